Background: an optimization exercise with open tools, aiming at small area and a short achievable clock period. Do not read the settings as production practice.
At most, simulation tests tie the RTL to the original design; equivalence was not proved.
Runs are listed by start time; runs that overlapped did not see each other's results, and the first one shown may already differ from the original design.
Some runs may be left out. An edit can pass the tests and still lose a function that they never use.
For runs 2 to 11 and 13 to 16, only the layout was checked, not whether the RTL still works.
No activity file was given, so power comes from the tool's default toggle rates.

<file path="design/flow/design.v">
`timescale 1ns / 1ps
module fir_filter (clk, reset, x, y);
    input clk, reset;
    input signed [31:0] x;
    output signed [31:0] y;
    reg signed [31:0] x_reg [9:0];
    reg signed [31:0] y_reg;
    reg signed [31:0] acc;
    integer i;
    localparam signed [31:0] C0 = -3;
    localparam signed [31:0] C1 = 4;
    localparam signed [31:0] C2 = 6;
    localparam signed [31:0] C3 = -2;
    localparam signed [31:0] C4 = -5;
    localparam signed [31:0] C5 = 3;
    localparam signed [31:0] C6 = 7;
    localparam signed [31:0] C7 = 2;
    localparam signed [31:0] C8 = -1;
    localparam signed [31:0] C9 = 4;
    always @(*) begin
        acc = x_reg[0] * C0 + x_reg[1] * C1 + x_reg[2] * C2 + x_reg[3] * C3
            + x_reg[4] * C4 + x_reg[5] * C5 + x_reg[6] * C6 + x_reg[7] * C7
            + x_reg[8] * C8 + x_reg[9] * C9;
    end
    always @(posedge clk or posedge reset) begin
        if (reset) begin
            y_reg <= 0;
            for (i = 0; i < 10; i = i + 1) begin
                x_reg[i] <= 0;
            end
        end else begin
            for (i = 9; i > 0; i = i - 1) begin
                x_reg[i] <= x_reg[i - 1];
            end
            x_reg[0] <= x;
            y_reg <= acc;
        end
    end
    assign y = y_reg;
endmodule
</file>
<file path="design/flow/run.sh">
#!/bin/bash
# synth_recipe.tcl (not shown) runs the flow's synth.tcl, then flattens the netlist and writes it again
# the make line also repeats each setting of config.mk as NAME=value (left out here)
make -C /OpenROAD-flow-scripts/flow DESIGN_CONFIG=/design/flow/config.mk WORK_HOME=/design/flow/orfs CLKGATE_MAP_FILE= SYNTH_SCRIPT=/design/flow/synth_recipe.tcl finish
</file>
<file path="design/flow/config.mk">
export PLATFORM = sky130hd
export DESIGN_NAME = fir_filter
export DESIGN_NICKNAME = fir_filter
export VERILOG_FILES = /design/flow/design.v
export SDC_FILE = /design/flow/constraint.sdc
export NUM_CORES = 4
export LEC_CHECK = 0
export CAP_MARGIN = 20
export CORE_MARGIN = 2
export CORE_UTILIZATION = 40
export SLEW_MARGIN = 20
</file>
<file path="design/flow/constraint.sdc">
create_clock -name core_clock -period 8.0 [get_ports {clk}]
set_input_delay 1.6000 -clock core_clock [delete_from_list [all_inputs] [get_ports {clk}]]
set_output_delay 1.6000 -clock core_clock [all_outputs]
set_load 0.01 [all_outputs]
</file>
==> out/qor.yml, run 1 <==
outcome: "timing/DRC/antenna clean"
synth.largest_area_cell: "dfrtp_1"
root_buffer: "clkbuf_16"
syn_avg_cell_area_um2: 12.9
hold_viol_final: 0
initial_core_util_pct: 40.3
post-dp-hpwl_um: 40300
synth_edf_count: 0
die_w_um: 250
antenna_found_initial: 0
path_class: "reg -> reg"
drc_errors: 0
clk_latency_ps: 590
clk_path_buf_depth: 3
hp-class: "reg -> reg"
ys_ff_latch: 350
tightest_slew_ps: 1060
layout_setup_ws_ps: 412
final_max_slew_viol_count: 0
slowest_stage: "fa_1"
max_freq_mhz: 132
via_per_inst: 4.65
largest_reg_flops: 318
yosys_warnings: 2
syn-cell-area_um2: 24300
rsz0062_at_grt: "true"
core_area_um2: 60200
antenna_left: 0
dpl_worst_slack_ps: 91.2
critPathArrivalTime_ps: 8080
nets: 2661
fin_skew_ps: 18.4
cts_tree: "built"
firstDrtPassIters: 5
wl_per_cell_um: 17.6
finalCritPeriodShare_pct: 94.9
syn_inst: 1880
setup_tns_ps: 0
vias: 13100
setup_viol: 0
yosysMostFrequentCell: "inv_1"
die-area_um2: 62700
first_global_vias: 15600
rows: 90
critPathRequiredTime_ps: 8500
relSlewSlack_pct: 29.6
synth_ff_type: "dfrtp_1"
totalWireLength_um: 49500
cp_common_cell: "fa_1"
max_stage_delay_ps: 550
num-fill-cells: 5338
drive_gt1_share_pct: 5.13
ys_types: 52
die_h_um: 250
fin_util_pct: 45.8
syn_nets: 2545
async_flop_share_pct: 100
cts_buffers: 43
area_delta_synth_final_pct: 13.5
place_congestion: 0.893
hold_buffers: 0
drt-initial-drc-count: 593
grt_pass1_wl_um: 83900
diodes: 0
holdWs_ps: 347
synth_top_area_share_pct: 36.1
synth-seq-area-share_pct: 36.1
min_period_ps: 7590
endpoint_kind: "register"
synthTopCellsByCount: "inv_1 (497), fa_1 (410), dfrtp_1 (350)"
cts.clk_slew.worst_paths_ps: 60
synth_area_leaders: "dfrtp_1 (36%), fa_1 (34%), ha_1 (11%)"
crit_path_max_fanout: 5
drv_cap: 0
start_kind: "register"
htree_levels: 2
grt_max_degree: 179
io_buffers: 65
numClockSinks: 350
grt_usage_pct: 17.3
overflow: 0
top_level_ports: 66
==> routing by layer <==
layer	vias up	wire [um]	share of wire (%)	track usage, %
met3	87	1640	3.3	2.59
met5	-	0	0	0
met2	173	25600	52	30.3
met1	6866	21000	43	22.4
li1	5930	-	-	-
met4	0	1230	2.5	4.94
==> final timing paths <==
path | from | endpoint | slack (ps) | cells past startpoint
hold / removal | x_reg[1][31]$_DFF_PP0_ | x_reg[2][31]$_DFF_PP0_ | 350 | 0
hold reg to reg | x_reg[1][31]$_DFF_PP0_ | x_reg[2][31]$_DFF_PP0_ | 350 | 0
setup / recovery | x_reg[2][1]$_DFF_PP0_ | y_reg[25]$_DFF_PP0_ | 410 | 30
min in group asynchronous | reset | x_reg[0][17]$_DFF_PP0_ | 1510 | 2
setup reg to reg | x_reg[2][1]$_DFF_PP0_ | y_reg[25]$_DFF_PP0_ | 410 | 30
max in group asynchronous | reset | x_reg[0][13]$_DFF_PP0_ | 5030 | 3
==> timing repair <==
action                                  in CTS  in global routing
setup buffers                                0                  2
gates resized for setup                      0                 13
endpoints found under the setup margin       0                  6
==> per-stage QoR <==
stage               area, um^2  instances
finish                   27600       2810
global route             27600       2810
global placement         26000       2731
floorplan                24300       1880
CTS                      27500       2808
detailed placement       26000       2731
==> final cells by class <==
type / instances / area, um^2 / share of cell area [%]
flip-flops and latches: 350 / 8760 / 31.8
well taps: 782 / 978 / 3.55
clock buffers: 62 / 1260 / 4.56
inverters: 497 / 1870 / 6.78
multi-input cells: 1031 / 13700 / 49.8
clock inverters: 15 / 245 / 0.889
repair buffers: 73 / 736 / 2.67
==> kinds of logic after synthesis <==
| kind of cell | synth area share, % |
|---|---|
| XOR/XNOR | 4.29 |
| flip-flops | 36.1 |
| multiplexers | 0.0876 |
| AND/OR/NAND/NOR | 3.16 |
| buffers and inverters | 7.71 |
| adder cells (fa/ha/maj) | 45.2 |
| AO/OA/AOI/OAI | 3.53 |
==> critical path: cells and delay by family (launching register included) <==
kind                     cells  cell delay, ps
AND/OR/NAND/NOR              6             730
AO/OA/AOI/OAI               11            2290
buffers and inverters        2             100
XOR/XNOR                     2             250
adder cells (fa/ha/maj)      9            3710
flip-flops                   1             400
==> cell usage in the layout, fill, tap and decap left out, types with 13 or more instances in the layout <==
master           instances
o21ai_0                 24
ha_1                   218
nor3_1                  15
clkdlybuf4s50_1         65
a21o_1                  21
nand2_1                 19
nor2_1                  42
fa_1                   409
o21a_1                  13
clkbuf_16               43
dfrtp_1                350
a21oi_1                 45
xnor2_1                101
inv_1                  496
xor2_1                  18
Power of run 1 is not shown: default switching activity piles up to over one toggle a cycle in this logic, so the estimate is an artifact.
==> run 2, diff against run 1 <==
==> design/flow/design.v (replaced) <==
module fir_filter (clk, reset, x, y);
  input clk, reset;
  input signed [31:0] x;
  output signed [31:0] y;
  reg [31:0] h0, h1, h2, h3, h4, h5, h6, h7, h8;
  reg [31:0] q0, q1;
  reg [31:0] y_reg;
  wire qs1, qc2;
  fir_fa u_qs1 (.a(h3[0]), .b(h5[0]), .c(h7[0]), .s(qs1), .co(qc2));
  wire qs3, qc4;
  fir_fa u_qs3 (.a(h1[0]), .b(h4[0]), .c(h4[1]), .s(qs3), .co(qc4));
  wire qs5, qc6;
  fir_fa u_qs5 (.a(h2[0]), .b(h3[1]), .c(h5[1]), .s(qs5), .co(qc6));
  wire qs7, qc8;
  fir_fa u_qs7 (.a(~h6[0]), .b(h7[1]), .c(qc2), .s(qs7), .co(qc8));
  wire qs9, qc10;
  fir_fa u_qs9 (.a(~qs3), .b(qs5), .c(qs7), .s(qs9), .co(qc10));
  wire qs11, qc12;
  fir_fa u_qs11 (.a(h0[0]), .b(h1[0]), .c(h1[1]), .s(qs11), .co(qc12));
  wire qs13, qc14;
  fir_fa u_qs13 (.a(h4[1]), .b(h4[2]), .c(h6[1]), .s(qs13), .co(qc14));
  wire qs15, qc16;
  fir_fa u_qs15 (.a(h2[1]), .b(h3[0]), .c(h3[2]), .s(qs15), .co(qc16));
  wire qs17, qc18;
  fir_fa u_qs17 (.a(h5[2]), .b(h7[2]), .c(~h8[0]), .s(qs17), .co(qc18));
  wire qs19, qc20;
  fir_fa u_qs19 (.a(qc4), .b(qs11), .c(qs13), .s(qs19), .co(qc20));
  wire qs21, qc22;
  fir_fa u_qs21 (.a(qc6), .b(qs15), .c(qs17), .s(qs21), .co(qc22));
  wire qs23, qc24;
  fir_fa u_qs23 (.a(qc8), .b(~qs19), .c(qs21), .s(qs23), .co(qc24));
  wire qs25, qc26;
  fir_fa u_qs25 (.a(h0[1]), .b(h1[1]), .c(h1[2]), .s(qs25), .co(qc26));
  wire qs27, qc28;
  fir_fa u_qs27 (.a(h4[2]), .b(h4[3]), .c(h5[0]), .s(qs27), .co(qc28));
  wire qs29, qc30;
  fir_fa u_qs29 (.a(h2[2]), .b(h3[1]), .c(h3[3]), .s(qs29), .co(qc30));
  wire qs31, qc32;
  fir_fa u_qs31 (.a(h5[3]), .b(~h6[2]), .c(h7[3]), .s(qs31), .co(qc32));
  wire qs33, qc34;
  fir_fa u_qs33 (.a(h8[1]), .b(qc12), .c(qc14), .s(qs33), .co(qc34));
  wire qs35, qc36;
  fir_fa u_qs35 (.a(qc16), .b(qc18), .c(qs29), .s(qs35), .co(qc36));
  wire qs37, qc38;
  fir_fa u_qs37 (.a(qs25), .b(qs27), .c(~qs31), .s(qs37), .co(qc38));
  wire qs39, qc40;
  fir_fa u_qs39 (.a(qc20), .b(~qc22), .c(qs33), .s(qs39), .co(qc40));
  wire qs41, qc42;
  fir_fa u_qs41 (.a(qs35), .b(~qs37), .c(qc24), .s(qs41), .co(qc42));
  wire qs43, qc44;
  fir_fa u_qs43 (.a(h0[2]), .b(h1[2]), .c(h1[3]), .s(qs43), .co(qc44));
  wire qs45, qc46;
  fir_fa u_qs45 (.a(h4[3]), .b(h4[4]), .c(h5[1]), .s(qs45), .co(qc46));
  wire qs47, qc48;
  fir_fa u_qs47 (.a(h2[3]), .b(h3[2]), .c(h3[4]), .s(qs47), .co(qc48));
  wire qs49, qc50;
  fir_fa u_qs49 (.a(h5[4]), .b(~h6[3]), .c(h7[4]), .s(qs49), .co(qc50));
  wire qs51, qc52;
  fir_fa u_qs51 (.a(h8[2]), .b(qc26), .c(qc28), .s(qs51), .co(qc52));
  wire qs53, qc54;
  fir_fa u_qs53 (.a(qc30), .b(qc32), .c(qs47), .s(qs53), .co(qc54));
  wire qs55, qc56;
  fir_fa u_qs55 (.a(qs43), .b(qs45), .c(~qs49), .s(qs55), .co(qc56));
  wire qs57, qc58;
  fir_fa u_qs57 (.a(qc34), .b(qc38), .c(qs51), .s(qs57), .co(qc58));
  wire qs59, qc60;
  fir_fa u_qs59 (.a(qc36), .b(qs53), .c(~qs55), .s(qs59), .co(qc60));
  wire qs61, qc62;
  fir_fa u_qs61 (.a(qc40), .b(qs57), .c(~qs59), .s(qs61), .co(qc62));
  wire qs63, qc64;
  fir_fa u_qs63 (.a(h0[3]), .b(h1[3]), .c(h1[4]), .s(qs63), .co(qc64));
  wire qs65, qc66;
  fir_fa u_qs65 (.a(h4[4]), .b(h4[5]), .c(h5[2]), .s(qs65), .co(qc66));
  wire qs67, qc68;
  fir_fa u_qs67 (.a(h2[4]), .b(h3[3]), .c(h3[5]), .s(qs67), .co(qc68));
  wire qs69, qc70;
  fir_fa u_qs69 (.a(h5[5]), .b(~h6[4]), .c(h7[5]), .s(qs69), .co(qc70));
  wire qs71, qc72;
  fir_fa u_qs71 (.a(h8[3]), .b(qc44), .c(qc46), .s(qs71), .co(qc72));
  wire qs73, qc74;
  fir_fa u_qs73 (.a(qc48), .b(qc50), .c(qs67), .s(qs73), .co(qc74));
  wire qs75, qc76;
  fir_fa u_qs75 (.a(qs63), .b(qs65), .c(~qs69), .s(qs75), .co(qc76));
  wire qs77, qc78;
  fir_fa u_qs77 (.a(qc52), .b(qc56), .c(qs71), .s(qs77), .co(qc78));
  wire qs79, qc80;
  fir_fa u_qs79 (.a(qc54), .b(qs73), .c(~qs75), .s(qs79), .co(qc80));
  wire qs81, qc82;
  fir_fa u_qs81 (.a(qc58), .b(~qc60), .c(qs77), .s(qs81), .co(qc82));
  wire qs83, qc84;
  fir_fa u_qs83 (.a(~qs79), .b(qc62), .c(qs81), .s(qs83), .co(qc84));
  wire qs85, qc86;
  fir_fa u_qs85 (.a(h0[4]), .b(h1[4]), .c(h1[5]), .s(qs85), .co(qc86));
  wire qs87, qc88;
  fir_fa u_qs87 (.a(h4[5]), .b(h4[6]), .c(h5[3]), .s(qs87), .co(qc88));
  wire qs89, qc90;
  fir_fa u_qs89 (.a(h2[5]), .b(h3[4]), .c(h3[6]), .s(qs89), .co(qc90));
  wire qs91, qc92;
  fir_fa u_qs91 (.a(h5[6]), .b(~h6[5]), .c(h7[6]), .s(qs91), .co(qc92));
  wire qs93, qc94;
  fir_fa u_qs93 (.a(h8[4]), .b(qc64), .c(qc66), .s(qs93), .co(qc94));
  wire qs95, qc96;
  fir_fa u_qs95 (.a(qc68), .b(qc70), .c(qs89), .s(qs95), .co(qc96));
  wire qs97, qc98;
  fir_fa u_qs97 (.a(qs85), .b(qs87), .c(~qs91), .s(qs97), .co(qc98));
  wire qs99, qc100;
  fir_fa u_qs99 (.a(qc72), .b(qc76), .c(qs93), .s(qs99), .co(qc100));
  wire qs101, qc102;
  fir_fa u_qs101 (.a(qc74), .b(qs95), .c(~qs97), .s(qs101), .co(qc102));
  wire qs103, qc104;
  fir_fa u_qs103 (.a(qc78), .b(~qc80), .c(qs99), .s(qs103), .co(qc104));
  wire qs105, qc106;
  fir_fa u_qs105 (.a(~qs101), .b(qc82), .c(qs103), .s(qs105), .co(qc106));
  wire qs107, qc108;
  fir_fa u_qs107 (.a(h0[5]), .b(h1[5]), .c(h1[6]), .s(qs107), .co(qc108));
  wire qs109, qc110;
  fir_fa u_qs109 (.a(h4[6]), .b(h4[7]), .c(h5[4]), .s(qs109), .co(qc110));
  wire qs111, qc112;
  fir_fa u_qs111 (.a(h2[6]), .b(h3[5]), .c(h3[7]), .s(qs111), .co(qc112));
  wire qs113, qc114;
  fir_fa u_qs113 (.a(h5[7]), .b(~h6[6]), .c(h7[7]), .s(qs113), .co(qc114));
  wire qs115, qc116;
  fir_fa u_qs115 (.a(h8[5]), .b(qc86), .c(qc88), .s(qs115), .co(qc116));
  wire qs117, qc118;
  fir_fa u_qs117 (.a(qc90), .b(qc92), .c(qs111), .s(qs117), .co(qc118));
  wire qs119, qc120;
  fir_fa u_qs119 (.a(qs107), .b(qs109), .c(~qs113), .s(qs119), .co(qc120));
  wire qs121, qc122;
  fir_fa u_qs121 (.a(qc94), .b(qc98), .c(qs115), .s(qs121), .co(qc122));
  wire qs123, qc124;
  fir_fa u_qs123 (.a(qc96), .b(qs117), .c(~qs119), .s(qs123), .co(qc124));
  wire qs125, qc126;
  fir_fa u_qs125 (.a(qc100), .b(~qc102), .c(qs121), .s(qs125), .co(qc126));
  wire qs127, qc128;
  fir_fa u_qs127 (.a(~qs123), .b(qc104), .c(qs125), .s(qs127), .co(qc128));
  wire qs129, qc130;
  fir_fa u_qs129 (.a(h0[6]), .b(h1[6]), .c(h1[7]), .s(qs129), .co(qc130));
  wire qs131, qc132;
  fir_fa u_qs131 (.a(h4[7]), .b(h4[8]), .c(h5[5]), .s(qs131), .co(qc132));
  wire qs133, qc134;
  fir_fa u_qs133 (.a(h2[7]), .b(h3[6]), .c(h3[8]), .s(qs133), .co(qc134));
  wire qs135, qc136;
  fir_fa u_qs135 (.a(h5[8]), .b(~h6[7]), .c(h7[8]), .s(qs135), .co(qc136));
  wire qs137, qc138;
  fir_fa u_qs137 (.a(h8[6]), .b(qc108), .c(qc110), .s(qs137), .co(qc138));
  wire qs139, qc140;
  fir_fa u_qs139 (.a(qc112), .b(qc114), .c(qs133), .s(qs139), .co(qc140));
  wire qs141, qc142;
  fir_fa u_qs141 (.a(qs129), .b(qs131), .c(~qs135), .s(qs141), .co(qc142));
  wire qs143, qc144;
  fir_fa u_qs143 (.a(qc116), .b(qc120), .c(qs137), .s(qs143), .co(qc144));
  wire qs145, qc146;
  fir_fa u_qs145 (.a(qc118), .b(qs139), .c(~qs141), .s(qs145), .co(qc146));
  wire qs147, qc148;
  fir_fa u_qs147 (.a(qc122), .b(~qc124), .c(qs143), .s(qs147), .co(qc148));
  wire qs149, qc150;
  fir_fa u_qs149 (.a(~qs145), .b(qc126), .c(qs147), .s(qs149), .co(qc150));
  wire qs151, qc152;
  fir_fa u_qs151 (.a(h0[7]), .b(h1[7]), .c(h1[8]), .s(qs151), .co(qc152));
  wire qs153, qc154;
  fir_fa u_qs153 (.a(h4[8]), .b(h4[9]), .c(h5[6]), .s(qs153), .co(qc154));
  wire qs155, qc156;
  fir_fa u_qs155 (.a(h2[8]), .b(h3[7]), .c(h3[9]), .s(qs155), .co(qc156));
  wire qs157, qc158;
  fir_fa u_qs157 (.a(h5[9]), .b(~h6[8]), .c(h7[9]), .s(qs157), .co(qc158));
  wire qs159, qc160;
  fir_fa u_qs159 (.a(h8[7]), .b(qc130), .c(qc132), .s(qs159), .co(qc160));
  wire qs161, qc162;
  fir_fa u_qs161 (.a(qc134), .b(qc136), .c(qs155), .s(qs161), .co(qc162));
  wire qs163, qc164;
  fir_fa u_qs163 (.a(qs151), .b(qs153), .c(~qs157), .s(qs163), .co(qc164));
  wire qs165, qc166;
  fir_fa u_qs165 (.a(qc138), .b(qc142), .c(qs159), .s(qs165), .co(qc166));
  wire qs167, qc168;
  fir_fa u_qs167 (.a(qc140), .b(qs161), .c(~qs163), .s(qs167), .co(qc168));
  wire qs169, qc170;
  fir_fa u_qs169 (.a(qc144), .b(~qc146), .c(qs165), .s(qs169), .co(qc170));
  wire qs171, qc172;
  fir_fa u_qs171 (.a(~qs167), .b(qc148), .c(qs169), .s(qs171), .co(qc172));
  wire qs173, qc174;
  fir_fa u_qs173 (.a(h0[8]), .b(h1[8]), .c(h1[9]), .s(qs173), .co(qc174));
  wire qs175, qc176;
  fir_fa u_qs175 (.a(h4[9]), .b(h4[10]), .c(h5[7]), .s(qs175), .co(qc176));
  wire qs177, qc178;
  fir_fa u_qs177 (.a(h2[9]), .b(h3[8]), .c(h3[10]), .s(qs177), .co(qc178));
  wire qs179, qc180;
  fir_fa u_qs179 (.a(h5[10]), .b(~h6[9]), .c(h7[10]), .s(qs179), .co(qc180));
  wire qs181, qc182;
  fir_fa u_qs181 (.a(h8[8]), .b(qc152), .c(qc154), .s(qs181), .co(qc182));
  wire qs183, qc184;
  fir_fa u_qs183 (.a(qc156), .b(qc158), .c(qs177), .s(qs183), .co(qc184));
  wire qs185, qc186;
  fir_fa u_qs185 (.a(qs173), .b(qs175), .c(~qs179), .s(qs185), .co(qc186));
  wire qs187, qc188;
  fir_fa u_qs187 (.a(qc160), .b(qc164), .c(qs181), .s(qs187), .co(qc188));
  wire qs189, qc190;
  fir_fa u_qs189 (.a(qc162), .b(qs183), .c(~qs185), .s(qs189), .co(qc190));
  wire qs191, qc192;
  fir_fa u_qs191 (.a(qc166), .b(~qc168), .c(qs187), .s(qs191), .co(qc192));
  wire qs193, qc194;
  fir_fa u_qs193 (.a(~qs189), .b(qc170), .c(qs191), .s(qs193), .co(qc194));
  wire qs195, qc196;
  fir_fa u_qs195 (.a(h0[9]), .b(h1[9]), .c(h1[10]), .s(qs195), .co(qc196));
  wire qs197, qc198;
  fir_fa u_qs197 (.a(h4[10]), .b(h4[11]), .c(h5[8]), .s(qs197), .co(qc198));
  wire qs199, qc200;
  fir_fa u_qs199 (.a(h2[10]), .b(h3[9]), .c(h3[11]), .s(qs199), .co(qc200));
  wire qs201, qc202;
  fir_fa u_qs201 (.a(h5[11]), .b(~h6[10]), .c(h7[11]), .s(qs201), .co(qc202));
  wire qs203, qc204;
  fir_fa u_qs203 (.a(h8[9]), .b(qc174), .c(qc176), .s(qs203), .co(qc204));
  wire qs205, qc206;
  fir_fa u_qs205 (.a(qc178), .b(qc180), .c(qs199), .s(qs205), .co(qc206));
  wire qs207, qc208;
  fir_fa u_qs207 (.a(qs195), .b(qs197), .c(~qs201), .s(qs207), .co(qc208));
  wire qs209, qc210;
  fir_fa u_qs209 (.a(qc182), .b(qc186), .c(qs203), .s(qs209), .co(qc210));
  wire qs211, qc212;
  fir_fa u_qs211 (.a(qc184), .b(qs205), .c(~qs207), .s(qs211), .co(qc212));
  wire qs213, qc214;
  fir_fa u_qs213 (.a(qc188), .b(~qc190), .c(qs209), .s(qs213), .co(qc214));
  wire qs215, qc216;
  fir_fa u_qs215 (.a(~qs211), .b(qc192), .c(qs213), .s(qs215), .co(qc216));
  wire qs217, qc218;
  fir_fa u_qs217 (.a(h0[10]), .b(h1[10]), .c(h1[11]), .s(qs217), .co(qc218));
  wire qs219, qc220;
  fir_fa u_qs219 (.a(h4[11]), .b(h4[12]), .c(h5[9]), .s(qs219), .co(qc220));
  wire qs221, qc222;
  fir_fa u_qs221 (.a(h2[11]), .b(h3[10]), .c(h3[12]), .s(qs221), .co(qc222));
  wire qs223, qc224;
  fir_fa u_qs223 (.a(h5[12]), .b(~h6[11]), .c(h7[12]), .s(qs223), .co(qc224));
  wire qs225, qc226;
  fir_fa u_qs225 (.a(h8[10]), .b(qc196), .c(qc198), .s(qs225), .co(qc226));
  wire qs227, qc228;
  fir_fa u_qs227 (.a(qc200), .b(qc202), .c(qs221), .s(qs227), .co(qc228));
  wire qs229, qc230;
  fir_fa u_qs229 (.a(qs217), .b(qs219), .c(~qs223), .s(qs229), .co(qc230));
  wire qs231, qc232;
  fir_fa u_qs231 (.a(qc204), .b(qc208), .c(qs225), .s(qs231), .co(qc232));
  wire qs233, qc234;
  fir_fa u_qs233 (.a(qc206), .b(qs227), .c(~qs229), .s(qs233), .co(qc234));
  wire qs235, qc236;
  fir_fa u_qs235 (.a(qc210), .b(~qc212), .c(qs231), .s(qs235), .co(qc236));
  wire qs237, qc238;
  fir_fa u_qs237 (.a(~qs233), .b(qc214), .c(qs235), .s(qs237), .co(qc238));
  wire qs239, qc240;
  fir_fa u_qs239 (.a(h0[11]), .b(h1[11]), .c(h1[12]), .s(qs239), .co(qc240));
  wire qs241, qc242;
  fir_fa u_qs241 (.a(h4[12]), .b(h4[13]), .c(h5[10]), .s(qs241), .co(qc242));
  wire qs243, qc244;
  fir_fa u_qs243 (.a(h2[12]), .b(h3[11]), .c(h3[13]), .s(qs243), .co(qc244));
  wire qs245, qc246;
  fir_fa u_qs245 (.a(h5[13]), .b(~h6[12]), .c(h7[13]), .s(qs245), .co(qc246));
  wire qs247, qc248;
  fir_fa u_qs247 (.a(h8[11]), .b(qc218), .c(qc220), .s(qs247), .co(qc248));
  wire qs249, qc250;
  fir_fa u_qs249 (.a(qc222), .b(qc224), .c(qs243), .s(qs249), .co(qc250));
  wire qs251, qc252;
  fir_fa u_qs251 (.a(qs239), .b(qs241), .c(~qs245), .s(qs251), .co(qc252));
  wire qs253, qc254;
  fir_fa u_qs253 (.a(qc226), .b(qc230), .c(qs247), .s(qs253), .co(qc254));
  wire qs255, qc256;
  fir_fa u_qs255 (.a(qc228), .b(qs249), .c(~qs251), .s(qs255), .co(qc256));
  wire qs257, qc258;
  fir_fa u_qs257 (.a(qc232), .b(~qc234), .c(qs253), .s(qs257), .co(qc258));
  wire qs259, qc260;
  fir_fa u_qs259 (.a(~qs255), .b(qc236), .c(qs257), .s(qs259), .co(qc260));
  wire qs261, qc262;
  fir_fa u_qs261 (.a(h0[12]), .b(h1[12]), .c(h1[13]), .s(qs261), .co(qc262));
  wire qs263, qc264;
  fir_fa u_qs263 (.a(h4[13]), .b(h4[14]), .c(h5[11]), .s(qs263), .co(qc264));
  wire qs265, qc266;
  fir_fa u_qs265 (.a(h2[13]), .b(h3[12]), .c(h3[14]), .s(qs265), .co(qc266));
  wire qs267, qc268;
  fir_fa u_qs267 (.a(h5[14]), .b(~h6[13]), .c(h7[14]), .s(qs267), .co(qc268));
  wire qs269, qc270;
  fir_fa u_qs269 (.a(h8[12]), .b(qc240), .c(qc242), .s(qs269), .co(qc270));
  wire qs271, qc272;
  fir_fa u_qs271 (.a(qc244), .b(qc246), .c(qs265), .s(qs271), .co(qc272));
  wire qs273, qc274;
  fir_fa u_qs273 (.a(qs261), .b(qs263), .c(~qs267), .s(qs273), .co(qc274));
  wire qs275, qc276;
  fir_fa u_qs275 (.a(qc248), .b(qc252), .c(qs269), .s(qs275), .co(qc276));
  wire qs277, qc278;
  fir_fa u_qs277 (.a(qc250), .b(qs271), .c(~qs273), .s(qs277), .co(qc278));
  wire qs279, qc280;
  fir_fa u_qs279 (.a(qc254), .b(~qc256), .c(qs275), .s(qs279), .co(qc280));
  wire qs281, qc282;
  fir_fa u_qs281 (.a(~qs277), .b(qc258), .c(qs279), .s(qs281), .co(qc282));
  wire qs283, qc284;
  fir_fa u_qs283 (.a(h0[13]), .b(h1[13]), .c(h1[14]), .s(qs283), .co(qc284));
  wire qs285, qc286;
  fir_fa u_qs285 (.a(h4[14]), .b(h4[15]), .c(h5[12]), .s(qs285), .co(qc286));
  wire qs287, qc288;
  fir_fa u_qs287 (.a(h2[14]), .b(h3[13]), .c(h3[15]), .s(qs287), .co(qc288));
  wire qs289, qc290;
  fir_fa u_qs289 (.a(h5[15]), .b(~h6[14]), .c(h7[15]), .s(qs289), .co(qc290));
  wire qs291, qc292;
  fir_fa u_qs291 (.a(h8[13]), .b(qc262), .c(qc264), .s(qs291), .co(qc292));
  wire qs293, qc294;
  fir_fa u_qs293 (.a(qc266), .b(qc268), .c(qs287), .s(qs293), .co(qc294));
  wire qs295, qc296;
  fir_fa u_qs295 (.a(qs283), .b(qs285), .c(~qs289), .s(qs295), .co(qc296));
  wire qs297, qc298;
  fir_fa u_qs297 (.a(qc270), .b(qc274), .c(qs291), .s(qs297), .co(qc298));
  wire qs299, qc300;
  fir_fa u_qs299 (.a(qc272), .b(qs293), .c(~qs295), .s(qs299), .co(qc300));
  wire qs301, qc302;
  fir_fa u_qs301 (.a(qc276), .b(~qc278), .c(qs297), .s(qs301), .co(qc302));
  wire qs303, qc304;
  fir_fa u_qs303 (.a(~qs299), .b(qc280), .c(qs301), .s(qs303), .co(qc304));
  wire qs305, qc306;
  fir_fa u_qs305 (.a(h0[14]), .b(h1[14]), .c(h1[15]), .s(qs305), .co(qc306));
  wire qs307, qc308;
  fir_fa u_qs307 (.a(h4[15]), .b(h4[16]), .c(h5[13]), .s(qs307), .co(qc308));
  wire qs309, qc310;
  fir_fa u_qs309 (.a(h2[15]), .b(h3[14]), .c(h3[16]), .s(qs309), .co(qc310));
  wire qs311, qc312;
  fir_fa u_qs311 (.a(h5[16]), .b(~h6[15]), .c(h7[16]), .s(qs311), .co(qc312));
  wire qs313, qc314;
  fir_fa u_qs313 (.a(h8[14]), .b(qc284), .c(qc286), .s(qs313), .co(qc314));
  wire qs315, qc316;
  fir_fa u_qs315 (.a(qc288), .b(qc290), .c(qs309), .s(qs315), .co(qc316));
  wire qs317, qc318;
  fir_fa u_qs317 (.a(qs305), .b(qs307), .c(~qs311), .s(qs317), .co(qc318));
  wire qs319, qc320;
  fir_fa u_qs319 (.a(qc292), .b(qc296), .c(qs313), .s(qs319), .co(qc320));
  wire qs321, qc322;
  fir_fa u_qs321 (.a(qc294), .b(qs315), .c(~qs317), .s(qs321), .co(qc322));
  wire qs323, qc324;
  fir_fa u_qs323 (.a(qc298), .b(~qc300), .c(qs319), .s(qs323), .co(qc324));
  wire qs325, qc326;
  fir_fa u_qs325 (.a(~qs321), .b(qc302), .c(qs323), .s(qs325), .co(qc326));
  wire qs327, qc328;
  fir_fa u_qs327 (.a(h0[15]), .b(h1[15]), .c(h1[16]), .s(qs327), .co(qc328));
  wire qs329, qc330;
  fir_fa u_qs329 (.a(h4[16]), .b(h4[17]), .c(h5[14]), .s(qs329), .co(qc330));
  wire qs331, qc332;
  fir_fa u_qs331 (.a(h2[16]), .b(h3[15]), .c(h3[17]), .s(qs331), .co(qc332));
  wire qs333, qc334;
  fir_fa u_qs333 (.a(h5[17]), .b(~h6[16]), .c(h7[17]), .s(qs333), .co(qc334));
  wire qs335, qc336;
  fir_fa u_qs335 (.a(h8[15]), .b(qc306), .c(qc308), .s(qs335), .co(qc336));
  wire qs337, qc338;
  fir_fa u_qs337 (.a(qc310), .b(qc312), .c(qs331), .s(qs337), .co(qc338));
  wire qs339, qc340;
  fir_fa u_qs339 (.a(qs327), .b(qs329), .c(~qs333), .s(qs339), .co(qc340));
  wire qs341, qc342;
  fir_fa u_qs341 (.a(qc314), .b(qc318), .c(qs335), .s(qs341), .co(qc342));
  wire qs343, qc344;
  fir_fa u_qs343 (.a(qc316), .b(qs337), .c(~qs339), .s(qs343), .co(qc344));
  wire qs345, qc346;
  fir_fa u_qs345 (.a(qc320), .b(~qc322), .c(qs341), .s(qs345), .co(qc346));
  wire qs347, qc348;
  fir_fa u_qs347 (.a(~qs343), .b(qc324), .c(qs345), .s(qs347), .co(qc348));
  wire qs349, qc350;
  fir_fa u_qs349 (.a(h0[16]), .b(h1[16]), .c(h1[17]), .s(qs349), .co(qc350));
  wire qs351, qc352;
  fir_fa u_qs351 (.a(h4[17]), .b(h4[18]), .c(h5[15]), .s(qs351), .co(qc352));
  wire qs353, qc354;
  fir_fa u_qs353 (.a(h2[17]), .b(h3[16]), .c(h3[18]), .s(qs353), .co(qc354));
  wire qs355, qc356;
  fir_fa u_qs355 (.a(h5[18]), .b(~h6[17]), .c(h7[18]), .s(qs355), .co(qc356));
  wire qs357, qc358;
  fir_fa u_qs357 (.a(h8[16]), .b(qc328), .c(qc330), .s(qs357), .co(qc358));
  wire qs359, qc360;
  fir_fa u_qs359 (.a(qc332), .b(qc334), .c(qs353), .s(qs359), .co(qc360));
  wire qs361, qc362;
  fir_fa u_qs361 (.a(qs349), .b(qs351), .c(~qs355), .s(qs361), .co(qc362));
  wire qs363, qc364;
  fir_fa u_qs363 (.a(qc336), .b(qc340), .c(qs357), .s(qs363), .co(qc364));
  wire qs365, qc366;
  fir_fa u_qs365 (.a(qc338), .b(qs359), .c(~qs361), .s(qs365), .co(qc366));
  wire qs367, qc368;
  fir_fa u_qs367 (.a(qc342), .b(~qc344), .c(qs363), .s(qs367), .co(qc368));
  wire qs369, qc370;
  fir_fa u_qs369 (.a(~qs365), .b(qc346), .c(qs367), .s(qs369), .co(qc370));
  wire qs371, qc372;
  fir_fa u_qs371 (.a(h0[17]), .b(h1[17]), .c(h1[18]), .s(qs371), .co(qc372));
  wire qs373, qc374;
  fir_fa u_qs373 (.a(h4[18]), .b(h4[19]), .c(h5[16]), .s(qs373), .co(qc374));
  wire qs375, qc376;
  fir_fa u_qs375 (.a(h2[18]), .b(h3[17]), .c(h3[19]), .s(qs375), .co(qc376));
  wire qs377, qc378;
  fir_fa u_qs377 (.a(h5[19]), .b(~h6[18]), .c(h7[19]), .s(qs377), .co(qc378));
  wire qs379, qc380;
  fir_fa u_qs379 (.a(h8[17]), .b(qc350), .c(qc352), .s(qs379), .co(qc380));
  wire qs381, qc382;
  fir_fa u_qs381 (.a(qc354), .b(qc356), .c(qs375), .s(qs381), .co(qc382));
  wire qs383, qc384;
  fir_fa u_qs383 (.a(qs371), .b(qs373), .c(~qs377), .s(qs383), .co(qc384));
  wire qs385, qc386;
  fir_fa u_qs385 (.a(qc358), .b(qc362), .c(qs379), .s(qs385), .co(qc386));
  wire qs387, qc388;
  fir_fa u_qs387 (.a(qc360), .b(qs381), .c(~qs383), .s(qs387), .co(qc388));
  wire qs389, qc390;
  fir_fa u_qs389 (.a(qc364), .b(~qc366), .c(qs385), .s(qs389), .co(qc390));
  wire qs391, qc392;
  fir_fa u_qs391 (.a(~qs387), .b(qc368), .c(qs389), .s(qs391), .co(qc392));
  wire qs393, qc394;
  fir_fa u_qs393 (.a(h0[18]), .b(h1[18]), .c(h1[19]), .s(qs393), .co(qc394));
  wire qs395, qc396;
  fir_fa u_qs395 (.a(h4[19]), .b(h4[20]), .c(h5[17]), .s(qs395), .co(qc396));
  wire qs397, qc398;
  fir_fa u_qs397 (.a(h2[19]), .b(h3[18]), .c(h3[20]), .s(qs397), .co(qc398));
  wire qs399, qc400;
  fir_fa u_qs399 (.a(h5[20]), .b(~h6[19]), .c(h7[20]), .s(qs399), .co(qc400));
  wire qs401, qc402;
  fir_fa u_qs401 (.a(h8[18]), .b(qc372), .c(qc374), .s(qs401), .co(qc402));
  wire qs403, qc404;
  fir_fa u_qs403 (.a(qc376), .b(qc378), .c(qs397), .s(qs403), .co(qc404));
  wire qs405, qc406;
  fir_fa u_qs405 (.a(qs393), .b(qs395), .c(~qs399), .s(qs405), .co(qc406));
  wire qs407, qc408;
  fir_fa u_qs407 (.a(qc380), .b(qc384), .c(qs401), .s(qs407), .co(qc408));
  wire qs409, qc410;
  fir_fa u_qs409 (.a(qc382), .b(qs403), .c(~qs405), .s(qs409), .co(qc410));
  wire qs411, qc412;
  fir_fa u_qs411 (.a(qc386), .b(~qc388), .c(qs407), .s(qs411), .co(qc412));
  wire qs413, qc414;
  fir_fa u_qs413 (.a(~qs409), .b(qc390), .c(qs411), .s(qs413), .co(qc414));
  wire qs415, qc416;
  fir_fa u_qs415 (.a(h0[19]), .b(h1[19]), .c(h1[20]), .s(qs415), .co(qc416));
  wire qs417, qc418;
  fir_fa u_qs417 (.a(h4[20]), .b(h4[21]), .c(h5[18]), .s(qs417), .co(qc418));
  wire qs419, qc420;
  fir_fa u_qs419 (.a(h2[20]), .b(h3[19]), .c(h3[21]), .s(qs419), .co(qc420));
  wire qs421, qc422;
  fir_fa u_qs421 (.a(h5[21]), .b(~h6[20]), .c(h7[21]), .s(qs421), .co(qc422));
  wire qs423, qc424;
  fir_fa u_qs423 (.a(h8[19]), .b(qc394), .c(qc396), .s(qs423), .co(qc424));
  wire qs425, qc426;
  fir_fa u_qs425 (.a(qc398), .b(qc400), .c(qs419), .s(qs425), .co(qc426));
  wire qs427, qc428;
  fir_fa u_qs427 (.a(qs415), .b(qs417), .c(~qs421), .s(qs427), .co(qc428));
  wire qs429, qc430;
  fir_fa u_qs429 (.a(qc402), .b(qc406), .c(qs423), .s(qs429), .co(qc430));
  wire qs431, qc432;
  fir_fa u_qs431 (.a(qc404), .b(qs425), .c(~qs427), .s(qs431), .co(qc432));
  wire qs433, qc434;
  fir_fa u_qs433 (.a(qc408), .b(~qc410), .c(qs429), .s(qs433), .co(qc434));
  wire qs435, qc436;
  fir_fa u_qs435 (.a(~qs431), .b(qc412), .c(qs433), .s(qs435), .co(qc436));
  wire qs437, qc438;
  fir_fa u_qs437 (.a(h0[20]), .b(h1[20]), .c(h1[21]), .s(qs437), .co(qc438));
  wire qs439, qc440;
  fir_fa u_qs439 (.a(h4[21]), .b(h4[22]), .c(h5[19]), .s(qs439), .co(qc440));
  wire qs441, qc442;
  fir_fa u_qs441 (.a(h2[21]), .b(h3[20]), .c(h3[22]), .s(qs441), .co(qc442));
  wire qs443, qc444;
  fir_fa u_qs443 (.a(h5[22]), .b(~h6[21]), .c(h7[22]), .s(qs443), .co(qc444));
  wire qs445, qc446;
  fir_fa u_qs445 (.a(h8[20]), .b(qc416), .c(qc418), .s(qs445), .co(qc446));
  wire qs447, qc448;
  fir_fa u_qs447 (.a(qc420), .b(qc422), .c(qs441), .s(qs447), .co(qc448));
  wire qs449, qc450;
  fir_fa u_qs449 (.a(qs437), .b(qs439), .c(~qs443), .s(qs449), .co(qc450));
  wire qs451, qc452;
  fir_fa u_qs451 (.a(qc424), .b(qc428), .c(qs445), .s(qs451), .co(qc452));
  wire qs453, qc454;
  fir_fa u_qs453 (.a(qc426), .b(qs447), .c(~qs449), .s(qs453), .co(qc454));
  wire qs455, qc456;
  fir_fa u_qs455 (.a(qc430), .b(~qc432), .c(qs451), .s(qs455), .co(qc456));
  wire qs457, qc458;
  fir_fa u_qs457 (.a(~qs453), .b(qc434), .c(qs455), .s(qs457), .co(qc458));
  wire qs459, qc460;
  fir_fa u_qs459 (.a(h0[21]), .b(h1[21]), .c(h1[22]), .s(qs459), .co(qc460));
  wire qs461, qc462;
  fir_fa u_qs461 (.a(h4[22]), .b(h4[23]), .c(h5[20]), .s(qs461), .co(qc462));
  wire qs463, qc464;
  fir_fa u_qs463 (.a(h2[22]), .b(h3[21]), .c(h3[23]), .s(qs463), .co(qc464));
  wire qs465, qc466;
  fir_fa u_qs465 (.a(h5[23]), .b(~h6[22]), .c(h7[23]), .s(qs465), .co(qc466));
  wire qs467, qc468;
  fir_fa u_qs467 (.a(h8[21]), .b(qc438), .c(qc440), .s(qs467), .co(qc468));
  wire qs469, qc470;
  fir_fa u_qs469 (.a(qc442), .b(qc444), .c(qs463), .s(qs469), .co(qc470));
  wire qs471, qc472;
  fir_fa u_qs471 (.a(qs459), .b(qs461), .c(~qs465), .s(qs471), .co(qc472));
  wire qs473, qc474;
  fir_fa u_qs473 (.a(qc446), .b(qc450), .c(qs467), .s(qs473), .co(qc474));
  wire qs475, qc476;
  fir_fa u_qs475 (.a(qc448), .b(qs469), .c(~qs471), .s(qs475), .co(qc476));
  wire qs477, qc478;
  fir_fa u_qs477 (.a(qc452), .b(~qc454), .c(qs473), .s(qs477), .co(qc478));
  wire qs479, qc480;
  fir_fa u_qs479 (.a(~qs475), .b(qc456), .c(qs477), .s(qs479), .co(qc480));
  wire qs481, qc482;
  fir_fa u_qs481 (.a(h0[22]), .b(h1[22]), .c(h1[23]), .s(qs481), .co(qc482));
  wire qs483, qc484;
  fir_fa u_qs483 (.a(h4[23]), .b(h4[24]), .c(h5[21]), .s(qs483), .co(qc484));
  wire qs485, qc486;
  fir_fa u_qs485 (.a(h2[23]), .b(h3[22]), .c(h3[24]), .s(qs485), .co(qc486));
  wire qs487, qc488;
  fir_fa u_qs487 (.a(h5[24]), .b(~h6[23]), .c(h7[24]), .s(qs487), .co(qc488));
  wire qs489, qc490;
  fir_fa u_qs489 (.a(h8[22]), .b(qc460), .c(qc462), .s(qs489), .co(qc490));
  wire qs491, qc492;
  fir_fa u_qs491 (.a(qc464), .b(qc466), .c(qs485), .s(qs491), .co(qc492));
  wire qs493, qc494;
  fir_fa u_qs493 (.a(qs481), .b(qs483), .c(~qs487), .s(qs493), .co(qc494));
  wire qs495, qc496;
  fir_fa u_qs495 (.a(qc468), .b(qc472), .c(qs489), .s(qs495), .co(qc496));
  wire qs497, qc498;
  fir_fa u_qs497 (.a(qc470), .b(qs491), .c(~qs493), .s(qs497), .co(qc498));
  wire qs499, qc500;
  fir_fa u_qs499 (.a(qc474), .b(~qc476), .c(qs495), .s(qs499), .co(qc500));
  wire qs501, qc502;
  fir_fa u_qs501 (.a(~qs497), .b(qc478), .c(qs499), .s(qs501), .co(qc502));
  wire qs503, qc504;
  fir_fa u_qs503 (.a(h0[23]), .b(h1[23]), .c(h1[24]), .s(qs503), .co(qc504));
  wire qs505, qc506;
  fir_fa u_qs505 (.a(h4[24]), .b(h4[25]), .c(h5[22]), .s(qs505), .co(qc506));
  wire qs507, qc508;
  fir_fa u_qs507 (.a(h2[24]), .b(h3[23]), .c(h3[25]), .s(qs507), .co(qc508));
  wire qs509, qc510;
  fir_fa u_qs509 (.a(h5[25]), .b(~h6[24]), .c(h7[25]), .s(qs509), .co(qc510));
  wire qs511, qc512;
  fir_fa u_qs511 (.a(h8[23]), .b(qc482), .c(qc484), .s(qs511), .co(qc512));
  wire qs513, qc514;
  fir_fa u_qs513 (.a(qc486), .b(qc488), .c(qs507), .s(qs513), .co(qc514));
  wire qs515, qc516;
  fir_fa u_qs515 (.a(qs503), .b(qs505), .c(~qs509), .s(qs515), .co(qc516));
  wire qs517, qc518;
  fir_fa u_qs517 (.a(qc490), .b(qc494), .c(qs511), .s(qs517), .co(qc518));
  wire qs519, qc520;
  fir_fa u_qs519 (.a(qc492), .b(qs513), .c(~qs515), .s(qs519), .co(qc520));
  wire qs521, qc522;
  fir_fa u_qs521 (.a(qc496), .b(~qc498), .c(qs517), .s(qs521), .co(qc522));
  wire qs523, qc524;
  fir_fa u_qs523 (.a(~qs519), .b(qc500), .c(qs521), .s(qs523), .co(qc524));
  wire qs525, qc526;
  fir_fa u_qs525 (.a(h0[24]), .b(h1[24]), .c(h1[25]), .s(qs525), .co(qc526));
  wire qs527, qc528;
  fir_fa u_qs527 (.a(h4[25]), .b(h4[26]), .c(h5[23]), .s(qs527), .co(qc528));
  wire qs529, qc530;
  fir_fa u_qs529 (.a(h2[25]), .b(h3[24]), .c(h3[26]), .s(qs529), .co(qc530));
  wire qs531, qc532;
  fir_fa u_qs531 (.a(h5[26]), .b(~h6[25]), .c(h7[26]), .s(qs531), .co(qc532));
  wire qs533, qc534;
  fir_fa u_qs533 (.a(h8[24]), .b(qc504), .c(qc506), .s(qs533), .co(qc534));
  wire qs535, qc536;
  fir_fa u_qs535 (.a(qc508), .b(qc510), .c(qs529), .s(qs535), .co(qc536));
  wire qs537, qc538;
  fir_fa u_qs537 (.a(qs525), .b(qs527), .c(~qs531), .s(qs537), .co(qc538));
  wire qs539, qc540;
  fir_fa u_qs539 (.a(qc512), .b(qc516), .c(qs533), .s(qs539), .co(qc540));
  wire qs541, qc542;
  fir_fa u_qs541 (.a(qc514), .b(qs535), .c(~qs537), .s(qs541), .co(qc542));
  wire qs543, qc544;
  fir_fa u_qs543 (.a(qc518), .b(~qc520), .c(qs539), .s(qs543), .co(qc544));
  wire qs545, qc546;
  fir_fa u_qs545 (.a(~qs541), .b(qc522), .c(qs543), .s(qs545), .co(qc546));
  wire qs547, qc548;
  fir_fa u_qs547 (.a(h0[25]), .b(h1[25]), .c(h1[26]), .s(qs547), .co(qc548));
  wire qs549, qc550;
  fir_fa u_qs549 (.a(h4[26]), .b(h4[27]), .c(h5[24]), .s(qs549), .co(qc550));
  wire qs551, qc552;
  fir_fa u_qs551 (.a(h2[26]), .b(h3[25]), .c(h3[27]), .s(qs551), .co(qc552));
  wire qs553, qc554;
  fir_fa u_qs553 (.a(h5[27]), .b(~h6[26]), .c(h7[27]), .s(qs553), .co(qc554));
  wire qs555, qc556;
  fir_fa u_qs555 (.a(h8[25]), .b(qc526), .c(qc528), .s(qs555), .co(qc556));
  wire qs557, qc558;
  fir_fa u_qs557 (.a(qc530), .b(qc532), .c(qs551), .s(qs557), .co(qc558));
  wire qs559, qc560;
  fir_fa u_qs559 (.a(qs547), .b(qs549), .c(~qs553), .s(qs559), .co(qc560));
  wire qs561, qc562;
  fir_fa u_qs561 (.a(qc534), .b(qc538), .c(qs555), .s(qs561), .co(qc562));
  wire qs563, qc564;
  fir_fa u_qs563 (.a(qc536), .b(qs557), .c(~qs559), .s(qs563), .co(qc564));
  wire qs565, qc566;
  fir_fa u_qs565 (.a(qc540), .b(~qc542), .c(qs561), .s(qs565), .co(qc566));
  wire qs567, qc568;
  fir_fa u_qs567 (.a(~qs563), .b(qc544), .c(qs565), .s(qs567), .co(qc568));
  wire qs569, qc570;
  fir_fa u_qs569 (.a(h0[26]), .b(h1[26]), .c(h1[27]), .s(qs569), .co(qc570));
  wire qs571, qc572;
  fir_fa u_qs571 (.a(h4[27]), .b(h4[28]), .c(h5[25]), .s(qs571), .co(qc572));
  wire qs573, qc574;
  fir_fa u_qs573 (.a(h2[27]), .b(h3[26]), .c(h3[28]), .s(qs573), .co(qc574));
  wire qs575, qc576;
  fir_fa u_qs575 (.a(h5[28]), .b(~h6[27]), .c(h7[28]), .s(qs575), .co(qc576));
  wire qs577, qc578;
  fir_fa u_qs577 (.a(h8[26]), .b(qc548), .c(qc550), .s(qs577), .co(qc578));
  wire qs579, qc580;
  fir_fa u_qs579 (.a(qc552), .b(qc554), .c(qs573), .s(qs579), .co(qc580));
  wire qs581, qc582;
  fir_fa u_qs581 (.a(qs569), .b(qs571), .c(~qs575), .s(qs581), .co(qc582));
  wire qs583, qc584;
  fir_fa u_qs583 (.a(qc556), .b(qc560), .c(qs577), .s(qs583), .co(qc584));
  wire qs585, qc586;
  fir_fa u_qs585 (.a(qc558), .b(qs579), .c(~qs581), .s(qs585), .co(qc586));
  wire qs587, qc588;
  fir_fa u_qs587 (.a(qc562), .b(~qc564), .c(qs583), .s(qs587), .co(qc588));
  wire qs589, qc590;
  fir_fa u_qs589 (.a(~qs585), .b(qc566), .c(qs587), .s(qs589), .co(qc590));
  wire qs591, qc592;
  fir_fa u_qs591 (.a(h0[27]), .b(h1[27]), .c(h1[28]), .s(qs591), .co(qc592));
  wire qs593, qc594;
  fir_fa u_qs593 (.a(h4[28]), .b(h4[29]), .c(h5[26]), .s(qs593), .co(qc594));
  wire qs595, qc596;
  fir_fa u_qs595 (.a(h2[28]), .b(h3[27]), .c(h3[29]), .s(qs595), .co(qc596));
  wire qs597, qc598;
  fir_fa u_qs597 (.a(h5[29]), .b(~h6[28]), .c(h7[29]), .s(qs597), .co(qc598));
  wire qs599, qc600;
  fir_fa u_qs599 (.a(h8[27]), .b(qc570), .c(qc572), .s(qs599), .co(qc600));
  wire qs601, qc602;
  fir_fa u_qs601 (.a(qc574), .b(qc576), .c(qs595), .s(qs601), .co(qc602));
  wire qs603, qc604;
  fir_fa u_qs603 (.a(qs591), .b(qs593), .c(~qs597), .s(qs603), .co(qc604));
  wire qs605, qc606;
  fir_fa u_qs605 (.a(qc578), .b(qc582), .c(qs599), .s(qs605), .co(qc606));
  wire qs607, qc608;
  fir_fa u_qs607 (.a(qc580), .b(qs601), .c(~qs603), .s(qs607), .co(qc608));
  wire qs609, qc610;
  fir_fa u_qs609 (.a(qc584), .b(~qc586), .c(qs605), .s(qs609), .co(qc610));
  wire qs611, qc612;
  fir_fa u_qs611 (.a(~qs607), .b(qc588), .c(qs609), .s(qs611), .co(qc612));
  wire qs613, qc614;
  fir_fa u_qs613 (.a(h0[28]), .b(h1[28]), .c(h1[29]), .s(qs613), .co(qc614));
  wire qs615, qc616;
  fir_fa u_qs615 (.a(h4[29]), .b(h4[30]), .c(h5[27]), .s(qs615), .co(qc616));
  wire qs617, qc618;
  fir_fa u_qs617 (.a(h2[29]), .b(h3[28]), .c(h3[30]), .s(qs617), .co(qc618));
  wire qs619, qc620;
  fir_fa u_qs619 (.a(h5[30]), .b(~h6[29]), .c(h7[30]), .s(qs619), .co(qc620));
  wire qs621, qc622;
  fir_fa u_qs621 (.a(h8[28]), .b(qc592), .c(qc594), .s(qs621), .co(qc622));
  wire qs623, qc624;
  fir_fa u_qs623 (.a(qc596), .b(qc598), .c(qs617), .s(qs623), .co(qc624));
  wire qs625, qc626;
  fir_fa u_qs625 (.a(qs613), .b(qs615), .c(~qs619), .s(qs625), .co(qc626));
  wire qs627, qc628;
  fir_fa u_qs627 (.a(qc600), .b(qc604), .c(qs621), .s(qs627), .co(qc628));
  wire qs629, qc630;
  fir_fa u_qs629 (.a(qc602), .b(qs623), .c(~qs625), .s(qs629), .co(qc630));
  wire qs631, qc632;
  fir_fa u_qs631 (.a(qc606), .b(~qc608), .c(qs627), .s(qs631), .co(qc632));
  wire qs633, qc634;
  fir_fa u_qs633 (.a(~qs629), .b(qc610), .c(qs631), .s(qs633), .co(qc634));
  wire qs635, qc636;
  fir_fa u_qs635 (.a(h0[29]), .b(h1[29]), .c(h1[30]), .s(qs635), .co(qc636));
  wire qs637, qc638;
  fir_fa u_qs637 (.a(h4[30]), .b(h4[31]), .c(h5[28]), .s(qs637), .co(qc638));
  wire qs639, qc640;
  fir_fa u_qs639 (.a(h2[30]), .b(h3[29]), .c(h3[31]), .s(qs639), .co(qc640));
  wire qs641, qc642;
  fir_fa u_qs641 (.a(h5[31]), .b(~h6[30]), .c(h7[31]), .s(qs641), .co(qc642));
  wire qs643, qc644;
  fir_fa u_qs643 (.a(h8[29]), .b(qc614), .c(qc616), .s(qs643), .co(qc644));
  wire qs645, qc646;
  fir_fa u_qs645 (.a(qc618), .b(qc620), .c(qs639), .s(qs645), .co(qc646));
  wire qs647, qc648;
  fir_fa u_qs647 (.a(qs635), .b(qs637), .c(~qs641), .s(qs647), .co(qc648));
  wire qs649, qc650;
  fir_fa u_qs649 (.a(qc622), .b(qc626), .c(qs643), .s(qs649), .co(qc650));
  wire qs651, qc652;
  fir_fa u_qs651 (.a(qc624), .b(qs645), .c(~qs647), .s(qs651), .co(qc652));
  wire qs653, qc654;
  fir_fa u_qs653 (.a(qc628), .b(~qc630), .c(qs649), .s(qs653), .co(qc654));
  wire qs655, qc656;
  fir_fa u_qs655 (.a(~qs651), .b(qc632), .c(qs653), .s(qs655), .co(qc656));
  wire [31:0] q0_d = {qc634, qc612, qc590, qc568, qc546, qc524, qc502, qc480, qc458, qc436, qc414, qc392, qc370, qc348, qc326, qc304, qc282, qc260, qc238, qc216, qc194, qc172, qc150, qc128, qc106, qc84, qs83, qc42, qs39, qc10, qs9, h4[0]};
  wire [31:0] q1_d = {qs655, qs633, qs611, qs589, qs567, qs545, qs523, qs501, qs479, qs457, qs435, qs413, qs391, qs369, qs347, qs325, qs303, qs281, qs259, qs237, qs215, qs193, qs171, qs149, qs127, qs105, 1'b0, qs61, qs41, qs23, 1'b0, qs1};
  wire ys657, yc658;
  fir_fa u_ys657 (.a(~q0[0]), .b(q1[0]), .c(h0[0]), .s(ys657), .co(yc658));
  wire ys659, yc660;
  fir_fa u_ys659 (.a(q0[1]), .b(h0[0]), .c(h0[1]), .s(ys659), .co(yc660));
  wire ys661, yc662;
  fir_fa u_ys661 (.a(q0[2]), .b(q1[2]), .c(h0[1]), .s(ys661), .co(yc662));
  wire ys663 = h0[2] ^ yc660;
  wire yc664 = h0[2] & yc660;
  wire ys665, yc666;
  fir_fa u_ys665 (.a(q1[3]), .b(h0[2]), .c(h0[3]), .s(ys665), .co(yc666));
  wire ys667 = ~(q0[3] ^ ~yc662);
  wire yc668 = q0[3] | ~yc662;
  wire ys669, yc670;
  fir_fa u_ys669 (.a(ys665), .b(yc664), .c(~ys667), .s(ys669), .co(yc670));
  wire ys671, yc672;
  fir_fa u_ys671 (.a(q0[4]), .b(h0[3]), .c(h0[4]), .s(ys671), .co(yc672));
  wire ys673, yc674;
  fir_fa u_ys673 (.a(~q1[4]), .b(yc666), .c(ys671), .s(ys673), .co(yc674));
  wire ys675, yc676;
  fir_fa u_ys675 (.a(~yc668), .b(ys673), .c(yc670), .s(ys675), .co(yc676));
  wire ys677, yc678;
  fir_fa u_ys677 (.a(~q0[5]), .b(h0[4]), .c(h0[5]), .s(ys677), .co(yc678));
  wire ys679, yc680;
  fir_fa u_ys679 (.a(yc672), .b(ys677), .c(yc674), .s(ys679), .co(yc680));
  wire ys681, yc682;
  fir_fa u_ys681 (.a(q0[6]), .b(q1[6]), .c(~h0[5]), .s(ys681), .co(yc682));
  wire ys683, yc684;
  fir_fa u_ys683 (.a(h0[6]), .b(yc678), .c(~ys681), .s(ys683), .co(yc684));
  wire ys685, yc686;
  fir_fa u_ys685 (.a(q0[7]), .b(q1[7]), .c(~h0[6]), .s(ys685), .co(yc686));
  wire ys687, yc688;
  fir_fa u_ys687 (.a(~h0[7]), .b(yc682), .c(ys685), .s(ys687), .co(yc688));
  wire ys689, yc690;
  fir_fa u_ys689 (.a(q0[8]), .b(q1[8]), .c(~h0[7]), .s(ys689), .co(yc690));
  wire ys691, yc692;
  fir_fa u_ys691 (.a(~h0[8]), .b(yc686), .c(ys689), .s(ys691), .co(yc692));
  wire ys693, yc694;
  fir_fa u_ys693 (.a(q0[9]), .b(q1[9]), .c(~h0[8]), .s(ys693), .co(yc694));
  wire ys695, yc696;
  fir_fa u_ys695 (.a(~h0[9]), .b(yc690), .c(ys693), .s(ys695), .co(yc696));
  wire ys697, yc698;
  fir_fa u_ys697 (.a(q0[10]), .b(q1[10]), .c(~h0[9]), .s(ys697), .co(yc698));
  wire ys699, yc700;
  fir_fa u_ys699 (.a(~h0[10]), .b(yc694), .c(ys697), .s(ys699), .co(yc700));
  wire ys701, yc702;
  fir_fa u_ys701 (.a(q0[11]), .b(q1[11]), .c(~h0[10]), .s(ys701), .co(yc702));
  wire ys703, yc704;
  fir_fa u_ys703 (.a(~h0[11]), .b(yc698), .c(ys701), .s(ys703), .co(yc704));
  wire ys705, yc706;
  fir_fa u_ys705 (.a(q0[12]), .b(q1[12]), .c(~h0[11]), .s(ys705), .co(yc706));
  wire ys707, yc708;
  fir_fa u_ys707 (.a(~h0[12]), .b(yc702), .c(ys705), .s(ys707), .co(yc708));
  wire ys709, yc710;
  fir_fa u_ys709 (.a(q0[13]), .b(q1[13]), .c(~h0[12]), .s(ys709), .co(yc710));
  wire ys711, yc712;
  fir_fa u_ys711 (.a(~h0[13]), .b(yc706), .c(ys709), .s(ys711), .co(yc712));
  wire ys713, yc714;
  fir_fa u_ys713 (.a(q0[14]), .b(q1[14]), .c(~h0[13]), .s(ys713), .co(yc714));
  wire ys715, yc716;
  fir_fa u_ys715 (.a(~h0[14]), .b(yc710), .c(ys713), .s(ys715), .co(yc716));
  wire ys717, yc718;
  fir_fa u_ys717 (.a(q0[15]), .b(q1[15]), .c(~h0[14]), .s(ys717), .co(yc718));
  wire ys719, yc720;
  fir_fa u_ys719 (.a(~h0[15]), .b(yc714), .c(ys717), .s(ys719), .co(yc720));
  wire ys721, yc722;
  fir_fa u_ys721 (.a(q0[16]), .b(q1[16]), .c(~h0[15]), .s(ys721), .co(yc722));
  wire ys723, yc724;
  fir_fa u_ys723 (.a(~h0[16]), .b(yc718), .c(ys721), .s(ys723), .co(yc724));
  wire ys725, yc726;
  fir_fa u_ys725 (.a(q0[17]), .b(q1[17]), .c(~h0[16]), .s(ys725), .co(yc726));
  wire ys727, yc728;
  fir_fa u_ys727 (.a(~h0[17]), .b(yc722), .c(ys725), .s(ys727), .co(yc728));
  wire ys729, yc730;
  fir_fa u_ys729 (.a(q0[18]), .b(q1[18]), .c(~h0[17]), .s(ys729), .co(yc730));
  wire ys731, yc732;
  fir_fa u_ys731 (.a(~h0[18]), .b(yc726), .c(ys729), .s(ys731), .co(yc732));
  wire ys733, yc734;
  fir_fa u_ys733 (.a(q0[19]), .b(q1[19]), .c(~h0[18]), .s(ys733), .co(yc734));
  wire ys735, yc736;
  fir_fa u_ys735 (.a(~h0[19]), .b(yc730), .c(ys733), .s(ys735), .co(yc736));
  wire ys737, yc738;
  fir_fa u_ys737 (.a(q0[20]), .b(q1[20]), .c(~h0[19]), .s(ys737), .co(yc738));
  wire ys739, yc740;
  fir_fa u_ys739 (.a(~h0[20]), .b(yc734), .c(ys737), .s(ys739), .co(yc740));
  wire ys741, yc742;
  fir_fa u_ys741 (.a(q0[21]), .b(q1[21]), .c(~h0[20]), .s(ys741), .co(yc742));
  wire ys743, yc744;
  fir_fa u_ys743 (.a(~h0[21]), .b(yc738), .c(ys741), .s(ys743), .co(yc744));
  wire ys745, yc746;
  fir_fa u_ys745 (.a(q0[22]), .b(q1[22]), .c(~h0[21]), .s(ys745), .co(yc746));
  wire ys747, yc748;
  fir_fa u_ys747 (.a(~h0[22]), .b(yc742), .c(ys745), .s(ys747), .co(yc748));
  wire ys749, yc750;
  fir_fa u_ys749 (.a(q0[23]), .b(q1[23]), .c(~h0[22]), .s(ys749), .co(yc750));
  wire ys751, yc752;
  fir_fa u_ys751 (.a(~h0[23]), .b(yc746), .c(ys749), .s(ys751), .co(yc752));
  wire ys753, yc754;
  fir_fa u_ys753 (.a(q0[24]), .b(q1[24]), .c(~h0[23]), .s(ys753), .co(yc754));
  wire ys755, yc756;
  fir_fa u_ys755 (.a(~h0[24]), .b(yc750), .c(ys753), .s(ys755), .co(yc756));
  wire ys757, yc758;
  fir_fa u_ys757 (.a(q0[25]), .b(q1[25]), .c(~h0[24]), .s(ys757), .co(yc758));
  wire ys759, yc760;
  fir_fa u_ys759 (.a(~h0[25]), .b(yc754), .c(ys757), .s(ys759), .co(yc760));
  wire ys761, yc762;
  fir_fa u_ys761 (.a(q0[26]), .b(q1[26]), .c(~h0[25]), .s(ys761), .co(yc762));
  wire ys763, yc764;
  fir_fa u_ys763 (.a(~h0[26]), .b(yc758), .c(ys761), .s(ys763), .co(yc764));
  wire ys765, yc766;
  fir_fa u_ys765 (.a(q0[27]), .b(q1[27]), .c(~h0[26]), .s(ys765), .co(yc766));
  wire ys767, yc768;
  fir_fa u_ys767 (.a(~h0[27]), .b(yc762), .c(ys765), .s(ys767), .co(yc768));
  wire ys769, yc770;
  fir_fa u_ys769 (.a(q0[28]), .b(q1[28]), .c(~h0[27]), .s(ys769), .co(yc770));
  wire ys771, yc772;
  fir_fa u_ys771 (.a(~h0[28]), .b(yc766), .c(ys769), .s(ys771), .co(yc772));
  wire ys773, yc774;
  fir_fa u_ys773 (.a(q0[29]), .b(q1[29]), .c(~h0[28]), .s(ys773), .co(yc774));
  wire ys775, yc776;
  fir_fa u_ys775 (.a(~h0[29]), .b(yc770), .c(ys773), .s(ys775), .co(yc776));
  wire ys777, yc778;
  fir_fa u_ys777 (.a(q0[30]), .b(q1[30]), .c(~h0[29]), .s(ys777), .co(yc778));
  wire ys779, yc780;
  fir_fa u_ys779 (.a(~h0[30]), .b(yc774), .c(ys777), .s(ys779), .co(yc780));
  wire ys781, yc782;
  fir_fa u_ys781 (.a(q0[31]), .b(q1[31]), .c(~h0[30]), .s(ys781), .co(yc782));
  wire ys783, yc784;
  fir_fa u_ys783 (.a(~h0[31]), .b(yc778), .c(ys781), .s(ys783), .co(yc784));
  wire [31:0] ya = {yc780, yc776, yc772, yc768, yc764, yc760, yc756, yc752, yc748, yc744, yc740, yc736, yc732, yc728, yc724, yc720, yc716, yc712, yc708, yc704, yc700, yc696, yc692, yc688, ~yc684, ~yc680, ~yc676, ~ys675, ~ys669, ~ys661, ~yc658, ~ys657};
  wire [31:0] yb = {ys783, ys779, ys775, ys771, ys767, ys763, ys759, ys755, ys751, ys747, ys743, ys739, ys735, ys731, ys727, ys723, ys719, ys715, ys711, ys707, ys703, ys699, ys695, ys691, ys687, ~ys683, ~ys679, 1'b0, 1'b0, ~ys663, ~ys659, 1'b0};
  wire [31:0] y_d = ya + yb;
  always @(posedge clk or posedge reset) begin
    if (reset) begin
      h0 <= 32'd0; h1 <= 32'd0; h2 <= 32'd0; h3 <= 32'd0; h4 <= 32'd0;
      h5 <= 32'd0; h6 <= 32'd0; h7 <= 32'd0; h8 <= 32'd0;
      q0 <= 32'h0000003c;
      q1 <= 32'hffffffc0;
      y_reg <= 32'd0;
    end else begin
      h0 <= x; h1 <= h0; h2 <= h1; h3 <= h2; h4 <= h3;
      h5 <= h4; h6 <= h5; h7 <= h6; h8 <= h7;
      q0 <= q0_d;
      q1 <= q1_d;
      y_reg <= y_d;
    end
  end
  assign y = y_reg;
endmodule
module fir_fa (a, b, c, s, co);
  input a, b, c;
  output s, co;
  assign s = a ^ b ^ c;
  assign co = (a & b) | (a & c) | (b & c);
endmodule
--- a/design/flow/config.mk
+++ b/design/flow/config.mk
@@ -6,6 +6,9 @@
 export NUM_CORES = 4
 export LEC_CHECK = 0
+export ABC_CLOCK_PERIOD_IN_PS = 2500
 export CAP_MARGIN = 20
 export CORE_MARGIN = 2
 export CORE_UTILIZATION = 40
 export SLEW_MARGIN = 20
+export SYNTH_HIERARCHICAL = 1
+export SYNTH_MINIMUM_KEEP_SIZE = 0
==> run 2 against run 1 <==
  * Core utilization up 0.73 points
  * Cell count shrank 28%
  * Clock skew increased by 0.72 ps
  * Setup slack improved by 3800 ps
  * Maximum frequency up 100%
  * Non-clock buffer count is 4 lower
  * Synthesized cell count down 34%
  * Hold slack lost 1.2 ps
  * Via count decreased by 28%
  * Synthesized area down 18%
  * Global-route usage decreased by 1.5 points
  * Critical endpoint is now y_reg[24]$_DFF_PP0_
==> out/qor.yml, run 2 <==
outcome: "timing/DRC/antenna clean"  # unchanged
cpLargestDelayFamily: "adder cells"  # unchanged
drt-initial-drc-count: 705  # was 593
r2r_slack_ps: 4250  # was 410 ps
core_area_um2: 49200  # was 60200 um^2
die_h_um: 227  # was 250 um
area_delta_synth_final_pct: 14.5  # was 13.5%
min_period_ps: 3750  # was 7590 ps
ctsResizeCount: 0  # unchanged
setup_viol: 0  # unchanged
syn-cell-area_um2: 20000  # was 24300 um^2
yosys_warnings: 7  # was 2
synth-seq-area-share_pct: 47.7  # was 36.1%
hold_viol_final: 0  # unchanged
slowest_stage: "fa_1"  # unchanged
numClockSinks: 379  # was 350
synth.largest_area_cell: "dfrtp_1"  # unchanged
synth_ff_type: "dfrtp_1"  # unchanged
setup_tns_ps: 0  # unchanged
max_stage_delay_ps: 490  # was 550 ps
tightest_slew_ps: 968  # was 1060 ps
drive_gt1_share_pct: 8.92  # was 5.13%
firstDrtPassIters: 5  # unchanged
holdWs_ps: 345  # was 347 ps
grt_usage_pct: 15.8  # was 17.3%
post-dp-hpwl_um: 28400  # was 40300 um
async_flop_share_pct: 100  # unchanged
hp-class: "reg -> reg"  # unchanged
crit_chain: "fa_1, fa_1, fa_1, inv_1, ha_1, nand2_1, o41ai_2, nand3_1, a211oi_2, nor4b_1, a311oi_1"
cts_buffers: 42  # was 43
post_cts_buffers: 0  # unchanged
grt_pass1_wl_um: 62400  # was 83900 um
syn_nets: 1689  # was 2545
critPathRequiredTime_ps: 8450  # was 8500 ps
initial_core_util_pct: 40.6  # was 40.3%
dpl_worst_slack_ps: 4080  # was 91.2 ps
rows: 81  # was 90
start_kind: "register"  # unchanged
antenna_left: 0  # unchanged
worst-path-buf-inv: 1  # was 2
final_cell_mix: "fa_1 (391), dfrtp_1 (349), inv_1 (191), clkdlybuf4s50_1 (65), clkbuf_16 (42)"  # was inv_1 (496), fa_1 (409), dfrtp_1 (350), ha_1 (218), xnor2_1 (101)
crit_path_max_fanout: 5  # unchanged
diodes: 0  # unchanged
vias: 9452  # was 13100
synth_edf_count: 0  # unchanged
overflow: 0  # unchanged
regToRegStartpoint: "h0[4]$_DFF_PP0_"  # was x_reg[2][1]$_DFF_PP0_
first_global_vias: 11400  # was 15600
layout_setup_ws_ps: 4250  # was 412 ps
die_w_um: 227  # was 250 um
clk_latency_ps: 570  # was 590 ps
cts.clk_slew.worst_paths_ps: 60  # about the same
rsz0062_at_grt: "false"  # was true
synth_area_leaders: "dfrtp_1 (44%), fa_1 (39%), dfstp_2 (3.9%)"  # was dfrtp_1 (36%), fa_1 (34%), ha_1 (11%)
critPathArrivalTime_ps: 4210  # was 8080 ps
relSlewSlack_pct: 35.5  # was 29.6%
max_freq_mhz: 267  # was 132 MHz
final_max_slew_viol_count: 0  # unchanged
root_buffer: "clkbuf_16"  # unchanged
num-fill-cells: 4256  # was 5338
syn_avg_cell_area_um2: 16.2  # was 12.9 um^2
synthTopCellsByCount: "fa_1 (391), dfrtp_1 (349), inv_1 (192)"  # was inv_1 (497), fa_1 (410), dfrtp_1 (350)
fin_skew_ps: 19.1  # was 18.4 ps
via_per_inst: 4.65  # about the same
drv_cap: 0  # unchanged
multi_input_comb_area_um2: 9670  # was 13700 um^2
startpoint: "h0[4]$_DFF_PP0_"  # was x_reg[2][1]$_DFF_PP0_
finalCritPeriodShare_pct: 46.9  # was 94.9%
htree_levels: 2  # unchanged
cts_tree: "built"  # unchanged
die-area_um2: 51700  # was 62700 um^2
clk_path_buf_depth: 3  # unchanged
syn_inst: 1234  # was 1880
cp_common_cell: "fa_1"  # unchanged
endpoint_kind: "register"  # unchanged
yosysMostFrequentCell: "fa_1"  # was inv_1
dp_cells: 1955  # was 2731
totalWireLength_um: 36100  # was 49500 um
hold_buffers: 0  # unchanged
io_buffers: 65  # unchanged
worstHoldStart: "h2[31]$_DFF_PP0_"  # was x_reg[1][31]$_DFF_PP0_
grt_max_degree: 166  # was 179
place_congestion: 0.811  # was 0.893
path_class: "reg -> reg"  # unchanged
synth_top_area_share_pct: 43.7  # was 36.1%
register_area_um2: 9520  # was 8760 um^2
wl_per_cell_um: 17.7  # was 17.6 um
nets: 1790  # was 2661
ys_ff_latch: 379  # was 350
stdcell_count: 2031  # was 2810
drc_errors: 0  # unchanged
antenna_found_initial: 0  # unchanged
final_common_cell: "fa_1"  # was inv_1
top_level_ports: 66  # unchanged
ys_types: 56  # was 52
-- run 2: cell count changes in the layout (fill, tap and decap cells not counted), moves of 11 or more --
cell     before  now
a21o_1       21    7
a21oi_1      45   28
dfstp_2       0   30
fa_1        409  391
ha_1        218   30
inv_1       496  191
nand2_1      19   31
nor2_1       42   23
xnor2_1     101   17
xor2_1       18    7
-- run 2: area by class of cell --
type                    count  share of cell area (%)
clock buffers              56                    5.13
clock inverters            20                    1.09
flip-flops and latches    379                    41.6
repair buffers             69                    3.03
multi-input cells         651                    42.3
inverters                 192                    3.17
well taps                 664                    3.63
-- run 2: final timing paths --
kind | depth (start not counted) | endpoint
worst max register to register | 11 | y_reg[24]$_DFF_PP0_
worst min register to register | 0 | h3[31]$_DFF_PP0_
min in group asynchronous | 2 | h6[30]$_DFF_PP0_
worst max-delay path | 11 | y_reg[24]$_DFF_PP0_
max in group asynchronous | 4 | h5[9]$_DFF_PP0_
worst min-delay path | 0 | h3[31]$_DFF_PP0_
-- run 2: cells by family (layout without fill, tap and decap cells) --
family / Yosys count / count (layout) / synth area share [%]
adders and majority gates: 421 / 421 / 41.1
DFF: 379 / 379 / 47.7
buffers and inverters: 204 / 337 / 3.89
AOI/OAI and AO/OA: 103 / 103 / 3.67
and+or+nand+nor: 102 / 102 / 2.58
xor gates and xnor gates: 24 / 24 / 1.05
muxes: 1 / 1 / 0.0564
-- run 2: per-stage QoR --
| step | util, % | area [um^2] |
|---|---|---|
| after global placement | 43.6 | 21400 |
| after detailed placement | 43.6 | 21400 |
| after floorplan | - | 20000 |
| after global routing | 46.5 | 22900 |
| final | 46.5 | 22900 |
| after CTS | 46.5 | 22900 |
-- run 2: layer usage --
| metal | share of wire, % | GRT usage, % | vias up |
|---|---|---|---|
| li1 | - | - | 4011 |
| met1 | 44 | 22.4 | 5229 |
| met2 | 50 | 25.3 | 160 |
| met3 | 3.8 | 2.93 | 52 |
| met4 | 2.0 | 4.26 | 0 |
| met5 | 0 | 0 | - |
-- run 2: Yosys stat by module (local to each module, per instance) --
module / times used / cells / flops+latches
fir_filter: 1 / 844 / 379
fir_fa: 390 / 1 / 0
Power of run 2 is not shown: the default activity estimate is doubtful for this run.
==> run 3, diff against run 2 <==
--- a/design/flow/config.mk
+++ b/design/flow/config.mk
@@ -10,4 +10,5 @@
 export CORE_MARGIN = 2
 export CORE_UTILIZATION = 40
+export SETUP_SLACK_MARGIN = 5.0
 export SLEW_MARGIN = 20
 export SYNTH_HIERARCHICAL = 1
==> run 3 against run 2 <==
  * Die area stayed put
  * Maximum frequency is 11% higher
  * Count of clock-buffer cells in the layout increased by 3
  * Highest routed layer unchanged
==> out/qor.yml, run 3 <==
outcome: "timing/DRC/antenna clean"  # unchanged
synthAdderAreaFrac_pct: 41.1  # unchanged
cp_common_cell: "fa_2"  # was fa_1
io_buffers: 65  # unchanged
slowest_stage: "fa_2"  # was fa_1
synth.largest_area_cell: "dfrtp_1"  # unchanged
setup_viol: 0  # unchanged
post-dp-hpwl_um: 29000  # was 28400 um
max_stage_delay_ps: 560  # was 490 ps
drive_gt1_share_pct: 29.9  # was 8.92%
grt_pass1_wl_um: 64100  # was 62400 um
ys_ff_latch: 379  # unchanged
synth_edf_count: 0  # unchanged
synth_compound_area_share_pct: 3.67  # unchanged
yosysMostFrequentCell: "fa_1"  # unchanged
syn_avg_cell_area_um2: 16.2  # unchanged
drc_errors: 0  # unchanged
final_max_slew_viol_count: 0  # unchanged
vias: 9603  # was 9452
die_h_um: 227  # unchanged
synth_ff_type: "dfrtp_1"  # unchanged
synthTopCellsByCount: "fa_1 (391), dfrtp_1 (349), inv_1 (192)"  # unchanged
numClockSinks: 379  # unchanged
yosys_warnings: 7  # unchanged
crit_chain: "fa_1, fa_2, fa_2, nand4bb_4, a21oi_4, a2111oi_4, buf_4, o21ai_4, a21oi_2, xnor2_2"  # was fa_1, fa_1, fa_1, inv_1, ha_1, nand2_1, o41ai_2, nand3_1, a211oi_2, nor4b_1, a311oi_1
yosys-mux-area-fraction_pct: 0.0564  # unchanged
multi_input_comb_area_um2: 10200  # was 9670 um^2
critPathArrivalTime_ps: 3830  # was 4210 ps
synth_top_area_share_pct: 43.7  # unchanged
synth-seq-area-share_pct: 47.7  # unchanged
synth-simple-area-share_pct: 2.58  # unchanged
rsz0062_at_grt: "true"  # was false
die-area_um2: 51700  # unchanged
syn_nets: 1689  # unchanged
hp-class: "reg -> reg"  # unchanged
synth_top_family_by_area: "adder cells"  # unchanged
clk_latency_ps: 560  # was 570 ps
syn-cell-area_um2: 20000  # unchanged
tightest_slew_ps: 749  # was 968 ps
setup_tns_ps: 0  # unchanged
drt-initial-drc-count: 582  # was 705
ys_types: 56  # unchanged
wl_per_cell_um: 18.2  # was 17.7 um
antenna_left: 0  # unchanged
nets: 1854  # was 1790
cts.clk_slew.worst_paths_ps: 60  # about the same
holdWs_ps: 347  # was 345 ps
place_congestion: 0.846  # was 0.811
drv_cap: 0  # unchanged
relSlewSlack_pct: 50.1  # was 35.5%
finalCritPeriodShare_pct: 42.2  # was 46.9%
final_common_cell: "fa_1"  # unchanged
register_area_um2: 9600  # was 9520 um^2
postPlaceCellArea_um2: 21500  # was 21400 um^2
firstDrtPassIters: 4  # was 5
synthXorXnorAreaFrac_pct: 1.05  # unchanged
core_area_um2: 49200  # unchanged
synth_area_leaders: "dfrtp_1 (44%), fa_1 (39%), dfstp_2 (3.9%)"  # unchanged
endpoint_kind: "register"  # unchanged
max_freq_mhz: 296  # was 267 MHz
root_buffer: "clkbuf_16"  # unchanged
via_per_inst: 4.58  # was 4.65
async_flop_share_pct: 100  # unchanged
top_level_ports: 66  # unchanged
hold_viol_final: 0  # unchanged
fin_skew_ps: 15.8  # was 19.1 ps
rows: 81  # unchanged
grt_usage_pct: 16.4  # was 15.8%
htree_levels: 2  # unchanged
min_period_ps: 3380  # was 3750 ps
final_cell_mix: "fa_1 (301), dfrtp_1 (290), inv_1 (153), fa_2 (90), dfrtp_2 (59)"  # was fa_1 (391), dfrtp_1 (349), inv_1 (191), clkdlybuf4s50_1 (65), clkbuf_16 (42)
area_delta_synth_final_pct: 21.0  # was 14.5%
antenna_found_initial: 4  # was 0
totalWireLength_um: 38100  # was 36100 um
syn_inst: 1234  # unchanged
cts_buffers: 42  # unchanged
first_global_vias: 11600  # was 11400
cts_tree: "built"  # unchanged
overflow: 0  # unchanged
die_w_um: 227  # unchanged
crit_path_max_fanout: 4  # was 5
clk_path_buf_depth: 3  # unchanged
initial_core_util_pct: 40.6  # unchanged
critPathRequiredTime_ps: 8460  # was 8450 ps
num-fill-cells: 4117  # was 4256
cpLargestDelayFamily: "adder cells"  # unchanged
start_kind: "register"  # unchanged
post-route-cell-area_um2: 24200  # was 22900 um^2
worst-path-buf-inv: 1  # unchanged
path_class: "reg -> reg"  # unchanged
grt_max_degree: 156  # was 166
-- run 3: layout make-up --
cell class | instances | area share, %
Antenna cell | 1 | 0.0104
Clock buffer | 59 | 5.21
Clock inverter | 19 | 0.958
Inverter | 192 | 3.00
Multi-Input combinational cell | 651 | 42.3
Sequential cell | 379 | 39.7
Tap cell | 664 | 3.44
Timing Repair Buffer | 133 | 5.43
-- run 3: kinds of logic after synthesis --
logic type,Yosys count
buf+inv,204
mux,1
simple gates,102
flops,379
xor+xnor,24
fa+ha+maj,421
compound gates,103
-- run 3: path summary, 6_finish.rpt --
check / start / end / slack (ps) / cells after the start
worst max-delay path: q0[4]$_DFF_PP1_ / y_reg[25]$_DFF_PP0_ / 4620 / 10
worst min-delay path: h1[31]$_DFF_PP0_ / h2[31]$_DFF_PP0_ / 350 / 0
worst max register to register: q0[4]$_DFF_PP1_ / y_reg[25]$_DFF_PP0_ / 4620 / 10
min in group asynchronous: reset / h3[31]$_DFF_PP0_ / 1540 / 3
worst min register to register: h1[31]$_DFF_PP0_ / h2[31]$_DFF_PP0_ / 350 / 0
max in group asynchronous: reset / h4[10]$_DFF_PP0_ / 5270 / 4
-- run 3: what timing repair did --
| item | CTS | global route |
|---|---|---|
| pin swaps | 63 | 88 |
| endpoints found under the setup margin | 238 | 232 |
| setup buffers | 35 | 29 |
| gates resized for setup | 136 | 151 |
| cloned | 1 | 0 |
| hold buffers | 0 | 0 |
-- run 3: modules after synthesis (local to each module, per instance) --
module | flops+latches | times used
fir_fa | 0 | 390
fir_filter | 379 | 1
-- run 3: metrics by stage --
stage,setup slack (ps),util (%),cells
floorplan,1330,-,1234
global placement,4350,43.8,1954
detailed placement,4340,43.8,1954
CTS,4590,48.0,2068
global route,4530,49.2,2097
finish,4620,49.2,2098
-- run 3: metal layers --
layer	wire length, um	track usage, %	vias up
met3	1340	2.72	55
met1	17100	23.5	5254
li1	-	-	4137
met4	844	4.76	0
met2	18800	26.1	157
met5	0	0	-
Power of run 3 is not shown: the default activity estimate is doubtful for this run.
==> run 4, diff against run 3 <==
--- a/design/flow/config.mk
+++ b/design/flow/config.mk
@@ -9,5 +9,7 @@
 export CAP_MARGIN = 20
 export CORE_MARGIN = 2
-export CORE_UTILIZATION = 40
+export CORE_UTILIZATION = 60
+export CTS_BUF_LIST = sky130_fd_sc_hd__clkbuf_8
+export CTS_CLUSTER_SIZE = 20
 export SETUP_SLACK_MARGIN = 5.0
 export SLEW_MARGIN = 20
==> run 4 against run 3 <==
  * Maximum frequency decreased by 1.9%
  * Die area decreased by 33%
  * Via count increased by 0.53%
  * Setup slack got worse by 64 ps
  * Non-clock buffer count decreased by 7
  * Design area decreased by 2.3%
  * Routed wire length decreased by 3.7%
  * Largest cell class unchanged
  * Highest routed layer is now met5
==> out/qor.yml, run 4 <==
drv_cap: 0  # unchanged
crit_path_max_fanout: 4  # unchanged
synth_area_leaders: "dfrtp_1 (44%), fa_1 (39%), dfstp_2 (3.9%)"  # unchanged
wl_per_cell_um: 19.3  # was 18.2 um
min_to: "h2[31]$_DFF_PP0_"  # unchanged
setup_tns_ps: 0  # unchanged
final_max_slew_viol_count: 0  # unchanged
die_w_um: 186  # was 227 um
synth.largest_area_cell: "dfrtp_1"  # unchanged
slowest_stage: "dfstp_2"  # was fa_2
diodes: 0  # was 1
min_period_ps: 3440  # was 3380 ps
totalWireLength_um: 36700  # was 38100 um
rsz0062_at_grt: "true"  # unchanged
grt_max_degree: 154  # was 156
async_flop_share_pct: 100  # unchanged
antenna_found_initial: 1  # was 4
critPathRequiredTime_ps: 8490  # was 8460 ps
reg2regPathDepth: 11  # was 10
drt-initial-drc-count: 331  # was 582
worstHoldStart: "h1[31]$_DFF_PP0_"  # unchanged
cts_buffers: 66  # was 42
area_delta_synth_final_pct: 18.3  # was 21.0%
hp-class: "reg -> reg"  # unchanged
post-dp-hpwl_um: 27200  # was 29000 um
io_buffers: 65  # unchanged
synth-seq-area-share_pct: 47.7  # unchanged
fin_skew_ps: 26.8  # was 15.8 ps
grtUsageMet1_pct: 34.5  # was 23.5%
overflow: 0  # unchanged
cp_common_cell: "fa_1"  # was fa_2
use_met3_pct: 4.80  # was 2.72%
tightest_slew_ps: 879  # was 749 ps
syn_nets: 1689  # unchanged
cts_tree: "built"  # unchanged
endpoint_kind: "register"  # unchanged
grt_usage_pct: 23.6  # was 16.4%
layout_setup_ws_ps: 4560  # was 4620 ps
clk_path_buf_depth: 3  # unchanged
r2r_end: "y_reg[24]$_DFF_PP0_"  # was y_reg[25]$_DFF_PP0_
register_area_um2: 9580  # was 9600 um^2
hold_buffers: 0  # unchanged
crit_chain: "fa_1, fa_2, fa_1, inv_2, ha_4, nand2_4, o41ai_4, nand3_2, a211oi_4, nor4b_1, a311oi_1"  # was fa_1, fa_2, fa_2, nand4bb_4, a21oi_4, a2111oi_4, buf_4, o21ai_4, a21oi_2, xnor2_2
met2_usage_pct: 37.1  # was 26.1%
yosysMostFrequentCell: "fa_1"  # unchanged
max_stage_delay_ps: 530  # was 560 ps
die_h_um: 186  # was 227 um
drc_errors: 0  # unchanged
r2r_slack_ps: 4560  # was 4620 ps
via_per_inst: 5.07  # was 4.58
grt-busiest-layer: "met2"  # unchanged
nets: 1871  # was 1854
num-fill-cells: 2110  # was 4117
max_freq_mhz: 291  # was 296 MHz
outcome: "timing/DRC/antenna clean"  # unchanged
ys_ff_latch: 379  # unchanged
yosys_warnings: 7  # unchanged
numClockSinks: 379  # unchanged
syn-cell-area_um2: 20000  # unchanged
stdcell_count: 1906  # was 2098
rows: 66  # was 81
synthTopCellsByCount: "fa_1 (391), dfrtp_1 (349), inv_1 (192)"  # unchanged
holdWs_ps: 350  # was 347 ps
core_area_um2: 32600  # was 49200 um^2
first_global_vias: 11700  # was 11600
clk_latency_ps: 590  # was 560 ps
critPathArrivalTime_ps: 3930  # was 3830 ps
relSlewSlack_pct: 41.4  # was 50.1%
start_kind: "register"  # unchanged
antenna_left: 0  # unchanged
hold_path_depth: 0  # unchanged
regToRegStartpoint: "q0[4]$_DFF_PP1_"  # unchanged
syn_inst: 1234  # unchanged
cts.clk_slew.worst_paths_ps: 70  # was 60 ps
die-area_um2: 34800  # was 51700 um^2
path_class: "reg -> reg"  # unchanged
place_congestion: 0.819  # was 0.846
dpl_worst_slack_ps: 4310  # was 4340 ps
grt_pass1_wl_um: 62700  # was 64100 um
synth_top_area_share_pct: 43.7  # unchanged
hold_viol_final: 0  # unchanged
root_buffer: "clkbuf_8"  # was clkbuf_16
firstDrtPassIters: 5  # was 4
final_common_cell: "fa_1"  # unchanged
ys_types: 56  # unchanged
dp_cells: 1731  # was 1954
top_level_ports: 66  # unchanged
final_cell_mix: "fa_1 (308), dfrtp_1 (303), inv_1 (167), fa_2 (83), clkbuf_8 (81)"  # was fa_1 (301), dfrtp_1 (290), inv_1 (153), fa_2 (90), dfrtp_2 (59)
synth_ff_type: "dfrtp_1"  # unchanged
syn_avg_cell_area_um2: 16.2  # unchanged
initial_core_util_pct: 61.2  # was 40.6%
multi_input_comb_area_um2: 10200  # about the same
finalCritPeriodShare_pct: 43.0  # was 42.2%
vias: 9654  # was 9603
synth_edf_count: 0  # unchanged
htree_levels: 3  # was 2
setup_viol: 0  # unchanged
drive_gt1_share_pct: 29.4  # was 29.9%
==> run 4: critical path, delay by kind of cell (launching register included) <==
family                     cells  cell delay (ps)
adders and majority gates      4             1570
and+or+nand+nor                3              330
buffers and inverters          1               50
DFF                            1              530
AOI/OAI and AO/OA              3              850
==> run 4: worst max path at each step <==
stage | start | endpoint | slack, ps
floorplan | reset | h0[0]$_DFF_PP0_ | 1330
CTS | q0[4]$_DFF_PP1_ | y_reg[24]$_DFF_PP0_ | 4580
global placement | reset | h7[18]$_DFF_PP0_ | 4320
finish | q0[4]$_DFF_PP1_ | y_reg[24]$_DFF_PP0_ | 4560
global route | q0[4]$_DFF_PP1_ | y_reg[24]$_DFF_PP0_ | 4450
detailed placement | reset | h4[17]$_DFF_PP0_ | 4310
==> run 4: logic make-up (layout without fill, tap and decap cells) <==
logic type / after synthesis / after routing / share of synthesized area [%]
adder cells (fa/ha/maj): 421 / 421 / 41.1
flip-flops: 379 / 379 / 47.7
buffers and inverters: 204 / 434 / 3.89
AO/OA/AOI/OAI: 103 / 103 / 3.67
AND/OR/NAND/NOR: 102 / 102 / 2.58
XOR/XNOR: 24 / 24 / 1.05
multiplexers: 1 / 1 / 0.0564
==> run 4: layer usage <==
metal	share of wire, %	vias up	wire length (um)
li1	-	4164	-
met1	44	5271	16100
met2	51	155	18500
met3	3.4	62	1260
met4	2.0	2	737
met5	0.035	-	13
==> run 4: timing repair <==
action	in CTS	in global routing
setup endpoints to repair	166	76
resized for setup	172	107
pin swaps	74	85
cloned	1	0
setup buffers	34	23
==> run 4: per-stage QoR <==
step / util [%] / instance area (um^2)
after CTS: 71.1 / 23200
after global routing: 72.4 / 23600
after detailed placement: 65.2 / 21300
final: 72.4 / 23600
after global placement: 65.2 / 21300
after floorplan: - / 20100
==> run 4: layout make-up <==
type / instances / share of cell area [%]
Multi-Input combinational cell: 651 / 43.3
Inverter: 192 / 3.07
Timing Repair Buffer: 126 / 5.28
Clock inverter: 35 / 0.726
Clock buffer: 81 / 4.72
Tap cell: 442 / 2.34
Sequential cell: 379 / 40.6
==> run 4: per-module statistics from Yosys, one instance, submodules excluded <==
module / times used / cells inside / flops+latches / cell area, um^2
fir_filter: 1 / 844 / 379 / 12200
fir_fa: 390 / 1 / 0 / 20.0
Power of run 4 is not shown: the default activity estimate is doubtful for this run.
==> run 5, diff against run 4 <==
--- a/design/flow/config.mk
+++ b/design/flow/config.mk
@@ -9,7 +9,8 @@
 export CAP_MARGIN = 20
 export CORE_MARGIN = 2
-export CORE_UTILIZATION = 60
-export CTS_BUF_LIST = sky130_fd_sc_hd__clkbuf_8
-export CTS_CLUSTER_SIZE = 20
+export CORE_UTILIZATION = 40
+export CTS_BUF_LIST = sky130_fd_sc_hd__clkbuf_8 sky130_fd_sc_hd__clkbuf_16
+export CTS_CLUSTER_DIAMETER = 60
+export CTS_CLUSTER_SIZE = 24
 export SETUP_SLACK_MARGIN = 5.0
 export SLEW_MARGIN = 20
==> run 5 against run 4 <==
  * Cell count is 9.2% higher
  * Setup slack better by 5.8 ps
  * Design area is 1.4% higher
  * Non-clock buffer count is 5 higher
  * Maximum frequency is 0.17% higher
  * Core utilization is 24 points lower
  * Register-to-register slack hardly changed
  * Synthesized area stayed put
  * Critical path depth stayed put
  * Critical path type unchanged
  * Largest cell class unchanged
==> out/qor.yml, run 5 <==
die_h_um: 227  # was 186 um
cts_tree: "built"  # unchanged
place_congestion: 0.846  # was 0.819
syn_avg_cell_area_um2: 16.2  # unchanged
drv_cap: 0  # unchanged
endpoint: "y_reg[24]$_DFF_PP0_"  # unchanged
first_global_vias: 11600  # was 11700
firstDrtPassIters: 4  # was 5
cts_buffers: 35  # was 66
r2r_slack_ps: 4560  # about the same
startpoint: "q0[4]$_DFF_PP1_"  # unchanged
tightest_slew_ps: 652  # was 879 ps
slowest_stage: "dfstp_2"  # unchanged
reg2regPathDepth: 11  # unchanged
hold_viol_final: 0  # unchanged
yosys_warnings: 7  # unchanged
synth_top_family_by_area: "adder cells"  # unchanged
synth_compound_area_share_pct: 3.67  # unchanged
top_level_ports: 66  # unchanged
core_area_um2: 49200  # was 32600 um^2
cpLargestDelayFamily: "adder cells"  # unchanged
final_max_slew_viol_count: 0  # unchanged
die-area_um2: 51700  # was 34800 um^2
regToRegStartpoint: "q0[4]$_DFF_PP1_"  # unchanged
drt-met1-wl_um: 17200  # was 16100 um
wl_met2_um: 18900  # was 18500 um
grt_max_degree: 156  # was 154
wl_per_cell_um: 18.5  # was 19.3 um
max_freq_mhz: 291  # about the same
die_w_um: 227  # was 186 um
nets: 1845  # was 1871
async_flop_share_pct: 100  # unchanged
synth.largest_area_cell: "dfrtp_1"  # unchanged
crit_chain: "fa_1, fa_2, fa_1, inv_2, ha_4, nand2_4, o41ai_4, nand3_2, a211oi_4, nor4b_1, a311oi_1"  # unchanged
setup_tns_ps: 0  # unchanged
via_per_inst: 4.61  # was 5.07
synth_edf_count: 0  # unchanged
timing.critical_path.depth: 11  # unchanged
initial_core_util_pct: 40.6  # was 61.2%
yosysMostFrequentCell: "fa_1"  # unchanged
clk_latency_ps: 560  # was 590 ps
outcome: "timing/DRC/antenna clean"  # unchanged
numClockSinks: 379  # unchanged
synth_top_area_share_pct: 43.7  # unchanged
num-fill-cells: 4152  # was 2110
post-route-cell-area_um2: 24000  # was 23600 um^2
fin_skew_ps: 22.3  # was 26.8 ps
drt-initial-drc-count: 566  # was 331
min_period_ps: 3440  # about the same
synth_ff_type: "dfrtp_1"  # unchanged
synthAdderAreaFrac_pct: 41.1  # unchanged
synth_area_leaders: "dfrtp_1 (44%), fa_1 (39%), dfstp_2 (3.9%)"  # unchanged
drc_errors: 0  # unchanged
clk_path_buf_depth: 3  # unchanged
syn_nets: 1689  # unchanged
synthTopCellsByCount: "fa_1 (391), dfrtp_1 (349), inv_1 (192)"  # unchanged
syn-cell-area_um2: 20000  # unchanged
cts.clk_slew.worst_paths_ps: 70  # about the same
postPlaceCellArea_um2: 21500  # was 21300 um^2
start_kind: "register"  # unchanged
path_class: "reg -> reg"  # unchanged
final_common_cell: "fa_1"  # unchanged
io_buffers: 65  # unchanged
routed.top_layer: "met4"  # was met5
grt_pass1_wl_um: 64100  # was 62700 um
antenna_left: 0  # unchanged
antenna_found_initial: 3  # was 1
syn_inst: 1234  # unchanged
relSlewSlack_pct: 56.6  # was 41.4%
drive_gt1_share_pct: 29.9  # was 29.4%
htree_levels: 2  # was 3
wl_met3_um: 1440  # was 1260 um
critPathRequiredTime_ps: 8420  # was 8490 ps
area_delta_synth_final_pct: 20.0  # was 18.3%
totalWireLength_um: 38500  # was 36700 um
setup_viol: 0  # unchanged
rows: 81  # was 66
overflow: 0  # unchanged
synthXorXnorAreaFrac_pct: 1.05  # unchanged
multi_input_comb_area_um2: 10300  # was 10200 um^2
yosys-mux-area-fraction_pct: 0.0564  # unchanged
ys_types: 56  # unchanged
register_area_um2: 9590  # was 9580 um^2
r2r_end: "y_reg[24]$_DFF_PP0_"  # unchanged
crit_path_max_fanout: 4  # unchanged
finalCritPeriodShare_pct: 43.0  # about the same
critPathArrivalTime_ps: 3860  # was 3930 ps
synth-seq-area-share_pct: 47.7  # unchanged
root_buffer: "clkbuf_16"  # was clkbuf_8
final_cell_mix: "fa_1 (294), dfrtp_1 (292), inv_1 (153), fa_2 (97), dfrtp_2 (57)"  # was fa_1 (308), dfrtp_1 (303), inv_1 (167), fa_2 (83), clkbuf_8 (81)
hold_buffers: 0  # unchanged
hp-class: "reg -> reg"  # unchanged
grt_usage_pct: 16.4  # was 23.6%
rsz0062_at_grt: "true"  # unchanged
synth-simple-area-share_pct: 2.58  # unchanged
vias: 9594  # was 9654
cp_common_cell: "fa_1"  # unchanged
endpoint_kind: "register"  # unchanged
worst-path-buf-inv: 1  # unchanged
ys_ff_latch: 379  # unchanged
max_stage_delay_ps: 540  # was 530 ps
post-dp-hpwl_um: 29000  # was 27200 um
[run 5: worst reg2reg max path: cells and delay by family (launching register included)]
kind	cells	cell delay [ps]
compound gates	3	880
fa+ha+maj	4	1560
buf+inv	1	50
flops	1	540
simple gates	3	290
[run 5: worst min path at each step]
stage / startpoint / end / slack (ps) / depth (start not counted)
2_1_floorplan: h1[31]$_DFF_PP0_ / h2[31]$_DFF_PP0_ / 330 / 0
3_3_place_gp: h1[31]$_DFF_PP0_ / h2[31]$_DFF_PP0_ / 330 / 0
3_5_place_dp: h2[31]$_DFF_PP0_ / h3[31]$_DFF_PP0_ / 340 / 0
4_1_cts: h1[31]$_DFF_PP0_ / h2[31]$_DFF_PP0_ / 350 / 0
5_1_grt: h1[31]$_DFF_PP0_ / h2[31]$_DFF_PP0_ / 370 / 0
6_report: h1[31]$_DFF_PP0_ / h2[31]$_DFF_PP0_ / 350 / 0
[run 5: logic make-up (layout without fill, tap and decap cells)]
family,Yosys count,after routing
DFF,379,379
xor gates and xnor gates,24,24
other,0,1
and+or+nand+nor,102,102
muxes,1,1
AOI/OAI and AO/OA,103,103
buffers and inverters,204,386
adders and majority gates,421,421
[run 5: area by class of cell]
| cell class | count | area share, % |
|---|---|---|
| tap | 664 | 3.47 |
| clock buffer | 37 | 3.77 |
| sequential | 379 | 40.0 |
| multi-input combinational | 651 | 43.0 |
| clock inverter | 26 | 1.35 |
| timing repair buffer | 131 | 5.39 |
| inverter | 192 | 3.02 |
| antenna | 1 | 0.0104 |
[run 5: per-stage QoR]
step / hold slack (ps) / util (%) / std cells / setup WS [ps]
after detailed placement: 344 / 43.8 / 1954 / 4340
final: 350 / 48.7 / 2081 / 4560
after CTS: 352 / 47.5 / 2055 / 4590
after floorplan: 331 / - / 1234 / 1330
after global placement: 333 / 43.8 / 1954 / 4350
after global routing: 369 / 48.7 / 2080 / 4490
[run 5: per-module statistics from Yosys, one instance, submodules excluded]
module      cell area, um^2  flip-flops and latches  cells inside  copies in the design
fir_fa                 20.0                       0             1                   390
fir_filter            12200                     379           844                     1
[run 5: timing repair]
| action | 4_1_cts | 5_1_grt |
|---|---|---|
| endpoints found under the setup margin | 241 | 230 |
| endpoints found under the hold margin | 0 | 0 |
| gates resized for setup | 131 | 171 |
| cloned | 1 | 1 |
| buffers inserted | 37 | 24 |
| pin swaps | 59 | 83 |
[run 5: per-layer routing]
metal | track usage (%) | up-vias
met5 | 0 | -
met4 | 5.08 | 0
met3 | 2.71 | 56
met2 | 26.1 | 161
met1 | 23.4 | 5261
li1 | - | 4116
Power of run 5 is not shown: the default activity estimate is doubtful for this run.
==> run 6, diff against run 5 <==
--- a/design/flow/config.mk
+++ b/design/flow/config.mk
@@ -10,7 +10,7 @@
 export CORE_MARGIN = 2
 export CORE_UTILIZATION = 40
-export CTS_BUF_LIST = sky130_fd_sc_hd__clkbuf_8 sky130_fd_sc_hd__clkbuf_16
-export CTS_CLUSTER_DIAMETER = 60
-export CTS_CLUSTER_SIZE = 24
+export CTS_BUF_LIST = sky130_fd_sc_hd__clkbuf_4 sky130_fd_sc_hd__clkbuf_8
+export CTS_CLUSTER_DIAMETER = 50
+export CTS_CLUSTER_SIZE = 16
 export SETUP_SLACK_MARGIN = 5.0
 export SLEW_MARGIN = 20
==> run 6 against run 5 <==
  * Critical endpoint is now y_reg[25]$_DFF_PP0_
  * Critical path depth down 1
  * Flip-flop and latch count unchanged
  * Via count down 0.76%
  * Core utilization down 0.51 points
  * Cell count up 0.62%
  * Non-clock buffer count down 1
  * Setup slack better by 30 ps
  * Routed wire length down 1.5%
  * Synthesized area unchanged
==> out/qor.yml, run 6 <==
synth_edf_count: 0  # unchanged
cpLargestDelayFamily: "adder cells"  # unchanged
firstDrtPassIters: 4  # unchanged
clk_path_buf_depth: 3  # unchanged
relSlewSlack_pct: 45.9  # was 56.6%
post-dp-hpwl_um: 29000  # unchanged
top_level_ports: 66  # unchanged
nets: 1851  # was 1845
critPathArrivalTime_ps: 3940  # was 3860 ps
cts_tree: "built"  # unchanged
die_h_um: 227  # unchanged
antenna_left: 0  # unchanged
grt_usage_pct: 16.3  # was 16.4%
die-area_um2: 51700  # unchanged
crit_path_max_fanout: 4  # unchanged
final_common_cell: "fa_1"  # unchanged
via_per_inst: 4.55  # was 4.61
tightest_slew_ps: 812  # was 652 ps
hp-class: "reg -> reg"  # unchanged
start_kind: "register"  # unchanged
regToRegStartpoint: "h0[3]$_DFF_PP0_"  # was q0[4]$_DFF_PP1_
min_to: "h2[31]$_DFF_PP0_"  # unchanged
synth_top_area_share_pct: 43.7  # unchanged
final_max_slew_viol_count: 0  # unchanged
drt-initial-drc-count: 488  # was 566
synth-seq-area-share_pct: 47.7  # unchanged
syn-cell-area_um2: 20000  # unchanged
fin_skew_ps: 38.4  # was 22.3 ps
syn_inst: 1234  # unchanged
overflow: 0  # unchanged
yosys_warnings: 7  # unchanged
wl_per_cell_um: 18.1  # was 18.5 um
outcome: "timing/DRC/antenna clean"  # unchanged
reg2regPathDepth: 10  # was 11
finalCritPeriodShare_pct: 42.6  # was 43.0%
yosysMostFrequentCell: "fa_1"  # unchanged
max_stage_delay_ps: 620  # was 540 ps
hold_viol_final: 0  # unchanged
cts_buffers: 42  # was 35
multi_input_comb_area_um2: 10300  # about the same
syn_nets: 1689  # unchanged
hold_path_depth: 0  # unchanged
drv_cap: 0  # unchanged
grt_max_degree: 170  # was 156
ys_types: 56  # unchanged
synthTopCellsByCount: "fa_1 (391), dfrtp_1 (349), inv_1 (192)"  # unchanged
cp_common_cell: "fa_2"  # was fa_1
setup_viol: 0  # unchanged
path_class: "reg -> reg"  # unchanged
drc_errors: 0  # unchanged
htree_levels: 2  # unchanged
synth_ff_type: "dfrtp_1"  # unchanged
antenna_found_initial: 1  # was 3
synth_area_leaders: "dfrtp_1 (44%), fa_1 (39%), dfstp_2 (3.9%)"  # unchanged
setup_tns_ps: 0  # unchanged
slowest_stage: "fa_2"  # was dfstp_2
place_congestion: 0.846  # unchanged
ys_ff_latch: 379  # unchanged
syn_avg_cell_area_um2: 16.2  # unchanged
first_global_vias: 11600  # about the same
max_freq_mhz: 294  # was 291 MHz
cts.clk_slew.worst_paths_ps: 90  # was 70 ps
drive_gt1_share_pct: 30.4  # was 29.9%
r2r_slack_ps: 4590  # was 4560 ps
worstHoldStart: "h1[31]$_DFF_PP0_"  # unchanged
final_cell_mix: "fa_1 (300), dfrtp_1 (294), inv_1 (146), fa_2 (91), dfrtp_2 (55)"  # was fa_1 (294), dfrtp_1 (292), inv_1 (153), fa_2 (97), dfrtp_2 (57)
area_delta_synth_final_pct: 18.7  # was 20.0%
r2r_end: "y_reg[25]$_DFF_PP0_"  # was y_reg[24]$_DFF_PP0_
min_period_ps: 3410  # was 3440 ps
numClockSinks: 379  # unchanged
core_area_um2: 49200  # unchanged
rsz0062_at_grt: "true"  # unchanged
critPathRequiredTime_ps: 8540  # was 8420 ps
grt_pass1_wl_um: 63600  # was 64100 um
rows: 81  # unchanged
root_buffer: "clkbuf_8"  # was clkbuf_16
endpoint_kind: "register"  # unchanged
vias: 9521  # was 9594
die_w_um: 227  # unchanged
async_flop_share_pct: 100  # unchanged
hold_buffers: 0  # unchanged
worst-path-buf-inv: 1  # unchanged
synth.largest_area_cell: "dfrtp_1"  # unchanged
register_area_um2: 9590  # about the same
io_buffers: 65  # unchanged
crit_chain: "fa_1, fa_2, fa_2, nand4bb_4, a21oi_4, a2111oi_4, buf_4, o21ai_4, a21oi_2, xnor2_2"  # was fa_1, fa_2, fa_1, inv_2, ha_4, nand2_4, o41ai_4, nand3_2, a211oi_4, nor4b_1, a311oi_1
initial_core_util_pct: 40.6  # unchanged
totalWireLength_um: 37900  # was 38500 um
clk_latency_ps: 630  # was 560 ps
num-fill-cells: 4188  # was 4152
[run 6: cells by family after synthesis]
logic type / after synthesis / share of synthesized area [%]
AOI/OAI and AO/OA: 103 / 3.67
xor gates and xnor gates: 24 / 1.05
adders and majority gates: 421 / 41.1
buffers and inverters: 204 / 3.89
DFF: 379 / 47.7
muxes: 1 / 0.0564
and+or+nand+nor: 102 / 2.58
[run 6: final cells by class]
cell class / instances / share of cell area, %
diodes: 1 / 0.0106
clock buffers: 45 / 2.59
flip-flops and latches: 379 / 40.4
well taps: 664 / 3.50
clock inverters: 32 / 1.85
inverters: 192 / 3.06
multi-input cells: 651 / 43.2
repair buffers: 130 / 5.32
[run 6: layer usage]
| layer | up-vias | share of wire, % | track usage [%] |
|---|---|---|---|
| li1 | 4133 | - | - |
| met3 | 52 | 4.5 | 3.70 |
| met5 | - | 0 | 0 |
| met1 | 5190 | 44 | 23.3 |
| met2 | 146 | 49 | 25.8 |
| met4 | 0 | 1.7 | 3.35 |
[run 6: worst max path at each step]
stage | end | startpoint | cells past startpoint | slack [ps]
finish | y_reg[25]$_DFF_PP0_ | h0[3]$_DFF_PP0_ | 10 | 4590
global route | y_reg[28]$_DFF_PP0_ | h0[7]$_DFF_PP0_ | 11 | 4500
floorplan | h0[0]$_DFF_PP0_ | reset | 1 | 1330
CTS | y_reg[28]$_DFF_PP0_ | h0[10]$_DFF_PP0_ | 11 | 4570
global placement | h5[19]$_DFF_PP0_ | reset | 4 | 4350
detailed placement | h3[22]$_DFF_PP0_ | reset | 4 | 4340
[run 6: per-module statistics from Yosys (local to each module, per instance)]
module,cells,flops+latches,copies in the design,area (um^2)
fir_filter,844,379,1,12200
fir_fa,1,0,390,20.0
[run 6: what timing repair did]
| item | in CTS | in global routing |
|---|---|---|
| buffers inserted | 42 | 19 |
| pin swaps | 84 | 77 |
| cloned | 0 | 1 |
| gates resized for setup | 183 | 129 |
| endpoints found under the setup margin | 93 | 368 |
[run 6: per-stage QoR]
step / cells / util, % / area [um^2] / setup WS (ps) / hold WS, ps
2_1_floorplan: 1234 / - / 20100 / 1330 / 331
3_3_place_gp: 1954 / 43.8 / 21500 / 4350 / 333
3_5_place_dp: 1954 / 43.8 / 21500 / 4340 / 344
4_1_cts: 2073 / 47.3 / 23300 / 4570 / 325
5_1_grt: 2093 / 48.2 / 23700 / 4500 / 351
6_report: 2094 / 48.2 / 23700 / 4590 / 330
Power of run 6 is not shown: the default activity estimate is doubtful for this run.
==> run 7, diff against run 6 <==
==> design/flow/design.v (replaced) <==
module fir_filter (clk, reset, x, y);
  input clk, reset;
  input signed [31:0] x;
  output signed [31:0] y;
  reg [31:0] h0, h1, h2, h3, h4, h5, h6, h7;
  reg [31:0] r0;
  reg [31:0] r1;
  reg [31:0] q0;
  reg [31:0] q1;
  reg [31:0] y_reg;
  wire rs1, rc2;
  fir_fa u_rs1 (.a(h2[0]), .b(h4[0]), .c(h6[0]), .s(rs1), .co(rc2));
  wire rs3, rc4;
  fir_fa u_rs3 (.a(h3[0]), .b(h3[1]), .c(h5[0]), .s(rs3), .co(rc4));
  wire rs5, rc6;
  fir_fa u_rs5 (.a(h2[1]), .b(h4[1]), .c(h6[1]), .s(rs5), .co(rc6));
  wire rs7, rc8;
  fir_fa u_rs7 (.a(rc2), .b(~rs3), .c(rs5), .s(rs7), .co(rc8));
  wire rs9, rc10;
  fir_fa u_rs9 (.a(h3[1]), .b(h3[2]), .c(h5[1]), .s(rs9), .co(rc10));
  wire rs11, rc12;
  fir_fa u_rs11 (.a(h2[0]), .b(h2[2]), .c(h4[2]), .s(rs11), .co(rc12));
  wire rs13, rc14;
  fir_fa u_rs13 (.a(~h6[2]), .b(h7[0]), .c(rc4), .s(rs13), .co(rc14));
  wire rs15, rc16;
  fir_fa u_rs15 (.a(rc6), .b(~rs9), .c(rs11), .s(rs15), .co(rc16));
  wire rs17, rc18;
  fir_fa u_rs17 (.a(~rs13), .b(rc8), .c(rs15), .s(rs17), .co(rc18));
  wire rs19, rc20;
  fir_fa u_rs19 (.a(h3[2]), .b(h3[3]), .c(h4[0]), .s(rs19), .co(rc20));
  wire rs21, rc22;
  fir_fa u_rs21 (.a(h2[1]), .b(h2[3]), .c(h4[3]), .s(rs21), .co(rc22));
  wire rs23, rc24;
  fir_fa u_rs23 (.a(h5[2]), .b(~h6[3]), .c(h7[1]), .s(rs23), .co(rc24));
  wire rs25, rc26;
  fir_fa u_rs25 (.a(rc10), .b(~rc12), .c(rs19), .s(rs25), .co(rc26));
  wire rs27, rc28;
  fir_fa u_rs27 (.a(~rs21), .b(rs23), .c(rc14), .s(rs27), .co(rc28));
  wire rs29, rc30;
  fir_fa u_rs29 (.a(~rc16), .b(rs25), .c(rs27), .s(rs29), .co(rc30));
  wire rs31, rc32;
  fir_fa u_rs31 (.a(h3[3]), .b(h3[4]), .c(h4[1]), .s(rs31), .co(rc32));
  wire rs33, rc34;
  fir_fa u_rs33 (.a(h2[2]), .b(h2[4]), .c(h4[4]), .s(rs33), .co(rc34));
  wire rs35, rc36;
  fir_fa u_rs35 (.a(h5[3]), .b(~h6[4]), .c(h7[2]), .s(rs35), .co(rc36));
  wire rs37, rc38;
  fir_fa u_rs37 (.a(rc20), .b(rc24), .c(rs31), .s(rs37), .co(rc38));
  wire rs39, rc40;
  fir_fa u_rs39 (.a(rc22), .b(rs33), .c(~rs35), .s(rs39), .co(rc40));
  wire rs41, rc42;
  fir_fa u_rs41 (.a(rc26), .b(rs37), .c(~rs39), .s(rs41), .co(rc42));
  wire rs43, rc44;
  fir_fa u_rs43 (.a(rc28), .b(rs41), .c(rc30), .s(rs43), .co(rc44));
  wire rs45, rc46;
  fir_fa u_rs45 (.a(h3[4]), .b(h3[5]), .c(h4[2]), .s(rs45), .co(rc46));
  wire rs47, rc48;
  fir_fa u_rs47 (.a(h2[3]), .b(h2[5]), .c(h4[5]), .s(rs47), .co(rc48));
  wire rs49, rc50;
  fir_fa u_rs49 (.a(h5[4]), .b(~h6[5]), .c(h7[3]), .s(rs49), .co(rc50));
  wire rs51, rc52;
  fir_fa u_rs51 (.a(rc32), .b(rc36), .c(rs45), .s(rs51), .co(rc52));
  wire rs53, rc54;
  fir_fa u_rs53 (.a(rc34), .b(rs47), .c(~rs49), .s(rs53), .co(rc54));
  wire rs55, rc56;
  fir_fa u_rs55 (.a(rc38), .b(rs51), .c(~rc40), .s(rs55), .co(rc56));
  wire rs57, rc58;
  fir_fa u_rs57 (.a(~rs53), .b(rc42), .c(rs55), .s(rs57), .co(rc58));
  wire rs59, rc60;
  fir_fa u_rs59 (.a(h3[5]), .b(h3[6]), .c(h4[3]), .s(rs59), .co(rc60));
  wire rs61, rc62;
  fir_fa u_rs61 (.a(h2[4]), .b(h2[6]), .c(h4[6]), .s(rs61), .co(rc62));
  wire rs63, rc64;
  fir_fa u_rs63 (.a(h5[5]), .b(~h6[6]), .c(h7[4]), .s(rs63), .co(rc64));
  wire rs65, rc66;
  fir_fa u_rs65 (.a(rc46), .b(rc50), .c(rs59), .s(rs65), .co(rc66));
  wire rs67, rc68;
  fir_fa u_rs67 (.a(rc48), .b(rs61), .c(~rs63), .s(rs67), .co(rc68));
  wire rs69, rc70;
  fir_fa u_rs69 (.a(rc52), .b(rs65), .c(~rc54), .s(rs69), .co(rc70));
  wire rs71, rc72;
  fir_fa u_rs71 (.a(~rs67), .b(rc56), .c(rs69), .s(rs71), .co(rc72));
  wire rs73, rc74;
  fir_fa u_rs73 (.a(h3[6]), .b(h3[7]), .c(h4[4]), .s(rs73), .co(rc74));
  wire rs75, rc76;
  fir_fa u_rs75 (.a(h2[5]), .b(h2[7]), .c(h4[7]), .s(rs75), .co(rc76));
  wire rs77, rc78;
  fir_fa u_rs77 (.a(h5[6]), .b(~h6[7]), .c(h7[5]), .s(rs77), .co(rc78));
  wire rs79, rc80;
  fir_fa u_rs79 (.a(rc60), .b(rc64), .c(rs73), .s(rs79), .co(rc80));
  wire rs81, rc82;
  fir_fa u_rs81 (.a(rc62), .b(rs75), .c(~rs77), .s(rs81), .co(rc82));
  wire rs83, rc84;
  fir_fa u_rs83 (.a(rc66), .b(rs79), .c(~rc68), .s(rs83), .co(rc84));
  wire rs85, rc86;
  fir_fa u_rs85 (.a(~rs81), .b(rc70), .c(rs83), .s(rs85), .co(rc86));
  wire rs87, rc88;
  fir_fa u_rs87 (.a(h3[7]), .b(h3[8]), .c(h4[5]), .s(rs87), .co(rc88));
  wire rs89, rc90;
  fir_fa u_rs89 (.a(h2[6]), .b(h2[8]), .c(h4[8]), .s(rs89), .co(rc90));
  wire rs91, rc92;
  fir_fa u_rs91 (.a(h5[7]), .b(~h6[8]), .c(h7[6]), .s(rs91), .co(rc92));
  wire rs93, rc94;
  fir_fa u_rs93 (.a(rc74), .b(rc78), .c(rs87), .s(rs93), .co(rc94));
  wire rs95, rc96;
  fir_fa u_rs95 (.a(rc76), .b(rs89), .c(~rs91), .s(rs95), .co(rc96));
  wire rs97, rc98;
  fir_fa u_rs97 (.a(rc80), .b(rs93), .c(~rc82), .s(rs97), .co(rc98));
  wire rs99, rc100;
  fir_fa u_rs99 (.a(~rs95), .b(rc84), .c(rs97), .s(rs99), .co(rc100));
  wire rs101, rc102;
  fir_fa u_rs101 (.a(h3[8]), .b(h3[9]), .c(h4[6]), .s(rs101), .co(rc102));
  wire rs103, rc104;
  fir_fa u_rs103 (.a(h2[7]), .b(h2[9]), .c(h4[9]), .s(rs103), .co(rc104));
  wire rs105, rc106;
  fir_fa u_rs105 (.a(h5[8]), .b(~h6[9]), .c(h7[7]), .s(rs105), .co(rc106));
  wire rs107, rc108;
  fir_fa u_rs107 (.a(rc88), .b(rc92), .c(rs101), .s(rs107), .co(rc108));
  wire rs109, rc110;
  fir_fa u_rs109 (.a(rc90), .b(rs103), .c(~rs105), .s(rs109), .co(rc110));
  wire rs111, rc112;
  fir_fa u_rs111 (.a(rc94), .b(rs107), .c(~rc96), .s(rs111), .co(rc112));
  wire rs113, rc114;
  fir_fa u_rs113 (.a(~rs109), .b(rc98), .c(rs111), .s(rs113), .co(rc114));
  wire rs115, rc116;
  fir_fa u_rs115 (.a(h3[9]), .b(h3[10]), .c(h4[7]), .s(rs115), .co(rc116));
  wire rs117, rc118;
  fir_fa u_rs117 (.a(h2[8]), .b(h2[10]), .c(h4[10]), .s(rs117), .co(rc118));
  wire rs119, rc120;
  fir_fa u_rs119 (.a(h5[9]), .b(~h6[10]), .c(h7[8]), .s(rs119), .co(rc120));
  wire rs121, rc122;
  fir_fa u_rs121 (.a(rc102), .b(rc106), .c(rs115), .s(rs121), .co(rc122));
  wire rs123, rc124;
  fir_fa u_rs123 (.a(rc104), .b(rs117), .c(~rs119), .s(rs123), .co(rc124));
  wire rs125, rc126;
  fir_fa u_rs125 (.a(rc108), .b(rs121), .c(~rc110), .s(rs125), .co(rc126));
  wire rs127, rc128;
  fir_fa u_rs127 (.a(~rs123), .b(rc112), .c(rs125), .s(rs127), .co(rc128));
  wire rs129, rc130;
  fir_fa u_rs129 (.a(h3[10]), .b(h3[11]), .c(h4[8]), .s(rs129), .co(rc130));
  wire rs131, rc132;
  fir_fa u_rs131 (.a(h2[9]), .b(h2[11]), .c(h4[11]), .s(rs131), .co(rc132));
  wire rs133, rc134;
  fir_fa u_rs133 (.a(h5[10]), .b(~h6[11]), .c(h7[9]), .s(rs133), .co(rc134));
  wire rs135, rc136;
  fir_fa u_rs135 (.a(rc116), .b(rc120), .c(rs129), .s(rs135), .co(rc136));
  wire rs137, rc138;
  fir_fa u_rs137 (.a(rc118), .b(rs131), .c(~rs133), .s(rs137), .co(rc138));
  wire rs139, rc140;
  fir_fa u_rs139 (.a(rc122), .b(rs135), .c(~rc124), .s(rs139), .co(rc140));
  wire rs141, rc142;
  fir_fa u_rs141 (.a(~rs137), .b(rc126), .c(rs139), .s(rs141), .co(rc142));
  wire rs143, rc144;
  fir_fa u_rs143 (.a(h3[11]), .b(h3[12]), .c(h4[9]), .s(rs143), .co(rc144));
  wire rs145, rc146;
  fir_fa u_rs145 (.a(h2[10]), .b(h2[12]), .c(h4[12]), .s(rs145), .co(rc146));
  wire rs147, rc148;
  fir_fa u_rs147 (.a(h5[11]), .b(~h6[12]), .c(h7[10]), .s(rs147), .co(rc148));
  wire rs149, rc150;
  fir_fa u_rs149 (.a(rc130), .b(rc134), .c(rs143), .s(rs149), .co(rc150));
  wire rs151, rc152;
  fir_fa u_rs151 (.a(rc132), .b(rs145), .c(~rs147), .s(rs151), .co(rc152));
  wire rs153, rc154;
  fir_fa u_rs153 (.a(rc136), .b(rs149), .c(~rc138), .s(rs153), .co(rc154));
  wire rs155, rc156;
  fir_fa u_rs155 (.a(~rs151), .b(rc140), .c(rs153), .s(rs155), .co(rc156));
  wire rs157, rc158;
  fir_fa u_rs157 (.a(h3[12]), .b(h3[13]), .c(h4[10]), .s(rs157), .co(rc158));
  wire rs159, rc160;
  fir_fa u_rs159 (.a(h2[11]), .b(h2[13]), .c(h4[13]), .s(rs159), .co(rc160));
  wire rs161, rc162;
  fir_fa u_rs161 (.a(h5[12]), .b(~h6[13]), .c(h7[11]), .s(rs161), .co(rc162));
  wire rs163, rc164;
  fir_fa u_rs163 (.a(rc144), .b(rc148), .c(rs157), .s(rs163), .co(rc164));
  wire rs165, rc166;
  fir_fa u_rs165 (.a(rc146), .b(rs159), .c(~rs161), .s(rs165), .co(rc166));
  wire rs167, rc168;
  fir_fa u_rs167 (.a(rc150), .b(rs163), .c(~rc152), .s(rs167), .co(rc168));
  wire rs169, rc170;
  fir_fa u_rs169 (.a(~rs165), .b(rc154), .c(rs167), .s(rs169), .co(rc170));
  wire rs171, rc172;
  fir_fa u_rs171 (.a(h3[13]), .b(h3[14]), .c(h4[11]), .s(rs171), .co(rc172));
  wire rs173, rc174;
  fir_fa u_rs173 (.a(h2[12]), .b(h2[14]), .c(h4[14]), .s(rs173), .co(rc174));
  wire rs175, rc176;
  fir_fa u_rs175 (.a(h5[13]), .b(~h6[14]), .c(h7[12]), .s(rs175), .co(rc176));
  wire rs177, rc178;
  fir_fa u_rs177 (.a(rc158), .b(rc162), .c(rs171), .s(rs177), .co(rc178));
  wire rs179, rc180;
  fir_fa u_rs179 (.a(rc160), .b(rs173), .c(~rs175), .s(rs179), .co(rc180));
  wire rs181, rc182;
  fir_fa u_rs181 (.a(rc164), .b(rs177), .c(~rc166), .s(rs181), .co(rc182));
  wire rs183, rc184;
  fir_fa u_rs183 (.a(~rs179), .b(rc168), .c(rs181), .s(rs183), .co(rc184));
  wire rs185, rc186;
  fir_fa u_rs185 (.a(h3[14]), .b(h3[15]), .c(h4[12]), .s(rs185), .co(rc186));
  wire rs187, rc188;
  fir_fa u_rs187 (.a(h2[13]), .b(h2[15]), .c(h4[15]), .s(rs187), .co(rc188));
  wire rs189, rc190;
  fir_fa u_rs189 (.a(h5[14]), .b(~h6[15]), .c(h7[13]), .s(rs189), .co(rc190));
  wire rs191, rc192;
  fir_fa u_rs191 (.a(rc172), .b(rc176), .c(rs185), .s(rs191), .co(rc192));
  wire rs193, rc194;
  fir_fa u_rs193 (.a(rc174), .b(rs187), .c(~rs189), .s(rs193), .co(rc194));
  wire rs195, rc196;
  fir_fa u_rs195 (.a(rc178), .b(rs191), .c(~rc180), .s(rs195), .co(rc196));
  wire rs197, rc198;
  fir_fa u_rs197 (.a(~rs193), .b(rc182), .c(rs195), .s(rs197), .co(rc198));
  wire rs199, rc200;
  fir_fa u_rs199 (.a(h3[15]), .b(h3[16]), .c(h4[13]), .s(rs199), .co(rc200));
  wire rs201, rc202;
  fir_fa u_rs201 (.a(h2[14]), .b(h2[16]), .c(h4[16]), .s(rs201), .co(rc202));
  wire rs203, rc204;
  fir_fa u_rs203 (.a(h5[15]), .b(~h6[16]), .c(h7[14]), .s(rs203), .co(rc204));
  wire rs205, rc206;
  fir_fa u_rs205 (.a(rc186), .b(rc190), .c(rs199), .s(rs205), .co(rc206));
  wire rs207, rc208;
  fir_fa u_rs207 (.a(rc188), .b(rs201), .c(~rs203), .s(rs207), .co(rc208));
  wire rs209, rc210;
  fir_fa u_rs209 (.a(rc192), .b(rs205), .c(~rc194), .s(rs209), .co(rc210));
  wire rs211, rc212;
  fir_fa u_rs211 (.a(~rs207), .b(rc196), .c(rs209), .s(rs211), .co(rc212));
  wire rs213, rc214;
  fir_fa u_rs213 (.a(h3[16]), .b(h3[17]), .c(h4[14]), .s(rs213), .co(rc214));
  wire rs215, rc216;
  fir_fa u_rs215 (.a(h2[15]), .b(h2[17]), .c(h4[17]), .s(rs215), .co(rc216));
  wire rs217, rc218;
  fir_fa u_rs217 (.a(h5[16]), .b(~h6[17]), .c(h7[15]), .s(rs217), .co(rc218));
  wire rs219, rc220;
  fir_fa u_rs219 (.a(rc200), .b(rc204), .c(rs213), .s(rs219), .co(rc220));
  wire rs221, rc222;
  fir_fa u_rs221 (.a(rc202), .b(rs215), .c(~rs217), .s(rs221), .co(rc222));
  wire rs223, rc224;
  fir_fa u_rs223 (.a(rc206), .b(rs219), .c(~rc208), .s(rs223), .co(rc224));
  wire rs225, rc226;
  fir_fa u_rs225 (.a(~rs221), .b(rc210), .c(rs223), .s(rs225), .co(rc226));
  wire rs227, rc228;
  fir_fa u_rs227 (.a(h3[17]), .b(h3[18]), .c(h4[15]), .s(rs227), .co(rc228));
  wire rs229, rc230;
  fir_fa u_rs229 (.a(h2[16]), .b(h2[18]), .c(h4[18]), .s(rs229), .co(rc230));
  wire rs231, rc232;
  fir_fa u_rs231 (.a(h5[17]), .b(~h6[18]), .c(h7[16]), .s(rs231), .co(rc232));
  wire rs233, rc234;
  fir_fa u_rs233 (.a(rc214), .b(rc218), .c(rs227), .s(rs233), .co(rc234));
  wire rs235, rc236;
  fir_fa u_rs235 (.a(rc216), .b(rs229), .c(~rs231), .s(rs235), .co(rc236));
  wire rs237, rc238;
  fir_fa u_rs237 (.a(rc220), .b(rs233), .c(~rc222), .s(rs237), .co(rc238));
  wire rs239, rc240;
  fir_fa u_rs239 (.a(~rs235), .b(rc224), .c(rs237), .s(rs239), .co(rc240));
  wire rs241, rc242;
  fir_fa u_rs241 (.a(h3[18]), .b(h3[19]), .c(h4[16]), .s(rs241), .co(rc242));
  wire rs243, rc244;
  fir_fa u_rs243 (.a(h2[17]), .b(h2[19]), .c(h4[19]), .s(rs243), .co(rc244));
  wire rs245, rc246;
  fir_fa u_rs245 (.a(h5[18]), .b(~h6[19]), .c(h7[17]), .s(rs245), .co(rc246));
  wire rs247, rc248;
  fir_fa u_rs247 (.a(rc228), .b(rc232), .c(rs241), .s(rs247), .co(rc248));
  wire rs249, rc250;
  fir_fa u_rs249 (.a(rc230), .b(rs243), .c(~rs245), .s(rs249), .co(rc250));
  wire rs251, rc252;
  fir_fa u_rs251 (.a(rc234), .b(rs247), .c(~rc236), .s(rs251), .co(rc252));
  wire rs253, rc254;
  fir_fa u_rs253 (.a(~rs249), .b(rc238), .c(rs251), .s(rs253), .co(rc254));
  wire rs255, rc256;
  fir_fa u_rs255 (.a(h3[19]), .b(h3[20]), .c(h4[17]), .s(rs255), .co(rc256));
  wire rs257, rc258;
  fir_fa u_rs257 (.a(h2[18]), .b(h2[20]), .c(h4[20]), .s(rs257), .co(rc258));
  wire rs259, rc260;
  fir_fa u_rs259 (.a(h5[19]), .b(~h6[20]), .c(h7[18]), .s(rs259), .co(rc260));
  wire rs261, rc262;
  fir_fa u_rs261 (.a(rc242), .b(rc246), .c(rs255), .s(rs261), .co(rc262));
  wire rs263, rc264;
  fir_fa u_rs263 (.a(rc244), .b(rs257), .c(~rs259), .s(rs263), .co(rc264));
  wire rs265, rc266;
  fir_fa u_rs265 (.a(rc248), .b(rs261), .c(~rc250), .s(rs265), .co(rc266));
  wire rs267, rc268;
  fir_fa u_rs267 (.a(~rs263), .b(rc252), .c(rs265), .s(rs267), .co(rc268));
  wire rs269, rc270;
  fir_fa u_rs269 (.a(h3[20]), .b(h3[21]), .c(h4[18]), .s(rs269), .co(rc270));
  wire rs271, rc272;
  fir_fa u_rs271 (.a(h2[19]), .b(h2[21]), .c(h4[21]), .s(rs271), .co(rc272));
  wire rs273, rc274;
  fir_fa u_rs273 (.a(h5[20]), .b(~h6[21]), .c(h7[19]), .s(rs273), .co(rc274));
  wire rs275, rc276;
  fir_fa u_rs275 (.a(rc256), .b(rc260), .c(rs269), .s(rs275), .co(rc276));
  wire rs277, rc278;
  fir_fa u_rs277 (.a(rc258), .b(rs271), .c(~rs273), .s(rs277), .co(rc278));
  wire rs279, rc280;
  fir_fa u_rs279 (.a(rc262), .b(rs275), .c(~rc264), .s(rs279), .co(rc280));
  wire rs281, rc282;
  fir_fa u_rs281 (.a(~rs277), .b(rc266), .c(rs279), .s(rs281), .co(rc282));
  wire rs283, rc284;
  fir_fa u_rs283 (.a(h3[21]), .b(h3[22]), .c(h4[19]), .s(rs283), .co(rc284));
  wire rs285, rc286;
  fir_fa u_rs285 (.a(h2[20]), .b(h2[22]), .c(h4[22]), .s(rs285), .co(rc286));
  wire rs287, rc288;
  fir_fa u_rs287 (.a(h5[21]), .b(~h6[22]), .c(h7[20]), .s(rs287), .co(rc288));
  wire rs289, rc290;
  fir_fa u_rs289 (.a(rc270), .b(rc274), .c(rs283), .s(rs289), .co(rc290));
  wire rs291, rc292;
  fir_fa u_rs291 (.a(rc272), .b(rs285), .c(~rs287), .s(rs291), .co(rc292));
  wire rs293, rc294;
  fir_fa u_rs293 (.a(rc276), .b(rs289), .c(~rc278), .s(rs293), .co(rc294));
  wire rs295, rc296;
  fir_fa u_rs295 (.a(~rs291), .b(rc280), .c(rs293), .s(rs295), .co(rc296));
  wire rs297, rc298;
  fir_fa u_rs297 (.a(h3[22]), .b(h3[23]), .c(h4[20]), .s(rs297), .co(rc298));
  wire rs299, rc300;
  fir_fa u_rs299 (.a(h2[21]), .b(h2[23]), .c(h4[23]), .s(rs299), .co(rc300));
  wire rs301, rc302;
  fir_fa u_rs301 (.a(h5[22]), .b(~h6[23]), .c(h7[21]), .s(rs301), .co(rc302));
  wire rs303, rc304;
  fir_fa u_rs303 (.a(rc284), .b(rc288), .c(rs297), .s(rs303), .co(rc304));
  wire rs305, rc306;
  fir_fa u_rs305 (.a(rc286), .b(rs299), .c(~rs301), .s(rs305), .co(rc306));
  wire rs307, rc308;
  fir_fa u_rs307 (.a(rc290), .b(rs303), .c(~rc292), .s(rs307), .co(rc308));
  wire rs309, rc310;
  fir_fa u_rs309 (.a(~rs305), .b(rc294), .c(rs307), .s(rs309), .co(rc310));
  wire rs311, rc312;
  fir_fa u_rs311 (.a(h3[23]), .b(h3[24]), .c(h4[21]), .s(rs311), .co(rc312));
  wire rs313, rc314;
  fir_fa u_rs313 (.a(h2[22]), .b(h2[24]), .c(h4[24]), .s(rs313), .co(rc314));
  wire rs315, rc316;
  fir_fa u_rs315 (.a(h5[23]), .b(~h6[24]), .c(h7[22]), .s(rs315), .co(rc316));
  wire rs317, rc318;
  fir_fa u_rs317 (.a(rc298), .b(rc302), .c(rs311), .s(rs317), .co(rc318));
  wire rs319, rc320;
  fir_fa u_rs319 (.a(rc300), .b(rs313), .c(~rs315), .s(rs319), .co(rc320));
  wire rs321, rc322;
  fir_fa u_rs321 (.a(rc304), .b(rs317), .c(~rc306), .s(rs321), .co(rc322));
  wire rs323, rc324;
  fir_fa u_rs323 (.a(~rs319), .b(rc308), .c(rs321), .s(rs323), .co(rc324));
  wire rs325, rc326;
  fir_fa u_rs325 (.a(h3[24]), .b(h3[25]), .c(h4[22]), .s(rs325), .co(rc326));
  wire rs327, rc328;
  fir_fa u_rs327 (.a(h2[23]), .b(h2[25]), .c(h4[25]), .s(rs327), .co(rc328));
  wire rs329, rc330;
  fir_fa u_rs329 (.a(h5[24]), .b(~h6[25]), .c(h7[23]), .s(rs329), .co(rc330));
  wire rs331, rc332;
  fir_fa u_rs331 (.a(rc312), .b(rc316), .c(rs325), .s(rs331), .co(rc332));
  wire rs333, rc334;
  fir_fa u_rs333 (.a(rc314), .b(rs327), .c(~rs329), .s(rs333), .co(rc334));
  wire rs335, rc336;
  fir_fa u_rs335 (.a(rc318), .b(rs331), .c(~rc320), .s(rs335), .co(rc336));
  wire rs337, rc338;
  fir_fa u_rs337 (.a(~rs333), .b(rc322), .c(rs335), .s(rs337), .co(rc338));
  wire rs339, rc340;
  fir_fa u_rs339 (.a(h3[25]), .b(h3[26]), .c(h4[23]), .s(rs339), .co(rc340));
  wire rs341, rc342;
  fir_fa u_rs341 (.a(h2[24]), .b(h2[26]), .c(h4[26]), .s(rs341), .co(rc342));
  wire rs343, rc344;
  fir_fa u_rs343 (.a(h5[25]), .b(~h6[26]), .c(h7[24]), .s(rs343), .co(rc344));
  wire rs345, rc346;
  fir_fa u_rs345 (.a(rc326), .b(rc330), .c(rs339), .s(rs345), .co(rc346));
  wire rs347, rc348;
  fir_fa u_rs347 (.a(rc328), .b(rs341), .c(~rs343), .s(rs347), .co(rc348));
  wire rs349, rc350;
  fir_fa u_rs349 (.a(rc332), .b(rs345), .c(~rc334), .s(rs349), .co(rc350));
  wire rs351, rc352;
  fir_fa u_rs351 (.a(~rs347), .b(rc336), .c(rs349), .s(rs351), .co(rc352));
  wire rs353, rc354;
  fir_fa u_rs353 (.a(h3[26]), .b(h3[27]), .c(h4[24]), .s(rs353), .co(rc354));
  wire rs355, rc356;
  fir_fa u_rs355 (.a(h2[25]), .b(h2[27]), .c(h4[27]), .s(rs355), .co(rc356));
  wire rs357, rc358;
  fir_fa u_rs357 (.a(h5[26]), .b(~h6[27]), .c(h7[25]), .s(rs357), .co(rc358));
  wire rs359, rc360;
  fir_fa u_rs359 (.a(rc340), .b(rc344), .c(rs353), .s(rs359), .co(rc360));
  wire rs361, rc362;
  fir_fa u_rs361 (.a(rc342), .b(rs355), .c(~rs357), .s(rs361), .co(rc362));
  wire rs363, rc364;
  fir_fa u_rs363 (.a(rc346), .b(rs359), .c(~rc348), .s(rs363), .co(rc364));
  wire rs365, rc366;
  fir_fa u_rs365 (.a(~rs361), .b(rc350), .c(rs363), .s(rs365), .co(rc366));
  wire rs367, rc368;
  fir_fa u_rs367 (.a(h3[27]), .b(h3[28]), .c(h4[25]), .s(rs367), .co(rc368));
  wire rs369, rc370;
  fir_fa u_rs369 (.a(h2[26]), .b(h2[28]), .c(h4[28]), .s(rs369), .co(rc370));
  wire rs371, rc372;
  fir_fa u_rs371 (.a(h5[27]), .b(~h6[28]), .c(h7[26]), .s(rs371), .co(rc372));
  wire rs373, rc374;
  fir_fa u_rs373 (.a(rc354), .b(rc358), .c(rs367), .s(rs373), .co(rc374));
  wire rs375, rc376;
  fir_fa u_rs375 (.a(rc356), .b(rs369), .c(~rs371), .s(rs375), .co(rc376));
  wire rs377, rc378;
  fir_fa u_rs377 (.a(rc360), .b(rs373), .c(~rc362), .s(rs377), .co(rc378));
  wire rs379, rc380;
  fir_fa u_rs379 (.a(~rs375), .b(rc364), .c(rs377), .s(rs379), .co(rc380));
  wire rs381, rc382;
  fir_fa u_rs381 (.a(h3[28]), .b(h3[29]), .c(h4[26]), .s(rs381), .co(rc382));
  wire rs383, rc384;
  fir_fa u_rs383 (.a(h2[27]), .b(h2[29]), .c(h4[29]), .s(rs383), .co(rc384));
  wire rs385, rc386;
  fir_fa u_rs385 (.a(h5[28]), .b(~h6[29]), .c(h7[27]), .s(rs385), .co(rc386));
  wire rs387, rc388;
  fir_fa u_rs387 (.a(rc368), .b(rc372), .c(rs381), .s(rs387), .co(rc388));
  wire rs389, rc390;
  fir_fa u_rs389 (.a(rc370), .b(rs383), .c(~rs385), .s(rs389), .co(rc390));
  wire rs391, rc392;
  fir_fa u_rs391 (.a(rc374), .b(rs387), .c(~rc376), .s(rs391), .co(rc392));
  wire rs393, rc394;
  fir_fa u_rs393 (.a(~rs389), .b(rc378), .c(rs391), .s(rs393), .co(rc394));
  wire rs395, rc396;
  fir_fa u_rs395 (.a(h3[29]), .b(h3[30]), .c(h4[27]), .s(rs395), .co(rc396));
  wire rs397, rc398;
  fir_fa u_rs397 (.a(h2[28]), .b(h2[30]), .c(h4[30]), .s(rs397), .co(rc398));
  wire rs399, rc400;
  fir_fa u_rs399 (.a(h5[29]), .b(~h6[30]), .c(h7[28]), .s(rs399), .co(rc400));
  wire rs401, rc402;
  fir_fa u_rs401 (.a(rc382), .b(rc386), .c(rs395), .s(rs401), .co(rc402));
  wire rs403, rc404;
  fir_fa u_rs403 (.a(rc384), .b(rs397), .c(~rs399), .s(rs403), .co(rc404));
  wire rs405, rc406;
  fir_fa u_rs405 (.a(rc388), .b(rs401), .c(~rc390), .s(rs405), .co(rc406));
  wire rs407, rc408;
  fir_fa u_rs407 (.a(~rs403), .b(rc392), .c(rs405), .s(rs407), .co(rc408));
  wire rs409, rc410;
  fir_fa u_rs409 (.a(h3[30]), .b(h3[31]), .c(h4[28]), .s(rs409), .co(rc410));
  wire rs411, rc412;
  fir_fa u_rs411 (.a(h2[29]), .b(h2[31]), .c(h4[31]), .s(rs411), .co(rc412));
  wire rs413, rc414;
  fir_fa u_rs413 (.a(h5[30]), .b(~h6[31]), .c(h7[29]), .s(rs413), .co(rc414));
  wire rs415, rc416;
  fir_fa u_rs415 (.a(rc396), .b(rc400), .c(rs409), .s(rs415), .co(rc416));
  wire rs417, rc418;
  fir_fa u_rs417 (.a(rc398), .b(rs411), .c(~rs413), .s(rs417), .co(rc418));
  wire rs419, rc420;
  fir_fa u_rs419 (.a(rc402), .b(rs415), .c(~rc404), .s(rs419), .co(rc420));
  wire rs421, rc422;
  fir_fa u_rs421 (.a(~rs417), .b(rc406), .c(rs419), .s(rs421), .co(rc422));
  wire qs423, qc424;
  fir_fa u_qs423 (.a(~r0[0]), .b(r1[0]), .c(x[0]), .s(qs423), .co(qc424));
  wire qs425, qc426;
  fir_fa u_qs425 (.a(~h1[0]), .b(h2[0]), .c(r0[1]), .s(qs425), .co(qc426));
  wire qs427, qc428;
  fir_fa u_qs427 (.a(qs425), .b(x[1]), .c(qc424), .s(qs427), .co(qc428));
  wire qs429, qc430;
  fir_fa u_qs429 (.a(h0[0]), .b(h1[0]), .c(h1[1]), .s(qs429), .co(qc430));
  wire qs431, qc432;
  fir_fa u_qs431 (.a(h2[1]), .b(r0[2]), .c(qc426), .s(qs431), .co(qc432));
  wire qs433, qc434;
  fir_fa u_qs433 (.a(~qs429), .b(x[2]), .c(qs431), .s(qs433), .co(qc434));
  wire qs435, qc436;
  fir_fa u_qs435 (.a(h0[1]), .b(h1[1]), .c(h1[2]), .s(qs435), .co(qc436));
  wire qs437, qc438;
  fir_fa u_qs437 (.a(h2[2]), .b(r0[3]), .c(~r1[3]), .s(qs437), .co(qc438));
  wire qs439, qc440;
  fir_fa u_qs439 (.a(qc430), .b(qs435), .c(~qs437), .s(qs439), .co(qc440));
  wire qs441, qc442;
  fir_fa u_qs441 (.a(x[3]), .b(qc432), .c(~qs439), .s(qs441), .co(qc442));
  wire qs443, qc444;
  fir_fa u_qs443 (.a(h0[2]), .b(h1[2]), .c(h1[3]), .s(qs443), .co(qc444));
  wire qs445, qc446;
  fir_fa u_qs445 (.a(~h2[3]), .b(r0[4]), .c(qc436), .s(qs445), .co(qc446));
  wire qs447, qc448;
  fir_fa u_qs447 (.a(qc438), .b(~qs443), .c(x[4]), .s(qs447), .co(qc448));
  wire qs449, qc450;
  fir_fa u_qs449 (.a(qs445), .b(qc440), .c(~qs447), .s(qs449), .co(qc450));
  wire qs451, qc452;
  fir_fa u_qs451 (.a(h0[3]), .b(h1[3]), .c(h1[4]), .s(qs451), .co(qc452));
  wire qs453, qc454;
  fir_fa u_qs453 (.a(~h2[4]), .b(r0[5]), .c(r1[5]), .s(qs453), .co(qc454));
  wire qs455, qc456;
  fir_fa u_qs455 (.a(qc444), .b(qs451), .c(qs453), .s(qs455), .co(qc456));
  wire qs457, qc458;
  fir_fa u_qs457 (.a(qc446), .b(~x[5]), .c(qs455), .s(qs457), .co(qc458));
  wire qs459, qc460;
  fir_fa u_qs459 (.a(~qc448), .b(qs457), .c(qc450), .s(qs459), .co(qc460));
  wire qs461, qc462;
  fir_fa u_qs461 (.a(h0[4]), .b(h1[4]), .c(h1[5]), .s(qs461), .co(qc462));
  wire qs463, qc464;
  fir_fa u_qs463 (.a(~h2[5]), .b(r0[6]), .c(r1[6]), .s(qs463), .co(qc464));
  wire qs465, qc466;
  fir_fa u_qs465 (.a(qc452), .b(qc454), .c(qs461), .s(qs465), .co(qc466));
  wire qs467, qc468;
  fir_fa u_qs467 (.a(qs463), .b(qc456), .c(qs465), .s(qs467), .co(qc468));
  wire qs469, qc470;
  fir_fa u_qs469 (.a(~x[6]), .b(qc458), .c(qs467), .s(qs469), .co(qc470));
  wire qs471, qc472;
  fir_fa u_qs471 (.a(h0[5]), .b(h1[5]), .c(h1[6]), .s(qs471), .co(qc472));
  wire qs473, qc474;
  fir_fa u_qs473 (.a(~h2[6]), .b(r0[7]), .c(r1[7]), .s(qs473), .co(qc474));
  wire qs475, qc476;
  fir_fa u_qs475 (.a(qc462), .b(qc464), .c(qs471), .s(qs475), .co(qc476));
  wire qs477, qc478;
  fir_fa u_qs477 (.a(qs473), .b(~x[7]), .c(qc466), .s(qs477), .co(qc478));
  wire qs479, qc480;
  fir_fa u_qs479 (.a(qs475), .b(qc468), .c(qs477), .s(qs479), .co(qc480));
  wire qs481, qc482;
  fir_fa u_qs481 (.a(h0[6]), .b(h1[6]), .c(h1[7]), .s(qs481), .co(qc482));
  wire qs483, qc484;
  fir_fa u_qs483 (.a(~h2[7]), .b(r0[8]), .c(r1[8]), .s(qs483), .co(qc484));
  wire qs485, qc486;
  fir_fa u_qs485 (.a(qc472), .b(qc474), .c(qs481), .s(qs485), .co(qc486));
  wire qs487, qc488;
  fir_fa u_qs487 (.a(qs483), .b(~x[8]), .c(qc476), .s(qs487), .co(qc488));
  wire qs489, qc490;
  fir_fa u_qs489 (.a(qs485), .b(qc478), .c(qs487), .s(qs489), .co(qc490));
  wire qs491, qc492;
  fir_fa u_qs491 (.a(h0[7]), .b(h1[7]), .c(h1[8]), .s(qs491), .co(qc492));
  wire qs493, qc494;
  fir_fa u_qs493 (.a(~h2[8]), .b(r0[9]), .c(r1[9]), .s(qs493), .co(qc494));
  wire qs495, qc496;
  fir_fa u_qs495 (.a(qc482), .b(qc484), .c(qs491), .s(qs495), .co(qc496));
  wire qs497, qc498;
  fir_fa u_qs497 (.a(qs493), .b(~x[9]), .c(qc486), .s(qs497), .co(qc498));
  wire qs499, qc500;
  fir_fa u_qs499 (.a(qs495), .b(qc488), .c(qs497), .s(qs499), .co(qc500));
  wire qs501, qc502;
  fir_fa u_qs501 (.a(h0[8]), .b(h1[8]), .c(h1[9]), .s(qs501), .co(qc502));
  wire qs503, qc504;
  fir_fa u_qs503 (.a(~h2[9]), .b(r0[10]), .c(r1[10]), .s(qs503), .co(qc504));
  wire qs505, qc506;
  fir_fa u_qs505 (.a(qc492), .b(qc494), .c(qs501), .s(qs505), .co(qc506));
  wire qs507, qc508;
  fir_fa u_qs507 (.a(qs503), .b(~x[10]), .c(qc496), .s(qs507), .co(qc508));
  wire qs509, qc510;
  fir_fa u_qs509 (.a(qs505), .b(qc498), .c(qs507), .s(qs509), .co(qc510));
  wire qs511, qc512;
  fir_fa u_qs511 (.a(h0[9]), .b(h1[9]), .c(h1[10]), .s(qs511), .co(qc512));
  wire qs513, qc514;
  fir_fa u_qs513 (.a(~h2[10]), .b(r0[11]), .c(r1[11]), .s(qs513), .co(qc514));
  wire qs515, qc516;
  fir_fa u_qs515 (.a(qc502), .b(qc504), .c(qs511), .s(qs515), .co(qc516));
  wire qs517, qc518;
  fir_fa u_qs517 (.a(qs513), .b(~x[11]), .c(qc506), .s(qs517), .co(qc518));
  wire qs519, qc520;
  fir_fa u_qs519 (.a(qs515), .b(qc508), .c(qs517), .s(qs519), .co(qc520));
  wire qs521, qc522;
  fir_fa u_qs521 (.a(h0[10]), .b(h1[10]), .c(h1[11]), .s(qs521), .co(qc522));
  wire qs523, qc524;
  fir_fa u_qs523 (.a(~h2[11]), .b(r0[12]), .c(r1[12]), .s(qs523), .co(qc524));
  wire qs525, qc526;
  fir_fa u_qs525 (.a(qc512), .b(qc514), .c(qs521), .s(qs525), .co(qc526));
  wire qs527, qc528;
  fir_fa u_qs527 (.a(qs523), .b(~x[12]), .c(qc516), .s(qs527), .co(qc528));
  wire qs529, qc530;
  fir_fa u_qs529 (.a(qs525), .b(qc518), .c(qs527), .s(qs529), .co(qc530));
  wire qs531, qc532;
  fir_fa u_qs531 (.a(h0[11]), .b(h1[11]), .c(h1[12]), .s(qs531), .co(qc532));
  wire qs533, qc534;
  fir_fa u_qs533 (.a(~h2[12]), .b(r0[13]), .c(r1[13]), .s(qs533), .co(qc534));
  wire qs535, qc536;
  fir_fa u_qs535 (.a(qc522), .b(qc524), .c(qs531), .s(qs535), .co(qc536));
  wire qs537, qc538;
  fir_fa u_qs537 (.a(qs533), .b(~x[13]), .c(qc526), .s(qs537), .co(qc538));
  wire qs539, qc540;
  fir_fa u_qs539 (.a(qs535), .b(qc528), .c(qs537), .s(qs539), .co(qc540));
  wire qs541, qc542;
  fir_fa u_qs541 (.a(h0[12]), .b(h1[12]), .c(h1[13]), .s(qs541), .co(qc542));
  wire qs543, qc544;
  fir_fa u_qs543 (.a(~h2[13]), .b(r0[14]), .c(r1[14]), .s(qs543), .co(qc544));
  wire qs545, qc546;
  fir_fa u_qs545 (.a(qc532), .b(qc534), .c(qs541), .s(qs545), .co(qc546));
  wire qs547, qc548;
  fir_fa u_qs547 (.a(qs543), .b(~x[14]), .c(qc536), .s(qs547), .co(qc548));
  wire qs549, qc550;
  fir_fa u_qs549 (.a(qs545), .b(qc538), .c(qs547), .s(qs549), .co(qc550));
  wire qs551, qc552;
  fir_fa u_qs551 (.a(h0[13]), .b(h1[13]), .c(h1[14]), .s(qs551), .co(qc552));
  wire qs553, qc554;
  fir_fa u_qs553 (.a(~h2[14]), .b(r0[15]), .c(r1[15]), .s(qs553), .co(qc554));
  wire qs555, qc556;
  fir_fa u_qs555 (.a(qc542), .b(qc544), .c(qs551), .s(qs555), .co(qc556));
  wire qs557, qc558;
  fir_fa u_qs557 (.a(qs553), .b(~x[15]), .c(qc546), .s(qs557), .co(qc558));
  wire qs559, qc560;
  fir_fa u_qs559 (.a(qs555), .b(qc548), .c(qs557), .s(qs559), .co(qc560));
  wire qs561, qc562;
  fir_fa u_qs561 (.a(h0[14]), .b(h1[14]), .c(h1[15]), .s(qs561), .co(qc562));
  wire qs563, qc564;
  fir_fa u_qs563 (.a(~h2[15]), .b(r0[16]), .c(r1[16]), .s(qs563), .co(qc564));
  wire qs565, qc566;
  fir_fa u_qs565 (.a(qc552), .b(qc554), .c(qs561), .s(qs565), .co(qc566));
  wire qs567, qc568;
  fir_fa u_qs567 (.a(qs563), .b(~x[16]), .c(qc556), .s(qs567), .co(qc568));
  wire qs569, qc570;
  fir_fa u_qs569 (.a(qs565), .b(qc558), .c(qs567), .s(qs569), .co(qc570));
  wire qs571, qc572;
  fir_fa u_qs571 (.a(h0[15]), .b(h1[15]), .c(h1[16]), .s(qs571), .co(qc572));
  wire qs573, qc574;
  fir_fa u_qs573 (.a(~h2[16]), .b(r0[17]), .c(r1[17]), .s(qs573), .co(qc574));
  wire qs575, qc576;
  fir_fa u_qs575 (.a(qc562), .b(qc564), .c(qs571), .s(qs575), .co(qc576));
  wire qs577, qc578;
  fir_fa u_qs577 (.a(qs573), .b(~x[17]), .c(qc566), .s(qs577), .co(qc578));
  wire qs579, qc580;
  fir_fa u_qs579 (.a(qs575), .b(qc568), .c(qs577), .s(qs579), .co(qc580));
  wire qs581, qc582;
  fir_fa u_qs581 (.a(h0[16]), .b(h1[16]), .c(h1[17]), .s(qs581), .co(qc582));
  wire qs583, qc584;
  fir_fa u_qs583 (.a(~h2[17]), .b(r0[18]), .c(r1[18]), .s(qs583), .co(qc584));
  wire qs585, qc586;
  fir_fa u_qs585 (.a(qc572), .b(qc574), .c(qs581), .s(qs585), .co(qc586));
  wire qs587, qc588;
  fir_fa u_qs587 (.a(qs583), .b(~x[18]), .c(qc576), .s(qs587), .co(qc588));
  wire qs589, qc590;
  fir_fa u_qs589 (.a(qs585), .b(qc578), .c(qs587), .s(qs589), .co(qc590));
  wire qs591, qc592;
  fir_fa u_qs591 (.a(h0[17]), .b(h1[17]), .c(h1[18]), .s(qs591), .co(qc592));
  wire qs593, qc594;
  fir_fa u_qs593 (.a(~h2[18]), .b(r0[19]), .c(r1[19]), .s(qs593), .co(qc594));
  wire qs595, qc596;
  fir_fa u_qs595 (.a(qc582), .b(qc584), .c(qs591), .s(qs595), .co(qc596));
  wire qs597, qc598;
  fir_fa u_qs597 (.a(qs593), .b(~x[19]), .c(qc586), .s(qs597), .co(qc598));
  wire qs599, qc600;
  fir_fa u_qs599 (.a(qs595), .b(qc588), .c(qs597), .s(qs599), .co(qc600));
  wire qs601, qc602;
  fir_fa u_qs601 (.a(h0[18]), .b(h1[18]), .c(h1[19]), .s(qs601), .co(qc602));
  wire qs603, qc604;
  fir_fa u_qs603 (.a(~h2[19]), .b(r0[20]), .c(r1[20]), .s(qs603), .co(qc604));
  wire qs605, qc606;
  fir_fa u_qs605 (.a(qc592), .b(qc594), .c(qs601), .s(qs605), .co(qc606));
  wire qs607, qc608;
  fir_fa u_qs607 (.a(qs603), .b(~x[20]), .c(qc596), .s(qs607), .co(qc608));
  wire qs609, qc610;
  fir_fa u_qs609 (.a(qs605), .b(qc598), .c(qs607), .s(qs609), .co(qc610));
  wire qs611, qc612;
  fir_fa u_qs611 (.a(h0[19]), .b(h1[19]), .c(h1[20]), .s(qs611), .co(qc612));
  wire qs613, qc614;
  fir_fa u_qs613 (.a(~h2[20]), .b(r0[21]), .c(r1[21]), .s(qs613), .co(qc614));
  wire qs615, qc616;
  fir_fa u_qs615 (.a(qc602), .b(qc604), .c(qs611), .s(qs615), .co(qc616));
  wire qs617, qc618;
  fir_fa u_qs617 (.a(qs613), .b(~x[21]), .c(qc606), .s(qs617), .co(qc618));
  wire qs619, qc620;
  fir_fa u_qs619 (.a(qs615), .b(qc608), .c(qs617), .s(qs619), .co(qc620));
  wire qs621, qc622;
  fir_fa u_qs621 (.a(h0[20]), .b(h1[20]), .c(h1[21]), .s(qs621), .co(qc622));
  wire qs623, qc624;
  fir_fa u_qs623 (.a(~h2[21]), .b(r0[22]), .c(r1[22]), .s(qs623), .co(qc624));
  wire qs625, qc626;
  fir_fa u_qs625 (.a(qc612), .b(qc614), .c(qs621), .s(qs625), .co(qc626));
  wire qs627, qc628;
  fir_fa u_qs627 (.a(qs623), .b(~x[22]), .c(qc616), .s(qs627), .co(qc628));
  wire qs629, qc630;
  fir_fa u_qs629 (.a(qs625), .b(qc618), .c(qs627), .s(qs629), .co(qc630));
  wire qs631, qc632;
  fir_fa u_qs631 (.a(h0[21]), .b(h1[21]), .c(h1[22]), .s(qs631), .co(qc632));
  wire qs633, qc634;
  fir_fa u_qs633 (.a(~h2[22]), .b(r0[23]), .c(r1[23]), .s(qs633), .co(qc634));
  wire qs635, qc636;
  fir_fa u_qs635 (.a(qc622), .b(qc624), .c(qs631), .s(qs635), .co(qc636));
  wire qs637, qc638;
  fir_fa u_qs637 (.a(qs633), .b(~x[23]), .c(qc626), .s(qs637), .co(qc638));
  wire qs639, qc640;
  fir_fa u_qs639 (.a(qs635), .b(qc628), .c(qs637), .s(qs639), .co(qc640));
  wire qs641, qc642;
  fir_fa u_qs641 (.a(h0[22]), .b(h1[22]), .c(h1[23]), .s(qs641), .co(qc642));
  wire qs643, qc644;
  fir_fa u_qs643 (.a(~h2[23]), .b(r0[24]), .c(r1[24]), .s(qs643), .co(qc644));
  wire qs645, qc646;
  fir_fa u_qs645 (.a(qc632), .b(qc634), .c(qs641), .s(qs645), .co(qc646));
  wire qs647, qc648;
  fir_fa u_qs647 (.a(qs643), .b(~x[24]), .c(qc636), .s(qs647), .co(qc648));
  wire qs649, qc650;
  fir_fa u_qs649 (.a(qs645), .b(qc638), .c(qs647), .s(qs649), .co(qc650));
  wire qs651, qc652;
  fir_fa u_qs651 (.a(h0[23]), .b(h1[23]), .c(h1[24]), .s(qs651), .co(qc652));
  wire qs653, qc654;
  fir_fa u_qs653 (.a(~h2[24]), .b(r0[25]), .c(r1[25]), .s(qs653), .co(qc654));
  wire qs655, qc656;
  fir_fa u_qs655 (.a(qc642), .b(qc644), .c(qs651), .s(qs655), .co(qc656));
  wire qs657, qc658;
  fir_fa u_qs657 (.a(qs653), .b(~x[25]), .c(qc646), .s(qs657), .co(qc658));
  wire qs659, qc660;
  fir_fa u_qs659 (.a(qs655), .b(qc648), .c(qs657), .s(qs659), .co(qc660));
  wire qs661, qc662;
  fir_fa u_qs661 (.a(h0[24]), .b(h1[24]), .c(h1[25]), .s(qs661), .co(qc662));
  wire qs663, qc664;
  fir_fa u_qs663 (.a(~h2[25]), .b(r0[26]), .c(r1[26]), .s(qs663), .co(qc664));
  wire qs665, qc666;
  fir_fa u_qs665 (.a(qc652), .b(qc654), .c(qs661), .s(qs665), .co(qc666));
  wire qs667, qc668;
  fir_fa u_qs667 (.a(qs663), .b(~x[26]), .c(qc656), .s(qs667), .co(qc668));
  wire qs669, qc670;
  fir_fa u_qs669 (.a(qs665), .b(qc658), .c(qs667), .s(qs669), .co(qc670));
  wire qs671, qc672;
  fir_fa u_qs671 (.a(h0[25]), .b(h1[25]), .c(h1[26]), .s(qs671), .co(qc672));
  wire qs673, qc674;
  fir_fa u_qs673 (.a(~h2[26]), .b(r0[27]), .c(r1[27]), .s(qs673), .co(qc674));
  wire qs675, qc676;
  fir_fa u_qs675 (.a(qc662), .b(qc664), .c(qs671), .s(qs675), .co(qc676));
  wire qs677, qc678;
  fir_fa u_qs677 (.a(qs673), .b(~x[27]), .c(qc666), .s(qs677), .co(qc678));
  wire qs679, qc680;
  fir_fa u_qs679 (.a(qs675), .b(qc668), .c(qs677), .s(qs679), .co(qc680));
  wire qs681, qc682;
  fir_fa u_qs681 (.a(h0[26]), .b(h1[26]), .c(h1[27]), .s(qs681), .co(qc682));
  wire qs683, qc684;
  fir_fa u_qs683 (.a(~h2[27]), .b(r0[28]), .c(r1[28]), .s(qs683), .co(qc684));
  wire qs685, qc686;
  fir_fa u_qs685 (.a(qc672), .b(qc674), .c(qs681), .s(qs685), .co(qc686));
  wire qs687, qc688;
  fir_fa u_qs687 (.a(qs683), .b(~x[28]), .c(qc676), .s(qs687), .co(qc688));
  wire qs689, qc690;
  fir_fa u_qs689 (.a(qs685), .b(qc678), .c(qs687), .s(qs689), .co(qc690));
  wire qs691, qc692;
  fir_fa u_qs691 (.a(h0[27]), .b(h1[27]), .c(h1[28]), .s(qs691), .co(qc692));
  wire qs693, qc694;
  fir_fa u_qs693 (.a(~h2[28]), .b(r0[29]), .c(r1[29]), .s(qs693), .co(qc694));
  wire qs695, qc696;
  fir_fa u_qs695 (.a(qc682), .b(qc684), .c(qs691), .s(qs695), .co(qc696));
  wire qs697, qc698;
  fir_fa u_qs697 (.a(qs693), .b(~x[29]), .c(qc686), .s(qs697), .co(qc698));
  wire qs699, qc700;
  fir_fa u_qs699 (.a(qs695), .b(qc688), .c(qs697), .s(qs699), .co(qc700));
  wire qs701, qc702;
  fir_fa u_qs701 (.a(h0[28]), .b(h1[28]), .c(h1[29]), .s(qs701), .co(qc702));
  wire qs703, qc704;
  fir_fa u_qs703 (.a(~h2[29]), .b(r0[30]), .c(r1[30]), .s(qs703), .co(qc704));
  wire qs705, qc706;
  fir_fa u_qs705 (.a(qc692), .b(qc694), .c(qs701), .s(qs705), .co(qc706));
  wire qs707, qc708;
  fir_fa u_qs707 (.a(qs703), .b(~x[30]), .c(qc696), .s(qs707), .co(qc708));
  wire qs709, qc710;
  fir_fa u_qs709 (.a(qs705), .b(qc698), .c(qs707), .s(qs709), .co(qc710));
  wire qs711, qc712;
  fir_fa u_qs711 (.a(h0[29]), .b(h1[29]), .c(h1[30]), .s(qs711), .co(qc712));
  wire qs713, qc714;
  fir_fa u_qs713 (.a(~h2[30]), .b(r0[31]), .c(r1[31]), .s(qs713), .co(qc714));
  wire qs715, qc716;
  fir_fa u_qs715 (.a(qc702), .b(qc704), .c(qs711), .s(qs715), .co(qc716));
  wire qs717, qc718;
  fir_fa u_qs717 (.a(qs713), .b(~x[31]), .c(qc706), .s(qs717), .co(qc718));
  wire qs719, qc720;
  fir_fa u_qs719 (.a(qs715), .b(qc708), .c(qs717), .s(qs719), .co(qc720));
  wire ys721, yc722;
  fir_fa u_ys721 (.a(h0[1]), .b(q0[2]), .c(q1[2]), .s(ys721), .co(yc722));
  wire ys723, yc724;
  fir_fa u_ys723 (.a(h0[2]), .b(q0[3]), .c(q1[3]), .s(ys723), .co(yc724));
  wire ys725 = ~(~yc722 ^ ~ys723);
  wire yc726 = ~yc722 | ~ys723;
  wire ys727, yc728;
  fir_fa u_ys727 (.a(h0[3]), .b(q0[4]), .c(~q1[4]), .s(ys727), .co(yc728));
  wire ys729, yc730;
  fir_fa u_ys729 (.a(yc724), .b(ys727), .c(~yc726), .s(ys729), .co(yc730));
  wire ys731, yc732;
  fir_fa u_ys731 (.a(h0[4]), .b(~q0[5]), .c(yc728), .s(ys731), .co(yc732));
  wire ys733, yc734;
  fir_fa u_ys733 (.a(~h0[5]), .b(q0[6]), .c(q1[6]), .s(ys733), .co(yc734));
  wire ys735, yc736;
  fir_fa u_ys735 (.a(~h0[6]), .b(q0[7]), .c(q1[7]), .s(ys735), .co(yc736));
  wire ys737, yc738;
  fir_fa u_ys737 (.a(~h0[7]), .b(q0[8]), .c(q1[8]), .s(ys737), .co(yc738));
  wire ys739, yc740;
  fir_fa u_ys739 (.a(~h0[8]), .b(q0[9]), .c(q1[9]), .s(ys739), .co(yc740));
  wire ys741, yc742;
  fir_fa u_ys741 (.a(~h0[9]), .b(q0[10]), .c(q1[10]), .s(ys741), .co(yc742));
  wire ys743, yc744;
  fir_fa u_ys743 (.a(~h0[10]), .b(q0[11]), .c(q1[11]), .s(ys743), .co(yc744));
  wire ys745, yc746;
  fir_fa u_ys745 (.a(~h0[11]), .b(q0[12]), .c(q1[12]), .s(ys745), .co(yc746));
  wire ys747, yc748;
  fir_fa u_ys747 (.a(~h0[12]), .b(q0[13]), .c(q1[13]), .s(ys747), .co(yc748));
  wire ys749, yc750;
  fir_fa u_ys749 (.a(~h0[13]), .b(q0[14]), .c(q1[14]), .s(ys749), .co(yc750));
  wire ys751, yc752;
  fir_fa u_ys751 (.a(~h0[14]), .b(q0[15]), .c(q1[15]), .s(ys751), .co(yc752));
  wire ys753, yc754;
  fir_fa u_ys753 (.a(~h0[15]), .b(q0[16]), .c(q1[16]), .s(ys753), .co(yc754));
  wire ys755, yc756;
  fir_fa u_ys755 (.a(~h0[16]), .b(q0[17]), .c(q1[17]), .s(ys755), .co(yc756));
  wire ys757, yc758;
  fir_fa u_ys757 (.a(~h0[17]), .b(q0[18]), .c(q1[18]), .s(ys757), .co(yc758));
  wire ys759, yc760;
  fir_fa u_ys759 (.a(~h0[18]), .b(q0[19]), .c(q1[19]), .s(ys759), .co(yc760));
  wire ys761, yc762;
  fir_fa u_ys761 (.a(~h0[19]), .b(q0[20]), .c(q1[20]), .s(ys761), .co(yc762));
  wire ys763, yc764;
  fir_fa u_ys763 (.a(~h0[20]), .b(q0[21]), .c(q1[21]), .s(ys763), .co(yc764));
  wire ys765, yc766;
  fir_fa u_ys765 (.a(~h0[21]), .b(q0[22]), .c(q1[22]), .s(ys765), .co(yc766));
  wire ys767, yc768;
  fir_fa u_ys767 (.a(~h0[22]), .b(q0[23]), .c(q1[23]), .s(ys767), .co(yc768));
  wire ys769, yc770;
  fir_fa u_ys769 (.a(~h0[23]), .b(q0[24]), .c(q1[24]), .s(ys769), .co(yc770));
  wire ys771, yc772;
  fir_fa u_ys771 (.a(~h0[24]), .b(q0[25]), .c(q1[25]), .s(ys771), .co(yc772));
  wire ys773, yc774;
  fir_fa u_ys773 (.a(~h0[25]), .b(q0[26]), .c(q1[26]), .s(ys773), .co(yc774));
  wire ys775, yc776;
  fir_fa u_ys775 (.a(~h0[26]), .b(q0[27]), .c(q1[27]), .s(ys775), .co(yc776));
  wire ys777, yc778;
  fir_fa u_ys777 (.a(~h0[27]), .b(q0[28]), .c(q1[28]), .s(ys777), .co(yc778));
  wire ys779, yc780;
  fir_fa u_ys779 (.a(~h0[28]), .b(q0[29]), .c(q1[29]), .s(ys779), .co(yc780));
  wire ys781, yc782;
  fir_fa u_ys781 (.a(~h0[29]), .b(q0[30]), .c(q1[30]), .s(ys781), .co(yc782));
  wire ys783, yc784;
  fir_fa u_ys783 (.a(~h0[30]), .b(q0[31]), .c(q1[31]), .s(ys783), .co(yc784));
  wire [31:0] r0_d = {rc408, rc394, rc380, rc366, rc352, rc338, rc324, rc310, rc296, rc282, rc268, rc254, rc240, rc226, rc212, rc198, rc184, rc170, rc156, rc142, rc128, rc114, rc100, rc86, rc72, rc58, rc44, rs43, rc18, rs17, rs7, h3[0]};
  wire [31:0] r1_d = {rs421, rs407, rs393, rs379, rs365, rs351, rs337, rs323, rs309, rs295, rs281, rs267, rs253, rs239, rs225, rs211, rs197, rs183, rs169, rs155, rs141, rs127, rs113, rs99, rs85, rs71, rs57, 1'b0, rs29, 1'b0, 1'b0, rs1};
  wire [31:0] q0_d = {qc710, qc700, qc690, qc680, qc670, qc660, qc650, qc640, qc630, qc620, qc610, qc600, qc590, qc580, qc570, qc560, qc550, qc540, qc530, qc520, qc510, qc500, qc490, qc480, qc470, qc460, qs459, qc442, qc434, qc428, qs427, qs423};
  wire [31:0] q1_d = {qs719, qs709, qs699, qs689, qs679, qs669, qs659, qs649, qs639, qs629, qs619, qs609, qs599, qs589, qs579, qs569, qs559, qs549, qs539, qs529, qs519, qs509, qs499, qs489, qs479, qs469, 1'b0, qs449, qs441, qs433, 1'b0, 1'b0};
  wire [31:0] ya = {yc782, yc780, yc778, yc776, yc774, yc772, yc770, yc768, yc766, yc764, yc762, yc760, yc758, yc756, yc754, yc752, yc750, yc748, yc746, yc744, yc742, yc740, yc738, yc736, yc734, ~yc732, ~yc730, ~ys729, ys725, 1'b1, ~h0[0], ~q0[0]};
  wire [31:0] yb = {ys783, ys781, ys779, ys777, ys775, ys773, ys771, ys769, ys767, ys765, ys763, ys761, ys759, ys757, ys755, ys753, ys751, ys749, ys747, ys745, ys743, ys741, ys739, ys737, ys735, ys733, ~ys731, 1'b0, 1'b0, ~ys721, ~q0[1], 1'b0};
  wire [31:0] y_d = ya + yb;
  always @(posedge clk or posedge reset) begin
    if (reset) begin
      h0 <= 32'd0; h1 <= 32'd0; h2 <= 32'd0; h3 <= 32'd0; h4 <= 32'd0; h5 <= 32'd0; h6 <= 32'd0; h7 <= 32'd0;
      r0 <= 32'hfffffff6;
      r1 <= 32'h00000000;
      q0 <= 32'hffffffb1;
      q1 <= 32'h00000044;
      y_reg <= 32'd0;
    end else begin
      h0 <= x; h1 <= h0; h2 <= h1; h3 <= h2; h4 <= h3; h5 <= h4; h6 <= h5; h7 <= h6;
      r0 <= r0_d;
      r1 <= r1_d;
      q0 <= q0_d;
      q1 <= q1_d;
      y_reg <= y_d;
    end
  end
  assign y = y_reg;
endmodule
module fir_fa (a, b, c, s, co);
  input a, b, c;
  output s, co;
  assign s = a ^ b ^ c;
  assign co = (a & b) | (a & c) | (b & c);
endmodule
==> run 7 against run 6 <==
  * Still clean on timing, DRC and antenna
  * Routed wire length is 3.3% lower
  * Die area is 2.6% higher
  * Non-clock buffer count is 44 lower
  * Highest routed layer unchanged
==> out/qor.yml, run 7 <==
rsz0062_at_grt: "true"  # unchanged
synth_top_area_share_pct: 42.4  # was 43.7%
synth_ff_type: "dfrtp_1"  # unchanged
critPathArrivalTime_ps: 3700  # was 3940 ps
root_buffer: "clkbuf_8"  # unchanged
syn_inst: 1238  # was 1234
start_kind: "register"  # unchanged
vias: 9320  # was 9521
die-area_um2: 53100  # was 51700 um^2
relSlewSlack_pct: 45.6  # was 45.9%
cts_buffers: 41  # was 42
drv_cap: 0  # unchanged
grt_usage_pct: 15.2  # was 16.3%
antenna_left: 0  # unchanged
top_level_ports: 66  # unchanged
firstDrtPassIters: 4  # unchanged
finalCritPeriodShare_pct: 39.8  # was 42.6%
overflow: 0  # unchanged
drt-initial-drc-count: 437  # was 488
area_delta_synth_final_pct: 14.1  # was 18.7%
setup_tns_ps: 0  # unchanged
ys_types: 47  # was 56
final_max_slew_viol_count: 0  # unchanged
cts.clk_slew.worst_paths_ps: 100  # was 90 ps
outcome: "timing/DRC/antenna clean"  # unchanged
via_per_inst: 4.52  # was 4.55
critPathRequiredTime_ps: 8520  # was 8540 ps
totalWireLength_um: 36700  # was 37900 um
initial_core_util_pct: 40.7  # was 40.6%
fin_skew_ps: 34.0  # was 38.4 ps
drive_gt1_share_pct: 14.0  # was 30.4%
max_freq_mhz: 314  # was 294 MHz
antenna_found_initial: 0  # was 1
yosys_warnings: 7  # unchanged
yosysMostFrequentCell: "fa_1"  # unchanged
numClockSinks: 407  # was 379
holdWs_ps: 360  # was 330 ps
io_buffers: 65  # unchanged
startpoint: "q1[3]$_DFF_PP0_"  # was h0[3]$_DFF_PP0_
crit_path_max_fanout: 3  # was 4
synthTopCellsByCount: "fa_1 (391), dfrtp_1 (347), inv_1 (223)"  # was fa_1 (391), dfrtp_1 (349), inv_1 (192)
endpoint: "y_reg[13]$_DFF_PP0_"  # was y_reg[25]$_DFF_PP0_
syn_avg_cell_area_um2: 16.6  # was 16.2 um^2
clk_path_buf_depth: 3  # unchanged
grt_pass1_wl_um: 61900  # was 63600 um
synth-seq-area-share_pct: 50.1  # was 47.7%
r2r_slack_ps: 4810  # was 4590 ps
endpoint_kind: "register"  # unchanged
hold_buffers: 0  # unchanged
die_w_um: 230  # was 227 um
r2r_end: "y_reg[13]$_DFF_PP0_"  # was y_reg[25]$_DFF_PP0_
grt_max_degree: 133  # was 170
drc_errors: 0  # unchanged
min_period_ps: 3190  # was 3410 ps
place_congestion: 0.819  # was 0.846
syn-cell-area_um2: 20500  # was 20000 um^2
async_flop_share_pct: 100  # unchanged
clk_latency_ps: 630  # about the same
final_cell_mix: "fa_1 (388), dfrtp_1 (346), inv_1 (221), dfstp_2 (60), clkbuf_8 (46)"  # was fa_1 (300), dfrtp_1 (294), inv_1 (146), fa_2 (91), dfrtp_2 (55)
synth.largest_area_cell: "dfrtp_1"  # unchanged
hp-class: "reg -> reg"  # unchanged
htree_levels: 2  # unchanged
path_class: "reg -> reg"  # unchanged
post-route-cell-area_um2: 23400  # was 23700 um^2
postPlaceCellArea_um2: 22000  # was 21500 um^2
post-dp-hpwl_um: 28200  # was 29000 um
wl_per_cell_um: 17.8  # was 18.1 um
syn_nets: 1692  # was 1689
diodes: 0  # was 1
cts_tree: "built"  # unchanged
rows: 82  # was 81
setup_viol: 0  # unchanged
core_area_um2: 50400  # was 49200 um^2
final_common_cell: "fa_1"  # unchanged
synth_area_leaders: "dfrtp_1 (42%), fa_1 (38%), dfstp_2 (7.7%)"  # was dfrtp_1 (44%), fa_1 (39%), dfstp_2 (3.9%)
tightest_slew_ps: 816  # was 812 ps
reg2regPathDepth: 12  # was 10
hold_viol_final: 0  # unchanged
regToRegStartpoint: "q1[3]$_DFF_PP0_"  # was h0[3]$_DFF_PP0_
nets: 1811  # was 1851
first_global_vias: 11400  # was 11600
synth_edf_count: 0  # unchanged
ys_ff_latch: 407  # was 379
die_h_um: 230  # was 227 um
layout_setup_ws_ps: 4810  # was 4590 ps
dpl_worst_slack_ps: 4210  # was 4340 ps
-- run 7: kinds of logic after synthesis --
logic type / share of synthesized area, %
flip-flops: 50.1
AND/OR/NAND/NOR: 1.43
adder cells (fa/ha/maj): 40.0
XOR/XNOR: 1.20
AO/OA/AOI/OAI: 3.09
buffers and inverters: 4.27
-- run 7: how the worst min path moves through the flow --
stage | startpoint | end | slack, ps | cells after the start
2_1_floorplan | h0[31]$_DFF_PP0_ | h1[31]$_DFF_PP0_ | 330 | 0
3_3_place_gp | h0[31]$_DFF_PP0_ | h1[31]$_DFF_PP0_ | 330 | 0
3_5_place_dp | h1[31]$_DFF_PP0_ | h2[31]$_DFF_PP0_ | 340 | 0
4_1_cts | h0[31]$_DFF_PP0_ | h1[31]$_DFF_PP0_ | 360 | 0
5_1_grt | h0[31]$_DFF_PP0_ | h1[31]$_DFF_PP0_ | 360 | 0
6_report | h0[31]$_DFF_PP0_ | h1[31]$_DFF_PP0_ | 360 | 0
-- run 7: layout make-up --
type                    count  area [um^2]
clock buffers              47          641
clock inverters            29          373
fillers                  4334        27000
inverters                 223          841
multi-input cells         598         9610
flip-flops and latches    407        10300
well taps                 672          841
repair buffers             86          825
-- run 7: critical path, stage by stage, from the launching register on --
cell,delay (ps)
dfrtp_1,400
fa_1,490
ha_2,210
fa_2,340
inv_2,80
ha_4,130
or3b_4,390
o221ai_4,220
buf_6,150
a31oi_4,110
o21bai_1,220
a21oi_2,110
xnor2_2,220
-- run 7: metal layers --
metal	part of all wire, %	track usage (%)
met4	2.1	4.44
met5	0	0
met1	44	21.4
met3	3.4	2.40
met2	50	24.7
-- run 7: Yosys stat by module (local to each module, per instance) --
| module | area [um^2] | cells | flip-flops and latches |
|---|---|---|---|
| fir_filter | 12700 | 847 | 407 |
| fir_fa | 20.0 | 1 | 0 |
-- run 7: metrics by stage --
step | cells | util [%]
4_1_cts | 2058 | 46.2
3_5_place_dp | 1970 | 43.7
6_report | 2062 | 46.4
5_1_grt | 2062 | 46.4
3_3_place_gp | 1970 | 43.7
2_1_floorplan | 1238 | -
-- run 7: timing repair --
| item | in CTS | in global routing |
|---|---|---|
| setup endpoints to repair | 179 | 97 |
| pin swaps | 18 | 15 |
| resized for setup | 72 | 20 |
| buffers inserted | 12 | 4 |
Power of run 7 is not shown: the default activity estimate is doubtful for this run.
==> run 8, diff against run 7 <==
==> design/flow/design.v (replaced) <==
module fir_filter (clk, reset, x, y);
  input clk, reset;
  input signed [31:0] x;
  output signed [31:0] y;
  reg [31:0] h0, h1, h2, h3, h4, h5, h6, h7;
  reg [31:0] r0;
  reg [31:0] r1;
  reg [31:0] q0;
  reg [31:0] q1;
  reg [31:0] y_reg;
  wire rs1, rc2;
  fir_fa u_rs1 (.a(h3[0]), .b(~h2[0]), .c(~h4[0]), .s(rs1), .co(rc2));
  wire rs3, rc4;
  fir_fa u_rs3 (.a(h3[0]), .b(h3[1]), .c(h5[0]), .s(rs3), .co(rc4));
  wire rs5, rc6;
  fir_fa u_rs5 (.a(~h2[1]), .b(~h4[1]), .c(~h6[1]), .s(rs5), .co(rc6));
  wire rs7, rc8;
  fir_fa u_rs7 (.a(rc2), .b(rs3), .c(rs5), .s(rs7), .co(rc8));
  wire rs9, rc10;
  fir_fa u_rs9 (.a(h3[1]), .b(h3[2]), .c(h5[1]), .s(rs9), .co(rc10));
  wire rs11, rc12;
  fir_fa u_rs11 (.a(h7[0]), .b(~h2[0]), .c(~h2[2]), .s(rs11), .co(rc12));
  wire rs13, rc14;
  fir_fa u_rs13 (.a(~h4[2]), .b(~h6[2]), .c(rc4), .s(rs13), .co(rc14));
  wire rs15, rc16;
  fir_fa u_rs15 (.a(rc6), .b(rs9), .c(rs11), .s(rs15), .co(rc16));
  wire rs17, rc18;
  fir_fa u_rs17 (.a(rs13), .b(rc8), .c(rs15), .s(rs17), .co(rc18));
  wire rs19, rc20;
  fir_fa u_rs19 (.a(h3[2]), .b(h3[3]), .c(h4[0]), .s(rs19), .co(rc20));
  wire rs21, rc22;
  fir_fa u_rs21 (.a(h5[2]), .b(h7[1]), .c(~h2[1]), .s(rs21), .co(rc22));
  wire rs23, rc24;
  fir_fa u_rs23 (.a(~h2[3]), .b(~h4[3]), .c(~h6[3]), .s(rs23), .co(rc24));
  wire rs25, rc26;
  fir_fa u_rs25 (.a(rc10), .b(rc12), .c(rs19), .s(rs25), .co(rc26));
  wire rs27, rc28;
  fir_fa u_rs27 (.a(rs21), .b(rs23), .c(rc14), .s(rs27), .co(rc28));
  wire rs29, rc30;
  fir_fa u_rs29 (.a(rc16), .b(rs25), .c(rs27), .s(rs29), .co(rc30));
  wire rs31, rc32;
  fir_fa u_rs31 (.a(h3[3]), .b(h3[4]), .c(h4[1]), .s(rs31), .co(rc32));
  wire rs33, rc34;
  fir_fa u_rs33 (.a(h5[3]), .b(h7[2]), .c(~h2[2]), .s(rs33), .co(rc34));
  wire rs35, rc36;
  fir_fa u_rs35 (.a(~h2[4]), .b(~h4[4]), .c(~h6[4]), .s(rs35), .co(rc36));
  wire rs37, rc38;
  fir_fa u_rs37 (.a(rc20), .b(rc22), .c(rc24), .s(rs37), .co(rc38));
  wire rs39, rc40;
  fir_fa u_rs39 (.a(rs31), .b(rs33), .c(rs35), .s(rs39), .co(rc40));
  wire rs41, rc42;
  fir_fa u_rs41 (.a(rc26), .b(rs37), .c(rs39), .s(rs41), .co(rc42));
  wire rs43, rc44;
  fir_fa u_rs43 (.a(rc28), .b(rs41), .c(rc30), .s(rs43), .co(rc44));
  wire rs45, rc46;
  fir_fa u_rs45 (.a(h3[4]), .b(h3[5]), .c(h4[2]), .s(rs45), .co(rc46));
  wire rs47, rc48;
  fir_fa u_rs47 (.a(h5[4]), .b(h7[3]), .c(~h2[3]), .s(rs47), .co(rc48));
  wire rs49, rc50;
  fir_fa u_rs49 (.a(~h2[5]), .b(~h4[5]), .c(~h6[5]), .s(rs49), .co(rc50));
  wire rs51, rc52;
  fir_fa u_rs51 (.a(rc32), .b(rc34), .c(rc36), .s(rs51), .co(rc52));
  wire rs53, rc54;
  fir_fa u_rs53 (.a(rs45), .b(rs47), .c(rs49), .s(rs53), .co(rc54));
  wire rs55, rc56;
  fir_fa u_rs55 (.a(rc38), .b(rc40), .c(rs51), .s(rs55), .co(rc56));
  wire rs57, rc58;
  fir_fa u_rs57 (.a(rs53), .b(rc42), .c(rs55), .s(rs57), .co(rc58));
  wire rs59, rc60;
  fir_fa u_rs59 (.a(h3[5]), .b(h3[6]), .c(h4[3]), .s(rs59), .co(rc60));
  wire rs61, rc62;
  fir_fa u_rs61 (.a(h5[5]), .b(h7[4]), .c(~h2[4]), .s(rs61), .co(rc62));
  wire rs63, rc64;
  fir_fa u_rs63 (.a(~h2[6]), .b(~h4[6]), .c(~h6[6]), .s(rs63), .co(rc64));
  wire rs65, rc66;
  fir_fa u_rs65 (.a(rc46), .b(rc48), .c(rc50), .s(rs65), .co(rc66));
  wire rs67, rc68;
  fir_fa u_rs67 (.a(rs59), .b(rs61), .c(rs63), .s(rs67), .co(rc68));
  wire rs69, rc70;
  fir_fa u_rs69 (.a(rc52), .b(rc54), .c(rs65), .s(rs69), .co(rc70));
  wire rs71, rc72;
  fir_fa u_rs71 (.a(rs67), .b(rc56), .c(rs69), .s(rs71), .co(rc72));
  wire rs73, rc74;
  fir_fa u_rs73 (.a(h3[6]), .b(h3[7]), .c(h4[4]), .s(rs73), .co(rc74));
  wire rs75, rc76;
  fir_fa u_rs75 (.a(h5[6]), .b(h7[5]), .c(~h2[5]), .s(rs75), .co(rc76));
  wire rs77, rc78;
  fir_fa u_rs77 (.a(~h2[7]), .b(~h4[7]), .c(~h6[7]), .s(rs77), .co(rc78));
  wire rs79, rc80;
  fir_fa u_rs79 (.a(rc60), .b(rc62), .c(rc64), .s(rs79), .co(rc80));
  wire rs81, rc82;
  fir_fa u_rs81 (.a(rs73), .b(rs75), .c(rs77), .s(rs81), .co(rc82));
  wire rs83, rc84;
  fir_fa u_rs83 (.a(rc66), .b(rc68), .c(rs79), .s(rs83), .co(rc84));
  wire rs85, rc86;
  fir_fa u_rs85 (.a(rs81), .b(rc70), .c(rs83), .s(rs85), .co(rc86));
  wire rs87, rc88;
  fir_fa u_rs87 (.a(h3[7]), .b(h3[8]), .c(h4[5]), .s(rs87), .co(rc88));
  wire rs89, rc90;
  fir_fa u_rs89 (.a(h5[7]), .b(h7[6]), .c(~h2[6]), .s(rs89), .co(rc90));
  wire rs91, rc92;
  fir_fa u_rs91 (.a(~h2[8]), .b(~h4[8]), .c(~h6[8]), .s(rs91), .co(rc92));
  wire rs93, rc94;
  fir_fa u_rs93 (.a(rc74), .b(rc76), .c(rc78), .s(rs93), .co(rc94));
  wire rs95, rc96;
  fir_fa u_rs95 (.a(rs87), .b(rs89), .c(rs91), .s(rs95), .co(rc96));
  wire rs97, rc98;
  fir_fa u_rs97 (.a(rc80), .b(rc82), .c(rs93), .s(rs97), .co(rc98));
  wire rs99, rc100;
  fir_fa u_rs99 (.a(rs95), .b(rc84), .c(rs97), .s(rs99), .co(rc100));
  wire rs101, rc102;
  fir_fa u_rs101 (.a(h3[8]), .b(h3[9]), .c(h4[6]), .s(rs101), .co(rc102));
  wire rs103, rc104;
  fir_fa u_rs103 (.a(h5[8]), .b(h7[7]), .c(~h2[7]), .s(rs103), .co(rc104));
  wire rs105, rc106;
  fir_fa u_rs105 (.a(~h2[9]), .b(~h4[9]), .c(~h6[9]), .s(rs105), .co(rc106));
  wire rs107, rc108;
  fir_fa u_rs107 (.a(rc88), .b(rc90), .c(rc92), .s(rs107), .co(rc108));
  wire rs109, rc110;
  fir_fa u_rs109 (.a(rs101), .b(rs103), .c(rs105), .s(rs109), .co(rc110));
  wire rs111, rc112;
  fir_fa u_rs111 (.a(rc94), .b(rc96), .c(rs107), .s(rs111), .co(rc112));
  wire rs113, rc114;
  fir_fa u_rs113 (.a(rs109), .b(rc98), .c(rs111), .s(rs113), .co(rc114));
  wire rs115, rc116;
  fir_fa u_rs115 (.a(h3[9]), .b(h3[10]), .c(h4[7]), .s(rs115), .co(rc116));
  wire rs117, rc118;
  fir_fa u_rs117 (.a(h5[9]), .b(h7[8]), .c(~h2[8]), .s(rs117), .co(rc118));
  wire rs119, rc120;
  fir_fa u_rs119 (.a(~h2[10]), .b(~h4[10]), .c(~h6[10]), .s(rs119), .co(rc120));
  wire rs121, rc122;
  fir_fa u_rs121 (.a(rc102), .b(rc104), .c(rc106), .s(rs121), .co(rc122));
  wire rs123, rc124;
  fir_fa u_rs123 (.a(rs115), .b(rs117), .c(rs119), .s(rs123), .co(rc124));
  wire rs125, rc126;
  fir_fa u_rs125 (.a(rc108), .b(rc110), .c(rs121), .s(rs125), .co(rc126));
  wire rs127, rc128;
  fir_fa u_rs127 (.a(rs123), .b(rc112), .c(rs125), .s(rs127), .co(rc128));
  wire rs129, rc130;
  fir_fa u_rs129 (.a(h3[10]), .b(h3[11]), .c(h4[8]), .s(rs129), .co(rc130));
  wire rs131, rc132;
  fir_fa u_rs131 (.a(h5[10]), .b(h7[9]), .c(~h2[9]), .s(rs131), .co(rc132));
  wire rs133, rc134;
  fir_fa u_rs133 (.a(~h2[11]), .b(~h4[11]), .c(~h6[11]), .s(rs133), .co(rc134));
  wire rs135, rc136;
  fir_fa u_rs135 (.a(rc116), .b(rc118), .c(rc120), .s(rs135), .co(rc136));
  wire rs137, rc138;
  fir_fa u_rs137 (.a(rs129), .b(rs131), .c(rs133), .s(rs137), .co(rc138));
  wire rs139, rc140;
  fir_fa u_rs139 (.a(rc122), .b(rc124), .c(rs135), .s(rs139), .co(rc140));
  wire rs141, rc142;
  fir_fa u_rs141 (.a(rs137), .b(rc126), .c(rs139), .s(rs141), .co(rc142));
  wire rs143, rc144;
  fir_fa u_rs143 (.a(h3[11]), .b(h3[12]), .c(h4[9]), .s(rs143), .co(rc144));
  wire rs145, rc146;
  fir_fa u_rs145 (.a(h5[11]), .b(h7[10]), .c(~h2[10]), .s(rs145), .co(rc146));
  wire rs147, rc148;
  fir_fa u_rs147 (.a(~h2[12]), .b(~h4[12]), .c(~h6[12]), .s(rs147), .co(rc148));
  wire rs149, rc150;
  fir_fa u_rs149 (.a(rc130), .b(rc132), .c(rc134), .s(rs149), .co(rc150));
  wire rs151, rc152;
  fir_fa u_rs151 (.a(rs143), .b(rs145), .c(rs147), .s(rs151), .co(rc152));
  wire rs153, rc154;
  fir_fa u_rs153 (.a(rc136), .b(rc138), .c(rs149), .s(rs153), .co(rc154));
  wire rs155, rc156;
  fir_fa u_rs155 (.a(rs151), .b(rc140), .c(rs153), .s(rs155), .co(rc156));
  wire rs157, rc158;
  fir_fa u_rs157 (.a(h3[12]), .b(h3[13]), .c(h4[10]), .s(rs157), .co(rc158));
  wire rs159, rc160;
  fir_fa u_rs159 (.a(h5[12]), .b(h7[11]), .c(~h2[11]), .s(rs159), .co(rc160));
  wire rs161, rc162;
  fir_fa u_rs161 (.a(~h2[13]), .b(~h4[13]), .c(~h6[13]), .s(rs161), .co(rc162));
  wire rs163, rc164;
  fir_fa u_rs163 (.a(rc144), .b(rc146), .c(rc148), .s(rs163), .co(rc164));
  wire rs165, rc166;
  fir_fa u_rs165 (.a(rs157), .b(rs159), .c(rs161), .s(rs165), .co(rc166));
  wire rs167, rc168;
  fir_fa u_rs167 (.a(rc150), .b(rc152), .c(rs163), .s(rs167), .co(rc168));
  wire rs169, rc170;
  fir_fa u_rs169 (.a(rs165), .b(rc154), .c(rs167), .s(rs169), .co(rc170));
  wire rs171, rc172;
  fir_fa u_rs171 (.a(h3[13]), .b(h3[14]), .c(h4[11]), .s(rs171), .co(rc172));
  wire rs173, rc174;
  fir_fa u_rs173 (.a(h5[13]), .b(h7[12]), .c(~h2[12]), .s(rs173), .co(rc174));
  wire rs175, rc176;
  fir_fa u_rs175 (.a(~h2[14]), .b(~h4[14]), .c(~h6[14]), .s(rs175), .co(rc176));
  wire rs177, rc178;
  fir_fa u_rs177 (.a(rc158), .b(rc160), .c(rc162), .s(rs177), .co(rc178));
  wire rs179, rc180;
  fir_fa u_rs179 (.a(rs171), .b(rs173), .c(rs175), .s(rs179), .co(rc180));
  wire rs181, rc182;
  fir_fa u_rs181 (.a(rc164), .b(rc166), .c(rs177), .s(rs181), .co(rc182));
  wire rs183, rc184;
  fir_fa u_rs183 (.a(rs179), .b(rc168), .c(rs181), .s(rs183), .co(rc184));
  wire rs185, rc186;
  fir_fa u_rs185 (.a(h3[14]), .b(h3[15]), .c(h4[12]), .s(rs185), .co(rc186));
  wire rs187, rc188;
  fir_fa u_rs187 (.a(h5[14]), .b(h7[13]), .c(~h2[13]), .s(rs187), .co(rc188));
  wire rs189, rc190;
  fir_fa u_rs189 (.a(~h2[15]), .b(~h4[15]), .c(~h6[15]), .s(rs189), .co(rc190));
  wire rs191, rc192;
  fir_fa u_rs191 (.a(rc172), .b(rc174), .c(rc176), .s(rs191), .co(rc192));
  wire rs193, rc194;
  fir_fa u_rs193 (.a(rs185), .b(rs187), .c(rs189), .s(rs193), .co(rc194));
  wire rs195, rc196;
  fir_fa u_rs195 (.a(rc178), .b(rc180), .c(rs191), .s(rs195), .co(rc196));
  wire rs197, rc198;
  fir_fa u_rs197 (.a(rs193), .b(rc182), .c(rs195), .s(rs197), .co(rc198));
  wire rs199, rc200;
  fir_fa u_rs199 (.a(h3[15]), .b(h3[16]), .c(h4[13]), .s(rs199), .co(rc200));
  wire rs201, rc202;
  fir_fa u_rs201 (.a(h5[15]), .b(h7[14]), .c(~h2[14]), .s(rs201), .co(rc202));
  wire rs203, rc204;
  fir_fa u_rs203 (.a(~h2[16]), .b(~h4[16]), .c(~h6[16]), .s(rs203), .co(rc204));
  wire rs205, rc206;
  fir_fa u_rs205 (.a(rc186), .b(rc188), .c(rc190), .s(rs205), .co(rc206));
  wire rs207, rc208;
  fir_fa u_rs207 (.a(rs199), .b(rs201), .c(rs203), .s(rs207), .co(rc208));
  wire rs209, rc210;
  fir_fa u_rs209 (.a(rc192), .b(rc194), .c(rs205), .s(rs209), .co(rc210));
  wire rs211, rc212;
  fir_fa u_rs211 (.a(rs207), .b(rc196), .c(rs209), .s(rs211), .co(rc212));
  wire rs213, rc214;
  fir_fa u_rs213 (.a(h3[16]), .b(h3[17]), .c(h4[14]), .s(rs213), .co(rc214));
  wire rs215, rc216;
  fir_fa u_rs215 (.a(h5[16]), .b(h7[15]), .c(~h2[15]), .s(rs215), .co(rc216));
  wire rs217, rc218;
  fir_fa u_rs217 (.a(~h2[17]), .b(~h4[17]), .c(~h6[17]), .s(rs217), .co(rc218));
  wire rs219, rc220;
  fir_fa u_rs219 (.a(rc200), .b(rc202), .c(rc204), .s(rs219), .co(rc220));
  wire rs221, rc222;
  fir_fa u_rs221 (.a(rs213), .b(rs215), .c(rs217), .s(rs221), .co(rc222));
  wire rs223, rc224;
  fir_fa u_rs223 (.a(rc206), .b(rc208), .c(rs219), .s(rs223), .co(rc224));
  wire rs225, rc226;
  fir_fa u_rs225 (.a(rs221), .b(rc210), .c(rs223), .s(rs225), .co(rc226));
  wire rs227, rc228;
  fir_fa u_rs227 (.a(h3[17]), .b(h3[18]), .c(h4[15]), .s(rs227), .co(rc228));
  wire rs229, rc230;
  fir_fa u_rs229 (.a(h5[17]), .b(h7[16]), .c(~h2[16]), .s(rs229), .co(rc230));
  wire rs231, rc232;
  fir_fa u_rs231 (.a(~h2[18]), .b(~h4[18]), .c(~h6[18]), .s(rs231), .co(rc232));
  wire rs233, rc234;
  fir_fa u_rs233 (.a(rc214), .b(rc216), .c(rc218), .s(rs233), .co(rc234));
  wire rs235, rc236;
  fir_fa u_rs235 (.a(rs227), .b(rs229), .c(rs231), .s(rs235), .co(rc236));
  wire rs237, rc238;
  fir_fa u_rs237 (.a(rc220), .b(rc222), .c(rs233), .s(rs237), .co(rc238));
  wire rs239, rc240;
  fir_fa u_rs239 (.a(rs235), .b(rc224), .c(rs237), .s(rs239), .co(rc240));
  wire rs241, rc242;
  fir_fa u_rs241 (.a(h3[18]), .b(h3[19]), .c(h4[16]), .s(rs241), .co(rc242));
  wire rs243, rc244;
  fir_fa u_rs243 (.a(h5[18]), .b(h7[17]), .c(~h2[17]), .s(rs243), .co(rc244));
  wire rs245, rc246;
  fir_fa u_rs245 (.a(~h2[19]), .b(~h4[19]), .c(~h6[19]), .s(rs245), .co(rc246));
  wire rs247, rc248;
  fir_fa u_rs247 (.a(rc228), .b(rc230), .c(rc232), .s(rs247), .co(rc248));
  wire rs249, rc250;
  fir_fa u_rs249 (.a(rs241), .b(rs243), .c(rs245), .s(rs249), .co(rc250));
  wire rs251, rc252;
  fir_fa u_rs251 (.a(rc234), .b(rc236), .c(rs247), .s(rs251), .co(rc252));
  wire rs253, rc254;
  fir_fa u_rs253 (.a(rs249), .b(rc238), .c(rs251), .s(rs253), .co(rc254));
  wire rs255, rc256;
  fir_fa u_rs255 (.a(h3[19]), .b(h3[20]), .c(h4[17]), .s(rs255), .co(rc256));
  wire rs257, rc258;
  fir_fa u_rs257 (.a(h5[19]), .b(h7[18]), .c(~h2[18]), .s(rs257), .co(rc258));
  wire rs259, rc260;
  fir_fa u_rs259 (.a(~h2[20]), .b(~h4[20]), .c(~h6[20]), .s(rs259), .co(rc260));
  wire rs261, rc262;
  fir_fa u_rs261 (.a(rc242), .b(rc244), .c(rc246), .s(rs261), .co(rc262));
  wire rs263, rc264;
  fir_fa u_rs263 (.a(rs255), .b(rs257), .c(rs259), .s(rs263), .co(rc264));
  wire rs265, rc266;
  fir_fa u_rs265 (.a(rc248), .b(rc250), .c(rs261), .s(rs265), .co(rc266));
  wire rs267, rc268;
  fir_fa u_rs267 (.a(rs263), .b(rc252), .c(rs265), .s(rs267), .co(rc268));
  wire rs269, rc270;
  fir_fa u_rs269 (.a(h3[20]), .b(h3[21]), .c(h4[18]), .s(rs269), .co(rc270));
  wire rs271, rc272;
  fir_fa u_rs271 (.a(h5[20]), .b(h7[19]), .c(~h2[19]), .s(rs271), .co(rc272));
  wire rs273, rc274;
  fir_fa u_rs273 (.a(~h2[21]), .b(~h4[21]), .c(~h6[21]), .s(rs273), .co(rc274));
  wire rs275, rc276;
  fir_fa u_rs275 (.a(rc256), .b(rc258), .c(rc260), .s(rs275), .co(rc276));
  wire rs277, rc278;
  fir_fa u_rs277 (.a(rs269), .b(rs271), .c(rs273), .s(rs277), .co(rc278));
  wire rs279, rc280;
  fir_fa u_rs279 (.a(rc262), .b(rc264), .c(rs275), .s(rs279), .co(rc280));
  wire rs281, rc282;
  fir_fa u_rs281 (.a(rs277), .b(rc266), .c(rs279), .s(rs281), .co(rc282));
  wire rs283, rc284;
  fir_fa u_rs283 (.a(h3[21]), .b(h3[22]), .c(h4[19]), .s(rs283), .co(rc284));
  wire rs285, rc286;
  fir_fa u_rs285 (.a(h5[21]), .b(h7[20]), .c(~h2[20]), .s(rs285), .co(rc286));
  wire rs287, rc288;
  fir_fa u_rs287 (.a(~h2[22]), .b(~h4[22]), .c(~h6[22]), .s(rs287), .co(rc288));
  wire rs289, rc290;
  fir_fa u_rs289 (.a(rc270), .b(rc272), .c(rc274), .s(rs289), .co(rc290));
  wire rs291, rc292;
  fir_fa u_rs291 (.a(rs283), .b(rs285), .c(rs287), .s(rs291), .co(rc292));
  wire rs293, rc294;
  fir_fa u_rs293 (.a(rc276), .b(rc278), .c(rs289), .s(rs293), .co(rc294));
  wire rs295, rc296;
  fir_fa u_rs295 (.a(rs291), .b(rc280), .c(rs293), .s(rs295), .co(rc296));
  wire rs297, rc298;
  fir_fa u_rs297 (.a(h3[22]), .b(h3[23]), .c(h4[20]), .s(rs297), .co(rc298));
  wire rs299, rc300;
  fir_fa u_rs299 (.a(h5[22]), .b(h7[21]), .c(~h2[21]), .s(rs299), .co(rc300));
  wire rs301, rc302;
  fir_fa u_rs301 (.a(~h2[23]), .b(~h4[23]), .c(~h6[23]), .s(rs301), .co(rc302));
  wire rs303, rc304;
  fir_fa u_rs303 (.a(rc284), .b(rc286), .c(rc288), .s(rs303), .co(rc304));
  wire rs305, rc306;
  fir_fa u_rs305 (.a(rs297), .b(rs299), .c(rs301), .s(rs305), .co(rc306));
  wire rs307, rc308;
  fir_fa u_rs307 (.a(rc290), .b(rc292), .c(rs303), .s(rs307), .co(rc308));
  wire rs309, rc310;
  fir_fa u_rs309 (.a(rs305), .b(rc294), .c(rs307), .s(rs309), .co(rc310));
  wire rs311, rc312;
  fir_fa u_rs311 (.a(h3[23]), .b(h3[24]), .c(h4[21]), .s(rs311), .co(rc312));
  wire rs313, rc314;
  fir_fa u_rs313 (.a(h5[23]), .b(h7[22]), .c(~h2[22]), .s(rs313), .co(rc314));
  wire rs315, rc316;
  fir_fa u_rs315 (.a(~h2[24]), .b(~h4[24]), .c(~h6[24]), .s(rs315), .co(rc316));
  wire rs317, rc318;
  fir_fa u_rs317 (.a(rc298), .b(rc300), .c(rc302), .s(rs317), .co(rc318));
  wire rs319, rc320;
  fir_fa u_rs319 (.a(rs311), .b(rs313), .c(rs315), .s(rs319), .co(rc320));
  wire rs321, rc322;
  fir_fa u_rs321 (.a(rc304), .b(rc306), .c(rs317), .s(rs321), .co(rc322));
  wire rs323, rc324;
  fir_fa u_rs323 (.a(rs319), .b(rc308), .c(rs321), .s(rs323), .co(rc324));
  wire rs325, rc326;
  fir_fa u_rs325 (.a(h3[24]), .b(h3[25]), .c(h4[22]), .s(rs325), .co(rc326));
  wire rs327, rc328;
  fir_fa u_rs327 (.a(h5[24]), .b(h7[23]), .c(~h2[23]), .s(rs327), .co(rc328));
  wire rs329, rc330;
  fir_fa u_rs329 (.a(~h2[25]), .b(~h4[25]), .c(~h6[25]), .s(rs329), .co(rc330));
  wire rs331, rc332;
  fir_fa u_rs331 (.a(rc312), .b(rc314), .c(rc316), .s(rs331), .co(rc332));
  wire rs333, rc334;
  fir_fa u_rs333 (.a(rs325), .b(rs327), .c(rs329), .s(rs333), .co(rc334));
  wire rs335, rc336;
  fir_fa u_rs335 (.a(rc318), .b(rc320), .c(rs331), .s(rs335), .co(rc336));
  wire rs337, rc338;
  fir_fa u_rs337 (.a(rs333), .b(rc322), .c(rs335), .s(rs337), .co(rc338));
  wire rs339, rc340;
  fir_fa u_rs339 (.a(h3[25]), .b(h3[26]), .c(h4[23]), .s(rs339), .co(rc340));
  wire rs341, rc342;
  fir_fa u_rs341 (.a(h5[25]), .b(h7[24]), .c(~h2[24]), .s(rs341), .co(rc342));
  wire rs343, rc344;
  fir_fa u_rs343 (.a(~h2[26]), .b(~h4[26]), .c(~h6[26]), .s(rs343), .co(rc344));
  wire rs345, rc346;
  fir_fa u_rs345 (.a(rc326), .b(rc328), .c(rc330), .s(rs345), .co(rc346));
  wire rs347, rc348;
  fir_fa u_rs347 (.a(rs339), .b(rs341), .c(rs343), .s(rs347), .co(rc348));
  wire rs349, rc350;
  fir_fa u_rs349 (.a(rc332), .b(rc334), .c(rs345), .s(rs349), .co(rc350));
  wire rs351, rc352;
  fir_fa u_rs351 (.a(rs347), .b(rc336), .c(rs349), .s(rs351), .co(rc352));
  wire rs353, rc354;
  fir_fa u_rs353 (.a(h3[26]), .b(h3[27]), .c(h4[24]), .s(rs353), .co(rc354));
  wire rs355, rc356;
  fir_fa u_rs355 (.a(h5[26]), .b(h7[25]), .c(~h2[25]), .s(rs355), .co(rc356));
  wire rs357, rc358;
  fir_fa u_rs357 (.a(~h2[27]), .b(~h4[27]), .c(~h6[27]), .s(rs357), .co(rc358));
  wire rs359, rc360;
  fir_fa u_rs359 (.a(rc340), .b(rc342), .c(rc344), .s(rs359), .co(rc360));
  wire rs361, rc362;
  fir_fa u_rs361 (.a(rs353), .b(rs355), .c(rs357), .s(rs361), .co(rc362));
  wire rs363, rc364;
  fir_fa u_rs363 (.a(rc346), .b(rc348), .c(rs359), .s(rs363), .co(rc364));
  wire rs365, rc366;
  fir_fa u_rs365 (.a(rs361), .b(rc350), .c(rs363), .s(rs365), .co(rc366));
  wire rs367, rc368;
  fir_fa u_rs367 (.a(h3[27]), .b(h3[28]), .c(h4[25]), .s(rs367), .co(rc368));
  wire rs369, rc370;
  fir_fa u_rs369 (.a(h5[27]), .b(h7[26]), .c(~h2[26]), .s(rs369), .co(rc370));
  wire rs371, rc372;
  fir_fa u_rs371 (.a(~h2[28]), .b(~h4[28]), .c(~h6[28]), .s(rs371), .co(rc372));
  wire rs373, rc374;
  fir_fa u_rs373 (.a(rc354), .b(rc356), .c(rc358), .s(rs373), .co(rc374));
  wire rs375, rc376;
  fir_fa u_rs375 (.a(rs367), .b(rs369), .c(rs371), .s(rs375), .co(rc376));
  wire rs377, rc378;
  fir_fa u_rs377 (.a(rc360), .b(rc362), .c(rs373), .s(rs377), .co(rc378));
  wire rs379, rc380;
  fir_fa u_rs379 (.a(rs375), .b(rc364), .c(rs377), .s(rs379), .co(rc380));
  wire rs381, rc382;
  fir_fa u_rs381 (.a(h3[28]), .b(h3[29]), .c(h4[26]), .s(rs381), .co(rc382));
  wire rs383, rc384;
  fir_fa u_rs383 (.a(h5[28]), .b(h7[27]), .c(~h2[27]), .s(rs383), .co(rc384));
  wire rs385, rc386;
  fir_fa u_rs385 (.a(~h2[29]), .b(~h4[29]), .c(~h6[29]), .s(rs385), .co(rc386));
  wire rs387, rc388;
  fir_fa u_rs387 (.a(rc368), .b(rc370), .c(rc372), .s(rs387), .co(rc388));
  wire rs389, rc390;
  fir_fa u_rs389 (.a(rs381), .b(rs383), .c(rs385), .s(rs389), .co(rc390));
  wire rs391, rc392;
  fir_fa u_rs391 (.a(rc374), .b(rc376), .c(rs387), .s(rs391), .co(rc392));
  wire rs393, rc394;
  fir_fa u_rs393 (.a(rs389), .b(rc378), .c(rs391), .s(rs393), .co(rc394));
  wire rs395, rc396;
  fir_fa u_rs395 (.a(h3[29]), .b(h3[30]), .c(h4[27]), .s(rs395), .co(rc396));
  wire rs397, rc398;
  fir_fa u_rs397 (.a(h5[29]), .b(h7[28]), .c(~h2[28]), .s(rs397), .co(rc398));
  wire rs399, rc400;
  fir_fa u_rs399 (.a(~h2[30]), .b(~h4[30]), .c(~h6[30]), .s(rs399), .co(rc400));
  wire rs401, rc402;
  fir_fa u_rs401 (.a(rc382), .b(rc384), .c(rc386), .s(rs401), .co(rc402));
  wire rs403, rc404;
  fir_fa u_rs403 (.a(rs395), .b(rs397), .c(rs399), .s(rs403), .co(rc404));
  wire rs405, rc406;
  fir_fa u_rs405 (.a(rc388), .b(rc390), .c(rs401), .s(rs405), .co(rc406));
  wire rs407, rc408;
  fir_fa u_rs407 (.a(rs403), .b(rc392), .c(rs405), .s(rs407), .co(rc408));
  wire rs409, rc410;
  fir_fa u_rs409 (.a(h3[30]), .b(h3[31]), .c(h4[28]), .s(rs409), .co(rc410));
  wire rs411, rc412;
  fir_fa u_rs411 (.a(h5[30]), .b(h7[29]), .c(~h2[29]), .s(rs411), .co(rc412));
  wire rs413, rc414;
  fir_fa u_rs413 (.a(~h2[31]), .b(~h4[31]), .c(~h6[31]), .s(rs413), .co(rc414));
  wire rs415, rc416;
  fir_fa u_rs415 (.a(rc396), .b(rc398), .c(rc400), .s(rs415), .co(rc416));
  wire rs417, rc418;
  fir_fa u_rs417 (.a(rs409), .b(rs411), .c(rs413), .s(rs417), .co(rc418));
  wire rs419, rc420;
  fir_fa u_rs419 (.a(rc402), .b(rc404), .c(rs415), .s(rs419), .co(rc420));
  wire rs421, rc422;
  fir_fa u_rs421 (.a(rs417), .b(rc406), .c(rs419), .s(rs421), .co(rc422));
  wire qs423, qc424;
  fir_fa u_qs423 (.a(r0[0]), .b(r1[0]), .c(~x[0]), .s(qs423), .co(qc424));
  wire qs425, qc426;
  fir_fa u_qs425 (.a(h1[0]), .b(r0[1]), .c(~h2[0]), .s(qs425), .co(qc426));
  wire qs427, qc428;
  fir_fa u_qs427 (.a(qs425), .b(~x[1]), .c(qc424), .s(qs427), .co(qc428));
  wire qs429, qc430;
  fir_fa u_qs429 (.a(h0[0]), .b(h1[0]), .c(h1[1]), .s(qs429), .co(qc430));
  wire qs431, qc432;
  fir_fa u_qs431 (.a(r0[2]), .b(~h2[1]), .c(qc426), .s(qs431), .co(qc432));
  wire qs433, qc434;
  fir_fa u_qs433 (.a(qs429), .b(~x[2]), .c(qs431), .s(qs433), .co(qc434));
  wire qs435, qc436;
  fir_fa u_qs435 (.a(h0[1]), .b(h1[1]), .c(h1[2]), .s(qs435), .co(qc436));
  wire qs437, qc438;
  fir_fa u_qs437 (.a(r0[3]), .b(r1[3]), .c(~h2[2]), .s(qs437), .co(qc438));
  wire qs439, qc440;
  fir_fa u_qs439 (.a(qc430), .b(qs435), .c(qs437), .s(qs439), .co(qc440));
  wire qs441, qc442;
  fir_fa u_qs441 (.a(qc432), .b(~x[3]), .c(qs439), .s(qs441), .co(qc442));
  wire qs443, qc444;
  fir_fa u_qs443 (.a(h0[2]), .b(h1[2]), .c(h1[3]), .s(qs443), .co(qc444));
  wire qs445, qc446;
  fir_fa u_qs445 (.a(r0[4]), .b(~h2[3]), .c(qc436), .s(qs445), .co(qc446));
  wire qs447, qc448;
  fir_fa u_qs447 (.a(qc438), .b(qs443), .c(qs445), .s(qs447), .co(qc448));
  wire qs449, qc450;
  fir_fa u_qs449 (.a(~x[4]), .b(qc440), .c(qs447), .s(qs449), .co(qc450));
  wire qs451, qc452;
  fir_fa u_qs451 (.a(h0[3]), .b(h1[3]), .c(h1[4]), .s(qs451), .co(qc452));
  wire qs453, qc454;
  fir_fa u_qs453 (.a(r0[5]), .b(r1[5]), .c(~h2[4]), .s(qs453), .co(qc454));
  wire qs455, qc456;
  fir_fa u_qs455 (.a(qc444), .b(qs451), .c(qs453), .s(qs455), .co(qc456));
  wire qs457, qc458;
  fir_fa u_qs457 (.a(qc446), .b(~x[5]), .c(qs455), .s(qs457), .co(qc458));
  wire qs459, qc460;
  fir_fa u_qs459 (.a(qc448), .b(qs457), .c(qc450), .s(qs459), .co(qc460));
  wire qs461, qc462;
  fir_fa u_qs461 (.a(h0[4]), .b(h1[4]), .c(h1[5]), .s(qs461), .co(qc462));
  wire qs463, qc464;
  fir_fa u_qs463 (.a(r0[6]), .b(r1[6]), .c(~h2[5]), .s(qs463), .co(qc464));
  wire qs465, qc466;
  fir_fa u_qs465 (.a(qc452), .b(qc454), .c(qs461), .s(qs465), .co(qc466));
  wire qs467, qc468;
  fir_fa u_qs467 (.a(qs463), .b(~x[6]), .c(qc456), .s(qs467), .co(qc468));
  wire qs469, qc470;
  fir_fa u_qs469 (.a(qs465), .b(qc458), .c(qs467), .s(qs469), .co(qc470));
  wire qs471, qc472;
  fir_fa u_qs471 (.a(h0[5]), .b(h1[5]), .c(h1[6]), .s(qs471), .co(qc472));
  wire qs473, qc474;
  fir_fa u_qs473 (.a(r0[7]), .b(r1[7]), .c(~h2[6]), .s(qs473), .co(qc474));
  wire qs475, qc476;
  fir_fa u_qs475 (.a(qc462), .b(qc464), .c(qs471), .s(qs475), .co(qc476));
  wire qs477, qc478;
  fir_fa u_qs477 (.a(qs473), .b(qc466), .c(~x[7]), .s(qs477), .co(qc478));
  wire qs479, qc480;
  fir_fa u_qs479 (.a(qs475), .b(qc468), .c(qs477), .s(qs479), .co(qc480));
  wire qs481, qc482;
  fir_fa u_qs481 (.a(h0[6]), .b(h1[6]), .c(h1[7]), .s(qs481), .co(qc482));
  wire qs483, qc484;
  fir_fa u_qs483 (.a(r0[8]), .b(r1[8]), .c(~h2[7]), .s(qs483), .co(qc484));
  wire qs485, qc486;
  fir_fa u_qs485 (.a(qc472), .b(qc474), .c(qs481), .s(qs485), .co(qc486));
  wire qs487, qc488;
  fir_fa u_qs487 (.a(qs483), .b(qc476), .c(~x[8]), .s(qs487), .co(qc488));
  wire qs489, qc490;
  fir_fa u_qs489 (.a(qs485), .b(qc478), .c(qs487), .s(qs489), .co(qc490));
  wire qs491, qc492;
  fir_fa u_qs491 (.a(h0[7]), .b(h1[7]), .c(h1[8]), .s(qs491), .co(qc492));
  wire qs493, qc494;
  fir_fa u_qs493 (.a(r0[9]), .b(r1[9]), .c(~h2[8]), .s(qs493), .co(qc494));
  wire qs495, qc496;
  fir_fa u_qs495 (.a(qc482), .b(qc484), .c(qs491), .s(qs495), .co(qc496));
  wire qs497, qc498;
  fir_fa u_qs497 (.a(qs493), .b(qc486), .c(~x[9]), .s(qs497), .co(qc498));
  wire qs499, qc500;
  fir_fa u_qs499 (.a(qs495), .b(qc488), .c(qs497), .s(qs499), .co(qc500));
  wire qs501, qc502;
  fir_fa u_qs501 (.a(h0[8]), .b(h1[8]), .c(h1[9]), .s(qs501), .co(qc502));
  wire qs503, qc504;
  fir_fa u_qs503 (.a(r0[10]), .b(r1[10]), .c(~h2[9]), .s(qs503), .co(qc504));
  wire qs505, qc506;
  fir_fa u_qs505 (.a(qc492), .b(qc494), .c(qs501), .s(qs505), .co(qc506));
  wire qs507, qc508;
  fir_fa u_qs507 (.a(qs503), .b(qc496), .c(~x[10]), .s(qs507), .co(qc508));
  wire qs509, qc510;
  fir_fa u_qs509 (.a(qs505), .b(qc498), .c(qs507), .s(qs509), .co(qc510));
  wire qs511, qc512;
  fir_fa u_qs511 (.a(h0[9]), .b(h1[9]), .c(h1[10]), .s(qs511), .co(qc512));
  wire qs513, qc514;
  fir_fa u_qs513 (.a(r0[11]), .b(r1[11]), .c(~h2[10]), .s(qs513), .co(qc514));
  wire qs515, qc516;
  fir_fa u_qs515 (.a(qc502), .b(qc504), .c(qs511), .s(qs515), .co(qc516));
  wire qs517, qc518;
  fir_fa u_qs517 (.a(qs513), .b(qc506), .c(~x[11]), .s(qs517), .co(qc518));
  wire qs519, qc520;
  fir_fa u_qs519 (.a(qs515), .b(qc508), .c(qs517), .s(qs519), .co(qc520));
  wire qs521, qc522;
  fir_fa u_qs521 (.a(h0[10]), .b(h1[10]), .c(h1[11]), .s(qs521), .co(qc522));
  wire qs523, qc524;
  fir_fa u_qs523 (.a(r0[12]), .b(r1[12]), .c(~h2[11]), .s(qs523), .co(qc524));
  wire qs525, qc526;
  fir_fa u_qs525 (.a(qc512), .b(qc514), .c(qs521), .s(qs525), .co(qc526));
  wire qs527, qc528;
  fir_fa u_qs527 (.a(qs523), .b(qc516), .c(~x[12]), .s(qs527), .co(qc528));
  wire qs529, qc530;
  fir_fa u_qs529 (.a(qs525), .b(qc518), .c(qs527), .s(qs529), .co(qc530));
  wire qs531, qc532;
  fir_fa u_qs531 (.a(h0[11]), .b(h1[11]), .c(h1[12]), .s(qs531), .co(qc532));
  wire qs533, qc534;
  fir_fa u_qs533 (.a(r0[13]), .b(r1[13]), .c(~h2[12]), .s(qs533), .co(qc534));
  wire qs535, qc536;
  fir_fa u_qs535 (.a(qc522), .b(qc524), .c(qs531), .s(qs535), .co(qc536));
  wire qs537, qc538;
  fir_fa u_qs537 (.a(qs533), .b(qc526), .c(~x[13]), .s(qs537), .co(qc538));
  wire qs539, qc540;
  fir_fa u_qs539 (.a(qs535), .b(qc528), .c(qs537), .s(qs539), .co(qc540));
  wire qs541, qc542;
  fir_fa u_qs541 (.a(h0[12]), .b(h1[12]), .c(h1[13]), .s(qs541), .co(qc542));
  wire qs543, qc544;
  fir_fa u_qs543 (.a(r0[14]), .b(r1[14]), .c(~h2[13]), .s(qs543), .co(qc544));
  wire qs545, qc546;
  fir_fa u_qs545 (.a(qc532), .b(qc534), .c(qs541), .s(qs545), .co(qc546));
  wire qs547, qc548;
  fir_fa u_qs547 (.a(qs543), .b(qc536), .c(~x[14]), .s(qs547), .co(qc548));
  wire qs549, qc550;
  fir_fa u_qs549 (.a(qs545), .b(qc538), .c(qs547), .s(qs549), .co(qc550));
  wire qs551, qc552;
  fir_fa u_qs551 (.a(h0[13]), .b(h1[13]), .c(h1[14]), .s(qs551), .co(qc552));
  wire qs553, qc554;
  fir_fa u_qs553 (.a(r0[15]), .b(r1[15]), .c(~h2[14]), .s(qs553), .co(qc554));
  wire qs555, qc556;
  fir_fa u_qs555 (.a(qc542), .b(qc544), .c(qs551), .s(qs555), .co(qc556));
  wire qs557, qc558;
  fir_fa u_qs557 (.a(qs553), .b(qc546), .c(~x[15]), .s(qs557), .co(qc558));
  wire qs559, qc560;
  fir_fa u_qs559 (.a(qs555), .b(qc548), .c(qs557), .s(qs559), .co(qc560));
  wire qs561, qc562;
  fir_fa u_qs561 (.a(h0[14]), .b(h1[14]), .c(h1[15]), .s(qs561), .co(qc562));
  wire qs563, qc564;
  fir_fa u_qs563 (.a(r0[16]), .b(r1[16]), .c(~h2[15]), .s(qs563), .co(qc564));
  wire qs565, qc566;
  fir_fa u_qs565 (.a(qc552), .b(qc554), .c(qs561), .s(qs565), .co(qc566));
  wire qs567, qc568;
  fir_fa u_qs567 (.a(qs563), .b(qc556), .c(~x[16]), .s(qs567), .co(qc568));
  wire qs569, qc570;
  fir_fa u_qs569 (.a(qs565), .b(qc558), .c(qs567), .s(qs569), .co(qc570));
  wire qs571, qc572;
  fir_fa u_qs571 (.a(h0[15]), .b(h1[15]), .c(h1[16]), .s(qs571), .co(qc572));
  wire qs573, qc574;
  fir_fa u_qs573 (.a(r0[17]), .b(r1[17]), .c(~h2[16]), .s(qs573), .co(qc574));
  wire qs575, qc576;
  fir_fa u_qs575 (.a(qc562), .b(qc564), .c(qs571), .s(qs575), .co(qc576));
  wire qs577, qc578;
  fir_fa u_qs577 (.a(qs573), .b(qc566), .c(~x[17]), .s(qs577), .co(qc578));
  wire qs579, qc580;
  fir_fa u_qs579 (.a(qs575), .b(qc568), .c(qs577), .s(qs579), .co(qc580));
  wire qs581, qc582;
  fir_fa u_qs581 (.a(h0[16]), .b(h1[16]), .c(h1[17]), .s(qs581), .co(qc582));
  wire qs583, qc584;
  fir_fa u_qs583 (.a(r0[18]), .b(r1[18]), .c(~h2[17]), .s(qs583), .co(qc584));
  wire qs585, qc586;
  fir_fa u_qs585 (.a(qc572), .b(qc574), .c(qs581), .s(qs585), .co(qc586));
  wire qs587, qc588;
  fir_fa u_qs587 (.a(qs583), .b(qc576), .c(~x[18]), .s(qs587), .co(qc588));
  wire qs589, qc590;
  fir_fa u_qs589 (.a(qs585), .b(qc578), .c(qs587), .s(qs589), .co(qc590));
  wire qs591, qc592;
  fir_fa u_qs591 (.a(h0[17]), .b(h1[17]), .c(h1[18]), .s(qs591), .co(qc592));
  wire qs593, qc594;
  fir_fa u_qs593 (.a(r0[19]), .b(r1[19]), .c(~h2[18]), .s(qs593), .co(qc594));
  wire qs595, qc596;
  fir_fa u_qs595 (.a(qc582), .b(qc584), .c(qs591), .s(qs595), .co(qc596));
  wire qs597, qc598;
  fir_fa u_qs597 (.a(qs593), .b(qc586), .c(~x[19]), .s(qs597), .co(qc598));
  wire qs599, qc600;
  fir_fa u_qs599 (.a(qs595), .b(qc588), .c(qs597), .s(qs599), .co(qc600));
  wire qs601, qc602;
  fir_fa u_qs601 (.a(h0[18]), .b(h1[18]), .c(h1[19]), .s(qs601), .co(qc602));
  wire qs603, qc604;
  fir_fa u_qs603 (.a(r0[20]), .b(r1[20]), .c(~h2[19]), .s(qs603), .co(qc604));
  wire qs605, qc606;
  fir_fa u_qs605 (.a(qc592), .b(qc594), .c(qs601), .s(qs605), .co(qc606));
  wire qs607, qc608;
  fir_fa u_qs607 (.a(qs603), .b(qc596), .c(~x[20]), .s(qs607), .co(qc608));
  wire qs609, qc610;
  fir_fa u_qs609 (.a(qs605), .b(qc598), .c(qs607), .s(qs609), .co(qc610));
  wire qs611, qc612;
  fir_fa u_qs611 (.a(h0[19]), .b(h1[19]), .c(h1[20]), .s(qs611), .co(qc612));
  wire qs613, qc614;
  fir_fa u_qs613 (.a(r0[21]), .b(r1[21]), .c(~h2[20]), .s(qs613), .co(qc614));
  wire qs615, qc616;
  fir_fa u_qs615 (.a(qc602), .b(qc604), .c(qs611), .s(qs615), .co(qc616));
  wire qs617, qc618;
  fir_fa u_qs617 (.a(qs613), .b(qc606), .c(~x[21]), .s(qs617), .co(qc618));
  wire qs619, qc620;
  fir_fa u_qs619 (.a(qs615), .b(qc608), .c(qs617), .s(qs619), .co(qc620));
  wire qs621, qc622;
  fir_fa u_qs621 (.a(h0[20]), .b(h1[20]), .c(h1[21]), .s(qs621), .co(qc622));
  wire qs623, qc624;
  fir_fa u_qs623 (.a(r0[22]), .b(r1[22]), .c(~h2[21]), .s(qs623), .co(qc624));
  wire qs625, qc626;
  fir_fa u_qs625 (.a(qc612), .b(qc614), .c(qs621), .s(qs625), .co(qc626));
  wire qs627, qc628;
  fir_fa u_qs627 (.a(qs623), .b(qc616), .c(~x[22]), .s(qs627), .co(qc628));
  wire qs629, qc630;
  fir_fa u_qs629 (.a(qs625), .b(qc618), .c(qs627), .s(qs629), .co(qc630));
  wire qs631, qc632;
  fir_fa u_qs631 (.a(h0[21]), .b(h1[21]), .c(h1[22]), .s(qs631), .co(qc632));
  wire qs633, qc634;
  fir_fa u_qs633 (.a(r0[23]), .b(r1[23]), .c(~h2[22]), .s(qs633), .co(qc634));
  wire qs635, qc636;
  fir_fa u_qs635 (.a(qc622), .b(qc624), .c(qs631), .s(qs635), .co(qc636));
  wire qs637, qc638;
  fir_fa u_qs637 (.a(qs633), .b(qc626), .c(~x[23]), .s(qs637), .co(qc638));
  wire qs639, qc640;
  fir_fa u_qs639 (.a(qs635), .b(qc628), .c(qs637), .s(qs639), .co(qc640));
  wire qs641, qc642;
  fir_fa u_qs641 (.a(h0[22]), .b(h1[22]), .c(h1[23]), .s(qs641), .co(qc642));
  wire qs643, qc644;
  fir_fa u_qs643 (.a(r0[24]), .b(r1[24]), .c(~h2[23]), .s(qs643), .co(qc644));
  wire qs645, qc646;
  fir_fa u_qs645 (.a(qc632), .b(qc634), .c(qs641), .s(qs645), .co(qc646));
  wire qs647, qc648;
  fir_fa u_qs647 (.a(qs643), .b(qc636), .c(~x[24]), .s(qs647), .co(qc648));
  wire qs649, qc650;
  fir_fa u_qs649 (.a(qs645), .b(qc638), .c(qs647), .s(qs649), .co(qc650));
  wire qs651, qc652;
  fir_fa u_qs651 (.a(h0[23]), .b(h1[23]), .c(h1[24]), .s(qs651), .co(qc652));
  wire qs653, qc654;
  fir_fa u_qs653 (.a(r0[25]), .b(r1[25]), .c(~h2[24]), .s(qs653), .co(qc654));
  wire qs655, qc656;
  fir_fa u_qs655 (.a(qc642), .b(qc644), .c(qs651), .s(qs655), .co(qc656));
  wire qs657, qc658;
  fir_fa u_qs657 (.a(qs653), .b(qc646), .c(~x[25]), .s(qs657), .co(qc658));
  wire qs659, qc660;
  fir_fa u_qs659 (.a(qs655), .b(qc648), .c(qs657), .s(qs659), .co(qc660));
  wire qs661, qc662;
  fir_fa u_qs661 (.a(h0[24]), .b(h1[24]), .c(h1[25]), .s(qs661), .co(qc662));
  wire qs663, qc664;
  fir_fa u_qs663 (.a(r0[26]), .b(r1[26]), .c(~h2[25]), .s(qs663), .co(qc664));
  wire qs665, qc666;
  fir_fa u_qs665 (.a(qc652), .b(qc654), .c(qs661), .s(qs665), .co(qc666));
  wire qs667, qc668;
  fir_fa u_qs667 (.a(qs663), .b(qc656), .c(~x[26]), .s(qs667), .co(qc668));
  wire qs669, qc670;
  fir_fa u_qs669 (.a(qs665), .b(qc658), .c(qs667), .s(qs669), .co(qc670));
  wire qs671, qc672;
  fir_fa u_qs671 (.a(h0[25]), .b(h1[25]), .c(h1[26]), .s(qs671), .co(qc672));
  wire qs673, qc674;
  fir_fa u_qs673 (.a(r0[27]), .b(r1[27]), .c(~h2[26]), .s(qs673), .co(qc674));
  wire qs675, qc676;
  fir_fa u_qs675 (.a(qc662), .b(qc664), .c(qs671), .s(qs675), .co(qc676));
  wire qs677, qc678;
  fir_fa u_qs677 (.a(qs673), .b(qc666), .c(~x[27]), .s(qs677), .co(qc678));
  wire qs679, qc680;
  fir_fa u_qs679 (.a(qs675), .b(qc668), .c(qs677), .s(qs679), .co(qc680));
  wire qs681, qc682;
  fir_fa u_qs681 (.a(h0[26]), .b(h1[26]), .c(h1[27]), .s(qs681), .co(qc682));
  wire qs683, qc684;
  fir_fa u_qs683 (.a(r0[28]), .b(r1[28]), .c(~h2[27]), .s(qs683), .co(qc684));
  wire qs685, qc686;
  fir_fa u_qs685 (.a(qc672), .b(qc674), .c(qs681), .s(qs685), .co(qc686));
  wire qs687, qc688;
  fir_fa u_qs687 (.a(qs683), .b(qc676), .c(~x[28]), .s(qs687), .co(qc688));
  wire qs689, qc690;
  fir_fa u_qs689 (.a(qs685), .b(qc678), .c(qs687), .s(qs689), .co(qc690));
  wire qs691, qc692;
  fir_fa u_qs691 (.a(h0[27]), .b(h1[27]), .c(h1[28]), .s(qs691), .co(qc692));
  wire qs693, qc694;
  fir_fa u_qs693 (.a(r0[29]), .b(r1[29]), .c(~h2[28]), .s(qs693), .co(qc694));
  wire qs695, qc696;
  fir_fa u_qs695 (.a(qc682), .b(qc684), .c(qs691), .s(qs695), .co(qc696));
  wire qs697, qc698;
  fir_fa u_qs697 (.a(qs693), .b(qc686), .c(~x[29]), .s(qs697), .co(qc698));
  wire qs699, qc700;
  fir_fa u_qs699 (.a(qs695), .b(qc688), .c(qs697), .s(qs699), .co(qc700));
  wire qs701, qc702;
  fir_fa u_qs701 (.a(h0[28]), .b(h1[28]), .c(h1[29]), .s(qs701), .co(qc702));
  wire qs703, qc704;
  fir_fa u_qs703 (.a(r0[30]), .b(r1[30]), .c(~h2[29]), .s(qs703), .co(qc704));
  wire qs705, qc706;
  fir_fa u_qs705 (.a(qc692), .b(qc694), .c(qs701), .s(qs705), .co(qc706));
  wire qs707, qc708;
  fir_fa u_qs707 (.a(qs703), .b(qc696), .c(~x[30]), .s(qs707), .co(qc708));
  wire qs709, qc710;
  fir_fa u_qs709 (.a(qs705), .b(qc698), .c(qs707), .s(qs709), .co(qc710));
  wire qs711, qc712;
  fir_fa u_qs711 (.a(h0[29]), .b(h1[29]), .c(h1[30]), .s(qs711), .co(qc712));
  wire qs713, qc714;
  fir_fa u_qs713 (.a(r0[31]), .b(r1[31]), .c(~h2[30]), .s(qs713), .co(qc714));
  wire qs715, qc716;
  fir_fa u_qs715 (.a(qc702), .b(qc704), .c(qs711), .s(qs715), .co(qc716));
  wire qs717, qc718;
  fir_fa u_qs717 (.a(qs713), .b(qc706), .c(~x[31]), .s(qs717), .co(qc718));
  wire qs719, qc720;
  fir_fa u_qs719 (.a(qs715), .b(qc708), .c(qs717), .s(qs719), .co(qc720));
  wire ys721 = ~(q0[2] ^ q1[2]);
  wire yc722 = q0[2] | q1[2];
  wire ys723 = ~(q0[3] ^ q1[3]);
  wire yc724 = q0[3] | q1[3];
  wire ys725, yc726;
  fir_fa u_ys725 (.a(~h0[2]), .b(yc722), .c(ys723), .s(ys725), .co(yc726));
  wire ys727, yc728;
  fir_fa u_ys727 (.a(q0[4]), .b(q1[4]), .c(~h0[3]), .s(ys727), .co(yc728));
  wire ys729, yc730;
  fir_fa u_ys729 (.a(yc724), .b(ys727), .c(yc726), .s(ys729), .co(yc730));
  wire ys731, yc732;
  fir_fa u_ys731 (.a(q0[5]), .b(~h0[4]), .c(yc728), .s(ys731), .co(yc732));
  wire ys733, yc734;
  fir_fa u_ys733 (.a(q0[6]), .b(q1[6]), .c(~h0[5]), .s(ys733), .co(yc734));
  wire ys735, yc736;
  fir_fa u_ys735 (.a(q0[7]), .b(q1[7]), .c(~h0[6]), .s(ys735), .co(yc736));
  wire ys737, yc738;
  fir_fa u_ys737 (.a(q0[8]), .b(q1[8]), .c(~h0[7]), .s(ys737), .co(yc738));
  wire ys739, yc740;
  fir_fa u_ys739 (.a(q0[9]), .b(q1[9]), .c(~h0[8]), .s(ys739), .co(yc740));
  wire ys741, yc742;
  fir_fa u_ys741 (.a(q0[10]), .b(q1[10]), .c(~h0[9]), .s(ys741), .co(yc742));
  wire ys743, yc744;
  fir_fa u_ys743 (.a(q0[11]), .b(q1[11]), .c(~h0[10]), .s(ys743), .co(yc744));
  wire ys745, yc746;
  fir_fa u_ys745 (.a(q0[12]), .b(q1[12]), .c(~h0[11]), .s(ys745), .co(yc746));
  wire ys747, yc748;
  fir_fa u_ys747 (.a(q0[13]), .b(q1[13]), .c(~h0[12]), .s(ys747), .co(yc748));
  wire ys749, yc750;
  fir_fa u_ys749 (.a(q0[14]), .b(q1[14]), .c(~h0[13]), .s(ys749), .co(yc750));
  wire ys751, yc752;
  fir_fa u_ys751 (.a(q0[15]), .b(q1[15]), .c(~h0[14]), .s(ys751), .co(yc752));
  wire ys753, yc754;
  fir_fa u_ys753 (.a(q0[16]), .b(q1[16]), .c(~h0[15]), .s(ys753), .co(yc754));
  wire ys755, yc756;
  fir_fa u_ys755 (.a(q0[17]), .b(q1[17]), .c(~h0[16]), .s(ys755), .co(yc756));
  wire ys757, yc758;
  fir_fa u_ys757 (.a(q0[18]), .b(q1[18]), .c(~h0[17]), .s(ys757), .co(yc758));
  wire ys759, yc760;
  fir_fa u_ys759 (.a(q0[19]), .b(q1[19]), .c(~h0[18]), .s(ys759), .co(yc760));
  wire ys761, yc762;
  fir_fa u_ys761 (.a(q0[20]), .b(q1[20]), .c(~h0[19]), .s(ys761), .co(yc762));
  wire ys763, yc764;
  fir_fa u_ys763 (.a(q0[21]), .b(q1[21]), .c(~h0[20]), .s(ys763), .co(yc764));
  wire ys765, yc766;
  fir_fa u_ys765 (.a(q0[22]), .b(q1[22]), .c(~h0[21]), .s(ys765), .co(yc766));
  wire ys767, yc768;
  fir_fa u_ys767 (.a(q0[23]), .b(q1[23]), .c(~h0[22]), .s(ys767), .co(yc768));
  wire ys769, yc770;
  fir_fa u_ys769 (.a(q0[24]), .b(q1[24]), .c(~h0[23]), .s(ys769), .co(yc770));
  wire ys771, yc772;
  fir_fa u_ys771 (.a(q0[25]), .b(q1[25]), .c(~h0[24]), .s(ys771), .co(yc772));
  wire ys773, yc774;
  fir_fa u_ys773 (.a(q0[26]), .b(q1[26]), .c(~h0[25]), .s(ys773), .co(yc774));
  wire ys775, yc776;
  fir_fa u_ys775 (.a(q0[27]), .b(q1[27]), .c(~h0[26]), .s(ys775), .co(yc776));
  wire ys777, yc778;
  fir_fa u_ys777 (.a(q0[28]), .b(q1[28]), .c(~h0[27]), .s(ys777), .co(yc778));
  wire ys779, yc780;
  fir_fa u_ys779 (.a(q0[29]), .b(q1[29]), .c(~h0[28]), .s(ys779), .co(yc780));
  wire ys781, yc782;
  fir_fa u_ys781 (.a(q0[30]), .b(q1[30]), .c(~h0[29]), .s(ys781), .co(yc782));
  wire ys783, yc784;
  fir_fa u_ys783 (.a(q0[31]), .b(q1[31]), .c(~h0[30]), .s(ys783), .co(yc784));
  wire [31:0] r0_d = {rc408, rc394, rc380, rc366, rc352, rc338, rc324, rc310, rc296, rc282, rc268, rc254, rc240, rc226, rc212, rc198, rc184, rc170, rc156, rc142, rc128, rc114, rc100, rc86, rc72, rc58, rc44, rs43, rc18, rs17, rs7, ~h6[0]};
  wire [31:0] r1_d = {rs421, rs407, rs393, rs379, rs365, rs351, rs337, rs323, rs309, rs295, rs281, rs267, rs253, rs239, rs225, rs211, rs197, rs183, rs169, rs155, rs141, rs127, rs113, rs99, rs85, rs71, rs57, 1'b0, rs29, 1'b0, 1'b0, rs1};
  wire [31:0] q0_d = {qc710, qc700, qc690, qc680, qc670, qc660, qc650, qc640, qc630, qc620, qc610, qc600, qc590, qc580, qc570, qc560, qc550, qc540, qc530, qc520, qc510, qc500, qc490, qc480, qc470, qc460, qs459, qc442, qc434, qc428, qs427, qs423};
  wire [31:0] q1_d = {qs719, qs709, qs699, qs689, qs679, qs669, qs659, qs649, qs639, qs629, qs619, qs609, qs599, qs589, qs579, qs569, qs559, qs549, qs539, qs529, qs519, qs509, qs499, qs489, qs479, qs469, 1'b0, qs449, qs441, qs433, 1'b0, 1'b0};
  wire [31:0] ya = {yc782, yc780, yc778, yc776, yc774, yc772, yc770, yc768, yc766, yc764, yc762, yc760, yc758, yc756, yc754, yc752, yc750, yc748, yc746, yc744, yc742, yc740, yc738, yc736, yc734, yc732, yc730, ys729, ys725, ~h0[1], ~h0[0], q0[0]};
  wire [31:0] yb = {ys783, ys781, ys779, ys777, ys775, ys773, ys771, ys769, ys767, ys765, ys763, ys761, ys759, ys757, ys755, ys753, ys751, ys749, ys747, ys745, ys743, ys741, ys739, ys737, ys735, ys733, ys731, 1'b0, 1'b0, ys721, q0[1], 1'b0};
  wire [31:0] y_d = ya + yb;
  always @(posedge clk or posedge reset) begin
    if (reset) begin
      h0 <= 32'd0; h1 <= 32'd0; h2 <= 32'd0; h3 <= 32'd0; h4 <= 32'd0; h5 <= 32'd0; h6 <= 32'd0; h7 <= 32'd0;
      r0 <= 32'h00000039;
      r1 <= 32'hffffffc0;
      q0 <= 32'hffffffae;
      q1 <= 32'h00000048;
      y_reg <= 32'd0;
    end else begin
      h0 <= x; h1 <= h0; h2 <= h1; h3 <= h2; h4 <= h3; h5 <= h4; h6 <= h5; h7 <= h6;
      r0 <= r0_d;
      r1 <= r1_d;
      q0 <= q0_d;
      q1 <= q1_d;
      y_reg <= y_d;
    end
  end
  assign y = y_reg;
endmodule
module fir_fa (a, b, c, s, co);
  input a, b, c;
  output s, co;
  assign s = a ^ b ^ c;
  assign co = (a & b) | (a & c) | (b & c);
endmodule
==> run 8 against run 7 <==
  * First-iteration DRC count rose by 22%
  * Cell count fell by 0.63%
  * Maximum frequency fell by 0.43%
  * Register-to-register slack barely moved
  * Hold slack got worse by 1.9 ps
  * Flip-flop and latch count rose by 1
  * Critical path depth rose by 1
  * Critical path type unchanged
==> out/qor.yml, run 8 <==
syn_nets: 1674  # was 1692
numClockSinks: 408  # was 407
regToRegStartpoint: "q1[3]$_DFF_PP1_"  # was q1[3]$_DFF_PP0_
core_area_um2: 51100  # was 50400 um^2
htree_levels: 2  # unchanged
cts.clk_slew.worst_paths_ps: 90  # was 100 ps
hold_path_depth: 0  # unchanged
grt_usage_pct: 14.9  # was 15.2%
drv_cap: 0  # unchanged
slowest_stage: "dfstp_2"  # was fa_1
syn-cell-area_um2: 20600  # was 20500 um^2
r2r_end: "y_reg[23]$_DFF_PP0_"  # was y_reg[13]$_DFF_PP0_
critPathRequiredTime_ps: 8510  # was 8520 ps
synth_edf_count: 0  # unchanged
top_level_ports: 66  # unchanged
postPlaceCellArea_um2: 22000  # about the same
cts_tree: "built"  # unchanged
syn_avg_cell_area_um2: 16.9  # was 16.6 um^2
synth-seq-area-share_pct: 50.0  # was 50.1%
min_to: "h1[31]$_DFF_PP0_"  # unchanged
yosys_warnings: 7  # unchanged
overflow: 0  # unchanged
die_h_um: 231  # was 230 um
endpoint_kind: "register"  # unchanged
grt_max_degree: 177  # was 133
crit_chain: "inv_2, ha_4, inv_2, fa_2, fa_2, ha_4, nand2_2, o211a_4, o211ai_4, nand3_2, buf_6, a21o_1, o311a_1"  # was fa_1, ha_2, fa_2, inv_2, ha_4, or3b_4, o221ai_4, buf_6, a31oi_4, o21bai_1, a21oi_2, xnor2_2
final_cell_mix: "fa_1 (389), dfrtp_1 (347), inv_1 (172), dfstp_2 (61), clkbuf_8 (50)"  # was fa_1 (388), dfrtp_1 (346), inv_1 (221), dfstp_2 (60), clkbuf_8 (46)
antenna_found_initial: 0  # unchanged
min_period_ps: 3200  # was 3190 ps
worst-path-buf-inv: 3  # was 2
io_buffers: 65  # unchanged
diodes: 0  # unchanged
critPathArrivalTime_ps: 3710  # was 3700 ps
reg2regPathDepth: 13  # was 12
setup_tns_ps: 0  # unchanged
vias: 9270  # was 9320
register_area_um2: 10300  # about the same
max_freq_mhz: 313  # was 314 MHz
antenna_left: 0  # unchanged
stdcell_count: 2049  # was 2062
place_congestion: 0.808  # was 0.819
path_class: "reg -> reg"  # unchanged
firstDrtPassIters: 4  # unchanged
dp_cells: 1955  # was 1970
async_flop_share_pct: 100  # unchanged
syn_inst: 1219  # was 1238
cpLargestDelayFamily: "adder cells"  # unchanged
synth.largest_area_cell: "dfrtp_1"  # unchanged
first_global_vias: 11400  # about the same
finalCritPeriodShare_pct: 40.0  # was 39.8%
nets: 1787  # was 1811
ys_ff_latch: 408  # was 407
final_max_slew_viol_count: 0  # unchanged
relSlewSlack_pct: 35.3  # was 45.6%
worstHoldStart: "h0[31]$_DFF_PP0_"  # unchanged
num-fill-cells: 4518  # was 4334
post-route-cell-area_um2: 23300  # was 23400 um^2
initial_core_util_pct: 40.3  # was 40.7%
drt-initial-drc-count: 532  # was 437
clk_latency_ps: 640  # was 630 ps
clk_path_buf_depth: 3  # unchanged
ys_types: 62  # was 47
hold_viol_final: 0  # unchanged
synth_ff_type: "dfrtp_1"  # unchanged
grt_pass1_wl_um: 61000  # was 61900 um
crit_path_max_fanout: 6  # was 3
die_w_um: 231  # was 230 um
synthTopCellsByCount: "fa_1 (391), dfrtp_1 (347), inv_1 (176)"  # was fa_1 (391), dfrtp_1 (347), inv_1 (223)
drc_errors: 0  # unchanged
root_buffer: "clkbuf_8"  # unchanged
final_common_cell: "fa_1"  # unchanged
outcome: "timing/DRC/antenna clean"  # unchanged
setup_viol: 0  # unchanged
max_stage_delay_ps: 530  # was 490 ps
totalWireLength_um: 35900  # was 36700 um
rows: 83  # was 82
start_kind: "register"  # unchanged
r2r_slack_ps: 4800  # was 4810 ps
yosysMostFrequentCell: "fa_1"  # unchanged
synth_area_leaders: "dfrtp_1 (42%), fa_1 (38%), dfstp_2 (7.8%)"  # was dfrtp_1 (42%), fa_1 (38%), dfstp_2 (7.7%)
via_per_inst: 4.52  # about the same
synth_top_area_share_pct: 42.2  # was 42.4%
multi_input_comb_area_um2: 9700  # was 9610 um^2
rsz0062_at_grt: "true"  # unchanged
drive_gt1_share_pct: 15.0  # was 14.0%
area_delta_synth_final_pct: 13.4  # was 14.1%
wl_per_cell_um: 17.5  # was 17.8 um
fin_skew_ps: 41.2  # was 34.0 ps
die-area_um2: 53300  # was 53100 um^2
post-dp-hpwl_um: 27700  # was 28200 um
hp-class: "reg -> reg"  # unchanged
tightest_slew_ps: 971  # was 816 ps
cts_buffers: 45  # was 41
-- run 8: cell count changes after synthesis, moves of 4 or more --
| cell | previous run | this run |
|---|---|---|
| a31oi_1 | 6 | 1 |
| clkbuf_1 | 9 | 0 |
| inv_1 | 223 | 176 |
| nand2_1 | 18 | 22 |
| nand3_1 | 3 | 9 |
| nor2_1 | 11 | 18 |
| clkbuf_2 | 0 | 4 |
-- run 8: final cells by class --
class | instances | share of cell area (%)
sequential | 408 | 44.1
multi-input combinational | 622 | 41.6
tap | 680 | 3.64
timing repair buffer | 79 | 3.30
clock buffer | 59 | 3.24
inverter | 176 | 2.85
clock inverter | 25 | 1.35
-- run 8: cells by family (layout without fill, tap and decap cells) --
logic type / count (synthesis) / in the layout / share of synthesized area [%]
XOR/XNOR: 24 / 24 / 1.02
AO/OA/AOI/OAI: 95 / 95 / 3.25
multiplexers: 1 / 1 / 0.0486
buffers and inverters: 189 / 339 / 3.77
flip-flops: 408 / 408 / 50.0
adder cells (fa/ha/maj): 421 / 421 / 39.8
AND/OR/NAND/NOR: 81 / 81 / 2.11
-- run 8: per-module statistics from Yosys, one instance, submodules excluded --
module | cells | cell area [um^2] | flops+latches | copies in the design
fir_fa | 1 | 20.0 | 0 | 390
fir_filter | 829 | 12800 | 408 | 1
-- run 8: timing repair --
item                                   in CTS  in global routing
endpoints found under the hold margin       0                  0
pin swaps                                  25                 13
buffers inserted                            5                  5
resized for setup                          75                 12
hold buffers                                0                  0
setup endpoints to repair                 132                 98
-- run 8: how the worst max path moves through the flow --
stage	cells after the start	end	start
after floorplan	1	h0[0]$_DFF_PP0_	reset
after global placement	4	h0[11]$_DFF_PP0_	reset
after detailed placement	4	h0[11]$_DFF_PP0_	reset
after CTS	11	y_reg[27]$_DFF_PP0_	q1[3]$_DFF_PP1_
after global routing	11	y_reg[27]$_DFF_PP0_	q1[3]$_DFF_PP1_
final	13	y_reg[23]$_DFF_PP0_	q1[3]$_DFF_PP1_
-- run 8: per-layer routing --
| metal | GRT usage, % | part of all wire (%) | up-vias |
|---|---|---|---|
| met5 | 0 | 0 | - |
| met4 | 4.31 | 2.0 | 0 |
| met3 | 2.37 | 3.3 | 47 |
| met2 | 24.0 | 50 | 126 |
| met1 | 21.2 | 45 | 5131 |
| li1 | - | - | 3966 |
-- run 8: per-stage QoR --
step                worst slack, ps  hold slack [ps]  util [%]
floorplan                       952              331         -
global placement               4050              332      43.1
detailed placement             4000              335      43.1
CTS                            4720              361      45.6
global route                   4720              367      45.7
finish                         4800              359      45.7
Power of run 8 is not shown: the default activity estimate is doubtful for this run.
==> run 9: too many edits to list; what changed since run 8 <==
design/flow/design.v: 826 -> 947 lines; modules unchanged: 1
  fir_filter: edited, 820 -> 941 lines, shown in part
==> module fir_filter, changes in run 9, first 36 of 1211 lines <==
@@ -10,45 +10,45 @@
   reg [31:0] y_reg;
   wire rs1, rc2;
-  fir_fa u_rs1 (.a(h3[0]), .b(~h2[0]), .c(~h4[0]), .s(rs1), .co(rc2));
+  fir_fa u_rs1 (.a(h2[0]), .b(h4[0]), .c(h6[0]), .s(rs1), .co(rc2));
   wire rs3, rc4;
   fir_fa u_rs3 (.a(h3[0]), .b(h3[1]), .c(h5[0]), .s(rs3), .co(rc4));
   wire rs5, rc6;
-  fir_fa u_rs5 (.a(~h2[1]), .b(~h4[1]), .c(~h6[1]), .s(rs5), .co(rc6));
+  fir_fa u_rs5 (.a(h2[1]), .b(h4[1]), .c(h6[1]), .s(rs5), .co(rc6));
   wire rs7, rc8;
-  fir_fa u_rs7 (.a(rc2), .b(rs3), .c(rs5), .s(rs7), .co(rc8));
+  fir_fa u_rs7 (.a(rc2), .b(~rs3), .c(rs5), .s(rs7), .co(rc8));
   wire rs9, rc10;
   fir_fa u_rs9 (.a(h3[1]), .b(h3[2]), .c(h5[1]), .s(rs9), .co(rc10));
   wire rs11, rc12;
-  fir_fa u_rs11 (.a(h7[0]), .b(~h2[0]), .c(~h2[2]), .s(rs11), .co(rc12));
+  fir_fa u_rs11 (.a(h2[0]), .b(h2[2]), .c(h4[2]), .s(rs11), .co(rc12));
   wire rs13, rc14;
-  fir_fa u_rs13 (.a(~h4[2]), .b(~h6[2]), .c(rc4), .s(rs13), .co(rc14));
+  fir_fa u_rs13 (.a(~h6[2]), .b(h7[0]), .c(rc4), .s(rs13), .co(rc14));
   wire rs15, rc16;
-  fir_fa u_rs15 (.a(rc6), .b(rs9), .c(rs11), .s(rs15), .co(rc16));
+  fir_fa u_rs15 (.a(rc6), .b(~rs9), .c(rs11), .s(rs15), .co(rc16));
   wire rs17, rc18;
-  fir_fa u_rs17 (.a(rs13), .b(rc8), .c(rs15), .s(rs17), .co(rc18));
+  fir_fa u_rs17 (.a(~rs13), .b(rc8), .c(rs15), .s(rs17), .co(rc18));
   wire rs19, rc20;
   fir_fa u_rs19 (.a(h3[2]), .b(h3[3]), .c(h4[0]), .s(rs19), .co(rc20));
   wire rs21, rc22;
-  fir_fa u_rs21 (.a(h5[2]), .b(h7[1]), .c(~h2[1]), .s(rs21), .co(rc22));
+  fir_fa u_rs21 (.a(h2[1]), .b(h2[3]), .c(h4[3]), .s(rs21), .co(rc22));
   wire rs23, rc24;
-  fir_fa u_rs23 (.a(~h2[3]), .b(~h4[3]), .c(~h6[3]), .s(rs23), .co(rc24));
+  fir_fa u_rs23 (.a(h5[2]), .b(~h6[3]), .c(h7[1]), .s(rs23), .co(rc24));
   wire rs25, rc26;
==> run 9 against run 8 <==
  * Hold slack worse by 1.1 ps
  * Routed wire length is 5.4% lower
  * Critical path depth is 4 lower
  * Clock skew is 15 ps lower
  * Non-clock buffer count is 13 higher
  * Die area is 2.4% lower
  * Design area is 1.3% lower
==> out/qor.yml, run 9 <==
p_comb_share_pct: 49.5
p_clk_share_pct: 17.4
path_class: "reg -> reg"  # unchanged
finalCritPeriodShare_pct: 42.0  # was 40.0%
rows: 82  # was 83
synth_ff_type: "dfrtp_1"  # unchanged
antenna_found_initial: 0  # unchanged
place_congestion: 0.756  # was 0.808
drc_errors: 0  # unchanged
tightest_slew_ps: 833  # was 971 ps
drive_gt1_share_pct: 15.6  # was 15.0%
crit_path_max_fanout: 5  # was 6
p_sw_share_pct: 37.9
final_common_cell: "fa_1"  # unchanged
async_flop_share_pct: 100  # unchanged
start_kind: "register"  # unchanged
root_buffer: "clkbuf_8"  # unchanged
min_period_ps: 3360  # was 3200 ps
die_w_um: 228  # was 231 um
syn_inst: 1165  # was 1219
cts_tree: "built"  # unchanged
io_buffers: 65  # unchanged
final_cell_mix: "fa_1 (389), dfrtp_1 (343), inv_1 (227), dfstp_2 (60), clkbuf_8 (46)"  # was fa_1 (389), dfrtp_1 (347), inv_1 (172), dfstp_2 (61), clkbuf_8 (50)
syn_avg_cell_area_um2: 17.2  # was 16.9 um^2
area_delta_synth_final_pct: 14.8  # was 13.4%
hp-class: "reg -> reg"  # unchanged
via_per_inst: 4.31  # was 4.52
totalWireLength_um: 34000  # was 35900 um
seqPwrFrac_pct: 33.1
relSlewSlack_pct: 44.4  # was 35.3%
ys_ff_latch: 407  # was 408
die_h_um: 228  # was 231 um
fin_util_pct: 46.2  # was 45.7%
cts_buffers: 44  # was 45
netSwitchingPower_mw: 3.47
power_density_nw_per_um2: 397
die-area_um2: 52000  # was 53300 um^2
top_level_ports: 66  # unchanged
clk_latency_ps: 640  # about the same
synth-seq-area-share_pct: 51.1  # was 50.0%
synthTopCellsByCount: "fa_1 (393), dfrtp_1 (347), inv_1 (229)"  # was fa_1 (391), dfrtp_1 (347), inv_1 (176)
rsz0062_at_grt: "true"  # unchanged
r2r_slack_ps: 4640  # was 4800 ps
hold_viol_final: 0  # unchanged
layout_setup_ws_ps: 4640  # was 4800 ps
ys_types: 32  # was 62
numClockSinks: 407  # was 408
grt_max_degree: 196  # was 177
ir_drop_v: 0.000192
first_global_vias: 10700  # was 11400
hold_buffers: 0  # unchanged
critPathRequiredTime_ps: 8520  # was 8510 ps
core_area_um2: 49900  # was 51100 um^2
nets: 1760  # was 1787
clk_path_buf_depth: 3  # unchanged
vias: 8667  # was 9270
post-dp-hpwl_um: 25900  # was 27700 um
yosys_warnings: 7  # unchanged
grt_pass1_wl_um: 57200  # was 61000 um
syn-cell-area_um2: 20100  # was 20600 um^2
grt_usage_pct: 14.2  # was 14.9%
synth_top_area_share_pct: 43.2  # was 42.2%
cts.clk_slew.worst_paths_ps: 100  # was 90 ps
antenna_left: 0  # unchanged
p_leak_nw: 10.3
synth_edf_count: 0  # unchanged
syn_nets: 1622  # was 1674
max_freq_mhz: 298  # was 313 MHz
initial_core_util_pct: 40.3  # about the same
firstDrtPassIters: 4  # unchanged
outcome: "timing/DRC/antenna clean"  # unchanged
endpoint_kind: "register"  # unchanged
htree_levels: 2  # unchanged
drt-initial-drc-count: 340  # was 532
setup_tns_ps: 0  # unchanged
synth.largest_area_cell: "dfrtp_1"  # unchanged
yosysMostFrequentCell: "fa_1"  # unchanged
critPathArrivalTime_ps: 3880  # was 3710 ps
setup_viol: 0  # unchanged
drv_cap: 0  # unchanged
p_int_mw: 5.69
overflow: 0  # unchanged
final_max_slew_viol_count: 0  # unchanged
wl_per_cell_um: 16.9  # was 17.5 um
synth_area_leaders: "dfrtp_1 (43%), fa_1 (39%), dfstp_2 (7.8%)"  # was dfrtp_1 (42%), fa_1 (38%), dfstp_2 (7.8%)
diodes: 0  # unchanged
dpl_worst_slack_ps: 4330  # was 4000 ps
fin_skew_ps: 25.9  # was 41.2 ps
## run 9: changes by cell type in the layout (fill, tap and decap cells not counted), sizes merged, moves of 5 or more
cell,delta
a21o,-9
a21oi,-13
buf,+12
clkbuf,-8
clkdlybuf4s15,-5
dlygate4sd2,+5
inv,+58
nand2,-13
nand3,-10
nand4,-5
nor2,-5
## run 9: Yosys stat by module, one instance, submodules excluded
module	times used	flip-flops and latches
fir_filter	1	407
fir_fa	391	0
## run 9: final cells by class
cell class,count,area [um^2]
inverters,229,863
well taps,672,841
fillers,4374,26800
multi-input cells,529,9120
clock inverters,32,393
clock buffers,50,663
flip-flops and latches,407,10300
repair buffers,92,903
## run 9: cell families (layout without fill, tap and decap cells)
group | count (synthesis) | after routing | share of synthesized area [%]
DFF | 407 | 407 | 51.1
and+or+nand+nor | 41 | 41 | 1.07
xor gates and xnor gates | 26 | 26 | 1.13
buffers and inverters | 229 | 403 | 4.28
adders and majority gates | 423 | 423 | 41.0
AOI/OAI and AO/OA | 39 | 39 | 1.41
## run 9: worst max-delay path: stages (launching register included)
cell and delay, ps:
dfrtp_1 390, fa_1 550, ha_2 180, fa_2 470, nor4b_4 400, a31oi_4 220, o21ai_4 290, a21oi_4 150
fa_2 540, inv_1 40
## run 9: path summary, 6_finish.rpt
path / from / end / cells after the start
min: h5[31]$_DFF_PP0_ / h6[31]$_DFF_PP0_ / 0
max reg2reg: q1[3]$_DFF_PP0_ / y_reg[16]$_DFF_PP0_ / 9
max in group asynchronous: reset / r0[17]$_DFF_PP1_ / 4
min in group asynchronous: reset / y_reg[25]$_DFF_PP0_ / 2
min reg2reg: h5[31]$_DFF_PP0_ / h6[31]$_DFF_PP0_ / 0
max: q1[3]$_DFF_PP0_ / y_reg[16]$_DFF_PP0_ / 9
## run 9: routing by layer
layer	GRT usage, %	vias up	routed length, um
met5	0	-	0
met1	20.0	4808	15300
met2	22.6	110	16700
met4	3.84	0	724
li1	-	3700	-
met3	2.80	49	1180
## run 9: what timing repair did
item                                    in CTS  in global routing
gates cloned                                 0                  1
pin swaps                                   27                 20
setup buffers                               13                  8
endpoints found under the setup margin      52                188
gates resized for setup                     57                 20
## run 9: power groups by stage
| stage | Sequential [mW] | Clock, mW | Combinational, mW |
|---|---|---|---|
| 5_1_grt | 3.10 | 1.76 | 5.23 |
| 2_1_floorplan | 3.05 | 0 | 2.97 |
| 3_3_place_gp | 3.07 | 0 | 4.08 |
| 4_1_cts | 3.04 | 1.66 | 4.42 |
| 6_report | 3.03 | 1.60 | 4.53 |
| 3_5_place_dp | 3.08 | 0 | 4.18 |
## run 9: per-stage QoR
stage / std cells / cell area [um^2] / hold slack, ps / power, mW
finish: 2011 / 23000 / 357 / 9.16
global route: 2011 / 23000 / 365 / 10.1
CTS: 2001 / 22900 / 360 / 9.13
detailed placement: 1906 / 21600 / 336 / 7.27
global placement: 1906 / 21600 / 334 / 7.15
floorplan: 1165 / 20100 / 331 / 6.01
==> run 10, diff against run 9 <==
--- a/design/flow/design.v
+++ b/design/flow/design.v
@@ -829,96 +829,50 @@
   wire y_dG15 = y_d_g[29] | (y_d_p[29] & y_d_g[28]);
   wire y_dP15 = y_d_p[29] & y_d_p[28];
-  wire y_dG16 = y_d_g[2] | (y_d_p[2] & y_dG1);
-  wire y_dG17 = y_dG2 | (y_dP2 & y_dG1);
-  wire y_dG18 = y_d_g[6] | (y_d_p[6] & y_dG3);
-  wire y_dP18 = y_d_p[6] & y_dP3;
-  wire y_dG19 = y_dG4 | (y_dP4 & y_dG3);
-  wire y_dP19 = y_dP4 & y_dP3;
-  wire y_dG20 = y_d_g[10] | (y_d_p[10] & y_dG5);
-  wire y_dP20 = y_d_p[10] & y_dP5;
-  wire y_dG21 = y_dG6 | (y_dP6 & y_dG5);
-  wire y_dP21 = y_dP6 & y_dP5;
-  wire y_dG22 = y_d_g[14] | (y_d_p[14] & y_dG7);
-  wire y_dP22 = y_d_p[14] & y_dP7;
-  wire y_dG23 = y_dG8 | (y_dP8 & y_dG7);
-  wire y_dP23 = y_dP8 & y_dP7;
-  wire y_dG24 = y_d_g[18] | (y_d_p[18] & y_dG9);
-  wire y_dP24 = y_d_p[18] & y_dP9;
-  wire y_dG25 = y_dG10 | (y_dP10 & y_dG9);
-  wire y_dP25 = y_dP10 & y_dP9;
-  wire y_dG26 = y_d_g[22] | (y_d_p[22] & y_dG11);
-  wire y_dP26 = y_d_p[22] & y_dP11;
-  wire y_dG27 = y_dG12 | (y_dP12 & y_dG11);
-  wire y_dP27 = y_dP12 & y_dP11;
-  wire y_dG28 = y_d_g[26] | (y_d_p[26] & y_dG13);
-  wire y_dP28 = y_d_p[26] & y_dP13;
-  wire y_dG29 = y_dG14 | (y_dP14 & y_dG13);
-  wire y_dP29 = y_dP14 & y_dP13;
-  wire y_dG30 = y_d_g[30] | (y_d_p[30] & y_dG15);
-  wire y_dP30 = y_d_p[30] & y_dP15;
-  wire y_dG31 = y_d_g[4] | (y_d_p[4] & y_dG17);
-  wire y_dG32 = y_dG3 | (y_dP3 & y_dG17);
-  wire y_dG33 = y_dG18 | (y_dP18 & y_dG17);
-  wire y_dG34 = y_dG19 | (y_dP19 & y_dG17);
-  wire y_dG35 = y_d_g[12] | (y_d_p[12] & y_dG21);
-  wire y_dP35 = y_d_p[12] & y_dP21;
-  wire y_dG36 = y_dG7 | (y_dP7 & y_dG21);
-  wire y_dP36 = y_dP7 & y_dP21;
-  wire y_dG37 = y_dG22 | (y_dP22 & y_dG21);
-  wire y_dP37 = y_dP22 & y_dP21;
-  wire y_dG38 = y_dG23 | (y_dP23 & y_dG21);
-  wire y_dP38 = y_dP23 & y_dP21;
-  wire y_dG39 = y_d_g[20] | (y_d_p[20] & y_dG25);
-  wire y_dP39 = y_d_p[20] & y_dP25;
-  wire y_dG40 = y_dG11 | (y_dP11 & y_dG25);
-  wire y_dP40 = y_dP11 & y_dP25;
-  wire y_dG41 = y_dG26 | (y_dP26 & y_dG25);
-  wire y_dP41 = y_dP26 & y_dP25;
-  wire y_dG42 = y_dG27 | (y_dP27 & y_dG25);
-  wire y_dP42 = y_dP27 & y_dP25;
-  wire y_dG43 = y_d_g[28] | (y_d_p[28] & y_dG29);
-  wire y_dP43 = y_d_p[28] & y_dP29;
-  wire y_dG44 = y_dG15 | (y_dP15 & y_dG29);
-  wire y_dP44 = y_dP15 & y_dP29;
-  wire y_dG45 = y_dG30 | (y_dP30 & y_dG29);
-  wire y_dP45 = y_dP30 & y_dP29;
-  wire y_dG46 = y_d_g[8] | (y_d_p[8] & y_dG34);
-  wire y_dG47 = y_dG5 | (y_dP5 & y_dG34);
-  wire y_dG48 = y_dG20 | (y_dP20 & y_dG34);
-  wire y_dG49 = y_dG21 | (y_dP21 & y_dG34);
-  wire y_dG50 = y_dG35 | (y_dP35 & y_dG34);
-  wire y_dG51 = y_dG36 | (y_dP36 & y_dG34);
-  wire y_dG52 = y_dG37 | (y_dP37 & y_dG34);
-  wire y_dG53 = y_dG38 | (y_dP38 & y_dG34);
-  wire y_dG54 = y_d_g[24] | (y_d_p[24] & y_dG42);
-  wire y_dP54 = y_d_p[24] & y_dP42;
-  wire y_dG55 = y_dG13 | (y_dP13 & y_dG42);
-  wire y_dP55 = y_dP13 & y_dP42;
-  wire y_dG56 = y_dG28 | (y_dP28 & y_dG42);
-  wire y_dP56 = y_dP28 & y_dP42;
-  wire y_dG57 = y_dG29 | (y_dP29 & y_dG42);
-  wire y_dP57 = y_dP29 & y_dP42;
-  wire y_dG58 = y_dG43 | (y_dP43 & y_dG42);
-  wire y_dP58 = y_dP43 & y_dP42;
-  wire y_dG59 = y_dG44 | (y_dP44 & y_dG42);
-  wire y_dP59 = y_dP44 & y_dP42;
-  wire y_dG60 = y_dG45 | (y_dP45 & y_dG42);
-  wire y_dP60 = y_dP45 & y_dP42;
-  wire y_dG61 = y_d_g[16] | (y_d_p[16] & y_dG53);
-  wire y_dG62 = y_dG9 | (y_dP9 & y_dG53);
-  wire y_dG63 = y_dG24 | (y_dP24 & y_dG53);
-  wire y_dG64 = y_dG25 | (y_dP25 & y_dG53);
-  wire y_dG65 = y_dG39 | (y_dP39 & y_dG53);
-  wire y_dG66 = y_dG40 | (y_dP40 & y_dG53);
-  wire y_dG67 = y_dG41 | (y_dP41 & y_dG53);
-  wire y_dG68 = y_dG42 | (y_dP42 & y_dG53);
-  wire y_dG69 = y_dG54 | (y_dP54 & y_dG53);
-  wire y_dG70 = y_dG55 | (y_dP55 & y_dG53);
-  wire y_dG71 = y_dG56 | (y_dP56 & y_dG53);
-  wire y_dG72 = y_dG57 | (y_dP57 & y_dG53);
-  wire y_dG73 = y_dG58 | (y_dP58 & y_dG53);
-  wire y_dG74 = y_dG59 | (y_dP59 & y_dG53);
-  wire y_dG75 = y_dG60 | (y_dP60 & y_dG53);
-  wire [31:0] y_d = {y_d_p[31] ^ y_dG75, y_d_p[30] ^ y_dG74, y_d_p[29] ^ y_dG73, y_d_p[28] ^ y_dG72, y_d_p[27] ^ y_dG71, y_d_p[26] ^ y_dG70, y_d_p[25] ^ y_dG69, y_d_p[24] ^ y_dG68, y_d_p[23] ^ y_dG67, y_d_p[22] ^ y_dG66, y_d_p[21] ^ y_dG65, y_d_p[20] ^ y_dG64, y_d_p[19] ^ y_dG63, y_d_p[18] ^ y_dG62, y_d_p[17] ^ y_dG61, y_d_p[16] ^ y_dG53, y_d_p[15] ^ y_dG52, y_d_p[14] ^ y_dG51, y_d_p[13] ^ y_dG50, y_d_p[12] ^ y_dG49, y_d_p[11] ^ y_dG48, y_d_p[10] ^ y_dG47, y_d_p[9] ^ y_dG46, y_d_p[8] ^ y_dG34, y_d_p[7] ^ y_dG33, y_d_p[6] ^ y_dG32, y_d_p[5] ^ y_dG31, y_d_p[4] ^ y_dG17, y_d_p[3] ^ y_dG16, y_d_p[2] ^ y_dG1, y_d_p[1] ^ y_d_g[0], y_d_p[0]};
+  wire y_dG16 = y_dG2 | (y_dP2 & y_dG1);
+  wire y_dG17 = y_dG4 | (y_dP4 & y_dG3);
+  wire y_dP17 = y_dP4 & y_dP3;
+  wire y_dG18 = y_dG6 | (y_dP6 & y_dG5);
+  wire y_dP18 = y_dP6 & y_dP5;
+  wire y_dG19 = y_dG8 | (y_dP8 & y_dG7);
+  wire y_dP19 = y_dP8 & y_dP7;
+  wire y_dG20 = y_dG10 | (y_dP10 & y_dG9);
+  wire y_dP20 = y_dP10 & y_dP9;
+  wire y_dG21 = y_dG12 | (y_dP12 & y_dG11);
+  wire y_dP21 = y_dP12 & y_dP11;
+  wire y_dG22 = y_dG14 | (y_dP14 & y_dG13);
+  wire y_dP22 = y_dP14 & y_dP13;
+  wire y_dG23 = y_dG17 | (y_dP17 & y_dG16);
+  wire y_dG24 = y_dG19 | (y_dP19 & y_dG18);
+  wire y_dP24 = y_dP19 & y_dP18;
+  wire y_dG25 = y_dG21 | (y_dP21 & y_dG20);
+  wire y_dP25 = y_dP21 & y_dP20;
+  wire y_dG26 = y_dG24 | (y_dP24 & y_dG23);
+  wire y_dG27 = y_dG25 | (y_dP25 & y_dG26);
+  wire y_dG28 = y_dG18 | (y_dP18 & y_dG23);
+  wire y_dG29 = y_dG20 | (y_dP20 & y_dG26);
+  wire y_dG30 = y_dG22 | (y_dP22 & y_dG27);
+  wire y_dG31 = y_dG3 | (y_dP3 & y_dG16);
+  wire y_dG32 = y_dG5 | (y_dP5 & y_dG23);
+  wire y_dG33 = y_dG7 | (y_dP7 & y_dG28);
+  wire y_dG34 = y_dG9 | (y_dP9 & y_dG26);
+  wire y_dG35 = y_dG11 | (y_dP11 & y_dG29);
+  wire y_dG36 = y_dG13 | (y_dP13 & y_dG27);
+  wire y_dG37 = y_dG15 | (y_dP15 & y_dG30);
+  wire y_dG38 = y_d_g[2] | (y_d_p[2] & y_dG1);
+  wire y_dG39 = y_d_g[4] | (y_d_p[4] & y_dG16);
+  wire y_dG40 = y_d_g[6] | (y_d_p[6] & y_dG31);
+  wire y_dG41 = y_d_g[8] | (y_d_p[8] & y_dG23);
+  wire y_dG42 = y_d_g[10] | (y_d_p[10] & y_dG32);
+  wire y_dG43 = y_d_g[12] | (y_d_p[12] & y_dG28);
+  wire y_dG44 = y_d_g[14] | (y_d_p[14] & y_dG33);
+  wire y_dG45 = y_d_g[16] | (y_d_p[16] & y_dG26);
+  wire y_dG46 = y_d_g[18] | (y_d_p[18] & y_dG34);
+  wire y_dG47 = y_d_g[20] | (y_d_p[20] & y_dG29);
+  wire y_dG48 = y_d_g[22] | (y_d_p[22] & y_dG35);
+  wire y_dG49 = y_d_g[24] | (y_d_p[24] & y_dG27);
+  wire y_dG50 = y_d_g[26] | (y_d_p[26] & y_dG36);
+  wire y_dG51 = y_d_g[28] | (y_d_p[28] & y_dG30);
+  wire y_dG52 = y_d_g[30] | (y_d_p[30] & y_dG37);
+  wire [31:0] y_d = {y_d_p[31] ^ y_dG52, y_d_p[30] ^ y_dG37, y_d_p[29] ^ y_dG51, y_d_p[28] ^ y_dG30, y_d_p[27] ^ y_dG50, y_d_p[26] ^ y_dG36, y_d_p[25] ^ y_dG49, y_d_p[24] ^ y_dG27, y_d_p[23] ^ y_dG48, y_d_p[22] ^ y_dG35, y_d_p[21] ^ y_dG47, y_d_p[20] ^ y_dG29, y_d_p[19] ^ y_dG46, y_d_p[18] ^ y_dG34, y_d_p[17] ^ y_dG45, y_d_p[16] ^ y_dG26, y_d_p[15] ^ y_dG44, y_d_p[14] ^ y_dG33, y_d_p[13] ^ y_dG43, y_d_p[12] ^ y_dG28, y_d_p[11] ^ y_dG42, y_d_p[10] ^ y_dG32, y_d_p[9] ^ y_dG41, y_d_p[8] ^ y_dG23, y_d_p[7] ^ y_dG40, y_d_p[6] ^ y_dG31, y_d_p[5] ^ y_dG39, y_d_p[4] ^ y_dG16, y_d_p[3] ^ y_dG38, y_d_p[2] ^ y_dG1, y_d_p[1] ^ y_d_g[0], y_d_p[0]};
   always @(posedge clk or posedge reset) begin
     if (reset) begin
==> run 10 against run 9 <==
  * Still clean on timing, DRC and antenna
  * Non-clock buffer count down 12
  * Sequential share of layout area is 0.53 points higher
  * Register-to-register slack worse by 40 ps
  * Die area hardly changed
  * Maximum frequency shrank 1.2%
  * Cell count shrank 1.7%
  * Critical path type unchanged
==> out/qor.yml, run 10 <==
antenna_left: 0  # unchanged
yosysMostFrequentCell: "fa_1"  # unchanged
synth-seq-area-share_pct: 51.1  # about the same
area_delta_synth_final_pct: 13.5  # was 14.8%
total_power_mw: 8.70  # was 9.16 mW
yosys_warnings: 7  # unchanged
r2r_end: "y_reg[24]$_DFF_PP0_"  # was y_reg[16]$_DFF_PP0_
io_buffers: 65  # unchanged
async_flop_share_pct: 100  # unchanged
postPlaceCellArea_um2: 21700  # was 21600 um^2
use_met3_pct: 3.18  # was 2.80%
met2_usage_pct: 23.2  # was 22.6%
antenna_found_initial: 0  # unchanged
hold_path_depth: 0  # unchanged
cts_buffers: 41  # was 44
endpoint: "y_reg[24]$_DFF_PP0_"  # was y_reg[16]$_DFF_PP0_
rows: 82  # unchanged
start_kind: "register"  # unchanged
drv_cap: 0  # unchanged
min_period_ps: 3400  # was 3360 ps
post-route-cell-area_um2: 22800  # was 23000 um^2
finalCritPeriodShare_pct: 42.5  # was 42.0%
drt-initial-drc-count: 281  # was 340
cts.clk_slew.worst_paths_ps: 90  # was 100 ps
p_leak_nw: 10.1  # was 10.3 nW
syn_inst: 1149  # was 1165
totalWireLength_um: 33200  # was 34000 um
synth_edf_count: 0  # unchanged
fin_util_pct: 45.7  # was 46.2%
crit_path_max_fanout: 4  # was 5
clk_latency_ps: 620  # was 640 ps
post-dp-hpwl_um: 25800  # was 25900 um
startpoint: "q0[3]$_DFF_PP0_"  # was q1[3]$_DFF_PP0_
dp_cells: 1889  # was 1906
drc_errors: 0  # unchanged
setup_tns_ps: 0  # unchanged
die_w_um: 228  # about the same
path_class: "reg -> reg"  # unchanged
place_congestion: 0.762  # was 0.756
syn-cell-area_um2: 20100  # about the same
relSlewSlack_pct: 36.7  # was 44.4%
numClockSinks: 407  # unchanged
final_common_cell: "fa_1"  # unchanged
stdcell_count: 1977  # was 2011
via_per_inst: 4.31  # about the same
grtUsageMet1_pct: 19.7  # was 20.0%
synth.largest_area_cell: "dfrtp_1"  # unchanged
wl_per_cell_um: 16.8  # was 16.9 um
first_global_vias: 10700  # about the same
cts_tree: "built"  # unchanged
synthTopCellsByCount: "fa_1 (404), dfrtp_1 (347), inv_1 (238)"  # was fa_1 (393), dfrtp_1 (347), inv_1 (229)
top_level_ports: 66  # unchanged
synth_ff_type: "dfrtp_1"  # unchanged
outcome: "timing/DRC/antenna clean"  # unchanged
final_cell_mix: "fa_1 (390), dfrtp_1 (343), inv_1 (232), dfstp_2 (60), clkbuf_8 (47)"  # was fa_1 (389), dfrtp_1 (343), inv_1 (227), dfstp_2 (60), clkbuf_8 (46)
regToRegStartpoint: "q0[3]$_DFF_PP0_"  # was q1[3]$_DFF_PP0_
synth_area_leaders: "dfrtp_1 (43%), fa_1 (40%), dfstp_2 (7.9%)"  # was dfrtp_1 (43%), fa_1 (39%), dfstp_2 (7.8%)
die_h_um: 228  # about the same
core_area_um2: 49900  # unchanged
ir_drop_v: 0.000176  # was 0.000192 V
synth_top_area_share_pct: 43.3  # was 43.2%
hp-class: "reg -> reg"  # unchanged
num-fill-cells: 4418  # was 4374
rsz0062_at_grt: "true"  # unchanged
htree_levels: 2  # unchanged
grt_max_degree: 176  # was 196
grt_usage_pct: 14.2  # about the same
critPathArrivalTime_ps: 3920  # was 3880 ps
r2r_slack_ps: 4600  # was 4640 ps
reg2regPathDepth: 10  # was 9
drive_gt1_share_pct: 15.2  # was 15.6%
grt-busiest-layer: "met2"  # unchanged
initial_core_util_pct: 40.3  # about the same
setup_viol: 0  # unchanged
hold_buffers: 0  # unchanged
nets: 1739  # was 1760
critPathRequiredTime_ps: 8520  # about the same
endpoint_kind: "register"  # unchanged
final_max_slew_viol_count: 0  # unchanged
ys_types: 28  # was 32
firstDrtPassIters: 4  # unchanged
syn_avg_cell_area_um2: 17.5  # was 17.2 um^2
ys_ff_latch: 407  # unchanged
fin_skew_ps: 28.8  # was 25.9 ps
max_freq_mhz: 294  # was 298 MHz
vias: 8524  # was 8667
overflow: 0  # unchanged
grt_pass1_wl_um: 57300  # was 57200 um
hold_viol_final: 0  # unchanged
die-area_um2: 52000  # about the same
diodes: 0  # unchanged
power_density_nw_per_um2: 382  # was 397 nW/um^2
syn_nets: 1616  # was 1622
root_buffer: "clkbuf_8"  # unchanged
clk_path_buf_depth: 3  # unchanged
tightest_slew_ps: 949  # was 833 ps
-- run 10: through the flow --
stage / setup slack [ps] / hold slack [ps]
2_1_floorplan: 965 / 331
3_3_place_gp: 4500 / 333
3_5_place_dp: 4430 / 335
4_1_cts: 4590 / 355
5_1_grt: 4500 / 384
6_report: 4600 / 353
-- run 10: critical path: stages, from the launching register on --
cell	delay [ps]
dfrtp_1	400
fa_1	560
ha_2	180
fa_2	460
nor4b_4	310
a31oi_4	150
o21ai_4	270
a31oi_4	170
or2_1	270
fa_2	530
inv_2	30
-- run 10: cells by family after synthesis --
| logic type | count (synthesis) | synth area share, % |
|---|---|---|
| simple gates | 26 | 0.711 |
| fa+ha+maj | 433 | 42.1 |
| xor+xnor | 16 | 0.698 |
| compound gates | 29 | 0.929 |
| buf+inv | 238 | 4.45 |
| flops | 407 | 51.1 |
-- run 10: Yosys stat by module, one instance, submodules excluded --
module / copies in the design / area, um^2
fir_filter: 1 / 12200
fir_fa: 391 / 20.0
-- run 10: per-layer routing --
layer  wire [um]  part of all wire [%]  vias to the layer above
met2       16900                    51                       99
met3        1250                   3.8                       47
met1       14500                    44                     4783
met5           0                     0                        -
met4         602                   1.8                        0
li1            -                     -                     3595
-- run 10: worst min-delay path by stage --
stage / start / endpoint / slack, ps
after floorplan: h0[31]$_DFF_PP0_ / h1[31]$_DFF_PP0_ / 330
after global placement: h5[31]$_DFF_PP0_ / h6[31]$_DFF_PP0_ / 330
after detailed placement: h5[31]$_DFF_PP0_ / h6[31]$_DFF_PP0_ / 330
after CTS: h5[31]$_DFF_PP0_ / h6[31]$_DFF_PP0_ / 360
after global routing: h5[31]$_DFF_PP0_ / h6[31]$_DFF_PP0_ / 380
final: h5[31]$_DFF_PP0_ / h6[31]$_DFF_PP0_ / 350
-- run 10: power breakdown --
group / total [mW] / switching, mW / internal, mW
logic: 4.26 / 2.24 / 2.02
registers: 3.03 / 0.278 / 2.75
clock network: 1.41 / 0.777 / 0.630
total: 8.70 / 3.30 / 5.40
-- run 10: cell type report --
type                    count  area [um^2]  area share, %
flip-flops and latches    407        10300           45.1
multi-input cells         504         9100           39.9
clock inverters            24          229           1.01
well taps                 672          841           3.69
repair buffers             80          766           3.36
inverters                 238          897           3.94
clock buffers              52          684           3.00
-- run 10: repair_timing --
action                     in CTS  in global routing
gates resized for setup        53                 23
setup endpoints to repair      52                101
setup buffers                   8                  4
pin swaps                      12                 11
## Run 11: large edit since run 10, in outline
design/flow/design.v: 901 -> 954 lines; modules unchanged: 1
  fir_filter: edited, 895 -> 942 lines, shown in part
  fir_pg: new, 6 lines
==> module fir_filter, changes in run 11, first 37 of 1359 lines <==
@@ -10,794 +10,795 @@
   reg [31:0] y_reg;
   wire rs1, rc2;
-  fir_fa u_rs1 (.a(h2[0]), .b(h4[0]), .c(h6[0]), .s(rs1), .co(rc2));
-  wire rs3, rc4;
-  fir_fa u_rs3 (.a(h3[0]), .b(h3[1]), .c(h5[0]), .s(rs3), .co(rc4));
+  fir_fa u_rs1 (.a(h3[0]), .b(~h2[0]), .c(~h4[0]), .s(rs1), .co(rc2));
+  wire rs3 = ~(~h6[0] ^ rs1);
+  wire rc4 = ~h6[0] | rs1;
   wire rs5, rc6;
-  fir_fa u_rs5 (.a(h2[1]), .b(h4[1]), .c(h6[1]), .s(rs5), .co(rc6));
+  fir_fa u_rs5 (.a(h3[0]), .b(h3[1]), .c(h5[0]), .s(rs5), .co(rc6));
   wire rs7, rc8;
-  fir_fa u_rs7 (.a(rc2), .b(~rs3), .c(rs5), .s(rs7), .co(rc8));
+  fir_fa u_rs7 (.a(~h2[1]), .b(~h4[1]), .c(~h6[1]), .s(rs7), .co(rc8));
   wire rs9, rc10;
-  fir_fa u_rs9 (.a(h3[1]), .b(h3[2]), .c(h5[1]), .s(rs9), .co(rc10));
+  fir_fa u_rs9 (.a(rc2), .b(rs5), .c(rs7), .s(rs9), .co(rc10));
   wire rs11, rc12;
-  fir_fa u_rs11 (.a(h2[0]), .b(h2[2]), .c(h4[2]), .s(rs11), .co(rc12));
+  fir_fa u_rs11 (.a(h3[1]), .b(h3[2]), .c(h5[1]), .s(rs11), .co(rc12));
   wire rs13, rc14;
-  fir_fa u_rs13 (.a(~h6[2]), .b(h7[0]), .c(rc4), .s(rs13), .co(rc14));
-  wire rs15, rc16;
-  fir_fa u_rs15 (.a(rc6), .b(~rs9), .c(rs11), .s(rs15), .co(rc16));
+  fir_fa u_rs13 (.a(h7[0]), .b(~h2[0]), .c(~h2[2]), .s(rs13), .co(rc14));
+  wire rs15 = ~(~h4[2] ^ ~h6[2]);
+  wire rc16 = ~h4[2] | ~h6[2];
   wire rs17, rc18;
-  fir_fa u_rs17 (.a(~rs13), .b(rc8), .c(rs15), .s(rs17), .co(rc18));
+  fir_fa u_rs17 (.a(rs15), .b(rc6), .c(rc8), .s(rs17), .co(rc18));
   wire rs19, rc20;
-  fir_fa u_rs19 (.a(h3[2]), .b(h3[3]), .c(h4[0]), .s(rs19), .co(rc20));
+  fir_fa u_rs19 (.a(rs11), .b(rs13), .c(rc10), .s(rs19), .co(rc20));
   wire rs21, rc22;
-  fir_fa u_rs21 (.a(h2[1]), .b(h2[3]), .c(h4[3]), .s(rs21), .co(rc22));
-  wire rs23, rc24;
==> module fir_pg as of run 11 <==
module fir_pg (a, b, p, g);
  input [31:0] a, b;
  output [31:0] p, g;
  assign p = a ^ b;
  assign g = a & b;
endmodule
==> run 11 against run 10 <==
  * Still clean on timing, DRC and antenna
  * Maximum frequency grew 12%
  * Sequential power is essentially flat
  * Hold slack lost 12 ps
  * Routed wire length grew 1.4%
  * Total power grew 4.1%
  * Core utilization grew 0.72 points
==> out/qor.yml, run 11 <==
outcome: "timing/DRC/antenna clean"  # unchanged
p_comb_share_pct: 48.3  # was 49.0%
fin_skew_ps: 49.5  # was 28.8 ps
p_int_mw: 5.67  # was 5.40 mW
synth_top_area_share_pct: 43.8  # was 43.3%
min_period_ps: 3020  # was 3400 ps
hp-class: "reg -> reg"  # unchanged
r2r_slack_ps: 4980  # was 4600 ps
p_leak_nw: 9.79  # was 10.1 nW
synth_area_leaders: "dfrtp_1 (44%), fa_1 (39%), dfstp_2 (8.1%)"  # was dfrtp_1 (43%), fa_1 (40%), dfstp_2 (7.9%)
die-area_um2: 51500  # was 52000 um^2
netSwitchingPower_mw: 3.38  # was 3.30 mW
synth_edf_count: 0  # unchanged
synth_ff_type: "dfrtp_1"  # unchanged
io_buffers: 65  # unchanged
root_buffer: "clkbuf_8"  # unchanged
ys_ff_latch: 409  # was 407
core_area_um2: 49100  # was 49900 um^2
die_w_um: 227  # was 228 um
drv_cap: 0  # unchanged
final_cell_mix: "fa_1 (387), dfrtp_1 (346), inv_1 (141), dfstp_2 (61), clkbuf_8 (46)"  # was fa_1 (390), dfrtp_1 (343), inv_1 (232), dfstp_2 (60), clkbuf_8 (47)
syn_avg_cell_area_um2: 18.4  # was 17.5 um^2
start_kind: "register"  # unchanged
via_per_inst: 4.36  # was 4.31
slowest_stage: "dfstp_2"  # was fa_1
place_congestion: 0.748  # was 0.762
synth-seq-area-share_pct: 51.9  # was 51.1%
nets: 1672  # was 1739
rows: 81  # was 82
post-dp-hpwl_um: 26000  # was 25800 um
firstDrtPassIters: 4  # unchanged
syn_inst: 1083  # was 1149
async_flop_share_pct: 100  # unchanged
fin_util_pct: 46.4  # was 45.7%
setup_viol: 0  # unchanged
tightest_slew_ps: 973  # was 949 ps
p_sw_share_pct: 37.4  # was 37.9%
p_clk_share_pct: 18.0  # was 16.2%
die_h_um: 227  # was 228 um
synth.largest_area_cell: "dfrtp_1"  # unchanged
yosysMostFrequentCell: "fa_1"  # unchanged
overflow: 0  # unchanged
critPathArrivalTime_ps: 3510  # was 3920 ps
synthTopCellsByCount: "fa_1 (387), dfrtp_1 (348), inv_1 (142)"  # was fa_1 (404), dfrtp_1 (347), inv_1 (238)
power_density_nw_per_um2: 398  # was 382 nW/um^2
max_stage_delay_ps: 530  # was 560 ps
ir_drop_v: 0.000172  # was 0.000176 V
drt-initial-drc-count: 316  # was 281
total_power_mw: 9.06  # was 8.70 mW
startpoint: "q1[9]$_DFF_PP1_"  # was q0[3]$_DFF_PP0_
htree_levels: 2  # unchanged
finalCritPeriodShare_pct: 37.8  # was 42.5%
area_delta_synth_final_pct: 14.5  # was 13.5%
rsz0062_at_grt: "true"  # unchanged
final_max_slew_viol_count: 0  # unchanged
critPathRequiredTime_ps: 8490  # was 8520 ps
setup_tns_ps: 0  # unchanged
endpoint_kind: "register"  # unchanged
antenna_found_initial: 0  # unchanged
antenna_left: 0  # unchanged
hold_buffers: 0  # unchanged
initial_core_util_pct: 40.5  # was 40.3%
hold_viol_final: 0  # unchanged
path_class: "reg -> reg"  # unchanged
clk_path_buf_depth: 3  # unchanged
ys_types: 38  # was 28
cts_tree: "built"  # unchanged
syn-cell-area_um2: 19900  # was 20100 um^2
numClockSinks: 409  # was 407
drc_errors: 0  # unchanged
cts.clk_slew.worst_paths_ps: 100  # was 90 ps
syn_nets: 1546  # was 1616
worst-path-buf-inv: 1  # unchanged
crit_path_max_fanout: 4  # unchanged
drive_gt1_share_pct: 15.9  # was 15.2%
grt_pass1_wl_um: 58000  # was 57300 um
relSlewSlack_pct: 35.1  # was 36.7%
max_freq_mhz: 331  # was 294 MHz
diodes: 0  # unchanged
clk_latency_ps: 630  # was 620 ps
grt_max_degree: 171  # was 176
cpLargestDelayFamily: "adder cells"  # unchanged
wl_per_cell_um: 17.7  # was 16.8 um
totalWireLength_um: 33700  # was 33200 um
cts_buffers: 43  # was 41
vias: 8316  # was 8524
first_global_vias: 10300  # was 10700
grt_usage_pct: 15.0  # was 14.2%
top_level_ports: 66  # unchanged
final_common_cell: "fa_1"  # unchanged
regToRegStartpoint: "q1[9]$_DFF_PP1_"  # was q0[3]$_DFF_PP0_
seqPwrFrac_pct: 33.8  # was 34.8%
worstHoldStart: "h6[4]$_DFF_PP0_"  # was h5[31]$_DFF_PP0_
yosys_warnings: 7  # unchanged
crit_chain: "fa_1, ha_4, nand4_1, buf_4, nor2_4, o2111ai_4, o211ai_4, nand3_4, o211ai_2, a31oi_1, xnor2_1"  # was fa_1, ha_2, fa_2, nor4b_4, a31oi_4, o21ai_4, a31oi_4, or2_1, fa_2, inv_2
## run 11: changes by cell type after synthesis, sizes merged, moves of 6 or more
| cell | before | now |
|---|---|---|
| inv | 238 | 142 |
| fa | 404 | 387 |
| ha | 29 | 42 |
| xnor2 | 6 | 19 |
| a21oi | 10 | 16 |
## run 11: logic make-up (layout without fill, tap and decap cells)
kind of cell	after synthesis	in the layout	share of synthesized area [%]
XOR/XNOR	26	26	1.15
flip-flops	409	409	51.9
buffers and inverters	142	301	2.68
other	1	1	0.0189
AND/OR/NAND/NOR	33	33	0.875
AO/OA/AOI/OAI	43	43	1.81
adder cells (fa/ha/maj)	429	429	41.6
## run 11: area by class of cell
class	instances	area (um^2)
timing repair buffer	81	777
multi-input combinational	532	9240
inverter	142	537
clock inverter	27	393
clock buffer	51	671
tap	664	831
fill	4242	26300
sequential	409	10300
## run 11: worst register-to-register path, delay by kind of cell, from the launching register on
| family | cells | cell delay [ps] |
|---|---|---|
| simple gates | 3 | 560 |
| buf+inv | 1 | 200 |
| fa+ha+maj | 2 | 770 |
| flops | 1 | 530 |
| compound gates | 4 | 700 |
| xor+xnor | 1 | 140 |
## run 11: worst paths after layout
| kind | end | depth (start not counted) |
|---|---|---|
| min in group asynchronous | h5[29]$_DFF_PP0_ | 2 |
| hold / removal | h7[4]$_DFF_PP0_ | 0 |
| hold reg to reg | h7[4]$_DFF_PP0_ | 0 |
| max in group asynchronous | r1[29]$_DFF_PP1_ | 4 |
| setup reg to reg | y_reg[31]$_DFF_PP0_ | 11 |
| setup / recovery | y_reg[31]$_DFF_PP0_ | 11 |
## run 11: power by group through the flow
stage	Sequential (mW)	Clock (mW)	Combinational (mW)
3_3_place_gp	3.11	0	4.12
2_1_floorplan	3.09	0	2.94
4_1_cts	3.08	1.70	4.40
3_5_place_dp	3.12	0	4.16
6_report	3.06	1.63	4.37
5_1_grt	3.14	1.79	5.01
## run 11: Yosys stat by module (local to each module, per instance)
module / flip-flops and latches / cell area (um^2) / cells / times used
fir_filter: 409 / 11700 / 664 / 1
fir_pg: 0 / 400 / 32 / 1
fir_fa: 0 / 20.0 / 1 / 387
## run 11: per-layer routing
metal  wire [um]  global-route usage, %
met5           0                      0
met2       15700                   22.3
met3        1070                   2.54
met4         687                   4.49
met1       16300                   23.1
## run 11: stage by stage
stage / cells / hold WS, ps / instance area (um^2) / worst slack (ps)
after floorplan: 1083 / 331 / 19900 / 938
after global placement: 1817 / 333 / 21400 / 4210
after detailed placement: 1817 / 336 / 21400 / 4210
after CTS: 1901 / 343 / 22700 / 4990
after global routing: 1906 / 355 / 22800 / 4910
final: 1906 / 341 / 22800 / 4980
## run 11: repair_timing
action / in CTS / in global routing
buffers inserted: 6 / 5
pin swaps: 11 / 18
gates resized for setup: 63 / 13
endpoints found under the setup margin: 125 / 41
==> run 12, diff against run 11 <==
--- a/design/flow/design.v
+++ b/design/flow/design.v
@@ -830,96 +830,50 @@
   wire y_dG15 = y_d_g[29] | (y_d_p[29] & y_d_g[28]);
   wire y_dP15 = y_d_p[29] & y_d_p[28];
-  wire y_dG16 = y_d_g[2] | (y_d_p[2] & y_dG1);
-  wire y_dG17 = y_dG2 | (y_dP2 & y_dG1);
-  wire y_dG18 = y_d_g[6] | (y_d_p[6] & y_dG3);
-  wire y_dP18 = y_d_p[6] & y_dP3;
-  wire y_dG19 = y_dG4 | (y_dP4 & y_dG3);
-  wire y_dP19 = y_dP4 & y_dP3;
-  wire y_dG20 = y_d_g[10] | (y_d_p[10] & y_dG5);
-  wire y_dP20 = y_d_p[10] & y_dP5;
-  wire y_dG21 = y_dG6 | (y_dP6 & y_dG5);
-  wire y_dP21 = y_dP6 & y_dP5;
-  wire y_dG22 = y_d_g[14] | (y_d_p[14] & y_dG7);
-  wire y_dP22 = y_d_p[14] & y_dP7;
-  wire y_dG23 = y_dG8 | (y_dP8 & y_dG7);
-  wire y_dP23 = y_dP8 & y_dP7;
-  wire y_dG24 = y_d_g[18] | (y_d_p[18] & y_dG9);
-  wire y_dP24 = y_d_p[18] & y_dP9;
-  wire y_dG25 = y_dG10 | (y_dP10 & y_dG9);
-  wire y_dP25 = y_dP10 & y_dP9;
-  wire y_dG26 = y_d_g[22] | (y_d_p[22] & y_dG11);
-  wire y_dP26 = y_d_p[22] & y_dP11;
-  wire y_dG27 = y_dG12 | (y_dP12 & y_dG11);
-  wire y_dP27 = y_dP12 & y_dP11;
-  wire y_dG28 = y_d_g[26] | (y_d_p[26] & y_dG13);
-  wire y_dP28 = y_d_p[26] & y_dP13;
-  wire y_dG29 = y_dG14 | (y_dP14 & y_dG13);
-  wire y_dP29 = y_dP14 & y_dP13;
-  wire y_dG30 = y_d_g[30] | (y_d_p[30] & y_dG15);
-  wire y_dP30 = y_d_p[30] & y_dP15;
-  wire y_dG31 = y_d_g[4] | (y_d_p[4] & y_dG17);
-  wire y_dG32 = y_dG3 | (y_dP3 & y_dG17);
-  wire y_dG33 = y_dG18 | (y_dP18 & y_dG17);
-  wire y_dG34 = y_dG19 | (y_dP19 & y_dG17);
-  wire y_dG35 = y_d_g[12] | (y_d_p[12] & y_dG21);
-  wire y_dP35 = y_d_p[12] & y_dP21;
-  wire y_dG36 = y_dG7 | (y_dP7 & y_dG21);
-  wire y_dP36 = y_dP7 & y_dP21;
-  wire y_dG37 = y_dG22 | (y_dP22 & y_dG21);
-  wire y_dP37 = y_dP22 & y_dP21;
-  wire y_dG38 = y_dG23 | (y_dP23 & y_dG21);
-  wire y_dP38 = y_dP23 & y_dP21;
-  wire y_dG39 = y_d_g[20] | (y_d_p[20] & y_dG25);
-  wire y_dP39 = y_d_p[20] & y_dP25;
-  wire y_dG40 = y_dG11 | (y_dP11 & y_dG25);
-  wire y_dP40 = y_dP11 & y_dP25;
-  wire y_dG41 = y_dG26 | (y_dP26 & y_dG25);
-  wire y_dP41 = y_dP26 & y_dP25;
-  wire y_dG42 = y_dG27 | (y_dP27 & y_dG25);
-  wire y_dP42 = y_dP27 & y_dP25;
-  wire y_dG43 = y_d_g[28] | (y_d_p[28] & y_dG29);
-  wire y_dP43 = y_d_p[28] & y_dP29;
-  wire y_dG44 = y_dG15 | (y_dP15 & y_dG29);
-  wire y_dP44 = y_dP15 & y_dP29;
-  wire y_dG45 = y_dG30 | (y_dP30 & y_dG29);
-  wire y_dP45 = y_dP30 & y_dP29;
-  wire y_dG46 = y_d_g[8] | (y_d_p[8] & y_dG34);
-  wire y_dG47 = y_dG5 | (y_dP5 & y_dG34);
-  wire y_dG48 = y_dG20 | (y_dP20 & y_dG34);
-  wire y_dG49 = y_dG21 | (y_dP21 & y_dG34);
-  wire y_dG50 = y_dG35 | (y_dP35 & y_dG34);
-  wire y_dG51 = y_dG36 | (y_dP36 & y_dG34);
-  wire y_dG52 = y_dG37 | (y_dP37 & y_dG34);
-  wire y_dG53 = y_dG38 | (y_dP38 & y_dG34);
-  wire y_dG54 = y_d_g[24] | (y_d_p[24] & y_dG42);
-  wire y_dP54 = y_d_p[24] & y_dP42;
-  wire y_dG55 = y_dG13 | (y_dP13 & y_dG42);
-  wire y_dP55 = y_dP13 & y_dP42;
-  wire y_dG56 = y_dG28 | (y_dP28 & y_dG42);
-  wire y_dP56 = y_dP28 & y_dP42;
-  wire y_dG57 = y_dG29 | (y_dP29 & y_dG42);
-  wire y_dP57 = y_dP29 & y_dP42;
-  wire y_dG58 = y_dG43 | (y_dP43 & y_dG42);
-  wire y_dP58 = y_dP43 & y_dP42;
-  wire y_dG59 = y_dG44 | (y_dP44 & y_dG42);
-  wire y_dP59 = y_dP44 & y_dP42;
-  wire y_dG60 = y_dG45 | (y_dP45 & y_dG42);
-  wire y_dP60 = y_dP45 & y_dP42;
-  wire y_dG61 = y_d_g[16] | (y_d_p[16] & y_dG53);
-  wire y_dG62 = y_dG9 | (y_dP9 & y_dG53);
-  wire y_dG63 = y_dG24 | (y_dP24 & y_dG53);
-  wire y_dG64 = y_dG25 | (y_dP25 & y_dG53);
-  wire y_dG65 = y_dG39 | (y_dP39 & y_dG53);
-  wire y_dG66 = y_dG40 | (y_dP40 & y_dG53);
-  wire y_dG67 = y_dG41 | (y_dP41 & y_dG53);
-  wire y_dG68 = y_dG42 | (y_dP42 & y_dG53);
-  wire y_dG69 = y_dG54 | (y_dP54 & y_dG53);
-  wire y_dG70 = y_dG55 | (y_dP55 & y_dG53);
-  wire y_dG71 = y_dG56 | (y_dP56 & y_dG53);
-  wire y_dG72 = y_dG57 | (y_dP57 & y_dG53);
-  wire y_dG73 = y_dG58 | (y_dP58 & y_dG53);
-  wire y_dG74 = y_dG59 | (y_dP59 & y_dG53);
-  wire y_dG75 = y_dG60 | (y_dP60 & y_dG53);
-  wire [31:0] y_d = {y_d_p[31] ^ y_dG75, y_d_p[30] ^ y_dG74, y_d_p[29] ^ y_dG73, y_d_p[28] ^ y_dG72, y_d_p[27] ^ y_dG71, y_d_p[26] ^ y_dG70, y_d_p[25] ^ y_dG69, y_d_p[24] ^ y_dG68, y_d_p[23] ^ y_dG67, y_d_p[22] ^ y_dG66, y_d_p[21] ^ y_dG65, y_d_p[20] ^ y_dG64, y_d_p[19] ^ y_dG63, y_d_p[18] ^ y_dG62, y_d_p[17] ^ y_dG61, y_d_p[16] ^ y_dG53, y_d_p[15] ^ y_dG52, y_d_p[14] ^ y_dG51, y_d_p[13] ^ y_dG50, y_d_p[12] ^ y_dG49, y_d_p[11] ^ y_dG48, y_d_p[10] ^ y_dG47, y_d_p[9] ^ y_dG46, y_d_p[8] ^ y_dG34, y_d_p[7] ^ y_dG33, y_d_p[6] ^ y_dG32, y_d_p[5] ^ y_dG31, y_d_p[4] ^ y_dG17, y_d_p[3] ^ y_dG16, y_d_p[2] ^ y_dG1, y_d_p[1] ^ y_d_g[0], y_d_p[0]};
+  wire y_dG16 = y_dG2 | (y_dP2 & y_dG1);
+  wire y_dG17 = y_dG4 | (y_dP4 & y_dG3);
+  wire y_dP17 = y_dP4 & y_dP3;
+  wire y_dG18 = y_dG6 | (y_dP6 & y_dG5);
+  wire y_dP18 = y_dP6 & y_dP5;
+  wire y_dG19 = y_dG8 | (y_dP8 & y_dG7);
+  wire y_dP19 = y_dP8 & y_dP7;
+  wire y_dG20 = y_dG10 | (y_dP10 & y_dG9);
+  wire y_dP20 = y_dP10 & y_dP9;
+  wire y_dG21 = y_dG12 | (y_dP12 & y_dG11);
+  wire y_dP21 = y_dP12 & y_dP11;
+  wire y_dG22 = y_dG14 | (y_dP14 & y_dG13);
+  wire y_dP22 = y_dP14 & y_dP13;
+  wire y_dG23 = y_dG17 | (y_dP17 & y_dG16);
+  wire y_dG24 = y_dG19 | (y_dP19 & y_dG18);
+  wire y_dP24 = y_dP19 & y_dP18;
+  wire y_dG25 = y_dG21 | (y_dP21 & y_dG20);
+  wire y_dP25 = y_dP21 & y_dP20;
+  wire y_dG26 = y_dG24 | (y_dP24 & y_dG23);
+  wire y_dG27 = y_dG25 | (y_dP25 & y_dG26);
+  wire y_dG28 = y_dG18 | (y_dP18 & y_dG23);
+  wire y_dG29 = y_dG20 | (y_dP20 & y_dG26);
+  wire y_dG30 = y_dG22 | (y_dP22 & y_dG27);
+  wire y_dG31 = y_dG3 | (y_dP3 & y_dG16);
+  wire y_dG32 = y_dG5 | (y_dP5 & y_dG23);
+  wire y_dG33 = y_dG7 | (y_dP7 & y_dG28);
+  wire y_dG34 = y_dG9 | (y_dP9 & y_dG26);
+  wire y_dG35 = y_dG11 | (y_dP11 & y_dG29);
+  wire y_dG36 = y_dG13 | (y_dP13 & y_dG27);
+  wire y_dG37 = y_dG15 | (y_dP15 & y_dG30);
+  wire y_dG38 = y_d_g[2] | (y_d_p[2] & y_dG1);
+  wire y_dG39 = y_d_g[4] | (y_d_p[4] & y_dG16);
+  wire y_dG40 = y_d_g[6] | (y_d_p[6] & y_dG31);
+  wire y_dG41 = y_d_g[8] | (y_d_p[8] & y_dG23);
+  wire y_dG42 = y_d_g[10] | (y_d_p[10] & y_dG32);
+  wire y_dG43 = y_d_g[12] | (y_d_p[12] & y_dG28);
+  wire y_dG44 = y_d_g[14] | (y_d_p[14] & y_dG33);
+  wire y_dG45 = y_d_g[16] | (y_d_p[16] & y_dG26);
+  wire y_dG46 = y_d_g[18] | (y_d_p[18] & y_dG34);
+  wire y_dG47 = y_d_g[20] | (y_d_p[20] & y_dG29);
+  wire y_dG48 = y_d_g[22] | (y_d_p[22] & y_dG35);
+  wire y_dG49 = y_d_g[24] | (y_d_p[24] & y_dG27);
+  wire y_dG50 = y_d_g[26] | (y_d_p[26] & y_dG36);
+  wire y_dG51 = y_d_g[28] | (y_d_p[28] & y_dG30);
+  wire y_dG52 = y_d_g[30] | (y_d_p[30] & y_dG37);
+  wire [31:0] y_d = {y_d_p[31] ^ y_dG52, y_d_p[30] ^ y_dG37, y_d_p[29] ^ y_dG51, y_d_p[28] ^ y_dG30, y_d_p[27] ^ y_dG50, y_d_p[26] ^ y_dG36, y_d_p[25] ^ y_dG49, y_d_p[24] ^ y_dG27, y_d_p[23] ^ y_dG48, y_d_p[22] ^ y_dG35, y_d_p[21] ^ y_dG47, y_d_p[20] ^ y_dG29, y_d_p[19] ^ y_dG46, y_d_p[18] ^ y_dG34, y_d_p[17] ^ y_dG45, y_d_p[16] ^ y_dG26, y_d_p[15] ^ y_dG44, y_d_p[14] ^ y_dG33, y_d_p[13] ^ y_dG43, y_d_p[12] ^ y_dG28, y_d_p[11] ^ y_dG42, y_d_p[10] ^ y_dG32, y_d_p[9] ^ y_dG41, y_d_p[8] ^ y_dG23, y_d_p[7] ^ y_dG40, y_d_p[6] ^ y_dG31, y_d_p[5] ^ y_dG39, y_d_p[4] ^ y_dG16, y_d_p[3] ^ y_dG38, y_d_p[2] ^ y_dG1, y_d_p[1] ^ y_d_g[0], y_d_p[0]};
   always @(posedge clk or posedge reset) begin
     if (reset) begin
==> run 12 against run 11 <==
  * Non-clock buffer count is 9 higher
  * Critical path depth increased by 2
  * Largest power group unchanged
  * Core utilization rose by 0.29 points
  * Sequential power hardly changed
  * Register-to-register slack improved by 40 ps
  * Still clean
  * Synthesized area shrank 0.12%
==> out/qor.yml, run 12 <==
place_congestion: 0.747  # was 0.748
netSwitchingPower_mw: 3.36  # was 3.38 mW
async_flop_share_pct: 100  # unchanged
synth_ff_type: "dfrtp_1"  # unchanged
drv_cap: 0  # unchanged
max_freq_mhz: 335  # was 331 MHz
p_int_mw: 5.71  # was 5.67 mW
critPathRequiredTime_ps: 8530  # was 8490 ps
crit_path_max_fanout: 4  # unchanged
top_level_ports: 66  # unchanged
stdcell_count: 1911  # was 1906
worstHoldStart: "r0[0]$_DFF_PP0_"  # was h6[4]$_DFF_PP0_
rsz0062_at_grt: "true"  # unchanged
rows: 81  # unchanged
regToRegStartpoint: "q1[15]$_DFF_PP1_"  # was q1[9]$_DFF_PP1_
hp-class: "reg -> reg"  # unchanged
finalCritPeriodShare_pct: 37.4  # was 37.8%
cts_buffers: 42  # was 43
firstDrtPassIters: 4  # unchanged
synth_top_family_by_area: "adder cells"  # unchanged
drive_gt1_share_pct: 17.0  # was 15.9%
synth_area_leaders: "dfrtp_1 (44%), fa_1 (39%), dfstp_2 (8.1%)"  # unchanged
synthXorXnorAreaFrac_pct: 0.662  # was 1.15%
yosys-mux-area-fraction_pct: 0  # unchanged
nets: 1688  # was 1672
die_h_um: 227  # about the same
seqPwrFrac_pct: 33.6  # was 33.8%
synthTopCellsByCount: "fa_1 (387), dfrtp_1 (348), inv_1 (135)"  # was fa_1 (387), dfrtp_1 (348), inv_1 (142)
clk_path_buf_depth: 3  # unchanged
power_density_nw_per_um2: 397  # was 398 nW/um^2
hold_viol_final: 0  # unchanged
drt-initial-drc-count: 421  # was 316
antenna_left: 0  # unchanged
numClockSinks: 409  # unchanged
fin_skew_ps: 37.2  # was 49.5 ps
min_period_ps: 2990  # was 3020 ps
antenna_found_initial: 0  # unchanged
first_global_vias: 10500  # was 10300
ys_ff_latch: 409  # unchanged
layout_setup_ws_ps: 5010  # was 4980 ps
crit_chain: "fa_1, ha_4, and4_4, nor4b_4, a211oi_2, o21ai_4, buf_12, a31oi_4, buf_12, inv_1, ha_1, nor2_2, xnor2_2"  # was fa_1, ha_4, nand4_1, buf_4, nor2_4, o2111ai_4, o211ai_4, nand3_4, o211ai_2, a31oi_1, xnor2_1
initial_core_util_pct: 40.6  # was 40.5%
area_delta_synth_final_pct: 15.1  # was 14.5%
root_buffer: "clkbuf_8"  # unchanged
syn-cell-area_um2: 19900  # about the same
critPathArrivalTime_ps: 3520  # was 3510 ps
p_leak_nw: 9.83  # was 9.79 nW
wl_met3_um: 1120  # was 1070 um
grt_usage_pct: 14.8  # was 15.0%
slowest_stage: "dfstp_2"  # unchanged
drc_errors: 0  # unchanged
io_buffers: 65  # unchanged
relSlewSlack_pct: 43.8  # was 35.1%
diodes: 0  # unchanged
min_to: "q1[0]$_DFF_PP0_"  # was h7[4]$_DFF_PP0_
via_per_inst: 4.39  # was 4.36
outcome: "timing/DRC/antenna clean"  # unchanged
syn_avg_cell_area_um2: 18.4  # about the same
dp_cells: 1814  # was 1817
synthAdderAreaFrac_pct: 42.4  # was 41.6%
reg2regPathDepth: 13  # was 11
cts.clk_slew.worst_paths_ps: 90  # was 100 ps
path_class: "reg -> reg"  # unchanged
ys_types: 34  # was 38
yosysMostFrequentCell: "fa_1"  # unchanged
r2r_end: "y_reg[25]$_DFF_PP0_"  # was y_reg[31]$_DFF_PP0_
routed.top_layer: "met4"  # unchanged
wl_per_cell_um: 17.6  # was 17.7 um
synth.largest_area_cell: "dfrtp_1"  # unchanged
p_sw_share_pct: 37.1  # was 37.4%
grt_pass1_wl_um: 57700  # was 58000 um
total_power_mw: 9.08  # was 9.06 mW
synth-simple-area-share_pct: 1.08  # was 0.875%
hold_path_depth: 0  # unchanged
synth-seq-area-share_pct: 51.9  # about the same
cp_common_cell: "buf_12"
syn_nets: 1554  # was 1546
core_area_um2: 49000  # was 49100 um^2
tightest_slew_ps: 843  # was 973 ps
grt_max_degree: 196  # was 171
synth_compound_area_share_pct: 1.41  # was 1.81%
final_cell_mix: "fa_1 (387), dfrtp_1 (347), inv_1 (133), dfstp_2 (61), clkbuf_8 (47)"  # was fa_1 (387), dfrtp_1 (346), inv_1 (141), dfstp_2 (61), clkbuf_8 (46)
synth_edf_count: 0  # unchanged
die_w_um: 227  # about the same
fin_util_pct: 46.7  # was 46.4%
wl_met2_um: 16400  # was 15700 um
yosys_warnings: 7  # unchanged
synth_top_area_share_pct: 43.9  # was 43.8%
endpoint_kind: "register"  # unchanged
setup_viol: 0  # unchanged
post-dp-hpwl_um: 25300  # was 26000 um
p_clk_share_pct: 16.8  # was 18.0%
cts_tree: "built"  # unchanged
syn_inst: 1080  # was 1083
drt-met1-wl_um: 15600  # was 16300 um
max_stage_delay_ps: 540  # was 530 ps
p_comb_share_pct: 49.6  # was 48.3%
ir_drop_v: 0.000175  # was 0.000172 V
vias: 8383  # was 8316
dpl_worst_slack_ps: 4470  # was 4210 ps
final_max_slew_viol_count: 0  # unchanged
setup_tns_ps: 0  # unchanged
die-area_um2: 51400  # was 51500 um^2
overflow: 0  # unchanged
start_kind: "register"  # unchanged
r2r_slack_ps: 5010  # was 4980 ps
worst-path-buf-inv: 3  # was 1
clk_latency_ps: 620  # was 630 ps
cpLargestDelayFamily: "adder cells"  # unchanged
htree_levels: 2  # unchanged
final_common_cell: "fa_1"  # unchanged
totalWireLength_um: 33700  # about the same
-- run 12: how the worst max path moves through the flow --
stage                          start                  end  slack [ps]  depth (start not counted)
global route        q1[15]$_DFF_PP1_  y_reg[27]$_DFF_PP0_        4900                         13
finish              q1[15]$_DFF_PP1_  y_reg[25]$_DFF_PP0_        5010                         13
CTS                 q1[17]$_DFF_PP1_  y_reg[25]$_DFF_PP0_        4980                         11
floorplan                      reset     h0[10]$_DFF_PP0_         940                          1
detailed placement             reset  y_reg[20]$_DFF_PP0_        4470                          4
global placement               reset  y_reg[20]$_DFF_PP0_        4480                          4
-- run 12: timing repair --
item | 4_1_cts | 5_1_grt
pin swaps | 17 | 23
hold buffers | 0 | 0
buffers inserted | 8 | 9
gates resized for setup | 68 | 16
cloned | 0 | 1
endpoints found under the setup margin | 49 | 103
-- run 12: logic make-up after synthesis --
logic type                 Yosys count
AOI/OAI and AO/OA                   38
xor gates and xnor gates            15
adders and majority gates          440
buffers and inverters              135
DFF                                409
other                                1
and+or+nand+nor                     42
-- run 12: stage by stage --
step / hold slack (ps) / area, um^2
final: 352 / 22900
after global routing: 362 / 22900
after CTS: 354 / 22600
after detailed placement: 335 / 21400
after global placement: 332 / 21400
after floorplan: 331 / 19900
-- run 12: power groups by stage --
stage | Combinational (mW) | Clock [mW] | Sequential [mW]
global route | 5.20 | 1.68 | 3.12
finish | 4.51 | 1.52 | 3.05
CTS | 4.44 | 1.59 | 3.07
detailed placement | 4.04 | 0 | 3.11
global placement | 3.98 | 0 | 3.10
floorplan | 2.77 | 0 | 3.09
-- run 12: worst reg2reg max path, stage by stage (launching register included) --
cell and delay (ps):
dfstp_2 540, fa_1 470, ha_4 280, and4_4 160, nor4b_4 130, a211oi_2 270, o21ai_4 100, buf_12 150
a31oi_4 150, buf_12 150, inv_1 50, ha_1 200, nor2_2 130, xnor2_2 140
-- run 12: modules after synthesis (local to each module, per instance) --
module      flops+latches  area (um^2)  copies in the design  cells
fir_filter            409        11700                     1    661
fir_pg                  0          400                     1     32
fir_fa                  0         20.0                   387      1
-- run 12: layout make-up --
cell class	instances	area [um^2]
fillers	4161	26100
flip-flops and latches	409	10300
multi-input cells	536	9320
repair buffers	90	897
well taps	664	831
clock buffers	51	677
inverters	135	510
clock inverters	26	304
-- run 12: per-layer routing --
| layer | track usage (%) | vias up |
|---|---|---|
| met5 | 0 | - |
| met4 | 4.01 | 0 |
| met3 | 2.86 | 53 |
| met2 | 22.7 | 94 |
| met1 | 21.7 | 4693 |
| li1 | - | 3543 |
==> run 13, diff against run 12 <==
--- a/design/flow/design.v
+++ b/design/flow/design.v
@@ -879,8 +879,8 @@
     if (reset) begin
       h0 <= 32'd0; h1 <= 32'd0; h2 <= 32'd0; h3 <= 32'd0; h4 <= 32'd0; h5 <= 32'd0; h6 <= 32'd0; h7 <= 32'd0;
-      r0 <= 32'h00000012;
-      r1 <= 32'hfffffff4;
-      q0 <= 32'h00000014;
-      q1 <= 32'hfffffff0;
+      r0 <= 32'h00000006;
+      r1 <= 32'h00000000;
+      q0 <= 32'h00000004;
+      q1 <= 32'h00000000;
       y_reg <= 32'd0;
     end else begin
==> run 13 against run 12 <==
  * Sequential power is 4% lower
  * Clock power up 7%
  * Non-clock buffer count is 4 higher
  * Synthesized area shrank 0.37%
  * Largest cell class unchanged
  * Largest power group unchanged
==> out/qor.yml, run 13 <==
die_w_um: 226  # was 227 um
root_buffer: "clkbuf_8"  # unchanged
async_flop_share_pct: 100  # unchanged
clk_path_buf_depth: 3  # unchanged
ys_ff_latch: 409  # unchanged
yosys_warnings: 7  # unchanged
relSlewSlack_pct: 40.2  # was 43.8%
p_clk_share_pct: 17.8  # was 16.8%
netSwitchingPower_mw: 3.42  # was 3.36 mW
path_class: "reg -> reg"  # unchanged
grt_max_degree: 142  # was 196
seqPwrFrac_pct: 32.1  # was 33.6%
fin_skew_ps: 25.7  # was 37.2 ps
final_cell_mix: "dfrtp_1 (405), fa_1 (386), inv_1 (129), clkbuf_8 (48), ha_1 (36)"  # was fa_1 (387), dfrtp_1 (347), inv_1 (133), dfstp_2 (61), clkbuf_8 (47)
min_period_ps: 2990  # about the same
synthTopCellsByCount: "dfrtp_1 (406), fa_1 (387), inv_1 (135)"  # was fa_1 (387), dfrtp_1 (348), inv_1 (135)
hp-class: "reg -> reg"  # unchanged
cts_tree: "built"  # unchanged
start_kind: "register"  # unchanged
antenna_found_initial: 0  # unchanged
p_comb_share_pct: 50.1  # was 49.6%
totalWireLength_um: 33500  # was 33700 um
ys_types: 34  # unchanged
synth_area_leaders: "dfrtp_1 (51%), fa_1 (39%), ha_1 (3.4%)"  # was dfrtp_1 (44%), fa_1 (39%), dfstp_2 (8.1%)
numClockSinks: 409  # unchanged
cts_buffers: 44  # was 42
via_per_inst: 4.41  # was 4.39
wl_per_cell_um: 17.5  # was 17.6 um
first_global_vias: 10700  # was 10500
diodes: 0  # unchanged
firstDrtPassIters: 4  # unchanged
io_buffers: 65  # unchanged
cts.clk_slew.worst_paths_ps: 110  # was 90 ps
max_freq_mhz: 334  # was 335 MHz
setup_viol: 0  # unchanged
die_h_um: 226  # was 227 um
grt_pass1_wl_um: 59100  # was 57700 um
area_delta_synth_final_pct: 15.7  # was 15.1%
syn-cell-area_um2: 19800  # was 19900 um^2
antenna_left: 0  # unchanged
die-area_um2: 51300  # was 51400 um^2
hold_viol_final: 0  # unchanged
final_common_cell: "dfrtp_1"  # was fa_1
vias: 8457  # was 8383
final_max_slew_viol_count: 0  # unchanged
initial_core_util_pct: 40.5  # was 40.6%
htree_levels: 2  # unchanged
drt-initial-drc-count: 413  # was 421
critPathRequiredTime_ps: 8540  # was 8530 ps
post-dp-hpwl_um: 25400  # was 25300 um
postPlaceCellArea_um2: 21300  # was 21400 um^2
synth.largest_area_cell: "dfrtp_1"  # unchanged
p_leak_nw: 9.94  # was 9.83 nW
critPathArrivalTime_ps: 3530  # was 3520 ps
grt_usage_pct: 15.1  # was 14.8%
synth_ff_type: "dfrtp_1"  # unchanged
syn_inst: 1080  # unchanged
crit_path_max_fanout: 4  # unchanged
ir_drop_v: 0.000179  # was 0.000175 V
nets: 1694  # was 1688
outcome: "timing/DRC/antenna clean"  # unchanged
post-route-cell-area_um2: 22900  # about the same
tightest_slew_ps: 897  # was 843 ps
top_level_ports: 66  # unchanged
finalCritPeriodShare_pct: 37.4  # about the same
drv_cap: 0  # unchanged
place_congestion: 0.743  # was 0.747
core_area_um2: 48800  # was 49000 um^2
overflow: 0  # unchanged
clk_latency_ps: 620  # about the same
holdWs_ps: 358  # was 352 ps
syn_nets: 1554  # unchanged
drc_errors: 0  # unchanged
synth_top_area_share_pct: 51.3  # was 43.9%
syn_avg_cell_area_um2: 18.3  # was 18.4 um^2
rsz0062_at_grt: "true"  # unchanged
yosysMostFrequentCell: "dfrtp_1"  # was fa_1
synth_edf_count: 0  # unchanged
layout_setup_ws_ps: 5010  # about the same
drive_gt1_share_pct: 13.6  # was 17.0%
synth-seq-area-share_pct: 51.7  # was 51.9%
p_int_mw: 5.70  # was 5.71 mW
rows: 81  # unchanged
power_density_nw_per_um2: 398  # was 397 nW/um^2
dpl_worst_slack_ps: 4550  # was 4470 ps
setup_tns_ps: 0  # unchanged
endpoint_kind: "register"  # unchanged
p_sw_share_pct: 37.5  # was 37.1%
-- run 13: cell types whose count changed after synthesis, sizes merged --
cell	change
dfrtp	+58
dfstp	-58
-- run 13: Yosys stat by module (local to each module, per instance) --
module / times used / area (um^2) / flip-flops and latches
fir_fa: 387 / 20.0 / 0
fir_filter: 1 / 11600 / 409
fir_pg: 1 / 400 / 0
-- run 13: critical path, cell delays in order, from the launching register on --
cell      delay [ps]
dfrtp_1          380
inv_2             50
fa_1             590
ha_4             240
a21oi_4          230
nor4b_4           70
a211oi_2         270
o21ai_4          100
buf_12           150
buf_6            110
buf_6            120
a21o_4           200
ha_4             150
nor2_4           110
xnor2_2          120
-- run 13: metal layers --
| layer | GRT usage [%] | part of all wire (%) | vias to the layer above |
|---|---|---|---|
| met5 | 0 | 0 | - |
| met4 | 4.52 | 2.3 | 0 |
| met3 | 2.31 | 3.0 | 55 |
| met2 | 23.8 | 49 | 109 |
| met1 | 22.2 | 46 | 4732 |
| li1 | - | - | 3561 |
-- run 13: path summary, 6_finish.rpt --
path / from / slack [ps] / end / cells past startpoint
worst max-delay path: h0[5]$_DFF_PP0_ / 5010 / y_reg[21]$_DFF_PP0_ / 14
max in group asynchronous: reset / 5300 / q1[31]$_DFF_PP0_ / 3
worst min-delay path: r0[0]$_DFF_PP0_ / 360 / q1[0]$_DFF_PP0_ / 0
min in group asynchronous: reset / 1390 / h6[29]$_DFF_PP0_ / 2
worst min register to register: r0[0]$_DFF_PP0_ / 360 / q1[0]$_DFF_PP0_ / 0
worst max register to register: h0[5]$_DFF_PP0_ / 5010 / y_reg[21]$_DFF_PP0_ / 14
-- run 13: logic make-up after synthesis --
| group | count (synthesis) | synth area share, % |
|---|---|---|
| compound gates | 38 | 1.42 |
| other cells | 1 | 0.0190 |
| xor+xnor | 15 | 0.664 |
| flops | 409 | 51.7 |
| fa+ha+maj | 440 | 42.5 |
| buf+inv | 135 | 2.56 |
| simple gates | 42 | 1.09 |
-- run 13: final cells by class --
| class | count | area [um^2] |
|---|---|---|
| tap | 664 | 831 |
| inverter | 135 | 510 |
| multi-input combinational | 536 | 9360 |
| fill | 4264 | 26000 |
| clock buffer | 50 | 676 |
| timing repair buffer | 94 | 878 |
| clock inverter | 31 | 395 |
| sequential | 409 | 10200 |
-- run 13: power by group through the flow --
| stage | Sequential (mW) | Combinational (mW) | Clock [mW] |
|---|---|---|---|
| final | 2.92 | 4.57 | 1.62 |
| after CTS | 2.95 | 4.40 | 1.70 |
| after global routing | 3.00 | 5.31 | 1.78 |
| after detailed placement | 2.98 | 4.00 | 0 |
| after floorplan | 2.97 | 2.72 | 0 |
| after global placement | 2.98 | 3.93 | 0 |
-- run 13: metrics by stage --
step / cells / util (%) / total power [mW]
after floorplan: 1080 / - / 5.68
after global placement: 1814 / 43.6 / 6.91
after detailed placement: 1814 / 43.6 / 6.98
after CTS: 1911 / 46.4 / 9.04
after global routing: 1919 / 46.9 / 10.1
final: 1919 / 46.9 / 9.12
-- run 13: timing repair --
action                                  in CTS  in global routing
endpoints found under the setup margin      48                 13
buffers inserted                            16                  8
resized for setup                           61                 37
hold buffers                                 0                  0
gates cloned                                 0                  0
pin swaps                                   13                 30
==> run 14, diff against run 13 <==
==> design/flow/flow/run.sh (new file) <==
#!/bin/bash
set -euo pipefail
MARGIN=5.4
sed "s/\"\\\${@:-finish}\"/SETUP_SLACK_MARGIN=$MARGIN \"\${@:-finish}\"/" standard.sh > standard_tight.sh
grep -q "SETUP_SLACK_MARGIN=$MARGIN" standard_tight.sh
bash standard_tight.sh > make_finish.log 2>&1
==> design/flow/standard.sh (new file) <==
#!/bin/bash
# synth_recipe.tcl (not shown) runs the flow's synth.tcl, then flattens the netlist and writes it again
# the make line also repeats each setting of config.mk as NAME=value (left out here)
make -C /OpenROAD-flow-scripts/flow DESIGN_CONFIG=/design/flow/config.mk WORK_HOME=/design/flow/orfs CLKGATE_MAP_FILE= SYNTH_SCRIPT=/design/flow/synth_recipe.tcl "${@:-finish}"
removed: design/flow/run.sh
==> run 14 against run 13 <==
  * Synthesized area unchanged
  * Non-clock buffer count grew 1
  * Core utilization rose by 0.37 points
  * Clock power barely moved
  * First-iteration DRC count up 13%
  * Global-route usage grew 0.14 points
  * Maximum frequency shrank 1.5%
  * Flip-flop and latch count unchanged
  * Hold slack got worse by 4.9 ps
  * Combinational power is 8.5% higher
  * Largest cell class unchanged
  * Register-to-register slack got worse by 50 ps
==> out/qor.yml, run 14 <==
synth_edf_count: 0  # unchanged
drt-initial-drc-count: 465  # was 413
fin_util_pct: 47.2  # was 46.9%
die_w_um: 226  # unchanged
root_buffer: "clkbuf_8"  # unchanged
drv_cap: 0  # unchanged
yosysMostFrequentCell: "dfrtp_1"  # unchanged
power_density_nw_per_um2: 412  # was 398 nW/um^2
critPathArrivalTime_ps: 3580  # was 3530 ps
r2r_end: "y_reg[29]$_DFF_PP0_"  # was y_reg[21]$_DFF_PP0_
grt_max_degree: 136  # was 142
reg2regPathDepth: 14  # unchanged
finalCritPeriodShare_pct: 38.0  # was 37.4%
totalWireLength_um: 34900  # was 33500 um
synth-seq-area-share_pct: 51.7  # unchanged
final_common_cell: "dfrtp_1"  # unchanged
relSlewSlack_pct: 62.8  # was 40.2%
async_flop_share_pct: 100  # unchanged
path_class: "reg -> reg"  # unchanged
outcome: "timing/DRC/antenna clean"  # unchanged
min_to: "q1[0]$_DFF_PP0_"  # unchanged
syn-cell-area_um2: 19800  # unchanged
cts_buffers: 43  # was 44
vias: 8411  # was 8457
ys_types: 34  # unchanged
initial_core_util_pct: 40.5  # unchanged
tightest_slew_ps: 558  # was 897 ps
yosys_warnings: 7  # unchanged
synth.largest_area_cell: "dfrtp_1"  # unchanged
clk_latency_ps: 630  # was 620 ps
synth_top_area_share_pct: 51.3  # unchanged
synth_ff_type: "dfrtp_1"  # unchanged
max_stage_delay_ps: 620  # was 590 ps
fin_skew_ps: 39.3  # was 25.7 ps
crit_path_max_fanout: 4  # unchanged
drive_gt1_share_pct: 21.4  # was 13.6%
die_h_um: 226  # unchanged
p_leak_nw: 9.92  # was 9.94 nW
top_level_ports: 66  # unchanged
rsz0062_at_grt: "true"  # unchanged
antenna_found_initial: 0  # unchanged
regToRegStartpoint: "q1[15]$_DFF_PP0_"  # was h0[5]$_DFF_PP0_
io_buffers: 65  # unchanged
grt_pass1_wl_um: 58900  # was 59100 um
cts_tree: "built"  # unchanged
r2r_slack_ps: 4960  # was 5010 ps
diodes: 0  # unchanged
crit_chain: "fa_2, ha_4, and4_4, nor4b_4, a211oi_2, o21ai_4, buf_12, a31oi_4, buf_12, buf_4, o21ai_2, ha_4, nor2_4, xnor2_2"  # was inv_2, fa_1, ha_4, a21oi_4, nor4b_4, a211oi_2, o21ai_4, buf_12, buf_6, buf_6, a21o_4, ha_4, nor2_4, xnor2_2
multi_input_comb_area_um2: 9520  # was 9360 um^2
ys_ff_latch: 409  # unchanged
synth_area_leaders: "dfrtp_1 (51%), fa_1 (39%), ha_1 (3.4%)"  # unchanged
cts.clk_slew.worst_paths_ps: 90  # was 110 ps
ir_drop_v: 0.000175  # was 0.000179 V
nets: 1694  # unchanged
synthTopCellsByCount: "dfrtp_1 (406), fa_1 (387), inv_1 (135)"  # unchanged
critPathRequiredTime_ps: 8540  # about the same
hold_path_depth: 0  # unchanged
die-area_um2: 51300  # unchanged
place_congestion: 0.778  # was 0.743
slowest_stage: "fa_2"  # was fa_1
syn_avg_cell_area_um2: 18.3  # unchanged
max_freq_mhz: 329  # was 334 MHz
register_area_um2: 10300  # was 10200 um^2
area_delta_synth_final_pct: 16.6  # was 15.7%
clk_path_buf_depth: 3  # unchanged
wl_per_cell_um: 18.2  # was 17.5 um
numClockSinks: 409  # unchanged
htree_levels: 2  # unchanged
drc_errors: 0  # unchanged
setup_tns_ps: 0  # unchanged
final_max_slew_viol_count: 0  # unchanged
syn_inst: 1080  # unchanged
start_kind: "register"  # unchanged
overflow: 0  # unchanged
final_cell_mix: "dfrtp_1 (395), fa_1 (372), inv_1 (104), clkbuf_8 (49), clkdlybuf4s50_1 (33)"  # was dfrtp_1 (405), fa_1 (386), inv_1 (129), clkbuf_8 (48), ha_1 (36)
core_area_um2: 48800  # unchanged
post-dp-hpwl_um: 26100  # was 25400 um
setup_viol: 0  # unchanged
hp-class: "reg -> reg"  # unchanged
num-fill-cells: 4164  # was 4264
first_global_vias: 10600  # was 10700
hold_viol_final: 0  # unchanged
min_period_ps: 3040  # was 2990 ps
grt_usage_pct: 15.3  # was 15.1%
syn_nets: 1554  # unchanged
firstDrtPassIters: 4  # unchanged
worstHoldStart: "r0[0]$_DFF_PP0_"  # unchanged
antenna_left: 0  # unchanged
via_per_inst: 4.39  # was 4.41
rows: 81  # unchanged
endpoint_kind: "register"  # unchanged
run 14: changes by cell type in the layout (fill, tap and decap cells not counted), moves of 5 or more:
cell / before / now
buf_2: 0 / 19
buf_6: 3 / 16
dfrtp_1: 405 / 395
dfrtp_2: 1 / 11
dlygate4sd2_1: 31 / 0
fa_1: 386 / 372
fa_2: 1 / 15
ha_1: 36 / 29
ha_4: 13 / 19
inv_1: 129 / 104
inv_2: 5 / 29
nor2_1: 11 / 6
run 14: layout make-up:
cell class	instances	area share [%]
multi-input combinational	536	41.3
timing repair buffer	95	3.95
clock buffer	54	3.09
inverter	135	2.22
sequential	409	44.4
clock inverter	24	1.43
tap	664	3.60
run 14: power by group:
part / leakage [nW] / switching (mW) / internal (mW)
sequential: 4.75 / 0.291 / 2.65
combinational: 4.64 / 2.48 / 2.48
clock: 0.527 / 0.812 / 0.785
total: 9.92 / 3.58 / 5.91
run 14: worst max-delay path by stage:
stage / startpoint / end / slack, ps
5_1_grt: q0[3]$_DFF_PP0_ / y_reg[29]$_DFF_PP0_ / 4870
2_1_floorplan: reset / h0[10]$_DFF_PP0_ / 890
3_5_place_dp: reset / y_reg[23]$_DFF_PP0_ / 4300
4_1_cts: q0[13]$_DFF_PP0_ / y_reg[31]$_DFF_PP0_ / 4960
3_3_place_gp: reset / y_reg[22]$_DFF_PP0_ / 4310
6_report: q1[15]$_DFF_PP0_ / y_reg[29]$_DFF_PP0_ / 4960
run 14: kinds of logic (layout without fill, tap and decap cells):
group / count (synthesis) / count (layout) / synth area share, %
AND/OR/NAND/NOR: 42 / 42 / 1.09
buffers and inverters: 135 / 308 / 2.56
adder cells (fa/ha/maj): 440 / 440 / 42.5
AO/OA/AOI/OAI: 38 / 38 / 1.42
flip-flops: 409 / 409 / 51.7
XOR/XNOR: 15 / 15 / 0.664
other: 1 / 1 / 0.0190
run 14: critical path: cells and delay by family, from the launching register on:
| family | cells | cell delay (ps) |
|---|---|---|
| AND/OR/NAND/NOR | 3 | 390 |
| flip-flops | 1 | 400 |
| AO/OA/AOI/OAI | 4 | 580 |
| buffers and inverters | 3 | 410 |
| adder cells (fa/ha/maj) | 3 | 1020 |
| XOR/XNOR | 1 | 120 |
run 14: metal layers:
metal,up-vias,track usage [%],share of wire [%]
met5,-,0,0
met4,0,4.07,2.1
met3,49,3.28,4.2
met2,110,23.0,47
met1,4704,22.8,47
li1,3548,-,-
run 14: through the flow:
step | worst slack, ps | hold slack [ps] | power, mW | cells | instance area, um^2
after floorplan | 891 | 331 | 5.76 | 1080 | 19800
after global placement | 4310 | 336 | 7.12 | 1813 | 21400
after detailed placement | 4300 | 338 | 7.20 | 1813 | 21400
after CTS | 4960 | 357 | 9.35 | 1910 | 22800
after global routing | 4870 | 360 | 10.4 | 1917 | 23100
final | 4960 | 353 | 9.50 | 1917 | 23100
run 14: per-module statistics from Yosys (local to each module, per instance):
module / area (um^2) / copies in the design / cells inside / flops+latches
fir_fa: 20.0 / 387 / 1 / 0
fir_filter: 11600 / 1 / 661 / 409
fir_pg: 400 / 1 / 32 / 0
run 14: repair_timing:
item	in CTS	in global routing
setup buffers	18	6
resized for setup	191	80
gates cloned	1	1
hold buffers	0	0
hold endpoints to repair	0	0
setup endpoints to repair	384	262
pin swaps	29	27
## Run 15: large edit since run 14, in outline
design/flow/design.v: 908 -> 916 lines; modules unchanged: 2
  fir_filter: edited, 896 -> 904 lines, shown in part
==> module fir_filter as of run 15, first 48 of 904 lines <==
module fir_filter (clk, reset, x, y);
  input clk, reset;
  input signed [31:0] x;
  output signed [31:0] y;
  reg [31:0] h0, h1, h2, h3, h4, h5, h6;
  reg [31:0] t0;
  reg [31:0] t1;
  reg [31:0] r0;
  reg [31:0] r1;
  reg [31:0] q0;
  reg [31:0] q1;
  reg [31:0] y_reg;
  wire ts1, tc2;
  fir_fa u_ts1 (.a(h2[0]), .b(~h1[0]), .c(~h3[0]), .s(ts1), .co(tc2));
  wire ts3 = ~(~h5[0] ^ ts1);
  wire tc4 = ~h5[0] | ts1;
  wire ts5, tc6;
  fir_fa u_ts5 (.a(h2[0]), .b(h2[1]), .c(h4[0]), .s(ts5), .co(tc6));
  wire ts7, tc8;
  fir_fa u_ts7 (.a(~h1[1]), .b(~h3[1]), .c(~h5[1]), .s(ts7), .co(tc8));
  wire ts9, tc10;
  fir_fa u_ts9 (.a(tc2), .b(ts5), .c(ts7), .s(ts9), .co(tc10));
  wire ts11, tc12;
  fir_fa u_ts11 (.a(h2[1]), .b(h2[2]), .c(h4[1]), .s(ts11), .co(tc12));
  wire ts13, tc14;
  fir_fa u_ts13 (.a(h6[0]), .b(~h1[0]), .c(~h1[2]), .s(ts13), .co(tc14));
  wire ts15 = ~(~h3[2] ^ ~h5[2]);
  wire tc16 = ~h3[2] | ~h5[2];
  wire ts17, tc18;
  fir_fa u_ts17 (.a(ts15), .b(tc6), .c(tc8), .s(ts17), .co(tc18));
  wire ts19, tc20;
  fir_fa u_ts19 (.a(ts11), .b(ts13), .c(tc10), .s(ts19), .co(tc20));
  wire ts21, tc22;
  fir_fa u_ts21 (.a(h2[2]), .b(h2[3]), .c(h3[0]), .s(ts21), .co(tc22));
  wire ts23 = ~(h4[2] ^ h6[1]);
  wire tc24 = h4[2] | h6[1];
  wire ts25, tc26;
  fir_fa u_ts25 (.a(~h1[1]), .b(~h1[3]), .c(~h3[3]), .s(ts25), .co(tc26));
  wire ts27, tc28;
  fir_fa u_ts27 (.a(~h5[3]), .b(ts23), .c(tc16), .s(ts27), .co(tc28));
  wire ts29, tc30;
  fir_fa u_ts29 (.a(tc12), .b(tc14), .c(ts21), .s(ts29), .co(tc30));
  wire ts31, tc32;
  fir_fa u_ts31 (.a(ts25), .b(ts27), .c(tc18), .s(ts31), .co(tc32));
  wire ts33, tc34;
  fir_fa u_ts33 (.a(ts29), .b(tc20), .c(ts31), .s(ts33), .co(tc34));
  wire ts35, tc36;
  fir_fa u_ts35 (.a(h2[3]), .b(h2[4]), .c(h3[1]), .s(ts35), .co(tc36));
==> design/flow/flow/run.sh (replaced) <==
#!/bin/bash
set -euo pipefail
export SETUP_SLACK_MARGIN=5.5
export BUFFER_PORTS_ARGS="-buffer_cell sky130_fd_sc_hd__buf_2"
bash standard.sh > make_finish.log 2>&1
--- a/design/flow/config.mk
+++ b/design/flow/config.mk
@@ -13,5 +13,4 @@
 export CTS_CLUSTER_DIAMETER = 50
 export CTS_CLUSTER_SIZE = 16
-export SETUP_SLACK_MARGIN = 5.0
 export SLEW_MARGIN = 20
 export SYNTH_HIERARCHICAL = 1
==> run 15 against run 14 <==
  * Still clean on timing, DRC and antenna
  * Synthesized cell count up 2.8%
  * Register-to-register slack better by 490 ps
  * Routed wire length about the same
  * Sequential power is 11% higher
  * Flip-flop and latch count is 30 higher
  * Core utilization decreased by 0.12 points
  * Cell count grew 4.0%
  * Setup slack improved by 200 ps
  * Design area is 4.1% higher
  * First-iteration DRC count fell by 1.7%
  * Critical path type is now reg -> out
  * Highest routed layer unchanged
==> out/qor.yml, run 15 <==
outcome: "timing/DRC/antenna clean"  # unchanged
register_area_um2: 11000  # was 10300 um^2
postPlaceCellArea_um2: 21800  # was 21400 um^2
cpLargestDelayFamily: "flip-flops"  # was adder cells
numClockSinks: 439  # was 409
grt_max_degree: 94  # was 136
synth_ff_type: "dfrtp_1"  # unchanged
drt-initial-drc-count: 457  # was 465
syn-cell-area_um2: 20500  # was 19800 um^2
cts.clk_slew.worst_paths_ps: 100  # was 90 ps
final_max_slew_viol_count: 0  # unchanged
drc_errors: 0  # unchanged
rows: 83  # was 81
first_global_vias: 10800  # was 10600
crit_path_max_fanout: 1  # was 4
vias: 8754  # was 8411
max_stage_delay_ps: 470  # was 620 ps
start_kind: "register"  # unchanged
async_flop_share_pct: 100  # unchanged
final_cell_mix: "dfrtp_1 (397), fa_1 (242), fa_2 (145), inv_1 (95)"  # was dfrtp_1 (395), fa_1 (372), inv_1 (104), clkbuf_8 (49), clkdlybuf4s50_1 (33)
syn_nets: 1584  # was 1554
num-fill-cells: 4273  # was 4164
post-dp-hpwl_um: 25800  # was 26100 um
finalCritPeriodShare_pct: 35.5  # was 38.0%
slowest_stage: "dfrtp_2"  # was fa_2
hp-class: "reg -> reg"  # unchanged
crit_chain: "buf_6"  # was fa_2, ha_4, and4_4, nor4b_4, a211oi_2, o21ai_4, buf_12, a31oi_4, buf_12, buf_4, o21ai_2, ha_4, nor2_4, xnor2_2
min_period_ps: 2840  # was 3040 ps
yosysMostFrequentCell: "dfrtp_1"  # unchanged
wl_per_cell_um: 17.5  # was 18.2 um
firstDrtPassIters: 4  # unchanged
die_w_um: 231  # was 226 um
area_delta_synth_final_pct: 17.0  # was 16.6%
clk_latency_ps: 630  # about the same
final_common_cell: "dfrtp_1"  # unchanged
synth_area_leaders: "dfrtp_1 (53%), fa_1 (38%), ha_1 (3.2%)"  # was dfrtp_1 (51%), fa_1 (39%), ha_1 (3.4%)
via_per_inst: 4.39  # about the same
drive_gt1_share_pct: 35.8  # was 21.4%
post-route-cell-area_um2: 24000  # was 23100 um^2
critPathRequiredTime_ps: 6400  # was 8540 ps
cts_tree: "built"  # unchanged
p_leak_nw: 10.2  # was 9.92 nW
synth_edf_count: 0  # unchanged
fin_skew_ps: 25.5  # was 39.3 ps
max_freq_mhz: 352  # was 329 MHz
multi_input_comb_area_um2: 9580  # was 9520 um^2
ys_ff_latch: 439  # was 409
ir_drop_v: 0.000200  # was 0.000175 V
total_power_mw: 8.83  # was 9.50 mW
drv_cap: 0  # unchanged
relSlewSlack_pct: 53.6  # was 62.8%
cts_buffers: 46  # was 43
tightest_slew_ps: 696  # was 558 ps
path_class: "reg -> out"  # was reg -> reg
top_level_ports: 66  # unchanged
htree_levels: 2  # unchanged
nets: 1752  # was 1694
setup_viol: 0  # unchanged
io_buffers: 65  # unchanged
root_buffer: "clkbuf_8"  # unchanged
setup_tns_ps: 0  # unchanged
hold_viol_final: 0  # unchanged
antenna_left: 0  # unchanged
core_area_um2: 51000  # was 48800 um^2
grt_usage_pct: 14.7  # was 15.3%
grt_pass1_wl_um: 60100  # was 58900 um
syn_avg_cell_area_um2: 18.5  # was 18.3 um^2
die_h_um: 231  # was 226 um
synth_top_area_share_pct: 53.1  # was 51.3%
endpoint_kind: "output port"  # was register
die-area_um2: 53200  # was 51300 um^2
synth-seq-area-share_pct: 53.5  # was 51.7%
syn_inst: 1110  # was 1080
synth.largest_area_cell: "dfrtp_1"  # unchanged
synthTopCellsByCount: "dfrtp_1 (436), fa_1 (387), inv_1 (135)"  # was dfrtp_1 (406), fa_1 (387), inv_1 (135)
critPathArrivalTime_ps: 1240  # was 3580 ps
yosys_warnings: 7  # unchanged
totalWireLength_um: 34900  # about the same
clk_path_buf_depth: 3  # unchanged
power_density_nw_per_um2: 368  # was 412 nW/um^2
overflow: 0  # unchanged
ys_types: 33  # was 34
antenna_found_initial: 0  # unchanged
diodes: 0  # unchanged
rsz0062_at_grt: "true"  # unchanged
initial_core_util_pct: 40.3  # was 40.5%
worst-path-buf-inv: 1  # was 3
place_congestion: 0.744  # was 0.778
run 15: changes by cell type in the layout (fill, tap and decap cells not counted), sizes merged:
cell           change
clkbuf             -1
clkdlybuf4s50     -33
dfrtp             +30
inv                +4
clkinv             +1
buf               +59
run 15: area by class of cell:
class	count	area share, %
clock buffer	54	3.02
clock inverter	29	1.64
inverter	135	2.15
multi-input combinational	536	39.9
sequential	439	46.0
tap	680	3.54
timing repair buffer	120	3.82
run 15: timing repair:
item                       CTS  global route
gates cloned                 1             0
hold buffers                 0             0
resized for setup          140           126
setup buffers               18            31
hold endpoints to repair     0             0
pin swaps                   31            55
setup endpoints to repair  427           336
run 15: metrics by stage:
step | hold WS [ps] | setup WS, ps | std cells | util, %
2_1_floorplan | 331 | 471 | 1110 | -
3_3_place_gp | 335 | 4530 | 1860 | 42.8
3_5_place_dp | 335 | 4500 | 1860 | 42.8
4_1_cts | 347 | 5060 | 1962 | 46.1
5_1_grt | 365 | 5090 | 1993 | 47.1
6_report | 344 | 5160 | 1993 | 47.1
run 15: cells by family (layout without fill, tap and decap cells):
group | Yosys count | count (layout) | synth area share (%)
adder cells (fa/ha/maj) | 440 | 440 | 41.0
flip-flops | 439 | 439 | 53.5
buffers and inverters | 135 | 338 | 2.47
AND/OR/NAND/NOR | 42 | 42 | 1.04
AO/OA/AOI/OAI | 38 | 38 | 1.35
XOR/XNOR | 15 | 15 | 0.640
other | 1 | 1 | 0.0183
run 15: worst paths after layout:
kind                                           from                   to  slack [ps]  cells after the start
worst max-delay path            y_reg[23]$_DFF_PP0_                y[23]        5160                      1
min in group asynchronous                     reset      q1[2]$_DFF_PP0_        1040                      2
worst max register to register      q1[1]$_DFF_PP0_  y_reg[31]$_DFF_PP0_        5450                     14
max in group asynchronous                     reset     h3[14]$_DFF_PP0_        5700                      4
worst min register to register      t0[0]$_DFF_PP0_      r0[0]$_DFF_PP0_         340                      0
worst min-delay path                t0[0]$_DFF_PP0_      r0[0]$_DFF_PP0_         340                      0
run 15: where the power goes:
group | internal, mW | leakage (nW) | switching, mW | total (mW)
Clock | 0.819 | 0.565 | 0.895 | 1.71
Combinational | 1.89 | 4.60 | 1.96 | 3.85
Sequential | 2.94 | 5.07 | 0.323 | 3.27
run 15: modules after synthesis (local to each module, per instance):
module      cells  flops+latches
fir_pg         32              0
fir_fa          1              0
fir_filter    691            439
run 15: worst reg2reg max path, stage by stage, from the launching register on:
cell and delay (ps):
dfrtp_1 410, ha_4 250, ha_4 150, o211ai_1 150
buf_4 150, a211oi_2 60, a21oi_2 240, o21ai_4 80
buf_12 150, a31oi_4 210, buf_12 150, o31ai_4 70
ha_2 200, nor2_2 110, xnor2_1 110
run 15: layer usage:
layer,global-route usage [%],part of all wire [%],vias to the layer above
li1,-,-,3711
met1,21.1,45,4892
met2,23.5,50,108
met3,2.29,3.0,43
met4,4.50,2.1,0
met5,0,0,-
--- run 16: outline of the changes from run 15 ---
design/flow/design.v: 916 -> 916 lines; modules unchanged: 2
  fir_filter: edited, 904 -> 904 lines, shown in part
==> module fir_filter, changes in run 16, first 40 of 998 lines <==
@@ -12,607 +12,607 @@
   reg [31:0] y_reg;
   wire ts1, tc2;
-  fir_fa u_ts1 (.a(h2[0]), .b(~h1[0]), .c(~h3[0]), .s(ts1), .co(tc2));
-  wire ts3 = ~(~h5[0] ^ ts1);
-  wire tc4 = ~h5[0] | ts1;
+  fir_fa u_ts1 (.a(h2[0]), .b(~h3[0]), .c(~h5[0]), .s(ts1), .co(tc2));
+  wire ts3, tc4;
+  fir_fa u_ts3 (.a(h2[0]), .b(h2[1]), .c(h4[0]), .s(ts3), .co(tc4));
   wire ts5, tc6;
-  fir_fa u_ts5 (.a(h2[0]), .b(h2[1]), .c(h4[0]), .s(ts5), .co(tc6));
+  fir_fa u_ts5 (.a(~h3[1]), .b(~h5[1]), .c(tc2), .s(ts5), .co(tc6));
   wire ts7, tc8;
-  fir_fa u_ts7 (.a(~h1[1]), .b(~h3[1]), .c(~h5[1]), .s(ts7), .co(tc8));
+  fir_fa u_ts7 (.a(h2[1]), .b(h2[2]), .c(h4[1]), .s(ts7), .co(tc8));
   wire ts9, tc10;
-  fir_fa u_ts9 (.a(tc2), .b(ts5), .c(ts7), .s(ts9), .co(tc10));
-  wire ts11, tc12;
-  fir_fa u_ts11 (.a(h2[1]), .b(h2[2]), .c(h4[1]), .s(ts11), .co(tc12));
+  fir_fa u_ts9 (.a(h6[0]), .b(~h3[2]), .c(~h5[2]), .s(ts9), .co(tc10));
+  wire ts11 = ~(tc4 ^ ts7);
+  wire tc12 = tc4 | ts7;
   wire ts13, tc14;
-  fir_fa u_ts13 (.a(h6[0]), .b(~h1[0]), .c(~h1[2]), .s(ts13), .co(tc14));
-  wire ts15 = ~(~h3[2] ^ ~h5[2]);
-  wire tc16 = ~h3[2] | ~h5[2];
-  wire ts17, tc18;
-  fir_fa u_ts17 (.a(ts15), .b(tc6), .c(tc8), .s(ts17), .co(tc18));
+  fir_fa u_ts13 (.a(ts9), .b(ts11), .c(tc6), .s(ts13), .co(tc14));
+  wire ts15, tc16;
+  fir_fa u_ts15 (.a(h2[2]), .b(h2[3]), .c(h3[0]), .s(ts15), .co(tc16));
+  wire ts17 = ~(h4[2] ^ h6[1]);
+  wire tc18 = h4[2] | h6[1];
   wire ts19, tc20;
-  fir_fa u_ts19 (.a(ts11), .b(ts13), .c(tc10), .s(ts19), .co(tc20));
+  fir_fa u_ts19 (.a(~h3[3]), .b(~h5[3]), .c(ts17), .s(ts19), .co(tc20));
   wire ts21, tc22;
-  fir_fa u_ts21 (.a(h2[2]), .b(h2[3]), .c(h3[0]), .s(ts21), .co(tc22));
-  wire ts23 = ~(h4[2] ^ h6[1]);
-  wire tc24 = h4[2] | h6[1];
==> run 16 against run 15 <==
  * Flip-flop and latch count stayed put
  * Count of clock-buffer cells in the layout is 2 lower
  * Core utilization is 1.1 points lower
  * Design area is 1.9% lower
  * Synthesized cell count is 3.2% higher
  * Sequential share of layout area is 1.2 points higher
  * Still clean on timing, DRC and antenna
  * Die area is 0.82% higher
  * Critical endpoint is now y[6]
  * Register-to-register slack better by 50 ps
  * Highest routed layer is now met5
  * Synthesized area is 0.83% higher
==> out/qor.yml, run 16 <==
finalCritPeriodShare_pct: 34.6  # was 35.5%
drive_gt1_share_pct: 25.8  # was 35.8%
core_area_um2: 51200  # was 51000 um^2
drt-initial-drc-count: 425  # was 457
timing.critical_path.depth: 1  # unchanged
hold_viol_final: 0  # unchanged
final_cell_mix: "dfrtp_1 (350), fa_1 (342), inv_1 (167), buf_2 (58), dfrtp_2 (57)"  # was dfrtp_1 (397), fa_1 (242), fa_2 (145), inv_1 (95)
crit_chain: "buf_2"  # was buf_6
reg2regPathDepth: 12  # was 14
layout_setup_ws_ps: 5230  # was 5160 ps
syn_nets: 1620  # was 1584
critPathRequiredTime_ps: 6400  # about the same
cts.clk_slew.worst_paths_ps: 90  # was 100 ps
overflow: 0  # unchanged
rsz0062_at_grt: "true"  # unchanged
outcome: "timing/DRC/antenna clean"  # unchanged
die_h_um: 232  # was 231 um
synthTopCellsByCount: "dfrtp_1 (407), fa_1 (387), inv_1 (171)"  # was dfrtp_1 (436), fa_1 (387), inv_1 (135)
fin_util_pct: 46.0  # was 47.1%
ys_types: 33  # unchanged
yosys_warnings: 7  # unchanged
max_freq_mhz: 361  # was 352 MHz
postPlaceCellArea_um2: 22000  # was 21800 um^2
endpoint_kind: "output port"  # unchanged
hp-class: "reg -> reg"  # unchanged
grt_max_degree: 141  # was 94
drv_cap: 0  # unchanged
p_leak_nw: 10.3  # was 10.2 nW
fin_skew_ps: 24.1  # was 25.5 ps
nets: 1752  # unchanged
slowest_stage: "dfrtp_1"  # was dfrtp_2
antenna_found_initial: 4  # was 0
die-area_um2: 53600  # was 53200 um^2
final_max_slew_viol_count: 0  # unchanged
crit_path_max_fanout: 1  # unchanged
tightest_slew_ps: 594  # was 696 ps
p_sw_share_pct: 35.7  # was 36.0%
grt_pass1_wl_um: 59500  # was 60100 um
syn-cell-area_um2: 20700  # was 20500 um^2
syn_inst: 1146  # was 1110
critPathArrivalTime_ps: 1170  # was 1240 ps
holdWs_ps: 355  # was 344 ps
p_int_mw: 5.66  # was 5.65 mW
top_level_ports: 66  # unchanged
yosysMostFrequentCell: "dfrtp_1"  # unchanged
synth_ff_type: "dfrtp_1"  # unchanged
totalWireLength_um: 35700  # was 34900 um
p_clk_share_pct: 18.6  # was 19.4%
hold_path_depth: 0  # unchanged
synth.largest_area_cell: "dfrtp_1"  # unchanged
min_period_ps: 2770  # was 2840 ps
relSlewSlack_pct: 60.4  # was 53.6%
via_per_inst: 4.40  # was 4.39
synth_area_leaders: "dfrtp_1 (49%), fa_1 (37%), dfstp_2 (4.1%)"  # was dfrtp_1 (53%), fa_1 (38%), ha_1 (3.2%)
clk_latency_ps: 620  # was 630 ps
area_delta_synth_final_pct: 13.8  # was 17.0%
dpl_worst_slack_ps: 4480  # was 4500 ps
cts_tree: "built"  # unchanged
syn_avg_cell_area_um2: 18.1  # was 18.5 um^2
dp_cells: 1895  # was 1860
io_buffers: 65  # unchanged
setup_viol: 0  # unchanged
synth_top_area_share_pct: 49.2  # was 53.1%
async_flop_share_pct: 100  # unchanged
firstDrtPassIters: 4  # unchanged
netSwitchingPower_mw: 3.14  # was 3.18 mW
first_global_vias: 10800  # about the same
rows: 83  # unchanged
initial_core_util_pct: 40.4  # was 40.3%
cts_buffers: 43  # was 46
post-dp-hpwl_um: 27000  # was 25800 um
max_stage_delay_ps: 410  # was 470 ps
htree_levels: 2  # unchanged
p_comb_share_pct: 43.9  # was 43.6%
clk_path_buf_depth: 3  # unchanged
wl_per_cell_um: 17.9  # was 17.5 um
place_congestion: 0.763  # was 0.744
seqPwrFrac_pct: 37.5  # was 37.0%
post-route-cell-area_um2: 23600  # was 24000 um^2
numClockSinks: 439  # unchanged
final_common_cell: "dfrtp_1"  # unchanged
path_class: "reg -> out"  # unchanged
total_power_mw: 8.80  # was 8.83 mW
root_buffer: "clkbuf_8"  # unchanged
cpLargestDelayFamily: "flip-flops"  # unchanged
power_density_nw_per_um2: 373  # was 368 nW/um^2
synth-seq-area-share_pct: 53.3  # was 53.5%
setup_tns_ps: 0  # unchanged
drc_errors: 0  # unchanged
stdcell_count: 1993  # unchanged
worst-path-buf-inv: 1  # unchanged
ir_drop_v: 0.000125  # was 0.000200 V
grt_usage_pct: 14.5  # was 14.7%
ys_ff_latch: 439  # unchanged
synth_edf_count: 0  # unchanged
antenna_left: 0  # unchanged
start_kind: "register"  # unchanged
die_w_um: 232  # was 231 um
vias: 8766  # was 8754
-- run 16: changes by cell type after synthesis --
cell / change
dfrtp_1: -29
inv_1: +36
dfstp_2: +29
-- run 16: layer usage --
metal / vias up / track usage [%] / share of wire (%)
met3: 61 / 2.76 / 3.7
met4: 4 / 3.97 / 2.2
met1: 4882 / 21.5 / 47
li1: 3712 / - / -
met2: 107 / 22.2 / 47
met5: - / 0 / 0.059
-- run 16: power by group through the flow --
stage	sequential, mW	combinational [mW]	clock, mW
floorplan	3.30	2.65	0
global route	3.37	4.57	1.80
global placement	3.33	3.62	0
detailed placement	3.35	3.76	0
CTS	3.31	3.88	1.71
finish	3.30	3.86	1.64
-- run 16: cell families (layout without fill, tap and decap cells) --
kind of cell,after synthesis,in the layout,share of synthesized area [%]
buffers and inverters,171,336,3.10
xor gates and xnor gates,15,15,0.635
AOI/OAI and AO/OA,38,38,1.34
and+or+nand+nor,42,42,1.03
adders and majority gates,440,440,40.6
DFF,439,439,53.3
other,1,3,0.0181
-- run 16: final timing paths --
| kind | from | to | slack [ps] |
|---|---|---|---|
| max | y_reg[6]$_DFF_PP0_ | y[6] | 5230 |
| min | h4[31]$_DFF_PP0_ | h5[31]$_DFF_PP0_ | 350 |
| max reg2reg | q0[1]$_DFF_PP0_ | y_reg[31]$_DFF_PP0_ | 5500 |
| min reg2reg | h4[31]$_DFF_PP0_ | h5[31]$_DFF_PP0_ | 350 |
| max in group asynchronous | reset | t0[27]$_DFF_PP1_ | 5650 |
| min in group asynchronous | reset | y_reg[26]$_DFF_PP0_ | 890 |
-- run 16: repair_timing --
action                                 4_1_cts  5_1_grt
buffers inserted                             5       11
hold buffers                                 0        0
setup endpoints to repair                  378      218
gates resized for setup                     48       75
endpoints found under the hold margin        0        0
cloned                                       1        1
pin swaps                                   20       20
-- run 16: per-module statistics from Yosys (local to each module, per instance) --
module      cell area (um^2)  cells inside  times used  flops+latches
fir_pg                   400            32           1              0
fir_filter             12600           727           1            439
fir_fa                  20.0             1         387              0
-- run 16: final cells by class --
class | count | area [um^2]
sequential | 439 | 11100
tap | 680 | 851
antenna | 2 | 5.00
timing repair buffer | 87 | 624
clock buffer | 52 | 691
fill | 4303 | 27600
clock inverter | 26 | 363
multi-input combinational | 536 | 9280
inverter | 171 | 646
==> run 17, diff against run 16 <==
--- a/design/flow/design.v
+++ b/design/flow/design.v
@@ -883,6 +883,6 @@
     if (reset) begin
       h0 <= 32'd0; h1 <= 32'd0; h2 <= 32'd0; h3 <= 32'd0; h4 <= 32'd0; h5 <= 32'd0; h6 <= 32'd0;
-      t0 <= 32'hffffffd8;
-      t1 <= 32'h00000032;
+      t0 <= 32'h0000000a;
+      t1 <= 32'h00000000;
       r0 <= 32'h00000004;
       r1 <= 32'h00000000;
--- a/design/flow/config.mk
+++ b/design/flow/config.mk
@@ -10,7 +10,7 @@
 export CORE_MARGIN = 2
 export CORE_UTILIZATION = 40
-export CTS_BUF_LIST = sky130_fd_sc_hd__clkbuf_4 sky130_fd_sc_hd__clkbuf_8
+export CTS_BUF_LIST = sky130_fd_sc_hd__clkbuf_8 sky130_fd_sc_hd__clkbuf_16
 export CTS_CLUSTER_DIAMETER = 50
-export CTS_CLUSTER_SIZE = 16
+export CTS_CLUSTER_SIZE = 20
 export SLEW_MARGIN = 20
 export SYNTH_HIERARCHICAL = 1
==> run 17 against run 16 <==
  * First-iteration DRC count increased by 2.6%
  * Core utilization increased by 0.34 points
  * Clock skew decreased by 4.9 ps
  * Clock power increased by about 20%
  * Synthesized area decreased by 0.18%
  * Routed wire length decreased by 1.9%
  * Total power increased by 1.9%
  * Non-clock buffer count decreased by 3
  * Register-to-register slack improved by 30 ps
  * Largest power group unchanged
==> out/qor.yml, run 17 <==
outcome: "timing/DRC/antenna clean"  # unchanged
grt_max_degree: 124  # was 141
antenna_found_initial: 3  # was 4
root_buffer: "clkbuf_16"  # was clkbuf_8
htree_levels: 2  # unchanged
numClockSinks: 439  # unchanged
synth.largest_area_cell: "dfrtp_1"  # unchanged
ys_types: 33  # unchanged
min_period_ps: 2700  # was 2770 ps
place_congestion: 0.751  # was 0.763
syn_nets: 1620  # unchanged
grt_usage_pct: 14.4  # was 14.5%
crit_chain: "buf_2"  # unchanged
via_per_inst: 4.38  # was 4.40
multi_input_comb_area_um2: 9230  # was 9280 um^2
layout_setup_ws_ps: 5300  # was 5230 ps
path_class: "reg -> out"  # unchanged
io_buffers: 65  # unchanged
final_cell_mix: "dfrtp_1 (383), fa_1 (343), inv_1 (168), buf_2 (59), dfrtp_2 (53)"  # was dfrtp_1 (350), fa_1 (342), inv_1 (167), buf_2 (58), dfrtp_2 (57)
die_h_um: 231  # was 232 um
final_max_slew_viol_count: 0  # unchanged
yosys-mux-area-fraction_pct: 0  # unchanged
clk_latency_ps: 570  # was 620 ps
stdcell_count: 1982  # was 1993
die_w_um: 231  # was 232 um
yosys_warnings: 7  # unchanged
drt-initial-drc-count: 436  # was 425
post-route-cell-area_um2: 23700  # was 23600 um^2
synth-simple-area-share_pct: 1.03  # about the same
synth_compound_area_share_pct: 1.34  # about the same
final_common_cell: "dfrtp_1"  # unchanged
synthAdderAreaFrac_pct: 40.7  # was 40.6%
cts_tree: "built"  # unchanged
drv_cap: 0  # unchanged
synth_top_area_share_pct: 52.8  # was 49.2%
critPathRequiredTime_ps: 6400  # about the same
antenna_left: 0  # unchanged
hp-class: "reg -> reg"  # unchanged
grt_pass1_wl_um: 59000  # was 59500 um
area_delta_synth_final_pct: 14.8  # was 13.8%
finalCritPeriodShare_pct: 33.8  # was 34.6%
synth_ff_type: "dfrtp_1"  # unchanged
start_kind: "register"  # unchanged
num-fill-cells: 4337  # was 4303
top_level_ports: 66  # unchanged
holdWs_ps: 352  # was 355 ps
clk_path_buf_depth: 3  # unchanged
synth_top_family_by_area: "adder cells"  # unchanged
power_density_nw_per_um2: 378  # was 373 nW/um^2
first_global_vias: 10600  # was 10800
post-dp-hpwl_um: 26600  # was 27000 um
tightest_slew_ps: 664  # was 594 ps
yosysMostFrequentCell: "dfrtp_1"  # unchanged
hold_viol_final: 0  # unchanged
max_stage_delay_ps: 390  # was 410 ps
core_area_um2: 51200  # unchanged
crit_path_max_fanout: 1  # unchanged
cts.clk_slew.worst_paths_ps: 70  # was 90 ps
firstDrtPassIters: 4  # unchanged
drive_gt1_share_pct: 22.2  # was 25.8%
drc_errors: 0  # unchanged
total_power_mw: 8.96  # was 8.80 mW
rows: 83  # unchanged
critPathArrivalTime_ps: 1100  # was 1170 ps
async_flop_share_pct: 100  # unchanged
overflow: 0  # unchanged
dp_cells: 1895  # unchanged
syn-cell-area_um2: 20700  # about the same
fin_skew_ps: 19.2  # was 24.1 ps
die-area_um2: 53500  # was 53600 um^2
p_leak_nw: 10.4  # was 10.3 nW
diodes: 0  # was 2
cts_buffers: 39  # was 43
synth-seq-area-share_pct: 53.2  # was 53.3%
dpl_worst_slack_ps: 4610  # was 4480 ps
register_area_um2: 11100  # about the same
initial_core_util_pct: 40.4  # about the same
ys_ff_latch: 439  # unchanged
max_freq_mhz: 370  # was 361 MHz
synth_area_leaders: "dfrtp_1 (53%), fa_1 (37%), ha_1 (3.2%)"  # was dfrtp_1 (49%), fa_1 (37%), dfstp_2 (4.1%)
ir_drop_v: 0.000165  # was 0.000125 V
rsz0062_at_grt: "true"  # unchanged
hold_buffers: 0  # unchanged
wl_per_cell_um: 17.7  # was 17.9 um
synthTopCellsByCount: "dfrtp_1 (436), fa_1 (387), inv_1 (171)"  # was dfrtp_1 (407), fa_1 (387), inv_1 (171)
relSlewSlack_pct: 55.7  # was 60.4%
totalWireLength_um: 35000  # was 35700 um
nets: 1745  # was 1752
setup_tns_ps: 0  # unchanged
worst-path-buf-inv: 1  # unchanged
endpoint_kind: "output port"  # unchanged
vias: 8680  # was 8766
syn_inst: 1146  # unchanged
synth_edf_count: 0  # unchanged
synthXorXnorAreaFrac_pct: 0.636  # was 0.635%
postPlaceCellArea_um2: 22000  # about the same
slowest_stage: "dfrtp_1"  # unchanged
cpLargestDelayFamily: "flip-flops"  # unchanged
setup_viol: 0  # unchanged
fin_util_pct: 46.4  # was 46.0%
syn_avg_cell_area_um2: 18.0  # was 18.1 um^2
## run 17: cell count changes after synthesis
cell	delta
dfstp_2	-29
dfrtp_1	+29
## run 17: worst register-to-register path: stages (launching register included)
cell and delay (ps):
dfrtp_2 430, ha_4 290, ha_4 140, o211ai_1 140, a211oi_2 250, a21oi_2 90
o21ai_4 240, a31oi_4 180, o31ai_2 250, ha_1 210, nor2_2 40, xnor2_1 110
## run 17: cells by family (layout without fill, tap and decap cells)
logic type                 Yosys count  after routing
buffers and inverters              171            327
and+or+nand+nor                     42             42
other                                1              1
DFF                                439            439
xor gates and xnor gates            15             15
adders and majority gates          440            440
AOI/OAI and AO/OA                   38             38
## run 17: layout make-up
type	count	share of cell area [%]
clock buffers	43	4.39
clock inverters	29	1.40
inverters	171	2.72
multi-input cells	536	38.9
flip-flops and latches	439	46.6
well taps	680	3.59
repair buffers	84	2.44
## run 17: Yosys stat by module, one instance, submodules excluded
module	area (um^2)	times used	flip-flops and latches	cells inside
fir_filter	12500	1	439	727
fir_fa	20.0	387	0	1
fir_pg	400	1	0	32
## run 17: path summary, 6_finish.rpt
kind | endpoint | depth (start not counted) | slack, ps | start
max | y[11] | 1 | 5300 | y_reg[11]$_DFF_PP0_
max in group asynchronous | h0[4]$_DFF_PP0_ | 4 | 5740 | reset
min reg2reg | h5[31]$_DFF_PP0_ | 0 | 350 | h4[31]$_DFF_PP0_
max reg2reg | y_reg[31]$_DFF_PP0_ | 11 | 5530 | q0[1]$_DFF_PP0_
min | h5[31]$_DFF_PP0_ | 0 | 350 | h4[31]$_DFF_PP0_
min in group asynchronous | y_reg[30]$_DFF_PP0_ | 2 | 1020 | reset
## run 17: what timing repair did
action / CTS / global route
resized for setup: 30 / 76
endpoints found under the setup margin: 253 / 86
gates cloned: 1 / 0
pin swaps: 10 / 19
buffers inserted: 3 / 10
## run 17: layer usage
layer	routed length, um	global-route usage [%]
met5	44	0
met4	658	3.89
met3	1530	3.38
met2	15900	21.2
met1	16900	21.6
## run 17: power breakdown
part | switching [mW] | leakage [nW] | internal (mW)
combinational | 1.92 | 4.71 | 1.82
clock | 0.934 | 0.670 | 1.03
sequential | 0.322 | 5.06 | 2.94
==> run 18, diff against run 17 <==
--- a/design/flow/config.mk
+++ b/design/flow/config.mk
@@ -10,7 +10,7 @@
 export CORE_MARGIN = 2
 export CORE_UTILIZATION = 40
-export CTS_BUF_LIST = sky130_fd_sc_hd__clkbuf_8 sky130_fd_sc_hd__clkbuf_16
-export CTS_CLUSTER_DIAMETER = 50
-export CTS_CLUSTER_SIZE = 20
+export CTS_BUF_LIST = sky130_fd_sc_hd__clkbuf_16
+export CTS_CLUSTER_DIAMETER = 60
+export CTS_CLUSTER_SIZE = 24
 export SLEW_MARGIN = 20
 export SYNTH_HIERARCHICAL = 1
==> run 18 against run 17 <==
  * Still clean on timing, DRC and antenna
  * Via count fell by 0.73%
  * Global-route usage rose by 0.15 points
  * Design area fell by 0.26%
  * Maximum frequency increased by 0.50%
  * Routed wire length increased by 0.81%
  * Critical path depth did not move
  * Sequential share of layout area up 0.14 points
  * Total power shrank 0.89%
  * First-iteration DRC count fell by 3.7%
  * Register-to-register slack about the same
==> out/qor.yml, run 18 <==
outcome: "timing/DRC/antenna clean"  # unchanged
min_period_ps: 2690  # was 2700 ps
first_global_vias: 10500  # was 10600
power_density_nw_per_um2: 375  # was 378 nW/um^2
p_sw_share_pct: 35.4  # about the same
max_freq_mhz: 372  # was 370 MHz
initial_core_util_pct: 40.4  # unchanged
drt-initial-drc-count: 420  # was 436
antenna_left: 0  # unchanged
grt_max_degree: 124  # unchanged
fin_util_pct: 46.2  # was 46.4%
hold_viol_final: 0  # unchanged
clk_latency_ps: 560  # was 570 ps
ir_drop_v: 0.000136  # was 0.000165 V
start_kind: "register"  # unchanged
grt-busiest-layer: "met1"  # unchanged
yosys-mux-area-fraction_pct: 0  # unchanged
worst-path-buf-inv: 1  # unchanged
setup_viol: 0  # unchanged
fin_skew_ps: 21.5  # was 19.2 ps
p_clk_share_pct: 20.7  # was 21.9%
synth_top_area_share_pct: 52.8  # unchanged
root_buffer: "clkbuf_16"  # unchanged
firstDrtPassIters: 6  # was 4
diodes: 0  # unchanged
dp_cells: 1895  # unchanged
synthXorXnorAreaFrac_pct: 0.636  # unchanged
seqPwrFrac_pct: 36.7  # was 36.4%
rsz0062_at_grt: "true"  # unchanged
netSwitchingPower_mw: 3.15  # was 3.17 mW
critPathArrivalTime_ps: 1090  # was 1100 ps
ys_ff_latch: 439  # unchanged
totalWireLength_um: 35300  # was 35000 um
numClockSinks: 439  # unchanged
antenna_found_initial: 3  # unchanged
final_common_cell: "dfrtp_1"  # unchanged
drive_gt1_share_pct: 23.0  # was 22.2%
async_flop_share_pct: 100  # unchanged
top_level_ports: 66  # unchanged
final_max_slew_viol_count: 0  # unchanged
clk_path_buf_depth: 3  # unchanged
p_int_mw: 5.74  # was 5.79 mW
wl_per_cell_um: 17.9  # was 17.7 um
die-area_um2: 53500  # unchanged
p_leak_nw: 10.4  # about the same
die_h_um: 231  # unchanged
synth_area_leaders: "dfrtp_1 (53%), fa_1 (37%), ha_1 (3.2%)"  # unchanged
area_delta_synth_final_pct: 14.5  # was 14.8%
startpoint: "y_reg[10]$_DFF_PP0_"  # was y_reg[11]$_DFF_PP0_
synth-seq-area-share_pct: 53.2  # unchanged
cts_tree: "built"  # unchanged
synthAdderAreaFrac_pct: 40.7  # unchanged
synth_ff_type: "dfrtp_1"  # unchanged
place_congestion: 0.751  # unchanged
overflow: 0  # unchanged
holdWs_ps: 354  # was 352 ps
core_area_um2: 51200  # unchanged
rows: 83  # unchanged
via_per_inst: 4.36  # was 4.38
syn_avg_cell_area_um2: 18.0  # unchanged
regToRegStartpoint: "q0[1]$_DFF_PP0_"  # unchanged
crit_path_max_fanout: 1  # unchanged
hold_buffers: 0  # unchanged
yosysMostFrequentCell: "dfrtp_1"  # unchanged
crit_chain: "buf_6"  # was buf_2
drv_cap: 0  # unchanged
syn_nets: 1620  # unchanged
path_class: "reg -> out"  # unchanged
grtUsageMet1_pct: 21.9  # was 21.6%
die_w_um: 231  # unchanged
cts.clk_slew.worst_paths_ps: 80  # was 70 ps
post-dp-hpwl_um: 26600  # unchanged
worstHoldStart: "h4[31]$_DFF_PP0_"  # unchanged
drc_errors: 0  # unchanged
grt_pass1_wl_um: 59300  # was 59000 um
cpLargestDelayFamily: "flip-flops"  # unchanged
htree_levels: 2  # unchanged
stdcell_count: 1978  # was 1982
synth-simple-area-share_pct: 1.03  # unchanged
met2_usage_pct: 21.3  # was 21.2%
max_stage_delay_ps: 400  # was 390 ps
cts_buffers: 35  # was 39
syn-cell-area_um2: 20700  # unchanged
tightest_slew_ps: 649  # was 664 ps
yosys_warnings: 7  # unchanged
use_met3_pct: 3.41  # was 3.38%
relSlewSlack_pct: 56.8  # was 55.7%
finalCritPeriodShare_pct: 33.6  # was 33.8%
synthTopCellsByCount: "dfrtp_1 (436), fa_1 (387), inv_1 (171)"  # unchanged
grt_usage_pct: 14.6  # was 14.4%
p_comb_share_pct: 42.6  # was 41.7%
final_cell_mix: "dfrtp_1 (380), fa_1 (338), inv_1 (164), buf_2 (59), dfrtp_2 (56)"  # was dfrtp_1 (383), fa_1 (343), inv_1 (168), buf_2 (59), dfrtp_2 (53)
setup_tns_ps: 0  # unchanged
io_buffers: 65  # unchanged
syn_inst: 1146  # unchanged
synth.largest_area_cell: "dfrtp_1"  # unchanged
synth_top_family_by_area: "adder cells"  # unchanged
r2r_slack_ps: 5540  # was 5530 ps
vias: 8617  # was 8680
hp-class: "reg -> reg"  # unchanged
synth_edf_count: 0  # unchanged
synth_compound_area_share_pct: 1.34  # unchanged
slowest_stage: "dfrtp_1"  # unchanged
nets: 1746  # was 1745
endpoint_kind: "output port"  # unchanged
ys_types: 33  # unchanged
critPathRequiredTime_ps: 6400  # about the same
run 18: cell counts after synthesis:
Identical to the previous run, type by type.
run 18: repair_timing:
item	in CTS	in global routing
pin swaps	11	21
buffers inserted	4	14
cloned	1	0
setup endpoints to repair	257	86
resized for setup	34	87
run 18: modules after synthesis (local to each module, per instance):
module,cell area (um^2),flip-flops and latches,times used
fir_filter,12500,439,1
fir_pg,400,0,1
fir_fa,20.0,0,387
run 18: metrics by stage:
step	power [mW]	cell area, um^2	worst slack (ps)
3_5_place_dp	7.01	22000	4610
4_1_cts	8.99	23400	5270
6_report	8.88	23700	5310
5_1_grt	9.83	23700	5250
3_3_place_gp	6.85	22000	4670
2_1_floorplan	5.90	20700	471
run 18: layout make-up:
type / instances / area (um^2)
timing repair buffer: 89 / 629
sequential: 439 / 11100
multi-input combinational: 536 / 9250
inverter: 171 / 646
clock buffer: 37 / 926
fill: 4357 / 27500
tap: 680 / 851
clock inverter: 26 / 304
run 18: final timing paths:
check | endpoint | depth (start not counted)
max | y[10] | 1
min | h5[31]$_DFF_PP0_ | 0
max reg2reg | y_reg[31]$_DFF_PP0_ | 11
min reg2reg | h5[31]$_DFF_PP0_ | 0
max in group asynchronous | h0[5]$_DFF_PP0_ | 4
min in group asynchronous | y_reg[29]$_DFF_PP0_ | 2
run 18: power by group through the flow:
stage | registers, mW | logic, mW | clock network, mW
global placement | 3.29 | 3.55 | 0
detailed placement | 3.31 | 3.71 | 0
floorplan | 3.26 | 2.64 | 0
CTS | 3.27 | 3.80 | 1.91
finish | 3.26 | 3.78 | 1.84
global route | 3.33 | 4.49 | 2.00
run 18: kinds of logic after synthesis:
| logic type | Yosys count |
|---|---|
| AOI/OAI and AO/OA | 38 |
| xor gates and xnor gates | 15 |
| adders and majority gates | 440 |
| buffers and inverters | 171 |
| DFF | 439 |
| other | 1 |
| and+or+nand+nor | 42 |
run 18: metal layers:
layer	vias to the layer above	wire (um)
li1	3696	-
met1	4769	17000
met2	101	16000
met3	45	1490
met4	6	816
met5	-	38
==> run 19, diff against run 18 <==
--- a/design/flow/config.mk
+++ b/design/flow/config.mk
@@ -11,6 +11,6 @@
 export CORE_UTILIZATION = 40
 export CTS_BUF_LIST = sky130_fd_sc_hd__clkbuf_16
-export CTS_CLUSTER_DIAMETER = 60
-export CTS_CLUSTER_SIZE = 24
+export CTS_CLUSTER_DIAMETER = 90
+export CTS_CLUSTER_SIZE = 32
 export SLEW_MARGIN = 20
 export SYNTH_HIERARCHICAL = 1
==> run 19 against run 18 <==
  * Still clean
  * Non-clock buffer count increased by 7
  * Total power decreased by 6.5%
  * Core utilization decreased by 0.97 points
  * Setup slack got worse by 13 ps
  * Design area decreased by 2.1%
  * Clock power decreased by about 30%
  * Largest cell class unchanged
==> out/qor.yml, run 19 <==
total_power_mw: 8.31  # was 8.88 mW
slowest_stage: "dfrtp_1"  # unchanged
ir_drop_v: 0.000184  # was 0.000136 V
drive_gt1_share_pct: 21.2  # was 23.0%
holdWs_ps: 349  # was 354 ps
totalWireLength_um: 34500  # was 35300 um
min_period_ps: 2700  # was 2690 ps
synth_edf_count: 0  # unchanged
syn_avg_cell_area_um2: 18.0  # unchanged
grt_pass1_wl_um: 57800  # was 59300 um
p_leak_nw: 10.2  # was 10.4 nW
synth_compound_area_share_pct: 1.34  # unchanged
yosys-mux-area-fraction_pct: 0  # unchanged
rsz0062_at_grt: "true"  # unchanged
worst-path-buf-inv: 1  # unchanged
firstDrtPassIters: 4  # was 6
synth-simple-area-share_pct: 1.03  # unchanged
via_per_inst: 4.35  # was 4.36
yosys_warnings: 7  # unchanged
synth_ff_type: "dfrtp_1"  # unchanged
place_congestion: 0.751  # unchanged
die_h_um: 231  # unchanged
relSlewSlack_pct: 55.9  # was 56.8%
start_kind: "register"  # unchanged
ys_types: 33  # unchanged
antenna_left: 0  # unchanged
wl_per_cell_um: 17.6  # was 17.9 um
final_cell_mix: "dfrtp_1 (381), fa_1 (337), inv_1 (167), buf_2 (59), dfrtp_2 (55)"  # was dfrtp_1 (380), fa_1 (338), inv_1 (164), buf_2 (59), dfrtp_2 (56)
numClockSinks: 439  # unchanged
syn-cell-area_um2: 20700  # unchanged
hold_viol_final: 0  # unchanged
synth_top_area_share_pct: 52.8  # unchanged
antenna_found_initial: 3  # unchanged
synth_area_leaders: "dfrtp_1 (53%), fa_1 (37%), ha_1 (3.2%)"  # unchanged
die-area_um2: 53500  # unchanged
critPathRequiredTime_ps: 6400  # about the same
r2r_slack_ps: 5520  # was 5540 ps
drt-initial-drc-count: 401  # was 420
htree_levels: 1  # was 2
power_density_nw_per_um2: 359  # was 375 nW/um^2
ys_ff_latch: 439  # unchanged
clk_path_buf_depth: 3  # unchanged
drc_errors: 0  # unchanged
outcome: "timing/DRC/antenna clean"  # unchanged
grt_usage_pct: 14.0  # was 14.6%
synthXorXnorAreaFrac_pct: 0.636  # unchanged
final_max_slew_viol_count: 0  # unchanged
top_level_ports: 66  # unchanged
rows: 83  # unchanged
synth_top_family_by_area: "adder cells"  # unchanged
endpoint_kind: "output port"  # unchanged
post-dp-hpwl_um: 26600  # unchanged
max_stage_delay_ps: 420  # was 400 ps
path_class: "reg -> out"  # unchanged
synth-seq-area-share_pct: 53.2  # unchanged
crit_chain: "buf_6"  # unchanged
cts.clk_slew.worst_paths_ps: 110  # was 80 ps
cpLargestDelayFamily: "flip-flops"  # unchanged
num-fill-cells: 4406  # was 4357
clk_latency_ps: 560  # about the same
yosysMostFrequentCell: "dfrtp_1"  # unchanged
finalCritPeriodShare_pct: 33.8  # was 33.6%
setup_viol: 0  # unchanged
async_flop_share_pct: 100  # unchanged
synth.largest_area_cell: "dfrtp_1"  # unchanged
crit_path_max_fanout: 1  # unchanged
initial_core_util_pct: 40.4  # unchanged
cts_buffers: 20  # was 35
fin_skew_ps: 21.3  # was 21.5 ps
hp-class: "reg -> reg"  # unchanged
tightest_slew_ps: 662  # was 649 ps
area_delta_synth_final_pct: 12.1  # was 14.5%
final_common_cell: "dfrtp_1"  # unchanged
diodes: 0  # unchanged
synthTopCellsByCount: "dfrtp_1 (436), fa_1 (387), inv_1 (171)"  # unchanged
synthAdderAreaFrac_pct: 40.7  # unchanged
setup_tns_ps: 0  # unchanged
nets: 1738  # was 1746
drv_cap: 0  # unchanged
root_buffer: "clkbuf_16"  # unchanged
cts_tree: "built"  # unchanged
syn_nets: 1620  # unchanged
max_freq_mhz: 370  # was 372 MHz
grt_max_degree: 124  # unchanged
overflow: 0  # unchanged
vias: 8497  # was 8617
syn_inst: 1146  # unchanged
first_global_vias: 10300  # was 10500
io_buffers: 65  # unchanged
critPathArrivalTime_ps: 1100  # was 1090 ps
die_w_um: 231  # unchanged
core_area_um2: 51200  # unchanged
[run 19: cell counts after synthesis]
Identical to the previous run, type by type.
[run 19: what timing repair did]
| action | in CTS | in global routing |
|---|---|---|
| gates cloned | 1 | 0 |
| buffers inserted | 5 | 20 |
| gates resized for setup | 35 | 80 |
| pin swaps | 12 | 24 |
| hold buffers | 0 | 0 |
| endpoints found under the setup margin | 255 | 93 |
[run 19: per-module statistics from Yosys (local to each module, per instance)]
module / copies in the design / flops+latches / area, um^2
fir_pg: 1 / 0 / 400
fir_fa: 387 / 0 / 20.0
fir_filter: 1 / 439 / 12500
[run 19: cell families (layout without fill, tap and decap cells)]
family | after synthesis | in the layout
adders and majority gates | 440 | 440
DFF | 439 | 439
buffers and inverters | 171 | 299
and+or+nand+nor | 42 | 42
AOI/OAI and AO/OA | 38 | 38
xor gates and xnor gates | 15 | 15
other | 1 | 1
[run 19: worst paths after layout]
path / start / to / depth (start not counted)
max: y_reg[10]$_DFF_PP0_ / y[10] / 1
min: h4[31]$_DFF_PP0_ / h5[31]$_DFF_PP0_ / 0
max reg2reg: q0[1]$_DFF_PP0_ / y_reg[31]$_DFF_PP0_ / 11
min reg2reg: h4[31]$_DFF_PP0_ / h5[31]$_DFF_PP0_ / 0
max in group asynchronous: reset / h2[2]$_DFF_PP0_ / 4
min in group asynchronous: reset / q0[31]$_DFF_PP0_ / 2
[run 19: area by class of cell]
cell class              instances  area [um^2]  area share [%]
repair buffers                 96          682            2.94
well taps                     680          851            3.67
flip-flops and latches        439        11100            47.7
inverters                     171          646            2.79
clock buffers                  21          526            2.27
multi-input cells             536         9250            39.9
clock inverters                11          156           0.675
[run 19: layer usage]
metal  part of all wire [%]  global-route usage [%]  up-vias
met2                     46                    21.0       86
met4                    1.6                    2.92        6
met1                     49                    21.6     4721
met5                   0.12                       0        -
li1                       -                       -     3649
met3                    3.8                    2.28       35
[run 19: power breakdown]
group	switching (mW)	internal [mW]	leakage [nW]
logic	1.93	1.84	4.76
clock network	0.738	0.544	0.335
registers	0.322	2.93	5.06
total	2.99	5.31	10.2
[run 19: per-stage QoR]
step	instance area, um^2	setup slack (ps)	util, %	instances
detailed placement	22000	4610	42.9	1895
floorplan	20700	471	-	1146
finish	23200	5300	45.3	1954
CTS	22800	5270	44.6	1933
global route	23200	5240	45.3	1954
global placement	22000	4670	42.9	1895
==> run 20, diff against run 19 <==
--- a/design/flow/config.mk
+++ b/design/flow/config.mk
@@ -9,8 +9,8 @@
 export CAP_MARGIN = 20
 export CORE_MARGIN = 2
-export CORE_UTILIZATION = 40
+export CORE_UTILIZATION = 65
 export CTS_BUF_LIST = sky130_fd_sc_hd__clkbuf_16
-export CTS_CLUSTER_DIAMETER = 90
-export CTS_CLUSTER_SIZE = 32
+export CTS_CLUSTER_DIAMETER = 60
+export CTS_CLUSTER_SIZE = 24
 export SLEW_MARGIN = 20
 export SYNTH_HIERARCHICAL = 1
==> run 20 against run 19 <==
  * Clock power rose by 43%
  * Design area increased by 1.0%
  * Cell count shrank 13%
  * First-iteration DRC count up 7.7%
  * Maximum frequency barely moved
  * Register-to-register slack got worse by 140 ps
  * Sequential share of layout area shrank 0.48 points
  * Via count is 3.1% higher
  * Flip-flop and latch count unchanged
  * Total power up 9.2%
  * Synthesized cell count stayed put
  * Non-clock buffer count shrank 10
  * Critical path type unchanged
  * Critical endpoint is now y[26]
  * Highest routed layer is now met4
==> out/qor.yml, run 20 <==
ys_types: 33  # unchanged
rsz0062_at_grt: "true"  # unchanged
post-dp-hpwl_um: 25600  # was 26600 um
diodes: 0  # unchanged
via_per_inst: 5.16  # was 4.35
p_int_mw: 5.80  # was 5.31 mW
syn-cell-area_um2: 20700  # unchanged
antenna_found_initial: 0  # was 3
ys_ff_latch: 439  # unchanged
synthTopCellsByCount: "dfrtp_1 (436), fa_1 (387), inv_1 (171)"  # unchanged
async_flop_share_pct: 100  # unchanged
syn_avg_cell_area_um2: 18.0  # unchanged
cpLargestDelayFamily: "flip-flops"  # unchanged
fin_util_pct: 74.6  # was 45.3%
clk_path_buf_depth: 3  # unchanged
clk_latency_ps: 530  # was 560 ps
crit_chain: "buf_2"  # was buf_6
firstDrtPassIters: 4  # unchanged
p_comb_share_pct: 43.9  # was 45.4%
drt-met1-wl_um: 15200  # was 16800 um
root_buffer: "clkbuf_16"  # unchanged
die_h_um: 182  # was 231 um
endpoint_kind: "output port"  # unchanged
fin_skew_ps: 22.7  # was 21.3 ps
setup_tns_ps: 0  # unchanged
wl_met3_um: 1040  # was 1310 um
totalWireLength_um: 34200  # was 34500 um
routed.top_layer: "met4"  # was met5
initial_core_util_pct: 65.8  # was 40.4%
cts_tree: "built"  # unchanged
drv_cap: 0  # unchanged
netSwitchingPower_mw: 3.28  # was 2.99 mW
critPathRequiredTime_ps: 6400  # about the same
top_level_ports: 66  # unchanged
relSlewSlack_pct: 63.1  # was 55.9%
seqPwrFrac_pct: 36.0  # was 39.2%
synth.largest_area_cell: "dfrtp_1"  # unchanged
synth_ff_type: "dfrtp_1"  # unchanged
p_clk_share_pct: 20.1  # was 15.4%
numClockSinks: 439  # unchanged
hp-class: "reg -> reg"  # unchanged
syn_inst: 1146  # unchanged
cts.clk_slew.worst_paths_ps: 80  # was 110 ps
postPlaceCellArea_um2: 21600  # was 22000 um^2
yosys_warnings: 7  # unchanged
grt_max_degree: 89  # was 124
antenna_left: 0  # unchanged
power_density_nw_per_um2: 387  # was 359 nW/um^2
post-route-cell-area_um2: 23400  # was 23200 um^2
drc_errors: 0  # unchanged
overflow: 0  # unchanged
synth_top_area_share_pct: 52.8  # unchanged
vias: 8762  # was 8497
synth-seq-area-share_pct: 53.2  # unchanged
die_w_um: 182  # was 231 um
hold_viol_final: 0  # unchanged
drt-initial-drc-count: 432  # was 401
grt_pass1_wl_um: 58600  # was 57800 um
htree_levels: 2  # was 1
max_stage_delay_ps: 420  # about the same
wl_met2_um: 17400  # was 15800 um
final_max_slew_viol_count: 0  # unchanged
core_area_um2: 31400  # was 51200 um^2
synth_area_leaders: "dfrtp_1 (53%), fa_1 (37%), ha_1 (3.2%)"  # unchanged
finalCritPeriodShare_pct: 33.8  # about the same
max_freq_mhz: 370  # about the same
die-area_um2: 33200  # was 53500 um^2
min_period_ps: 2700  # about the same
setup_viol: 0  # unchanged
rows: 65  # was 83
first_global_vias: 10800  # was 10300
synth_edf_count: 0  # unchanged
critPathArrivalTime_ps: 1100  # about the same
slowest_stage: "dfrtp_1"  # unchanged
crit_path_max_fanout: 1  # unchanged
final_common_cell: "dfrtp_1"  # unchanged
p_sw_share_pct: 36.1  # was 36.0%
outcome: "timing/DRC/antenna clean"  # unchanged
start_kind: "register"  # unchanged
cts_buffers: 36  # was 20
syn_nets: 1620  # unchanged
hold_buffers: 0  # unchanged
wl_per_cell_um: 20.1  # was 17.6 um
drive_gt1_share_pct: 23.4  # was 21.2%
tightest_slew_ps: 553  # was 662 ps
ir_drop_v: 0.000233  # was 0.000184 V
area_delta_synth_final_pct: 13.3  # was 12.1%
io_buffers: 65  # unchanged
final_cell_mix: "dfrtp_1 (380), fa_1 (337), inv_1 (165), dfrtp_2 (56), buf_2 (56)"  # was dfrtp_1 (381), fa_1 (337), inv_1 (167), buf_2 (59), dfrtp_2 (55)
grt_usage_pct: 23.6  # was 14.0%
path_class: "reg -> out"  # unchanged
yosysMostFrequentCell: "dfrtp_1"  # unchanged
worst-path-buf-inv: 1  # unchanged
nets: 1744  # was 1738
place_congestion: 0.812  # was 0.751
p_leak_nw: 10.4  # was 10.2 nW
-- run 20: cell types whose count changed in the layout (fill, tap and decap cells not counted), sizes merged --
cell	delta
clkinvlp	+3
clkbuf	+16
inv	+10
buf	-10
clkinv	+3
-- run 20: logic make-up (layout without fill, tap and decap cells) --
family | count (synthesis) | after routing | share of synthesized area [%]
adders and majority gates | 440 | 440 | 40.7
DFF | 439 | 439 | 53.2
buffers and inverters | 171 | 321 | 3.11
and+or+nand+nor | 42 | 42 | 1.03
AOI/OAI and AO/OA | 38 | 38 | 1.34
xor gates and xnor gates | 15 | 15 | 0.636
other | 1 | 1 | 0.0181
-- run 20: power groups by stage --
stage	combinational, mW	sequential [mW]	clock [mW]
2_1_floorplan	2.64	3.26	0
3_3_place_gp	3.55	3.29	0
3_5_place_dp	3.74	3.30	0
4_1_cts	4.00	3.27	1.88
5_1_grt	4.67	3.33	1.97
6_report	3.98	3.26	1.83
-- run 20: cell type report --
cell class / instances / area [um^2]
repair buffers: 86 / 627
multi-input cells: 536 / 9350
clock inverters: 27 / 299
well taps: 402 / 503
clock buffers: 37 / 926
fillers: 1899 / 7980
inverters: 171 / 646
flip-flops and latches: 439 / 11100
-- run 20: routing by layer --
| layer | up-vias | global-route usage, % |
|---|---|---|
| met3 | 41 | 3.25 |
| met5 | - | 0 |
| met1 | 4945 | 36.2 |
| met4 | 0 | 4.81 |
| met2 | 90 | 38.0 |
| li1 | 3686 | - |
-- run 20: timing repair --
item                                    CTS  global route
pin swaps                                22            10
endpoints found under the setup margin  393           335
setup buffers                             7             8
gates resized for setup                  60            87
gates cloned                              1             0
-- run 20: worst register-to-register path: stages, from the launching register on --
cell      delay [ps]
dfrtp_2          430
ha_4             280
ha_4             120
o211ai_1         130
a211oi_2         330
a21oi_4           90
o21ai_4          280
a31oi_4          140
buf_12           170
o31ai_4          230
ha_4             160
nor2_1            40
xnor2_1          110
-- run 20: final timing paths --
kind | slack (ps) | from | end | cells after the start
worst max-delay path | 5300 | y_reg[26]$_DFF_PP0_ | y[26] | 1
worst min-delay path | 350 | h4[31]$_DFF_PP0_ | h5[31]$_DFF_PP0_ | 0
worst max register to register | 5380 | q0[1]$_DFF_PP0_ | y_reg[31]$_DFF_PP0_ | 12
worst min register to register | 350 | h4[31]$_DFF_PP0_ | h5[31]$_DFF_PP0_ | 0
max in group asynchronous | 5740 | reset | t0[1]$_DFF_PP1_ | 4
min in group asynchronous | 1230 | reset | y_reg[28]$_DFF_PP0_ | 3
-- run 20: stage by stage --
stage          setup WS [ps]  hold slack, ps  total power, mW  instances
6_report                5300             349             9.07       1698
5_1_grt                 5260             362             9.98       1698
4_1_cts                 5270             352             9.15       1690
3_5_place_dp            4640             336             7.04       1618
3_3_place_gp            4680             332             6.84       1618
2_1_floorplan            471             331             5.90       1146
-- run 20: Yosys stat by module (local to each module, per instance) --
module,cell area (um^2),copies in the design,flops+latches
fir_fa,20.0,387,0
fir_pg,400,1,0
fir_filter,12500,1,439
==> run 21, diff against run 20 <==
--- a/design/flow/config.mk
+++ b/design/flow/config.mk
@@ -9,8 +9,8 @@
 export CAP_MARGIN = 20
 export CORE_MARGIN = 2
-export CORE_UTILIZATION = 65
+export CORE_UTILIZATION = 40
 export CTS_BUF_LIST = sky130_fd_sc_hd__clkbuf_16
-export CTS_CLUSTER_DIAMETER = 60
-export CTS_CLUSTER_SIZE = 24
+export CTS_CLUSTER_DIAMETER = 80
+export CTS_CLUSTER_SIZE = 32
 export SLEW_MARGIN = 20
 export SYNTH_HIERARCHICAL = 1
==> run 21 against run 20 <==
  * Non-clock buffer count up 6
  * Total power down 6.4%
  * Largest cell class unchanged
  * Synthesized cell count did not move
  * Flip-flop and latch count is the same
  * Critical path depth stayed put
  * Critical path type unchanged
  * Die area rose by 61%
==> out/qor.yml, run 21 <==
outcome: "timing/DRC/antenna clean"  # unchanged
ys_ff_latch: 439  # unchanged
cpLargestDelayFamily: "flip-flops"  # unchanged
synthXorXnorAreaFrac_pct: 0.636  # unchanged
htree_levels: 1  # was 2
drc_errors: 0  # unchanged
top_level_ports: 66  # unchanged
crit_chain: "buf_2"  # unchanged
cts_tree: "built"  # unchanged
cts.clk_slew.worst_paths_ps: 110  # was 80 ps
ys_types: 33  # unchanged
yosys-mux-area-fraction_pct: 0  # unchanged
r2r_end: "t1[17]$_DFF_PP0_"  # was y_reg[31]$_DFF_PP0_
p_leak_nw: 10.2  # was 10.4 nW
totalWireLength_um: 34700  # was 34200 um
hold_viol_final: 0  # unchanged
diodes: 0  # unchanged
die_h_um: 231  # was 182 um
wl_per_cell_um: 17.7  # was 20.1 um
p_clk_share_pct: 17.5  # was 20.1%
final_max_slew_viol_count: 0  # unchanged
synthAdderAreaFrac_pct: 40.7  # unchanged
synth_edf_count: 0  # unchanged
endpoint_kind: "output port"  # unchanged
p_sw_share_pct: 36.1  # about the same
drt-initial-drc-count: 413  # was 432
dpl_worst_slack_ps: 4610  # was 4640 ps
max_freq_mhz: 367  # was 370 MHz
core_area_um2: 51200  # was 31400 um^2
final_cell_mix: "dfrtp_1 (381), fa_1 (334), inv_1 (166), buf_2 (59), dfrtp_2 (55)"  # was dfrtp_1 (380), fa_1 (337), inv_1 (165), dfrtp_2 (56), buf_2 (56)
die-area_um2: 53500  # was 33200 um^2
setup_tns_ps: 0  # unchanged
numClockSinks: 439  # unchanged
grt_usage_pct: 14.1  # was 23.6%
synth-simple-area-share_pct: 1.03  # unchanged
synth_top_family_by_area: "adder cells"  # unchanged
rows: 83  # was 65
synth.largest_area_cell: "dfrtp_1"  # unchanged
hp-class: "reg -> reg"  # unchanged
io_buffers: 65  # unchanged
synth_top_area_share_pct: 52.8  # unchanged
worstHoldStart: "h4[31]$_DFF_PP0_"  # unchanged
power_density_nw_per_um2: 364  # was 387 nW/um^2
syn_inst: 1146  # unchanged
rsz0062_at_grt: "true"  # unchanged
endpoint: "y[11]"  # was y[26]
setup_viol: 0  # unchanged
clk_latency_ps: 570  # was 530 ps
reg2regPathDepth: 5  # was 12
syn_avg_cell_area_um2: 18.0  # unchanged
initial_core_util_pct: 40.4  # was 65.8%
synth_area_leaders: "dfrtp_1 (53%), fa_1 (37%), ha_1 (3.2%)"  # unchanged
p_comb_share_pct: 44.2  # was 43.9%
cts_buffers: 24  # was 36
firstDrtPassIters: 4  # unchanged
root_buffer: "clkbuf_16"  # unchanged
netSwitchingPower_mw: 3.07  # was 3.28 mW
worst-path-buf-inv: 1  # unchanged
slowest_stage: "dfrtp_1"  # unchanged
yosys_warnings: 7  # unchanged
p_int_mw: 5.43  # was 5.80 mW
critPathRequiredTime_ps: 6400  # about the same
die_w_um: 231  # was 182 um
startpoint: "y_reg[11]$_DFF_PP0_"  # was y_reg[26]$_DFF_PP0_
layout_setup_ws_ps: 5270  # was 5300 ps
grt_max_degree: 124  # was 89
async_flop_share_pct: 100  # unchanged
regToRegStartpoint: "h2[14]$_DFF_PP0_"  # was q0[1]$_DFF_PP0_
vias: 8586  # was 8762
synth-seq-area-share_pct: 53.2  # unchanged
register_area_um2: 11100  # about the same
max_stage_delay_ps: 410  # was 420 ps
synthTopCellsByCount: "dfrtp_1 (436), fa_1 (387), inv_1 (171)"  # unchanged
ir_drop_v: 0.000165  # was 0.000233 V
drive_gt1_share_pct: 22.0  # was 23.4%
fin_skew_ps: 22.6  # was 22.7 ps
r2r_slack_ps: 5490  # was 5380 ps
hold_buffers: 0  # unchanged
clk_path_buf_depth: 3  # unchanged
via_per_inst: 4.38  # was 5.16
yosysMostFrequentCell: "dfrtp_1"  # unchanged
first_global_vias: 10400  # was 10800
synth_compound_area_share_pct: 1.34  # unchanged
syn_nets: 1620  # unchanged
area_delta_synth_final_pct: 13.0  # was 13.3%
final_common_cell: "dfrtp_1"  # unchanged
multi_input_comb_area_um2: 9250  # was 9350 um^2
antenna_found_initial: 3  # was 0
synth_ff_type: "dfrtp_1"  # unchanged
tightest_slew_ps: 668  # was 553 ps
syn-cell-area_um2: 20700  # unchanged
seqPwrFrac_pct: 38.3  # was 36.0%
start_kind: "register"  # unchanged
relSlewSlack_pct: 55.4  # was 63.1%
crit_path_max_fanout: 1  # unchanged
drv_cap: 0  # unchanged
timing.critical_path.depth: 1  # unchanged
min_period_ps: 2730  # was 2700 ps
finalCritPeriodShare_pct: 34.1  # was 33.8%
grt_pass1_wl_um: 58400  # was 58600 um
antenna_left: 0  # unchanged
overflow: 0  # unchanged
num-fill-cells: 4394  # was 1899
path_class: "reg -> out"  # unchanged
place_congestion: 0.751  # was 0.812
post-dp-hpwl_um: 26600  # was 25600 um
nets: 1738  # was 1744
critPathArrivalTime_ps: 1130  # was 1100 ps
==> run 21: cell counts after synthesis <==
Identical to the previous run, type by type.
==> run 21: cells by family after synthesis <==
family,after synthesis
XOR/XNOR,15
AO/OA/AOI/OAI,38
adder cells (fa/ha/maj),440
buffers and inverters,171
other,1
flip-flops,439
AND/OR/NAND/NOR,42
==> run 21: Yosys stat by module (local to each module, per instance) <==
module / flops+latches / cells inside / times used / cell area, um^2
fir_filter: 439 / 727 / 1 / 12500
fir_fa: 0 / 1 / 387 / 20.0
fir_pg: 0 / 32 / 1 / 400
==> run 21: power groups by stage <==
stage,logic [mW],clock network [mW],registers (mW)
finish,3.75,1.49,3.26
global route,4.46,1.64,3.33
CTS,3.78,1.55,3.27
detailed placement,3.71,0,3.31
global placement,3.55,0,3.29
floorplan,2.64,0,3.26
==> run 21: layout make-up <==
type	instances	area share [%]
Sequential cell	439	47.4
Clock buffer	25	2.68
Inverter	171	2.76
Timing Repair Buffer	92	2.79
Clock inverter	19	1.16
Multi-Input combinational cell	536	39.6
Tap cell	680	3.64
==> run 21: metal layers <==
metal / vias to the layer above / share of wire [%] / global-route usage, %
li1: 3669 / - / -
met1: 4777 / 48 / 21.6
met2: 96 / 46 / 21.2
met3: 38 / 3.9 / 2.42
met4: 6 / 1.7 / 3.33
met5: - / 0.11 / 0
==> run 21: per-stage QoR <==
step / power, mW / instance area (um^2) / utilization (%) / instances / hold WS (ps)
floorplan: 5.90 / 20700 / - / 1146 / 331
global placement: 6.85 / 22000 / 42.9 / 1895 / 333
detailed placement: 7.01 / 22000 / 42.9 / 1895 / 338
CTS: 8.60 / 23000 / 45.0 / 1944 / 359
global route: 9.42 / 23400 / 45.6 / 1962 / 366
finish: 8.49 / 23400 / 45.6 / 1962 / 356
==> run 21: worst min path at each step <==
stage / endpoint / slack, ps / depth (start not counted)
2_1_floorplan: h1[31]$_DFF_PP0_ / 330 / 0
3_3_place_gp: h5[31]$_DFF_PP0_ / 330 / 0
3_5_place_dp: h5[31]$_DFF_PP0_ / 340 / 0
4_1_cts: h5[31]$_DFF_PP0_ / 360 / 0
5_1_grt: q1[0]$_DFF_PP0_ / 370 / 0
6_report: h5[31]$_DFF_PP0_ / 360 / 0
==> run 21: worst register-to-register path, delay by kind of cell, from the launching register on <==
| kind | cells | cell delay [ps] |
|---|---|---|
| adders and majority gates | 4 | 1820 |
| DFF | 1 | 440 |
| buffers and inverters | 1 | 140 |
==> run 21: repair_timing <==
action,4_1_cts,5_1_grt
setup endpoints to repair,259,87
buffers inserted,4,17
resized for setup,39,79
gates cloned,1,0
pin swaps,9,19
==> run 22, diff against run 21 <==
==> design/flow/flow/run.sh (replaced) <==
#!/bin/bash
set -euo pipefail
export SETUP_SLACK_MARGIN=5.3
export BUFFER_PORTS_ARGS="-buffer_cell sky130_fd_sc_hd__buf_2"
bash standard.sh > make_finish.log 2>&1
--- a/design/flow/config.mk
+++ b/design/flow/config.mk
@@ -11,5 +11,5 @@
 export CORE_UTILIZATION = 40
 export CTS_BUF_LIST = sky130_fd_sc_hd__clkbuf_16
-export CTS_CLUSTER_DIAMETER = 80
+export CTS_CLUSTER_DIAMETER = 90
 export CTS_CLUSTER_SIZE = 32
 export SLEW_MARGIN = 20
==> run 22 against run 21 <==
  * Still clean
  * Critical path depth did not move
  * Setup slack improved by 43 ps
  * Cell count fell by 1.6%
  * Synthesized cell count did not move
  * Total power fell by 6.9%
  * First-iteration DRC count rose by 3.1%
  * Synthesized area did not move
  * Count of clock-buffer cells in the layout fell by 6
  * Combinational power fell by 5.9%
==> out/qor.yml, run 22 <==
final_max_slew_viol_count: 0  # unchanged
async_flop_share_pct: 100  # unchanged
fin_skew_ps: 20.3  # was 22.6 ps
wl_per_cell_um: 17.1  # was 17.7 um
die_h_um: 231  # unchanged
rsz0062_at_grt: "true"  # unchanged
yosys_warnings: 7  # unchanged
critPathRequiredTime_ps: 6400  # about the same
setup_tns_ps: 0  # unchanged
diodes: 0  # unchanged
outcome: "timing/DRC/antenna clean"  # unchanged
regToRegStartpoint: "h2[12]$_DFF_PP0_"  # was h2[14]$_DFF_PP0_
drv_cap: 0  # unchanged
drt-initial-drc-count: 426  # was 413
antenna_found_initial: 4  # was 3
endpoint_kind: "output port"  # unchanged
synth-seq-area-share_pct: 53.2  # unchanged
final_cell_mix: "dfrtp_1 (434), fa_1 (387), inv_1 (175), buf_2 (61), ha_1 (51)"  # was dfrtp_1 (381), fa_1 (334), inv_1 (166), buf_2 (59), dfrtp_2 (55)
relSlewSlack_pct: 58.2  # was 55.4%
clk_latency_ps: 550  # was 570 ps
via_per_inst: 4.40  # was 4.38
synthTopCellsByCount: "dfrtp_1 (436), fa_1 (387), inv_1 (171)"  # unchanged
nets: 1716  # was 1738
startpoint: "y_reg[15]$_DFF_PP0_"  # was y_reg[11]$_DFF_PP0_
root_buffer: "clkbuf_16"  # unchanged
clk_path_buf_depth: 3  # unchanged
synth_ff_type: "dfrtp_1"  # unchanged
cpLargestDelayFamily: "flip-flops"  # unchanged
hp-class: "reg -> reg"  # unchanged
layout_setup_ws_ps: 5320  # was 5270 ps
worstHoldStart: "h4[31]$_DFF_PP0_"  # unchanged
yosysMostFrequentCell: "dfrtp_1"  # unchanged
htree_levels: 1  # unchanged
overflow: 0  # unchanged
syn_nets: 1620  # unchanged
start_kind: "register"  # unchanged
finalCritPeriodShare_pct: 33.5  # was 34.1%
syn-cell-area_um2: 20700  # unchanged
syn_avg_cell_area_um2: 18.0  # unchanged
synth.largest_area_cell: "dfrtp_1"  # unchanged
core_area_um2: 51200  # unchanged
max_freq_mhz: 373  # was 367 MHz
antenna_left: 0  # unchanged
max_stage_delay_ps: 410  # about the same
hold_viol_final: 0  # unchanged
cts_buffers: 18  # was 24
first_global_vias: 10200  # was 10400
cts.clk_slew.worst_paths_ps: 110  # about the same
grt_max_degree: 175  # was 124
grt_usage_pct: 13.4  # was 14.1%
rows: 83  # unchanged
area_delta_synth_final_pct: 9.21  # was 13.0%
numClockSinks: 439  # unchanged
min_period_ps: 2680  # was 2730 ps
post-dp-hpwl_um: 25800  # was 26600 um
drc_errors: 0  # unchanged
synth_top_area_share_pct: 52.8  # unchanged
ir_drop_v: 0.000158  # was 0.000165 V
place_congestion: 0.736  # was 0.751
ys_types: 33  # unchanged
path_class: "reg -> out"  # unchanged
worst-path-buf-inv: 1  # unchanged
crit_path_max_fanout: 1  # unchanged
drive_gt1_share_pct: 9.35  # was 22.0%
hold_buffers: 0  # unchanged
total_power_mw: 7.91  # was 8.49 mW
ys_ff_latch: 439  # unchanged
synth_area_leaders: "dfrtp_1 (53%), fa_1 (37%), ha_1 (3.2%)"  # unchanged
final_common_cell: "dfrtp_1"  # unchanged
synth_edf_count: 0  # unchanged
crit_chain: "buf_2"  # unchanged
syn_inst: 1146  # unchanged
vias: 8487  # was 8586
slowest_stage: "dfrtp_1"  # unchanged
die_w_um: 231  # unchanged
power_density_nw_per_um2: 350  # was 364 nW/um^2
p_leak_nw: 10.1  # was 10.2 nW
dpl_worst_slack_ps: 4330  # was 4610 ps
io_buffers: 65  # unchanged
totalWireLength_um: 33000  # was 34700 um
top_level_ports: 66  # unchanged
initial_core_util_pct: 40.4  # unchanged
tightest_slew_ps: 626  # was 668 ps
cts_tree: "built"  # unchanged
critPathArrivalTime_ps: 1080  # was 1130 ps
setup_viol: 0  # unchanged
grt_pass1_wl_um: 56300  # was 58400 um
firstDrtPassIters: 4  # unchanged
die-area_um2: 53500  # unchanged
run 22: cell counts after synthesis:
No cell type changed its count.
run 22: logic make-up (layout without fill, tap and decap cells):
logic type	after synthesis	after routing	synth area share [%]
XOR/XNOR	15	15	0.636
buffers and inverters	171	276	3.11
AO/OA/AOI/OAI	38	38	1.34
adder cells (fa/ha/maj)	440	440	40.7
flip-flops	439	439	53.2
AND/OR/NAND/NOR	42	42	1.03
other	1	1	0.0181
run 22: what timing repair did:
item | CTS | global route
resized for setup | 1 | 13
pin swaps | 0 | 7
gates cloned | 0 | 1
setup endpoints to repair | 345 | 401
hold endpoints to repair | 0 | 0
setup buffers | 0 | 5
run 22: metrics by stage:
stage	cells	utilization (%)	hold slack, ps	area [um^2]
floorplan	1146	-	331	20700
global placement	1896	42.8	331	21900
detailed placement	1896	42.8	336	21900
CTS	1925	43.8	362	22400
global route	1931	44.1	378	22600
finish	1931	44.1	359	22600
run 22: cell type report:
cell class | instances | area [um^2]
clock buffer | 19 | 475
clock inverter | 10 | 71.3
fill | 4441 | 28600
inverter | 171 | 646
multi-input combinational | 536 | 9050
sequential | 439 | 11000
tap | 680 | 851
timing repair buffer | 76 | 485
run 22: per-layer routing:
layer / track usage (%) / vias to the layer above / share of wire, %
li1: - / 3603 / -
met1: 21.3 / 4747 / 49
met2: 19.4 / 96 / 45
met3: 2.46 / 35 / 4.2
met4: 2.70 / 6 / 1.5
met5: 0 / - / 0.14
run 22: where the power goes:
group	internal, mW	switching, mW	total (mW)
sequential	2.93	0.311	3.24
clock	0.449	0.687	1.14
combinational	1.70	1.83	3.53
run 22: final timing paths:
path                               endpoint  slack (ps)  cells after the start
max reg2reg                r1[16]$_DFF_PP0_        5450                      5
min reg2reg                h5[31]$_DFF_PP0_         360                      0
min in group asynchronous  q1[31]$_DFF_PP0_         980                      2
max                                   y[15]        5320                      1
min                        h5[31]$_DFF_PP0_         360                      0
max in group asynchronous  t0[15]$_DFF_PP0_        5610                      4
run 22: per-module statistics from Yosys, one instance, submodules excluded:
module,flip-flops and latches,area (um^2),times used,cells inside
fir_fa,0,20.0,387,1
fir_filter,439,12500,1,727
fir_pg,0,400,1,32
run 22: worst register-to-register path: cells and delay by family (launching register included):
kind                       cells  cell delay (ps)
adders and majority gates      4             1780
DFF                            1              490
buffers and inverters          1              140
==> run 23, diff against run 22 <==
==> design/flow/flow/run.sh (replaced) <==
#!/bin/bash
set -euo pipefail
export SETUP_SLACK_MARGIN=5.2
export BUFFER_PORTS_ARGS="-buffer_cell sky130_fd_sc_hd__buf_2"
bash standard.sh > make_finish.log 2>&1
==> run 23 against run 22 <==
  * Flip-flop and latch count stayed put
  * Critical path type unchanged
  * Largest cell class unchanged
  * Routed wire length is 0.23% lower
  * Clock skew hardly changed
  * Synthesized area stayed put
  * Highest routed layer unchanged
  * Register-to-register slack hardly changed
  * Sequential power hardly changed
  * Synthesized cell count stayed put
==> out/qor.yml, run 23 <==
diodes: 0  # unchanged
fin_skew_ps: 20.2  # was 20.3 ps
stdcell_count: 1930  # was 1931
synth-seq-area-share_pct: 53.2  # unchanged
hp-class: "reg -> reg"  # unchanged
ys_ff_latch: 439  # unchanged
netSwitchingPower_mw: 2.82  # was 2.83 mW
critPathArrivalTime_ps: 1090  # was 1080 ps
relSlewSlack_pct: 49.3  # was 58.2%
yosysMostFrequentCell: "dfrtp_1"  # unchanged
ir_drop_v: 0.000158  # about the same
die-area_um2: 53500  # unchanged
dp_cells: 1896  # unchanged
p_comb_share_pct: 44.5  # was 44.7%
setup_tns_ps: 0  # unchanged
timing.critical_path.depth: 1  # unchanged
path_class: "reg -> out"  # unchanged
multi_input_comb_area_um2: 9040  # was 9050 um^2
drc_errors: 0  # unchanged
synthTopCellsByCount: "dfrtp_1 (436), fa_1 (387), inv_1 (171)"  # unchanged
power_density_nw_per_um2: 350  # about the same
core_area_um2: 51200  # unchanged
place_congestion: 0.736  # unchanged
num-fill-cells: 4442  # was 4441
crit_chain: "buf_2"  # unchanged
endpoint_kind: "output port"  # unchanged
crit_path_max_fanout: 1  # unchanged
cts.clk_slew.worst_paths_ps: 110  # about the same
seqPwrFrac_pct: 41.1  # was 41.0%
critPathRequiredTime_ps: 6400  # about the same
antenna_found_initial: 4  # unchanged
yosys_warnings: 7  # unchanged
synth.largest_area_cell: "dfrtp_1"  # unchanged
p_sw_share_pct: 35.8  # about the same
drv_cap: 0  # unchanged
tightest_slew_ps: 761  # was 626 ps
p_int_mw: 5.06  # was 5.08 mW
vias: 8448  # was 8487
reg2regPathDepth: 11  # was 5
initial_core_util_pct: 40.4  # unchanged
root_buffer: "clkbuf_16"  # unchanged
p_clk_share_pct: 14.4  # about the same
rows: 83  # unchanged
cts_tree: "built"  # unchanged
numClockSinks: 439  # unchanged
final_cell_mix: "dfrtp_1 (434), fa_1 (387), inv_1 (175), buf_2 (65), ha_1 (53)"  # was dfrtp_1 (434), fa_1 (387), inv_1 (175), buf_2 (61), ha_1 (51)
die_w_um: 231  # unchanged
min_to: "h5[31]$_DFF_PP0_"  # unchanged
die_h_um: 231  # unchanged
max_stage_delay_ps: 410  # about the same
totalWireLength_um: 33000  # about the same
via_per_inst: 4.38  # was 4.40
nets: 1715  # was 1716
slowest_stage: "dfrtp_1"  # unchanged
register_area_um2: 11000  # unchanged
rsz0062_at_grt: "false"  # was true
final_common_cell: "dfrtp_1"  # unchanged
r2r_end: "y_reg[13]$_DFF_PP0_"  # was r1[16]$_DFF_PP0_
setup_viol: 0  # unchanged
drive_gt1_share_pct: 9.12  # was 9.35%
finalCritPeriodShare_pct: 33.6  # was 33.5%
final_max_slew_viol_count: 0  # unchanged
overflow: 0  # unchanged
synth_edf_count: 0  # unchanged
first_global_vias: 10200  # about the same
post-dp-hpwl_um: 25800  # unchanged
synth_area_leaders: "dfrtp_1 (53%), fa_1 (37%), ha_1 (3.2%)"  # unchanged
syn_avg_cell_area_um2: 18.0  # unchanged
r2r_slack_ps: 5440  # was 5450 ps
wl_per_cell_um: 17.1  # about the same
cpLargestDelayFamily: "flip-flops"  # unchanged
async_flop_share_pct: 100  # unchanged
hold_viol_final: 0  # unchanged
fin_util_pct: 44.0  # was 44.1%
start_kind: "register"  # unchanged
synth_ff_type: "dfrtp_1"  # unchanged
grt_usage_pct: 13.4  # about the same
syn-cell-area_um2: 20700  # unchanged
firstDrtPassIters: 4  # unchanged
syn_inst: 1146  # unchanged
drt-initial-drc-count: 474  # was 426
outcome: "timing/DRC/antenna clean"  # unchanged
hold_path_depth: 0  # unchanged
worst-path-buf-inv: 1  # unchanged
antenna_left: 0  # unchanged
clk_path_buf_depth: 3  # unchanged
top_level_ports: 66  # unchanged
area_delta_synth_final_pct: 8.97  # was 9.21%
grt_pass1_wl_um: 56300  # about the same
io_buffers: 65  # unchanged
htree_levels: 1  # unchanged
regToRegStartpoint: "q0[1]$_DFF_PP0_"  # was h2[12]$_DFF_PP0_
p_leak_nw: 10.1  # about the same
min_period_ps: 2690  # was 2680 ps
clk_latency_ps: 550  # about the same
synth_top_area_share_pct: 52.8  # unchanged
ys_types: 33  # unchanged
syn_nets: 1620  # unchanged
cts_buffers: 18  # unchanged
hold_buffers: 0  # unchanged
worstHoldStart: "h4[31]$_DFF_PP0_"  # unchanged
max_freq_mhz: 372  # was 373 MHz
grt_max_degree: 175  # unchanged
[run 23: cell counts after synthesis]
No cell type changed its count.
[run 23: logic make-up (layout without fill, tap and decap cells)]
group | after synthesis | in the layout | synth area share [%]
adder cells (fa/ha/maj) | 440 | 440 | 40.7
flip-flops | 439 | 439 | 53.2
buffers and inverters | 171 | 275 | 3.11
AND/OR/NAND/NOR | 42 | 42 | 1.03
AO/OA/AOI/OAI | 38 | 38 | 1.34
XOR/XNOR | 15 | 15 | 0.636
other | 1 | 1 | 0.0181
[run 23: through the flow]
step	cell area, um^2	total power, mW	hold WS (ps)	setup slack [ps]
2_1_floorplan	20700	5.86	331	471
3_3_place_gp	21900	6.79	331	4420
3_5_place_dp	21900	6.93	336	4330
4_1_cts	22400	8.08	362	5130
5_1_grt	22500	8.81	378	5200
6_report	22500	7.88	359	5310
[run 23: modules after synthesis (local to each module, per instance)]
module      area [um^2]  copies in the design  flops+latches  cells inside
fir_filter        12500                     1            439           727
fir_pg              400                     1              0            32
fir_fa             20.0                   387              0             1
[run 23: cell type report]
class	count	share of cell area [%]
flip-flops and latches	439	48.8
multi-input cells	536	40.1
well taps	680	3.78
inverters	171	2.87
clock buffers	19	2.11
repair buffers	75	1.99
clock inverters	10	0.317
[run 23: timing repair]
action,4_1_cts,5_1_grt
resized for setup,1,5
setup buffers,0,4
gates cloned,0,1
pin swaps,0,2
setup endpoints to repair,330,342
[run 23: how the worst max path moves through the flow]
stage,startpoint,end,slack [ps]
floorplan,reset,h0[10]$_DFF_PP0_,470
global placement,reset,h6[9]$_DFF_PP0_,4420
detailed placement,reset,h4[9]$_DFF_PP0_,4330
CTS,reset,t0[15]$_DFF_PP0_,5130
global route,q0[1]$_DFF_PP0_,y_reg[13]$_DFF_PP0_,5200
finish,y_reg[15]$_DFF_PP0_,y[15],5310
[run 23: power groups by stage]
stage / combinational [mW] / sequential [mW] / clock [mW]
2_1_floorplan: 2.60 / 3.26 / 0
3_3_place_gp: 3.49 / 3.29 / 0
3_5_place_dp: 3.63 / 3.30 / 0
4_1_cts: 3.64 / 3.25 / 1.19
5_1_grt: 4.22 / 3.31 / 1.28
6_report: 3.51 / 3.24 / 1.14
[run 23: layer usage]
layer / global-route usage [%] / routed length, um
met1: 21.4 / 16300
met3: 2.46 / 1360
met2: 19.4 / 14700
met5: 0 / 46
met4: 2.70 / 489
==> run 24, diff against run 23 <==
==> design/flow/flow/run.sh (replaced) <==
#!/bin/bash
set -euo pipefail
export SETUP_SLACK_MARGIN=5.3
export BUFFER_PORTS_ARGS="-buffer_cell sky130_fd_sc_hd__buf_2"
bash standard.sh > make_finish.log 2>&1
--- a/design/flow/config.mk
+++ b/design/flow/config.mk
@@ -6,4 +6,5 @@
 export NUM_CORES = 4
 export LEC_CHECK = 0
+export ABC_AREA = 1
 export ABC_CLOCK_PERIOD_IN_PS = 2500
 export CAP_MARGIN = 20
==> run 24 against run 23 <==
  * Cell count rose by 1.5%
  * Still clean
  * Setup slack got worse by 46 ps
  * Flip-flop and latch count did not move
  * First-iteration DRC count rose by 1.7%
  * Via count fell by 0.88%
  * Hold slack improved by 0.66 ps
  * Combinational power fell by 3%
  * Critical endpoint is now y[11]
==> out/qor.yml, run 24 <==
outcome: "timing/DRC/antenna clean"  # unchanged
overflow: 0  # unchanged
critPathArrivalTime_ps: 1130  # was 1090 ps
cts.clk_slew.worst_paths_ps: 110  # about the same
relSlewSlack_pct: 44.5  # was 49.3%
hold_viol_final: 0  # unchanged
antenna_found_initial: 0  # was 4
initial_core_util_pct: 40.4  # about the same
area_delta_synth_final_pct: 10.2  # was 8.97%
core_area_um2: 51200  # unchanged
setup_tns_ps: 0  # unchanged
place_congestion: 0.744  # was 0.736
crit_path_max_fanout: 1  # unchanged
synth-seq-area-share_pct: 53.1  # was 53.2%
syn_nets: 1640  # was 1620
final_max_slew_viol_count: 0  # unchanged
reg2regPathDepth: 5  # was 11
max_stage_delay_ps: 420  # was 410 ps
synth_ff_type: "dfrtp_1"  # unchanged
drc_errors: 0  # unchanged
drv_cap: 0  # unchanged
wl_per_cell_um: 15.9  # was 17.1 um
first_global_vias: 10000  # was 10200
ir_drop_v: 0.000171  # was 0.000158 V
diodes: 0  # unchanged
clk_path_buf_depth: 3  # unchanged
synth_edf_count: 0  # unchanged
numClockSinks: 439  # unchanged
p_leak_nw: 10.3  # was 10.1 nW
setup_viol: 0  # unchanged
finalCritPeriodShare_pct: 34.2  # was 33.6%
post-dp-hpwl_um: 24000  # was 25800 um
worst-path-buf-inv: 1  # unchanged
power_density_nw_per_um2: 354  # was 350 nW/um^2
synth_top_area_share_pct: 52.8  # about the same
start_kind: "register"  # unchanged
synthTopCellsByCount: "dfrtp_1 (436), fa_1 (387), inv_1 (184)"  # was dfrtp_1 (436), fa_1 (387), inv_1 (171)
yosysMostFrequentCell: "dfrtp_1"  # unchanged
firstDrtPassIters: 4  # unchanged
io_buffers: 65  # unchanged
nets: 1735  # was 1715
die_h_um: 231  # about the same
drive_gt1_share_pct: 10.4  # was 9.12%
grt_pass1_wl_um: 54100  # was 56300 um
ys_types: 25  # was 33
syn-cell-area_um2: 20700  # about the same
total_power_mw: 8.06  # was 7.88 mW
htree_levels: 1  # unchanged
ys_ff_latch: 439  # unchanged
grt_usage_pct: 12.8  # was 13.4%
hold_buffers: 0  # unchanged
syn_inst: 1166  # was 1146
vias: 8374  # was 8448
clk_latency_ps: 570  # was 550 ps
async_flop_share_pct: 100  # unchanged
die-area_um2: 53500  # about the same
drt-initial-drc-count: 482  # was 474
grt_max_degree: 154  # was 175
final_common_cell: "dfrtp_1"  # unchanged
synth.largest_area_cell: "dfrtp_1"  # unchanged
endpoint_kind: "output port"  # unchanged
yosys_warnings: 7  # unchanged
die_w_um: 231  # about the same
path_class: "reg -> out"  # unchanged
via_per_inst: 4.28  # was 4.38
slowest_stage: "dfrtp_1"  # unchanged
tightest_slew_ps: 832  # was 761 ps
critPathRequiredTime_ps: 6400  # about the same
hold_path_depth: 0  # unchanged
syn_avg_cell_area_um2: 17.7  # was 18.0 um^2
cts_buffers: 23  # was 18
crit_chain: "buf_2"  # unchanged
cpLargestDelayFamily: "flip-flops"  # unchanged
totalWireLength_um: 31200  # was 33000 um
max_freq_mhz: 366  # was 372 MHz
fin_skew_ps: 22.9  # was 20.2 ps
final_cell_mix: "dfrtp_1 (435), fa_1 (387), inv_1 (185), buf_2 (63), ha_1 (53)"  # was dfrtp_1 (434), fa_1 (387), inv_1 (175), buf_2 (65), ha_1 (53)
hp-class: "reg -> reg"  # unchanged
synth_area_leaders: "dfrtp_1 (53%), fa_1 (37%), inv_1 (3.3%)"  # was dfrtp_1 (53%), fa_1 (37%), ha_1 (3.2%)
min_period_ps: 2730  # was 2690 ps
cts_tree: "built"  # unchanged
rsz0062_at_grt: "true"  # was false
top_level_ports: 66  # unchanged
timing.critical_path.depth: 1  # unchanged
root_buffer: "clkbuf_16"  # unchanged
antenna_left: 0  # unchanged
rows: 83  # unchanged
==> run 24: cell types whose count changed after synthesis, moves of 4 or more <==
cell,before,now
nand2_2,0,7
inv_1,171,184
nand2_4,0,4
o21ai_0,6,0
nand2_1,10,26
==> run 24: cells by family after synthesis <==
logic type / synth area share (%)
adders and majority gates: 40.7
DFF: 53.1
buffers and inverters: 3.36
and+or+nand+nor: 1.59
AOI/OAI and AO/OA: 0.587
xor gates and xnor gates: 0.635
other: 0.0181
==> run 24: per-module statistics from Yosys, one instance, submodules excluded <==
module      flip-flops and latches  cells  times used  area, um^2
fir_filter                     439    747           1       12500
fir_pg                           0     32           1         400
fir_fa                           0      1         387        20.0
==> run 24: area by class of cell <==
cell class	count	area, um^2
fillers	4438	28400
inverters	185	698
multi-input cells	542	8990
well taps	680	851
repair buffers	70	408
clock inverters	19	260
clock buffers	23	576
flip-flops and latches	439	11000
==> run 24: through the flow <==
step / instances / instance area, um^2 / util, % / hold WS [ps] / setup slack, ps
2_1_floorplan: 1166 / 20700 / - / 331 / 471
4_1_cts: 1957 / 22800 / 44.5 / 364 / 5220
5_1_grt: 1958 / 22800 / 44.5 / 381 / 5220
6_report: 1958 / 22800 / 44.5 / 360 / 5270
3_3_place_gp: 1915 / 21900 / 42.8 / 334 / 4510
3_5_place_dp: 1915 / 21900 / 42.8 / 337 / 4450
==> run 24: per-layer routing <==
metal  up-vias  GRT usage (%)  share of wire (%)
met5         -              0                  0
met4         0           2.98                1.7
met3        29           1.50                2.4
met2        70           18.8                 45
met1      4652           20.6                 51
li1       3623              -                  -
==> run 24: where the power goes <==
part / total, mW / switching, mW / internal (mW)
sequential: 3.23 / 0.303 / 2.93
combinational: 3.42 / 1.77 / 1.65
clock: 1.41 / 0.814 / 0.593
total: 8.06 / 2.89 / 5.17
==> run 24: path summary, 6_finish.rpt <==
check | to | slack (ps) | from
min in group asynchronous | h2[15]$_DFF_PP0_ | 990 | reset
max in group asynchronous | t0[3]$_DFF_PP1_ | 5560 | reset
max reg2reg | r1[15]$_DFF_PP0_ | 5480 | h2[11]$_DFF_PP0_
min reg2reg | h1[31]$_DFF_PP0_ | 360 | h0[31]$_DFF_PP0_
min | h1[31]$_DFF_PP0_ | 360 | h0[31]$_DFF_PP0_
max | y[11] | 5270 | y_reg[11]$_DFF_PP0_
==> run 24: what timing repair did <==
item,in CTS,in global routing
setup buffers,0,1
setup endpoints to repair,101,108
resized for setup,3,3
pin swaps,0,0
==> run 25, diff against run 24 <==
==> design/flow/flow/run.sh (replaced) <==
#!/bin/bash
set -euo pipefail
export SETUP_SLACK_MARGIN=5.3
export BUFFER_PORTS_ARGS="-buffer_cell sky130_fd_sc_hd__buf_1"
bash standard.sh > make_finish.log 2>&1
--- a/design/flow/config.mk
+++ b/design/flow/config.mk
@@ -6,5 +6,4 @@
 export NUM_CORES = 4
 export LEC_CHECK = 0
-export ABC_AREA = 1
 export ABC_CLOCK_PERIOD_IN_PS = 2500
 export CAP_MARGIN = 20
==> run 25 against run 24 <==
  * Count of clock-buffer cells in the layout fell by 4
  * Largest cell class unchanged
  * First-iteration DRC count fell by 29%
  * Via count rose by 1.3%
  * Setup slack improved by 34 ps
  * Cell count fell by 1.3%
  * Still clean on timing, DRC and antenna
  * Total power fell by 0.75%
  * Core utilization fell by 0.46 points
  * Flip-flop and latch count did not move
  * Die area barely moved
  * Combinational power rose by 5%
  * Synthesized area barely moved
  * Hold slack got worse by 1.3 ps
==> out/qor.yml, run 25 <==
synth.largest_area_cell: "dfrtp_1"  # unchanged
p_leak_nw: 9.98  # was 10.3 nW
max_freq_mhz: 371  # was 366 MHz
yosys_warnings: 7  # unchanged
totalWireLength_um: 33800  # was 31200 um
yosysMostFrequentCell: "dfrtp_1"  # unchanged
critPathRequiredTime_ps: 6400  # about the same
drive_gt1_share_pct: 5.99  # was 10.4%
vias: 8479  # was 8374
drc_errors: 0  # unchanged
place_congestion: 0.772  # was 0.744
hp-class: "reg -> reg"  # unchanged
grt_max_degree: 168  # was 154
die-area_um2: 53500  # about the same
synth_area_leaders: "dfrtp_1 (53%), fa_1 (37%), ha_1 (3.2%)"  # was dfrtp_1 (53%), fa_1 (37%), inv_1 (3.3%)
syn-cell-area_um2: 20700  # about the same
rsz0062_at_grt: "true"  # unchanged
setup_tns_ps: 0  # unchanged
start_kind: "register"  # unchanged
crit_path_max_fanout: 1  # unchanged
overflow: 0  # unchanged
root_buffer: "clkbuf_16"  # unchanged
wl_met2_um: 15700  # was 14100 um
synth_ff_type: "dfrtp_1"  # unchanged
cts_tree: "built"  # unchanged
total_power_mw: 8.00  # was 8.06 mW
synth_top_area_share_pct: 52.8  # about the same
cpLargestDelayFamily: "flip-flops"  # unchanged
outcome: "timing/DRC/antenna clean"  # unchanged
dp_cells: 1895  # was 1915
fin_skew_ps: 22.3  # was 22.9 ps
initial_core_util_pct: 40.4  # about the same
slowest_stage: "dfrtp_1"  # unchanged
via_per_inst: 4.39  # was 4.28
ir_drop_v: 0.000156  # was 0.000171 V
min_period_ps: 2700  # was 2730 ps
drt-met1-wl_um: 16300  # was 15800 um
ys_types: 33  # was 25
stdcell_count: 1932  # was 1958
antenna_found_initial: 3  # was 0
clk_latency_ps: 550  # was 570 ps
final_cell_mix: "dfrtp_1 (434), fa_1 (387), inv_1 (175), ha_1 (52), buf_1 (46)"  # was dfrtp_1 (435), fa_1 (387), inv_1 (185), buf_2 (63), ha_1 (53)
relSlewSlack_pct: 34.4  # was 44.5%
rows: 83  # unchanged
grt_pass1_wl_um: 57600  # was 54100 um
setup_viol: 0  # unchanged
syn_nets: 1620  # was 1640
core_area_um2: 51200  # unchanged
register_area_um2: 11000  # about the same
io_buffers: 65  # unchanged
post-dp-hpwl_um: 26800  # was 24000 um
area_delta_synth_final_pct: 9.06  # was 10.2%
routed.top_layer: "met5"  # was met4
hold_viol_final: 0  # unchanged
tightest_slew_ps: 985  # was 832 ps
ys_ff_latch: 439  # unchanged
firstDrtPassIters: 4  # unchanged
final_max_slew_viol_count: 0  # unchanged
synth-seq-area-share_pct: 53.2  # was 53.1%
hold_buffers: 0  # unchanged
top_level_ports: 66  # unchanged
wl_met3_um: 1170  # was 749 um
htree_levels: 1  # unchanged
endpoint_kind: "output port"  # unchanged
max_stage_delay_ps: 420  # about the same
num-fill-cells: 4445  # was 4438
die_w_um: 231  # about the same
cts.clk_slew.worst_paths_ps: 120  # was 110 ps
critPathArrivalTime_ps: 1100  # was 1130 ps
numClockSinks: 439  # unchanged
drv_cap: 0  # unchanged
multi_input_comb_area_um2: 9060  # was 8990 um^2
worst-path-buf-inv: 1  # unchanged
cts_buffers: 19  # was 23
syn_inst: 1146  # was 1166
clk_path_buf_depth: 3  # unchanged
async_flop_share_pct: 100  # unchanged
first_global_vias: 10300  # was 10000
finalCritPeriodShare_pct: 33.7  # was 34.2%
final_common_cell: "dfrtp_1"  # unchanged
path_class: "reg -> out"  # unchanged
crit_chain: "clkbuf_2"  # was buf_2
nets: 1716  # was 1735
die_h_um: 231  # about the same
grt_usage_pct: 13.9  # was 12.8%
wl_per_cell_um: 17.5  # was 15.9 um
power_density_nw_per_um2: 355  # was 354 nW/um^2
drt-initial-drc-count: 342  # was 482
syn_avg_cell_area_um2: 18.0  # was 17.7 um^2
antenna_left: 0  # unchanged
synth_edf_count: 0  # unchanged
synthTopCellsByCount: "dfrtp_1 (436), fa_1 (387), inv_1 (171)"  # was dfrtp_1 (436), fa_1 (387), inv_1 (184)
diodes: 0  # unchanged
[run 25: cell count changes in the layout (fill, tap and decap cells not counted), sizes merged, moves of 5 or more]
| cell | delta |
|---|---|
| nand2 | -27 |
| inv | -16 |
| clkbuf | +11 |
| buf | -10 |
| o21ai | +8 |
| clkinv | -5 |
[run 25: per-module statistics from Yosys (local to each module, per instance)]
| module | area, um^2 | flops+latches |
|---|---|---|
| fir_filter | 12500 | 439 |
| fir_pg | 400 | 0 |
| fir_fa | 20.0 | 0 |
[run 25: area by class of cell]
class                   instances  area share (%)
well taps                     680            3.77
flip-flops and latches        439            48.8
clock inverters                12           0.500
clock buffers                  19            2.11
multi-input cells             536            40.2
repair buffers                 75            1.77
inverters                     171            2.86
[run 25: logic make-up after synthesis]
group | Yosys count | share of synthesized area [%]
XOR/XNOR | 15 | 0.636
AO/OA/AOI/OAI | 38 | 1.34
adder cells (fa/ha/maj) | 440 | 40.7
buffers and inverters | 171 | 3.11
AND/OR/NAND/NOR | 42 | 1.03
flip-flops | 439 | 53.2
other | 1 | 0.0181
[run 25: report_power, final]
part	internal [mW]	switching, mW
combinational	1.71	1.88
sequential	2.93	0.317
clock	0.461	0.703
total	5.10	2.90
[run 25: metal layers]
metal | vias up | track usage (%)
li1 | 3610 | -
met1 | 4751 | 21.3
met2 | 78 | 21.3
met3 | 34 | 2.04
met4 | 6 | 2.94
met5 | - | 0
[run 25: per-stage QoR]
stage / setup slack [ps] / area (um^2) / hold WS, ps / utilization, %
2_1_floorplan: 471 / 20700 / 331 / -
3_3_place_gp: 4720 / 21800 / 333 / 42.6
3_5_place_dp: 4720 / 21800 / 337 / 42.6
4_1_cts: 5270 / 22400 / 362 / 43.8
5_1_grt: 5260 / 22500 / 372 / 44.0
6_report: 5300 / 22500 / 359 / 44.0
[run 25: what timing repair did]
action                                 in CTS  in global routing
buffers inserted                            1                  4
setup endpoints to repair                  13                 33
pin swaps                                   1                  6
endpoints found under the hold margin       0                  0
cloned                                      0                  0
gates resized for setup                    10                 23
[run 25: worst paths after layout]
kind	from	end	slack [ps]	cells past startpoint
worst max-delay path	y_reg[10]$_DFF_PP0_	y[10]	5300	1
worst min-delay path	h4[31]$_DFF_PP0_	h5[31]$_DFF_PP0_	360	0
worst max register to register	h2[6]$_DFF_PP0_	r1[10]$_DFF_PP0_	5450	5
worst min register to register	h4[31]$_DFF_PP0_	h5[31]$_DFF_PP0_	360	0
max in group asynchronous	reset	h0[13]$_DFF_PP0_	5700	3
min in group asynchronous	reset	r1[27]$_DFF_PP0_	1030	2
==> run 26, diff against run 25 <==
==> design/flow/flow/run.sh (replaced) <==
#!/bin/bash
set -euo pipefail
export SETUP_SLACK_MARGIN=5.3
export BUFFER_PORTS_ARGS="-buffer_cell sky130_fd_sc_hd__buf_2"
bash standard.sh > make_finish.log 2>&1
--- a/design/flow/config.mk
+++ b/design/flow/config.mk
@@ -13,4 +13,5 @@
 export CTS_CLUSTER_DIAMETER = 90
 export CTS_CLUSTER_SIZE = 32
+export PLACE_DENSITY = 0.75
 export SLEW_MARGIN = 20
 export SYNTH_HIERARCHICAL = 1
==> run 26 against run 25 <==
  * Register-to-register slack worse by 80 ps
  * Sequential share of layout area fell by 0.35 points
  * First-iteration DRC count grew 56%
  * Synthesized area unchanged
  * Sequential power about the same
  * Design area grew 0.73%
  * Largest power group unchanged
==> out/qor.yml, run 26 <==
die-area_um2: 53500  # unchanged
register_area_um2: 11000  # unchanged
min_period_ps: 2700  # about the same
synth_ff_type: "dfrtp_1"  # unchanged
r2r_end: "q1[5]$_DFF_PP0_"  # was r1[10]$_DFF_PP0_
synth_edf_count: 0  # unchanged
final_cell_mix: "dfrtp_1 (434), fa_1 (387), inv_1 (175), buf_2 (63), ha_1 (50)"  # was dfrtp_1 (434), fa_1 (387), inv_1 (175), ha_1 (52), buf_1 (46)
yosysMostFrequentCell: "dfrtp_1"  # unchanged
start_kind: "register"  # unchanged
totalWireLength_um: 31800  # was 33800 um
final_common_cell: "dfrtp_1"  # unchanged
numClockSinks: 439  # unchanged
seqPwrFrac_pct: 40.3  # was 40.6%
regToRegStartpoint: "q0[1]$_DFF_PP0_"  # was h2[6]$_DFF_PP0_
dp_cells: 1895  # unchanged
reg2regPathDepth: 6  # was 5
p_clk_share_pct: 15.4  # was 14.5%
syn_inst: 1146  # unchanged
ir_drop_v: 0.000220  # was 0.000156 V
die_h_um: 231  # unchanged
relSlewSlack_pct: 35.6  # was 34.4%
critPathArrivalTime_ps: 1100  # about the same
setup_tns_ps: 0  # unchanged
synthTopCellsByCount: "dfrtp_1 (436), fa_1 (387), inv_1 (171)"  # unchanged
critPathRequiredTime_ps: 6400  # about the same
power_density_nw_per_um2: 353  # was 355 nW/um^2
async_flop_share_pct: 100  # unchanged
hold_viol_final: 0  # unchanged
endpoint_kind: "output port"  # unchanged
firstDrtPassIters: 4  # unchanged
drt-initial-drc-count: 535  # was 342
ys_ff_latch: 439  # unchanged
drc_errors: 0  # unchanged
cts_buffers: 20  # was 19
fin_skew_ps: 39.9  # was 22.3 ps
min_to: "h6[12]$_DFF_PP0_"  # was h5[31]$_DFF_PP0_
max_freq_mhz: 371  # about the same
nets: 1718  # was 1716
r2r_slack_ps: 5370  # was 5450 ps
yosys_warnings: 7  # unchanged
hp-class: "reg -> reg"  # unchanged
finalCritPeriodShare_pct: 33.7  # about the same
wl_per_cell_um: 16.4  # was 17.5 um
area_delta_synth_final_pct: 9.86  # was 9.06%
synth_area_leaders: "dfrtp_1 (53%), fa_1 (37%), ha_1 (3.2%)"  # unchanged
p_int_mw: 5.16  # was 5.10 mW
root_buffer: "clkbuf_16"  # unchanged
multi_input_comb_area_um2: 9080  # was 9060 um^2
cts_tree: "built"  # unchanged
overflow: 0  # unchanged
grt_pass1_wl_um: 54200  # was 57600 um
setup_viol: 0  # unchanged
first_global_vias: 10300  # unchanged
synth.largest_area_cell: "dfrtp_1"  # unchanged
antenna_found_initial: 6  # was 3
drive_gt1_share_pct: 10.2  # was 5.99%
tightest_slew_ps: 960  # was 985 ps
hold_buffers: 0  # unchanged
synth_top_area_share_pct: 52.8  # unchanged
grt_usage_pct: 12.9  # was 13.9%
die_w_um: 231  # unchanged
via_per_inst: 4.44  # was 4.39
rsz0062_at_grt: "true"  # unchanged
holdWs_ps: 351  # was 359 ps
max_stage_delay_ps: 390  # was 420 ps
rows: 83  # unchanged
syn_nets: 1620  # unchanged
cts.clk_slew.worst_paths_ps: 120  # about the same
path_class: "reg -> out"  # unchanged
antenna_left: 0  # unchanged
p_sw_share_pct: 35.6  # was 36.3%
core_area_um2: 51200  # unchanged
place_congestion: 0.758  # was 0.772
ys_types: 33  # unchanged
clk_path_buf_depth: 3  # unchanged
syn_avg_cell_area_um2: 18.0  # unchanged
initial_core_util_pct: 40.4  # unchanged
worstHoldStart: "h5[12]$_DFF_PP0_"  # was h4[31]$_DFF_PP0_
outcome: "timing/DRC/antenna clean"  # unchanged
vias: 8610  # was 8479
final_max_slew_viol_count: 0  # unchanged
netSwitchingPower_mw: 2.85  # was 2.90 mW
hold_path_depth: 0  # unchanged
crit_path_max_fanout: 1  # unchanged
top_level_ports: 66  # unchanged
num-fill-cells: 4324  # was 4445
synth-seq-area-share_pct: 53.2  # unchanged
slowest_stage: "dfrtp_1"  # unchanged
cpLargestDelayFamily: "flip-flops"  # unchanged
p_comb_share_pct: 44.2  # was 44.9%
htree_levels: 1  # unchanged
p_leak_nw: 10.1  # was 9.98 nW
timing.critical_path.depth: 1  # unchanged
grt_max_degree: 183  # was 168
drv_cap: 0  # unchanged
crit_chain: "buf_2"  # was clkbuf_2
post-dp-hpwl_um: 25000  # was 26800 um
syn-cell-area_um2: 20700  # unchanged
stdcell_count: 1939  # was 1932
clk_latency_ps: 560  # was 550 ps
worst-path-buf-inv: 1  # unchanged
io_buffers: 65  # unchanged
[run 26: cell count changes in the layout (fill, tap and decap cells not counted), sizes merged]
cell and change:
buf +15, clkbuf -13, clkinv -3, clkinvlp +3, inv +3, diode +2
[run 26: cells by family (layout without fill, tap and decap cells)]
| kind of cell | Yosys count | after routing | share of synthesized area (%) |
|---|---|---|---|
| flops | 439 | 439 | 53.2 |
| xor+xnor | 15 | 15 | 0.636 |
| fa+ha+maj | 440 | 440 | 40.7 |
| buf+inv | 171 | 282 | 3.11 |
| compound gates | 38 | 38 | 1.34 |
| simple gates | 42 | 42 | 1.03 |
| other cells | 1 | 3 | 0.0181 |
[run 26: how the worst max path moves through the flow]
stage,slack (ps),end,startpoint
6_report,5300,y[3],y_reg[3]$_DFF_PP0_
5_1_grt,5240,y_reg[31]$_DFF_PP0_,q0[1]$_DFF_PP0_
4_1_cts,5260,y[3],y_reg[3]$_DFF_PP0_
3_5_place_dp,4500,h4[30]$_DFF_PP0_,reset
3_3_place_gp,4600,h4[27]$_DFF_PP0_,reset
2_1_floorplan,470,h0[10]$_DFF_PP0_,reset
[run 26: Yosys stat by module (local to each module, per instance)]
module      cell area [um^2]  flip-flops and latches
fir_fa                  20.0                       0
fir_filter             12500                     439
fir_pg                   400                       0
[run 26: metal layers]
layer	wire [um]	vias up	global-route usage [%]
li1	-	3623	-
met1	14100	4836	18.7
met2	15900	108	20.9
met3	1240	39	1.91
met4	586	4	2.56
met5	23	-	0
[run 26: per-stage QoR]
stage | total power, mW | cell area [um^2] | utilization, % | setup slack, ps
floorplan | 5.86 | 20700 | - | 471
global placement | 6.62 | 21900 | 42.8 | 4600
detailed placement | 6.85 | 21900 | 42.8 | 4500
CTS | 8.12 | 22600 | 44.1 | 5260
global route | 8.90 | 22700 | 44.3 | 5240
finish | 8.01 | 22700 | 44.3 | 5300
[run 26: layout make-up]
type | count | share of cell area, %
sequential | 439 | 48.4
multi-input combinational | 536 | 40.0
tap | 680 | 3.75
inverter | 171 | 2.84
clock buffer | 21 | 2.31
timing repair buffer | 75 | 1.99
clock inverter | 14 | 0.634
timing repair inverter | 1 | 0.0220
antenna | 2 | 0.0220
[run 26: power groups by stage]
stage | clock (mW) | sequential [mW] | combinational (mW)
6_report | 1.24 | 3.23 | 3.54
5_1_grt | 1.37 | 3.31 | 4.22
4_1_cts | 1.29 | 3.24 | 3.59
3_5_place_dp | 0 | 3.29 | 3.56
3_3_place_gp | 0 | 3.27 | 3.34
2_1_floorplan | 0 | 3.26 | 2.60
[run 26: what timing repair did]
item	4_1_cts	5_1_grt
gates resized for setup	8	9
buffers inserted	2	4
pin swaps	9	10
endpoints found under the setup margin	116	406
cloned	0	1
==> run 27, diff against run 26 <==
--- a/design/flow/config.mk
+++ b/design/flow/config.mk
@@ -13,5 +13,6 @@
 export CTS_CLUSTER_DIAMETER = 90
 export CTS_CLUSTER_SIZE = 32
-export PLACE_DENSITY = 0.75
+export GPL_ROUTABILITY_DRIVEN = 0
+export GPL_TIMING_DRIVEN = 0
 export SLEW_MARGIN = 20
 export SYNTH_HIERARCHICAL = 1
==> run 27 against run 26 <==
  * Still clean
  * Clock skew decreased by 19 ps
  * Highest routed layer unchanged
  * Setup slack got worse by 38 ps
  * Sequential share of layout area decreased by 0.51 points
  * Global-route usage increased by 0.58 points
  * Non-clock buffer count increased by 9
  * Largest power group unchanged
==> out/qor.yml, run 27 <==
clk_path_buf_depth: 3  # unchanged
drive_gt1_share_pct: 11.0  # was 10.2%
endpoint_kind: "output port"  # unchanged
p_clk_share_pct: 16.1  # was 15.4%
synth_ff_type: "dfrtp_1"  # unchanged
drv_cap: 0  # unchanged
post-dp-hpwl_um: 26000  # was 25000 um
synthAdderAreaFrac_pct: 40.7  # unchanged
yosysMostFrequentCell: "dfrtp_1"  # unchanged
cts_tree: "built"  # unchanged
met2_usage_pct: 20.1  # was 20.9%
hold_path_depth: 0  # unchanged
final_cell_mix: "dfrtp_1 (434), fa_1 (387), inv_1 (174), buf_2 (64), ha_1 (50)"  # was dfrtp_1 (434), fa_1 (387), inv_1 (175), buf_2 (63), ha_1 (50)
synth_area_leaders: "dfrtp_1 (53%), fa_1 (37%), ha_1 (3.2%)"  # unchanged
wl_per_cell_um: 16.7  # was 16.4 um
synth.largest_area_cell: "dfrtp_1"  # unchanged
yosys-mux-area-fraction_pct: 0  # unchanged
cts.clk_slew.worst_paths_ps: 110  # was 120 ps
power_density_nw_per_um2: 354  # was 353 nW/um^2
synthXorXnorAreaFrac_pct: 0.636  # unchanged
relSlewSlack_pct: 55.5  # was 35.6%
slowest_stage: "dfrtp_1"  # unchanged
drt-initial-drc-count: 438  # was 535
grt_usage_pct: 13.4  # was 12.9%
rsz0062_at_grt: "true"  # unchanged
cpLargestDelayFamily: "flip-flops"  # unchanged
antenna_left: 0  # unchanged
max_stage_delay_ps: 430  # was 390 ps
synth_top_family_by_area: "adder cells"  # unchanged
p_sw_share_pct: 35.6  # about the same
max_freq_mhz: 366  # was 371 MHz
seqPwrFrac_pct: 39.8  # was 40.3%
critPathRequiredTime_ps: 6400  # about the same
ys_ff_latch: 439  # unchanged
synth-simple-area-share_pct: 1.03  # unchanged
syn_inst: 1146  # unchanged
io_buffers: 65  # unchanged
syn_nets: 1620  # unchanged
overflow: 0  # unchanged
clk_latency_ps: 540  # was 560 ps
hold_viol_final: 0  # unchanged
root_buffer: "clkbuf_16"  # unchanged
setup_tns_ps: 0  # unchanged
use_met3_pct: 2.13  # was 1.91%
synth_edf_count: 0  # unchanged
vias: 8506  # was 8610
via_per_inst: 4.37  # was 4.44
htree_levels: 1  # unchanged
syn_avg_cell_area_um2: 18.0  # unchanged
r2r_end: "y_reg[29]$_DFF_PP0_"  # was q1[5]$_DFF_PP0_
worstHoldStart: "r0[0]$_DFF_PP0_"  # was h5[12]$_DFF_PP0_
die_w_um: 231  # unchanged
reg2regPathDepth: 11  # was 6
p_comb_share_pct: 44.1  # was 44.2%
fin_util_pct: 44.8  # was 44.3%
core_area_um2: 51200  # unchanged
firstDrtPassIters: 4  # unchanged
rows: 83  # unchanged
p_leak_nw: 10.3  # was 10.1 nW
hp-class: "reg -> reg"  # unchanged
finalCritPeriodShare_pct: 34.2  # was 33.7%
die_h_um: 231  # unchanged
worst-path-buf-inv: 1  # unchanged
outcome: "timing/DRC/antenna clean"  # unchanged
top_level_ports: 66  # unchanged
crit_path_max_fanout: 1  # unchanged
final_common_cell: "dfrtp_1"  # unchanged
critPathArrivalTime_ps: 1130  # was 1100 ps
synth_compound_area_share_pct: 1.34  # unchanged
dpl_worst_slack_ps: 4660  # was 4500 ps
antenna_found_initial: 4  # was 6
grt-busiest-layer: "met1"  # was met2
setup_viol: 0  # unchanged
final_max_slew_viol_count: 0  # unchanged
cts_buffers: 20  # unchanged
layout_setup_ws_ps: 5270  # was 5300 ps
yosys_warnings: 7  # unchanged
synth-seq-area-share_pct: 53.2  # unchanged
drc_errors: 0  # unchanged
start_kind: "register"  # unchanged
async_flop_share_pct: 100  # unchanged
netSwitchingPower_mw: 2.90  # was 2.85 mW
nets: 1727  # was 1718
die-area_um2: 53500  # unchanged
ys_types: 33  # unchanged
numClockSinks: 439  # unchanged
grtUsageMet1_pct: 21.1  # was 18.7%
totalWireLength_um: 32500  # was 31800 um
grt_pass1_wl_um: 56000  # was 54200 um
fin_skew_ps: 21.2  # was 39.9 ps
syn-cell-area_um2: 20700  # unchanged
path_class: "reg -> out"  # unchanged
ir_drop_v: 0.000180  # was 0.000220 V
initial_core_util_pct: 40.4  # unchanged
num-fill-cells: 4420  # was 4324
grt_max_degree: 37  # was 183
synthTopCellsByCount: "dfrtp_1 (436), fa_1 (387), inv_1 (171)"  # unchanged
synth_top_area_share_pct: 52.8  # unchanged
p_int_mw: 5.23  # was 5.16 mW
min_period_ps: 2730  # was 2700 ps
regToRegStartpoint: "q0[1]$_DFF_PP0_"  # unchanged
first_global_vias: 10300  # about the same
crit_chain: "buf_2"  # unchanged
tightest_slew_ps: 663  # was 960 ps
r2r_slack_ps: 5390  # was 5370 ps
area_delta_synth_final_pct: 11.0  # was 9.86%
hold_buffers: 0  # unchanged
min_to: "q1[0]$_DFF_PP0_"  # was h6[12]$_DFF_PP0_
==> run 27: cell counts after synthesis <==
No cell type changed its count.
==> run 27: logic make-up (layout without fill, tap and decap cells) <==
kind of cell / Yosys count / after routing
AND/OR/NAND/NOR: 42 / 42
buffers and inverters: 171 / 291
XOR/XNOR: 15 / 15
AO/OA/AOI/OAI: 38 / 38
adder cells (fa/ha/maj): 440 / 440
other: 1 / 2
flip-flops: 439 / 439
==> run 27: cell type report <==
cell class	count	area (um^2)	share of cell area (%)
Antenna cell	1	2.50	0.0109
Multi-Input combinational cell	536	9090	39.6
Clock buffer	21	526	2.29
Tap cell	680	851	3.71
Timing Repair inverter	1	5.00	0.0218
Inverter	171	646	2.81
Sequential cell	439	11000	47.9
Clock inverter	14	189	0.823
Timing Repair Buffer	84	644	2.81
==> run 27: repair_timing <==
action                                  4_1_cts  5_1_grt
gates resized for setup                       2       11
endpoints found under the setup margin       43       37
gates cloned                                  1        0
pin swaps                                     3       13
buffers inserted                              2        4
==> run 27: metal layers <==
layer / vias to the layer above / part of all wire [%]
li1: 3632 / -
met1: 4760 / 48
met2: 86 / 47
met3: 24 / 4.0
met4: 4 / 1.1
met5: - / 0.083
==> run 27: modules after synthesis (local to each module, per instance) <==
module      area, um^2  flip-flops and latches  cells
fir_pg             400                       0     32
fir_filter       12500                     439    727
fir_fa            20.0                       0      1
==> run 27: worst max path at each step <==
stage	cells past startpoint	startpoint	endpoint	slack, ps
floorplan	1	reset	h0[10]$_DFF_PP0_	470
global placement	2	reset	h6[6]$_DFF_PP0_	-1840
global route	1	y_reg[14]$_DFF_PP0_	y[14]	5200
detailed placement	7	reset	h5[7]$_DFF_PP0_	4660
finish	1	y_reg[14]$_DFF_PP0_	y[14]	5270
CTS	1	y_reg[14]$_DFF_PP0_	y[14]	5200
==> run 27: per-stage QoR <==
stage	power [mW]	area [um^2]	cells	hold WS, ps
3_5_place_dp	6.91	22100	1904	337
6_report	8.13	22900	1947	362
5_1_grt	9.07	22900	1946	369
2_1_floorplan	5.86	20700	1146	331
4_1_cts	8.27	22900	1942	365
3_3_place_gp	6.78	21800	1891	334
==> run 27: power by group through the flow <==
stage | Sequential (mW) | Combinational (mW) | Clock (mW)
after floorplan | 3.26 | 2.60 | 0
after global routing | 3.31 | 4.30 | 1.46
after detailed placement | 3.30 | 3.61 | 0
after global placement | 3.29 | 3.49 | 0
after CTS | 3.25 | 3.64 | 1.38
final | 3.23 | 3.59 | 1.31
==> run 28, diff against run 27 <==
==> design/flow/run.sh (new file) <==
#!/bin/bash
# synth_recipe.tcl (not shown) runs the flow's synth.tcl, then flattens the netlist and writes it again
# the make line also repeats each setting of config.mk as NAME=value (left out here)
make -C /OpenROAD-flow-scripts/flow DESIGN_CONFIG=/design/flow/config.mk WORK_HOME=/design/flow/orfs CLKGATE_MAP_FILE= SYNTH_SCRIPT=/design/flow/synth_recipe.tcl finish
--- a/design/flow/config.mk
+++ b/design/flow/config.mk
@@ -13,6 +13,5 @@
 export CTS_CLUSTER_DIAMETER = 90
 export CTS_CLUSTER_SIZE = 32
-export GPL_ROUTABILITY_DRIVEN = 0
-export GPL_TIMING_DRIVEN = 0
+export SETUP_SLACK_MARGIN = 5.0
 export SLEW_MARGIN = 20
 export SYNTH_HIERARCHICAL = 1
removed: design/flow/flow/run.sh
removed: design/flow/standard.sh
==> run 28 against run 27 <==
  * Count of clock-buffer cells in the layout decreased by 2
  * Design area down 0.63%
  * Sequential power about the same
  * Non-clock buffer count decreased by 12
  * Critical path depth stayed put
  * Sequential share of layout area increased by 0.29 points
  * Largest power group unchanged
  * Synthesized cell count unchanged
  * Routed wire length grew 4.1%
  * Flip-flop and latch count did not move
==> out/qor.yml, run 28 <==
fin_skew_ps: 14.4  # was 21.2 ps
grt_pass1_wl_um: 57100  # was 56000 um
place_congestion: 0.760
htree_levels: 1  # unchanged
root_buffer: "clkbuf_16"  # unchanged
drc_errors: 0  # unchanged
ir_drop_v: 0.000163  # was 0.000180 V
rsz0062_at_grt: "true"  # unchanged
synthTopCellsByCount: "dfrtp_1 (436), fa_1 (387), inv_1 (171)"  # unchanged
critPathRequiredTime_ps: 6400  # about the same
endpoint_kind: "output port"  # unchanged
antenna_left: 0  # unchanged
diodes: 0  # was 1
die_w_um: 231  # unchanged
hp-class: "reg -> reg"  # unchanged
fin_util_pct: 44.5  # was 44.8%
async_flop_share_pct: 100  # unchanged
min_to: "h5[31]$_DFF_PP0_"  # was q1[0]$_DFF_PP0_
antenna_found_initial: 3  # was 4
cpLargestDelayFamily: "flip-flops"  # unchanged
first_global_vias: 10200  # was 10300
layout_setup_ws_ps: 5160  # was 5270 ps
yosys_warnings: 7  # unchanged
crit_chain: "dlygate4sd2_1"  # was buf_2
synth_ff_type: "dfrtp_1"  # unchanged
final_cell_mix: "dfrtp_1 (436), fa_1 (387), inv_1 (173), ha_1 (53), clkdlybuf4s50_1 (33)"  # was dfrtp_1 (434), fa_1 (387), inv_1 (174), buf_2 (64), ha_1 (50)
syn_inst: 1146  # unchanged
finalCritPeriodShare_pct: 35.5  # was 34.2%
drt-initial-drc-count: 395  # was 438
syn_nets: 1620  # unchanged
yosysMostFrequentCell: "dfrtp_1"  # unchanged
crit_path_max_fanout: 1  # unchanged
totalWireLength_um: 33900  # was 32500 um
worst-path-buf-inv: 1  # unchanged
nets: 1712  # was 1727
critPathArrivalTime_ps: 1240  # was 1130 ps
grt_max_degree: 143  # was 37
die-area_um2: 53500  # unchanged
wl_per_cell_um: 17.6  # was 16.7 um
die_h_um: 231  # unchanged
clk_path_buf_depth: 3  # unchanged
synth_top_area_share_pct: 52.8  # unchanged
ys_ff_latch: 439  # unchanged
power_density_nw_per_um2: 349  # was 354 nW/um^2
synth-seq-area-share_pct: 53.2  # unchanged
clk_latency_ps: 540  # about the same
regToRegStartpoint: "q0[9]$_DFF_PP0_"  # was q0[1]$_DFF_PP0_
final_max_slew_viol_count: 0  # unchanged
cts_buffers: 18  # was 20
hold_viol_final: 0  # unchanged
grt_usage_pct: 13.8  # was 13.4%
post-dp-hpwl_um: 26900  # was 26000 um
synth.largest_area_cell: "dfrtp_1"  # unchanged
tightest_slew_ps: 809  # was 663 ps
final_common_cell: "dfrtp_1"  # unchanged
synth_area_leaders: "dfrtp_1 (53%), fa_1 (37%), ha_1 (3.2%)"  # unchanged
drive_gt1_share_pct: 3.69  # was 11.0%
drv_cap: 0  # unchanged
initial_core_util_pct: 40.4  # unchanged
min_period_ps: 2840  # was 2730 ps
r2r_slack_ps: 5240  # was 5390 ps
r2r_end: "y_reg[23]$_DFF_PP0_"  # was y_reg[29]$_DFF_PP0_
drt-met1-wl_um: 16600  # was 15700 um
routed.top_layer: "met5"  # unchanged
numClockSinks: 439  # unchanged
io_buffers: 65  # unchanged
area_delta_synth_final_pct: 10.3  # was 11.0%
max_stage_delay_ps: 390  # was 430 ps
worstHoldStart: "h4[31]$_DFF_PP0_"  # was r0[0]$_DFF_PP0_
relSlewSlack_pct: 46.0  # was 55.5%
top_level_ports: 66  # unchanged
outcome: "timing/DRC/antenna clean"  # unchanged
syn-cell-area_um2: 20700  # unchanged
synth_edf_count: 0  # unchanged
cts.clk_slew.worst_paths_ps: 110  # about the same
rows: 83  # unchanged
post_cts_buffers: 0  # was 2
overflow: 0  # unchanged
max_freq_mhz: 352  # was 366 MHz
p_leak_nw: 10.1  # was 10.3 nW
wl_met3_um: 1260  # was 1300 um
ys_types: 33  # unchanged
cts_tree: "built"  # unchanged
via_per_inst: 4.37  # about the same
wl_met2_um: 15400  # was 15100 um
setup_viol: 0  # unchanged
hold_path_depth: 0  # unchanged
setup_tns_ps: 0  # unchanged
syn_avg_cell_area_um2: 18.0  # unchanged
core_area_um2: 51200  # unchanged
holdWs_ps: 358  # was 362 ps
start_kind: "register"  # unchanged
firstDrtPassIters: 4  # unchanged
vias: 8424  # was 8506
slowest_stage: "dfrtp_1"  # unchanged
dpl_worst_slack_ps: 4320  # was 4660 ps
reg2regPathDepth: 10  # was 11
path_class: "reg -> out"  # unchanged
==> run 28: cell count changes in the layout (fill, tap and decap cells not counted), moves of 3 or more <==
cell | before | now
buf_4 | 6 | 3
clkdlybuf4s50_1 | 0 | 33
buf_12 | 12 | 0
inv_12 | 3 | 0
nor2_2 | 3 | 0
buf_2 | 64 | 0
ha_1 | 50 | 53
dlygate4sd2_1 | 0 | 32
nor2_1 | 15 | 18
==> run 28: how the worst max path moves through the flow <==
stage / startpoint / to / slack [ps] / depth (start not counted)
global placement: reset / h1[6]$_DFF_PP0_ / 4380 / 4
finish: y_reg[15]$_DFF_PP0_ / y[15] / 5160 / 1
CTS: reset / t0[11]$_DFF_PP0_ / 5100 / 4
global route: reset / r0[15]$_DFF_PP0_ / 4960 / 4
detailed placement: reset / h2[6]$_DFF_PP0_ / 4320 / 4
floorplan: reset / h0[10]$_DFF_PP0_ / 470 / 1
==> run 28: Yosys stat by module, one instance, submodules excluded <==
module,cells inside,copies in the design,flops+latches,area (um^2)
fir_fa,1,387,0,20.0
fir_filter,727,1,439,12500
fir_pg,32,1,0,400
==> run 28: report_power, final <==
| part | internal [mW] | switching [mW] |
|---|---|---|
| registers | 2.93 | 0.315 |
| clock network | 0.479 | 0.679 |
| logic | 1.70 | 1.85 |
==> run 28: kinds of logic after synthesis <==
| group | share of synthesized area, % |
|---|---|
| fa+ha+maj | 40.7 |
| flops | 53.2 |
| buf+inv | 3.11 |
| simple gates | 1.03 |
| compound gates | 1.34 |
| xor+xnor | 0.636 |
| other cells | 0.0181 |
==> run 28: metal layers <==
| layer | vias up | track usage (%) |
|---|---|---|
| met3 | 33 | 2.12 |
| met1 | 4691 | 21.5 |
| met5 | - | 0 |
| met4 | 6 | 2.96 |
| li1 | 3600 | - |
| met2 | 94 | 20.8 |
==> run 28: through the flow <==
| step | area (um^2) | instances | total power [mW] |
|---|---|---|---|
| 6_report | 22800 | 1927 | 7.95 |
| 5_1_grt | 22800 | 1927 | 8.86 |
| 4_1_cts | 22800 | 1926 | 8.15 |
| 3_5_place_dp | 22200 | 1897 | 7.03 |
| 3_3_place_gp | 22200 | 1897 | 6.91 |
| 2_1_floorplan | 20700 | 1146 | 5.86 |
==> run 28: cell type report <==
cell class                 instances  area (um^2)
fill                            4370        28400
sequential                       439        11000
multi-input combinational        536         9040
tap                              680          851
timing repair buffer              72          708
inverter                         171          646
clock buffer                      19          475
clock inverter                    10         90.1
==> run 28: what timing repair did <==
| item | in CTS | in global routing |
|---|---|---|
| gates resized for setup | 34 | 2 |
| gates cloned | 0 | 1 |
| pin swaps | 0 | 0 |
| hold buffers | 0 | 0 |
| setup endpoints to repair | 165 | 139 |
==> run 29, diff against run 28 <==
==> design/flow/flow/run.sh (new file) <==
#!/bin/bash
set -euo pipefail
export SETUP_SLACK_MARGIN=5.3
export BUFFER_PORTS_ARGS="-buffer_cell sky130_fd_sc_hd__buf_2"
bash standard.sh > make_finish.log 2>&1
==> design/flow/standard.sh (new file) <==
#!/bin/bash
# synth_recipe.tcl (not shown) runs the flow's synth.tcl, then flattens the netlist and writes it again
# the make line also repeats each setting of config.mk as NAME=value (left out here)
make -C /OpenROAD-flow-scripts/flow DESIGN_CONFIG=/design/flow/config.mk WORK_HOME=/design/flow/orfs CLKGATE_MAP_FILE= SYNTH_SCRIPT=/design/flow/synth_recipe.tcl "${@:-finish}"
--- a/design/flow/config.mk
+++ b/design/flow/config.mk
@@ -9,9 +9,8 @@
 export CAP_MARGIN = 20
 export CORE_MARGIN = 2
-export CORE_UTILIZATION = 40
+export CORE_UTILIZATION = 52
 export CTS_BUF_LIST = sky130_fd_sc_hd__clkbuf_16
 export CTS_CLUSTER_DIAMETER = 90
 export CTS_CLUSTER_SIZE = 32
-export SETUP_SLACK_MARGIN = 5.0
 export SLEW_MARGIN = 20
 export SYNTH_HIERARCHICAL = 1
removed: design/flow/run.sh
==> run 29 against run 28 <==
  * Maximum frequency grew 3.3%
  * Design area shrank 1.4%
  * Via count up 1.3%
  * Sequential power barely moved
  * Global-route usage rose by 4.0 points
  * Core utilization is 12 points higher
  * Die area down 23%
  * Sequential share of layout area up 0.70 points
  * Setup slack improved by 92 ps
  * Critical path depth unchanged
  * Clock skew grew 2.7 ps
  * Largest power group unchanged
==> out/qor.yml, run 29 <==
wl_per_cell_um: 18.9  # was 17.6 um
root_buffer: "clkbuf_16"  # unchanged
critPathRequiredTime_ps: 6400  # about the same
die_h_um: 203  # was 231 um
syn_inst: 1146  # unchanged
grt_max_degree: 140  # was 143
max_stage_delay_ps: 440  # was 390 ps
clk_latency_ps: 540  # about the same
path_class: "reg -> out"  # unchanged
crit_chain: "buf_2"  # was dlygate4sd2_1
post-dp-hpwl_um: 26500  # was 26900 um
synth_compound_area_share_pct: 1.34  # unchanged
crit_path_max_fanout: 1  # unchanged
synth.largest_area_cell: "dfrtp_1"  # unchanged
overflow: 0  # unchanged
antenna_found_initial: 0  # was 3
holdWs_ps: 353  # was 358 ps
htree_levels: 1  # unchanged
vias: 8537  # was 8424
synth_area_leaders: "dfrtp_1 (53%), fa_1 (37%), ha_1 (3.2%)"  # unchanged
first_global_vias: 10400  # was 10200
drc_errors: 0  # unchanged
relSlewSlack_pct: 59.2  # was 46.0%
worst-path-buf-inv: 1  # unchanged
endpoint_kind: "output port"  # unchanged
ys_ff_latch: 439  # unchanged
initial_core_util_pct: 52.4  # was 40.4%
die-area_um2: 41400  # was 53500 um^2
drive_gt1_share_pct: 9.80  # was 3.69%
antenna_left: 0  # unchanged
total_power_mw: 7.99  # was 7.95 mW
clk_path_buf_depth: 3  # unchanged
hold_buffers: 0  # unchanged
synth_top_area_share_pct: 52.8  # unchanged
totalWireLength_um: 33700  # was 33900 um
synthAdderAreaFrac_pct: 40.7  # unchanged
yosys_warnings: 7  # unchanged
nets: 1718  # was 1712
rsz0062_at_grt: "true"  # unchanged
cpLargestDelayFamily: "flip-flops"  # unchanged
place_congestion: 0.784  # was 0.760
synthTopCellsByCount: "dfrtp_1 (436), fa_1 (387), inv_1 (171)"  # unchanged
setup_viol: 0  # unchanged
final_common_cell: "dfrtp_1"  # unchanged
async_flop_share_pct: 100  # unchanged
post-route-cell-area_um2: 22500  # was 22800 um^2
drt-initial-drc-count: 352  # was 395
critPathArrivalTime_ps: 1150  # was 1240 ps
final_cell_mix: "dfrtp_1 (434), fa_1 (387), inv_1 (173), buf_2 (55), ha_1 (50)"  # was dfrtp_1 (436), fa_1 (387), inv_1 (173), ha_1 (53), clkdlybuf4s50_1 (33)
via_per_inst: 4.79  # was 4.37
io_buffers: 65  # unchanged
tightest_slew_ps: 612  # was 809 ps
p_leak_nw: 10.1  # about the same
syn_nets: 1620  # unchanged
syn_avg_cell_area_um2: 18.0  # unchanged
grt_usage_pct: 17.9  # was 13.8%
hold_viol_final: 0  # unchanged
cts_tree: "built"  # unchanged
yosysMostFrequentCell: "dfrtp_1"  # unchanged
top_level_ports: 66  # unchanged
numClockSinks: 439  # unchanged
slowest_stage: "dfrtp_1"  # unchanged
outcome: "timing/DRC/antenna clean"  # unchanged
synth_edf_count: 0  # unchanged
rows: 73  # was 83
hp-class: "reg -> reg"  # unchanged
finalCritPeriodShare_pct: 34.3  # was 35.5%
drv_cap: 0  # unchanged
final_max_slew_viol_count: 0  # unchanged
min_period_ps: 2750  # was 2840 ps
die_w_um: 203  # was 231 um
synth-seq-area-share_pct: 53.2  # unchanged
synthXorXnorAreaFrac_pct: 0.636  # unchanged
cts.clk_slew.worst_paths_ps: 120  # was 110 ps
grt_pass1_wl_um: 56200  # was 57100 um
syn-cell-area_um2: 20700  # unchanged
area_delta_synth_final_pct: 8.78  # was 10.3%
max_freq_mhz: 364  # was 352 MHz
yosys-mux-area-fraction_pct: 0  # unchanged
fin_util_pct: 57.0  # was 44.5%
synth_top_family_by_area: "adder cells"  # unchanged
ir_drop_v: 0.000144  # was 0.000163 V
start_kind: "register"  # unchanged
ys_types: 33  # unchanged
fin_skew_ps: 17.1  # was 14.4 ps
core_area_um2: 39500  # was 51200 um^2
power_density_nw_per_um2: 355  # was 349 nW/um^2
synth_ff_type: "dfrtp_1"  # unchanged
setup_tns_ps: 0  # unchanged
synth-simple-area-share_pct: 1.03  # unchanged
postPlaceCellArea_um2: 21700  # was 22200 um^2
firstDrtPassIters: 6  # was 4
cts_buffers: 18  # unchanged
[run 29: cell types whose count changed in the layout (fill, tap and decap cells not counted), sizes merged]
cell           delta
buf              +71
clkdlybuf4s50    -33
dlygate4sd2      -32
clkinv            +5
diode             +2
inv               -2
bufinv            -1
[run 29: cells by family (layout without fill, tap and decap cells)]
kind of cell               Yosys count  count (layout)
adders and majority gates          440             440
DFF                                439             439
buffers and inverters              171             280
and+or+nand+nor                     42              42
AOI/OAI and AO/OA                   38              38
xor gates and xnor gates            15              15
other                                1               3
[run 29: through the flow]
stage | setup slack (ps) | cells
after floorplan | 471 | 1146
after global placement | 4480 | 1742
after detailed placement | 4440 | 1742
after CTS | 5230 | 1775
after global routing | 5220 | 1780
final | 5250 | 1782
[run 29: path summary, 6_finish.rpt]
path / to / startpoint / depth (start not counted) / slack, ps
max: y[24] / y_reg[24]$_DFF_PP0_ / 1 / 5250
min: h2[31]$_DFF_PP0_ / h1[31]$_DFF_PP0_ / 0 / 350
max reg2reg: y_reg[19]$_DFF_PP0_ / q0[1]$_DFF_PP0_ / 14 / 5350
min reg2reg: h2[31]$_DFF_PP0_ / h1[31]$_DFF_PP0_ / 0 / 350
max in group asynchronous: q0[27]$_DFF_PP0_ / reset / 4 / 5550
min in group asynchronous: y_reg[3]$_DFF_PP0_ / reset / 2 / 1050
[run 29: report_power, final]
| part | total, mW | switching [mW] | leakage, nW | internal [mW] |
|---|---|---|---|---|
| Clock | 1.11 | 0.669 | 0.276 | 0.446 |
| Sequential | 3.26 | 0.328 | 5.11 | 2.93 |
| Combinational | 3.62 | 1.89 | 4.72 | 1.73 |
[run 29: cell type report]
cell class | count | area [um^2]
inverters | 171 | 646
repair buffers | 78 | 551
clock buffers | 19 | 475
multi-input cells | 536 | 9090
well taps | 525 | 657
diodes | 2 | 5.00
fillers | 3071 | 17000
clock inverters | 12 | 70.1
flip-flops and latches | 439 | 11000
[run 29: per-module statistics from Yosys, one instance, submodules excluded]
module	cells	flip-flops and latches
fir_filter	727	439
fir_pg	32	0
fir_fa	1	0
[run 29: timing repair]
action                     CTS  global route
pin swaps                    3             5
cloned                       0             1
setup endpoints to repair  362           304
setup buffers                2             4
resized for setup           20            16
[run 29: per-layer routing]
layer  global-route usage (%)  part of all wire (%)  vias up
met2                     30.0                    51       58
met3                     1.76                   1.9       23
met5                        0                     0        -
met4                     2.82                   1.3        0
met1                     26.5                    46     4841
li1                         -                     -     3615
[run 29: worst register-to-register path: stages, from the launching register on]
cell	delay [ps]
dfrtp_2	450
ha_4	280
ha_4	120
o211ai_1	80
buf_4	170
a211oi_4	230
a21oi_2	50
buf_6	130
o21ai_4	280
buf_4	180
nand3_1	70
nand2_1	70
ha_1	130
nor2_1	50
xnor2_1	250
==> run 30, diff against run 29 <==
--- a/design/flow/config.mk
+++ b/design/flow/config.mk
@@ -9,8 +9,8 @@
 export CAP_MARGIN = 20
 export CORE_MARGIN = 2
-export CORE_UTILIZATION = 52
+export CORE_UTILIZATION = 40
 export CTS_BUF_LIST = sky130_fd_sc_hd__clkbuf_16
 export CTS_CLUSTER_DIAMETER = 90
-export CTS_CLUSTER_SIZE = 32
+export CTS_CLUSTER_SIZE = 28
 export SLEW_MARGIN = 20
 export SYNTH_HIERARCHICAL = 1
==> run 30 against run 29 <==
  * Still clean
  * Maximum frequency is 1.9% higher
  * Synthesized cell count stayed put
  * Synthesized area stayed put
  * Core utilization is 13 points lower
  * Clock skew is 13 ps higher
  * Critical path depth stayed put
  * Sequential share of layout area is 0.33 points lower
  * Total power is 0.34% lower
  * Critical endpoint is now y[15]
  * Largest cell class unchanged
  * Largest power group unchanged
  * Highest routed layer is now met5
==> out/qor.yml, run 30 <==
outcome: "timing/DRC/antenna clean"  # unchanged
ys_ff_latch: 439  # unchanged
yosysMostFrequentCell: "dfrtp_1"  # unchanged
slowest_stage: "dfrtp_1"  # unchanged
finalCritPeriodShare_pct: 33.7  # was 34.3%
r2r_end: "y_reg[31]$_DFF_PP0_"  # was y_reg[19]$_DFF_PP0_
rows: 83  # was 73
final_cell_mix: "dfrtp_1 (434), fa_1 (387), inv_1 (177), buf_2 (60), ha_1 (53)"  # was dfrtp_1 (434), fa_1 (387), inv_1 (173), buf_2 (55), ha_1 (50)
min_to: "h5[31]$_DFF_PP0_"  # was h2[31]$_DFF_PP0_
synth.largest_area_cell: "dfrtp_1"  # unchanged
grt_pass1_wl_um: 56800  # was 56200 um
place_congestion: 0.736  # was 0.784
drc_errors: 0  # unchanged
synth_edf_count: 0  # unchanged
synth_ff_type: "dfrtp_1"  # unchanged
crit_chain: "buf_2"  # unchanged
wl_per_cell_um: 17.1  # was 18.9 um
regToRegStartpoint: "q0[1]$_DFF_PP0_"  # unchanged
antenna_found_initial: 4  # was 0
core_area_um2: 51200  # was 39500 um^2
initial_core_util_pct: 40.4  # was 52.4%
power_density_nw_per_um2: 352  # was 355 nW/um^2
ir_drop_v: 0.000166  # was 0.000144 V
vias: 8492  # was 8537
endpoint_kind: "output port"  # unchanged
async_flop_share_pct: 100  # unchanged
die_w_um: 231  # was 203 um
diodes: 0  # was 2
cts_buffers: 20  # was 18
die_h_um: 231  # was 203 um
via_per_inst: 4.39  # was 4.79
top_level_ports: 66  # unchanged
clk_path_buf_depth: 3  # unchanged
max_freq_mhz: 371  # was 364 MHz
p_int_mw: 5.13  # was 5.11 mW
relSlewSlack_pct: 58.2  # was 59.2%
synthTopCellsByCount: "dfrtp_1 (436), fa_1 (387), inv_1 (171)"  # unchanged
reg2regPathDepth: 12  # was 14
yosys_warnings: 7  # unchanged
grt_max_degree: 89  # was 140
hold_viol_final: 0  # unchanged
drive_gt1_share_pct: 9.41  # was 9.80%
syn_inst: 1146  # unchanged
synth_top_area_share_pct: 52.8  # unchanged
start_kind: "register"  # unchanged
hp-class: "reg -> reg"  # unchanged
numClockSinks: 439  # unchanged
post-route-cell-area_um2: 22600  # was 22500 um^2
setup_viol: 0  # unchanged
drv_cap: 0  # unchanged
first_global_vias: 10300  # was 10400
post-dp-hpwl_um: 25800  # was 26500 um
netSwitchingPower_mw: 2.84  # was 2.89 mW
cts.clk_slew.worst_paths_ps: 110  # was 120 ps
syn_nets: 1620  # unchanged
hold_buffers: 0  # unchanged
io_buffers: 65  # unchanged
cpLargestDelayFamily: "flip-flops"  # unchanged
overflow: 0  # unchanged
htree_levels: 1  # unchanged
tightest_slew_ps: 627  # was 612 ps
hold_path_depth: 0  # unchanged
rsz0062_at_grt: "true"  # unchanged
fin_skew_ps: 30.5  # was 17.1 ps
syn_avg_cell_area_um2: 18.0  # unchanged
path_class: "reg -> out"  # unchanged
r2r_slack_ps: 5400  # was 5350 ps
synth_area_leaders: "dfrtp_1 (53%), fa_1 (37%), ha_1 (3.2%)"  # unchanged
nets: 1719  # was 1718
worstHoldStart: "h4[31]$_DFF_PP0_"  # was h1[31]$_DFF_PP0_
max_stage_delay_ps: 410  # was 440 ps
clk_latency_ps: 550  # was 540 ps
postPlaceCellArea_um2: 21900  # was 21700 um^2
p_comb_share_pct: 44.5  # was 45.3%
totalWireLength_um: 33100  # was 33700 um
final_max_slew_viol_count: 0  # unchanged
drt-initial-drc-count: 497  # was 352
firstDrtPassIters: 5  # was 6
synth-seq-area-share_pct: 53.2  # unchanged
area_delta_synth_final_pct: 9.52  # was 8.78%
syn-cell-area_um2: 20700  # unchanged
root_buffer: "clkbuf_16"  # unchanged
critPathRequiredTime_ps: 6400  # about the same
p_sw_share_pct: 35.6  # was 36.1%
worst-path-buf-inv: 1  # unchanged
setup_tns_ps: 0  # unchanged
p_clk_share_pct: 14.8  # was 13.9%
cts_tree: "built"  # unchanged
grt_usage_pct: 13.6  # was 17.9%
ys_types: 33  # unchanged
seqPwrFrac_pct: 40.7  # was 40.8%
final_common_cell: "dfrtp_1"  # unchanged
min_period_ps: 2700  # was 2750 ps
die-area_um2: 53500  # was 41400 um^2
critPathArrivalTime_ps: 1100  # was 1150 ps
antenna_left: 0  # unchanged
p_leak_nw: 10.1  # about the same
crit_path_max_fanout: 1  # unchanged
run 30: cell counts after synthesis:
Identical to the previous run, type by type.
run 30: power by group through the flow:
stage	clock network, mW	logic, mW	registers, mW
after floorplan	0	2.60	3.26
after global placement	0	3.49	3.29
after detailed placement	0	3.63	3.30
after CTS	1.24	3.65	3.25
after global routing	1.32	4.26	3.31
final	1.18	3.55	3.24
run 30: worst reg2reg max path, delay by kind of cell (launching register included):
kind,cells,cell delay [ps]
adders and majority gates,3,670
and+or+nand+nor,1,50
AOI/OAI and AO/OA,6,1130
buffers and inverters,1,140
xor gates and xnor gates,1,110
DFF,1,410
run 30: worst max-delay path by stage:
stage	endpoint	slack (ps)	start	depth (start not counted)
floorplan	h0[10]$_DFF_PP0_	470	reset	1
global route	y[15]	5240	y_reg[15]$_DFF_PP0_	1
finish	y[15]	5300	y_reg[15]$_DFF_PP0_	1
detailed placement	h4[9]$_DFF_PP0_	4330	reset	4
CTS	h5[27]$_DFF_PP0_	5230	reset	4
global placement	h6[9]$_DFF_PP0_	4420	reset	4
run 30: modules after synthesis (local to each module, per instance):
module / cells inside / cell area (um^2) / copies in the design
fir_fa: 1 / 20.0 / 387
fir_filter: 727 / 12500 / 1
fir_pg: 32 / 400 / 1
run 30: through the flow:
stage	hold slack (ps)	total power [mW]	worst slack, ps	util [%]	cells
after floorplan	331	5.86	471	-	1146
final	358	7.96	5300	44.2	1934
after global placement	331	6.79	4420	42.8	1896
after global routing	377	8.89	5240	44.2	1934
after CTS	361	8.14	5230	44.1	1929
after detailed placement	336	6.93	4330	42.8	1896
run 30: kinds of logic after synthesis:
logic type | Yosys count | share of synthesized area [%]
AO/OA/AOI/OAI | 38 | 1.34
XOR/XNOR | 15 | 0.636
adder cells (fa/ha/maj) | 440 | 40.7
buffers and inverters | 171 | 3.11
flip-flops | 439 | 53.2
other | 1 | 0.0181
AND/OR/NAND/NOR | 42 | 1.03
run 30: per-layer routing:
metal	wire [um]	GRT usage [%]	up-vias	share of wire, %
met5	46	0	-	0.14
met4	495	2.72	6	1.5
met1	16400	21.4	4744	49
met3	1310	2.50	37	4.0
li1	-	-	3616	-
met2	14900	19.8	89	45
run 30: timing repair:
item,in CTS,in global routing
pin swaps,1,6
setup endpoints to repair,342,317
gates resized for setup,5,11
gates cloned,1,0
buffers inserted,1,5
run 30: area by class of cell:
cell class / instances / area, um^2
Tap cell: 680 / 851
Clock buffer: 21 / 526
Inverter: 171 / 646
Fill cell: 4419 / 28600
Timing Repair Buffer: 77 / 507
Clock inverter: 10 / 72.6
Sequential cell: 439 / 11000
Multi-Input combinational cell: 536 / 9040
==> run 31, diff against run 30 <==
--- a/design/flow/config.mk
+++ b/design/flow/config.mk
@@ -11,6 +11,6 @@
 export CORE_UTILIZATION = 40
 export CTS_BUF_LIST = sky130_fd_sc_hd__clkbuf_16
-export CTS_CLUSTER_DIAMETER = 90
-export CTS_CLUSTER_SIZE = 28
+export CTS_CLUSTER_DIAMETER = 80
+export CTS_CLUSTER_SIZE = 36
 export SLEW_MARGIN = 20
 export SYNTH_HIERARCHICAL = 1
==> run 31 against run 30 <==
  * Still clean on timing, DRC and antenna
  * Register-to-register slack better by 60 ps
  * Cell count is 0.31% higher
  * Hold slack better by 5.7 ps
  * First-iteration DRC count increased by 0.80%
  * Clock skew is 7.4 ps lower
  * Routed wire length shrank 0.66%
  * Largest power group unchanged
==> out/qor.yml, run 31 <==
grt_max_degree: 89  # unchanged
max_freq_mhz: 366  # was 371 MHz
startpoint: "y_reg[15]$_DFF_PP0_"  # unchanged
syn_avg_cell_area_um2: 18.0  # unchanged
die_h_um: 231  # unchanged
setup_viol: 0  # unchanged
yosysMostFrequentCell: "dfrtp_1"  # unchanged
synthXorXnorAreaFrac_pct: 0.636  # unchanged
clk_latency_ps: 570  # was 550 ps
finalCritPeriodShare_pct: 34.2  # was 33.7%
crit_path_max_fanout: 1  # unchanged
nets: 1719  # unchanged
die_w_um: 231  # unchanged
worst-path-buf-inv: 1  # unchanged
synth.largest_area_cell: "dfrtp_1"  # unchanged
wl_per_cell_um: 17.0  # was 17.1 um
reg2regPathDepth: 5  # was 12
antenna_found_initial: 4  # unchanged
synthTopCellsByCount: "dfrtp_1 (436), fa_1 (387), inv_1 (171)"  # unchanged
die-area_um2: 53500  # unchanged
ir_drop_v: 0.000194  # was 0.000166 V
first_global_vias: 10300  # about the same
initial_core_util_pct: 40.4  # unchanged
htree_levels: 1  # unchanged
cts_tree: "built"  # unchanged
tightest_slew_ps: 628  # was 627 ps
final_cell_mix: "dfrtp_1 (434), fa_1 (387), inv_1 (170), buf_2 (59), ha_1 (51)"  # was dfrtp_1 (434), fa_1 (387), inv_1 (177), buf_2 (60), ha_1 (53)
drive_gt1_share_pct: 10.5  # was 9.41%
core_area_um2: 51200  # unchanged
drv_cap: 0  # unchanged
io_buffers: 65  # unchanged
max_stage_delay_ps: 420  # was 410 ps
cts.clk_slew.worst_paths_ps: 120  # was 110 ps
ys_ff_latch: 439  # unchanged
hp-class: "reg -> reg"  # unchanged
top_level_ports: 66  # unchanged
yosys_warnings: 7  # unchanged
worstHoldStart: "h4[31]$_DFF_PP0_"  # unchanged
syn_inst: 1146  # unchanged
clk_path_buf_depth: 3  # unchanged
via_per_inst: 4.36  # was 4.39
synth-simple-area-share_pct: 1.03  # unchanged
vias: 8459  # was 8492
timing.critical_path.depth: 1  # unchanged
post-dp-hpwl_um: 25800  # unchanged
area_delta_synth_final_pct: 10.6  # was 9.52%
cpLargestDelayFamily: "flip-flops"  # unchanged
endpoint_kind: "output port"  # unchanged
numClockSinks: 439  # unchanged
power_density_nw_per_um2: 359  # was 352 nW/um^2
firstDrtPassIters: 4  # was 5
synth_top_family_by_area: "adder cells"  # unchanged
final_common_cell: "dfrtp_1"  # unchanged
synth_compound_area_share_pct: 1.34  # unchanged
overflow: 0  # unchanged
syn-cell-area_um2: 20700  # unchanged
totalWireLength_um: 32900  # was 33100 um
critPathArrivalTime_ps: 1130  # was 1100 ps
p_leak_nw: 10.2  # was 10.1 nW
synth-seq-area-share_pct: 53.2  # unchanged
crit_chain: "buf_2"  # unchanged
hold_buffers: 0  # unchanged
path_class: "reg -> out"  # unchanged
grt_pass1_wl_um: 56500  # was 56800 um
grt_usage_pct: 13.5  # was 13.6%
synth_top_area_share_pct: 52.8  # unchanged
start_kind: "register"  # unchanged
async_flop_share_pct: 100  # unchanged
setup_tns_ps: 0  # unchanged
synth_edf_count: 0  # unchanged
syn_nets: 1620  # unchanged
synth_ff_type: "dfrtp_1"  # unchanged
root_buffer: "clkbuf_16"  # unchanged
slowest_stage: "dfrtp_1"  # unchanged
place_congestion: 0.736  # unchanged
hold_path_depth: 0  # unchanged
hold_viol_final: 0  # unchanged
cts_buffers: 21  # was 20
outcome: "timing/DRC/antenna clean"  # unchanged
critPathRequiredTime_ps: 6400  # about the same
fin_skew_ps: 23.2  # was 30.5 ps
rsz0062_at_grt: "true"  # unchanged
min_period_ps: 2730  # was 2700 ps
synth_area_leaders: "dfrtp_1 (53%), fa_1 (37%), ha_1 (3.2%)"  # unchanged
ys_types: 33  # unchanged
drc_errors: 0  # unchanged
diodes: 0  # unchanged
fin_util_pct: 44.7  # was 44.2%
rows: 83  # unchanged
drt-initial-drc-count: 501  # was 497
antenna_left: 0  # unchanged
relSlewSlack_pct: 58.1  # was 58.2%
final_max_slew_viol_count: 0  # unchanged
regToRegStartpoint: "q0[1]$_DFF_PP0_"  # unchanged
synthAdderAreaFrac_pct: 40.7  # unchanged
yosys-mux-area-fraction_pct: 0  # unchanged
## run 31: metrics by stage
stage	area, um^2	worst slack, ps	instances	hold slack (ps)	power [mW]
5_1_grt	22900	5220	1940	381	9.13
4_1_cts	22800	5240	1936	366	8.38
3_5_place_dp	21900	4330	1896	336	6.93
6_report	22900	5270	1940	363	8.20
2_1_floorplan	20700	471	1146	331	5.86
3_3_place_gp	21900	4420	1896	331	6.79
## run 31: logic make-up (layout without fill, tap and decap cells)
| logic type | count (synthesis) | count (layout) |
|---|---|---|
| simple gates | 42 | 42 |
| fa+ha+maj | 440 | 440 |
| xor+xnor | 15 | 15 |
| compound gates | 38 | 38 |
| buf+inv | 171 | 285 |
| other cells | 1 | 1 |
| flops | 439 | 439 |
## run 31: Yosys stat by module (local to each module, per instance)
module,flops+latches,times used,cells inside
fir_fa,0,387,1
fir_pg,0,1,32
fir_filter,439,1,727
## run 31: area by class of cell
cell class	instances	area, um^2
clock inverter	17	287
inverter	171	646
tap	680	851
sequential	439	11000
multi-input combinational	536	9050
timing repair buffer	76	505
clock buffer	21	526
fill	4410	28300
## run 31: worst paths after layout
| kind | end | slack [ps] |
|---|---|---|
| min in group asynchronous | q1[31]$_DFF_PP0_ | 950 |
| hold / removal | h5[31]$_DFF_PP0_ | 360 |
| max in group asynchronous | h3[4]$_DFF_PP0_ | 5620 |
| setup reg to reg | r1[5]$_DFF_PP0_ | 5460 |
| hold reg to reg | h5[31]$_DFF_PP0_ | 360 |
| setup / recovery | y[15] | 5270 |
## run 31: what timing repair did
action                     in CTS  in global routing
setup endpoints to repair     365                331
resized for setup               6                 12
pin swaps                       1                  9
buffers inserted                1                  4
cloned                          1                  0
## run 31: power by group
part	switching [mW]	internal, mW	leakage, nW	total (mW)
clock network	0.819	0.590	0.388	1.41
registers	0.313	2.93	5.11	3.24
logic	1.84	1.71	4.71	3.55
total	2.97	5.23	10.2	8.20
## run 31: layer usage
layer	wire length [um]	vias up	track usage, %
met2	14800	88	19.9
li1	-	3621	-
met3	1370	32	2.50
met5	46	-	0
met4	510	6	2.74
met1	16200	4712	21.2

## what the ideal ports hide
In the flow no input, the clock included, has a driving cell. The finished layouts below were timed again as built, in two steps. Step 1: set_driving_cell puts a clkbuf_16 on clk and a buf_2 on each other input, an assumption about the parent block. Step 2 times the ports against the registers' clock, not the clock port: input delays grow and output delays shrink by t, the midpoint of the rising clock arrivals with the driver on. Three values: no drivers, after step 1, after step 2; two values: the first two.
| run | shift t [ns] | slack for setup (ns) | worst setup path at the end | latest minus earliest clock arrival (ns) |
|---|---|---|---|---|
| run 1 | 0.635 | 0.412 / 0.412 / 0.412 | register to register | 0.020 / 0.021 |
| run 2 | 0.613 | 4.248 / 4.248 / 4.189 | input, reset recovery | 0.021 / 0.021 |
| run 3 | 0.607 | 4.622 / 4.622 / 4.622 | register to register | 0.018 / 0.018 |
| run 4 | 0.629 | 4.558 / 4.558 / 4.558 | register to register | 0.027 / 0.027 |
| run 5 | 0.605 | 4.564 / 4.564 / 4.564 | register to register | 0.024 / 0.024 |
| run 6 | 0.659 | 4.594 / 4.594 / 4.594 | register to register | 0.039 / 0.039 |
| run 7 | 0.664 | 4.814 / 4.814 / 4.507 | input to register | 0.040 / 0.040 |
| run 8 | 0.673 | 4.800 / 4.800 / 4.665 | input, reset recovery | 0.044 / 0.044 |
| run 9 | 0.676 | 4.640 / 4.640 / 4.505 | input to register | 0.030 / 0.030 |
| run 10 | 0.654 | 4.598 / 4.598 / 4.490 | input to register | 0.030 / 0.030 |
| run 11 | 0.657 | 4.975 / 4.975 / 4.683 | input, reset recovery | 0.054 / 0.054 |
| run 12 | 0.652 | 5.012 / 5.012 / 4.676 | input, reset recovery | 0.040 / 0.040 |
| run 13 | 0.661 | 5.009 / 5.009 / 4.673 | input, reset recovery | 0.025 / 0.026 |
| run 14 | 0.667 | 4.962 / 4.962 / 4.764 | input to register | 0.040 / 0.040 |
| run 15 | 0.670 | 5.160 / 5.109 / 5.066 | input, reset recovery | 0.041 / 0.041 |
| run 16 | 0.654 | 5.232 / 5.183 / 5.024 | input, reset recovery | 0.030 / 0.030 |
| run 17 | 0.611 | 5.298 / 5.243 / 5.129 | input to register | 0.023 / 0.023 |
| run 18 | 0.603 | 5.312 / 5.256 / 5.134 | input to register | 0.022 / 0.022 |
| run 19 | 0.599 | 5.298 / 5.242 / 5.128 | input to register | 0.032 / 0.032 |
| run 20 | 0.571 | 5.297 / 5.244 / 5.110 | input to register | 0.023 / 0.022 |
| run 21 | 0.617 | 5.274 / 5.216 / 5.134 | input to register | 0.031 / 0.031 |
| run 22 | 0.589 | 5.317 / 5.265 / 5.055 | input, reset recovery | 0.022 / 0.021 |
| run 23 | 0.589 | 5.314 / 5.262 / 4.950 | input, reset recovery | 0.022 / 0.022 |
| run 24 | 0.615 | 5.267 / 5.210 / 4.983 | input, reset recovery | 0.027 / 0.027 |
| run 25 | 0.589 | 5.301 / 5.248 / 5.081 | input to register | 0.026 / 0.025 |
| run 26 | 0.593 | 5.303 / 5.252 / 5.050 | input, reset recovery | 0.050 / 0.050 |
| run 27 | 0.593 | 5.265 / 5.212 / 5.149 | input to register | 0.034 / 0.034 |
| run 28 | 0.589 | 5.162 / 5.111 / 4.666 | input, reset recovery | 0.022 / 0.023 |
| run 29 | 0.583 | 5.254 / 5.203 / 5.003 | input, reset recovery | 0.021 / 0.021 |
| run 30 | 0.587 | 5.305 / 5.251 / 5.067 | input, reset recovery | 0.035 / 0.035 |
| run 31 | 0.609 | 5.265 / 5.213 / 5.042 | input, reset recovery | 0.029 / 0.029 |
After both steps every run listed still meets setup and hold. The setup slack of run 28, which loses most, moves by -0.051 ns with the drivers and by -0.496 ns with both steps. The worst setup slack also covers recovery checks on asynchronous resets.
